This design comes from an exercise in tuning for small area and a short achievable clock period on the open sky130 flow, not from production work.
RTL that was checked went through simulation tests only; none was proved equivalent to the original.
Order is by start time. A run may have started before the one above it ended, and the first run may already hold edits.
Some runs may be left out. An edit can pass the tests and still lose a function that they never use.
Only the layout flow was run in runs 1 to 3, 8, 9, 12 to 22 and 29 to 31; the RTL was not checked for function there.
Power is estimated from default activity; no workload was simulated.

==> flow/design.v <==
module add_sub (
    input  wire [31:0] A, B,
    input  wire        clk,
    input  wire        reset,
    input  wire        stt,         
    input  wire        op_add,      
    output reg  [31:0] result,
    output reg        result_valid
);
reg comp_fr, comp_se, comp_th, comp_fo, comp_fi;  
wire [23:0] mantissax;  
wire [7:0] expx;  
reg [31:0] A0, B0;
reg        op_add0;
wire       comp;
reg [23:0] A1_mantissa, B1_mantissa;
reg [7:0]  A1_exp, B1_exp;
reg        A1_sign, B1_sign;
reg        op_add1;
reg [23:0] B2_aligned, A2_mantissa;
reg [7:0]  exp2;
reg        op_add2;
reg        A2_sign, B2_sign;
reg [23:0] mantissa2;
reg        carry2;
reg [23:0] mantissa3;
reg [7:0]  exp3;
reg        op_add3;
reg        sign3;
reg        sign5;
reg        carry3;
reg [22:0] mantissa4;
reg [7:0]  exp4;
reg        sign4;
wire [31:0] result5;
reg [4:0] valid_pipe; 
FloatingCompare comp_abs (
  .A(A[31:0]),
  .B(B[31:0]),
  .result(comp)
);
mantissa_normalizer norm (
    .mantissa_in(mantissa2),
    .exponent_in(exp2),
    .mantissa_out(mantissax),
    .exponent_out(expx)
);
always @(posedge clk) begin
    if (reset) begin
        A0 <= 0; B0 <= 0; op_add0 <= 0; comp_fr <= 0;
        valid_pipe[0] <= 0;
    end else if (stt) begin
        A0 <= comp ? A : B;
        B0 <= comp ? B : A;
        op_add0 <= op_add;
        comp_fr <= comp; 
        valid_pipe[0] <= stt; 
    end else valid_pipe[0] <= 0;
end
always @(posedge clk) begin
    valid_pipe[1] <= valid_pipe[0];
    if (valid_pipe[0] && (!reset) ) begin 
        A1_sign <= A0[31];
        B1_sign <= B0[31];
        A1_exp  <= A0[30:23];
        B1_exp  <= B0[30:23];
        A1_mantissa <= (A0[30:23] == 8'h00) ? {1'b0, A0[22:0]} : {1'b1, A0[22:0]};
        B1_mantissa <= (B0[30:23] == 8'h00) ? {1'b0, B0[22:0]} : {1'b1, B0[22:0]};
        op_add1 <= op_add0;
        comp_se <= comp_fr; 
    end else begin
        A1_sign <= 0;
        B1_sign <= 0;
        A1_exp <= 0;
        B1_exp <= 0;
        A1_mantissa <= 0;
        B1_mantissa <= 0;
        op_add1 <= 0;
        comp_se <= 0; 
    end
end
always @(posedge clk) begin
    valid_pipe[2] <= valid_pipe[1];
    if (valid_pipe[1] && (!reset)) begin
        exp2 <= A1_exp;
        op_add2 <= op_add1;
        comp_th <= comp_se;
        A2_sign <= A1_sign;
        B2_sign <= B1_sign;
        if (op_add1) begin
            {carry2, mantissa2} <= (A1_sign ~^ B1_sign) ?
                (A1_mantissa + (B1_mantissa >> (A1_exp - B1_exp))) :
                (A1_mantissa - (B1_mantissa >> (A1_exp - B1_exp)));
        end else begin
            {carry2, mantissa2} <= (A1_sign ~^ B1_sign) ?
                (A1_mantissa - (B1_mantissa >> (A1_exp - B1_exp))) :
                (A1_mantissa + (B1_mantissa >> (A1_exp - B1_exp)));
        end
    end else begin
        exp2 <= 0;
        op_add2 <= 0;
        A2_sign <= 0;
        B2_sign <= 0;
        mantissa2 <= 0;
        carry2 <= 0;
        comp_th <= 0; 
    end
end
always @(posedge clk) begin
    valid_pipe[3] <= valid_pipe[2];
    if (valid_pipe[2] && (!reset)) begin
        sign3 <= A2_sign;
        op_add3 <= op_add2;
        sign5 <= B2_sign;  
        comp_fo <= comp_th; 
        carry3 <= carry2;
        if (carry2) begin
            mantissa3 <= mantissa2 >> 1;
            exp3 <= (exp2 < 8'hFF) ? exp2 + 1 : 8'hFF;
        end else begin
            mantissa3 <= mantissax;
            exp3 <= expx;
        end
    end else begin
        sign3 <= 0;
        op_add3 <= 0;
        mantissa3 <= 0;
        exp3 <= 0;
        comp_fo <= 0; 
        carry3 <= 0;
    end
end
always @(posedge clk) begin
    valid_pipe[4] <= valid_pipe[3];
    if (valid_pipe[3] && (!reset)) begin
        comp_fi <= comp_fo;
        if (mantissa3 == 0 && carry3 == 0)begin
            exp4 <= 8'h00;  
            mantissa4 <= 23'b0;  
            sign4 <= 1'b0;  
        end else if (exp3 == 8'hff) begin 
            exp4 <= 8'h00;  
            mantissa4 <= 23'b0; 
            sign4 <= 1'b0; 
        end else begin
            exp4 <= exp3;
            mantissa4 <= mantissa3[22:0];
            if (!op_add3) begin
                if ((!sign3) && (sign5)) begin
                   if (comp_fo) sign4 <= 1'b0;
                   else sign4 <= 1'b1;
                end else if ((sign3) && (!sign5)) begin
                    if (comp_fo) sign4 <= 1'b1;
                   else sign4 <= 1'b0;
                end else if ((!sign3) &&(!sign5)) begin
                    if(!comp_fo) sign4 <= 1'b1;
                    else sign4 <= 1'b0;
                end else if ((sign3) && (sign5)) begin
                    if(!comp_fo)sign4 <= 1'b0;
                    else sign4 <= 1'b1;
                end 
            end else begin
                sign4 <= sign3;
            end
        end
    end else begin
        exp4 <= 0;
        mantissa4 <= 0;
        sign4 <= 0;
        comp_fi <= 0;  
    end
end 
always @(posedge clk) begin
    if (valid_pipe[4] && (!reset)) begin
        result <= {sign4, exp4, mantissa4};  
        result_valid <= 1'b1;  
    end else begin
        result_valid <= 1'b0;
        result <= 32'b0; 
    end
end
endmodule
module FloatingCompare (
input  [31:0] A,
input  [31:0] B,
output reg    result
);
always @(*) begin
    if (A[30:23] != B[30:23]) begin 
        result = (A[30:23] > B[30:23]) ? 1'b1 : 1'b0;  
    end
    else begin
        if(A[22:0] != B[22:0])begin
            result = (A[22:0] > B[22:0]) ? 1'b1 : 1'b0;  
        end else begin 
            result = 1'b1;
        end
    end 
end
endmodule
module mantissa_normalizer (
    input  wire [23:0] mantissa_in,      
    input  wire [7:0]  exponent_in,      
    output wire [23:0] mantissa_out,     
    output wire [7:0]  exponent_out      
);
    function [4:0] count_leading_zeros;
        input [23:0] in;
        begin
            casex (in)
                24'b1xxxxxxxxxxxxxxxxxxxxxxx: count_leading_zeros = 5'd0;
                24'b01xxxxxxxxxxxxxxxxxxxxxx: count_leading_zeros = 5'd1;
                24'b001xxxxxxxxxxxxxxxxxxxxx: count_leading_zeros = 5'd2;
                24'b0001xxxxxxxxxxxxxxxxxxxx: count_leading_zeros = 5'd3;
                24'b00001xxxxxxxxxxxxxxxxxxx: count_leading_zeros = 5'd4;
                24'b000001xxxxxxxxxxxxxxxxxx: count_leading_zeros = 5'd5;
                24'b0000001xxxxxxxxxxxxxxxxx: count_leading_zeros = 5'd6;
                24'b00000001xxxxxxxxxxxxxxxx: count_leading_zeros = 5'd7;
                24'b000000001xxxxxxxxxxxxxxx: count_leading_zeros = 5'd8;
                24'b0000000001xxxxxxxxxxxxxx: count_leading_zeros = 5'd9;
                24'b00000000001xxxxxxxxxxxxx: count_leading_zeros = 5'd10;
                24'b000000000001xxxxxxxxxxxx: count_leading_zeros = 5'd11;
                24'b0000000000001xxxxxxxxxxx: count_leading_zeros = 5'd12;
                24'b00000000000001xxxxxxxxxx: count_leading_zeros = 5'd13;
                24'b000000000000001xxxxxxxxx: count_leading_zeros = 5'd14;
                24'b0000000000000001xxxxxxxx: count_leading_zeros = 5'd15;
                24'b00000000000000001xxxxxxx: count_leading_zeros = 5'd16;
                24'b000000000000000001xxxxxx: count_leading_zeros = 5'd17;
                24'b0000000000000000001xxxxx: count_leading_zeros = 5'd18;
                24'b00000000000000000001xxxx: count_leading_zeros = 5'd19;
                24'b000000000000000000001xxx: count_leading_zeros = 5'd20;
                24'b0000000000000000000001xx: count_leading_zeros = 5'd21;
                24'b00000000000000000000001x: count_leading_zeros = 5'd22;
                24'b000000000000000000000001: count_leading_zeros = 5'd23;
                default: count_leading_zeros = 5'd24;  
            endcase
        end
    endfunction
    wire [4:0] shift_amount = count_leading_zeros(mantissa_in);
    assign mantissa_out  = mantissa_in << shift_amount;
    assign exponent_out  = exponent_in - shift_amount;
endmodule
module buff_as (
input clk,
input rst,
input enable, 
input [31:0] in_data,
output reg [31:0] out_data
);
reg [31:0] bsa;
reg [31:0] bsn;
reg [31:0]  bus;
reg [31:0] bsz;
reg [31:0]  buz;
always @(posedge clk) begin
    if (enable) bsa <= in_data;
    else bsa <= 0;
end
always @(posedge clk) begin    
    bsn <= bsa;
    bus <= bsn;
    bsz <= bus;
    buz <= bsz;
    out_data <= buz;
end 
  endmodule   
module buff_mul (
input clk,
input rst,
input enable, 
input [31:0] in_data,
output reg [31:0] out_data
);
reg [31:0] bsa;
reg [31:0] bsn;
reg [31:0]  bus;
reg [31:0] bsz;
reg [31:0]  buz;
reg [31:0] bsb;
always @(posedge clk) begin
    if (enable) bsa <= in_data;
    else bsa <= 0;
end 
always @(posedge clk) begin
    bsn <= bsa;
    bus <= bsn;
    bsz <= bus;
    buz <= bsz;
    bsb <= buz;
    out_data <= bsb;
   end 
  endmodule   
module mul (
    input  wire        clk,
    input  wire        rst,
    input  wire        stt,  
    input  wire [31:0] a,
    input  wire [31:0] b,
    output reg  [31:0] z,
    output reg        com
);
reg [6:0] valid_pipe;
reg [23:0] a_m1, b_m1;
reg [9:0]  a_e1, b_e1;
reg        a_s1, b_s1;
always @(posedge clk) begin
    if (rst) begin
        a_m1 <= 0;
        b_m1 <= 0;
        a_e1 <= 0;
        b_e1 <= 0;
        a_s1 <= 0;
        b_s1 <= 0;
        valid_pipe[0] <= 0;
    end else begin
        if (stt) begin  
            a_m1 <= a[22:0];
            b_m1 <= b[22:0];
            a_e1 <= a[30:23] - 127;  
            b_e1 <= b[30:23] - 127;  
            a_s1 <= a[31];           
            b_s1 <= b[31];           
            valid_pipe[0] <= 1; 
        end else begin 
            a_m1 <= 0;
            b_m1 <= 0;
            a_e1 <= 0;
            b_e1 <= 0;
            a_s1 <= 0;
            b_s1 <= 0;
            valid_pipe[0] <= 0;
        end
    end
end
reg [23:0] a_m2, b_m2;
reg [9:0]  a_e2, b_e2;
reg        a_s2, b_s2;
reg [31:0] z2;
reg        early_exit;
always @(posedge clk) begin
    if (valid_pipe[0]) begin
        a_m2 <= a_m1;
        b_m2 <= b_m1;
        a_e2 <= a_e1;
        b_e2 <= b_e1;
        a_s2 <= a_s1;
        b_s2 <= b_s1;
        early_exit <= 0;
        z2 <= 0;
        valid_pipe[1] <= 1;
        if ((a_e1 == 128 && a_m1 != 0) || (b_e1 == 128 && b_m1 != 0)) begin
            z2 <= {1'b1, 8'hFF, 1'b1, 22'b0};   
            early_exit <= 1;
        end else if (a_e1 == 128) begin
            z2 <= {a_s1 ^ b_s1, 8'hFF, 23'b0};
            if (b_e1 == -127 && b_m1 == 0) begin
                z2 <= {1'b1, 8'hFF, 1'b1, 22'b0};   
            end
            early_exit <= 1;
        end else if (b_e1 == 128) begin
            z2 <= {a_s1 ^ b_s1, 8'hFF, 23'b0};
            if (a_e1 == -127 && a_m1 == 0) begin
                z2 <= {1'b1, 8'hFF, 1'b1, 22'b0};   
            end
            early_exit <= 1;
        end else if ((a_e1 == -127 && a_m1 == 0) || (b_e1 == -127 && b_m1 == 0)) begin
            z2 <= {a_s1 ^ b_s1, 31'b0};   
            early_exit <= 1;
        end else begin
            if (a_e1 == -127) a_e2 <= -126; else a_m2[23] <= 1;
            if (b_e1 == -127) b_e2 <= -126; else b_m2[23] <= 1;
        end
    end else begin
        valid_pipe[1] <= 0;
    end 
end
reg [23:0] a_m3, b_m3;
reg [9:0]  a_e3, b_e3;
reg        a_s3, b_s3;
always @(posedge clk) begin
    if (valid_pipe[1]) begin
        a_m3 <= a_m2;
        b_m3 <= b_m2;
        a_s3 <= a_s2;
        b_s3 <= b_s2;
        a_e3 <= (~a_m2[23]) ? a_e2 - 1 : a_e2;
        valid_pipe[2] <= 1;
        b_e3 <= (~b_m2[23]) ? b_e2 - 1 : b_e2;
        if (~a_m2[23]) a_m3 <= a_m2 << 1;
        if (~b_m2[23]) b_m3 <= b_m2 << 1; 
    end else valid_pipe[2] <= 0; 
end
    reg [49:0] product4;
    reg [9:0]  z_e4;
    reg        z_s4;
    always @(posedge clk) begin
        if (valid_pipe[2]) begin
            product4 <= a_m3 * b_m3 * 4;
            z_e4 <= a_e3 + b_e3 + 1;
            z_s4 <= a_s3 ^ b_s3;
            valid_pipe[3] <= 1;
        end else valid_pipe[3] <=0;
    end
    reg [23:0] z_m5;
    reg        guard5, round5, sticky5;
    reg [9:0]  z_e5;
    reg        z_s5;
    always @(posedge clk) begin
        if (valid_pipe[3]) begin
            z_m5 <= product4[49:26];
            guard5  <= product4[25];
            round5  <= product4[24];
            sticky5 <= |product4[23:0];
            z_e5 <= z_e4;
            z_s5 <= z_s4;
            valid_pipe[4] <= 1;
       end else valid_pipe[4] <= 0;
    end
    reg [23:0] z_m6;
    reg [9:0]  z_e6;
    reg        z_s6;
    always @(posedge clk) begin
        if (valid_pipe[4]) begin 
            z_m6 <= z_m5;
            z_e6 <= z_e5;
            z_s6 <= z_s5;
            valid_pipe[5] <= 1;
            if ($signed(z_e5) < -126) begin
                z_e6 <= z_e5 + (-126 - $signed(z_e5));
                z_m6 <= z_m5 >> (-126 - $signed(z_e5));
            end else if (~z_m5[23]) begin
                z_e6 <= z_e5 - 1;
                z_m6 <= (z_m5 << 1) | guard5;
            end else if (guard5 && (round5 | sticky5 | z_m5[0])) begin
                z_m6 <= z_m5 + 1;
                if (z_m5 == 24'hffffff)  z_e6 <= z_e5 + 1;
            end
        end else valid_pipe[5] <= 0;
    end
    always @(posedge clk) begin
        if (valid_pipe[5]) begin 
            valid_pipe[6] <= 1;
            if (early_exit) z <= z2;
            else begin
                z[31] <= z_s6;
                z[30:23] <= ($signed(z_e6) > 127) ? 8'hFF :
                            ($signed(z_e6) == -126 && ~z_m6[23]) ? 8'h00 :
                            z_e6[7:0] + 127;
                z[22:0] <= ($signed(z_e6) > 127) ? 0 : z_m6[22:0];
                com <= 1'b1;
            end
        end else com <= 0;
    end
endmodule
module dct_core (
    input                clk,
    input                rst_n,
    input                start,
    input signed [255:0] a1,
    output reg           done,
    output reg [255:0]   final_output
);
reg signed [31:0] a [0:7];
reg signed [31:0] g0, g1, g2, g3, g4, g5, g6, g7;
reg reset1;
reg stage; 
reg stage1;  
reg stage2;  
reg stage3;  
reg stage4;  
reg stage5;  
reg stage6;  
wire [7:0] re_val_fi;
wire [6:0] re_val_se;
wire [3:0] re_val_th;
wire [5:0] re_val_fiv;
wire [3:0] re_val_si;
wire [4:0] valid ;
parameter  m1 = 32'h3f350481;
parameter  m2 = 32'h3ec3f141;
parameter  m3 = 32'h3f0a8c15;
parameter  m4 = 32'h3fa73b64;
reg signed [31:0] b0, b1, b2, b3, b4, b5, b6, b7;
reg signed [31:0] c0, c1, c2, c3, c4, c5, c6, c7;
reg signed [31:0] d0, d1, d2, d3, d4, d5, d6, d7,d8;
reg signed [31:0] e0, e1, e2, e3, e4, e5, e6, e7,e8;
reg signed [31:0] f0, f1, f2, f3, f4, f5, f6, f7;
wire signed [31:0] resu_a0, resu_a1, resu_a2, resu_a3, resu_a4, resu_a5, resu_a6, resu_a7;
wire signed [31:0] resu_b0, resu_b1, resu_b2, resu_b3, resu_b4, resu_b5, resu_b6, res_b;
wire signed [31:0] resu_c0, resu_c1, resu_c2, resu_c3, resu_c4, resu_c5, resu_c6, res_c2, res_c4, res_c5, res_c6, res_c7;
wire signed [31:0] resu_d2, resu_d3, resu_d4, resu_d6, resu_d7, res_d0, res_d1, res_d5, res_d8;
wire signed [31:0] resu_e2, resu_e3, resu_e4, resu_e5, resu_e6, resu_e7, res_e0, res_e1;
wire signed [31:0] resu_f1, resu_f3, resu_f5, resu_f7, res_f0, res_f1, res_f2, res_f3;
wire signed [31:0] resu_g1, resu_g3, resu_g5, resu_g7;
wire signed [31:0] resu_g0, resu_g2, resu_g4, resu_g6;
always @(posedge clk ) begin
    if (rst_n) begin
        reset1 <= 1;  
        stage <= 0;
    end else begin
        case (start) 
            1:begin
                a[0] <= a1[255:224];
                a[1] <= a1[223:192];
                a[2] <= a1[191:160];
                a[3] <= a1[159:128];
                a[4] <= a1[127:96];
                a[5] <= a1[95:64];
                a[6] <= a1[63:32];
                a[7] <= a1[31:0];
                stage <= 1;
                reset1 <= 0;  
            end 
            0:begin
                stage <= 0;
            end
        endcase
    end
end
add_sub as1_1(a[0], a[7], clk, reset1, stage, 1'b1, resu_a0, re_val_fi[0]);
add_sub as1_2(a[1], a[6], clk, reset1, stage, 1'b1, resu_a1, re_val_fi[1]);
add_sub as1_3(a[2], a[5], clk, reset1, stage, 1'b1, resu_a4, re_val_fi[2]);
add_sub as1_4(a[3], a[4], clk, reset1, stage, 1'b1, resu_a5, re_val_fi[3]);
add_sub as1_5(a[3], a[4], clk, reset1, stage, 1'b0, resu_a2, re_val_fi[4]);
add_sub as1_6(a[1], a[6], clk, reset1, stage, 1'b0, resu_a3, re_val_fi[5]);
add_sub as1_7(a[2], a[5], clk, reset1, stage, 1'b0, resu_a6, re_val_fi[6]);
add_sub as1_8(a[0], a[7], clk, reset1, stage, 1'b0, resu_a7, re_val_fi[7]);
always @(posedge clk) begin
    if (rst_n) begin
        stage1 <= 0;
    end else if (re_val_fi == 8'hff) begin
        b0 <= resu_a0;
        b1 <= resu_a1;
        b2 <= resu_a2;
        b3 <= resu_a3;
        b4 <= resu_a4;
        b5 <= resu_a5;
        b6 <= resu_a6;
        b7 <= resu_a7;
        stage1 <= 1;
    end else begin
        stage1 <= 0;
    end
end
add_sub as2_1(b0, b5, clk, reset1, stage1, 1'b1, resu_b0, re_val_se[0]);
add_sub as2_2(b1, b4, clk, reset1, stage1, 1'b0, resu_b1, re_val_se[1]);
add_sub as2_3(b2, b6, clk, reset1, stage1, 1'b1, resu_b2, re_val_se[2]);
add_sub as2_4(b1, b4, clk, reset1, stage1, 1'b1, resu_b3, re_val_se[3]);
add_sub as2_5(b3, b7, clk, reset1, stage1, 1'b1, resu_b5, re_val_se[4]);
add_sub as2_6(b0, b5, clk, reset1, stage1, 1'b0, resu_b4, re_val_se[5]);
add_sub as2_7(b3, b6, clk, reset1, stage1, 1'b1, resu_b6, re_val_se[6]);
always @(posedge clk) begin
    if (rst_n) begin
        stage2 <= 0;
    end else if (re_val_se == 7'b1111111) begin
        c0 <= resu_b0;
        c1 <= resu_b1;
        c2 <= resu_b2;                          
        c3 <= resu_b3;
        c4 <= resu_b4;
        c5 <= resu_b5;
        c7 <= res_b;    
        c6 <= resu_b6;  
        stage2 <= 1;
    end else begin
        stage2 <= 0;
    end
end
buff_as buff1 (clk, reset1, stage1, b7, res_b);
add_sub as3_1(c0, c3, clk, reset1, stage2, 1'b1, resu_c0, re_val_th[0]);
add_sub as3_2(c0, c3, clk, reset1, stage2, 1'b0, resu_c1, re_val_th[1]);
add_sub as3_4(c1, c4, clk, reset1, stage2, 1'b1, resu_c3, re_val_th[2]);
add_sub as3_5(c2, c5, clk, reset1, stage2, 1'b0, resu_c4, re_val_th[3]);
always @(posedge clk) begin
    if (rst_n) begin
        stage3 <= 0;
    end else if (re_val_th == 4'hf) begin
        d0 <= resu_c0;
        d1 <= resu_c1;
        d2 <= res_c2;
        d3 <= resu_c3;
        d4 <= resu_c4;
        d5 <= res_c4;  
        d6 <= res_c5;  
        d7 <= res_c6;  
        d8 <= res_c7;  
        stage3 <= 1;
    end else stage3 <= 0;
end
buff_as buff12 (clk, reset1, stage2, c2, res_c2);
buff_as buff13 (clk, reset1, stage2, c4, res_c4);
buff_as buff14 (clk, reset1, stage2, c5, res_c5);
buff_as buff15 (clk, reset1, stage2, c6, res_c6);
buff_as buff16 (clk, reset1, stage2, c7, res_c7);
mul m4_1(clk, reset1, stage3, m3, d2, resu_d2, valid[0]);
mul m4_2(clk, reset1, stage3, m1, d7, resu_d3, valid[1]);
mul m4_3(clk, reset1, stage3, m4, d6, resu_d4, valid[2]);
mul m4_4(clk, reset1, stage3, m1, d3, resu_d6, valid[3]);
mul m4_5(clk, reset1, stage3, m2, d4, resu_d7, valid[4]);
always @(posedge clk) begin
    if (rst_n) begin
        stage4 <= 0;
    end else if (valid == 5'b11111) begin
        e0 <= res_d0;
        e1 <= res_d1;
        e2 <= resu_d2;
        e3 <= resu_d3;
        e4 <= resu_d4;
        e5 <= res_d5;  
        e6 <= resu_d6;  
        e7 <= resu_d7;  
        e8 <= res_d8;  
        stage4 <= 1;
    end else begin
        stage4 <= 0;
    end
end
buff_mul buff2 (clk, reset1, stage3, d0, res_d0);
buff_mul buff3 (clk, reset1, stage3, d1, res_d1);
buff_mul buff4 (clk, reset1, stage3, d5, res_d5);
buff_mul buff5 (clk, reset1, stage3, d8, res_d8);
add_sub as5_1(e5, e6, clk, reset1, stage4, 1'b1, resu_e2, re_val_fiv[0]);
add_sub as5_2(e5, e6, clk, reset1, stage4, 1'b0, resu_e3, re_val_fiv[1]);
add_sub as5_3(e3, e8, clk, reset1, stage4, 1'b1, resu_e4, re_val_fiv[2]);
add_sub as5_4(e8, e3, clk, reset1, stage4, 1'b0, resu_e5, re_val_fiv[3]);
add_sub as5_5(e2, e7, clk, reset1, stage4, 1'b1, resu_e6, re_val_fiv[4]);
add_sub as5_6(e4, e7, clk, reset1, stage4, 1'b1, resu_e7, re_val_fiv[5]);
always @(posedge clk) begin
    if (rst_n) begin
        stage5 <= 0;
    end else if (re_val_fiv == 6'b111111) begin
        f0 <= res_e0;
        f1 <= res_e1;
        f2 <= resu_e2;
        f3 <= resu_e3;
        f4 <= resu_e4;
        f5 <= resu_e5;  
        f6 <= resu_e6;  
        f7 <= resu_e7;  
        stage5 <= 1;
    end else begin
        stage5 <= 0;
    end
end
buff_as buff6 (clk, reset1, stage4, e0, res_e0);
buff_as buff7 (clk, reset1, stage4, e1, res_e1);
add_sub as6_1(f4, f7, clk, reset1, stage5, 1'b1, resu_f1, re_val_si[0]);                                    
add_sub as6_3(f6, f5, clk, reset1, stage5, 1'b1, resu_f5, re_val_si[1]);
add_sub as6_5(f5,f6,  clk, reset1, stage5, 1'b0, resu_f3, re_val_si[2]);
add_sub as6_6(f4, f7, clk, reset1, stage5, 1'b0, resu_f7, re_val_si[3]);
 always @(posedge clk) begin
    if (rst_n) begin
            stage6 <= 0;
    end else if (re_val_si[3:0] == 4'hf) begin
            g0 <= res_f0;
            g2 <= res_f2;
            g4 <= res_f1;
            g6 <= res_f3; 
            g1 <= resu_f1;
            g3 <= resu_f3;
            g5 <= resu_f5; 
            g7 <= resu_f7; 
            stage6 <= 1;
    end else stage6 <= 0;
end
buff_as buff8 (clk, reset1, stage5, f0, res_f0);
buff_as buff9 (clk, reset1, stage5, f1, res_f1);
buff_as buff10 (clk, reset1, stage5, f3, res_f3);
buff_as buff11 (clk, reset1, stage5, f2, res_f2);
always @(posedge clk) begin
    if (rst_n) begin
        done <= 0;
        final_output <= 256'h0;
    end else if (stage6 == 1) begin
        final_output <= {g0, g1, g2, g3, g4, g5, g6, g7};
        done <= 1;
    end else begin 
        done <= 0;
        final_output <= 256'h0;  
    end
end
endmodule
==> flow/run.sh <==
#!/bin/bash
# synth_recipe.tcl (not shown) runs the flow's synth.tcl, then flattens the netlist and writes it again
# the make line also repeats each setting of config.mk as NAME=value (left out here)
make -C /OpenROAD-flow-scripts/flow DESIGN_CONFIG=/design/flow/config.mk WORK_HOME=/design/flow/orfs CLKGATE_MAP_FILE= SYNTH_SCRIPT=/design/flow/synth_recipe.tcl finish
==> flow/config.mk <==
export PLATFORM = sky130hd
export DESIGN_NAME = dct_core
export DESIGN_NICKNAME = dct_core
export VERILOG_FILES = /design/flow/design.v
export SDC_FILE = /design/flow/constraint.sdc
export NUM_CORES = 8
export LEC_CHECK = 0
export CAP_MARGIN = 20
export CORE_MARGIN = 2
export CORE_UTILIZATION = 40
export SLEW_MARGIN = 40
==> flow/constraint.sdc <==
create_clock -name core_clock -period 10.0 [get_ports {clk}]
set_input_delay 2.0000 -clock core_clock [delete_from_list [all_inputs] [get_ports {clk}]]
set_output_delay 2.0000 -clock core_clock [all_outputs]
set_load 0.01 [all_outputs]
==> results of run 1 <==
[cells in the final DEF, fill, tap and decap left out, types with 1337 or more instances in the layout]
cell and n:
sky130_fd_sc_hd__inv_1 3949, sky130_fd_sc_hd__dfxtp_1 10097, sky130_fd_sc_hd__edfxtp_1 3080, sky130_fd_sc_hd__mux2i_1 3005, sky130_fd_sc_hd__nand2_1 3553, sky130_fd_sc_hd__a211oi_1 1625
sky130_fd_sc_hd__nor2_1 4513, sky130_fd_sc_hd__clkbuf_16 1501, sky130_fd_sc_hd__ha_1 3140, sky130_fd_sc_hd__o21ai_0 1771, sky130_fd_sc_hd__fa_1 1337, sky130_fd_sc_hd__a21oi_1 2331
sky130_fd_sc_hd__and2_1 4883
[flip-flops by register name (all words and copies together) (netlist names), 46 cells and up]
| register | cells |
|---|---|
| a | 256 |
| final_output | 256 |
| m4_1.product4 | 48 |
| m4_2.product4 | 48 |
| m4_3.product4 | 46 |
| m4_4.product4 | 48 |
| m4_5.product4 | 48 |
[where the power goes]
part | leakage [nW] | switching [W] | internal, W
Clock | 23.2 | 0.0211 | 0.0312
Sequential | 111 | 0.000132 | 0.0545
Combinational | 139 | 0.00106 | 0.000704
[routing by layer]
layer,vias up,track usage (%),wire (µm)
met5,-,0,48
met3,2537,2.12,53300
met4,8,7.20,59700
li1,189759,-,-
met1,177311,25.0,649000
met2,7322,32.2,673000
[layout make-up]
type	count	share of cell area (%)
multi-input combinational	35494	40.2
tap	19357	3.69
clock inverter	554	0.874
timing repair buffer	1098	1.61
sequential	13199	45.0
antenna	139	0.0530
inverter	4009	2.29
clock buffer	2003	6.32
[worst max-delay path: stages, from the launching register on]
cell and delay, ns:
sky130_fd_sc_hd__edfxtp_1 0.56, sky130_fd_sc_hd__buf_6 0.23, sky130_fd_sc_hd__and2_1 0.25, sky130_fd_sc_hd__ha_1 0.25, sky130_fd_sc_hd__inv_1 0.07, sky130_fd_sc_hd__fa_1 0.49
sky130_fd_sc_hd__fa_1 0.55, sky130_fd_sc_hd__inv_1 0.07, sky130_fd_sc_hd__fa_1 0.50, sky130_fd_sc_hd__inv_1 0.06, sky130_fd_sc_hd__fa_1 0.53, sky130_fd_sc_hd__inv_1 0.05
sky130_fd_sc_hd__fa_1 0.49, sky130_fd_sc_hd__fa_1 0.42, sky130_fd_sc_hd__ha_1 0.38, sky130_fd_sc_hd__a211oi_1 0.33, sky130_fd_sc_hd__o221ai_1 0.27, sky130_fd_sc_hd__a32oi_1 0.44
sky130_fd_sc_hd__a21boi_2 0.32, sky130_fd_sc_hd__o21ai_0 0.19, sky130_fd_sc_hd__or4_1 0.41, sky130_fd_sc_hd__o21ai_0 0.21, sky130_fd_sc_hd__o31ai_1 0.21, sky130_fd_sc_hd__or4_1 0.43
sky130_fd_sc_hd__a31o_2 0.26, sky130_fd_sc_hd__a31o_2 0.25, sky130_fd_sc_hd__xnor2_1 0.12
[cells in the mapped netlist (all sizes together), types with 797 or more instances]
master,count,area [µm²]
a211oi,1627,12200
a21oi,2337,11700
and2,4892,30600
clkbuf,2165,8130
dfxtp,10119,203000
edfxtp,3080,92500
fa,1343,26900
ha,3144,39300
inv,3983,15000
mux2i,3007,30100
nand2,3555,13300
nor2,4538,17100
nor3,797,4020
o21ai,1825,9140
xnor2,984,8630
[stage by stage]
| step | worst slack, ns | instances |
|---|---|---|
| 6_report | 1.32 | 75853 |
| 5_1_grt | 0.935 | 75836 |
| 4_1_cts | 1.29 | 75689 |
| 3_5_place_dp | 1.34 | 73132 |
| 3_3_place_gp | 1.16 | 73113 |
| 2_1_floorplan | -4.29 | 55200 |
[kinds of logic (layout without fill, tap and decap cells)]
group,after synthesis,in the layout
flip-flops,13199,13199
AND/OR/NAND/NOR,16648,16648
multiplexers,3615,3615
buffers and inverters,6507,7664
other,0,139
adder cells (fa/ha/maj),4487,4487
AO/OA/AOI/OAI,9218,9218
XOR/XNOR,1526,1526
[worst max path at each step]
stage                  startpoint           endpoint  slack [ns]  depth (start not counted)
global placement    m4_4.a_m3[17]  m4_4.product4[49]        1.16                         25
CTS                 m4_4.a_m3[17]  m4_4.product4[49]        1.29                         26
finish              m4_4.a_m3[17]  m4_4.product4[49]        1.32                         26
floorplan                   rst_n              b0[0]       -4.29                          2
global route        m4_4.a_m3[17]  m4_4.product4[49]        0.93                         26
detailed placement  m4_4.a_m3[17]  m4_4.product4[49]        1.34                         26
==> reports/results.tsv, run 1 <==
stage	metric	value	unit
yosys	number_of_standard_cells_after_synthesis	55200	
finish	sequential_cell_area	0.295	mm²
yosys	avgSynthCellArea	10.5	µm²
critical_path	reg2regPathDepth	26	
yosys	number_of_enable_type_register_cells_in_the_synthesized_netlist	3080	
drt	drcViolationCount	0	
finish	drive_above_1_share	7.04	%
critical_path	crit_type	register to register	
drt	num_vias	376937	
yosys	synth-seq-cells	13199	
grt	first_global_vias	371135	
finish	flow.area_growth_from_synthesis	12.8	%
yosys	synthFlopType	sky130_fd_sc_hd__dfxtp_1	
yosys	synth_top_family_by_area	simple AND/OR/NAND/NOR gates	
yosys	postSynthNetCount	59946	
clock_tree	cts_tree	done	
clock_tree	post_cts_hold_buffer_count	0	
finish	postLayoutCellArea	0.656	mm²
clock_tree	cts.repair_timing.setup_buffer_count	0	
yosys	synthesis.area	0.582	mm²
floorplanning	die_height	1210	µm
critical_path	critical_r2r_launch	m4_4.a_m3[17]	
placement	place.detailed.hpwl	1100000	µm
timing	min_period	8.68	ns
yosys	async_reset_ff_share	0	%
critical_path	critical_path.startpoint_type	register	
critical_path	crit_arrival	9.66	ns
yosys	synth_seq_area_share	50.7	%
timing	fmax	115	MHz
grt	grt_antenna_before_repair	90	
finish	final_net_count	59981	
timing	rsz_0062_raised_after_global_routing	false	
critical_path	reg_to_reg_setup_timing_slack	1.32	ns
grt	grt_use_total	19.0	%
timing	setup_viol	0	
timing	min_period_over_period	86.8	%
clock_tree	cts-root-to-sink-buffers	6	
yosys	post_synth_xor_area_fraction	2.30	%
floorplanning	coreArea	1.45	mm²
clock_tree	cts.sink_count	13199	
clock_tree	cts-htree-levels	7	
timing	max_slew_margin	40.2	%
grt	grt_start_max_net_pins	207	
power	power_density	166	mW/mm²
clock_tree	clk_latency	1.33	ns
timing	drv_slew	0	
timing	worst_pin_slew	0.897	ns
grt	globalRouteOverflowTotal	0	
power	total_power	0.109	W
timing	fin_tns_setup	0	ns
critical_path	r2r-end	m4_4.product4[49]	
floorplanning	initial_utilization	40.0	%
hold_path	worst_hold_path_type	register to register	
critical_path	crit_fanout	15	
clock_tree	master_cell_of_the_clock_root_buffer	sky130_fd_sc_hd__clkbuf_16	
grt	grt_pass1_wl	2220000	µm
yosys	yosys-mux-area-fraction	6.77	%
floorplanning	ios	516	
yosys	synth.distinct_cells	121	
finish	multiInputGateArea	0.264	mm²
drt	number_of_violations_reported_at_the_end_of_detailed_routing_iteration_0	23512	
critical_path	worstSetupEndpointType	register	
drt	antenna_left	0	
hold_path	hold_path_end	buff6.buz[31]	
yosys	synth-adder-area-share	11.4	%
hold_path	worstHoldStart	buff6.bsz[31]	
drt	wl	1430000	µm
drt	avgRoutedWirePerCell	18.9	µm
placement	gp_routability_congestion	0.910	
yosys	synthesized_area_fraction_occupied_by_ao_oa_aoi_and_oai_cells	10.4	%
timing	fin_hold_ws	0.245	ns
run	maxCapViolCount	0	
power	peakVddDrop	0.171	mV
placement	port_buffers	515	
yosys	number_of_warnings_reported_in_the_yosys_synthesis_log	9	
placement	detailed_place.area	0.608	mm²
power	static-leakage-power	273	nW
floorplanning	design.die.area	1.46	mm²
timing	hold_viol_final	0	
floorplanning	rows	443	
critical_path	critPathRequiredTime	10.98	ns
floorplanning	die_w	1210	µm
outcome	run_status	timing/DRC/antenna clean	
yosys	yosys.area_share.simple	14.2	%
timing	worst_clock_skew	0.132	ns
finish	post-route-util	45.2	%
clock_tree	clk_pin_slew	0.07	ns
drt	via_to_cell_ratio	4.97	
hold_path	hold_path_depth	0	
drt	drt_pre_antenna_iters	8	
finish	final.fill_count	136502	
clock_tree	cts_buf_count	1433	
clock_tree	cts.repair.resized	0	
==> run 2, diff against run 1 <==
==> flow/design.v (replaced) <==
module fnorm (
    input         s,
    input  [7:0]  e,
    input  [24:0] m,
    output [31:0] y
);
    wire        z16 = ~|m[23:8];
    wire [23:0] m1  = z16 ? {m[7:0], 16'b0} : m[23:0];
    wire        z8  = ~|m1[23:16];
    wire [23:0] m2  = z8 ? {m1[15:0], 8'b0} : m1;
    wire        z4  = ~|m2[23:20];
    wire [23:0] m3  = z4 ? {m2[19:0], 4'b0} : m2;
    wire        z2  = ~|m3[23:22];
    wire [23:0] m4  = z2 ? {m3[21:0], 2'b0} : m3;
    wire        z1  = ~m4[23];
    wire [22:0] m5  = z1 ? {m4[21:0], 1'b0} : m4[22:0];
    wire [7:0]  en  = e - {3'b0, z16, z8, z4, z2, z1};
    wire        zero = ~|m[23:0];
    wire [7:0]  ec  = e + 8'd1;
    wire        fl  = m[24] ? (e[7:1] == 7'h7f) : (zero | (&en));
    assign y = fl ? 32'b0 : m[24] ? {s, ec, m[23:1]} : {s, en, m5};
endmodule
module ffront (
    input  [30:0] a,
    input  [30:0] b,
    output        comp,
    output [62:0] q
);
    assign comp = a >= b;
    wire [30:0] l = comp ? a : b;
    wire [30:0] s = comp ? b : a;
    wire [7:0]  d = l[30:23] - s[30:23];
    assign q = {l, |s[30:23], s[22:0], d};
endmodule
module falign (
    input  [62:0] q,
    output [55:0] r
);
    wire [30:0] l  = q[62:32];
    wire [23:0] ms = q[31:8];
    wire [7:0]  d  = q[7:0];
    wire [23:0] sh = (|d[7:5]) ? 24'b0 : (ms >> d[4:0]);
    assign r = {l[30:23], |l[30:23], l[22:0], sh};
endmodule
module fadd1 #(parameter K1 = 0, K2 = 1, K3 = 0, K4 = 1) (
    input         clk,
    input  [31:0] a,
    input  [31:0] b,
    output [31:0] y
);
    wire        comp;
    wire [62:0] q0, q1;
    ffront f (.a(a[30:0]), .b(b[30:0]), .comp(comp), .q(q0));
    wire        sg0 = comp ? a[31] : b[31];
    wire        x0  = a[31] ^ b[31];
    wire        sg1, x1;
    dly #(65, K1) c1 (clk, {sg0, x0, q0}, {sg1, x1, q1});
    wire [55:0] r1, r2;
    falign al (.q(q1), .r(r1));
    wire        sg2, x2;
    dly #(58, K2) c2 (clk, {sg1, x1, r1}, {sg2, x2, r2});
    wire [24:0] m = x2 ? ({1'b0, r2[47:24]} - {1'b0, r2[23:0]})
                       : ({1'b0, r2[47:24]} + {1'b0, r2[23:0]});
    wire [24:0] m3;
    wire [7:0]  e3;
    wire        sg3;
    dly #(34, K3) c3 (clk, {sg2, r2[55:48], m}, {sg3, e3, m3});
    wire [31:0] y0;
    fnorm n (.s(sg3), .e(e3), .m(m3), .y(y0));
    dly #(32, K4) c4 (clk, y0, y);
endmodule
module fadd2 #(parameter K1 = 0, K2 = 1, K3 = 0, K4 = 1) (
    input         clk,
    input  [31:0] a,
    input  [31:0] b,
    output [31:0] ya,
    output [31:0] ys
);
    wire        comp;
    wire [62:0] q0, q1;
    ffront f (.a(a[30:0]), .b(b[30:0]), .comp(comp), .q(q0));
    wire        sa0 = comp ? a[31] : b[31];
    wire        ss0 = comp ? a[31] : ~b[31];
    wire        x0  = a[31] ^ b[31];       
    wire        sa1, ss1, x1;
    dly #(66, K1) c1 (clk, {sa0, ss0, x0, q0}, {sa1, ss1, x1, q1});
    wire [55:0] r1, r2;
    falign al (.q(q1), .r(r1));
    wire        sa2, ss2, x2;
    dly #(59, K2) c2 (clk, {sa1, ss1, x1, r1}, {sa2, ss2, x2, r2});
    wire [24:0] mp = {1'b0, r2[47:24]} + {1'b0, r2[23:0]};
    wire [24:0] mm = {1'b0, r2[47:24]} - {1'b0, r2[23:0]};
    wire [24:0] ma = x2 ? mm : mp;
    wire [24:0] ms = x2 ? mp : mm;
    wire [24:0] ma3, ms3;
    wire [7:0]  e3;
    wire        sa3, ss3;
    dly #(60, K3) c3 (clk, {sa2, ss2, r2[55:48], ma, ms}, {sa3, ss3, e3, ma3, ms3});
    wire [31:0] ya0, ys0;
    fnorm na (.s(sa3), .e(e3), .m(ma3), .y(ya0));
    fnorm ns (.s(ss3), .e(e3), .m(ms3), .y(ys0));
    dly #(64, K4) c4 (clk, {ya0, ys0}, {ya, ys});
endmodule
module dly #(parameter W = 32, parameter N = 1) (
    input              clk,
    input  [W-1:0]     d,
    output [W-1:0]     q
);
generate
    if (N == 0) begin : g_wire
        assign q = d;
    end else begin : g_regs
        genvar i;
        for (i = 0; i < N; i = i + 1) begin : s
            reg [W-1:0] r;
            if (i == 0) begin : g0
                always @(posedge clk) r <= d;
            end else begin : gn
                always @(posedge clk) r <= s[i-1].r;
            end
        end
        assign q = s[N-1].r;
    end
endgenerate
endmodule
module fmulc #(parameter [23:0] KM = 24'h800000, parameter [7:0] EA = 8'd127,
               parameter [23:0] THR = 24'h800000, parameter TZ = 0,
               parameter K1 = 1, K2 = 1) (
    input         clk,
    input  [31:0] b,
    output [31:0] y
);
    wire [23:0] mb  = {1'b1, b[22:0]};
    wire [8:0]  es  = {1'b0, EA} + {1'b0, b[30:23]};    
    wire        p47 = mb >= THR;
    wire        den = es < 9'd127;                      
    wire        inj = p47 & ~den;
    wire [48:0] r   = mb * KM + {inj, 23'b0};
    wire        tie = (TZ == 0) ? ~|b[22:0] : (b[21] & ~|b[20:0]);
    wire [25:0] r1;
    wire [8:0]  es1;
    wire        p1, d1, t1, s1;
    dly #(39, K1) c1 (clk, {r[48:23], es, p47, den, tie, b[31]}, {r1, es1, p1, d1, t1, s1});
    wire        ovf  = r1[25];
    wire [7:0]  ex_n = es1[7:0] - 8'd127;
    wire [8:0]  ex_p = es1 - 9'd126 + {8'b0, ovf};
    wire        inf  = ex_p[8] | (&ex_p[7:0]);
    wire [23:0] top  = r1[24:1];                         
    wire [23:0] dsh  = es1[0] ? top >> 2 : top >> 1;    
    wire [22:0] mant = d1 ? dsh[22:0] :
                       ~p1 ? r1[22:0] :
                       inf ? 23'b0 : {r1[23:2], r1[1] & ~t1};
    wire [7:0]  ex   = d1 ? 8'h00 : ~p1 ? ex_n : inf ? 8'hFF : ex_p[7:0];
    dly #(32, K2) c2 (clk, {s1, ex, mant}, y);
endmodule
module dct_core (
    input                clk,
    input                rst_n,
    input                start,
    input signed [255:0] a1,
    output               done,
    output       [255:0] final_output
);
localparam F1 = 0, F2 = 1, F3 = 0, F4 = 1;
localparam A1 = 0, A2 = 1, A3 = 0, A4 = 1;
localparam M1 = 1, M2 = 1;
localparam LF = F1 + F2 + F3 + F4;
localparam LA = A1 + A2 + A3 + A4;
localparam LM = M1 + M2;
localparam T1 = LF;           
localparam T2 = T1 + LA;      
localparam T3 = T2 + LA;      
localparam T4 = T3 + LM;      
localparam T5 = T4 + LA;      
localparam T6 = T5 + LA;      
localparam NEG = 32'h80000000;
wire [31:0] x0 = a1[255:224], x1 = a1[223:192], x2 = a1[191:160], x3 = a1[159:128];
wire [31:0] x4 = a1[127:96],  x5 = a1[95:64],   x6 = a1[63:32],   x7 = a1[31:0];
wire [31:0] b0, b1, b2, b3, b4, b5, b6, b7;
fadd2 #(F1, F2, F3, F4) u_b07 (clk, x0, x7, b0, b7);
fadd2 #(F1, F2, F3, F4) u_b13 (clk, x1, x6, b1, b3);
fadd2 #(F1, F2, F3, F4) u_b46 (clk, x2, x5, b4, b6);
fadd2 #(F1, F2, F3, F4) u_b52 (clk, x3, x4, b5, b2);
wire [31:0] c0, c1, c2, c3, c4, c5, c6;
fadd2 #(A1, A2, A3, A4) u_c04 (clk, b0, b5, c0, c4);
fadd2 #(A1, A2, A3, A4) u_c31 (clk, b1, b4, c3, c1);
fadd1 #(A1, A2, A3, A4) u_c2  (clk, b2, b6, c2);
fadd1 #(A1, A2, A3, A4) u_c5  (clk, b3, b7, c5);
fadd1 #(A1, A2, A3, A4) u_c6  (clk, b3, b6, c6);
wire [31:0] d0, d1, d3, d4;
fadd2 #(A1, A2, A3, A4) u_d01 (clk, c0, c3, d0, d1);
fadd1 #(A1, A2, A3, A4) u_d3  (clk, c1, c4, d3);
fadd1 #(A1, A2, A3, A4) u_d4  (clk, c2, c5 ^ NEG, d4);
wire [31:0] e2, e3, e4, e6, e7, e2i, e3i, e4i;
fmulc #(24'h8a8c15, 8'd126, 24'hec82f0, 0, M1, M2) u_e2 (clk, c2, e2i);
fmulc #(24'hb50481, 8'd126, 24'hb50566, 0, M1, M2) u_e3 (clk, c6, e3i);
fmulc #(24'ha73b64, 8'd127, 24'hc3f181, 2, M1, M2) u_e4 (clk, c5, e4i);
fmulc #(24'hb50481, 8'd126, 24'hb50566, 0, M1, M2) u_e6 (clk, d3, e6);
fmulc #(24'hc3f141, 8'd125, 24'ha73b9b, 0, M1, M2) u_e7 (clk, d4, e7);
dly #(96, T4 - T2 - LM) dl_e (clk, {e2i, e3i, e4i}, {e2, e3, e4});
wire [31:0] b7d, c4d;
dly #(32, T4 - T1) dl_b7 (clk, b7, b7d);
dly #(32, T4 - T2) dl_c4 (clk, c4, c4d);
wire [31:0] f2, f3, f4, f5, f6, f7;
fadd2 #(A1, A2, A3, A4) u_f23 (clk, c4d, e6, f2, f3);
fadd2 #(A1, A2, A3, A4) u_f45 (clk, b7d, e3, f4, f5);
fadd1 #(A1, A2, A3, A4) u_f6  (clk, e2, e7, f6);
fadd1 #(A1, A2, A3, A4) u_f7  (clk, e4, e7, f7);
wire [31:0] y0, y1, y2, y3, y4, y5, y6, y7;
fadd2 #(A1, A2, A3, A4) u_y17 (clk, f4, f7, y1, y7);
fadd2 #(A1, A2, A3, A4) u_y53 (clk, f5, f6, y5, y3);
dly #(64, T6 - T3) dl_d (clk, {d0, d1}, {y0, y4});
dly #(64, T6 - T5) dl_f (clk, {f2, f3}, {y2, y6});
assign final_output = {y0, y1, y2, y3, y4, y5, y6, y7};
reg [T6-1:0] vld;
always @(posedge clk) begin
    if (rst_n) vld <= {T6{1'b0}};
    else       vld <= {vld[T6-2:0], start};
end
assign done = vld[T6-1];
endmodule
==> reports/results.tsv, run 2 <==
stage	metric	value	unit
outcome	run_status	timing/DRC/antenna clean	
hold_path	worst_hold_path_type	register to register	
drt	num_vias	245770	
finish	multiInputGateArea	0.192	mm²
drt	number_of_violations_reported_at_the_end_of_detailed_routing_iteration_0	22682	
hold_path	worstHoldStart	dl_d.g_regs.s[1].r[63]	
grt	globalRouteOverflowTotal	0	
yosys	yosys.area_share.simple	15.6	%
yosys	synth-seq-cells	3374	
finish	final_common_cell	sky130_fd_sc_hd__dfxtp_1	
timing	worst_pin_slew	1.03	ns
floorplanning	die_height	834	µm
timing	rsz_0062_raised_after_global_routing	false	
clock_tree	cts_buf_count	366	
critical_path	crit_fanout	36	
placement	port_buffers	515	
yosys	yosys.cell_count.top_type	sky130_fd_sc_hd__dfxtp_1	
yosys	yosysTopAreaCell	sky130_fd_sc_hd__dfxtp_1	
clock_tree	cts-root-to-sink-buffers	4	
critical_path	worst-path-buf-inv	4	
clock_tree	cts.repair_timing.setup_buffer_count	0	
run	maxCapViolCount	0	
floorplanning	design.die.area	0.695	mm²
finish	largest_register_ffs	384	
drt	avgRoutedWirePerCell	21.3	µm
critical_path	critical_r2r_launch	u_c04.c2.g_regs.s[0].r[7]	
grt	first_global_vias	235121	
yosys	synth_seq_area_share	24.5	%
clock_tree	post_cts_hold_buffer_count	0	
timing	min_period	9.42	ns
critical_path	reg2regPathDepth	28	
drt	drt_pre_antenna_iters	7	
clock_tree	clk_latency	1.05	ns
critical_path	r2r-end	u_c04.c4.g_regs.s[0].r[30]	
yosys	number_of_warnings_reported_in_the_yosys_synthesis_log	11	
yosys	synth-adder-area-share	17.9	%
grt	grt_antenna_before_repair	43	
timing	fmax	106	MHz
hold_path	hold_path_end	dl_d.g_regs.s[2].r[63]	
floorplanning	coreArea	0.686	mm²
clock_tree	clk_pin_slew	0.07	ns
placement	place.detailed.hpwl	727000	µm
timing	drv_slew	0	
drt	wl	898000	µm
drt	antenna_left	0	
critical_path	cpLargestDelayFamily	compound AO/OA/AOI/OAI gates	
yosys	number_of_enable_type_register_cells_in_the_synthesized_netlist	0	
timing	min_period_over_period	94.2	%
clock_tree	master_cell_of_the_clock_root_buffer	sky130_fd_sc_hd__clkbuf_16	
yosys	avgSynthCellArea	8.37	µm²
yosys	post_synth_main_area_contributors	sky130_fd_sc_hd__dfxtp_1 (25%), sky130_fd_sc_hd__ha_1 (12%), sky130_fd_sc_hd__mux2i_1 (6.9%), sky130_fd_sc_hd__fa_1 (5.6%), sky130_fd_sc_hd__a21oi_1 (4.1%)	
timing	hold_viol_final	0	
floorplanning	die_w	834	µm
finish	reg.largest.list	dl_d.g_regs.s.r (384), dl_b7.g_regs.s.r (192), dl_e.g_regs.s.r (192)	
finish	drive_above_1_share	7.31	%
yosys	synth.distinct_cells	153	
floorplanning	initial_utilization	40.2	%
yosys	synth_common_cells	sky130_fd_sc_hd__dfxtp_1 (3374), sky130_fd_sc_hd__ha_1 (2690), sky130_fd_sc_hd__inv_1 (2668), sky130_fd_sc_hd__nor2_1 (2601), sky130_fd_sc_hd__a21oi_1 (2279)	
clock_tree	cts-htree-levels	5	
finish	final_net_count	36407	
grt	grt_start_max_net_pins	89	
timing	max_slew_margin	30.3	%
drt	drcViolationCount	0	
finish	sequential_cell_area	0.0676	mm²
finish	final.fill_count	67582	
finish	most_frequent_cells_in_the_layout	sky130_fd_sc_hd__dfxtp_1 (3362), sky130_fd_sc_hd__ha_1 (2680), sky130_fd_sc_hd__inv_1 (2664), sky130_fd_sc_hd__nor2_1 (2590), sky130_fd_sc_hd__a21oi_1 (2265)	
critical_path	cell_with_the_largest_stage_delay_on_the_worst_path	sky130_fd_sc_hd__a211oi_1	
yosys	yosys-mux-area-fraction	9.54	%
critical_path	critical_path.startpoint_type	register	
critical_path	crit_type	register to register	
yosys	post_synth_xor_area_fraction	4.70	%
yosys	synth_top_family_by_area	compound AO/OA/AOI/OAI gates	
yosys	synth.top_cell.area_share	24.5	%
critical_path	critPathRequiredTime	10.87	ns
yosys	number_of_standard_cells_after_synthesis	32895	
timing	fin_tns_setup	0	ns
clock_tree	cts.sink_count	3374	
floorplanning	ios	516	
timing	worst_clock_skew	0.0725	ns
yosys	postSynthNetCount	36621	
grt	grt_pass1_wl	1380000	µm
placement	gp_routability_congestion	0.992	
critical_path	reg_to_reg_setup_timing_slack	0.58	ns
hold_path	hold_path_depth	0	
critical_path	worstSetupEndpointType	register	
yosys	synthFlopType	sky130_fd_sc_hd__dfxtp_1	
clock_tree	cts_tree	done	
timing	setup_viol	0	
grt	grt_use_total	24.6	%
floorplanning	rows	304	
clock_tree	cts.repair.resized	0	
yosys	synthesis.area	0.275	mm²
finish	flow.area_growth_from_synthesis	10.3	%
finish	largest_register	dl_d.g_regs.s.r	
critical_path	crit_arrival	10.29	ns
critical_path	setup.worst_path.start	u_c04.c2.g_regs.s[0].r[7]	
yosys	synthesized_area_fraction_occupied_by_ao_oa_aoi_and_oai_cells	21.7	%
yosys	async_reset_ff_share	0	%
finish	post-route-util	44.3	%
drt	via_to_cell_ratio	5.83	
critical_path	slowest_delay	0.80	ns
## run 2: final cells by class
class,count,area share (%)
Inverter,2755,3.41
Sequential cell,3374,22.2
Clock inverter,216,1.03
Tap cell,9180,3.78
Timing Repair Buffer,1000,2.91
Multi-Input combinational cell,25184,63.3
Clock buffer,459,3.32
Antenna cell,13,0.0107
## run 2: worst max-delay path by stage
| stage | endpoint | cells past startpoint |
|---|---|---|
| global route | u_d4.c4.g_regs.s[0].r[25] | 36 |
| detailed placement | u_c04.c4.g_regs.s[0].r[30] | 29 |
| CTS | u_c04.c4.g_regs.s[0].r[30] | 29 |
| finish | u_c04.c4.g_regs.s[0].r[30] | 28 |
| floorplan | u_f7.c4.g_regs.s[0].r[10] | 40 |
| global placement | u_e4.c1.g_regs.s[0].r[37] | 27 |
## run 2: cell families after synthesis
family	count (synthesis)
xor gates and xnor gates	1475
muxes	2459
DFF	3374
AOI/OAI and AO/OA	8915
adders and majority gates	3468
buffers and inverters	4337
and+or+nand+nor	8867
## run 2: layer usage
| metal | global-route usage, % | part of all wire, % | up-vias |
|---|---|---|---|
| li1 | - | - | 117954 |
| met1 | 33.5 | 45 | 117263 |
| met2 | 40.1 | 45 | 8779 |
| met3 | 3.12 | 6.4 | 1756 |
| met4 | 8.67 | 4.1 | 18 |
| met5 | 0 | 0.013 | - |
## run 2: stage by stage
stage,setup slack (ns),hold slack [ns],instances,cell area [µm²]
floorplan,1.91,0.310,32895,275000
global placement,1.10,0.310,41488,290000
detailed placement,0.845,0.312,41492,290000
CTS,0.827,0.256,42167,304000
global route,0.0570,0.249,42170,304000
finish,0.581,0.272,42181,304000
Power of run 2 is not shown: default switching activity piles up to over one toggle a cycle in this logic, so the estimate is an artifact.
==> run 3, diff against run 2 <==
==> flow/design.v (replaced) <==
module f_front (
    input  [30:0] a,
    input  [30:0] b,
    output        comp,
    output [63:0] q
);
    assign comp = a >= b;
    wire [7:0]  dab = a[30:23] - b[30:23];
    wire [7:0]  dba = b[30:23] - a[30:23];
    wire [30:0] l   = comp ? a : b;
    wire [22:0] s   = comp ? b[22:0] : a[22:0];
    wire        hs  = comp ? |b[30:23] : |a[30:23];
    assign q = {l[30:23], |l[30:23], l[22:0], hs, s, comp ? dab : dba};
endmodule
module f_align (
    input  [63:0] q,
    output [55:0] r
);
    wire [7:0]  d  = q[7:0];
    wire [23:0] ms = q[31:8];
    wire [23:0] sh = (|d[7:5]) ? 24'b0 : (ms >> d[4:0]);
    assign r = {q[63:32], sh};
endmodule
module f_lzc (
    input  [23:0] m,
    output [4:0]  k
);
    reg [4:0] c;
    integer j;
    always @* begin
        c = 5'd24;
        for (j = 0; j < 24; j = j + 1) if (m[j]) c = 23 - j;
    end
    assign k = c;
endmodule
module f_count (
    input  [23:0] ml,
    input  [23:0] ms,
    output [4:0]  ks,
    output [4:0]  kd,
    output        zs,
    output        zd
);
    wire [23:0] t = ml ^ ms;
    wire [23:0] n = ~ml & ms;
    wire [23:0] f = t & ~{n[22:0], 1'b0};
    f_lzc cs (.m(ml), .k(ks));
    f_lzc cd (.m(f),  .k(kd));
    assign zs = ~|ml;
    assign zd = ~|t;
endmodule
module f_norm (
    input         s,
    input  [7:0]  e,
    input  [24:0] m,
    input  [4:0]  k,
    input         z,
    output [31:0] y
);
    wire [24:0] v   = m << k;
    wire [8:0]  e0  = {1'b0, e} - {4'b0, k};
    wire [22:0] mt  = v[24] ? v[23:1] : v[23] ? v[22:0] : {v[21:0], 1'b0};
    wire [7:0]  ex  = v[24] ? e0[7:0] + 8'd1 : v[23] ? e0[7:0] : e0[7:0] - 8'd1;
    wire        fl  = z | (v[24] ? ((e0[7:1] == 7'h7f) & ~(e0[8] & e0[0])) :
                           v[23] ? (e0[7:0] == 8'hff) : (e0[7:0] == 8'h00));
    assign y = fl ? 32'b0 : {s, ex, mt};
endmodule
module fadd1 #(parameter [3:0] C = 4'b1111) (
    input         clk,
    input  [31:0] a,
    input  [31:0] b,
    output [31:0] y
);
    wire        comp;
    wire [63:0] q0, q1;
    f_front f (.a(a[30:0]), .b(b[30:0]), .comp(comp), .q(q0));
    wire        sg1, x1;
    dly #(66, C[0]) c1 (clk, {comp ? a[31] : b[31], a[31] ^ b[31], q0}, {sg1, x1, q1});
    wire [55:0] r1, r2;
    f_align al (.q(q1), .r(r1));
    wire        sg2, x2;
    dly #(58, C[1]) c2 (clk, {sg1, x1, r1}, {sg2, x2, r2});
    wire [23:0] ml = r2[47:24], ms = r2[23:0];
    wire [4:0]  ks, kd;
    wire        zs, zd;
    f_count ct (.ml(ml), .ms(ms), .ks(ks), .kd(kd), .zs(zs), .zd(zd));
    wire [24:0] m = {1'b0, ml} + {x2, x2 ? ~ms : ms} + {24'b0, x2};
    wire [24:0] m3;
    wire [7:0]  e3;
    wire [4:0]  k3;
    wire        sg3, z3;
    dly #(40, C[2]) c3 (clk, {sg2, r2[55:48], m, x2 ? kd : ks, x2 ? zd : zs}, {sg3, e3, m3, k3, z3});
    wire [31:0] y0;
    f_norm n (.s(sg3), .e(e3), .m(m3), .k(k3), .z(z3), .y(y0));
    dly #(32, C[3]) c4 (clk, y0, y);
endmodule
module fadd2 #(parameter [3:0] C = 4'b1111) (
    input         clk,
    input  [31:0] a,
    input  [31:0] b,
    output [31:0] ya,
    output [31:0] ys
);
    wire        comp;
    wire [63:0] q0, q1;
    f_front f (.a(a[30:0]), .b(b[30:0]), .comp(comp), .q(q0));
    wire        sa1, ss1, x1;
    dly #(67, C[0]) c1 (clk, {comp ? a[31] : b[31], comp ? a[31] : ~b[31], a[31] ^ b[31], q0},
                             {sa1, ss1, x1, q1});
    wire [55:0] r1, r2;
    f_align al (.q(q1), .r(r1));
    wire        sa2, ss2, x2;
    dly #(59, C[1]) c2 (clk, {sa1, ss1, x1, r1}, {sa2, ss2, x2, r2});
    wire [23:0] ml = r2[47:24], ms = r2[23:0];
    wire [4:0]  ks, kd;
    wire        zs, zd;
    f_count ct (.ml(ml), .ms(ms), .ks(ks), .kd(kd), .zs(zs), .zd(zd));
    wire [24:0] mp = {1'b0, ml} + {1'b0, ms};
    wire [24:0] mm = {1'b0, ml} - {1'b0, ms};
    wire [24:0] ma3, ms3;
    wire [7:0]  e3;
    wire [4:0]  ka3, ks3;
    wire        sa3, ss3, za3, zs3;
    dly #(72, C[2]) c3 (clk, {sa2, ss2, r2[55:48], x2 ? mm : mp, x2 ? mp : mm,
                              x2 ? kd : ks, x2 ? ks : kd, x2 ? zd : zs, x2 ? zs : zd},
                             {sa3, ss3, e3, ma3, ms3, ka3, ks3, za3, zs3});
    wire [31:0] ya0, ys0;
    f_norm na (.s(sa3), .e(e3), .m(ma3), .k(ka3), .z(za3), .y(ya0));
    f_norm ns (.s(ss3), .e(e3), .m(ms3), .k(ks3), .z(zs3), .y(ys0));
    dly #(64, C[3]) c4 (clk, {ya0, ys0}, {ya, ys});
endmodule
module dly #(parameter W = 32, parameter N = 1) (
    input              clk,
    input  [W-1:0]     d,
    output [W-1:0]     q
);
generate
    if (N == 0) begin : g_wire
        assign q = d;
    end else begin : g_regs
        genvar i;
        for (i = 0; i < N; i = i + 1) begin : s
            reg [W-1:0] r;
            if (i == 0) begin : g0
                always @(posedge clk) r <= d;
            end else begin : gn
                always @(posedge clk) r <= s[i-1].r;
            end
        end
        assign q = s[N-1].r;
    end
endgenerate
endmodule
module fmulc #(parameter [23:0] KM = 24'h800000, parameter [7:0] EA = 8'd127,
               parameter [23:0] THR = 24'h800000, parameter TZ = 0,
               parameter [1:0] C = 2'b11) (
    input         clk,
    input  [31:0] b,
    output [31:0] y
);
    wire [23:0] mb  = {1'b1, b[22:0]};
    wire [8:0]  es  = {1'b0, EA} + {1'b0, b[30:23]};    
    wire        p47 = mb >= THR;
    wire        den = es < 9'd127;                      
    wire        inj = p47 & ~den;
    wire        tie = (TZ == 0) ? ~|b[22:0] : (b[21] & ~|b[20:0]);
    wire [48:0] s, c;
    generate
        if (KM == 24'hb50481)      begin : g1 csa_m1 u (b[22:0], inj, s, c); end
        else if (KM == 24'hc3f141) begin : g2 csa_m2 u (b[22:0], inj, s, c); end
        else if (KM == 24'h8a8c15) begin : g3 csa_m3 u (b[22:0], inj, s, c); end
        else                       begin : g4 csa_m4 u (b[22:0], inj, s, c); end
    endgenerate
    wire [23:0] lo  = {1'b0, s[22:0]} + {1'b0, c[22:0]};
    wire [24:0] s1, c1;
    wire        ci1;
    wire [8:0]  es1;
    wire        p1, d1, t1, sg1;
    dly #(64, C[0]) k1 (clk, {s[47:23], c[47:23], lo[23], es, p47, den, tie, b[31]},
                             {s1, c1, ci1, es1, p1, d1, t1, sg1});
    wire [24:0] r    = s1 + c1 + {24'b0, ci1};           
    wire [7:0]  ex_n = es1[7:0] - 8'd127;
    wire [8:0]  ex_p = es1 - 9'd126;
    wire        inf  = &ex_p[7:0];
    wire [23:0] top  = r[24:1];                          
    wire [23:0] dsh  = es1[0] ? top >> 2 : top >> 1;     
    wire [22:0] mant = d1 ? dsh[22:0] :
                       ~p1 ? r[22:0] :
                       inf ? 23'b0 : {r[23:2], r[1] & ~t1};
    wire [7:0]  ex   = d1 ? 8'h00 : ~p1 ? ex_n : inf ? 8'hFF : ex_p[7:0];
    dly #(32, C[1]) k2 (clk, {sg1, ex, mant}, y);
endmodule
module csa_m1 (
    input  [22:0] b,
    input         inj,
    output [48:0] s,
    output [48:0] c
);
    wire [23:0] mb = {1'b1, b};
    wire w1 = mb[10] ^ mb[3] ^ mb[0];
    wire w2 = (mb[10] & mb[3]) | (mb[10] & mb[0]) | (mb[3] & mb[0]);
    wire w3 = mb[11] ^ mb[4] ^ mb[1];
    wire w4 = (mb[11] & mb[4]) | (mb[11] & mb[1]) | (mb[4] & mb[1]);
    wire w5 = mb[12] ^ mb[5] ^ mb[2];
    wire w6 = (mb[12] & mb[5]) | (mb[12] & mb[2]) | (mb[5] & mb[2]);
    wire w7 = mb[13] ^ mb[6] ^ mb[3];
    wire w8 = (mb[13] & mb[6]) | (mb[13] & mb[3]) | (mb[6] & mb[3]);
    wire w9 = mb[14] ^ mb[7] ^ mb[4];
    wire w10 = (mb[14] & mb[7]) | (mb[14] & mb[4]) | (mb[7] & mb[4]);
    wire w11 = mb[15] ^ mb[8] ^ mb[5];
    wire w12 = (mb[15] & mb[8]) | (mb[15] & mb[5]) | (mb[8] & mb[5]);
    wire w13 = mb[16] ^ mb[9] ^ mb[6];
    wire w14 = (mb[16] & mb[9]) | (mb[16] & mb[6]) | (mb[9] & mb[6]);
    wire w15 = mb[17] ^ mb[10] ^ mb[7];
    wire w16 = (mb[17] & mb[10]) | (mb[17] & mb[7]) | (mb[10] & mb[7]);
    wire w17 = mb[18] ^ mb[11] ^ mb[8];
    wire w18 = (mb[18] & mb[11]) | (mb[18] & mb[8]) | (mb[11] & mb[8]);
    wire w19 = mb[19] ^ mb[12] ^ mb[9];
    wire w20 = (mb[19] & mb[12]) | (mb[19] & mb[9]) | (mb[12] & mb[9]);
    wire w21 = mb[20] ^ mb[13] ^ mb[10];
    wire w22 = (mb[20] & mb[13]) | (mb[20] & mb[10]) | (mb[13] & mb[10]);
    wire w23 = mb[4] ^ mb[2] ^ ~mb[0];
    wire w24 = (mb[4] & mb[2]) | (mb[4] & ~mb[0]) | (mb[2] & ~mb[0]);
    wire w25 = mb[21] ^ mb[14] ^ mb[11];
    wire w26 = (mb[21] & mb[14]) | (mb[21] & mb[11]) | (mb[14] & mb[11]);
    wire w27 = mb[5] ^ mb[3] ^ ~mb[1];
    wire w28 = (mb[5] & mb[3]) | (mb[5] & ~mb[1]) | (mb[3] & ~mb[1]);
    wire w29 = mb[22] ^ mb[15] ^ mb[12];
    wire w30 = (mb[22] & mb[15]) | (mb[22] & mb[12]) | (mb[15] & mb[12]);
    wire w31 = mb[6] ^ mb[4] ^ ~mb[2];
    wire w32 = (mb[6] & mb[4]) | (mb[6] & ~mb[2]) | (mb[4] & ~mb[2]);
    wire w33 = mb[16] ^ mb[13] ^ mb[7];
    wire w34 = (mb[16] & mb[13]) | (mb[16] & mb[7]) | (mb[13] & mb[7]);
    wire w35 = mb[5] ^ ~mb[3] ^ ~mb[1];
    wire w36 = (mb[5] & ~mb[3]) | (mb[5] & ~mb[1]) | (~mb[3] & ~mb[1]);
    wire w37 = mb[17] ^ mb[14] ^ mb[8];
    wire w38 = (mb[17] & mb[14]) | (mb[17] & mb[8]) | (mb[14] & mb[8]);
    wire w39 = mb[6] ^ ~mb[4] ^ ~mb[2];
    wire w40 = (mb[6] & ~mb[4]) | (mb[6] & ~mb[2]) | (~mb[4] & ~mb[2]);
    wire w41 = mb[18] ^ mb[15] ^ mb[9];
    wire w42 = (mb[18] & mb[15]) | (mb[18] & mb[9]) | (mb[15] & mb[9]);
    wire w43 = mb[7] ^ ~mb[5] ^ ~mb[3];
    wire w44 = (mb[7] & ~mb[5]) | (mb[7] & ~mb[3]) | (~mb[5] & ~mb[3]);
    wire w45 = mb[19] ^ mb[16] ^ mb[10];
    wire w46 = (mb[19] & mb[16]) | (mb[19] & mb[10]) | (mb[16] & mb[10]);
    wire w47 = mb[8] ^ ~mb[6] ^ ~mb[4];
    wire w48 = (mb[8] & ~mb[6]) | (mb[8] & ~mb[4]) | (~mb[6] & ~mb[4]);
    wire w49 = mb[20] ^ mb[17] ^ mb[11];
    wire w50 = (mb[20] & mb[17]) | (mb[20] & mb[11]) | (mb[17] & mb[11]);
    wire w51 = mb[9] ^ ~mb[7] ^ ~mb[5];
    wire w52 = (mb[9] & ~mb[7]) | (mb[9] & ~mb[5]) | (~mb[7] & ~mb[5]);
    wire w53 = mb[21] ^ mb[18] ^ mb[12];
    wire w54 = (mb[21] & mb[18]) | (mb[21] & mb[12]) | (mb[18] & mb[12]);
    wire w55 = mb[10] ^ ~mb[8] ^ ~mb[6];
    wire w56 = (mb[10] & ~mb[8]) | (mb[10] & ~mb[6]) | (~mb[8] & ~mb[6]);
    wire w57 = mb[22] ^ mb[19] ^ mb[13];
    wire w58 = (mb[22] & mb[19]) | (mb[22] & mb[13]) | (mb[19] & mb[13]);
    wire w59 = mb[11] ^ ~mb[9] ^ ~mb[7];
    wire w60 = (mb[11] & ~mb[9]) | (mb[11] & ~mb[7]) | (~mb[9] & ~mb[7]);
    wire w61 = mb[20] ^ mb[14] ^ mb[12];
    wire w62 = (mb[20] & mb[14]) | (mb[20] & mb[12]) | (mb[14] & mb[12]);
    wire w63 = ~mb[10] ^ ~mb[8] ^ mb[6];
    wire w64 = (~mb[10] & ~mb[8]) | (~mb[10] & mb[6]) | (~mb[8] & mb[6]);
    wire w65 = mb[21] ^ mb[15] ^ mb[13];
    wire w66 = (mb[21] & mb[15]) | (mb[21] & mb[13]) | (mb[15] & mb[13]);
    wire w67 = ~mb[11] ^ ~mb[9] ^ mb[7];
    wire w68 = (~mb[11] & ~mb[9]) | (~mb[11] & mb[7]) | (~mb[9] & mb[7]);
    wire w69 = mb[22] ^ mb[16] ^ mb[14];
    wire w70 = (mb[22] & mb[16]) | (mb[22] & mb[14]) | (mb[16] & mb[14]);
    wire w71 = ~mb[12] ^ ~mb[10] ^ mb[8];
    wire w72 = (~mb[12] & ~mb[10]) | (~mb[12] & mb[8]) | (~mb[10] & mb[8]);
    wire w73 = mb[17] ^ mb[15] ^ ~mb[13];
    wire w74 = (mb[17] & mb[15]) | (mb[17] & ~mb[13]) | (mb[15] & ~mb[13]);
    wire w75 = ~mb[11] ^ mb[9] ^ 1'b1;
    wire w76 = (~mb[11] & mb[9]) | (~mb[11] & 1'b1) | (mb[9] & 1'b1);
    wire w77 = mb[18] ^ mb[16] ^ ~mb[14];
    wire w78 = (mb[18] & mb[16]) | (mb[18] & ~mb[14]) | (mb[16] & ~mb[14]);
    wire w79 = mb[19] ^ mb[17] ^ ~mb[15];
    wire w80 = (mb[19] & mb[17]) | (mb[19] & ~mb[15]) | (mb[17] & ~mb[15]);
    wire w81 = mb[20] ^ mb[18] ^ ~mb[16];
    wire w82 = (mb[20] & mb[18]) | (mb[20] & ~mb[16]) | (mb[18] & ~mb[16]);
    wire w83 = mb[21] ^ mb[19] ^ ~mb[17];
    wire w84 = (mb[21] & mb[19]) | (mb[21] & ~mb[17]) | (mb[19] & ~mb[17]);
    wire w85 = mb[22] ^ mb[20] ^ ~mb[18];
    wire w86 = (mb[22] & mb[20]) | (mb[22] & ~mb[18]) | (mb[20] & ~mb[18]);
    wire w87 = mb[21] ^ ~mb[19] ^ ~mb[17];
    wire w88 = (mb[21] & ~mb[19]) | (mb[21] & ~mb[17]) | (~mb[19] & ~mb[17]);
    wire w89 = mb[22] ^ ~mb[20] ^ ~mb[18];
    wire w90 = (mb[22] & ~mb[20]) | (mb[22] & ~mb[18]) | (~mb[20] & ~mb[18]);
    wire w91 = ~mb[21] ^ ~mb[19] ^ mb[17];
    wire w92 = (~mb[21] & ~mb[19]) | (~mb[21] & mb[17]) | (~mb[19] & mb[17]);
    wire w93 = ~mb[22] ^ ~mb[20] ^ mb[18];
    wire w94 = (~mb[22] & ~mb[20]) | (~mb[22] & mb[18]) | (~mb[20] & mb[18]);
    wire w95 = ~mb[22] ^ mb[20] ^ 1'b1;
    wire w96 = (~mb[22] & mb[20]) | (~mb[22] & 1'b1) | (mb[20] & 1'b1);
    wire w97 = w12 ^ w13 ^ mb[0];
    wire w98 = (w12 & w13) | (w12 & mb[0]) | (w13 & mb[0]);
    wire w99 = w14 ^ w15 ^ mb[1];
    wire w100 = (w14 & w15) | (w14 & mb[1]) | (w15 & mb[1]);
    wire w101 = w16 ^ w17 ^ mb[2];
    wire w102 = (w16 & w17) | (w16 & mb[2]) | (w17 & mb[2]);
    wire w103 = w18 ^ w19 ^ mb[3];
    wire w104 = (w18 & w19) | (w18 & mb[3]) | (w19 & mb[3]);
    wire w105 = w20 ^ w21 ^ w23;
    wire w106 = (w20 & w21) | (w20 & w23) | (w21 & w23);
    wire w107 = w22 ^ w24 ^ w25;
    wire w108 = (w22 & w24) | (w22 & w25) | (w24 & w25);
    wire w109 = w26 ^ w28 ^ w29;
    wire w110 = (w26 & w28) | (w26 & w29) | (w28 & w29);
    wire w111 = w31 ^ ~mb[0] ^ 1'b1;
    wire w112 = (w31 & ~mb[0]) | (w31 & 1'b1) | (~mb[0] & 1'b1);
    wire w113 = w30 ^ w32 ^ w33;
    wire w114 = (w30 & w32) | (w30 & w33) | (w32 & w33);
    wire w115 = w35 ^ 1'b1 ^ inj;
    wire w116 = (w35 & 1'b1) | (w35 & inj) | (1'b1 & inj);
    wire w117 = w34 ^ w36 ^ w37;
    wire w118 = (w34 & w36) | (w34 & w37) | (w36 & w37);
    wire w119 = w38 ^ w40 ^ w41;
    wire w120 = (w38 & w40) | (w38 & w41) | (w40 & w41);
    wire w121 = w42 ^ w44 ^ w45;
    wire w122 = (w42 & w44) | (w42 & w45) | (w44 & w45);
    wire w123 = w46 ^ w48 ^ w49;
    wire w124 = (w46 & w48) | (w46 & w49) | (w48 & w49);
    wire w125 = w50 ^ w52 ^ w53;
    wire w126 = (w50 & w52) | (w50 & w53) | (w52 & w53);
    wire w127 = w54 ^ w56 ^ w57;
    wire w128 = (w54 & w56) | (w54 & w57) | (w56 & w57);
    wire w129 = w58 ^ w60 ^ w61;
    wire w130 = (w58 & w60) | (w58 & w61) | (w60 & w61);
    wire w131 = w62 ^ w64 ^ w65;
    wire w132 = (w62 & w64) | (w62 & w65) | (w64 & w65);
    wire w133 = w66 ^ w68 ^ w69;
    wire w134 = (w66 & w68) | (w66 & w69) | (w68 & w69);
    wire w135 = w70 ^ w72 ^ w73;
    wire w136 = (w70 & w72) | (w70 & w73) | (w72 & w73);
    wire w137 = w74 ^ w76 ^ w77;
    wire w138 = (w74 & w76) | (w74 & w77) | (w76 & w77);
    wire w139 = w78 ^ w79 ^ ~mb[13];
    wire w140 = (w78 & w79) | (w78 & ~mb[13]) | (w79 & ~mb[13]);
    wire w141 = w80 ^ w81 ^ ~mb[14];
    wire w142 = (w80 & w81) | (w80 & ~mb[14]) | (w81 & ~mb[14]);
    wire w143 = w82 ^ w83 ^ ~mb[15];
    wire w144 = (w82 & w83) | (w82 & ~mb[15]) | (w83 & ~mb[15]);
    wire w145 = w84 ^ w85 ^ ~mb[16];
    wire w146 = (w84 & w85) | (w84 & ~mb[16]) | (w85 & ~mb[16]);
    wire w147 = w86 ^ w87 ^ mb[15];
    wire w148 = (w86 & w87) | (w86 & mb[15]) | (w87 & mb[15]);
    wire w149 = w88 ^ w89 ^ mb[16];
    wire w150 = (w88 & w89) | (w88 & mb[16]) | (w89 & mb[16]);
    wire w151 = w90 ^ w91 ^ 1'b1;
    wire w152 = (w90 & w91) | (w90 & 1'b1) | (w91 & 1'b1);
    wire w153 = w94 ^ ~mb[21] ^ mb[19];
    wire w154 = (w94 & ~mb[21]) | (w94 & mb[19]) | (~mb[21] & mb[19]);
    wire w155 = w96 ^ mb[21] ^ 1'b1;
    wire w156 = (w96 & mb[21]) | (w96 & 1'b1) | (mb[21] & 1'b1);
    wire w157 = w100 ^ w101 ^ mb[0];
    wire w158 = (w100 & w101) | (w100 & mb[0]) | (w101 & mb[0]);
    wire w159 = w102 ^ w103 ^ mb[1];
    wire w160 = (w102 & w103) | (w102 & mb[1]) | (w103 & mb[1]);
    wire w161 = w104 ^ w105 ^ 1'b1;
    wire w162 = (w104 & w105) | (w104 & 1'b1) | (w105 & 1'b1);
    wire w163 = w106 ^ w107 ^ w27;
    wire w164 = (w106 & w107) | (w106 & w27) | (w107 & w27);
    wire w165 = w108 ^ w109 ^ w111;
    wire w166 = (w108 & w109) | (w108 & w111) | (w109 & w111);
    wire w167 = w110 ^ w112 ^ w113;
    wire w168 = (w110 & w112) | (w110 & w113) | (w112 & w113);
    wire w169 = w114 ^ w116 ^ w117;
    wire w170 = (w114 & w116) | (w114 & w117) | (w116 & w117);
    wire w171 = w118 ^ w119 ^ w43;
    wire w172 = (w118 & w119) | (w118 & w43) | (w119 & w43);
    wire w173 = w120 ^ w121 ^ w47;
    wire w174 = (w120 & w121) | (w120 & w47) | (w121 & w47);
    wire w175 = w122 ^ w123 ^ w51;
    wire w176 = (w122 & w123) | (w122 & w51) | (w123 & w51);
    wire w177 = w124 ^ w125 ^ w55;
    wire w178 = (w124 & w125) | (w124 & w55) | (w125 & w55);
    wire w179 = w126 ^ w127 ^ w59;
    wire w180 = (w126 & w127) | (w126 & w59) | (w127 & w59);
    wire w181 = w128 ^ w129 ^ w63;
    wire w182 = (w128 & w129) | (w128 & w63) | (w129 & w63);
    wire w183 = w130 ^ w131 ^ w67;
    wire w184 = (w130 & w131) | (w130 & w67) | (w131 & w67);
    wire w185 = w132 ^ w133 ^ w71;
    wire w186 = (w132 & w133) | (w132 & w71) | (w133 & w71);
    wire w187 = w134 ^ w135 ^ w75;
    wire w188 = (w134 & w135) | (w134 & w75) | (w135 & w75);
    wire w189 = w136 ^ w137 ^ ~mb[12];
    wire w190 = (w136 & w137) | (w136 & ~mb[12]) | (w137 & ~mb[12]);
    wire w191 = w138 ^ w139 ^ mb[11];
    wire w192 = (w138 & w139) | (w138 & mb[11]) | (w139 & mb[11]);
    wire w193 = w140 ^ w141 ^ mb[12];
    wire w194 = (w140 & w141) | (w140 & mb[12]) | (w141 & mb[12]);
    wire w195 = w142 ^ w143 ^ mb[13];
    wire w196 = (w142 & w143) | (w142 & mb[13]) | (w143 & mb[13]);
    wire w197 = w144 ^ w145 ^ mb[14];
    wire w198 = (w144 & w145) | (w144 & mb[14]) | (w145 & mb[14]);
    wire w199 = w146 ^ w147 ^ 1'b1;
    wire w200 = (w146 & w147) | (w146 & 1'b1) | (w147 & 1'b1);
    wire w201 = w152 ^ w92 ^ w93;
    wire w202 = (w152 & w92) | (w152 & w93) | (w92 & w93);
    wire w203 = w166 ^ w167 ^ w115;
    wire w204 = (w166 & w167) | (w166 & w115) | (w167 & w115);
    wire w205 = w168 ^ w169 ^ w39;
    wire w206 = (w168 & w169) | (w168 & w39) | (w169 & w39);
    wire w207 = w170 ^ w171 ^ mb[1];
    wire w208 = (w170 & w171) | (w170 & mb[1]) | (w171 & mb[1]);
    wire w209 = w172 ^ w173 ^ mb[2];
    wire w210 = (w172 & w173) | (w172 & mb[2]) | (w173 & mb[2]);
    wire w211 = w174 ^ w175 ^ mb[3];
    wire w212 = (w174 & w175) | (w174 & mb[3]) | (w175 & mb[3]);
    wire w213 = w176 ^ w177 ^ mb[4];
    wire w214 = (w176 & w177) | (w176 & mb[4]) | (w177 & mb[4]);
    wire w215 = w178 ^ w179 ^ mb[5];
    wire w216 = (w178 & w179) | (w178 & mb[5]) | (w179 & mb[5]);
    wire w217 = w180 ^ w181 ^ 1'b1;
    wire w218 = (w180 & w181) | (w180 & 1'b1) | (w181 & 1'b1);
    wire w219 = w188 ^ w189 ^ mb[10];
    wire w220 = (w188 & w189) | (w188 & mb[10]) | (w189 & mb[10]);
    wire w221 = w200 ^ w148 ^ w149;
    wire w222 = (w200 & w148) | (w200 & w149) | (w148 & w149);
    wire w223 = w204 ^ w205 ^ mb[0];
    wire w224 = (w204 & w205) | (w204 & mb[0]) | (w205 & mb[0]);
    wire w225 = w218 ^ w182 ^ w183;
    wire w226 = (w218 & w182) | (w218 & w183) | (w182 & w183);
    wire w227 = w220 ^ w190 ^ w191;
    wire w228 = (w220 & w190) | (w220 & w191) | (w190 & w191);
    wire w229 = w222 ^ w150 ^ w151;
    wire w230 = (w222 & w150) | (w222 & w151) | (w150 & w151);
    wire w231 = w224 ^ w206 ^ w207;
    wire w232 = (w224 & w206) | (w224 & w207) | (w206 & w207);
    wire w233 = w226 ^ w184 ^ w185;
    wire w234 = (w226 & w184) | (w226 & w185) | (w184 & w185);
    wire w235 = w228 ^ w192 ^ w193;
    wire w236 = (w228 & w192) | (w228 & w193) | (w192 & w193);
    wire w237 = w232 ^ w208 ^ w209;
    wire w238 = (w232 & w208) | (w232 & w209) | (w208 & w209);
    wire w239 = w234 ^ w186 ^ w187;
    wire w240 = (w234 & w186) | (w234 & w187) | (w186 & w187);
    wire w241 = w236 ^ w194 ^ w195;
    wire w242 = (w236 & w194) | (w236 & w195) | (w194 & w195);
    wire w243 = w238 ^ w210 ^ w211;
    wire w244 = (w238 & w210) | (w238 & w211) | (w210 & w211);
    wire w245 = w242 ^ w196 ^ w197;
    wire w246 = (w242 & w196) | (w242 & w197) | (w196 & w197);
    wire w247 = w244 ^ w212 ^ w213;
    wire w248 = (w244 & w212) | (w244 & w213) | (w212 & w213);
    wire w249 = w246 ^ w198 ^ w199;
    wire w250 = (w246 & w198) | (w246 & w199) | (w198 & w199);
    wire w251 = w248 ^ w214 ^ w215;
    wire w252 = (w248 & w214) | (w248 & w215) | (w214 & w215);
    wire w253 = w252 ^ w216 ^ w217;
    wire w254 = (w252 & w216) | (w252 & w217) | (w216 & w217);
    assign s = {1'b0, 1'b0, w156, w155, w154, w202, w230, w229, w250, w249, w245, w241, w235, w227, w240, w239, w233, w254, w253, w251, w247, w243, w237, w231, w223, w203, w164, w162, w160, w158, w157, w98, w97, w10, w8, w6, w4, w2, w1, mb[9], mb[8], mb[7], mb[6], mb[5], mb[4], mb[3], mb[2], mb[1], mb[0]};
    assign c = {1'b0, 1'b0, mb[22], 1'b0, w95, w153, w201, 1'b0, w221, 1'b0, 1'b0, 1'b0, 1'b0, 1'b0, w219, 1'b0, 1'b0, w225, 1'b0, 1'b0, 1'b0, 1'b0, 1'b0, 1'b0, 1'b0, 1'b0, w165, w163, w161, w159, 1'b0, w99, 1'b0, w11, w9, w7, w5, w3, 1'b0, mb[2], mb[1], mb[0], 1'b0, 1'b0, 1'b0, 1'b0, 1'b0, 1'b0, 1'b0};
endmodule
module csa_m2 (
    input  [22:0] b,
    input         inj,
    output [48:0] s,
    output [48:0] c
);
    wire [23:0] mb = {1'b1, b};
    wire w1 = mb[8] ^ mb[2] ^ mb[0];
    wire w2 = (mb[8] & mb[2]) | (mb[8] & mb[0]) | (mb[2] & mb[0]);
    wire w3 = mb[9] ^ mb[3] ^ mb[1];
    wire w4 = (mb[9] & mb[3]) | (mb[9] & mb[1]) | (mb[3] & mb[1]);
    wire w5 = mb[10] ^ mb[4] ^ mb[2];
    wire w6 = (mb[10] & mb[4]) | (mb[10] & mb[2]) | (mb[4] & mb[2]);
    wire w7 = mb[11] ^ mb[5] ^ mb[3];
    wire w8 = (mb[11] & mb[5]) | (mb[11] & mb[3]) | (mb[5] & mb[3]);
    wire w9 = mb[12] ^ mb[6] ^ mb[4];
    wire w10 = (mb[12] & mb[6]) | (mb[12] & mb[4]) | (mb[6] & mb[4]);
    wire w11 = mb[13] ^ mb[7] ^ mb[5];
    wire w12 = (mb[13] & mb[7]) | (mb[13] & mb[5]) | (mb[7] & mb[5]);
    wire w13 = mb[14] ^ mb[8] ^ mb[6];
    wire w14 = (mb[14] & mb[8]) | (mb[14] & mb[6]) | (mb[8] & mb[6]);
    wire w15 = mb[15] ^ mb[9] ^ mb[7];
    wire w16 = (mb[15] & mb[9]) | (mb[15] & mb[7]) | (mb[9] & mb[7]);
    wire w17 = mb[16] ^ mb[10] ^ mb[8];
    wire w18 = (mb[16] & mb[10]) | (mb[16] & mb[8]) | (mb[10] & mb[8]);
    wire w19 = mb[17] ^ mb[11] ^ mb[9];
    wire w20 = (mb[17] & mb[11]) | (mb[17] & mb[9]) | (mb[11] & mb[9]);
    wire w21 = mb[18] ^ mb[12] ^ mb[10];
    wire w22 = (mb[18] & mb[12]) | (mb[18] & mb[10]) | (mb[12] & mb[10]);
    wire w23 = mb[19] ^ mb[13] ^ mb[11];
    wire w24 = (mb[19] & mb[13]) | (mb[19] & mb[11]) | (mb[13] & mb[11]);
    wire w25 = mb[20] ^ mb[14] ^ mb[12];
    wire w26 = (mb[20] & mb[14]) | (mb[20] & mb[12]) | (mb[14] & mb[12]);
    wire w27 = mb[21] ^ mb[15] ^ mb[13];
    wire w28 = (mb[21] & mb[15]) | (mb[21] & mb[13]) | (mb[15] & mb[13]);
    wire w29 = mb[22] ^ mb[16] ^ mb[14];
    wire w30 = (mb[22] & mb[16]) | (mb[22] & mb[14]) | (mb[16] & mb[14]);
    wire w31 = ~mb[10] ^ mb[4] ^ ~mb[0];
    wire w32 = (~mb[10] & mb[4]) | (~mb[10] & ~mb[0]) | (mb[4] & ~mb[0]);
    wire w33 = mb[17] ^ mb[15] ^ ~mb[11];
    wire w34 = (mb[17] & mb[15]) | (mb[17] & ~mb[11]) | (mb[15] & ~mb[11]);
    wire w35 = mb[5] ^ ~mb[1] ^ 1'b1;
    wire w36 = (mb[5] & ~mb[1]) | (mb[5] & 1'b1) | (~mb[1] & 1'b1);
    wire w37 = mb[18] ^ mb[16] ^ ~mb[12];
    wire w38 = (mb[18] & mb[16]) | (mb[18] & ~mb[12]) | (mb[16] & ~mb[12]);
    wire w39 = mb[6] ^ ~mb[2] ^ mb[0];
    wire w40 = (mb[6] & ~mb[2]) | (mb[6] & mb[0]) | (~mb[2] & mb[0]);
    wire w41 = mb[19] ^ mb[17] ^ ~mb[13];
    wire w42 = (mb[19] & mb[17]) | (mb[19] & ~mb[13]) | (mb[17] & ~mb[13]);
    wire w43 = mb[7] ^ ~mb[3] ^ mb[1];
    wire w44 = (mb[7] & ~mb[3]) | (mb[7] & mb[1]) | (~mb[3] & mb[1]);
    wire w45 = mb[20] ^ mb[18] ^ ~mb[14];
    wire w46 = (mb[20] & mb[18]) | (mb[20] & ~mb[14]) | (mb[18] & ~mb[14]);
    wire w47 = mb[8] ^ ~mb[4] ^ mb[2];
    wire w48 = (mb[8] & ~mb[4]) | (mb[8] & mb[2]) | (~mb[4] & mb[2]);
    wire w49 = mb[21] ^ mb[19] ^ ~mb[15];
    wire w50 = (mb[21] & mb[19]) | (mb[21] & ~mb[15]) | (mb[19] & ~mb[15]);
    wire w51 = mb[9] ^ ~mb[5] ^ mb[3];
    wire w52 = (mb[9] & ~mb[5]) | (mb[9] & mb[3]) | (~mb[5] & mb[3]);
    wire w53 = mb[22] ^ mb[20] ^ ~mb[16];
    wire w54 = (mb[22] & mb[20]) | (mb[22] & ~mb[16]) | (mb[20] & ~mb[16]);
    wire w55 = mb[10] ^ ~mb[6] ^ mb[4];
    wire w56 = (mb[10] & ~mb[6]) | (mb[10] & mb[4]) | (~mb[6] & mb[4]);
    wire w57 = mb[21] ^ ~mb[17] ^ mb[11];
    wire w58 = (mb[21] & ~mb[17]) | (mb[21] & mb[11]) | (~mb[17] & mb[11]);
    wire w59 = ~mb[7] ^ mb[5] ^ 1'b1;
    wire w60 = (~mb[7] & mb[5]) | (~mb[7] & 1'b1) | (mb[5] & 1'b1);
    wire w61 = mb[22] ^ ~mb[18] ^ mb[12];
    wire w62 = (mb[22] & ~mb[18]) | (mb[22] & mb[12]) | (~mb[18] & mb[12]);
    wire w63 = ~mb[19] ^ mb[13] ^ ~mb[9];
    wire w64 = (~mb[19] & mb[13]) | (~mb[19] & ~mb[9]) | (mb[13] & ~mb[9]);
    wire w65 = ~mb[20] ^ mb[14] ^ ~mb[10];
    wire w66 = (~mb[20] & mb[14]) | (~mb[20] & ~mb[10]) | (mb[14] & ~mb[10]);
    wire w67 = ~mb[21] ^ mb[15] ^ ~mb[11];
    wire w68 = (~mb[21] & mb[15]) | (~mb[21] & ~mb[11]) | (mb[15] & ~mb[11]);
    wire w69 = ~mb[22] ^ mb[16] ^ ~mb[12];
    wire w70 = (~mb[22] & mb[16]) | (~mb[22] & ~mb[12]) | (mb[16] & ~mb[12]);
    wire w71 = mb[17] ^ ~mb[13] ^ mb[11];
    wire w72 = (mb[17] & ~mb[13]) | (mb[17] & mb[11]) | (~mb[13] & mb[11]);
    wire w73 = mb[18] ^ ~mb[14] ^ mb[12];
    wire w74 = (mb[18] & ~mb[14]) | (mb[18] & mb[12]) | (~mb[14] & mb[12]);
    wire w75 = mb[19] ^ ~mb[15] ^ mb[13];
    wire w76 = (mb[19] & ~mb[15]) | (mb[19] & mb[13]) | (~mb[15] & mb[13]);
    wire w77 = mb[20] ^ ~mb[16] ^ mb[14];
    wire w78 = (mb[20] & ~mb[16]) | (mb[20] & mb[14]) | (~mb[16] & mb[14]);
    wire w79 = mb[21] ^ ~mb[17] ^ mb[15];
    wire w80 = (mb[21] & ~mb[17]) | (mb[21] & mb[15]) | (~mb[17] & mb[15]);
    wire w81 = mb[22] ^ ~mb[18] ^ mb[16];
    wire w82 = (mb[22] & ~mb[18]) | (mb[22] & mb[16]) | (~mb[18] & mb[16]);
    wire w83 = w8 ^ w9 ^ ~mb[0];
    wire w84 = (w8 & w9) | (w8 & ~mb[0]) | (w9 & ~mb[0]);
    wire w85 = w10 ^ w11 ^ ~mb[1];
    wire w86 = (w10 & w11) | (w10 & ~mb[1]) | (w11 & ~mb[1]);
    wire w87 = w12 ^ w13 ^ ~mb[2];
    wire w88 = (w12 & w13) | (w12 & ~mb[2]) | (w13 & ~mb[2]);
    wire w89 = w14 ^ w15 ^ ~mb[3];
    wire w90 = (w14 & w15) | (w14 & ~mb[3]) | (w15 & ~mb[3]);
    wire w91 = w16 ^ w17 ^ ~mb[4];
    wire w92 = (w16 & w17) | (w16 & ~mb[4]) | (w17 & ~mb[4]);
    wire w93 = w18 ^ w19 ^ ~mb[5];
    wire w94 = (w18 & w19) | (w18 & ~mb[5]) | (w19 & ~mb[5]);
    wire w95 = w20 ^ w21 ^ ~mb[6];
    wire w96 = (w20 & w21) | (w20 & ~mb[6]) | (w21 & ~mb[6]);
    wire w97 = w22 ^ w23 ^ ~mb[7];
    wire w98 = (w22 & w23) | (w22 & ~mb[7]) | (w23 & ~mb[7]);
    wire w99 = w24 ^ w25 ^ ~mb[8];
    wire w100 = (w24 & w25) | (w24 & ~mb[8]) | (w25 & ~mb[8]);
    wire w101 = w26 ^ w27 ^ ~mb[9];
    wire w102 = (w26 & w27) | (w26 & ~mb[9]) | (w27 & ~mb[9]);
    wire w103 = w28 ^ w29 ^ w31;
    wire w104 = (w28 & w29) | (w28 & w31) | (w29 & w31);
    wire w105 = w30 ^ w32 ^ w33;
    wire w106 = (w30 & w32) | (w30 & w33) | (w32 & w33);
    wire w107 = w34 ^ w36 ^ w37;
    wire w108 = (w34 & w36) | (w34 & w37) | (w36 & w37);
    wire w109 = w38 ^ w40 ^ w41;
    wire w110 = (w38 & w40) | (w38 & w41) | (w40 & w41);
    wire w111 = w42 ^ w44 ^ w45;
    wire w112 = (w42 & w44) | (w42 & w45) | (w44 & w45);
    wire w113 = w46 ^ w48 ^ w49;
    wire w114 = (w46 & w48) | (w46 & w49) | (w48 & w49);
    wire w115 = w50 ^ w52 ^ w53;
    wire w116 = (w50 & w52) | (w50 & w53) | (w52 & w53);
    wire w117 = w54 ^ w56 ^ w57;
    wire w118 = (w54 & w56) | (w54 & w57) | (w56 & w57);
    wire w119 = w58 ^ w60 ^ w61;
    wire w120 = (w58 & w60) | (w58 & w61) | (w60 & w61);
    wire w121 = w62 ^ w63 ^ mb[7];
    wire w122 = (w62 & w63) | (w62 & mb[7]) | (w63 & mb[7]);
    wire w123 = w64 ^ w65 ^ mb[8];
    wire w124 = (w64 & w65) | (w64 & mb[8]) | (w65 & mb[8]);
    wire w125 = w66 ^ w67 ^ mb[9];
    wire w126 = (w66 & w67) | (w66 & mb[9]) | (w67 & mb[9]);
    wire w127 = w68 ^ w69 ^ mb[10];
    wire w128 = (w68 & w69) | (w68 & mb[10]) | (w69 & mb[10]);
    wire w129 = w72 ^ w73 ^ 1'b1;
    wire w130 = (w72 & w73) | (w72 & 1'b1) | (w73 & 1'b1);
    wire w131 = w74 ^ w75 ^ 1'b1;
    wire w132 = (w74 & w75) | (w74 & 1'b1) | (w75 & 1'b1);
    wire w133 = w76 ^ w77 ^ 1'b1;
    wire w134 = (w76 & w77) | (w76 & 1'b1) | (w77 & 1'b1);
    wire w135 = w78 ^ w79 ^ 1'b1;
    wire w136 = (w78 & w79) | (w78 & 1'b1) | (w79 & 1'b1);
    wire w137 = w80 ^ w81 ^ 1'b1;
    wire w138 = (w80 & w81) | (w80 & 1'b1) | (w81 & 1'b1);
    wire w139 = w82 ^ ~mb[19] ^ mb[17];
    wire w140 = (w82 & ~mb[19]) | (w82 & mb[17]) | (~mb[19] & mb[17]);
    wire w141 = w94 ^ w95 ^ mb[0];
    wire w142 = (w94 & w95) | (w94 & mb[0]) | (w95 & mb[0]);
    wire w143 = w96 ^ w97 ^ mb[1];
    wire w144 = (w96 & w97) | (w96 & mb[1]) | (w97 & mb[1]);
    wire w145 = w98 ^ w99 ^ mb[2];
    wire w146 = (w98 & w99) | (w98 & mb[2]) | (w99 & mb[2]);
    wire w147 = w100 ^ w101 ^ mb[3];
    wire w148 = (w100 & w101) | (w100 & mb[3]) | (w101 & mb[3]);
    wire w149 = w102 ^ w103 ^ 1'b1;
    wire w150 = (w102 & w103) | (w102 & 1'b1) | (w103 & 1'b1);
    wire w151 = w104 ^ w105 ^ w35;
    wire w152 = (w104 & w105) | (w104 & w35) | (w105 & w35);
    wire w153 = w106 ^ w107 ^ w39;
    wire w154 = (w106 & w107) | (w106 & w39) | (w107 & w39);
    wire w155 = w108 ^ w109 ^ w43;
    wire w156 = (w108 & w109) | (w108 & w43) | (w109 & w43);
    wire w157 = w110 ^ w111 ^ w47;
    wire w158 = (w110 & w111) | (w110 & w47) | (w111 & w47);
    wire w159 = w112 ^ w113 ^ w51;
    wire w160 = (w112 & w113) | (w112 & w51) | (w113 & w51);
    wire w161 = w114 ^ w115 ^ w55;
    wire w162 = (w114 & w115) | (w114 & w55) | (w115 & w55);
    wire w163 = w116 ^ w117 ^ w59;
    wire w164 = (w116 & w117) | (w116 & w59) | (w117 & w59);
    wire w165 = w118 ^ w119 ^ ~mb[8];
    wire w166 = (w118 & w119) | (w118 & ~mb[8]) | (w119 & ~mb[8]);
    wire w167 = w120 ^ w121 ^ 1'b1;
    wire w168 = (w120 & w121) | (w120 & 1'b1) | (w121 & 1'b1);
    wire w169 = w128 ^ w70 ^ w71;
    wire w170 = (w128 & w70) | (w128 & w71) | (w70 & w71);
    wire w171 = w140 ^ ~mb[20] ^ mb[18];
    wire w172 = (w140 & ~mb[20]) | (w140 & mb[18]) | (~mb[20] & mb[18]);
    wire w173 = w150 ^ w151 ^ inj;
    wire w174 = (w150 & w151) | (w150 & inj) | (w151 & inj);
    wire w175 = w164 ^ w165 ^ mb[6];
    wire w176 = (w164 & w165) | (w164 & mb[6]) | (w165 & mb[6]);
    wire w177 = w168 ^ w122 ^ w123;
    wire w178 = (w168 & w122) | (w168 & w123) | (w122 & w123);
    wire w179 = w172 ^ ~mb[21] ^ mb[19];
    wire w180 = (w172 & ~mb[21]) | (w172 & mb[19]) | (~mb[21] & mb[19]);
    wire w181 = w174 ^ w152 ^ w153;
    wire w182 = (w174 & w152) | (w174 & w153) | (w152 & w153);
    wire w183 = w176 ^ w166 ^ w167;
    wire w184 = (w176 & w166) | (w176 & w167) | (w166 & w167);
    wire w185 = w178 ^ w124 ^ w125;
    wire w186 = (w178 & w124) | (w178 & w125) | (w124 & w125);
    wire w187 = w180 ^ ~mb[22] ^ mb[20];
    wire w188 = (w180 & ~mb[22]) | (w180 & mb[20]) | (~mb[22] & mb[20]);
    wire w189 = w182 ^ w154 ^ w155;
    wire w190 = (w182 & w154) | (w182 & w155) | (w154 & w155);
    wire w191 = w186 ^ w126 ^ w127;
    wire w192 = (w186 & w126) | (w186 & w127) | (w126 & w127);
    wire w193 = w190 ^ w156 ^ w157;
    wire w194 = (w190 & w156) | (w190 & w157) | (w156 & w157);
    wire w195 = w194 ^ w158 ^ w159;
    wire w196 = (w194 & w158) | (w194 & w159) | (w158 & w159);
    wire w197 = w196 ^ w160 ^ w161;
    wire w198 = (w196 & w160) | (w196 & w161) | (w160 & w161);
    wire w199 = w198 ^ w162 ^ w163;
    wire w200 = (w198 & w162) | (w198 & w163) | (w162 & w163);
    assign s = {1'b0, 1'b0, mb[22], w188, w187, w179, w171, w138, w136, w134, w132, w130, w170, w192, w191, w185, w184, w183, w200, w199, w197, w195, w193, w189, w181, w173, w148, w146, w144, w142, w141, w92, w90, w88, w86, w84, w83, w6, w4, w2, w1, mb[7], mb[6], mb[5], mb[4], mb[3], mb[2], mb[1], mb[0]};
    assign c = {1'b0, 1'b0, 1'b1, mb[21], 1'b0, 1'b0, 1'b0, w139, w137, w135, w133, w131, w129, w169, 1'b0, 1'b0, w177, 1'b0, w175, 1'b0, 1'b0, 1'b0, 1'b0, 1'b0, 1'b0, 1'b0, w149, w147, w145, w143, 1'b0, w93, w91, w89, w87, w85, 1'b1, w7, w5, w3, 1'b0, mb[1], mb[0], 1'b0, 1'b0, 1'b0, 1'b0, 1'b0, 1'b0};
endmodule
module csa_m3 (
    input  [22:0] b,
    input         inj,
    output [48:0] s,
    output [48:0] c
);
    wire [23:0] mb = {1'b1, b};
    wire w1 = mb[4] ^ mb[2] ^ mb[0];
    wire w2 = (mb[4] & mb[2]) | (mb[4] & mb[0]) | (mb[2] & mb[0]);
    wire w3 = mb[5] ^ mb[3] ^ mb[1];
    wire w4 = (mb[5] & mb[3]) | (mb[5] & mb[1]) | (mb[3] & mb[1]);
    wire w5 = mb[6] ^ mb[4] ^ mb[2];
    wire w6 = (mb[6] & mb[4]) | (mb[6] & mb[2]) | (mb[4] & mb[2]);
    wire w7 = mb[7] ^ mb[5] ^ mb[3];
    wire w8 = (mb[7] & mb[5]) | (mb[7] & mb[3]) | (mb[5] & mb[3]);
    wire w9 = mb[8] ^ mb[6] ^ mb[4];
    wire w10 = (mb[8] & mb[6]) | (mb[8] & mb[4]) | (mb[6] & mb[4]);
    wire w11 = mb[9] ^ mb[7] ^ mb[5];
    wire w12 = (mb[9] & mb[7]) | (mb[9] & mb[5]) | (mb[7] & mb[5]);
    wire w13 = mb[10] ^ mb[8] ^ mb[6];
    wire w14 = (mb[10] & mb[8]) | (mb[10] & mb[6]) | (mb[8] & mb[6]);
    wire w15 = mb[11] ^ mb[9] ^ mb[7];
    wire w16 = (mb[11] & mb[9]) | (mb[11] & mb[7]) | (mb[9] & mb[7]);
    wire w17 = mb[12] ^ mb[10] ^ mb[8];
    wire w18 = (mb[12] & mb[10]) | (mb[12] & mb[8]) | (mb[10] & mb[8]);
    wire w19 = mb[13] ^ mb[11] ^ mb[9];
    wire w20 = (mb[13] & mb[11]) | (mb[13] & mb[9]) | (mb[11] & mb[9]);
    wire w21 = mb[14] ^ mb[12] ^ mb[10];
    wire w22 = (mb[14] & mb[12]) | (mb[14] & mb[10]) | (mb[12] & mb[10]);
    wire w23 = mb[15] ^ mb[13] ^ mb[11];
    wire w24 = (mb[15] & mb[13]) | (mb[15] & mb[11]) | (mb[13] & mb[11]);
    wire w25 = ~mb[5] ^ mb[3] ^ mb[0];
    wire w26 = (~mb[5] & mb[3]) | (~mb[5] & mb[0]) | (mb[3] & mb[0]);
    wire w27 = mb[16] ^ mb[14] ^ mb[12];
    wire w28 = (mb[16] & mb[14]) | (mb[16] & mb[12]) | (mb[14] & mb[12]);
    wire w29 = ~mb[6] ^ mb[4] ^ mb[1];
    wire w30 = (~mb[6] & mb[4]) | (~mb[6] & mb[1]) | (mb[4] & mb[1]);
    wire w31 = mb[17] ^ mb[15] ^ mb[13];
    wire w32 = (mb[17] & mb[15]) | (mb[17] & mb[13]) | (mb[15] & mb[13]);
    wire w33 = ~mb[7] ^ mb[5] ^ mb[2];
    wire w34 = (~mb[7] & mb[5]) | (~mb[7] & mb[2]) | (mb[5] & mb[2]);
    wire w35 = mb[18] ^ mb[16] ^ mb[14];
    wire w36 = (mb[18] & mb[16]) | (mb[18] & mb[14]) | (mb[16] & mb[14]);
    wire w37 = ~mb[8] ^ mb[6] ^ mb[3];
    wire w38 = (~mb[8] & mb[6]) | (~mb[8] & mb[3]) | (mb[6] & mb[3]);
    wire w39 = mb[19] ^ mb[17] ^ mb[15];
    wire w40 = (mb[19] & mb[17]) | (mb[19] & mb[15]) | (mb[17] & mb[15]);
    wire w41 = ~mb[9] ^ mb[7] ^ mb[4];
    wire w42 = (~mb[9] & mb[7]) | (~mb[9] & mb[4]) | (mb[7] & mb[4]);
    wire w43 = mb[20] ^ mb[18] ^ mb[16];
    wire w44 = (mb[20] & mb[18]) | (mb[20] & mb[16]) | (mb[18] & mb[16]);
    wire w45 = ~mb[10] ^ mb[8] ^ mb[5];
    wire w46 = (~mb[10] & mb[8]) | (~mb[10] & mb[5]) | (mb[8] & mb[5]);
    wire w47 = mb[21] ^ mb[19] ^ mb[17];
    wire w48 = (mb[21] & mb[19]) | (mb[21] & mb[17]) | (mb[19] & mb[17]);
    wire w49 = ~mb[11] ^ mb[9] ^ mb[6];
    wire w50 = (~mb[11] & mb[9]) | (~mb[11] & mb[6]) | (mb[9] & mb[6]);
    wire w51 = mb[22] ^ mb[20] ^ mb[18];
    wire w52 = (mb[22] & mb[20]) | (mb[22] & mb[18]) | (mb[20] & mb[18]);
    wire w53 = ~mb[12] ^ mb[10] ^ mb[7];
    wire w54 = (~mb[12] & mb[10]) | (~mb[12] & mb[7]) | (mb[10] & mb[7]);
    wire w55 = mb[21] ^ mb[19] ^ ~mb[13];
    wire w56 = (mb[21] & mb[19]) | (mb[21] & ~mb[13]) | (mb[19] & ~mb[13]);
    wire w57 = mb[11] ^ mb[8] ^ mb[6];
    wire w58 = (mb[11] & mb[8]) | (mb[11] & mb[6]) | (mb[8] & mb[6]);
    wire w59 = mb[4] ^ mb[0] ^ 1'b1;
    wire w60 = (mb[4] & mb[0]) | (mb[4] & 1'b1) | (mb[0] & 1'b1);
    wire w61 = mb[22] ^ mb[20] ^ ~mb[14];
    wire w62 = (mb[22] & mb[20]) | (mb[22] & ~mb[14]) | (mb[20] & ~mb[14]);
    wire w63 = mb[12] ^ mb[9] ^ mb[7];
    wire w64 = (mb[12] & mb[9]) | (mb[12] & mb[7]) | (mb[9] & mb[7]);
    wire w65 = mb[21] ^ ~mb[15] ^ mb[13];
    wire w66 = (mb[21] & ~mb[15]) | (mb[21] & mb[13]) | (~mb[15] & mb[13]);
    wire w67 = mb[10] ^ mb[8] ^ mb[6];
    wire w68 = (mb[10] & mb[8]) | (mb[10] & mb[6]) | (mb[8] & mb[6]);
    wire w69 = mb[22] ^ ~mb[16] ^ mb[14];
    wire w70 = (mb[22] & ~mb[16]) | (mb[22] & mb[14]) | (~mb[16] & mb[14]);
    wire w71 = mb[11] ^ mb[9] ^ mb[7];
    wire w72 = (mb[11] & mb[9]) | (mb[11] & mb[7]) | (mb[9] & mb[7]);
    wire w73 = ~mb[17] ^ mb[15] ^ mb[12];
    wire w74 = (~mb[17] & mb[15]) | (~mb[17] & mb[12]) | (mb[15] & mb[12]);
    wire w75 = mb[10] ^ mb[8] ^ mb[4];
    wire w76 = (mb[10] & mb[8]) | (mb[10] & mb[4]) | (mb[8] & mb[4]);
    wire w77 = ~mb[18] ^ mb[16] ^ mb[13];
    wire w78 = (~mb[18] & mb[16]) | (~mb[18] & mb[13]) | (mb[16] & mb[13]);
    wire w79 = mb[11] ^ mb[9] ^ mb[5];
    wire w80 = (mb[11] & mb[9]) | (mb[11] & mb[5]) | (mb[9] & mb[5]);
    wire w81 = ~mb[19] ^ mb[17] ^ mb[14];
    wire w82 = (~mb[19] & mb[17]) | (~mb[19] & mb[14]) | (mb[17] & mb[14]);
    wire w83 = mb[12] ^ mb[10] ^ mb[6];
    wire w84 = (mb[12] & mb[10]) | (mb[12] & mb[6]) | (mb[10] & mb[6]);
    wire w85 = ~mb[20] ^ mb[18] ^ mb[15];
    wire w86 = (~mb[20] & mb[18]) | (~mb[20] & mb[15]) | (mb[18] & mb[15]);
    wire w87 = mb[13] ^ mb[11] ^ mb[7];
    wire w88 = (mb[13] & mb[11]) | (mb[13] & mb[7]) | (mb[11] & mb[7]);
    wire w89 = ~mb[21] ^ mb[19] ^ mb[16];
    wire w90 = (~mb[21] & mb[19]) | (~mb[21] & mb[16]) | (mb[19] & mb[16]);
    wire w91 = mb[14] ^ mb[12] ^ mb[8];
    wire w92 = (mb[14] & mb[12]) | (mb[14] & mb[8]) | (mb[12] & mb[8]);
    wire w93 = ~mb[22] ^ mb[20] ^ mb[17];
    wire w94 = (~mb[22] & mb[20]) | (~mb[22] & mb[17]) | (mb[20] & mb[17]);
    wire w95 = mb[15] ^ mb[13] ^ mb[9];
    wire w96 = (mb[15] & mb[13]) | (mb[15] & mb[9]) | (mb[13] & mb[9]);
    wire w97 = mb[21] ^ mb[18] ^ mb[16];
    wire w98 = (mb[21] & mb[18]) | (mb[21] & mb[16]) | (mb[18] & mb[16]);
    wire w99 = mb[22] ^ mb[19] ^ mb[17];
    wire w100 = (mb[22] & mb[19]) | (mb[22] & mb[17]) | (mb[19] & mb[17]);
    wire w101 = mb[15] ^ mb[11] ^ 1'b1;
    wire w102 = (mb[15] & mb[11]) | (mb[15] & 1'b1) | (mb[11] & 1'b1);
    wire w103 = mb[20] ^ mb[18] ^ mb[16];
    wire w104 = (mb[20] & mb[18]) | (mb[20] & mb[16]) | (mb[18] & mb[16]);
    wire w105 = mb[21] ^ mb[19] ^ mb[17];
    wire w106 = (mb[21] & mb[19]) | (mb[21] & mb[17]) | (mb[19] & mb[17]);
    wire w107 = mb[22] ^ mb[20] ^ mb[18];
    wire w108 = (mb[22] & mb[20]) | (mb[22] & mb[18]) | (mb[20] & mb[18]);
    wire w109 = mb[21] ^ mb[19] ^ mb[15];
    wire w110 = (mb[21] & mb[19]) | (mb[21] & mb[15]) | (mb[19] & mb[15]);
    wire w111 = mb[22] ^ mb[20] ^ mb[16];
    wire w112 = (mb[22] & mb[20]) | (mb[22] & mb[16]) | (mb[20] & mb[16]);
    wire w113 = mb[21] ^ mb[17] ^ 1'b1;
    wire w114 = (mb[21] & mb[17]) | (mb[21] & 1'b1) | (mb[17] & 1'b1);
    wire w115 = w12 ^ w13 ^ ~mb[0];
    wire w116 = (w12 & w13) | (w12 & ~mb[0]) | (w13 & ~mb[0]);
    wire w117 = w14 ^ w15 ^ ~mb[1];
    wire w118 = (w14 & w15) | (w14 & ~mb[1]) | (w15 & ~mb[1]);
    wire w119 = w16 ^ w17 ^ ~mb[2];
    wire w120 = (w16 & w17) | (w16 & ~mb[2]) | (w17 & ~mb[2]);
    wire w121 = w18 ^ w19 ^ ~mb[3];
    wire w122 = (w18 & w19) | (w18 & ~mb[3]) | (w19 & ~mb[3]);
    wire w123 = w20 ^ w21 ^ ~mb[4];
    wire w124 = (w20 & w21) | (w20 & ~mb[4]) | (w21 & ~mb[4]);
    wire w125 = w22 ^ w23 ^ w25;
    wire w126 = (w22 & w23) | (w22 & w25) | (w23 & w25);
    wire w127 = w24 ^ w26 ^ w27;
    wire w128 = (w24 & w26) | (w24 & w27) | (w26 & w27);
    wire w129 = w28 ^ w30 ^ w31;
    wire w130 = (w28 & w30) | (w28 & w31) | (w30 & w31);
    wire w131 = w32 ^ w34 ^ w35;
    wire w132 = (w32 & w34) | (w32 & w35) | (w34 & w35);
    wire w133 = w36 ^ w38 ^ w39;
    wire w134 = (w36 & w38) | (w36 & w39) | (w38 & w39);
    wire w135 = w41 ^ mb[2] ^ mb[0];
    wire w136 = (w41 & mb[2]) | (w41 & mb[0]) | (mb[2] & mb[0]);
    wire w137 = w40 ^ w42 ^ w43;
    wire w138 = (w40 & w42) | (w40 & w43) | (w42 & w43);
    wire w139 = w45 ^ mb[3] ^ mb[1];
    wire w140 = (w45 & mb[3]) | (w45 & mb[1]) | (mb[3] & mb[1]);
    wire w141 = w44 ^ w46 ^ w47;
    wire w142 = (w44 & w46) | (w44 & w47) | (w46 & w47);
    wire w143 = w49 ^ mb[4] ^ mb[2];
    wire w144 = (w49 & mb[4]) | (w49 & mb[2]) | (mb[4] & mb[2]);
    wire w145 = w48 ^ w50 ^ w51;
    wire w146 = (w48 & w50) | (w48 & w51) | (w50 & w51);
    wire w147 = w53 ^ mb[5] ^ mb[3];
    wire w148 = (w53 & mb[5]) | (w53 & mb[3]) | (mb[5] & mb[3]);
    wire w149 = w52 ^ w54 ^ w55;
    wire w150 = (w52 & w54) | (w52 & w55) | (w54 & w55);
    wire w151 = w57 ^ w59 ^ inj;
    wire w152 = (w57 & w59) | (w57 & inj) | (w59 & inj);
    wire w153 = w56 ^ w58 ^ w60;
    wire w154 = (w56 & w58) | (w56 & w60) | (w58 & w60);
    wire w155 = w61 ^ w63 ^ mb[5];
    wire w156 = (w61 & w63) | (w61 & mb[5]) | (w63 & mb[5]);
    wire w157 = w62 ^ w64 ^ w65;
    wire w158 = (w62 & w64) | (w62 & w65) | (w64 & w65);
    wire w159 = w67 ^ mb[2] ^ 1'b1;
    wire w160 = (w67 & mb[2]) | (w67 & 1'b1) | (mb[2] & 1'b1);
    wire w161 = w66 ^ w68 ^ w69;
    wire w162 = (w66 & w68) | (w66 & w69) | (w68 & w69);
    wire w163 = w70 ^ w72 ^ w73;
    wire w164 = (w70 & w72) | (w70 & w73) | (w72 & w73);
    wire w165 = w74 ^ w76 ^ w77;
    wire w166 = (w74 & w76) | (w74 & w77) | (w76 & w77);
    wire w167 = w78 ^ w80 ^ w81;
    wire w168 = (w78 & w80) | (w78 & w81) | (w80 & w81);
    wire w169 = w82 ^ w84 ^ w85;
    wire w170 = (w82 & w84) | (w82 & w85) | (w84 & w85);
    wire w171 = w86 ^ w88 ^ w89;
    wire w172 = (w86 & w88) | (w86 & w89) | (w88 & w89);
    wire w173 = w90 ^ w92 ^ w93;
    wire w174 = (w90 & w92) | (w90 & w93) | (w92 & w93);
    wire w175 = w94 ^ w96 ^ w97;
    wire w176 = (w94 & w96) | (w94 & w97) | (w96 & w97);
    wire w177 = w98 ^ w99 ^ w101;
    wire w178 = (w98 & w99) | (w98 & w101) | (w99 & w101);
    wire w179 = w100 ^ w102 ^ w103;
    wire w180 = (w100 & w102) | (w100 & w103) | (w102 & w103);
    wire w181 = w104 ^ w105 ^ mb[13];
    wire w182 = (w104 & w105) | (w104 & mb[13]) | (w105 & mb[13]);
    wire w183 = w106 ^ w107 ^ mb[14];
    wire w184 = (w106 & w107) | (w106 & mb[14]) | (w107 & mb[14]);
    wire w185 = w108 ^ w109 ^ 1'b1;
    wire w186 = (w108 & w109) | (w108 & 1'b1) | (w109 & 1'b1);
    wire w187 = w114 ^ mb[22] ^ mb[18];
    wire w188 = (w114 & mb[22]) | (w114 & mb[18]) | (mb[22] & mb[18]);
    wire w189 = w118 ^ w119 ^ mb[0];
    wire w190 = (w118 & w119) | (w118 & mb[0]) | (w119 & mb[0]);
    wire w191 = w120 ^ w121 ^ mb[1];
    wire w192 = (w120 & w121) | (w120 & mb[1]) | (w121 & mb[1]);
    wire w193 = w122 ^ w123 ^ mb[2];
    wire w194 = (w122 & w123) | (w122 & mb[2]) | (w123 & mb[2]);
    wire w195 = w126 ^ w127 ^ w29;
    wire w196 = (w126 & w127) | (w126 & w29) | (w127 & w29);
    wire w197 = w128 ^ w129 ^ w33;
    wire w198 = (w128 & w129) | (w128 & w33) | (w129 & w33);
    wire w199 = w130 ^ w131 ^ w37;
    wire w200 = (w130 & w131) | (w130 & w37) | (w131 & w37);
    wire w201 = w132 ^ w133 ^ w135;
    wire w202 = (w132 & w133) | (w132 & w135) | (w133 & w135);
    wire w203 = w134 ^ w136 ^ w137;
    wire w204 = (w134 & w136) | (w134 & w137) | (w136 & w137);
    wire w205 = w138 ^ w140 ^ w141;
    wire w206 = (w138 & w140) | (w138 & w141) | (w140 & w141);
    wire w207 = w142 ^ w144 ^ w145;
    wire w208 = (w142 & w144) | (w142 & w145) | (w144 & w145);
    wire w209 = w146 ^ w148 ^ w149;
    wire w210 = (w146 & w148) | (w146 & w149) | (w148 & w149);
    wire w211 = w150 ^ w152 ^ w153;
    wire w212 = (w150 & w152) | (w150 & w153) | (w152 & w153);
    wire w213 = w154 ^ w156 ^ w157;
    wire w214 = (w154 & w156) | (w154 & w157) | (w156 & w157);
    wire w215 = w158 ^ w160 ^ w161;
    wire w216 = (w158 & w160) | (w158 & w161) | (w160 & w161);
    wire w217 = w162 ^ w163 ^ w75;
    wire w218 = (w162 & w163) | (w162 & w75) | (w163 & w75);
    wire w219 = w164 ^ w165 ^ w79;
    wire w220 = (w164 & w165) | (w164 & w79) | (w165 & w79);
    wire w221 = w166 ^ w167 ^ w83;
    wire w222 = (w166 & w167) | (w166 & w83) | (w167 & w83);
    wire w223 = w168 ^ w169 ^ w87;
    wire w224 = (w168 & w169) | (w168 & w87) | (w169 & w87);
    wire w225 = w170 ^ w171 ^ w91;
    wire w226 = (w170 & w171) | (w170 & w91) | (w171 & w91);
    wire w227 = w172 ^ w173 ^ w95;
    wire w228 = (w172 & w173) | (w172 & w95) | (w173 & w95);
    wire w229 = w174 ^ w175 ^ mb[14];
    wire w230 = (w174 & w175) | (w174 & mb[14]) | (w175 & mb[14]);
    wire w231 = w178 ^ w179 ^ mb[12];
    wire w232 = (w178 & w179) | (w178 & mb[12]) | (w179 & mb[12]);
    wire w233 = w186 ^ w110 ^ w111;
    wire w234 = (w186 & w110) | (w186 & w111) | (w110 & w111);
    wire w235 = w188 ^ mb[19] ^ 1'b1;
    wire w236 = (w188 & mb[19]) | (w188 & 1'b1) | (mb[19] & 1'b1);
    wire w237 = w194 ^ w124 ^ w125;
    wire w238 = (w194 & w124) | (w194 & w125) | (w124 & w125);
    wire w239 = w196 ^ w197 ^ mb[0];
    wire w240 = (w196 & w197) | (w196 & mb[0]) | (w197 & mb[0]);
    wire w241 = w198 ^ w199 ^ mb[1];
    wire w242 = (w198 & w199) | (w198 & mb[1]) | (w199 & mb[1]);
    wire w243 = w202 ^ w203 ^ w139;
    wire w244 = (w202 & w203) | (w202 & w139) | (w203 & w139);
    wire w245 = w204 ^ w205 ^ w143;
    wire w246 = (w204 & w205) | (w204 & w143) | (w205 & w143);
    wire w247 = w206 ^ w207 ^ w147;
    wire w248 = (w206 & w207) | (w206 & w147) | (w207 & w147);
    wire w249 = w208 ^ w209 ^ w151;
    wire w250 = (w208 & w209) | (w208 & w151) | (w209 & w151);
    wire w251 = w210 ^ w211 ^ w155;
    wire w252 = (w210 & w211) | (w210 & w155) | (w211 & w155);
    wire w253 = w212 ^ w213 ^ w159;
    wire w254 = (w212 & w213) | (w212 & w159) | (w213 & w159);
    wire w255 = w214 ^ w215 ^ w71;
    wire w256 = (w214 & w215) | (w214 & w71) | (w215 & w71);
    wire w257 = w216 ^ w217 ^ 1'b1;
    wire w258 = (w216 & w217) | (w216 & 1'b1) | (w217 & 1'b1);
    wire w259 = w228 ^ w229 ^ mb[10];
    wire w260 = (w228 & w229) | (w228 & mb[10]) | (w229 & mb[10]);
    wire w261 = w230 ^ w176 ^ w177;
    wire w262 = (w230 & w176) | (w230 & w177) | (w176 & w177);
    wire w263 = w232 ^ w180 ^ w181;
    wire w264 = (w232 & w180) | (w232 & w181) | (w180 & w181);
    wire w265 = w234 ^ w112 ^ w113;
    wire w266 = (w234 & w112) | (w234 & w113) | (w112 & w113);
    wire w267 = w242 ^ w200 ^ w201;
    wire w268 = (w242 & w200) | (w242 & w201) | (w200 & w201);
    wire w269 = w250 ^ w251 ^ mb[1];
    wire w270 = (w250 & w251) | (w250 & mb[1]) | (w251 & mb[1]);
    wire w271 = w254 ^ w255 ^ mb[3];
    wire w272 = (w254 & w255) | (w254 & mb[3]) | (w255 & mb[3]);
    wire w273 = w258 ^ w218 ^ w219;
    wire w274 = (w258 & w218) | (w258 & w219) | (w218 & w219);
    wire w275 = w264 ^ w182 ^ w183;
    wire w276 = (w264 & w182) | (w264 & w183) | (w182 & w183);
    wire w277 = w270 ^ w252 ^ w253;
    wire w278 = (w270 & w252) | (w270 & w253) | (w252 & w253);
    wire w279 = w272 ^ w256 ^ w257;
    wire w280 = (w272 & w256) | (w272 & w257) | (w256 & w257);
    wire w281 = w274 ^ w220 ^ w221;
    wire w282 = (w274 & w220) | (w274 & w221) | (w220 & w221);
    wire w283 = w276 ^ w184 ^ w185;
    wire w284 = (w276 & w184) | (w276 & w185) | (w184 & w185);
    wire w285 = w282 ^ w222 ^ w223;
    wire w286 = (w282 & w222) | (w282 & w223) | (w222 & w223);
    wire w287 = w286 ^ w224 ^ w225;
    wire w288 = (w286 & w224) | (w286 & w225) | (w224 & w225);
    wire w289 = w288 ^ w226 ^ w227;
    wire w290 = (w288 & w226) | (w288 & w227) | (w226 & w227);
    assign s = {1'b0, 1'b0, 1'b1, mb[22], mb[21], w236, w235, w266, w265, w284, w283, w275, w263, w262, w260, w290, w289, w287, w285, w281, w280, w279, w278, w277, w269, w248, w246, w244, w268, w267, w240, w239, w238, w237, w192, w190, w189, w116, w115, w10, w8, w6, w4, w2, w1, mb[3], mb[2], mb[1], mb[0]};
    assign c = {1'b0, 1'b0, 1'b0, 1'b0, 1'b0, mb[20], 1'b0, w187, 1'b0, w233, 1'b0, 1'b0, 1'b0, w231, w261, w259, 1'b0, 1'b0, 1'b0, 1'b0, w273, 1'b0, w271, 1'b0, 1'b0, w249, w247, w245, w243, 1'b0, w241, 1'b0, w195, 1'b0, w193, w191, 1'b0, w117, 1'b1, w11, w9, w7, w5, w3, 1'b0, mb[1], mb[0], 1'b0, 1'b0};
endmodule
module csa_m4 (
    input  [22:0] b,
    input         inj,
    output [48:0] s,
    output [48:0] c
);
    wire [23:0] mb = {1'b1, b};
    wire w1 = mb[3] ^ ~mb[0] ^ 1'b1;
    wire w2 = (mb[3] & ~mb[0]) | (mb[3] & 1'b1) | (~mb[0] & 1'b1);
    wire w3 = mb[5] ^ ~mb[2] ^ ~mb[0];
    wire w4 = (mb[5] & ~mb[2]) | (mb[5] & ~mb[0]) | (~mb[2] & ~mb[0]);
    wire w5 = mb[6] ^ ~mb[3] ^ ~mb[1];
    wire w6 = (mb[6] & ~mb[3]) | (mb[6] & ~mb[1]) | (~mb[3] & ~mb[1]);
    wire w7 = mb[7] ^ ~mb[4] ^ ~mb[2];
    wire w8 = (mb[7] & ~mb[4]) | (mb[7] & ~mb[2]) | (~mb[4] & ~mb[2]);
    wire w9 = mb[8] ^ ~mb[5] ^ ~mb[3];
    wire w10 = (mb[8] & ~mb[5]) | (mb[8] & ~mb[3]) | (~mb[5] & ~mb[3]);
    wire w11 = mb[9] ^ ~mb[6] ^ ~mb[4];
    wire w12 = (mb[9] & ~mb[6]) | (mb[9] & ~mb[4]) | (~mb[6] & ~mb[4]);
    wire w13 = mb[10] ^ ~mb[7] ^ ~mb[5];
    wire w14 = (mb[10] & ~mb[7]) | (mb[10] & ~mb[5]) | (~mb[7] & ~mb[5]);
    wire w15 = mb[11] ^ ~mb[8] ^ ~mb[6];
    wire w16 = (mb[11] & ~mb[8]) | (mb[11] & ~mb[6]) | (~mb[8] & ~mb[6]);
    wire w17 = mb[12] ^ ~mb[9] ^ ~mb[7];
    wire w18 = (mb[12] & ~mb[9]) | (mb[12] & ~mb[7]) | (~mb[9] & ~mb[7]);
    wire w19 = mb[13] ^ ~mb[10] ^ ~mb[8];
    wire w20 = (mb[13] & ~mb[10]) | (mb[13] & ~mb[8]) | (~mb[10] & ~mb[8]);
    wire w21 = mb[14] ^ ~mb[11] ^ ~mb[9];
    wire w22 = (mb[14] & ~mb[11]) | (mb[14] & ~mb[9]) | (~mb[11] & ~mb[9]);
    wire w23 = ~mb[6] ^ mb[2] ^ ~mb[0];
    wire w24 = (~mb[6] & mb[2]) | (~mb[6] & ~mb[0]) | (mb[2] & ~mb[0]);
    wire w25 = mb[15] ^ ~mb[12] ^ ~mb[10];
    wire w26 = (mb[15] & ~mb[12]) | (mb[15] & ~mb[10]) | (~mb[12] & ~mb[10]);
    wire w27 = ~mb[7] ^ mb[3] ^ ~mb[1];
    wire w28 = (~mb[7] & mb[3]) | (~mb[7] & ~mb[1]) | (mb[3] & ~mb[1]);
    wire w29 = mb[16] ^ ~mb[13] ^ ~mb[11];
    wire w30 = (mb[16] & ~mb[13]) | (mb[16] & ~mb[11]) | (~mb[13] & ~mb[11]);
    wire w31 = ~mb[8] ^ mb[4] ^ ~mb[2];
    wire w32 = (~mb[8] & mb[4]) | (~mb[8] & ~mb[2]) | (mb[4] & ~mb[2]);
    wire w33 = mb[17] ^ ~mb[14] ^ ~mb[12];
    wire w34 = (mb[17] & ~mb[14]) | (mb[17] & ~mb[12]) | (~mb[14] & ~mb[12]);
    wire w35 = ~mb[9] ^ mb[5] ^ ~mb[3];
    wire w36 = (~mb[9] & mb[5]) | (~mb[9] & ~mb[3]) | (mb[5] & ~mb[3]);
    wire w37 = mb[18] ^ ~mb[15] ^ ~mb[13];
    wire w38 = (mb[18] & ~mb[15]) | (mb[18] & ~mb[13]) | (~mb[15] & ~mb[13]);
    wire w39 = ~mb[10] ^ mb[6] ^ ~mb[4];
    wire w40 = (~mb[10] & mb[6]) | (~mb[10] & ~mb[4]) | (mb[6] & ~mb[4]);
    wire w41 = mb[19] ^ ~mb[16] ^ ~mb[14];
    wire w42 = (mb[19] & ~mb[16]) | (mb[19] & ~mb[14]) | (~mb[16] & ~mb[14]);
    wire w43 = ~mb[11] ^ mb[7] ^ ~mb[5];
    wire w44 = (~mb[11] & mb[7]) | (~mb[11] & ~mb[5]) | (mb[7] & ~mb[5]);
    wire w45 = mb[20] ^ ~mb[17] ^ ~mb[15];
    wire w46 = (mb[20] & ~mb[17]) | (mb[20] & ~mb[15]) | (~mb[17] & ~mb[15]);
    wire w47 = ~mb[12] ^ mb[8] ^ ~mb[6];
    wire w48 = (~mb[12] & mb[8]) | (~mb[12] & ~mb[6]) | (mb[8] & ~mb[6]);
    wire w49 = mb[21] ^ ~mb[18] ^ ~mb[16];
    wire w50 = (mb[21] & ~mb[18]) | (mb[21] & ~mb[16]) | (~mb[18] & ~mb[16]);
    wire w51 = ~mb[13] ^ mb[9] ^ ~mb[7];
    wire w52 = (~mb[13] & mb[9]) | (~mb[13] & ~mb[7]) | (mb[9] & ~mb[7]);
    wire w53 = mb[4] ^ mb[2] ^ mb[0];
    wire w54 = (mb[4] & mb[2]) | (mb[4] & mb[0]) | (mb[2] & mb[0]);
    wire w55 = mb[22] ^ ~mb[19] ^ ~mb[17];
    wire w56 = (mb[22] & ~mb[19]) | (mb[22] & ~mb[17]) | (~mb[19] & ~mb[17]);
    wire w57 = ~mb[14] ^ mb[10] ^ ~mb[8];
    wire w58 = (~mb[14] & mb[10]) | (~mb[14] & ~mb[8]) | (mb[10] & ~mb[8]);
    wire w59 = mb[5] ^ mb[3] ^ mb[1];
    wire w60 = (mb[5] & mb[3]) | (mb[5] & mb[1]) | (mb[3] & mb[1]);
    wire w61 = ~mb[20] ^ ~mb[18] ^ ~mb[15];
    wire w62 = (~mb[20] & ~mb[18]) | (~mb[20] & ~mb[15]) | (~mb[18] & ~mb[15]);
    wire w63 = mb[11] ^ ~mb[9] ^ mb[6];
    wire w64 = (mb[11] & ~mb[9]) | (mb[11] & mb[6]) | (~mb[9] & mb[6]);
    wire w65 = mb[4] ^ mb[2] ^ 1'b1;
    wire w66 = (mb[4] & mb[2]) | (mb[4] & 1'b1) | (mb[2] & 1'b1);
    wire w67 = ~mb[21] ^ ~mb[19] ^ ~mb[16];
    wire w68 = (~mb[21] & ~mb[19]) | (~mb[21] & ~mb[16]) | (~mb[19] & ~mb[16]);
    wire w69 = mb[12] ^ ~mb[10] ^ mb[7];
    wire w70 = (mb[12] & ~mb[10]) | (mb[12] & mb[7]) | (~mb[10] & mb[7]);
    wire w71 = ~mb[22] ^ ~mb[20] ^ ~mb[17];
    wire w72 = (~mb[22] & ~mb[20]) | (~mb[22] & ~mb[17]) | (~mb[20] & ~mb[17]);
    wire w73 = mb[13] ^ ~mb[11] ^ mb[8];
    wire w74 = (mb[13] & ~mb[11]) | (mb[13] & mb[8]) | (~mb[11] & mb[8]);
    wire w75 = ~mb[21] ^ ~mb[18] ^ mb[14];
    wire w76 = (~mb[21] & ~mb[18]) | (~mb[21] & mb[14]) | (~mb[18] & mb[14]);
    wire w77 = ~mb[12] ^ mb[9] ^ mb[7];
    wire w78 = (~mb[12] & mb[9]) | (~mb[12] & mb[7]) | (mb[9] & mb[7]);
    wire w79 = ~mb[22] ^ ~mb[19] ^ mb[15];
    wire w80 = (~mb[22] & ~mb[19]) | (~mb[22] & mb[15]) | (~mb[19] & mb[15]);
    wire w81 = ~mb[13] ^ mb[10] ^ mb[8];
    wire w82 = (~mb[13] & mb[10]) | (~mb[13] & mb[8]) | (mb[10] & mb[8]);
    wire w83 = ~mb[20] ^ mb[16] ^ ~mb[14];
    wire w84 = (~mb[20] & mb[16]) | (~mb[20] & ~mb[14]) | (mb[16] & ~mb[14]);
    wire w85 = mb[11] ^ mb[9] ^ mb[7];
    wire w86 = (mb[11] & mb[9]) | (mb[11] & mb[7]) | (mb[9] & mb[7]);
    wire w87 = ~mb[21] ^ mb[17] ^ ~mb[15];
    wire w88 = (~mb[21] & mb[17]) | (~mb[21] & ~mb[15]) | (mb[17] & ~mb[15]);
    wire w89 = mb[12] ^ mb[10] ^ mb[8];
    wire w90 = (mb[12] & mb[10]) | (mb[12] & mb[8]) | (mb[10] & mb[8]);
    wire w91 = ~mb[22] ^ mb[18] ^ ~mb[16];
    wire w92 = (~mb[22] & mb[18]) | (~mb[22] & ~mb[16]) | (mb[18] & ~mb[16]);
    wire w93 = mb[13] ^ mb[11] ^ mb[9];
    wire w94 = (mb[13] & mb[11]) | (mb[13] & mb[9]) | (mb[11] & mb[9]);
    wire w95 = mb[19] ^ ~mb[17] ^ mb[14];
    wire w96 = (mb[19] & ~mb[17]) | (mb[19] & mb[14]) | (~mb[17] & mb[14]);
    wire w97 = mb[12] ^ mb[10] ^ 1'b1;
    wire w98 = (mb[12] & mb[10]) | (mb[12] & 1'b1) | (mb[10] & 1'b1);
    wire w99 = mb[20] ^ ~mb[18] ^ mb[15];
    wire w100 = (mb[20] & ~mb[18]) | (mb[20] & mb[15]) | (~mb[18] & mb[15]);
    wire w101 = mb[21] ^ ~mb[19] ^ mb[16];
    wire w102 = (mb[21] & ~mb[19]) | (mb[21] & mb[16]) | (~mb[19] & mb[16]);
    wire w103 = mb[14] ^ mb[12] ^ 1'b1;
    wire w104 = (mb[14] & mb[12]) | (mb[14] & 1'b1) | (mb[12] & 1'b1);
    wire w105 = mb[22] ^ ~mb[20] ^ mb[17];
    wire w106 = (mb[22] & ~mb[20]) | (mb[22] & mb[17]) | (~mb[20] & mb[17]);
    wire w107 = mb[15] ^ mb[13] ^ 1'b1;
    wire w108 = (mb[15] & mb[13]) | (mb[15] & 1'b1) | (mb[13] & 1'b1);
    wire w109 = ~mb[21] ^ mb[18] ^ mb[16];
    wire w110 = (~mb[21] & mb[18]) | (~mb[21] & mb[16]) | (mb[18] & mb[16]);
    wire w111 = ~mb[22] ^ mb[19] ^ mb[17];
    wire w112 = (~mb[22] & mb[19]) | (~mb[22] & mb[17]) | (mb[19] & mb[17]);
    wire w113 = mb[20] ^ mb[18] ^ mb[16];
    wire w114 = (mb[20] & mb[18]) | (mb[20] & mb[16]) | (mb[18] & mb[16]);
    wire w115 = mb[21] ^ mb[19] ^ mb[17];
    wire w116 = (mb[21] & mb[19]) | (mb[21] & mb[17]) | (mb[19] & mb[17]);
    wire w117 = mb[22] ^ mb[20] ^ mb[18];
    wire w118 = (mb[22] & mb[20]) | (mb[22] & mb[18]) | (mb[20] & mb[18]);
    wire w119 = w2 ^ mb[4] ^ ~mb[1];
    wire w120 = (w2 & mb[4]) | (w2 & ~mb[1]) | (mb[4] & ~mb[1]);
    wire w121 = w8 ^ w9 ^ ~mb[0];
    wire w122 = (w8 & w9) | (w8 & ~mb[0]) | (w9 & ~mb[0]);
    wire w123 = w10 ^ w11 ^ ~mb[1];
    wire w124 = (w10 & w11) | (w10 & ~mb[1]) | (w11 & ~mb[1]);
    wire w125 = w12 ^ w13 ^ ~mb[2];
    wire w126 = (w12 & w13) | (w12 & ~mb[2]) | (w13 & ~mb[2]);
    wire w127 = w14 ^ w15 ^ ~mb[3];
    wire w128 = (w14 & w15) | (w14 & ~mb[3]) | (w15 & ~mb[3]);
    wire w129 = w16 ^ w17 ^ ~mb[4];
    wire w130 = (w16 & w17) | (w16 & ~mb[4]) | (w17 & ~mb[4]);
    wire w131 = w18 ^ w19 ^ ~mb[5];
    wire w132 = (w18 & w19) | (w18 & ~mb[5]) | (w19 & ~mb[5]);
    wire w133 = w20 ^ w21 ^ w23;
    wire w134 = (w20 & w21) | (w20 & w23) | (w21 & w23);
    wire w135 = w22 ^ w24 ^ w25;
    wire w136 = (w22 & w24) | (w22 & w25) | (w24 & w25);
    wire w137 = w26 ^ w28 ^ w29;
    wire w138 = (w26 & w28) | (w26 & w29) | (w28 & w29);
    wire w139 = w30 ^ w32 ^ w33;
    wire w140 = (w30 & w32) | (w30 & w33) | (w32 & w33);
    wire w141 = w34 ^ w36 ^ w37;
    wire w142 = (w34 & w36) | (w34 & w37) | (w36 & w37);
    wire w143 = w38 ^ w40 ^ w41;
    wire w144 = (w38 & w40) | (w38 & w41) | (w40 & w41);
    wire w145 = w43 ^ mb[2] ^ mb[0];
    wire w146 = (w43 & mb[2]) | (w43 & mb[0]) | (mb[2] & mb[0]);
    wire w147 = w42 ^ w44 ^ w45;
    wire w148 = (w42 & w44) | (w42 & w45) | (w44 & w45);
    wire w149 = w47 ^ mb[3] ^ mb[1];
    wire w150 = (w47 & mb[3]) | (w47 & mb[1]) | (mb[3] & mb[1]);
    wire w151 = w46 ^ w48 ^ w49;
    wire w152 = (w46 & w48) | (w46 & w49) | (w48 & w49);
    wire w153 = w51 ^ w53 ^ inj;
    wire w154 = (w51 & w53) | (w51 & inj) | (w53 & inj);
    wire w155 = w50 ^ w52 ^ w54;
    wire w156 = (w50 & w52) | (w50 & w54) | (w52 & w54);
    wire w157 = w55 ^ w57 ^ w59;
    wire w158 = (w55 & w57) | (w55 & w59) | (w57 & w59);
    wire w159 = w56 ^ w58 ^ w60;
    wire w160 = (w56 & w58) | (w56 & w60) | (w58 & w60);
    wire w161 = w61 ^ w63 ^ w65;
    wire w162 = (w61 & w63) | (w61 & w65) | (w63 & w65);
    wire w163 = w62 ^ w64 ^ w66;
    wire w164 = (w62 & w64) | (w62 & w66) | (w64 & w66);
    wire w165 = w67 ^ w69 ^ mb[5];
    wire w166 = (w67 & w69) | (w67 & mb[5]) | (w69 & mb[5]);
    wire w167 = w68 ^ w70 ^ w71;
    wire w168 = (w68 & w70) | (w68 & w71) | (w70 & w71);
    wire w169 = w73 ^ mb[6] ^ mb[4];
    wire w170 = (w73 & mb[6]) | (w73 & mb[4]) | (mb[6] & mb[4]);
    wire w171 = w72 ^ w74 ^ w75;
    wire w172 = (w72 & w74) | (w72 & w75) | (w74 & w75);
    wire w173 = w76 ^ w78 ^ w79;
    wire w174 = (w76 & w78) | (w76 & w79) | (w78 & w79);
    wire w175 = w81 ^ mb[6] ^ 1'b1;
    wire w176 = (w81 & mb[6]) | (w81 & 1'b1) | (mb[6] & 1'b1);
    wire w177 = w80 ^ w82 ^ w83;
    wire w178 = (w80 & w82) | (w80 & w83) | (w82 & w83);
    wire w179 = w84 ^ w86 ^ w87;
    wire w180 = (w84 & w86) | (w84 & w87) | (w86 & w87);
    wire w181 = w88 ^ w90 ^ w91;
    wire w182 = (w88 & w90) | (w88 & w91) | (w90 & w91);
    wire w183 = w92 ^ w94 ^ w95;
    wire w184 = (w92 & w94) | (w92 & w95) | (w94 & w95);
    wire w185 = w96 ^ w98 ^ w99;
    wire w186 = (w96 & w98) | (w96 & w99) | (w98 & w99);
    wire w187 = w100 ^ w101 ^ w103;
    wire w188 = (w100 & w101) | (w100 & w103) | (w101 & w103);
    wire w189 = w102 ^ w104 ^ w105;
    wire w190 = (w102 & w104) | (w102 & w105) | (w104 & w105);
    wire w191 = w106 ^ w108 ^ w109;
    wire w192 = (w106 & w108) | (w106 & w109) | (w108 & w109);
    wire w193 = w110 ^ w111 ^ mb[15];
    wire w194 = (w110 & w111) | (w110 & mb[15]) | (w111 & mb[15]);
    wire w195 = w114 ^ w115 ^ 1'b1;
    wire w196 = (w114 & w115) | (w114 & 1'b1) | (w115 & 1'b1);
    wire w197 = w116 ^ w117 ^ 1'b1;
    wire w198 = (w116 & w117) | (w116 & 1'b1) | (w117 & 1'b1);
    wire w199 = w118 ^ mb[21] ^ mb[19];
    wire w200 = (w118 & mb[21]) | (w118 & mb[19]) | (mb[21] & mb[19]);
    wire w201 = w120 ^ w3 ^ 1'b1;
    wire w202 = (w120 & w3) | (w120 & 1'b1) | (w3 & 1'b1);
    wire w203 = w128 ^ w129 ^ mb[0];
    wire w204 = (w128 & w129) | (w128 & mb[0]) | (w129 & mb[0]);
    wire w205 = w130 ^ w131 ^ mb[1];
    wire w206 = (w130 & w131) | (w130 & mb[1]) | (w131 & mb[1]);
    wire w207 = w132 ^ w133 ^ 1'b1;
    wire w208 = (w132 & w133) | (w132 & 1'b1) | (w133 & 1'b1);
    wire w209 = w134 ^ w135 ^ w27;
    wire w210 = (w134 & w135) | (w134 & w27) | (w135 & w27);
    wire w211 = w136 ^ w137 ^ w31;
    wire w212 = (w136 & w137) | (w136 & w31) | (w137 & w31);
    wire w213 = w138 ^ w139 ^ w35;
    wire w214 = (w138 & w139) | (w138 & w35) | (w139 & w35);
    wire w215 = w140 ^ w141 ^ w39;
    wire w216 = (w140 & w141) | (w140 & w39) | (w141 & w39);
    wire w217 = w142 ^ w143 ^ w145;
    wire w218 = (w142 & w143) | (w142 & w145) | (w143 & w145);
    wire w219 = w144 ^ w146 ^ w147;
    wire w220 = (w144 & w146) | (w144 & w147) | (w146 & w147);
    wire w221 = w148 ^ w150 ^ w151;
    wire w222 = (w148 & w150) | (w148 & w151) | (w150 & w151);
    wire w223 = w152 ^ w154 ^ w155;
    wire w224 = (w152 & w154) | (w152 & w155) | (w154 & w155);
    wire w225 = w156 ^ w158 ^ w159;
    wire w226 = (w156 & w158) | (w156 & w159) | (w158 & w159);
    wire w227 = w160 ^ w162 ^ w163;
    wire w228 = (w160 & w162) | (w160 & w163) | (w162 & w163);
    wire w229 = w164 ^ w166 ^ w167;
    wire w230 = (w164 & w166) | (w164 & w167) | (w166 & w167);
    wire w231 = w168 ^ w170 ^ w171;
    wire w232 = (w168 & w170) | (w168 & w171) | (w170 & w171);
    wire w233 = w172 ^ w173 ^ w175;
    wire w234 = (w172 & w173) | (w172 & w175) | (w173 & w175);
    wire w235 = w174 ^ w176 ^ w177;
    wire w236 = (w174 & w176) | (w174 & w177) | (w176 & w177);
    wire w237 = w178 ^ w179 ^ w89;
    wire w238 = (w178 & w179) | (w178 & w89) | (w179 & w89);
    wire w239 = w180 ^ w181 ^ w93;
    wire w240 = (w180 & w181) | (w180 & w93) | (w181 & w93);
    wire w241 = w182 ^ w183 ^ w97;
    wire w242 = (w182 & w183) | (w182 & w97) | (w183 & w97);
    wire w243 = w184 ^ w185 ^ mb[13];
    wire w244 = (w184 & w185) | (w184 & mb[13]) | (w185 & mb[13]);
    wire w245 = w188 ^ w189 ^ w107;
    wire w246 = (w188 & w189) | (w188 & w107) | (w189 & w107);
    wire w247 = w190 ^ w191 ^ mb[14];
    wire w248 = (w190 & w191) | (w190 & mb[14]) | (w191 & mb[14]);
    wire w249 = w194 ^ w112 ^ w113;
    wire w250 = (w194 & w112) | (w194 & w113) | (w112 & w113);
    wire w251 = w200 ^ mb[22] ^ mb[20];
    wire w252 = (w200 & mb[22]) | (w200 & mb[20]) | (mb[22] & mb[20]);
    wire w253 = w202 ^ w4 ^ w5;
    wire w254 = (w202 & w4) | (w202 & w5) | (w4 & w5);
    wire w255 = w212 ^ w213 ^ mb[0];
    wire w256 = (w212 & w213) | (w212 & mb[0]) | (w213 & mb[0]);
    wire w257 = w214 ^ w215 ^ mb[1];
    wire w258 = (w214 & w215) | (w214 & mb[1]) | (w215 & mb[1]);
    wire w259 = w218 ^ w219 ^ w149;
    wire w260 = (w218 & w219) | (w218 & w149) | (w219 & w149);
    wire w261 = w220 ^ w221 ^ w153;
    wire w262 = (w220 & w221) | (w220 & w153) | (w221 & w153);
    wire w263 = w222 ^ w223 ^ w157;
    wire w264 = (w222 & w223) | (w222 & w157) | (w223 & w157);
    wire w265 = w224 ^ w225 ^ w161;
    wire w266 = (w224 & w225) | (w224 & w161) | (w225 & w161);
    wire w267 = w226 ^ w227 ^ w165;
    wire w268 = (w226 & w227) | (w226 & w165) | (w227 & w165);
    wire w269 = w228 ^ w229 ^ w169;
    wire w270 = (w228 & w229) | (w228 & w169) | (w229 & w169);
    wire w271 = w230 ^ w231 ^ w77;
    wire w272 = (w230 & w231) | (w230 & w77) | (w231 & w77);
    wire w273 = w234 ^ w235 ^ w85;
    wire w274 = (w234 & w235) | (w234 & w85) | (w235 & w85);
    wire w275 = w238 ^ w239 ^ 1'b1;
    wire w276 = (w238 & w239) | (w238 & 1'b1) | (w239 & 1'b1);
    wire w277 = w242 ^ w243 ^ mb[11];
    wire w278 = (w242 & w243) | (w242 & mb[11]) | (w243 & mb[11]);
    wire w279 = w244 ^ w186 ^ w187;
    wire w280 = (w244 & w186) | (w244 & w187) | (w186 & w187);
    wire w281 = w248 ^ w192 ^ w193;
    wire w282 = (w248 & w192) | (w248 & w193) | (w192 & w193);
    wire w283 = w252 ^ mb[21] ^ 1'b1;
    wire w284 = (w252 & mb[21]) | (w252 & 1'b1) | (mb[21] & 1'b1);
    wire w285 = w254 ^ w6 ^ w7;
    wire w286 = (w254 & w6) | (w254 & w7) | (w6 & w7);
    wire w287 = w258 ^ w216 ^ w217;
    wire w288 = (w258 & w216) | (w258 & w217) | (w216 & w217);
    wire w289 = w266 ^ w267 ^ mb[3];
    wire w290 = (w266 & w267) | (w266 & mb[3]) | (w267 & mb[3]);
    wire w291 = w270 ^ w271 ^ mb[5];
    wire w292 = (w270 & w271) | (w270 & mb[5]) | (w271 & mb[5]);
    wire w293 = w272 ^ w232 ^ w233;
    wire w294 = (w272 & w232) | (w272 & w233) | (w232 & w233);
    wire w295 = w274 ^ w236 ^ w237;
    wire w296 = (w274 & w236) | (w274 & w237) | (w236 & w237);
    wire w297 = w276 ^ w240 ^ w241;
    wire w298 = (w276 & w240) | (w276 & w241) | (w240 & w241);
    wire w299 = w286 ^ w121 ^ 1'b1;
    wire w300 = (w286 & w121) | (w286 & 1'b1) | (w121 & 1'b1);
    wire w301 = w290 ^ w268 ^ w269;
    wire w302 = (w290 & w268) | (w290 & w269) | (w268 & w269);
    wire w303 = w294 ^ w273 ^ 1'b1;
    wire w304 = (w294 & w273) | (w294 & 1'b1) | (w273 & 1'b1);
    wire w305 = w300 ^ w122 ^ w123;
    wire w306 = (w300 & w122) | (w300 & w123) | (w122 & w123);
    wire w307 = w306 ^ w124 ^ w125;
    wire w308 = (w306 & w124) | (w306 & w125) | (w124 & w125);
    wire w309 = w308 ^ w126 ^ w127;
    wire w310 = (w308 & w126) | (w308 & w127) | (w126 & w127);
    assign s = {1'b0, 1'b0, 1'b1, w284, w283, w251, w198, w196, w250, w282, w281, w246, w280, w278, w298, w297, w296, w304, w303, w292, w302, w301, w289, w264, w262, w260, w288, w287, w256, w255, w210, w208, w206, w204, w310, w309, w307, w305, w299, w285, w253, w201, w119, w1, mb[2], mb[1], mb[0], 1'b0, 1'b0};
    assign c = {1'b0, 1'b0, 1'b0, mb[22], 1'b0, 1'b0, w199, w197, w195, w249, 1'b0, w247, w245, w279, w277, 1'b0, w275, w295, 1'b0, w293, w291, 1'b0, 1'b0, w265, w263, w261, w259, 1'b0, w257, 1'b0, w211, w209, w207, w205, w203, 1'b0, 1'b0, 1'b0, 1'b0, 1'b0, 1'b0, 1'b0, 1'b0, 1'b0, 1'b0, 1'b0, 1'b0, 1'b0, 1'b0};
endmodule
module dct_core (
    input                clk,
    input                rst_n,
    input                start,
    input signed [255:0] a1,
    output               done,
    output       [255:0] final_output
);
localparam [3:0] CF = 4'b1111;
localparam [3:0] CA = 4'b1111;
localparam [1:0] CM = 2'b11;
function integer ones(input [3:0] c);
    ones = c[0] + c[1] + c[2] + c[3];
endfunction
localparam LF = ones(CF);
localparam LA = ones(CA);
localparam LM = ones({2'b0, CM});
localparam T1 = LF;           
localparam T2 = T1 + LA;      
localparam T3 = T2 + LA;      
localparam T4 = T3 + LM;      
localparam T5 = T4 + LA;      
localparam T6 = T5 + LA;      
localparam NEG = 32'h80000000;
wire [31:0] x0 = a1[255:224], x1 = a1[223:192], x2 = a1[191:160], x3 = a1[159:128];
wire [31:0] x4 = a1[127:96],  x5 = a1[95:64],   x6 = a1[63:32],   x7 = a1[31:0];
wire [31:0] b0, b1, b2, b3, b4, b5, b6, b7;
fadd2 #(CF) u_b07 (clk, x0, x7, b0, b7);
fadd2 #(CF) u_b13 (clk, x1, x6, b1, b3);
fadd2 #(CF) u_b46 (clk, x2, x5, b4, b6);
fadd2 #(CF) u_b52 (clk, x3, x4, b5, b2);
wire [31:0] c0, c1, c2, c3, c4, c5, c6;
fadd2 #(CA) u_c04 (clk, b0, b5, c0, c4);
fadd2 #(CA) u_c31 (clk, b1, b4, c3, c1);
fadd1 #(CA) u_c2  (clk, b2, b6, c2);
fadd1 #(CA) u_c5  (clk, b3, b7, c5);
fadd1 #(CA) u_c6  (clk, b3, b6, c6);
wire [31:0] d0, d1, d3, d4;
fadd2 #(CA) u_d01 (clk, c0, c3, d0, d1);
fadd1 #(CA) u_d3  (clk, c1, c4, d3);
fadd1 #(CA) u_d4  (clk, c2, c5 ^ NEG, d4);
wire [31:0] e2, e3, e4, e6, e7, e2i, e3i, e4i;
fmulc #(24'h8a8c15, 8'd126, 24'hec82f0, 0, CM) u_e2 (clk, c2, e2i);
fmulc #(24'hb50481, 8'd126, 24'hb50566, 0, CM) u_e3 (clk, c6, e3i);
fmulc #(24'ha73b64, 8'd127, 24'hc3f181, 2, CM) u_e4 (clk, c5, e4i);
fmulc #(24'hb50481, 8'd126, 24'hb50566, 0, CM) u_e6 (clk, d3, e6);
fmulc #(24'hc3f141, 8'd125, 24'ha73b9b, 0, CM) u_e7 (clk, d4, e7);
dly #(96, T4 - T2 - LM) dl_e (clk, {e2i, e3i, e4i}, {e2, e3, e4});
wire [31:0] b7d, c4d;
dly #(32, T4 - T1) dl_b7 (clk, b7, b7d);
dly #(32, T4 - T2) dl_c4 (clk, c4, c4d);
wire [31:0] f2, f3, f4, f5, f6, f7;
fadd2 #(CA) u_f23 (clk, c4d, e6, f2, f3);
fadd2 #(CA) u_f45 (clk, b7d, e3, f4, f5);
fadd1 #(CA) u_f6  (clk, e2, e7, f6);
fadd1 #(CA) u_f7  (clk, e4, e7, f7);
wire [31:0] y0, y1, y2, y3, y4, y5, y6, y7;
fadd2 #(CA) u_y17 (clk, f4, f7, y1, y7);
fadd2 #(CA) u_y53 (clk, f5, f6, y5, y3);
dly #(64, T6 - T3) dl_d (clk, {d0, d1}, {y0, y4});
dly #(64, T6 - T5) dl_f (clk, {f2, f3}, {y2, y6});
assign final_output = {y0, y1, y2, y3, y4, y5, y6, y7};
reg [T6-1:0] vld;
always @(posedge clk) begin
    if (rst_n) vld <= {T6{1'b0}};
    else       vld <= {vld[T6-2:0], start};
end
assign done = vld[T6-1];
endmodule
==> reports/results.tsv, run 3 <==
stage	metric	value	unit
yosys	avgSynthCellArea	9.30	µm²
finish	flow.area_growth_from_synthesis	11.7	%
grt	met3_track_usage_gr	2.26	%
timing	fin_tns_setup	0	ns
critical_path	critPathRequiredTime	10.98	ns
grt	first_global_vias	242549	
finish	most_frequent_cells_in_the_layout	sky130_fd_sc_hd__dfxtp_1 (6382), sky130_fd_sc_hd__nor2_1 (3374), sky130_fd_sc_hd__inv_1 (2771), sky130_fd_sc_hd__nand2_1 (2672), sky130_fd_sc_hd__a21oi_1 (2220)	
drt	drt_pre_antenna_iters	8	
finish	largest_register	dl_d.g_regs.s.r	
grt	globalRouteOverflowTotal	0	
grt	grt_antenna_before_repair	38	
critical_path	worstSetupEndpointType	register	
clock_tree	cts-htree-levels	6	
placement	gp_routability_congestion	0.949	
clock_tree	master_cell_of_the_clock_root_buffer	sky130_fd_sc_hd__clkbuf_16	
timing	min_period	6.78	ns
critical_path	critical_path.startpoint_type	register	
yosys	number_of_enable_type_register_cells_in_the_synthesized_netlist	0	
finish	largest_register_ffs	640	
floorplanning	die_w	914	µm
clock_tree	clk_latency	1.15	ns
clock_tree	cts.repair.resized	0	
yosys	synthFlopType	sky130_fd_sc_hd__dfxtp_1	
yosys	synth_seq_area_share	39.0	%
drt	avgRoutedWirePerCell	19.5	µm
finish	reg.largest.list	dl_d.g_regs.s.r (640), dl_e.g_regs.s.r (384), dl_b7.g_regs.s.r (320)	
timing	worst_clock_skew	0.0676	ns
timing	max_slew_margin	38.5	%
finish	drive_above_1_share	9.27	%
clock_tree	cts_buf_count	673	
critical_path	crit_arrival	7.76	ns
yosys	async_reset_ff_share	0	%
floorplanning	coreArea	0.826	mm²
clock_tree	cts.sink_count	6449	
timing	fmax	148	MHz
drt	wl	915000	µm
floorplanning	ios	516	
clock_tree	cts-root-to-sink-buffers	4	
drt	num_vias	249167	
yosys	synth_top_family_by_area	compound AO/OA/AOI/OAI gates	
timing	worst_pin_slew	0.914	ns
placement	detailed_place.area	0.345	mm²
grt	grt_use_total	21.0	%
yosys	synth.top_cell.area_share	39.0	%
timing	rsz_0062_raised_after_global_routing	false	
drt	antenna_left	0	
yosys	synth-adder-area-share	12.5	%
yosys	yosys.area_share.simple	12.9	%
outcome	run_status	timing/DRC/antenna clean	
yosys	synth.distinct_cells	106	
yosys	synth-seq-cells	6449	
finish	final_net_count	38457	
yosys	yosys-mux-area-fraction	11.6	%
critical_path	crit_type	register to register	
clock_tree	clk_pin_slew	0.06	ns
placement	port_buffers	515	
yosys	postSynthNetCount	38765	
grt	grt_start_max_net_pins	103	
timing	min_period_over_period	67.8	%
clock_tree	cts_tree	done	
floorplanning	die_height	914	µm
yosys	yosysTopAreaCell	sky130_fd_sc_hd__dfxtp_1	
floorplanning	rows	334	
yosys	post_synth_xor_area_fraction	3.79	%
run	maxCapViolCount	0	
grt	grtUsageMet1	28.0	%
yosys	number_of_standard_cells_after_synthesis	35620	
finish	postLayoutCellArea	0.370	mm²
clock_tree	cts.repair_timing.setup_buffer_count	0	
drt	number_of_violations_reported_at_the_end_of_detailed_routing_iteration_0	17464	
grt	grt_pass1_wl	1420000	µm
yosys	yosys.cell_count.top_type	sky130_fd_sc_hd__dfxtp_1	
timing	hold_viol_final	0	
yosys	synth_common_cells	sky130_fd_sc_hd__dfxtp_1 (6449), sky130_fd_sc_hd__nor2_1 (3374), sky130_fd_sc_hd__inv_1 (2771), sky130_fd_sc_hd__nand2_1 (2677), sky130_fd_sc_hd__a21oi_1 (2236)	
drt	drcViolationCount	0	
placement	place.detailed.hpwl	729000	µm
grt	groute.layer.met2.usage	35.6	%
critical_path	crit_fanout	9	
hold_path	worst_hold_path_type	register to register	
timing	setup_viol	0	
yosys	post_synth_main_area_contributors	sky130_fd_sc_hd__dfxtp_1 (39%), sky130_fd_sc_hd__ha_1 (8.3%), sky130_fd_sc_hd__mux2i_1 (4.3%), sky130_fd_sc_hd__mux4_2 (4.2%), sky130_fd_sc_hd__fa_1 (4.1%)	
yosys	synthesized_area_fraction_occupied_by_ao_oa_aoi_and_oai_cells	14.9	%
grt	global_route.peak_usage_layer	met2	
clock_tree	post_cts_hold_buffer_count	0	
timing	drv_slew	0	
yosys	synthesis.area	0.331	mm²
finish	final_common_cell	sky130_fd_sc_hd__dfxtp_1	
timing	fin_hold_ws	0.282	ns
finish	final.fill_count	78488	
drt	via_to_cell_ratio	5.32	
floorplanning	initial_utilization	40.1	%
yosys	number_of_warnings_reported_in_the_yosys_synthesis_log	15	
floorplanning	design.die.area	0.835	mm²
-- run 3: changes by cell type after synthesis, moves of 414 or more --
cell                      before   now
sky130_fd_sc_hd__dfxtp_1    3374  6449
sky130_fd_sc_hd__ha_1       2690  2202
sky130_fd_sc_hd__mux2_2      471   885
sky130_fd_sc_hd__mux2i_1    1897  1433
sky130_fd_sc_hd__mux4_2       84   624
sky130_fd_sc_hd__nand2_1    2213  2677
sky130_fd_sc_hd__nor2_1     2601  3374
-- run 3: critical path, cell delays in order, from the launching register on --
cell and delay (ns):
sky130_fd_sc_hd__dfxtp_1 0.71, sky130_fd_sc_hd__a211oi_1 0.17, sky130_fd_sc_hd__o31ai_1 0.29, sky130_fd_sc_hd__a21oi_1 0.12, sky130_fd_sc_hd__o21ai_0 0.24, sky130_fd_sc_hd__a21oi_1 0.10, sky130_fd_sc_hd__nor2_1 0.15, sky130_fd_sc_hd__nor2_1 0.05
sky130_fd_sc_hd__o31ai_1 0.34, sky130_fd_sc_hd__o21ai_0 0.36, sky130_fd_sc_hd__ha_1 0.29, sky130_fd_sc_hd__inv_1 0.07, sky130_fd_sc_hd__fa_1 0.16, sky130_fd_sc_hd__inv_1 0.06, sky130_fd_sc_hd__fa_1 0.52, sky130_fd_sc_hd__fa_1 0.17
sky130_fd_sc_hd__inv_1 0.06, sky130_fd_sc_hd__fa_1 0.45, sky130_fd_sc_hd__fa_1 0.48, sky130_fd_sc_hd__fa_1 0.47, sky130_fd_sc_hd__fa_1 0.46, sky130_fd_sc_hd__fa_1 0.46, sky130_fd_sc_hd__fa_1 0.48
-- run 3: path summary, 6_finish.rpt --
path | start | endpoint | slack, ns | cells past startpoint
max reg2reg | u_d3.c4.g_regs.s[0].r[1] | u_e6.k1.g_regs.s[0].r[46] | 3.22 | 22
min | dl_b7.g_regs.s[1].r[16] | dl_b7.g_regs.s[2].r[16] | 0.28 | 0
min reg2reg | dl_b7.g_regs.s[1].r[16] | dl_b7.g_regs.s[2].r[16] | 0.28 | 0
max | u_d3.c4.g_regs.s[0].r[1] | u_e6.k1.g_regs.s[0].r[46] | 3.22 | 22
-- run 3: final cells by class --
| cell class | count | area (µm²) | area share, % |
|---|---|---|---|
| diodes | 18 | 45.0 | 0.0122 |
| clock buffers | 877 | 18800 | 5.08 |
| repair buffers | 776 | 7160 | 1.94 |
| well taps | 10920 | 13700 | 3.69 |
| clock inverters | 363 | 5510 | 1.49 |
| multi-input cells | 24557 | 185000 | 50.0 |
| inverters | 2855 | 10700 | 2.90 |
| flip-flops and latches | 6449 | 129000 | 34.9 |
-- run 3: logic make-up after synthesis --
| family | after synthesis |
|---|---|
| AO/OA/AOI/OAI | 7888 |
| XOR/XNOR | 1434 |
| adder cells (fa/ha/maj) | 2889 |
| buffers and inverters | 4614 |
| flip-flops | 6449 |
| multiplexers | 2951 |
| AND/OR/NAND/NOR | 9395 |
-- run 3: metal layers --
layer,routed length [µm],vias up
met5,198,-
met4,32800,28
met3,39600,1358
met2,428000,6063
met1,414000,118203
li1,-,123515
-- run 3: metrics by stage --
| step | utilization, % | cells | worst slack, ns |
|---|---|---|---|
| floorplan | - | 35620 | 4.23 |
| global placement | 41.8 | 45549 | 3.14 |
| detailed placement | 41.8 | 45555 | 3.16 |
| CTS | 44.8 | 46795 | 3.09 |
| global route | 44.8 | 46798 | 2.78 |
| finish | 44.8 | 46815 | 3.22 |
Power of run 3 is not shown: the default activity estimate is doubtful for this run.
--- run 4: outline of the changes from run 3 ---
flow/design.v: 1355 -> 1400 lines; modules unchanged: 6
  f_norm: edited, 16 -> 20 lines
  fadd1: edited, 29 -> 29 lines
  fmulc: edited, 39 -> 42 lines
  csa_m1: edited, 264 -> 270 lines, not shown
  csa_m2: edited, 210 -> 224 lines
  csa_m3: edited, 300 -> 306 lines, not shown
  csa_m4: edited, 320 -> 332 lines, shown in part
  dct_core: edited, 69 -> 69 lines
==> module f_norm as of run 4 <==
module f_norm (
    input         s,
    input  [7:0]  e,
    input  [24:0] m,
    input  [4:0]  k,
    input         z,
    output [31:0] y
);
    wire [24:0] v   = m << k;
    wire [7:0]  ep  = e + 8'd1;
    wire [7:0]  em  = e - 8'd1;
    wire [7:0]  e2  = e + 8'd2;
    wire        fp  = (e2 == {3'b0, k}) | ((e == 8'hff) & (k == 5'd0));
    wire        f0  = (ep == {3'b0, k});
    wire        fm  = (e  == {3'b0, k});
    wire [22:0] mt  = v[24] ? v[23:1] : v[23] ? v[22:0] : {v[21:0], 1'b0};
    wire [7:0]  ex  = v[24] ? ep - {3'b0, k} : v[23] ? e - {3'b0, k} : em - {3'b0, k};
    wire        fl  = z | (v[24] ? fp : v[23] ? f0 : fm);
    assign y = fl ? 32'b0 : {s, ex, mt};
endmodule
==> module fadd1, changes in run 4 <==
@@ -12,12 +12,12 @@
     wire [55:0] r1, r2;
     f_align al (.q(q1), .r(r1));
     wire        sg2, x2;
-    dly #(58, C[1]) c2 (clk, {sg1, x1, r1}, {sg2, x2, r2});
-    wire [23:0] ml = r2[47:24], ms = r2[23:0];
+    dly #(58, C[1]) c2 (clk, {sg1, x1, r1[55:24], r1[23:0] ^ {24{x1}}}, {sg2, x2, r2});
+    wire [23:0] ml = r2[47:24], mx = r2[23:0];
     wire [4:0]  ks, kd;
     wire        zs, zd;
-    f_count ct (.ml(ml), .ms(ms), .ks(ks), .kd(kd), .zs(zs), .zd(zd));
-    wire [24:0] m = {1'b0, ml} + {x2, x2 ? ~ms : ms} + {24'b0, x2};
+    f_count ct (.ml(ml), .ms(~mx), .ks(ks), .kd(kd), .zs(zs), .zd(zd));
+    wire [24:0] m = {1'b0, ml} + {x2, mx} + {24'b0, x2};
     wire [24:0] m3;
     wire [7:0]  e3;
     wire [4:0]  k3;
==> module fmulc as of run 4 <==
module fmulc #(parameter [23:0] KM = 24'h800000, parameter [7:0] EA = 8'd127,
               parameter [23:0] THR = 24'h800000, parameter TZ = 0,
               parameter [2:0] C = 3'b101) (
    input         clk,
    input  [31:0] b,
    output [31:0] y
);
    wire [23:0] mb  = {1'b1, b[22:0]};
    wire [8:0]  es  = {1'b0, EA} + {1'b0, b[30:23]};    
    wire        p47 = mb >= THR;
    wire        den = es < 9'd127;                      
    wire        inj = p47 & ~den;
    wire        tie = (TZ == 0) ? ~|b[22:0] : (b[21] & ~|b[20:0]);
    wire [48:0] s, c;
    generate
        if (KM == 24'hb50481)      begin : g1 csa_m1 u (b[22:0], inj, s, c); end
        else if (KM == 24'hc3f141) begin : g2 csa_m2 u (b[22:0], inj, s, c); end
        else if (KM == 24'h8a8c15) begin : g3 csa_m3 u (b[22:0], inj, s, c); end
        else                       begin : g4 csa_m4 u (b[22:0], inj, s, c); end
    endgenerate
    wire [47:0] s1, c1;
    wire [8:0]  es1;
    wire        p1, d1, t1, sg1;
    dly #(109, C[0]) k1 (clk, {s[47:0], c[47:0], es, p47, den, tie, b[31]},
                              {s1, c1, es1, p1, d1, t1, sg1});
    wire [47:0] rf = s1 + c1;
    wire [24:0] r1 = rf[47:23];
    wire [24:0] r;
    wire [8:0]  es2;
    wire        p2, d2, t2, sg2;
    dly #(38, C[1]) k2 (clk, {r1, es1, p1, d1, t1, sg1}, {r, es2, p2, d2, t2, sg2});
    wire [7:0]  ex_n = es2[7:0] - 8'd127;
    wire [8:0]  ex_p = es2 - 9'd126;
    wire        inf  = &ex_p[7:0];
    wire [23:0] top  = r[24:1];                          
    wire [23:0] dsh  = es2[0] ? top >> 2 : top >> 1;     
    wire [22:0] mant = d2 ? dsh[22:0] :
                       ~p2 ? r[22:0] :
                       inf ? 23'b0 : {r[23:2], r[1] & ~t2};
    wire [7:0]  ex   = d2 ? 8'h00 : ~p2 ? ex_n : inf ? 8'hFF : ex_p[7:0];
    dly #(32, C[2]) k3 (clk, {sg2, ex, mant}, y);
endmodule
==> module csa_m2 as of run 4 <==
module csa_m2 (
    input  [22:0] b,
    input         inj,
    output [48:0] s,
    output [48:0] c
);
    wire [23:0] mb = {1'b1, b};
    wire w1 = 1'b1 ^ mb[22];
    wire w2 = 1'b1 & mb[22];
    wire w3 = 1'b1 ^ mb[17] ^ mb[15];
    wire w4 = (1'b1 & mb[17]) | (1'b1 & mb[15]) | (mb[17] & mb[15]);
    wire w5 = mb[18] ^ mb[16];
    wire w6 = mb[18] & mb[16];
    wire w7 = mb[19] ^ mb[17];
    wire w8 = mb[19] & mb[17];
    wire w9 = mb[20] ^ mb[18];
    wire w10 = mb[20] & mb[18];
    wire w11 = mb[21] ^ mb[19];
    wire w12 = mb[21] & mb[19];
    wire w13 = mb[22] ^ mb[20];
    wire w14 = mb[22] & mb[20];
    wire w15 = 1'b1 ^ mb[21];
    wire w16 = 1'b1 & mb[21];
    wire w17 = 1'b1 ^ mb[12];
    wire w18 = 1'b1 & mb[12];
    wire w19 = mb[13] ^ mb[7];
    wire w20 = mb[13] & mb[7];
    wire w21 = mb[14] ^ mb[8];
    wire w22 = mb[14] & mb[8];
    wire w23 = mb[15] ^ mb[9];
    wire w24 = mb[15] & mb[9];
    wire w25 = mb[16] ^ mb[10];
    wire w26 = mb[16] & mb[10];
    wire w27 = mb[17] ^ mb[11];
    wire w28 = mb[17] & mb[11];
    wire w29 = mb[18] ^ mb[12] ^ mb[10];
    wire w30 = (mb[18] & mb[12]) | (mb[18] & mb[10]) | (mb[12] & mb[10]);
    wire w31 = mb[19] ^ mb[13] ^ mb[11];
    wire w32 = (mb[19] & mb[13]) | (mb[19] & mb[11]) | (mb[13] & mb[11]);
    wire w33 = mb[20] ^ mb[14] ^ mb[12];
    wire w34 = (mb[20] & mb[14]) | (mb[20] & mb[12]) | (mb[14] & mb[12]);
    wire w35 = mb[21] ^ mb[15] ^ mb[13];
    wire w36 = (mb[21] & mb[15]) | (mb[21] & mb[13]) | (mb[15] & mb[13]);
    wire w37 = mb[16] ^ mb[14] ^ ~mb[10];
    wire w38 = (mb[16] & mb[14]) | (mb[16] & ~mb[10]) | (mb[14] & ~mb[10]);
    wire w39 = mb[4] ^ ~mb[0];
    wire w40 = mb[4] & ~mb[0];
    wire w41 = ~mb[11] ^ mb[5] ^ ~mb[1];
    wire w42 = (~mb[11] & mb[5]) | (~mb[11] & ~mb[1]) | (mb[5] & ~mb[1]);
    wire w43 = w2 ^ w3 ^ inj;
    wire w44 = (w2 & w3) | (w2 & inj) | (w3 & inj);
    wire w45 = ~mb[12] ^ mb[6] ^ ~mb[2];
    wire w46 = (~mb[12] & mb[6]) | (~mb[12] & ~mb[2]) | (mb[6] & ~mb[2]);
    wire w47 = mb[0] ^ w5 ^ w4;
    wire w48 = (mb[0] & w5) | (mb[0] & w4) | (w5 & w4);
    wire w49 = ~mb[13] ^ mb[7] ^ ~mb[3];
    wire w50 = (~mb[13] & mb[7]) | (~mb[13] & ~mb[3]) | (mb[7] & ~mb[3]);
    wire w51 = mb[1] ^ w6 ^ w7;
    wire w52 = (mb[1] & w6) | (mb[1] & w7) | (w6 & w7);
    wire w53 = ~mb[14] ^ mb[8] ^ ~mb[4];
    wire w54 = (~mb[14] & mb[8]) | (~mb[14] & ~mb[4]) | (mb[8] & ~mb[4]);
    wire w55 = mb[2] ^ w8 ^ w9;
    wire w56 = (mb[2] & w8) | (mb[2] & w9) | (w8 & w9);
    wire w57 = ~mb[15] ^ mb[9] ^ ~mb[5];
    wire w58 = (~mb[15] & mb[9]) | (~mb[15] & ~mb[5]) | (mb[9] & ~mb[5]);
    wire w59 = mb[3] ^ w10 ^ w11;
    wire w60 = (mb[3] & w10) | (mb[3] & w11) | (w10 & w11);
    wire w61 = ~mb[16] ^ mb[10] ^ ~mb[6];
    wire w62 = (~mb[16] & mb[10]) | (~mb[16] & ~mb[6]) | (mb[10] & ~mb[6]);
    wire w63 = mb[4] ^ w12 ^ w13;
    wire w64 = (mb[4] & w12) | (mb[4] & w13) | (w12 & w13);
    wire w65 = ~mb[17] ^ mb[11] ^ ~mb[7];
    wire w66 = (~mb[17] & mb[11]) | (~mb[17] & ~mb[7]) | (mb[11] & ~mb[7]);
    wire w67 = mb[5] ^ w14 ^ w15;
    wire w68 = (mb[5] & w14) | (mb[5] & w15) | (w14 & w15);
    wire w69 = mb[22] ^ ~mb[18] ^ mb[12];
    wire w70 = (mb[22] & ~mb[18]) | (mb[22] & mb[12]) | (~mb[18] & mb[12]);
    wire w71 = ~mb[8] ^ mb[6] ^ w16;
    wire w72 = (~mb[8] & mb[6]) | (~mb[8] & w16) | (mb[6] & w16);
    wire w73 = 1'b1 ^ ~mb[19] ^ mb[13];
    wire w74 = (1'b1 & ~mb[19]) | (1'b1 & mb[13]) | (~mb[19] & mb[13]);
    wire w75 = ~mb[9] ^ mb[7];
    wire w76 = ~mb[9] & mb[7];
    wire w77 = ~mb[20] ^ mb[14] ^ ~mb[10];
    wire w78 = (~mb[20] & mb[14]) | (~mb[20] & ~mb[10]) | (mb[14] & ~mb[10]);
    wire w79 = ~mb[21] ^ mb[15];
    wire w80 = ~mb[21] & mb[15];
    wire w81 = ~mb[22] ^ mb[16];
    wire w82 = ~mb[22] & mb[16];
    wire w83 = mb[6] ^ mb[4];
    wire w84 = mb[6] & mb[4];
    wire w85 = mb[5] ^ ~mb[1] ^ w18;
    wire w86 = (mb[5] & ~mb[1]) | (mb[5] & w18) | (~mb[1] & w18);
    wire w87 = mb[6] ^ ~mb[2] ^ w20;
    wire w88 = (mb[6] & ~mb[2]) | (mb[6] & w20) | (~mb[2] & w20);
    wire w89 = mb[7] ^ ~mb[3] ^ w22;
    wire w90 = (mb[7] & ~mb[3]) | (mb[7] & w22) | (~mb[3] & w22);
    wire w91 = mb[8] ^ ~mb[4] ^ w24;
    wire w92 = (mb[8] & ~mb[4]) | (mb[8] & w24) | (~mb[4] & w24);
    wire w93 = mb[9] ^ ~mb[5] ^ w26;
    wire w94 = (mb[9] & ~mb[5]) | (mb[9] & w26) | (~mb[5] & w26);
    wire w95 = ~mb[6] ^ mb[0] ^ w28;
    wire w96 = (~mb[6] & mb[0]) | (~mb[6] & w28) | (mb[0] & w28);
    wire w97 = ~mb[7] ^ mb[1] ^ w30;
    wire w98 = (~mb[7] & mb[1]) | (~mb[7] & w30) | (mb[1] & w30);
    wire w99 = ~mb[8] ^ mb[2] ^ w32;
    wire w100 = (~mb[8] & mb[2]) | (~mb[8] & w32) | (mb[2] & w32);
    wire w101 = ~mb[9] ^ mb[3] ^ w34;
    wire w102 = (~mb[9] & mb[3]) | (~mb[9] & w34) | (mb[3] & w34);
    wire w103 = w1 ^ w39 ^ w36;
    wire w104 = (w1 & w39) | (w1 & w36) | (w39 & w36);
    wire w105 = w40 ^ w38 ^ w41;
    wire w106 = (w40 & w38) | (w40 & w41) | (w38 & w41);
    wire w107 = w42 ^ w45 ^ w47;
    wire w108 = (w42 & w45) | (w42 & w47) | (w45 & w47);
    wire w109 = w46 ^ w49 ^ w51;
    wire w110 = (w46 & w49) | (w46 & w51) | (w49 & w51);
    wire w111 = w50 ^ w53 ^ w52;
    wire w112 = (w50 & w53) | (w50 & w52) | (w53 & w52);
    wire w113 = w54 ^ w57 ^ w56;
    wire w114 = (w54 & w57) | (w54 & w56) | (w57 & w56);
    wire w115 = w58 ^ w61 ^ w60;
    wire w116 = (w58 & w61) | (w58 & w60) | (w61 & w60);
    wire w117 = w62 ^ w65 ^ w64;
    wire w118 = (w62 & w65) | (w62 & w64) | (w65 & w64);
    wire w119 = w66 ^ w69 ^ w71;
    wire w120 = (w66 & w69) | (w66 & w71) | (w69 & w71);
    wire w121 = w75 ^ w70 ^ w73;
    wire w122 = (w75 & w70) | (w75 & w73) | (w70 & w73);
    wire w123 = mb[8] ^ w76 ^ w74;
    wire w124 = (mb[8] & w76) | (mb[8] & w74) | (w76 & w74);
    wire w125 = ~mb[11] ^ mb[9] ^ w79;
    wire w126 = (~mb[11] & mb[9]) | (~mb[11] & w79) | (mb[9] & w79);
    wire w127 = ~mb[12] ^ mb[10] ^ w80;
    wire w128 = (~mb[12] & mb[10]) | (~mb[12] & w80) | (mb[10] & w80);
    wire w129 = mb[17] ^ ~mb[13] ^ mb[11];
    wire w130 = (mb[17] & ~mb[13]) | (mb[17] & mb[11]) | (~mb[13] & mb[11]);
    wire w131 = 1'b1 ^ mb[18] ^ ~mb[14];
    wire w132 = (1'b1 & mb[18]) | (1'b1 & ~mb[14]) | (mb[18] & ~mb[14]);
    wire w133 = 1'b1 ^ mb[19] ^ ~mb[15];
    wire w134 = (1'b1 & mb[19]) | (1'b1 & ~mb[15]) | (mb[19] & ~mb[15]);
    wire w135 = 1'b1 ^ mb[20] ^ ~mb[16];
    wire w136 = (1'b1 & mb[20]) | (1'b1 & ~mb[16]) | (mb[20] & ~mb[16]);
    wire w137 = 1'b1 ^ mb[21] ^ ~mb[17];
    wire w138 = (1'b1 & mb[21]) | (1'b1 & ~mb[17]) | (mb[21] & ~mb[17]);
    wire w139 = 1'b1 ^ mb[22] ^ ~mb[18];
    wire w140 = (1'b1 & mb[22]) | (1'b1 & ~mb[18]) | (mb[22] & ~mb[18]);
    wire w141 = mb[8] ^ mb[2];
    wire w142 = mb[8] & mb[2];
    wire w143 = mb[9] ^ mb[3] ^ mb[1];
    wire w144 = (mb[9] & mb[3]) | (mb[9] & mb[1]) | (mb[3] & mb[1]);
    wire w145 = mb[10] ^ mb[4] ^ mb[2];
    wire w146 = (mb[10] & mb[4]) | (mb[10] & mb[2]) | (mb[4] & mb[2]);
    wire w147 = mb[11] ^ mb[5] ^ mb[3];
    wire w148 = (mb[11] & mb[5]) | (mb[11] & mb[3]) | (mb[5] & mb[3]);
    wire w149 = ~mb[0] ^ w17 ^ w83;
    wire w150 = (~mb[0] & w17) | (~mb[0] & w83) | (w17 & w83);
    wire w151 = w84 ^ w19 ^ w85;
    wire w152 = (w84 & w19) | (w84 & w85) | (w19 & w85);
    wire w153 = w21 ^ w86 ^ w87;
    wire w154 = (w21 & w86) | (w21 & w87) | (w86 & w87);
    wire w155 = w23 ^ w88 ^ w89;
    wire w156 = (w23 & w88) | (w23 & w89) | (w88 & w89);
    wire w157 = w25 ^ w90 ^ w91;
    wire w158 = (w25 & w90) | (w25 & w91) | (w90 & w91);
    wire w159 = w27 ^ w92 ^ w93;
    wire w160 = (w27 & w92) | (w27 & w93) | (w92 & w93);
    wire w161 = w29 ^ w94 ^ w95;
    wire w162 = (w29 & w94) | (w29 & w95) | (w94 & w95);
    wire w163 = w31 ^ w96 ^ w97;
    wire w164 = (w31 & w96) | (w31 & w97) | (w96 & w97);
    wire w165 = w33 ^ w98 ^ w99;
    wire w166 = (w33 & w98) | (w33 & w99) | (w98 & w99);
    wire w167 = w35 ^ w100 ^ w101;
    wire w168 = (w35 & w100) | (w35 & w101) | (w100 & w101);
    wire w169 = w37 ^ w102 ^ w103;
    wire w170 = (w37 & w102) | (w37 & w103) | (w102 & w103);
    wire w171 = w104 ^ w105 ^ w43;
    wire w172 = (w104 & w105) | (w104 & w43) | (w105 & w43);
    wire w173 = w106 ^ w44 ^ w107;
    wire w174 = (w106 & w44) | (w106 & w107) | (w44 & w107);
    wire w175 = w48 ^ w109 ^ w108;
    wire w176 = (w48 & w109) | (w48 & w108) | (w109 & w108);
    wire w177 = w55 ^ w110 ^ w111;
    wire w178 = (w55 & w110) | (w55 & w111) | (w110 & w111);
    wire w179 = w59 ^ w112 ^ w113;
    wire w180 = (w59 & w112) | (w59 & w113) | (w112 & w113);
    wire w181 = w63 ^ w114 ^ w115;
    wire w182 = (w63 & w114) | (w63 & w115) | (w114 & w115);
    wire w183 = w67 ^ w116 ^ w117;
    wire w184 = (w67 & w116) | (w67 & w117) | (w116 & w117);
    wire w185 = w68 ^ w118 ^ w119;
    wire w186 = (w68 & w118) | (w68 & w119) | (w118 & w119);
    wire w187 = w72 ^ w121 ^ w120;
    wire w188 = (w72 & w121) | (w72 & w120) | (w121 & w120);
    wire w189 = w77 ^ w122 ^ w123;
    wire w190 = (w77 & w122) | (w77 & w123) | (w122 & w123);
    wire w191 = w78 ^ w125 ^ w124;
    wire w192 = (w78 & w125) | (w78 & w124) | (w125 & w124);
    wire w193 = w81 ^ w127 ^ w126;
    wire w194 = (w81 & w127) | (w81 & w126) | (w127 & w126);
    wire w195 = w82 ^ w129 ^ w128;
    wire w196 = (w82 & w129) | (w82 & w128) | (w129 & w128);
    wire w197 = mb[12] ^ w130 ^ w131;
    wire w198 = (mb[12] & w130) | (mb[12] & w131) | (w130 & w131);
    wire w199 = mb[13] ^ w132 ^ w133;
    wire w200 = (mb[13] & w132) | (mb[13] & w133) | (w132 & w133);
    wire w201 = mb[14] ^ w134 ^ w135;
    wire w202 = (mb[14] & w134) | (mb[14] & w135) | (w134 & w135);
    wire w203 = mb[15] ^ w136 ^ w137;
    wire w204 = (mb[15] & w136) | (mb[15] & w137) | (w136 & w137);
    wire w205 = mb[16] ^ w138 ^ w139;
    wire w206 = (mb[16] & w138) | (mb[16] & w139) | (w138 & w139);
    wire w207 = ~mb[19] ^ mb[17] ^ w140;
    wire w208 = (~mb[19] & mb[17]) | (~mb[19] & w140) | (mb[17] & w140);
    wire w209 = ~mb[20] ^ mb[18];
    wire w210 = ~mb[20] & mb[18];
    wire w211 = ~mb[21] ^ mb[19];
    wire w212 = ~mb[21] & mb[19];
    wire w213 = ~mb[22] ^ mb[20];
    wire w214 = ~mb[22] & mb[20];
    assign s = {1'b0, 1'b0, 1'b1, mb[21], w212, w210, w209, w206, w204, w202, w200, w198, w197, w195, w193, w190, w189, w186, w184, w182, w180, w178, w177, w175, w172, w170, w168, w166, w164, w162, w160, w158, w156, w154, w152, w150, w148, w146, w144, w142, mb[0], mb[7], mb[6], mb[5], mb[4], mb[3], mb[2], mb[1], mb[0]};
    assign c = {1'b0, 1'b0, mb[22], w214, w213, w211, w208, w207, w205, w203, w201, w199, w196, w194, w192, w191, w188, w187, w185, w183, w181, w179, w176, w174, w173, w171, w169, w167, w165, w163, w161, w159, w157, w155, w153, w151, w149, w147, w145, w143, w141, mb[1], mb[0], 1'b0, 1'b0, 1'b0, 1'b0, 1'b0, 1'b0};
endmodule
==> module csa_m4 as of run 4, first 43 of 332 lines <==
module csa_m4 (
    input  [22:0] b,
    input         inj,
    output [48:0] s,
    output [48:0] c
);
    wire [23:0] mb = {1'b1, b};
    wire w1 = mb[21] ^ ~mb[18];
    wire w2 = mb[21] & ~mb[18];
    wire w3 = mb[22] ^ ~mb[19];
    wire w4 = mb[22] & ~mb[19];
    wire w5 = 1'b1 ^ ~mb[20];
    wire w6 = 1'b1 & ~mb[20];
    wire w7 = 1'b1 ^ mb[14];
    wire w8 = 1'b1 & mb[14];
    wire w9 = mb[15] ^ ~mb[12];
    wire w10 = mb[15] & ~mb[12];
    wire w11 = mb[16] ^ ~mb[13];
    wire w12 = mb[16] & ~mb[13];
    wire w13 = mb[17] ^ ~mb[14] ^ ~mb[12];
    wire w14 = (mb[17] & ~mb[14]) | (mb[17] & ~mb[12]) | (~mb[14] & ~mb[12]);
    wire w15 = mb[18] ^ ~mb[15] ^ ~mb[13];
    wire w16 = (mb[18] & ~mb[15]) | (mb[18] & ~mb[13]) | (~mb[15] & ~mb[13]);
    wire w17 = mb[19] ^ ~mb[16] ^ ~mb[14];
    wire w18 = (mb[19] & ~mb[16]) | (mb[19] & ~mb[14]) | (~mb[16] & ~mb[14]);
    wire w19 = ~mb[11] ^ mb[7];
    wire w20 = ~mb[11] & mb[7];
    wire w21 = mb[20] ^ ~mb[17] ^ ~mb[15];
    wire w22 = (mb[20] & ~mb[17]) | (mb[20] & ~mb[15]) | (~mb[17] & ~mb[15]);
    wire w23 = ~mb[12] ^ mb[8] ^ ~mb[6];
    wire w24 = (~mb[12] & mb[8]) | (~mb[12] & ~mb[6]) | (mb[8] & ~mb[6]);
    wire w25 = ~mb[16] ^ ~mb[13] ^ mb[9];
    wire w26 = (~mb[16] & ~mb[13]) | (~mb[16] & mb[9]) | (~mb[13] & mb[9]);
    wire w27 = ~mb[7] ^ mb[4] ^ mb[2];
    wire w28 = (~mb[7] & mb[4]) | (~mb[7] & mb[2]) | (mb[4] & mb[2]);
    wire w29 = mb[0] ^ w1;
    wire w30 = mb[0] & w1;
    wire w31 = ~mb[17] ^ ~mb[14] ^ mb[10];
    wire w32 = (~mb[17] & ~mb[14]) | (~mb[17] & mb[10]) | (~mb[14] & mb[10]);
    wire w33 = ~mb[8] ^ mb[5] ^ mb[3];
    wire w34 = (~mb[8] & mb[5]) | (~mb[8] & mb[3]) | (mb[5] & mb[3]);
    wire w35 = mb[1] ^ w2 ^ w3;
    wire w36 = (mb[1] & w2) | (mb[1] & w3) | (w2 & w3);
==> module dct_core, changes in run 4 <==
@@ -8,13 +8,13 @@
 );
 localparam [3:0] CF = 4'b1111;
 localparam [3:0] CA = 4'b1111;
-localparam [1:0] CM = 2'b11;
+localparam [2:0] CM = 3'b101;
 function integer ones(input [3:0] c);
     ones = c[0] + c[1] + c[2] + c[3];
 endfunction
 localparam LF = ones(CF);
 localparam LA = ones(CA);
-localparam LM = ones({2'b0, CM});
+localparam LM = ones({1'b0, CM});
 localparam T1 = LF;           
 localparam T2 = T1 + LA;      
 localparam T3 = T2 + LA;      
removed: flow/run.sh
==> flow/flow/run.sh (new file) <==
#!/bin/bash
# Standard ORFS flow (standard.sh, standard synthesis) with two
# changes to how the layout is made: the ports are buffered with buf_4
# instead of the default pick, and timing repair aims at a 3.7 ns period
# (setup margin 6.3 ns against the 10 ns clock). Constraints are unchanged.
set -e
bash standard.sh BUFFER_PORTS_ARGS="-buffer_cell sky130_fd_sc_hd__buf_4" \
    SETUP_SLACK_MARGIN=6.3 finish > flow.log 2>&1
==> flow/standard.sh (new file) <==
#!/bin/bash
# synth_recipe.tcl (not shown) runs the flow's synth.tcl, then flattens the netlist and writes it again
# the make line also repeats each setting of config.mk as NAME=value (left out here)
make -C /OpenROAD-flow-scripts/flow DESIGN_CONFIG=/design/flow/config.mk WORK_HOME=/design/flow/orfs CLKGATE_MAP_FILE= SYNTH_SCRIPT=/design/flow/synth_recipe.tcl "${@:-finish}"
==> reports/results.tsv, run 4 <==
stage	metric	value	unit
yosys	yosys.cell_count.top_type	sky130_fd_sc_hd__dfxtp_1	
yosys	yosys-mux-area-fraction	9.97	%
drt	drcViolationCount	0	
drt	drt_pre_antenna_iters	7	
floorplanning	initial_utilization	40.1	%
yosys	post_synth_main_area_contributors	sky130_fd_sc_hd__dfxtp_1 (38%), sky130_fd_sc_hd__ha_1 (9.4%), sky130_fd_sc_hd__mux2i_1 (4.4%), sky130_fd_sc_hd__fa_1 (3.9%), sky130_fd_sc_hd__nor2_1 (3.8%)	
critical_path	crit_fanout	11	
grt	grt_start_max_net_pins	95	
critical_path	r2r-end	u_b46.c4.g_regs.s[0].r[2]	
drt	avgRoutedWirePerCell	20.0	µm
finish	final_common_cell	sky130_fd_sc_hd__dfxtp_1	
yosys	async_reset_ff_share	0	%
yosys	post_synth_xor_area_fraction	4.49	%
timing	worst_clock_skew	0.0883	ns
critical_path	crit_arrival	4.71	ns
clock_tree	cts.sink_count	6682	
clock_tree	clk_pin_slew	0.06	ns
critical_path	reg2regPathDepth	12	
placement	port_buffers	515	
timing	min_period	3.71	ns
yosys	number_of_standard_cells_after_synthesis	38235	
yosys	yosys.area_share.simple	12.9	%
clock_tree	cts_tree	done	
timing	worst_pin_slew	0.995	ns
floorplanning	design.die.area	0.880	mm²
yosys	yosysTopAreaCell	sky130_fd_sc_hd__dfxtp_1	
drt	num_vias	267127	
timing	fmax	270	MHz
grt	grt_use_total	21.7	%
hold_path	hold_path_depth	0	
clock_tree	master_cell_of_the_clock_root_buffer	sky130_fd_sc_hd__clkbuf_16	
floorplanning	rows	343	
timing	min_period_over_period	37.1	%
yosys	synth.top_cell.area_share	38.3	%
timing	setup_viol	0	
hold_path	hold_path_end	dl_e.g_regs.s[1].r[42]	
floorplanning	die_height	938	µm
timing	fin_tns_setup	0	ns
timing	max_slew_margin	33.3	%
run	maxCapViolCount	0	
yosys	synth-adder-area-share	13.3	%
floorplanning	die_w	938	µm
yosys	synth_seq_area_share	38.3	%
placement	place.detailed.hpwl	787000	µm
floorplanning	ios	516	
drt	antenna_left	0	
critical_path	worstSetupEndpointType	register	
finish	most_frequent_cells_in_the_layout	sky130_fd_sc_hd__dfxtp_1 (6248), sky130_fd_sc_hd__nor2_1 (3549), sky130_fd_sc_hd__nand2_1 (2845), sky130_fd_sc_hd__inv_1 (2838), sky130_fd_sc_hd__ha_1 (2587)	
yosys	synthFlopType	sky130_fd_sc_hd__dfxtp_1	
finish	largest_register	dl_d.g_regs.s.r	
timing	rsz_0062_raised_after_global_routing	true	
critical_path	critPathRequiredTime	11.00	ns
critical_path	critical_r2r_launch	u_b46.c3.g_regs.s[0].r[2]	
grt	grt_antenna_before_repair	31	
floorplanning	coreArea	0.871	mm²
finish	drive_above_1_share	12.4	%
yosys	postSynthNetCount	41800	
clock_tree	cts-htree-levels	6	
timing	hold_viol_final	0	
grt	globalRouteOverflowTotal	0	
yosys	synth.distinct_cells	94	
critical_path	critical_path.startpoint_type	input port	
grt	grt_pass1_wl	1540000	µm
yosys	synth_common_cells	sky130_fd_sc_hd__dfxtp_1 (6682), sky130_fd_sc_hd__nor2_1 (3577), sky130_fd_sc_hd__inv_1 (2897), sky130_fd_sc_hd__nand2_1 (2861), sky130_fd_sc_hd__ha_1 (2619)	
clock_tree	clk_latency	1.17	ns
timing	drv_slew	0	
finish	flow.area_growth_from_synthesis	13.5	%
yosys	number_of_warnings_reported_in_the_yosys_synthesis_log	16	
yosys	synthesized_area_fraction_occupied_by_ao_oa_aoi_and_oai_cells	15.6	%
placement	gp_routability_congestion	0.929	
finish	reg.largest.list	dl_d.g_regs.s.r (640), dl_e.g_regs.s.r (384), dl_b7.g_regs.s.r (320)	
clock_tree	post_cts_hold_buffer_count	0	
yosys	number_of_enable_type_register_cells_in_the_synthesized_netlist	0	
yosys	synthesis.area	0.349	mm²
finish	final_net_count	41635	
yosys	synth_top_family_by_area	compound AO/OA/AOI/OAI gates	
outcome	run_status	timing/DRC/antenna clean	
drt	number_of_violations_reported_at_the_end_of_detailed_routing_iteration_0	18246	
hold_path	worst_hold_path_type	register to register	
clock_tree	cts_buf_count	705	
critical_path	reg_to_reg_setup_timing_slack	6.35	ns
drt	via_to_cell_ratio	5.32	
grt	first_global_vias	259332	
yosys	synth-seq-cells	6682	
drt	wl	1000000	µm
clock_tree	cts-root-to-sink-buffers	4	
finish	largest_register_ffs	640	
hold_path	worstHoldStart	dl_e.g_regs.s[0].r[42]	
critical_path	crit_type	input port to register	
yosys	avgSynthCellArea	9.13	µm²
-- run 4: cell type report --
cell class,count,area [µm²]
sequential,6682,134000
timing repair buffer,1049,9880
antenna,5,12.5
fill,82857,475000
clock buffer,904,19600
clock inverter,395,5790
multi-input combinational,26646,200000
tap,11557,14500
inverter,2969,11400
timing repair inverter,17,85.1
-- run 4: how the worst max path moves through the flow --
stage                     cells after the start                 startpoint                          to
after floorplan                              16                    a1[119]   u_b52.c1.g_regs.s[0].r[5]
after global placement                       13                     a1[51]  u_b13.c1.g_regs.s[0].r[55]
after detailed placement                     14                     a1[87]   u_b46.c1.g_regs.s[0].r[8]
after CTS                                     1  u_y17.c4.g_regs.s[0].r[7]             final_output[7]
after global routing                         16                     a1[65]   u_b46.c1.g_regs.s[0].r[5]
final                                        16                      a1[1]   u_b07.c1.g_regs.s[0].r[5]
-- run 4: metrics by stage --
step	util, %	cells	worst slack (ns)	hold slack [ns]	instance area [µm²]
final	45.5	50224	6.29	0.250	396000
after detailed placement	41.7	48647	4.06	0.312	363000
after global placement	41.7	48642	4.09	0.310	363000
after CTS	45.1	50062	6.16	0.229	392000
after global routing	45.5	50220	6.19	0.236	396000
after floorplan	-	38235	5.58	0.310	350000
-- run 4: worst max-delay path, stage by stage --
cell and delay (ns):
sky130_fd_sc_hd__buf_4 0.13, sky130_fd_sc_hd__inv_12 0.03, sky130_fd_sc_hd__ha_4 0.26, sky130_fd_sc_hd__nor2b_1 0.13, sky130_fd_sc_hd__o21a_1 0.12, sky130_fd_sc_hd__o21a_1 0.11
sky130_fd_sc_hd__o21ai_1 0.07, sky130_fd_sc_hd__a211o_1 0.32, sky130_fd_sc_hd__a31oi_4 0.24, sky130_fd_sc_hd__nor3_4 0.08, sky130_fd_sc_hd__o31ai_4 0.31, sky130_fd_sc_hd__buf_6 0.21
sky130_fd_sc_hd__mux2_4 0.33, sky130_fd_sc_hd__o21ai_1 0.14, sky130_fd_sc_hd__a21oi_1 0.09, sky130_fd_sc_hd__xnor2_1 0.13
-- run 4: per-layer routing --
layer,up-vias,wire length (µm),GRT usage [%]
li1,132243,-,-
met1,126711,452000,28.9
met2,6530,451000,35.3
met3,1637,41900,2.19
met4,6,58200,10.8
met5,-,41,0
-- run 4: cells by family (layout without fill, tap and decap cells) --
logic type,after synthesis,after routing
and+or+nand+nor,9937,9947
AOI/OAI and AO/OA,8822,8836
DFF,6682,6682
buffers and inverters,4933,5334
adders and majority gates,3306,3306
muxes,2768,2770
xor gates and xnor gates,1787,1787
other,0,5
-- run 4: repair_timing --
item | CTS | global route
gates resized for setup | 916 | 577
pin swaps | 38 | 115
setup endpoints to repair | 1785 | 961
cloned | 33 | 20
buffers inserted | 83 | 137
hold endpoints to repair | 0 | 0
Power of run 4 is not shown: the default activity estimate is doubtful for this run.
==> run 5, diff against run 4 <==
==> flow/flow/run.sh (replaced) <==
#!/bin/bash
# Standard ORFS flow (standard.sh, standard synthesis) with two
# changes to how the layout is made: the ports are buffered with buf_4
# instead of the default pick, the core is 60% utilised, and timing repair aims at a 3.7 ns period
# (setup margin 6.3 ns against the 10 ns clock). Constraints are unchanged.
set -e
bash standard.sh BUFFER_PORTS_ARGS="-buffer_cell sky130_fd_sc_hd__buf_4" \
    SETUP_SLACK_MARGIN=6.3 CORE_UTILIZATION=60 PLACE_DENSITY=0.72 finish > flow.log 2>&1
==> reports/results.tsv, run 5 <==
stage	metric	value	unit
clock_tree	clk_latency	1.24	ns
finish	drive_above_1_share	11.9	%
drt	drcViolationCount	0	
yosys	avgSynthCellArea	9.13	µm²
yosys	number_of_standard_cells_after_synthesis	38235	
timing	min_period	3.72	ns
timing	drv_slew	0	
clock_tree	cts.sink_count	6682	
critical_path	critPathRequiredTime	11.06	ns
critical_path	crit_fanout	8	
yosys	synthesis.area	0.349	mm²
yosys	synth_seq_area_share	38.3	%
drt	num_vias	272206	
yosys	synthFlopType	sky130_fd_sc_hd__dfxtp_1	
yosys	synth_common_cells	sky130_fd_sc_hd__dfxtp_1 (6682), sky130_fd_sc_hd__nor2_1 (3577), sky130_fd_sc_hd__inv_1 (2897), sky130_fd_sc_hd__nand2_1 (2861), sky130_fd_sc_hd__ha_1 (2619)	
clock_tree	cts-htree-levels	6	
placement	gp_routability_congestion	0.995	
clock_tree	cts_tree	done	
floorplanning	design.die.area	0.588	mm²
yosys	synth-seq-cells	6682	
drt	avgRoutedWirePerCell	21.5	µm
outcome	run_status	timing/DRC/antenna clean	
timing	worst_pin_slew	0.996	ns
timing	hold_viol_final	0	
placement	numPlacedInstances	44870	
finish	instances_no_fill	46420	
finish	largest_register_ffs	640	
yosys	synth.distinct_cells	94	
timing	min_period_over_period	37.2	%
clock_tree	post_cts_hold_buffer_count	0	
drt	number_of_violations_reported_at_the_end_of_detailed_routing_iteration_0	20947	
hold_path	worst_hold_path_type	register to register	
drt	antenna_left	0	
timing	worst_clock_skew	0.0970	ns
yosys	yosys.cell_count.top_type	sky130_fd_sc_hd__dfxtp_1	
timing	setup_viol	0	
yosys	async_reset_ff_share	0	%
floorplanning	die_w	767	µm
finish	final_net_count	41636	
drt	via_to_cell_ratio	5.86	
placement	place.detailed.hpwl	776000	µm
yosys	postSynthNetCount	41800	
clock_tree	master_cell_of_the_clock_root_buffer	sky130_fd_sc_hd__clkbuf_16	
yosys	number_of_enable_type_register_cells_in_the_synthesized_netlist	0	
yosys	synth.top_cell.area_share	38.3	%
finish	most_frequent_cells_in_the_layout	sky130_fd_sc_hd__dfxtp_1 (6439), sky130_fd_sc_hd__nor2_1 (3549), sky130_fd_sc_hd__nand2_1 (2847), sky130_fd_sc_hd__inv_1 (2843), sky130_fd_sc_hd__ha_1 (2587)	
timing	fin_tns_setup	0	ns
grt	globalRouteOverflowTotal	0	
floorplanning	rows	280	
drt	drt_pre_antenna_iters	7	
finish	post-route-util	67.1	%
floorplanning	coreArea	0.581	mm²
clock_tree	cts_buf_count	667	
finish	final_common_cell	sky130_fd_sc_hd__dfxtp_1	
finish	flow.area_growth_from_synthesis	11.6	%
timing	max_slew_margin	33.2	%
grt	grt_start_max_net_pins	100	
critical_path	critical_path.startpoint_type	input port	
yosys	post_synth_main_area_contributors	sky130_fd_sc_hd__dfxtp_1 (38%), sky130_fd_sc_hd__ha_1 (9.4%), sky130_fd_sc_hd__mux2i_1 (4.4%), sky130_fd_sc_hd__fa_1 (3.9%), sky130_fd_sc_hd__nor2_1 (3.8%)	
yosys	number_of_warnings_reported_in_the_yosys_synthesis_log	16	
critical_path	crit_type	input port to register	
timing	fmax	269	MHz
grt	first_global_vias	260842	
finish	largest_register	dl_d.g_regs.s.r	
timing	rsz_0062_raised_after_global_routing	true	
timing	fin_hold_ws	0.246	ns
placement	port_buffers	515	
finish	reg.largest.list	dl_d.g_regs.s.r (640), dl_e.g_regs.s.r (384), dl_b7.g_regs.s.r (320)	
drt	wl	999000	µm
grt	grt_pass1_wl	1520000	µm
critical_path	reg_to_reg_setup_timing_slack	6.28	ns
clock_tree	clk_pin_slew	0.07	ns
grt	grt_use_total	32.4	%
floorplanning	initial_utilization	60.1	%
run	maxCapViolCount	0	
critical_path	worstSetupEndpointType	register	
floorplanning	die_height	767	µm
critical_path	crit_arrival	4.78	ns
grt	grt_antenna_before_repair	50	
yosys	yosysTopAreaCell	sky130_fd_sc_hd__dfxtp_1	
floorplanning	ios	516	
clock_tree	cts-root-to-sink-buffers	4	
run 5: cell counts after synthesis:
No cell type changed its count.
run 5: worst paths after layout:
path,startpoint,end,depth (start not counted)
worst max-delay path,a1[87],u_b46.c1.g_regs.s[0].r[5],16
worst min-delay path,u_y17.c1.g_regs.s[0].r[32],u_y17.c2.g_regs.s[0].r[24],0
worst max register to register,u_c04.c4.g_regs.s[0].r[19],u_d3.c1.g_regs.s[0].r[55],14
worst min register to register,u_y17.c1.g_regs.s[0].r[32],u_y17.c2.g_regs.s[0].r[24],0
run 5: per-layer routing:
layer,share of wire [%],global-route usage (%)
met5,0.011,0
met4,6.9,18.9
met3,5.1,3.43
met2,47,54.3
met1,41,40.6
run 5: repair_timing:
item                        CTS  global route
pin swaps                    38           136
setup endpoints to repair  1441           811
resized for setup           570           574
gates cloned                 30            33
setup buffers                58           166
run 5: worst max-delay path, stage by stage:
cell and delay (ns):
sky130_fd_sc_hd__buf_12 0.09, sky130_fd_sc_hd__inv_12 0.03, sky130_fd_sc_hd__ha_4 0.15, sky130_fd_sc_hd__fa_2 0.36, sky130_fd_sc_hd__a21oi_2 0.17, sky130_fd_sc_hd__o21bai_1 0.09, sky130_fd_sc_hd__a21oi_1 0.18, sky130_fd_sc_hd__o21bai_1 0.14
sky130_fd_sc_hd__a211oi_2 0.26, sky130_fd_sc_hd__o21ai_2 0.10, sky130_fd_sc_hd__o31ai_4 0.34, sky130_fd_sc_hd__buf_6 0.19, sky130_fd_sc_hd__mux2_4 0.32, sky130_fd_sc_hd__o21ai_2 0.16, sky130_fd_sc_hd__a21oi_2 0.08, sky130_fd_sc_hd__xnor2_1 0.13
run 5: kinds of logic (layout without fill, tap and decap cells):
kind of cell / Yosys count / count (layout) / synth area share (%)
XOR/XNOR: 1787 / 1787 / 4.49
buffers and inverters: 4933 / 5309 / 5.35
AO/OA/AOI/OAI: 8822 / 8843 / 15.6
multiplexers: 2768 / 2768 / 9.97
other: 0 / 27 / 0
flip-flops: 6682 / 6682 / 38.3
AND/OR/NAND/NOR: 9937 / 9943 / 12.9
adder cells (fa/ha/maj): 3306 / 3306 / 13.3
run 5: final cells by class:
type | instances | area (µm²)
Antenna cell | 27 | 67.6
Clock buffer | 856 | 18400
Clock inverter | 380 | 5640
Fill cell | 46786 | 191000
Inverter | 2969 | 11400
Multi-Input combinational cell | 26647 | 201000
Sequential cell | 6682 | 134000
Tap cell | 7755 | 9700
Timing Repair Buffer | 1092 | 9560
Timing Repair inverter | 12 | 60.1
run 5: metrics by stage:
step | area (µm²) | setup slack (ns)
floorplan | 350000 | 5.58
global placement | 358000 | 4.11
detailed placement | 359000 | 4.52
CTS | 385000 | 6.24
global route | 389000 | 6.22
finish | 389000 | 6.28
Power of run 5 is not shown: the default activity estimate is doubtful for this run.
==> run 6, diff against run 5 <==
==> flow/flow/run.sh (replaced) <==
#!/bin/bash
# Standard ORFS flow (standard.sh, standard synthesis) with two
# changes to how the layout is made: the ports are buffered with buf_4
# instead of the default pick, the core is 60% utilised, and timing repair aims at a 3.3 ns period
# (setup margin 6.7 ns against the 10 ns clock). Constraints are unchanged.
set -e
bash standard.sh BUFFER_PORTS_ARGS="-buffer_cell sky130_fd_sc_hd__buf_4" \
    SETUP_SLACK_MARGIN=6.7 CORE_UTILIZATION=60 PLACE_DENSITY=0.72 finish > flow.log 2>&1
==> reports/results.tsv, run 6 <==
stage	metric	value	unit
grt	first_global_vias	267921	
grt	grt_pass1_wl	1550000	µm
finish	largest_register_ffs	640	
timing	hold_viol_final	0	
grt	grt_antenna_before_repair	43	
hold_path	worst_hold_path_type	register to register	
timing	fin_tns_setup	0	ns
yosys	yosysTopAreaCell	sky130_fd_sc_hd__dfxtp_1	
yosys	synth_seq_area_share	38.3	%
critical_path	critical_path.startpoint_type	input port	
run	maxCapViolCount	0	
timing	max_slew_margin	35.5	%
timing	rsz_0062_raised_after_global_routing	true	
yosys	avgSynthCellArea	9.13	µm²
yosys	synth.distinct_cells	94	
placement	gp_routability_congestion	0.992	
yosys	yosys.cell_count.top_type	sky130_fd_sc_hd__dfxtp_1	
finish	largest_register	dl_d.g_regs.s.r	
yosys	number_of_warnings_reported_in_the_yosys_synthesis_log	16	
finish	most_frequent_cells_in_the_layout	sky130_fd_sc_hd__dfxtp_1 (5983), sky130_fd_sc_hd__nor2_1 (3516), sky130_fd_sc_hd__nand2_1 (2758), sky130_fd_sc_hd__inv_1 (2744), sky130_fd_sc_hd__ha_1 (2472)	
drt	num_vias	278939	
critical_path	reg_to_reg_setup_timing_slack	6.34	ns
finish	reg.largest.list	dl_d.g_regs.s.r (640), dl_e.g_regs.s.r (384), dl_b7.g_regs.s.r (320)	
yosys	synthesis.area	0.349	mm²
yosys	synth_common_cells	sky130_fd_sc_hd__dfxtp_1 (6682), sky130_fd_sc_hd__nor2_1 (3577), sky130_fd_sc_hd__inv_1 (2897), sky130_fd_sc_hd__nand2_1 (2861), sky130_fd_sc_hd__ha_1 (2619)	
critical_path	cell_with_the_largest_stage_delay_on_the_worst_path	sky130_fd_sc_hd__o31a_1	
timing	fmax	261	MHz
finish	drive_above_1_share	17.2	%
placement	place.detailed.hpwl	760000	µm
finish	final_net_count	42399	
yosys	synth.top_cell.area_share	38.3	%
drt	number_of_violations_reported_at_the_end_of_detailed_routing_iteration_0	22666	
clock_tree	post_cts_hold_buffer_count	0	
timing	worst_clock_skew	0.0850	ns
critical_path	critPathRequiredTime	11.01	ns
floorplanning	die_w	767	µm
floorplanning	ios	516	
timing	drv_slew	0	
clock_tree	cts-htree-levels	6	
drt	via_to_cell_ratio	5.91	
grt	globalRouteOverflowTotal	0	
floorplanning	coreArea	0.581	mm²
finish	final_common_cell	sky130_fd_sc_hd__dfxtp_1	
timing	worst_pin_slew	0.954	ns
yosys	postSynthNetCount	41800	
floorplanning	die_height	767	µm
timing	setup_viol	0	
clock_tree	master_cell_of_the_clock_root_buffer	sky130_fd_sc_hd__clkbuf_16	
critical_path	crit_type	input port to register	
critical_path	crit_fanout	4	
drt	drt_pre_antenna_iters	8	
drt	antenna_left	0	
critical_path	timing.critical_path.cells	buf_4 -> inv_1 -> ha_1 -> a21oi_1 -> nor2b_1 -> o21ai_0 -> o41ai_1 -> o31a_1 -> o31ai_4 -> buf_12 -> mux2_4 -> o21ai_2 -> a21oi_2 -> xnor2_1	
clock_tree	cts_tree	done	
hold_path	hold_path_depth	0	
drt	avgRoutedWirePerCell	21.9	µm
yosys	synth-seq-cells	6682	
timing	min_period	3.83	ns
clock_tree	clk_latency	1.18	ns
critical_path	crit_arrival	4.84	ns
clock_tree	cts-root-to-sink-buffers	4	
critical_path	worstSetupEndpointType	register	
timing	min_period_over_period	38.3	%
yosys	post_synth_main_area_contributors	sky130_fd_sc_hd__dfxtp_1 (38%), sky130_fd_sc_hd__ha_1 (9.4%), sky130_fd_sc_hd__mux2i_1 (4.4%), sky130_fd_sc_hd__fa_1 (3.9%), sky130_fd_sc_hd__nor2_1 (3.8%)	
clock_tree	cts_buf_count	672	
clock_tree	clk_pin_slew	0.06	ns
clock_tree	cts.sink_count	6682	
floorplanning	design.die.area	0.588	mm²
drt	drcViolationCount	0	
critical_path	slowest_delay	0.40	ns
yosys	number_of_enable_type_register_cells_in_the_synthesized_netlist	0	
outcome	run_status	timing/DRC/antenna clean	
yosys	async_reset_ff_share	0	%
critical_path	reg2regPathDepth	15	
drt	wl	1030000	µm
yosys	number_of_standard_cells_after_synthesis	38235	
floorplanning	initial_utilization	60.1	%
grt	grt_start_max_net_pins	81	
grt	grt_use_total	33.1	%
floorplanning	rows	280	
yosys	synthFlopType	sky130_fd_sc_hd__dfxtp_1	
placement	port_buffers	515	
finish	flow.area_growth_from_synthesis	16.5	%
[run 6: kinds of logic after synthesis]
logic type,Yosys count,synth area share [%]
AOI/OAI and AO/OA,8822,15.6
DFF,6682,38.3
and+or+nand+nor,9937,12.9
xor gates and xnor gates,1787,4.49
muxes,2768,9.97
buffers and inverters,4933,5.35
adders and majority gates,3306,13.3
[run 6: area by class of cell]
type / instances / area [µm²]
Sequential cell: 6682 / 135000
Multi-Input combinational cell: 26668 / 206000
Timing Repair Buffer: 1826 / 19800
Clock inverter: 368 / 5120
Timing Repair inverter: 15 / 77.6
Tap cell: 7755 / 9700
Clock buffer: 870 / 18700
Fill cell: 44324 / 174000
Inverter: 2969 / 11600
Antenna cell: 41 / 103
[run 6: metal layers]
layer | vias up | global-route usage [%] | wire length (µm)
met2 | 9584 | 55.6 | 486000
met4 | 12 | 19.5 | 72000
met5 | - | 0 | 80
met3 | 2511 | 3.94 | 56800
met1 | 132955 | 41.0 | 418000
li1 | 133877 | - | -
[run 6: per-stage QoR]
stage | setup slack [ns] | instances | hold slack (ns) | area [µm²] | util (%)
after floorplan | 5.58 | 38235 | 0.310 | 350000 | -
after global placement | 3.98 | 44822 | 0.310 | 358000 | 61.7
after detailed placement | 4.31 | 44829 | 0.312 | 358000 | 61.8
after CTS | 6.24 | 46638 | 0.258 | 396000 | 68.3
after global routing | 6.15 | 47168 | 0.264 | 406000 | 70.0
final | 6.17 | 47194 | 0.266 | 407000 | 70.0
[run 6: worst paths after layout]
check / to / from
worst max register to register: u_e7.k3.g_regs.s[0].r[20] / u_e7.k1.g_regs.s[0].r[69]
worst min-delay path: dl_b7.g_regs.s[8].r[20] / dl_b7.g_regs.s[7].r[20]
worst min register to register: dl_b7.g_regs.s[8].r[20] / dl_b7.g_regs.s[7].r[20]
worst max-delay path: u_b46.c1.g_regs.s[0].r[5] / a1[76]
[run 6: critical path: cells and delay by family]
family	cells	cell delay, ns
buf+inv	3	0.31
compound gates	7	1.65
mux	1	0.31
xor+xnor	1	0.13
simple gates	1	0.09
fa+ha+maj	1	0.33
[run 6: timing repair]
item                        CTS  global route
gates resized for setup    2098          1470
pin swaps                   299           537
cloned                      151            51
setup endpoints to repair  2459          1723
buffers inserted            420           464
Power of run 6 is not shown: the default activity estimate is doubtful for this run.
==> run 7, diff against run 6 <==
==> flow/flow/run.sh (replaced) <==
#!/bin/bash
set -e
bash standard.sh BUFFER_PORTS_ARGS="-buffer_cell sky130_fd_sc_hd__buf_4" \
    SETUP_SLACK_MARGIN=6.4 finish > flow.log 2>&1
--- a/flow/config.mk
+++ b/flow/config.mk
@@ -5,7 +5,11 @@
 export SDC_FILE = /design/flow/constraint.sdc
 export NUM_CORES = 8
 export LEC_CHECK = 0
+export ABC_AREA = 1
 export CAP_MARGIN = 20
 export CORE_MARGIN = 2
-export CORE_UTILIZATION = 40
+export CORE_UTILIZATION = 60
+export CTS_CLUSTER_DIAMETER = 70
+export CTS_CLUSTER_SIZE = 30
+export PLACE_DENSITY = 0.72
 export SLEW_MARGIN = 40
==> reports/results.tsv, run 7 <==
stage	metric	value	unit
yosys	postSynthNetCount	51019	
timing	min_period	3.60	ns
outcome	run_status	timing/DRC/antenna clean	
clock_tree	clk_latency	1.11	ns
yosys	async_reset_ff_share	0	%
timing	fmax	278	MHz
finish	largest_register_ffs	640	
timing	hold_viol_final	0	
yosys	yosys.cell_count.top_type	sky130_fd_sc_hd__nand2_1	
timing	rsz_0062_raised_after_global_routing	true	
timing	drv_slew	0	
clock_tree	cts_buf_count	404	
floorplanning	die_w	776	µm
clock_tree	clk_pin_slew	0.10	ns
critical_path	setup.worst_path.start	u_y53.c4.g_regs.s[0].r[49]	
clock_tree	cts-htree-levels	5	
timing	setup_viol	0	
finish	final_net_count	50412	
critical_path	crit_arrival	1.60	ns
timing	min_period_over_period	36.0	%
yosys	number_of_standard_cells_after_synthesis	47454	
floorplanning	rows	283	
critical_path	timing.critical_path.cells	buf_6	
drt	drcViolationCount	0	
yosys	synth_seq_area_share	37.4	%
critical_path	cpLargestDelayFamily	flip-flops	
yosys	synth_top_family_by_area	simple AND/OR/NAND/NOR gates	
drt	avgRoutedWirePerCell	19.6	µm
yosys	yosys-mux-area-fraction	0.882	%
floorplanning	design.die.area	0.602	mm²
drt	number_of_violations_reported_at_the_end_of_detailed_routing_iteration_0	27013	
critical_path	crit_fanout	1	
timing	fin_tns_setup	0	ns
finish	multiInputGateArea	0.196	mm²
timing	max_slew_margin	27.5	%
finish	final.fill_count	51630	
finish	flow.area_growth_from_synthesis	7.87	%
yosys	synthFlopType	sky130_fd_sc_hd__dfxtp_1	
critical_path	critical_r2r_launch	u_b13.c4.g_regs.s[0].r[28]	
floorplanning	coreArea	0.594	mm²
yosys	synthesis.area	0.358	mm²
hold_path	worst_hold_path_type	register to register	
yosys	number_of_enable_type_register_cells_in_the_synthesized_netlist	0	
critical_path	worstSetupEndpointType	primary output	
clock_tree	post_cts_hold_buffer_count	0	
timing	worst_clock_skew	0.0661	ns
clock_tree	cts.sink_count	6682	
floorplanning	die_height	776	µm
run	maxCapViolCount	0	
finish	drive_above_1_share	6.26	%
placement	port_buffers	515	
placement	place.detailed.hpwl	856000	µm
clock_tree	cts-root-to-sink-buffers	4	
yosys	post_synth_main_area_contributors	sky130_fd_sc_hd__dfxtp_1 (37%), sky130_fd_sc_hd__nand2_1 (11%), sky130_fd_sc_hd__ha_1 (9.2%), sky130_fd_sc_hd__o21ai_0 (6.1%), sky130_fd_sc_hd__inv_1 (5.7%)	
yosys	synth_common_cells	sky130_fd_sc_hd__nand2_1 (10252), sky130_fd_sc_hd__dfxtp_1 (6682), sky130_fd_sc_hd__inv_1 (5448), sky130_fd_sc_hd__o21ai_0 (4380), sky130_fd_sc_hd__nor2_1 (4148)	
yosys	post_synth_xor_area_fraction	3.69	%
drt	drt_pre_antenna_iters	13	
drt	via_to_cell_ratio	5.67	
grt	globalRouteOverflowTotal	0	
critical_path	crit_type	register to primary output	
yosys	synth-adder-area-share	13.0	%
yosys	avgSynthCellArea	7.54	µm²
drt	wl	1080000	µm
critical_path	cell_with_the_largest_stage_delay_on_the_worst_path	sky130_fd_sc_hd__dfxtp_4	
yosys	synth.distinct_cells	100	
finish	reg.largest.list	dl_d.g_regs.s.r (640), dl_e.g_regs.s.r (384), dl_b7.g_regs.s.r (320)	
placement	gp_routability_congestion	1.04	
hold_path	worstHoldStart	dl_e.g_regs.s[0].r[83]	
grt	grt_pass1_wl	1640000	µm
yosys	synth-seq-cells	6682	
yosys	number_of_warnings_reported_in_the_yosys_synthesis_log	16	
finish	largest_register	dl_d.g_regs.s.r	
yosys	yosysTopAreaCell	sky130_fd_sc_hd__dfxtp_1	
grt	grt_use_total	34.0	%
grt	first_global_vias	293876	
critical_path	slowest_delay	0.38	ns
critical_path	critPathRequiredTime	8.00	ns
finish	final_common_cell	sky130_fd_sc_hd__nand2_1	
clock_tree	master_cell_of_the_clock_root_buffer	sky130_fd_sc_hd__clkbuf_16	
finish	most_frequent_cells_in_the_layout	sky130_fd_sc_hd__nand2_1 (10206), sky130_fd_sc_hd__dfxtp_1 (6324), sky130_fd_sc_hd__inv_1 (5354), sky130_fd_sc_hd__o21ai_0 (4246), sky130_fd_sc_hd__nor2_1 (4128)	
finish	sequential_cell_area	0.134	mm²
yosys	synth.top_cell.area_share	37.4	%
clock_tree	cts_tree	done	
yosys	yosys.area_share.simple	20.4	%
critical_path	critical_path.startpoint_type	register	
critical_path	worst-path-buf-inv	1	
drt	antenna_left	0	
timing	worst_pin_slew	1.08	ns
grt	grt_antenna_before_repair	72	
yosys	synthesized_area_fraction_occupied_by_ao_oa_aoi_and_oai_cells	16.3	%
grt	grt_start_max_net_pins	121	
floorplanning	initial_utilization	60.2	%
floorplanning	ios	516	
drt	num_vias	312640	
-- run 7: path summary, 6_finish.rpt --
| check | slack (ns) | cells after the start | to |
|---|---|---|---|
| worst max register to register | 6.41 | 8 | u_c5.c1.g_regs.s[0].r[36] |
| worst max-delay path | 6.40 | 1 | final_output[81] |
| worst min-delay path | 0.30 | 0 | dl_e.g_regs.s[1].r[83] |
| worst min register to register | 0.30 | 0 | dl_e.g_regs.s[1].r[83] |
-- run 7: repair_timing --
item,4_1_cts,5_1_grt
pin swaps,11,27
gates resized for setup,617,281
buffers inserted,18,118
gates cloned,29,34
endpoints found under the setup margin,1307,1269
-- run 7: metrics by stage --
step	hold slack, ns	util [%]	std cells	setup WS (ns)	area [µm²]
5_1_grt	0.301	65.0	55089	6.30	386000
3_5_place_dp	0.312	61.6	54079	4.92	366000
2_1_floorplan	0.310	-	47454	6.08	359000
3_3_place_gp	0.310	61.5	54071	4.30	365000
6_report	0.305	65.0	55116	6.40	386000
4_1_cts	0.284	64.6	54833	6.32	383000
-- run 7: logic make-up after synthesis --
kind of cell               count (synthesis)
buffers and inverters                   7552
xor gates and xnor gates                1506
and+or+nand+nor                        17825
muxes                                    312
AOI/OAI and AO/OA                      10271
DFF                                     6682
adders and majority gates               3306
-- run 7: final cells by class --
type	instances	share of cell area (%)
inverters	5631	5.58
diodes	131	0.0849
well taps	7837	2.54
multi-input cells	33241	50.9
clock inverters	284	1.40
flip-flops and latches	6682	34.8
clock buffers	423	2.68
repair inverters	38	0.0512
repair buffers	849	1.99
-- run 7: worst reg2reg max path: stages, from the launching register on --
cell and delay, ns:
sky130_fd_sc_hd__dfxtp_1 0.64, sky130_fd_sc_hd__inv_1 0.28, sky130_fd_sc_hd__ha_1 0.48, sky130_fd_sc_hd__a21oi_1 0.24, sky130_fd_sc_hd__o221ai_1 0.16, sky130_fd_sc_hd__a21oi_2 0.40, sky130_fd_sc_hd__nand3_4 0.27, sky130_fd_sc_hd__buf_16 0.29
sky130_fd_sc_hd__o21ai_0 0.66
-- run 7: metal layers --
layer / vias up / global-route usage [%] / part of all wire, %
met2: 11722 / 57.1 / 46
met3: 2828 / 4.64 / 6.6
met4: 50 / 19.9 / 7.0
li1: 153829 / - / -
met1: 144211 / 41.8 / 40
met5: - / 0 / 0.029
Power of run 7 is not shown: the default activity estimate is doubtful for this run.
==> run 8, diff against run 7 <==
--- a/flow/design.v
+++ b/flow/design.v
@@ -12,93 +12,103 @@
     wire        hs  = comp ? |b[30:23] : |a[30:23];
     assign q = {l[30:23], |l[30:23], l[22:0], hs, s, comp ? dab : dba};
 endmodule
-module f_align (
+module f_align1 (
     input  [63:0] q,
-    output [55:0] r
+    input         x,
+    output [56:0] r
 );
     wire [7:0]  d  = q[7:0];
     wire [23:0] ms = q[31:8];
-    wire [23:0] sh = (|d[7:5]) ? 24'b0 : (ms >> d[4:0]);
-    assign r = {q[63:32], sh};
+    wire [23:0] s1 = (|d[7:5] | (&d[4:3])) ? 24'b0 : (ms >> {d[4:1], 1'b0});
+    assign r = {q[63:32], s1 ^ {24{x}}, d[0]};
+endmodule
+module f_align2 (
+    input  [56:0] q,
+    input         x,
+    output [55:0] r
+);
+    wire [23:0] s1 = q[24:1];
+    assign r = {q[56:25], q[0] ? {x, s1[23:1]} : s1};
 endmodule
 module f_lzc (
     input  [23:0] m,
     output [4:0]  k
 );
-    reg [4:0] c;
-    integer j;
-    always @* begin
-        c = 5'd24;
-        for (j = 0; j < 24; j = j + 1) if (m[j]) c = 23 - j;
+    wire [31:0] x = {m, 8'b0};
+    genvar i;
+    wire [15:0] z1, p1;
+    for (i = 0; i < 16; i = i + 1) begin : l1
+        assign z1[i] = ~(x[2*i+1] | x[2*i]);
+        assign p1[i] = ~x[2*i+1];
+    end
+    wire [7:0] z2; wire [15:0] p2;
+    for (i = 0; i < 8; i = i + 1) begin : l2
+        assign z2[i] = z1[2*i+1] & z1[2*i];
+        assign p2[2*i+1:2*i] = z1[2*i+1] ? {1'b1, p1[2*i]} : {1'b0, p1[2*i+1]};
+    end
+    wire [3:0] z3; wire [11:0] p3;
+    for (i = 0; i < 4; i = i + 1) begin : l3
+        assign z3[i] = z2[2*i+1] & z2[2*i];
+        assign p3[3*i+2:3*i] = z2[2*i+1] ? {1'b1, p2[4*i+1:4*i]} : {1'b0, p2[4*i+3:4*i+2]};
+    end
+    wire [1:0] z4; wire [7:0] p4;
+    for (i = 0; i < 2; i = i + 1) begin : l4
+        assign z4[i] = z3[2*i+1] & z3[2*i];
+        assign p4[4*i+3:4*i] = z3[2*i+1] ? {1'b1, p3[6*i+2:6*i]} : {1'b0, p3[6*i+5:6*i+3]};
     end
-    assign k = c;
+    assign k = z4[1] ? {1'b1, p4[3:0]} : {1'b0, p4[7:4]};
 endmodule
-module f_count (
-    input  [23:0] ml,
-    input  [23:0] ms,
-    output [4:0]  ks,
-    output [4:0]  kd,
-    output        zs,
-    output        zd
+module f_esub (
+    input  [7:0] e,
+    input  [4:0] k,
+    output [7:0] d
 );
-    wire [23:0] t = ml ^ ms;
-    wire [23:0] n = ~ml & ms;
-    wire [23:0] f = t & ~{n[22:0], 1'b0};
-    f_lzc cs (.m(ml), .k(ks));
-    f_lzc cd (.m(f),  .k(kd));
-    assign zs = ~|ml;
-    assign zd = ~|t;
+    wire [5:0] lo  = {1'b1, e[4:0]} - {1'b0, k};
+    wire [2:0] hi1 = e[7:5] - 3'd1;
+    assign d = {lo[5] ? e[7:5] : hi1, lo[4:0]};
 endmodule
 module f_norm (
     input         s,
     input  [7:0]  e,
     input  [24:0] m,
-    input  [4:0]  k,
-    input         z,
     output [31:0] y
 );
-    wire [24:0] v   = m << k;
-    wire [7:0]  ep  = e + 8'd1;
-    wire [7:0]  em  = e - 8'd1;
-    wire [7:0]  e2  = e + 8'd2;
-    wire        fp  = (e2 == {3'b0, k}) | ((e == 8'hff) & (k == 5'd0));
-    wire        f0  = (ep == {3'b0, k});
-    wire        fm  = (e  == {3'b0, k});
-    wire [22:0] mt  = v[24] ? v[23:1] : v[23] ? v[22:0] : {v[21:0], 1'b0};
-    wire [7:0]  ex  = v[24] ? ep - {3'b0, k} : v[23] ? e - {3'b0, k} : em - {3'b0, k};
-    wire        fl  = z | (v[24] ? fp : v[23] ? f0 : fm);
-    assign y = fl ? 32'b0 : {s, ex, mt};
+    wire [4:0]  k;
+    f_lzc z (.m(m[23:0]), .k(k));
+    wire [23:0] ms   = m[23:0] << k;
+    wire [7:0]  en;
+    f_esub xn (.e(e), .k(k), .d(en));
+    wire [7:0]  e1   = e + 8'd1;
+    wire        zero = ~|m[23:0];
+    wire        fl   = m[24] ? (e[7:1] == 7'h7f) : (zero | (e1 == {3'b0, k}));
+    assign y = fl ? 32'b0 : m[24] ? {s, e1, m[23:1]} : {s, en, ms[22:0]};
 endmodule
-module fadd1 #(parameter [3:0] C = 4'b1111) (
+module fadd1 #(parameter [2:0] C = 3'b111) (
     input         clk,
     input  [31:0] a,
     input  [31:0] b,
     output [31:0] y
 );
     wire        comp;
-    wire [63:0] q0, q1;
+    wire [63:0] q0;
+    wire [56:0] r0, r1;
     f_front f (.a(a[30:0]), .b(b[30:0]), .comp(comp), .q(q0));
+    wire        x0 = a[31] ^ b[31];
+    f_align1 a1 (.q(q0), .x(x0), .r(r0));
     wire        sg1, x1;
-    dly #(66, C[0]) c1 (clk, {comp ? a[31] : b[31], a[31] ^ b[31], q0}, {sg1, x1, q1});
-    wire [55:0] r1, r2;
-    f_align al (.q(q1), .r(r1));
-    wire        sg2, x2;
-    dly #(58, C[1]) c2 (clk, {sg1, x1, r1[55:24], r1[23:0] ^ {24{x1}}}, {sg2, x2, r2});
-    wire [23:0] ml = r2[47:24], mx = r2[23:0];
-    wire [4:0]  ks, kd;
-    wire        zs, zd;
-    f_count ct (.ml(ml), .ms(~mx), .ks(ks), .kd(kd), .zs(zs), .zd(zd));
-    wire [24:0] m = {1'b0, ml} + {x2, mx} + {24'b0, x2};
-    wire [24:0] m3;
-    wire [7:0]  e3;
-    wire [4:0]  k3;
-    wire        sg3, z3;
-    dly #(40, C[2]) c3 (clk, {sg2, r2[55:48], m, x2 ? kd : ks, x2 ? zd : zs}, {sg3, e3, m3, k3, z3});
+    dly #(59, C[0]) c1 (clk, {comp ? a[31] : b[31], x0, r0}, {sg1, x1, r1});
+    wire [55:0] t1;
+    f_align2 a2 (.q(r1), .x(x1), .r(t1));
+    wire [24:0] m = {1'b0, t1[47:24]} + {x1, t1[23:0]} + {24'b0, x1};
+    wire [24:0] m2;
+    wire [7:0]  e2;
+    wire        sg2;
+    dly #(34, C[1]) c2 (clk, {sg1, t1[55:48], m}, {sg2, e2, m2});
     wire [31:0] y0;
-    f_norm n (.s(sg3), .e(e3), .m(m3), .k(k3), .z(z3), .y(y0));
-    dly #(32, C[3]) c4 (clk, y0, y);
+    f_norm n (.s(sg2), .e(e2), .m(m2), .y(y0));
+    dly #(32, C[2]) c3 (clk, y0, y);
 endmodule
-module fadd2 #(parameter [3:0] C = 4'b1111) (
+module fadd2 #(parameter [2:0] C = 3'b111) (
     input         clk,
     input  [31:0] a,
     input  [31:0] b,
@@ -106,32 +116,27 @@
     output [31:0] ys
 );
     wire        comp;
-    wire [63:0] q0, q1;
+    wire [63:0] q0;
+    wire [56:0] r0, r1;
     f_front f (.a(a[30:0]), .b(b[30:0]), .comp(comp), .q(q0));
+    f_align1 a1 (.q(q0), .x(1'b0), .r(r0));
     wire        sa1, ss1, x1;
-    dly #(67, C[0]) c1 (clk, {comp ? a[31] : b[31], comp ? a[31] : ~b[31], a[31] ^ b[31], q0},
-                             {sa1, ss1, x1, q1});
-    wire [55:0] r1, r2;
-    f_align al (.q(q1), .r(r1));
-    wire        sa2, ss2, x2;
-    dly #(59, C[1]) c2 (clk, {sa1, ss1, x1, r1}, {sa2, ss2, x2, r2});
-    wire [23:0] ml = r2[47:24], ms = r2[23:0];
-    wire [4:0]  ks, kd;
-    wire        zs, zd;
-    f_count ct (.ml(ml), .ms(ms), .ks(ks), .kd(kd), .zs(zs), .zd(zd));
+    dly #(60, C[0]) c1 (clk, {comp ? a[31] : b[31], comp ? a[31] : ~b[31], a[31] ^ b[31], r0},
+                             {sa1, ss1, x1, r1});
+    wire [55:0] t1;
+    f_align2 a2 (.q(r1), .x(1'b0), .r(t1));
+    wire [23:0] ml = t1[47:24], ms = t1[23:0];
     wire [24:0] mp = {1'b0, ml} + {1'b0, ms};
     wire [24:0] mm = {1'b0, ml} - {1'b0, ms};
-    wire [24:0] ma3, ms3;
-    wire [7:0]  e3;
-    wire [4:0]  ka3, ks3;
-    wire        sa3, ss3, za3, zs3;
-    dly #(72, C[2]) c3 (clk, {sa2, ss2, r2[55:48], x2 ? mm : mp, x2 ? mp : mm,
-                              x2 ? kd : ks, x2 ? ks : kd, x2 ? zd : zs, x2 ? zs : zd},
-                             {sa3, ss3, e3, ma3, ms3, ka3, ks3, za3, zs3});
+    wire [24:0] ma2, ms2;
+    wire [7:0]  e2;
+    wire        sa2, ss2;
+    dly #(60, C[1]) c2 (clk, {sa1, ss1, t1[55:48], x1 ? mm : mp, x1 ? mp : mm},
+                             {sa2, ss2, e2, ma2, ms2});
     wire [31:0] ya0, ys0;
-    f_norm na (.s(sa3), .e(e3), .m(ma3), .k(ka3), .z(za3), .y(ya0));
-    f_norm ns (.s(ss3), .e(e3), .m(ms3), .k(ks3), .z(zs3), .y(ys0));
-    dly #(64, C[3]) c4 (clk, {ya0, ys0}, {ya, ys});
+    f_norm na (.s(sa2), .e(e2), .m(ma2), .y(ya0));
+    f_norm ns (.s(ss2), .e(e2), .m(ms2), .y(ys0));
+    dly #(64, C[2]) c3 (clk, {ya0, ys0}, {ya, ys});
 endmodule
 module dly #(parameter W = 32, parameter N = 1) (
     input              clk,
@@ -1337,15 +1342,15 @@
     output               done,
     output       [255:0] final_output
 );
-localparam [3:0] CF = 4'b1111;
-localparam [3:0] CA = 4'b1111;
+localparam [2:0] CF = 3'b111;
+localparam [2:0] CA = 3'b111;
 localparam [2:0] CM = 3'b101;
-function integer ones(input [3:0] c);
-    ones = c[0] + c[1] + c[2] + c[3];
+function integer ones(input [2:0] c);
+    ones = c[0] + c[1] + c[2];
 endfunction
 localparam LF = ones(CF);
 localparam LA = ones(CA);
-localparam LM = ones({1'b0, CM});
+localparam LM = ones(CM);
 localparam T1 = LF;           
 localparam T2 = T1 + LA;      
 localparam T3 = T2 + LA;      
==> reports/results.tsv, run 8 <==
stage	metric	value	unit
drt	number_of_violations_reported_at_the_end_of_detailed_routing_iteration_0	31823	
yosys	synthFlopType	sky130_fd_sc_hd__dfxtp_1	
placement	place.detailed.hpwl	751000	µm
timing	min_period_over_period	37.0	%
clock_tree	cts-root-to-sink-buffers	4	
grt	groute.layer.met2.usage	59.3	%
yosys	synthesized_area_fraction_occupied_by_ao_oa_aoi_and_oai_cells	13.8	%
finish	reg.largest.list	dl_d.g_regs.s.r (512), dl_e.g_regs.s.r (288), dl_b7.g_regs.s.r (256)	
timing	min_period	3.70	ns
clock_tree	clk_pin_slew	0.10	ns
yosys	synth_top_family_by_area	simple AND/OR/NAND/NOR gates	
finish	final_net_count	44408	
yosys	post_synth_xor_area_fraction	3.18	%
yosys	number_of_enable_type_register_cells_in_the_synthesized_netlist	0	
clock_tree	cts-htree-levels	5	
floorplanning	design.die.area	0.493	mm²
finish	most_frequent_cells_in_the_layout	sky130_fd_sc_hd__nand2_1 (10979), sky130_fd_sc_hd__dfxtp_1 (4793), sky130_fd_sc_hd__inv_1 (4525), sky130_fd_sc_hd__o21ai_0 (3541), sky130_fd_sc_hd__nand3_1 (3196)	
drt	wl	975000	µm
yosys	synth-seq-cells	4938	
critical_path	reg2regPathDepth	21	
timing	rsz_0062_raised_after_global_routing	true	
grt	first_global_vias	258630	
yosys	async_reset_ff_share	0	%
hold_path	worst_hold_path_type	register to register	
critical_path	crit_arrival	4.61	ns
run	maxCapViolCount	0	
yosys	number_of_warnings_reported_in_the_yosys_synthesis_log	12	
timing	fin_hold_ws	0.292	ns
critical_path	critical_r2r_launch	u_b46.c3.g_regs.s[0].r[20]	
floorplanning	ios	516	
critical_path	worstSetupEndpointType	register	
yosys	yosysTopAreaCell	sky130_fd_sc_hd__dfxtp_1	
timing	fmax	270	MHz
clock_tree	clk_latency	1.06	ns
critical_path	critical_path.startpoint_type	input port	
grt	met3_track_usage_gr	5.40	%
grt	grt_start_max_net_pins	81	
yosys	synth_common_cells	sky130_fd_sc_hd__nand2_1 (11228), sky130_fd_sc_hd__dfxtp_1 (4938), sky130_fd_sc_hd__inv_1 (4642), sky130_fd_sc_hd__o21ai_0 (3805), sky130_fd_sc_hd__nand3_1 (3287)	
clock_tree	cts.sink_count	4938	
placement	gp_routability_congestion	1.05	
floorplanning	die_w	702	µm
timing	hold_viol_final	0	
yosys	synth-adder-area-share	12.7	%
yosys	avgSynthCellArea	7.04	µm²
yosys	yosys.area_share.simple	27.5	%
yosys	yosys-mux-area-fraction	0.252	%
timing	worst_pin_slew	1.13	ns
clock_tree	cts_tree	done	
clock_tree	cts_buf_count	317	
timing	max_slew_margin	23.9	%
yosys	yosys.cell_count.top_type	sky130_fd_sc_hd__nand2_1	
finish	post-route-util	66.7	%
yosys	synth_seq_area_share	33.8	%
yosys	synthesis.area	0.293	mm²
timing	setup_viol	0	
finish	flow.area_growth_from_synthesis	10.8	%
grt	grt_antenna_before_repair	58	
drt	num_vias	281928	
drt	via_to_cell_ratio	5.84	
grt	global_route.peak_usage_layer	met2	
drt	antenna_left	0	
grt	grtUsageMet1	47.9	%
finish	final_common_cell	sky130_fd_sc_hd__nand2_1	
floorplanning	initial_utilization	60.2	%
floorplanning	rows	256	
hold_path	hold_path_end	dl_e.g_regs.s[0].r[14]	
clock_tree	post_cts_hold_buffer_count	0	
timing	fin_tns_setup	0	ns
drt	avgRoutedWirePerCell	20.2	µm
floorplanning	die_height	702	µm
hold_path	worstHoldStart	u_e4.k3.g_regs.s[0].r[14]	
critical_path	crit_fanout	7	
clock_tree	master_cell_of_the_clock_root_buffer	sky130_fd_sc_hd__clkbuf_16	
critical_path	reg_to_reg_setup_timing_slack	6.44	ns
yosys	post_synth_main_area_contributors	sky130_fd_sc_hd__dfxtp_1 (34%), sky130_fd_sc_hd__nand2_1 (14%), sky130_fd_sc_hd__ha_1 (8.4%), sky130_fd_sc_hd__o21ai_0 (6.5%), sky130_fd_sc_hd__inv_1 (6.0%)	
grt	grt_use_total	37.3	%
floorplanning	coreArea	0.486	mm²
outcome	run_status	timing/DRC/antenna clean	
critical_path	crit_type	input port to register	
finish	drive_above_1_share	9.15	%
timing	worst_clock_skew	0.0728	ns
timing	drv_slew	0	
yosys	postSynthNetCount	44417	
yosys	synth.distinct_cells	80	
drt	drt_pre_antenna_iters	10	
finish	largest_register	dl_d.g_regs.s.r	
placement	port_buffers	515	
hold_path	hold_path_depth	0	
grt	globalRouteOverflowTotal	0	
grt	grt_pass1_wl	1470000	µm
critical_path	critPathRequiredTime	10.91	ns
yosys	synth.top_cell.area_share	33.8	%
critical_path	r2r-end	u_c6.c1.g_regs.s[0].r[7]	
finish	largest_register_ffs	512	
yosys	number_of_standard_cells_after_synthesis	41560	
drt	drcViolationCount	0	
==> run 8: cell types whose count changed in the layout (fill, tap and decap cells not counted), moves of 228 or more <==
cell and change:
sky130_fd_sc_hd__o21ai_0 -705, sky130_fd_sc_hd__inv_1 -829, sky130_fd_sc_hd__xor2_1 -397, sky130_fd_sc_hd__ha_1 -761, sky130_fd_sc_hd__buf_4 +487, sky130_fd_sc_hd__nand2_1 +773
sky130_fd_sc_hd__nand3_1 +1355, sky130_fd_sc_hd__dfxtp_1 -1531, sky130_fd_sc_hd__nor2_1 -1723, sky130_fd_sc_hd__a21oi_1 -758, sky130_fd_sc_hd__buf_6 -228
==> run 8: cells by family after synthesis <==
group           count (synthesis)
simple gates                18947
compound gates               7508
buf+inv                      6435
flops                        4938
fa+ha+maj                    2598
xor+xnor                     1061
mux                            73
==> run 8: worst max path at each step <==
stage | depth (start not counted) | slack, ns | start | endpoint
floorplan | 20 | 5.83 | a1[57] | u_b13.c1.g_regs.s[0].r[3]
global placement | 15 | 3.48 | a1[91] | u_b46.c1.g_regs.s[0].r[4]
detailed placement | 18 | 3.47 | a1[185] | u_b46.c1.g_regs.s[0].r[1]
CTS | 17 | 6.32 | u_f45.c2.g_regs.s[0].r[18] | u_f45.c3.g_regs.s[0].r[30]
global route | 22 | 6.27 | a1[66] | u_b46.c1.g_regs.s[0].r[7]
finish | 20 | 6.30 | a1[92] | u_b46.c1.g_regs.s[0].r[7]
==> run 8: layer usage <==
| layer | share of wire (%) | vias to the layer above |
|---|---|---|
| met2 | 44 | 14447 |
| met4 | 7.4 | 30 |
| li1 | - | 135201 |
| met1 | 40 | 129143 |
| met3 | 8.7 | 3107 |
| met5 | 0.021 | - |
==> run 8: metrics by stage <==
step           std cells  worst slack, ns  instance area, µm²
2_1_floorplan      41560             5.83              294000
3_3_place_gp       47054             3.48              299000
3_5_place_dp       47057             3.47              300000
4_1_cts            47893             6.32              317000
5_1_grt            48284             6.27              324000
6_report           48310             6.30              324000
==> run 8: worst max-delay path, stage by stage <==
cell                      delay (ns)
sky130_fd_sc_hd__buf_6          0.10
sky130_fd_sc_hd__inv_12         0.03
sky130_fd_sc_hd__ha_4           0.26
sky130_fd_sc_hd__a21oi_4        0.16
sky130_fd_sc_hd__nor2_1         0.06
sky130_fd_sc_hd__nor2_1         0.18
sky130_fd_sc_hd__nand3_2        0.12
sky130_fd_sc_hd__a21oi_4        0.22
sky130_fd_sc_hd__nand3_4        0.18
sky130_fd_sc_hd__buf_16         0.20
sky130_fd_sc_hd__buf_8          0.13
sky130_fd_sc_hd__buf_4          0.13
sky130_fd_sc_hd__o21ai_2        0.21
sky130_fd_sc_hd__nand2_1        0.13
sky130_fd_sc_hd__nand2_1        0.09
sky130_fd_sc_hd__nand2_1        0.06
sky130_fd_sc_hd__nand3_1        0.08
sky130_fd_sc_hd__nand3_1        0.10
sky130_fd_sc_hd__nand2_1        0.10
sky130_fd_sc_hd__inv_1          0.05
==> run 8: final cells by class <==
cell class                 count  area (µm²)
timing repair inverter        40         298
sequential                  4938       99100
clock buffer                 341        8390
antenna                       69         173
timing repair buffer        1193       10600
inverter                    4786       18600
fill                       42523      162000
tap                         6450        8070
multi-input combinational  30275      175000
clock inverter               218        3730
==> run 8: repair_timing <==
action,CTS,global route
resized for setup,829,945
cloned,100,63
endpoints found under the setup margin,1696,1349
setup buffers,177,285
pin swaps,98,239
Power of run 8 is not shown: default switching activity piles up to over one toggle a cycle in this logic, so the estimate is an artifact.
==> run 9, diff against run 8 <==
--- a/flow/design.v
+++ b/flow/design.v
@@ -22,6 +22,26 @@
     wire [23:0] s1 = (|d[7:5] | (&d[4:3])) ? 24'b0 : (ms >> {d[4:1], 1'b0});
     assign r = {q[63:32], s1 ^ {24{x}}, d[0]};
 endmodule
+module f_front_al (
+    input  [30:0] a,
+    input  [30:0] b,
+    input         x,
+    output        comp,
+    output [56:0] r
+);
+    assign comp = a >= b;
+    wire        ge  = a[30:23] >= b[30:23];
+    wire        eq  = a[30:23] == b[30:23];
+    wire [7:0]  dab = a[30:23] - b[30:23];
+    wire [7:0]  dba = b[30:23] - a[30:23];
+    wire [7:0]  d   = ge ? dab : dba;
+    wire [23:0] ma  = {|a[30:23], a[22:0]};
+    wire [23:0] mb  = {|b[30:23], b[22:0]};
+    wire [23:0] se  = ge ? mb : ma;
+    wire [23:0] s1  = (|d[7:5] | (&d[4:3])) ? 24'b0 : (se >> {d[4:1], 1'b0});
+    wire [23:0] s2  = eq ? (comp ? mb : ma) : s1;
+    assign r = {ge ? a[30:23] : b[30:23], comp ? ma : mb, s2 ^ {24{x}}, d[0]};
+endmodule
 module f_align2 (
     input  [56:0] q,
     input         x,
@@ -83,32 +103,41 @@
     wire        fl   = m[24] ? (e[7:1] == 7'h7f) : (zero | (e1 == {3'b0, k}));
     assign y = fl ? 32'b0 : m[24] ? {s, e1, m[23:1]} : {s, en, ms[22:0]};
 endmodule
-module fadd1 #(parameter [2:0] C = 3'b111) (
+module fadd1 #(parameter [3:0] C = 4'b1110) (
     input         clk,
     input  [31:0] a,
     input  [31:0] b,
     output [31:0] y
 );
     wire        comp;
-    wire [63:0] q0;
-    wire [56:0] r0, r1;
-    f_front f (.a(a[30:0]), .b(b[30:0]), .comp(comp), .q(q0));
-    wire        x0 = a[31] ^ b[31];
-    f_align1 a1 (.q(q0), .x(x0), .r(r0));
+    wire [56:0] r1, r2;
     wire        sg1, x1;
-    dly #(59, C[0]) c1 (clk, {comp ? a[31] : b[31], x0, r0}, {sg1, x1, r1});
-    wire [55:0] t1;
-    f_align2 a2 (.q(r1), .x(x1), .r(t1));
-    wire [24:0] m = {1'b0, t1[47:24]} + {x1, t1[23:0]} + {24'b0, x1};
-    wire [24:0] m2;
-    wire [7:0]  e2;
-    wire        sg2;
-    dly #(34, C[1]) c2 (clk, {sg1, t1[55:48], m}, {sg2, e2, m2});
+    generate
+        if (C[0]) begin : g_cut
+            wire [63:0] q0, q1;
+            f_front f (.a(a[30:0]), .b(b[30:0]), .comp(comp), .q(q0));
+            dly #(66, 1) c0 (clk, {comp ? a[31] : b[31], a[31] ^ b[31], q0}, {sg1, x1, q1});
+            f_align1 a1 (.q(q1), .x(x1), .r(r1));
+        end else begin : g_comb
+            assign x1 = a[31] ^ b[31];
+            f_front_al f (.a(a[30:0]), .b(b[30:0]), .x(x1), .comp(comp), .r(r1));
+            assign sg1 = comp ? a[31] : b[31];
+        end
+    endgenerate
+    wire        sg2, x2;
+    dly #(59, C[1]) c1 (clk, {sg1, x1, r1}, {sg2, x2, r2});
+    wire [55:0] t2;
+    f_align2 a2 (.q(r2), .x(x2), .r(t2));
+    wire [24:0] m = {1'b0, t2[47:24]} + {x2, t2[23:0]} + {24'b0, x2};
+    wire [24:0] m3;
+    wire [7:0]  e3;
+    wire        sg3;
+    dly #(34, C[2]) c2 (clk, {sg2, t2[55:48], m}, {sg3, e3, m3});
     wire [31:0] y0;
-    f_norm n (.s(sg2), .e(e2), .m(m2), .y(y0));
-    dly #(32, C[2]) c3 (clk, y0, y);
+    f_norm n (.s(sg3), .e(e3), .m(m3), .y(y0));
+    dly #(32, C[3]) c3 (clk, y0, y);
 endmodule
-module fadd2 #(parameter [2:0] C = 3'b111) (
+module fadd2 #(parameter [3:0] C = 4'b1110) (
     input         clk,
     input  [31:0] a,
     input  [31:0] b,
@@ -116,27 +145,38 @@
     output [31:0] ys
 );
     wire        comp;
-    wire [63:0] q0;
-    wire [56:0] r0, r1;
-    f_front f (.a(a[30:0]), .b(b[30:0]), .comp(comp), .q(q0));
-    f_align1 a1 (.q(q0), .x(1'b0), .r(r0));
+    wire [56:0] r1, r2;
     wire        sa1, ss1, x1;
-    dly #(60, C[0]) c1 (clk, {comp ? a[31] : b[31], comp ? a[31] : ~b[31], a[31] ^ b[31], r0},
-                             {sa1, ss1, x1, r1});
-    wire [55:0] t1;
-    f_align2 a2 (.q(r1), .x(1'b0), .r(t1));
-    wire [23:0] ml = t1[47:24], ms = t1[23:0];
+    generate
+        if (C[0]) begin : g_cut
+            wire [63:0] q0, q1;
+            f_front f (.a(a[30:0]), .b(b[30:0]), .comp(comp), .q(q0));
+            dly #(67, 1) c0 (clk, {comp ? a[31] : b[31], comp ? a[31] : ~b[31], a[31] ^ b[31], q0},
+                                  {sa1, ss1, x1, q1});
+            f_align1 a1 (.q(q1), .x(1'b0), .r(r1));
+        end else begin : g_comb
+            f_front_al f (.a(a[30:0]), .b(b[30:0]), .x(1'b0), .comp(comp), .r(r1));
+            assign sa1 = comp ? a[31] : b[31];
+            assign ss1 = comp ? a[31] : ~b[31];
+            assign x1  = a[31] ^ b[31];
+        end
+    endgenerate
+    wire        sa2, ss2, x2;
+    dly #(60, C[1]) c1 (clk, {sa1, ss1, x1, r1}, {sa2, ss2, x2, r2});
+    wire [55:0] t2;
+    f_align2 a2 (.q(r2), .x(1'b0), .r(t2));
+    wire [23:0] ml = t2[47:24], ms = t2[23:0];
     wire [24:0] mp = {1'b0, ml} + {1'b0, ms};
     wire [24:0] mm = {1'b0, ml} - {1'b0, ms};
-    wire [24:0] ma2, ms2;
-    wire [7:0]  e2;
-    wire        sa2, ss2;
-    dly #(60, C[1]) c2 (clk, {sa1, ss1, t1[55:48], x1 ? mm : mp, x1 ? mp : mm},
-                             {sa2, ss2, e2, ma2, ms2});
+    wire [24:0] ma3, ms3;
+    wire [7:0]  e3;
+    wire        sa3, ss3;
+    dly #(60, C[2]) c2 (clk, {sa2, ss2, t2[55:48], x2 ? mm : mp, x2 ? mp : mm},
+                             {sa3, ss3, e3, ma3, ms3});
     wire [31:0] ya0, ys0;
-    f_norm na (.s(sa2), .e(e2), .m(ma2), .y(ya0));
-    f_norm ns (.s(ss2), .e(e2), .m(ms2), .y(ys0));
-    dly #(64, C[2]) c3 (clk, {ya0, ys0}, {ya, ys});
+    f_norm na (.s(sa3), .e(e3), .m(ma3), .y(ya0));
+    f_norm ns (.s(ss3), .e(e3), .m(ms3), .y(ys0));
+    dly #(64, C[3]) c3 (clk, {ya0, ys0}, {ya, ys});
 endmodule
 module dly #(parameter W = 32, parameter N = 1) (
     input              clk,
@@ -1342,15 +1382,15 @@
     output               done,
     output       [255:0] final_output
 );
-localparam [2:0] CF = 3'b111;
-localparam [2:0] CA = 3'b111;
+localparam [3:0] CF = 4'b1111;
+localparam [3:0] CA = 4'b1110;
 localparam [2:0] CM = 3'b101;
-function integer ones(input [2:0] c);
-    ones = c[0] + c[1] + c[2];
+function integer ones(input [3:0] c);
+    ones = c[0] + c[1] + c[2] + c[3];
 endfunction
 localparam LF = ones(CF);
 localparam LA = ones(CA);
-localparam LM = ones(CM);
+localparam LM = ones({1'b0, CM});
 localparam T1 = LF;           
 localparam T2 = T1 + LA;      
 localparam T3 = T2 + LA;      
==> reports/results.tsv, run 9 <==
stage	metric	value	unit
timing	min_period_over_period	36.0	%
grt	globalRouteOverflowTotal	0	
timing	drv_slew	0	
floorplanning	coreArea	0.512	mm²
yosys	synth_common_cells	sky130_fd_sc_hd__nand2_1 (11460), sky130_fd_sc_hd__dfxtp_1 (5207), sky130_fd_sc_hd__nand3_1 (4835), sky130_fd_sc_hd__inv_1 (4791), sky130_fd_sc_hd__o21ai_0 (3572)	
timing	fmax	278	MHz
drt	avgRoutedWirePerCell	20.8	µm
grt	first_global_vias	278046	
placement	gp_routability_congestion	1.06	
finish	drive_above_1_share	7.16	%
timing	rsz_0062_raised_after_global_routing	true	
yosys	number_of_enable_type_register_cells_in_the_synthesized_netlist	0	
floorplanning	ios	516	
drt	drt_pre_antenna_iters	22	
finish	final_net_count	46581	
drt	num_vias	301719	
critical_path	setup.worst_path.start	u_b13.c1.g_regs.s[0].r[0]	
critical_path	setup.worst_path.end	u_b13.c2.g_regs.s[0].r[17]	
yosys	number_of_standard_cells_after_synthesis	43986	
finish	most_frequent_cells_in_the_layout	sky130_fd_sc_hd__nand2_1 (11384), sky130_fd_sc_hd__dfxtp_1 (5101), sky130_fd_sc_hd__nand3_1 (4822), sky130_fd_sc_hd__inv_1 (4720), sky130_fd_sc_hd__o21ai_0 (3427)	
clock_tree	cts.sink_count	5207	
clock_tree	cts_tree	done	
yosys	synth-seq-cells	5207	
yosys	synthesis.area	0.308	mm²
yosys	yosys.cell_count.top_type	sky130_fd_sc_hd__nand2_1	
timing	worst_clock_skew	0.0873	ns
critical_path	timing.critical_path.cells	buf_12 -> clkinvlp_4 -> or2_2 -> o21ai_0 -> ha_2 -> inv_1 -> a21oi_1 -> a21boi_2 -> o21ai_2 -> a21oi_1 -> o21ai_2 -> a21oi_1 -> inv_1 -> nand2_1 -> nand3_1 -> nand2_1	
hold_path	worst_hold_path_type	register to register	
yosys	synth.top_cell.area_share	33.8	%
finish	flow.area_growth_from_synthesis	9.07	%
finish	final_common_cell	sky130_fd_sc_hd__nand2_1	
floorplanning	initial_utilization	60.2	%
grt	grt_start_max_net_pins	116	
timing	hold_viol_final	0	
critical_path	crit_fanout	27	
critical_path	reg2regPathDepth	16	
floorplanning	rows	263	
drt	wl	1060000	µm
outcome	run_status	timing/DRC/antenna clean	
yosys	avgSynthCellArea	7.01	µm²
yosys	postSynthNetCount	46843	
finish	largest_register	dl_d.g_regs.s.r	
critical_path	reg_to_reg_setup_timing_slack	6.40	ns
yosys	number_of_warnings_reported_in_the_yosys_synthesis_log	13	
clock_tree	cts-root-to-sink-buffers	4	
clock_tree	cts_buf_count	350	
critical_path	slowest_delay	0.42	ns
drt	antenna_left	0	
critical_path	crit_type	register to register	
grt	grt_pass1_wl	1600000	µm
yosys	synth.distinct_cells	81	
placement	place.detailed.hpwl	807000	µm
clock_tree	clk_pin_slew	0.10	ns
clock_tree	master_cell_of_the_clock_root_buffer	sky130_fd_sc_hd__clkbuf_16	
critical_path	crit_arrival	4.53	ns
critical_path	r2r-end	u_b13.c2.g_regs.s[0].r[17]	
placement	port_buffers	515	
drt	drcViolationCount	0	
yosys	async_reset_ff_share	0	%
drt	number_of_violations_reported_at_the_end_of_detailed_routing_iteration_0	37831	
grt	grt_antenna_before_repair	79	
timing	fin_tns_setup	0	ns
floorplanning	design.die.area	0.520	mm²
clock_tree	cts-htree-levels	5	
yosys	yosysTopAreaCell	sky130_fd_sc_hd__dfxtp_1	
critical_path	critPathRequiredTime	10.93	ns
timing	setup_viol	0	
critical_path	critical_r2r_launch	u_b13.c1.g_regs.s[0].r[0]	
floorplanning	die_height	721	µm
yosys	synthFlopType	sky130_fd_sc_hd__dfxtp_1	
critical_path	worst_path_most_repeated_cell	sky130_fd_sc_hd__a21oi_1	
finish	reg.largest.list	dl_d.g_regs.s.r (512), dl_e.g_regs.s.r (288), dl_b7.g_regs.s.r (256)	
clock_tree	post_cts_hold_buffer_count	0	
yosys	synth_seq_area_share	33.8	%
timing	max_slew_margin	28.5	%
drt	via_to_cell_ratio	5.93	
critical_path	worstSetupEndpointType	register	
critical_path	cell_with_the_largest_stage_delay_on_the_worst_path	sky130_fd_sc_hd__ha_2	
clock_tree	clk_latency	1.06	ns
run	maxCapViolCount	0	
critical_path	critical_path.startpoint_type	register	
timing	min_period	3.60	ns
grt	grt_use_total	38.5	%
floorplanning	die_w	721	µm
finish	largest_register_ffs	512	
timing	worst_pin_slew	1.06	ns
yosys	post_synth_main_area_contributors	sky130_fd_sc_hd__dfxtp_1 (34%), sky130_fd_sc_hd__nand2_1 (14%), sky130_fd_sc_hd__ha_1 (8.0%), sky130_fd_sc_hd__nand3_1 (7.8%), sky130_fd_sc_hd__inv_1 (5.8%)	
[run 9: cell type report]
type	instances	area [µm²]
clock inverter	258	4850
fill	45079	176000
clock buffer	368	9000
multi-input combinational	32106	181000
inverter	4988	19200
antenna	100	250
tap	6757	8450
timing repair buffer	1046	8870
sequential	5207	104000
timing repair inverter	25	160
[run 9: logic make-up (layout without fill, tap and decap cells)]
group | count (synthesis) | after routing | share of synthesized area (%)
AO/OA/AOI/OAI | 7594 | 7603 | 13.3
buffers and inverters | 6745 | 6685 | 8.74
adder cells (fa/ha/maj) | 2598 | 2598 | 12.1
flip-flops | 5207 | 5207 | 33.8
multiplexers | 70 | 70 | 0.235
AND/OR/NAND/NOR | 20796 | 20859 | 29.1
XOR/XNOR | 976 | 976 | 2.77
other | 0 | 100 | 0
[run 9: worst min path at each step]
stage | slack (ns) | cells after the start | end | from
3_3_place_gp | 0.31 | 0 | dl_f.g_regs.s[1].r[0] | dl_f.g_regs.s[0].r[0]
4_1_cts | 0.29 | 0 | dl_e.g_regs.s[0].r[19] | u_e4.k3.g_regs.s[0].r[19]
3_5_place_dp | 0.31 | 0 | dl_b7.g_regs.s[1].r[15] | dl_b7.g_regs.s[0].r[15]
5_1_grt | 0.29 | 0 | dl_e.g_regs.s[0].r[19] | u_e4.k3.g_regs.s[0].r[19]
6_report | 0.29 | 0 | dl_e.g_regs.s[0].r[19] | u_e4.k3.g_regs.s[0].r[19]
2_1_floorplan | 0.31 | 0 | dl_b7.g_regs.s[1].r[0] | dl_b7.g_regs.s[0].r[0]
[run 9: per-stage QoR]
stage / worst slack, ns / hold slack, ns / util (%) / cells / instance area (µm²)
after detailed placement: 4.88 / 0.312 / 61.5 / 49726 / 315000
after global placement: 4.89 / 0.310 / 61.5 / 49726 / 315000
final: 6.40 / 0.291 / 65.6 / 50855 / 336000
after CTS: 6.36 / 0.292 / 64.8 / 50508 / 332000
after floorplan: 6.27 / 0.310 / - / 43986 / 309000
after global routing: 6.22 / 0.290 / 65.6 / 50821 / 336000
[run 9: layer usage]
layer | vias to the layer above | global-route usage (%) | wire length, µm
li1 | 143285 | - | -
met1 | 138612 | 50.0 | 419000
met2 | 16340 | 60.0 | 459000
met3 | 3440 | 6.85 | 103000
met4 | 42 | 22.9 | 76500
met5 | - | 0 | 275
[run 9: critical path: cells and delay by family, from the launching register on]
kind                     cells  cell delay [ns]
AO/OA/AOI/OAI                7             1.47
adder cells (fa/ha/maj)      1             0.42
buffers and inverters        4             0.52
flip-flops                   1             0.36
AND/OR/NAND/NOR              4             0.72
[run 9: repair_timing]
| action | in CTS | in global routing |
|---|---|---|
| resized for setup | 503 | 546 |
| pin swaps | 63 | 107 |
| gates cloned | 61 | 43 |
| buffers inserted | 95 | 204 |
| setup endpoints to repair | 1549 | 1388 |
Power of run 9 is left out for the same reason.
==> run 10, diff against run 9 <==
--- a/flow/design.v
+++ b/flow/design.v
@@ -22,26 +22,6 @@
     wire [23:0] s1 = (|d[7:5] | (&d[4:3])) ? 24'b0 : (ms >> {d[4:1], 1'b0});
     assign r = {q[63:32], s1 ^ {24{x}}, d[0]};
 endmodule
-module f_front_al (
-    input  [30:0] a,
-    input  [30:0] b,
-    input         x,
-    output        comp,
-    output [56:0] r
-);
-    assign comp = a >= b;
-    wire        ge  = a[30:23] >= b[30:23];
-    wire        eq  = a[30:23] == b[30:23];
-    wire [7:0]  dab = a[30:23] - b[30:23];
-    wire [7:0]  dba = b[30:23] - a[30:23];
-    wire [7:0]  d   = ge ? dab : dba;
-    wire [23:0] ma  = {|a[30:23], a[22:0]};
-    wire [23:0] mb  = {|b[30:23], b[22:0]};
-    wire [23:0] se  = ge ? mb : ma;
-    wire [23:0] s1  = (|d[7:5] | (&d[4:3])) ? 24'b0 : (se >> {d[4:1], 1'b0});
-    wire [23:0] s2  = eq ? (comp ? mb : ma) : s1;
-    assign r = {ge ? a[30:23] : b[30:23], comp ? ma : mb, s2 ^ {24{x}}, d[0]};
-endmodule
 module f_align2 (
     input  [56:0] q,
     input         x,
@@ -110,20 +90,12 @@
     output [31:0] y
 );
     wire        comp;
+    wire [63:0] q0, q1;
     wire [56:0] r1, r2;
+    f_front f (.a(a[30:0]), .b(b[30:0]), .comp(comp), .q(q0));
     wire        sg1, x1;
-    generate
-        if (C[0]) begin : g_cut
-            wire [63:0] q0, q1;
-            f_front f (.a(a[30:0]), .b(b[30:0]), .comp(comp), .q(q0));
-            dly #(66, 1) c0 (clk, {comp ? a[31] : b[31], a[31] ^ b[31], q0}, {sg1, x1, q1});
-            f_align1 a1 (.q(q1), .x(x1), .r(r1));
-        end else begin : g_comb
-            assign x1 = a[31] ^ b[31];
-            f_front_al f (.a(a[30:0]), .b(b[30:0]), .x(x1), .comp(comp), .r(r1));
-            assign sg1 = comp ? a[31] : b[31];
-        end
-    endgenerate
+    dly #(66, C[0]) c0 (clk, {comp ? a[31] : b[31], a[31] ^ b[31], q0}, {sg1, x1, q1});
+    f_align1 a1 (.q(q1), .x(x1), .r(r1));
     wire        sg2, x2;
     dly #(59, C[1]) c1 (clk, {sg1, x1, r1}, {sg2, x2, r2});
     wire [55:0] t2;
@@ -145,22 +117,13 @@
     output [31:0] ys
 );
     wire        comp;
+    wire [63:0] q0, q1;
     wire [56:0] r1, r2;
+    f_front f (.a(a[30:0]), .b(b[30:0]), .comp(comp), .q(q0));
     wire        sa1, ss1, x1;
-    generate
-        if (C[0]) begin : g_cut
-            wire [63:0] q0, q1;
-            f_front f (.a(a[30:0]), .b(b[30:0]), .comp(comp), .q(q0));
-            dly #(67, 1) c0 (clk, {comp ? a[31] : b[31], comp ? a[31] : ~b[31], a[31] ^ b[31], q0},
-                                  {sa1, ss1, x1, q1});
-            f_align1 a1 (.q(q1), .x(1'b0), .r(r1));
-        end else begin : g_comb
-            f_front_al f (.a(a[30:0]), .b(b[30:0]), .x(1'b0), .comp(comp), .r(r1));
-            assign sa1 = comp ? a[31] : b[31];
-            assign ss1 = comp ? a[31] : ~b[31];
-            assign x1  = a[31] ^ b[31];
-        end
-    endgenerate
+    dly #(67, C[0]) c0 (clk, {comp ? a[31] : b[31], comp ? a[31] : ~b[31], a[31] ^ b[31], q0},
+                             {sa1, ss1, x1, q1});
+    f_align1 a1 (.q(q1), .x(1'b0), .r(r1));
     wire        sa2, ss2, x2;
     dly #(60, C[1]) c1 (clk, {sa1, ss1, x1, r1}, {sa2, ss2, x2, r2});
     wire [55:0] t2;
==> reports/results.tsv, run 10 <==
stage	metric	value	unit
grt	groute.layer.met2.usage	59.9	%
timing	drv_slew	0	
placement	gp_routability_congestion	1.06	
critical_path	reg_to_reg_setup_timing_slack	6.41	ns
critical_path	critical_r2r_launch	u_c31.c2.g_regs.s[0].r[47]	
finish	flow.area_growth_from_synthesis	9.27	%
critical_path	reg2regPathDepth	17	
yosys	number_of_enable_type_register_cells_in_the_synthesized_netlist	0	
yosys	number_of_warnings_reported_in_the_yosys_synthesis_log	13	
finish	final_net_count	44153	
timing	hold_viol_final	0	
finish	largest_register_ffs	512	
yosys	synthesis.area	0.297	mm²
grt	grt_pass1_wl	1460000	µm
finish	reg.largest.list	dl_d.g_regs.s.r (512), dl_e.g_regs.s.r (288), dl_b7.g_regs.s.r (256)	
yosys	number_of_standard_cells_after_synthesis	41476	
yosys	synth.top_cell.area_share	35.2	%
finish	final_common_cell	sky130_fd_sc_hd__nand2_1	
critical_path	setup.worst_path.end	u_c31.c3.g_regs.s[0].r[62]	
critical_path	critical_path.startpoint_type	register	
floorplanning	rows	258	
critical_path	crit_type	register to register	
finish	largest_register	dl_d.g_regs.s.r	
critical_path	worstSetupEndpointType	register	
outcome	run_status	timing/DRC/antenna clean	
finish	sequential_cell_area	0.104	mm²
timing	min_period	3.59	ns
drt	antenna_left	0	
timing	min_period_over_period	35.9	%
finish	drive_above_1_share	7.39	%
grt	global_route.peak_usage_layer	met2	
grt	grt_start_max_net_pins	122	
clock_tree	cts-root-to-sink-buffers	4	
drt	number_of_violations_reported_at_the_end_of_detailed_routing_iteration_0	30950	
grt	grt_use_total	36.6	%
yosys	synth-seq-cells	5207	
yosys	synthFlopType	sky130_fd_sc_hd__dfxtp_1	
clock_tree	clk_pin_slew	0.10	ns
yosys	yosysTopAreaCell	sky130_fd_sc_hd__dfxtp_1	
critical_path	r2r-end	u_c31.c3.g_regs.s[0].r[62]	
timing	max_slew_margin	35.9	%
floorplanning	ios	516	
yosys	postSynthNetCount	44333	
drt	num_vias	279003	
yosys	yosys.cell_count.top_type	sky130_fd_sc_hd__nand2_1	
floorplanning	coreArea	0.493	mm²
clock_tree	clk_latency	1.07	ns
placement	place.detailed.hpwl	752000	µm
timing	worst_pin_slew	0.951	ns
yosys	post_synth_main_area_contributors	sky130_fd_sc_hd__dfxtp_1 (35%), sky130_fd_sc_hd__nand2_1 (14%), sky130_fd_sc_hd__ha_1 (8.3%), sky130_fd_sc_hd__o21ai_0 (6.5%), sky130_fd_sc_hd__inv_1 (6.0%)	
grt	grtUsageMet1	45.0	%
grt	met3_track_usage_gr	5.36	%
grt	grt_antenna_before_repair	87	
timing	fmax	279	MHz
clock_tree	master_cell_of_the_clock_root_buffer	sky130_fd_sc_hd__clkbuf_16	
clock_tree	cts_tree	done	
critical_path	critPathRequiredTime	10.88	ns
clock_tree	cts-htree-levels	5	
drt	wl	971000	µm
placement	port_buffers	515	
critical_path	crit_fanout	29	
timing	rsz_0062_raised_after_global_routing	true	
yosys	async_reset_ff_share	0	%
floorplanning	die_height	707	µm
yosys	synth.distinct_cells	88	
finish	most_frequent_cells_in_the_layout	sky130_fd_sc_hd__nand2_1 (10665), sky130_fd_sc_hd__dfxtp_1 (5087), sky130_fd_sc_hd__inv_1 (4626), sky130_fd_sc_hd__o21ai_0 (3688), sky130_fd_sc_hd__nand3_1 (2975)	
drt	drt_pre_antenna_iters	10	
drt	via_to_cell_ratio	5.79	
timing	worst_clock_skew	0.0690	ns
clock_tree	cts_buf_count	326	
drt	drcViolationCount	0	
critical_path	crit_arrival	4.47	ns
yosys	synth_seq_area_share	35.2	%
clock_tree	cts.sink_count	5207	
grt	first_global_vias	257781	
floorplanning	die_w	707	µm
floorplanning	design.die.area	0.500	mm²
finish	final.fill_count	43607	
drt	avgRoutedWirePerCell	20.1	µm
finish	multiInputGateArea	0.171	mm²
yosys	synth_common_cells	sky130_fd_sc_hd__nand2_1 (10775), sky130_fd_sc_hd__dfxtp_1 (5207), sky130_fd_sc_hd__inv_1 (4702), sky130_fd_sc_hd__o21ai_0 (3876), sky130_fd_sc_hd__nand3_1 (2990)	
timing	fin_tns_setup	0	ns
grt	globalRouteOverflowTotal	0	
run	maxCapViolCount	0	
hold_path	worst_hold_path_type	register to register	
clock_tree	post_cts_hold_buffer_count	0	
yosys	avgSynthCellArea	7.15	µm²
floorplanning	initial_utilization	60.2	%
critical_path	setup.worst_path.start	u_c31.c2.g_regs.s[0].r[47]	
timing	setup_viol	0	
-- run 10: cell types whose count changed after synthesis, moves of 49 or more --
cell and delta:
sky130_fd_sc_hd__nand4_1 -107, sky130_fd_sc_hd__nand3_1 -1845, sky130_fd_sc_hd__o22ai_1 +49, sky130_fd_sc_hd__o21ai_1 +95, sky130_fd_sc_hd__a21oi_1 -148, sky130_fd_sc_hd__inv_1 -89
sky130_fd_sc_hd__mux2i_1 +60, sky130_fd_sc_hd__o211ai_1 -83, sky130_fd_sc_hd__o21ai_0 +304, sky130_fd_sc_hd__clkbuf_1 -61, sky130_fd_sc_hd__a21boi_0 -58, sky130_fd_sc_hd__nand2_1 -685
sky130_fd_sc_hd__xor2_1 +79, sky130_fd_sc_hd__nor3_1 +147
-- run 10: worst min-delay path by stage --
stage / start / endpoint / slack [ns] / cells past startpoint
after detailed placement: dl_b7.g_regs.s[0].r[15] / dl_b7.g_regs.s[1].r[15] / 0.31 / 0
after global routing: u_f23.c3.g_regs.s[0].r[16] / dl_f.g_regs.s[0].r[16] / 0.31 / 0
final: u_f23.c3.g_regs.s[0].r[10] / dl_f.g_regs.s[0].r[10] / 0.30 / 0
after floorplan: dl_b7.g_regs.s[0].r[0] / dl_b7.g_regs.s[1].r[0] / 0.31 / 0
after global placement: dl_d.g_regs.s[3].r[43] / dl_d.g_regs.s[4].r[43] / 0.31 / 0
after CTS: dl_e.g_regs.s[1].r[49] / dl_e.g_regs.s[2].r[49] / 0.29 / 0
-- run 10: cell type report --
type / instances / area share (%)
well taps: 6500 / 2.51
repair buffers: 1025 / 2.68
repair inverters: 28 / 0.0599
inverters: 4873 / 5.80
diodes: 190 / 0.147
multi-input cells: 29835 / 52.7
flip-flops and latches: 5207 / 32.2
clock inverters: 231 / 1.25
clock buffers: 338 / 2.58
-- run 10: kinds of logic (layout without fill, tap and decap cells) --
logic type	after synthesis	count (layout)	synth area share [%]
flops	5207	5207	35.2
mux	123	123	0.421
buf+inv	6512	6495	8.71
simple gates	18137	18212	25.8
other cells	0	190	0
compound gates	7821	7824	14.1
xor+xnor	1078	1078	3.18
fa+ha+maj	2598	2598	12.6
-- run 10: worst max-delay path: stages, from the launching register on --
cell and delay (ns):
sky130_fd_sc_hd__dfxtp_1 0.39, sky130_fd_sc_hd__nor2_1 0.16, sky130_fd_sc_hd__nand3_2 0.14, sky130_fd_sc_hd__nor2_4 0.19, sky130_fd_sc_hd__inv_1 0.14, sky130_fd_sc_hd__nor2_4 0.13
sky130_fd_sc_hd__nand2_1 0.15, sky130_fd_sc_hd__nand2_8 0.21, sky130_fd_sc_hd__ha_1 0.31, sky130_fd_sc_hd__a21oi_1 0.17, sky130_fd_sc_hd__nand2_1 0.12, sky130_fd_sc_hd__a21oi_1 0.17
sky130_fd_sc_hd__nor2_1 0.06, sky130_fd_sc_hd__nor2_1 0.12, sky130_fd_sc_hd__inv_1 0.10, sky130_fd_sc_hd__o21ai_0 0.14, sky130_fd_sc_hd__o21ai_0 0.17, sky130_fd_sc_hd__nor2_4 0.56
-- run 10: per-layer routing --
layer	wire [µm]	part of all wire, %
met1	377000	39
met2	437000	45
met3	77800	8.0
met4	78400	8.1
met5	245	0.025
-- run 10: timing repair --
action                                  in CTS  in global routing
pin swaps                                   58                118
cloned                                      62                 62
endpoints found under the setup margin    1644               1251
gates resized for setup                    569                599
setup buffers                              105                166
-- run 10: through the flow --
stage	worst slack (ns)	utilization [%]	hold WS, ns	cell area, µm²	std cells
final	6.41	65.7	0.302	324000	48227
after detailed placement	4.62	61.6	0.312	304000	47073
after floorplan	6.13	-	0.310	297000	41476
after CTS	6.37	64.8	0.288	319000	47809
after global routing	6.25	65.7	0.309	324000	48197
after global placement	4.49	61.5	0.309	303000	47071
Power of run 10 is left out for the same reason.
==> run 11, diff against run 10 <==
==> flow/flow/run.sh (replaced) <==
#!/bin/bash
set -e
bash standard.sh BUFFER_PORTS_ARGS="-buffer_cell sky130_fd_sc_hd__buf_4" \
    SETUP_SLACK_MARGIN=6.5 finish > flow.log 2>&1
==> reports/results.tsv, run 11 <==
stage	metric	value	unit
critical_path	critPathRequiredTime	8.00	ns
grt	grt_use_total	36.8	%
placement	port_buffers	515	
timing	hold_viol_final	0	
floorplanning	design.die.area	0.500	mm²
finish	final_net_count	44236	
timing	rsz_0062_raised_after_global_routing	true	
yosys	yosys.cell_count.top_type	sky130_fd_sc_hd__nand2_1	
finish	most_frequent_cells_in_the_layout	sky130_fd_sc_hd__nand2_1 (10626), sky130_fd_sc_hd__dfxtp_1 (4811), sky130_fd_sc_hd__inv_1 (4606), sky130_fd_sc_hd__o21ai_0 (3571), sky130_fd_sc_hd__nand3_1 (2972)	
critical_path	crit_arrival	1.53	ns
critical_path	crit_fanout	1	
clock_tree	cts.sink_count	5207	
floorplanning	ios	516	
grt	grt_pass1_wl	1470000	µm
clock_tree	cts-root-to-sink-buffers	4	
floorplanning	rows	258	
grt	grt_start_max_net_pins	113	
finish	reg.largest.list	dl_d.g_regs.s.r (512), dl_e.g_regs.s.r (288), dl_b7.g_regs.s.r (256)	
yosys	post_synth_main_area_contributors	sky130_fd_sc_hd__dfxtp_1 (35%), sky130_fd_sc_hd__nand2_1 (14%), sky130_fd_sc_hd__ha_1 (8.3%), sky130_fd_sc_hd__o21ai_0 (6.5%), sky130_fd_sc_hd__inv_1 (6.0%)	
clock_tree	cts_tree	done	
finish	final.fill_count	42729	
yosys	synth-seq-cells	5207	
drt	num_vias	280340	
timing	fmax	283	MHz
floorplanning	coreArea	0.493	mm²
yosys	number_of_warnings_reported_in_the_yosys_synthesis_log	13	
drt	drt_pre_antenna_iters	11	
timing	worst_pin_slew	0.964	ns
hold_path	worst_hold_path_type	register to register	
finish	flow.area_growth_from_synthesis	10.5	%
yosys	yosysTopAreaCell	sky130_fd_sc_hd__dfxtp_1	
timing	fin_tns_setup	0	ns
yosys	number_of_enable_type_register_cells_in_the_synthesized_netlist	0	
critical_path	cpLargestDelayFamily	flip-flops	
yosys	avgSynthCellArea	7.15	µm²
clock_tree	cts-htree-levels	5	
finish	largest_register	dl_d.g_regs.s.r	
outcome	run_status	timing/DRC/antenna clean	
critical_path	crit_type	register to primary output	
yosys	synthesis.area	0.297	mm²
yosys	postSynthNetCount	44333	
grt	globalRouteOverflowTotal	0	
finish	largest_register_ffs	512	
critical_path	worst-path-buf-inv	1	
run	maxCapViolCount	0	
yosys	synthFlopType	sky130_fd_sc_hd__dfxtp_1	
timing	min_period	3.53	ns
placement	gp_routability_congestion	1.07	
critical_path	cell_with_the_largest_stage_delay_on_the_worst_path	sky130_fd_sc_hd__dfxtp_1	
timing	setup_viol	0	
placement	place.detailed.hpwl	751000	µm
floorplanning	die_height	707	µm
yosys	synth_common_cells	sky130_fd_sc_hd__nand2_1 (10775), sky130_fd_sc_hd__dfxtp_1 (5207), sky130_fd_sc_hd__inv_1 (4702), sky130_fd_sc_hd__o21ai_0 (3876), sky130_fd_sc_hd__nand3_1 (2990)	
grt	grt_antenna_before_repair	88	
timing	min_period_over_period	35.3	%
finish	drive_above_1_share	8.71	%
floorplanning	die_w	707	µm
yosys	number_of_standard_cells_after_synthesis	41476	
drt	via_to_cell_ratio	5.81	
clock_tree	master_cell_of_the_clock_root_buffer	sky130_fd_sc_hd__clkbuf_16	
drt	wl	979000	µm
drt	drcViolationCount	0	
yosys	synth.top_cell.area_share	35.2	%
grt	first_global_vias	258177	
drt	antenna_left	0	
floorplanning	initial_utilization	60.2	%
clock_tree	clk_pin_slew	0.10	ns
yosys	async_reset_ff_share	0	%
timing	worst_clock_skew	0.0722	ns
clock_tree	clk_latency	1.06	ns
critical_path	critical_path.startpoint_type	register	
drt	avgRoutedWirePerCell	20.3	µm
timing	max_slew_margin	35.1	%
finish	final_common_cell	sky130_fd_sc_hd__nand2_1	
critical_path	worstSetupEndpointType	primary output	
clock_tree	cts_buf_count	329	
yosys	synth.distinct_cells	88	
timing	drv_slew	0	
critical_path	slowest_delay	0.36	ns
drt	number_of_violations_reported_at_the_end_of_detailed_routing_iteration_0	32244	
yosys	synth_seq_area_share	35.2	%
critical_path	timing.critical_path.cells	buf_6	
-- run 11: changes by cell type in the layout (fill, tap and decap cells not counted), sizes merged, moves of 13 or more --
cell | previous run | this run
buf | 1005 | 1051
clkbuf | 351 | 364
clkinvlp | 83 | 99
diode | 190 | 105
inv | 4899 | 4878
nand2 | 10966 | 10982
-- run 11: per-stage QoR --
stage / cells / utilization (%) / worst slack (ns) / hold WS [ns] / instance area (µm²)
6_report: 48235 / 66.5 / 6.47 / 0.287 / 328000
5_1_grt: 48209 / 66.5 / 6.25 / 0.264 / 328000
4_1_cts: 47836 / 65.3 / 6.40 / 0.285 / 322000
3_5_place_dp: 47049 / 61.5 / 4.92 / 0.312 / 303000
3_3_place_gp: 47048 / 61.5 / 4.42 / 0.310 / 303000
2_1_floorplan: 41476 / - / 6.13 / 0.310 / 298000
-- run 11: cell families (layout without fill, tap and decap cells) --
logic type	after synthesis	count (layout)	synth area share [%]
other	0	105	0
AO/OA/AOI/OAI	7821	7826	14.1
multiplexers	123	123	0.421
adder cells (fa/ha/maj)	2598	2598	12.6
buffers and inverters	6512	6566	8.71
AND/OR/NAND/NOR	18137	18232	25.8
XOR/XNOR	1078	1078	3.18
flip-flops	5207	5207	35.2
-- run 11: timing repair --
action,CTS,global route
cloned,79,83
hold buffers,0,0
endpoints found under the setup margin,2050,1593
setup buffers,126,211
pin swaps,82,170
resized for setup,1170,890
-- run 11: final timing paths --
path	start	to	slack (ns)	cells past startpoint
setup / recovery	u_y53.c3.g_regs.s[0].r[29]	final_output[157]	6.47	1
hold / removal	dl_d.g_regs.s[3].r[50]	dl_d.g_regs.s[4].r[50]	0.29	0
setup reg to reg	u_y53.c2.g_regs.s[0].r[22]	u_y53.c3.g_regs.s[0].r[29]	6.50	16
hold reg to reg	dl_d.g_regs.s[3].r[50]	dl_d.g_regs.s[4].r[50]	0.29	0
-- run 11: area by class of cell --
class	instances	area [µm²]	area share (%)
multi-input cells	29857	172000	52.6
flip-flops and latches	5207	105000	32.0
inverters	4873	18900	5.75
repair buffers	1080	10400	3.16
clock buffers	345	8450	2.58
well taps	6500	8130	2.48
clock inverters	237	4330	1.32
diodes	105	263	0.0802
repair inverters	31	216	0.0661
-- run 11: per-layer routing --
| metal | up-vias | track usage [%] | share of wire, % | routed length, µm |
|---|---|---|---|---|
| li1 | 134752 | - | - | - |
| met1 | 128361 | 46.8 | 40 | 388000 |
| met2 | 14142 | 58.7 | 44 | 433000 |
| met3 | 3057 | 5.81 | 8.7 | 85100 |
| met4 | 28 | 23.2 | 7.5 | 73700 |
| met5 | - | 0 | 0.019 | 183 |
Power of run 11 is left out for the same reason.
==> run 12, diff against run 11 <==
--- a/flow/design.v
+++ b/flow/design.v
@@ -100,7 +100,8 @@
     dly #(59, C[1]) c1 (clk, {sg1, x1, r1}, {sg2, x2, r2});
     wire [55:0] t2;
     f_align2 a2 (.q(r2), .x(x2), .r(t2));
-    wire [24:0] m = {1'b0, t2[47:24]} + {x2, t2[23:0]} + {24'b0, x2};
+    wire [25:0] ms = {1'b0, t2[47:24], 1'b1} + {x2, t2[23:0], x2};
+    wire [24:0] m  = ms[25:1];
     wire [24:0] m3;
     wire [7:0]  e3;
     wire        sg3;
@@ -123,19 +124,20 @@
     wire        sa1, ss1, x1;
     dly #(67, C[0]) c0 (clk, {comp ? a[31] : b[31], comp ? a[31] : ~b[31], a[31] ^ b[31], q0},
                              {sa1, ss1, x1, q1});
-    f_align1 a1 (.q(q1), .x(1'b0), .r(r1));
+    f_align1 a1 (.q(q1), .x(x1), .r(r1));
     wire        sa2, ss2, x2;
     dly #(60, C[1]) c1 (clk, {sa1, ss1, x1, r1}, {sa2, ss2, x2, r2});
     wire [55:0] t2;
-    f_align2 a2 (.q(r2), .x(1'b0), .r(t2));
-    wire [23:0] ml = t2[47:24], ms = t2[23:0];
-    wire [24:0] mp = {1'b0, ml} + {1'b0, ms};
-    wire [24:0] mm = {1'b0, ml} - {1'b0, ms};
+    f_align2 a2 (.q(r2), .x(x2), .r(t2));
+    wire [23:0] ml = t2[47:24], mt = t2[23:0];
+    wire [25:0] sa = {1'b0, ml, 1'b1} + {x2, mt, x2};
+    wire [25:0] sz = {1'b0, ml, 1'b1} + {~x2, ~mt, ~x2};
+    wire [24:0] ma = sa[25:1];
+    wire [24:0] mz = sz[25:1];
     wire [24:0] ma3, ms3;
     wire [7:0]  e3;
     wire        sa3, ss3;
-    dly #(60, C[2]) c2 (clk, {sa2, ss2, t2[55:48], x2 ? mm : mp, x2 ? mp : mm},
-                             {sa3, ss3, e3, ma3, ms3});
+    dly #(60, C[2]) c2 (clk, {sa2, ss2, t2[55:48], ma, mz}, {sa3, ss3, e3, ma3, ms3});
     wire [31:0] ya0, ys0;
     f_norm na (.s(sa3), .e(e3), .m(ma3), .y(ya0));
     f_norm ns (.s(ss3), .e(e3), .m(ms3), .y(ys0));
==> flow/flow/run.sh (replaced) <==
#!/bin/bash
set -e
bash standard.sh BUFFER_PORTS_ARGS="-buffer_cell sky130_fd_sc_hd__buf_4" \
    SETUP_SLACK_MARGIN=6.4 finish > flow.log 2>&1
==> reports/results.tsv, run 12 <==
stage	metric	value	unit
clock_tree	cts-htree-levels	5	
drt	avgRoutedWirePerCell	20.4	µm
floorplanning	rows	257	
finish	final_net_count	43584	
grt	grt_pass1_wl	1460000	µm
placement	port_buffers	515	
grt	globalRouteOverflowTotal	0	
outcome	run_status	timing/DRC/antenna clean	
drt	via_to_cell_ratio	5.76	
yosys	number_of_standard_cells_after_synthesis	40790	
critical_path	timing.critical_path.cells	buf_6	
placement	place.detailed.hpwl	754000	µm
clock_tree	cts_buf_count	330	
clock_tree	cts.sink_count	5218	
drt	drcViolationCount	0	
finish	largest_register	dl_d.g_regs.s.r	
finish	flow.area_growth_from_synthesis	9.60	%
finish	final_common_cell	sky130_fd_sc_hd__nand2_1	
finish	drive_above_1_share	7.13	%
timing	max_slew_margin	31.7	%
finish	final.fill_count	42746	
yosys	yosysTopAreaCell	sky130_fd_sc_hd__dfxtp_1	
critical_path	slowest_delay	0.43	ns
timing	drv_slew	0	
yosys	synth_common_cells	sky130_fd_sc_hd__nand2_1 (10554), sky130_fd_sc_hd__dfxtp_1 (5218), sky130_fd_sc_hd__inv_1 (4778), sky130_fd_sc_hd__o21ai_0 (3527), sky130_fd_sc_hd__nand3_1 (2807)	
drt	antenna_left	0	
timing	fmax	278	MHz
drt	drt_pre_antenna_iters	11	
yosys	synthFlopType	sky130_fd_sc_hd__dfxtp_1	
floorplanning	coreArea	0.490	mm²
clock_tree	master_cell_of_the_clock_root_buffer	sky130_fd_sc_hd__clkbuf_16	
critical_path	setup.worst_path.start	dl_d.g_regs.s[7].r[29]	
timing	hold_viol_final	0	
critical_path	cpLargestDelayFamily	flip-flops	
timing	fin_tns_setup	0	ns
timing	min_period	3.60	ns
yosys	synthesis.area	0.295	mm²
critical_path	cell_with_the_largest_stage_delay_on_the_worst_path	sky130_fd_sc_hd__dfxtp_4	
drt	number_of_violations_reported_at_the_end_of_detailed_routing_iteration_0	31407	
grt	grt_start_max_net_pins	72	
yosys	postSynthNetCount	43677	
floorplanning	die_height	705	µm
drt	wl	973000	µm
run	maxCapViolCount	0	
drt	num_vias	274926	
timing	setup_viol	0	
floorplanning	design.die.area	0.497	mm²
clock_tree	cts_tree	done	
finish	multiInputGateArea	0.169	mm²
critical_path	crit_arrival	1.60	ns
clock_tree	clk_latency	1.03	ns
finish	sequential_cell_area	0.105	mm²
finish	most_frequent_cells_in_the_layout	sky130_fd_sc_hd__nand2_1 (10450), sky130_fd_sc_hd__dfxtp_1 (5137), sky130_fd_sc_hd__inv_1 (4695), sky130_fd_sc_hd__o21ai_0 (3371), sky130_fd_sc_hd__nand3_1 (2796)	
critical_path	crit_fanout	1	
timing	worst_clock_skew	0.0721	ns
finish	largest_register_ffs	512	
hold_path	worst_hold_path_type	register to register	
floorplanning	ios	516	
timing	worst_pin_slew	1.01	ns
yosys	number_of_enable_type_register_cells_in_the_synthesized_netlist	0	
critical_path	critical_r2r_launch	u_y53.c2.g_regs.s[0].r[16]	
critical_path	critPathRequiredTime	8.00	ns
critical_path	worst-path-buf-inv	1	
critical_path	critical_path.startpoint_type	register	
critical_path	crit_type	register to primary output	
yosys	number_of_warnings_reported_in_the_yosys_synthesis_log	13	
floorplanning	die_w	705	µm
yosys	synth.distinct_cells	89	
clock_tree	clk_pin_slew	0.10	ns
yosys	synth_seq_area_share	35.4	%
critical_path	worstSetupEndpointType	primary output	
yosys	synth.top_cell.area_share	35.4	%
floorplanning	initial_utilization	60.2	%
yosys	avgSynthCellArea	7.23	µm²
clock_tree	cts-root-to-sink-buffers	4	
yosys	synth-seq-cells	5218	
grt	grt_antenna_before_repair	93	
timing	rsz_0062_raised_after_global_routing	true	
grt	first_global_vias	253893	
yosys	post_synth_main_area_contributors	sky130_fd_sc_hd__dfxtp_1 (35%), sky130_fd_sc_hd__nand2_1 (13%), sky130_fd_sc_hd__ha_1 (8.5%), sky130_fd_sc_hd__inv_1 (6.1%), sky130_fd_sc_hd__o21ai_0 (6.0%)	
finish	reg.largest.list	dl_d.g_regs.s.r (512), dl_e.g_regs.s.r (288), dl_b7.g_regs.s.r (256)	
hold_path	worstHoldStart	dl_e.g_regs.s[1].r[72]	
timing	min_period_over_period	36.0	%
placement	gp_routability_congestion	1.04	
yosys	async_reset_ff_share	0	%
yosys	yosys.cell_count.top_type	sky130_fd_sc_hd__nand2_1	
grt	grt_use_total	36.9	%
clock_tree	post_cts_hold_buffer_count	0	
==> run 12: metrics by stage <==
| step | hold slack [ns] | std cells | instance area (µm²) | worst slack, ns | util, % |
|---|---|---|---|---|---|
| 2_1_floorplan | 0.310 | 40790 | 296000 | 6.17 | - |
| 3_3_place_gp | 0.310 | 46439 | 302000 | 4.59 | 61.6 |
| 3_5_place_dp | 0.312 | 46446 | 302000 | 4.77 | 61.7 |
| 4_1_cts | 0.293 | 47208 | 318000 | 6.35 | 65.0 |
| 5_1_grt | 0.299 | 47755 | 323000 | 6.31 | 66.0 |
| 6_report | 0.295 | 47767 | 323000 | 6.40 | 66.0 |
==> run 12: worst paths after layout <==
check / cells after the start / to / slack, ns
max: 1 / final_output[125] / 6.40
min: 0 / dl_e.g_regs.s[2].r[72] / 0.29
max reg2reg: 15 / u_y53.c3.g_regs.s[0].r[23] / 6.44
min reg2reg: 0 / dl_e.g_regs.s[2].r[72] / 0.29
==> run 12: cells by family after synthesis <==
| group | Yosys count | synth area share, % |
|---|---|---|
| mux | 104 | 0.355 |
| compound gates | 7505 | 13.7 |
| flops | 5218 | 35.4 |
| fa+ha+maj | 2628 | 12.7 |
| buf+inv | 6506 | 8.79 |
| xor+xnor | 1413 | 4.20 |
| simple gates | 17416 | 24.8 |
==> run 12: layer usage <==
| layer | up-vias | global-route usage [%] | wire length, µm |
|---|---|---|---|
| met5 | - | 0 | 193 |
| met4 | 26 | 21.9 | 69800 |
| met3 | 2739 | 5.20 | 81500 |
| met2 | 13391 | 58.4 | 427000 |
| met1 | 126777 | 48.1 | 395000 |
| li1 | 131993 | - | - |
==> run 12: cell type report <==
class | instances | share of cell area [%]
inverter | 4960 | 5.91
clock inverter | 240 | 1.32
timing repair inverter | 25 | 0.0526
multi-input combinational | 29142 | 52.3
clock buffer | 350 | 2.64
timing repair buffer | 1020 | 2.69
sequential | 5218 | 32.4
tap | 6475 | 2.51
antenna | 337 | 0.261
==> run 12: repair_timing <==
item | CTS | global route
endpoints found under the setup margin | 1343 | 1266
buffers inserted | 106 | 171
pin swaps | 60 | 88
gates resized for setup | 482 | 589
cloned | 66 | 51
Power of run 12 is left out for the same reason.
==> run 13, diff against run 12 <==
==> flow/flow/run.sh (replaced) <==
#!/bin/bash
set -e
bash standard.sh BUFFER_PORTS_ARGS="-buffer_cell sky130_fd_sc_hd__buf_4" \
    SETUP_SLACK_MARGIN=6.5 finish > flow.log 2>&1
==> reports/results.tsv, run 13 <==
stage	metric	value	unit
drt	via_to_cell_ratio	5.78	
critical_path	critPathRequiredTime	8.00	ns
timing	fin_tns_setup	0	ns
yosys	yosysTopAreaCell	sky130_fd_sc_hd__dfxtp_1	
floorplanning	rows	257	
timing	rsz_0062_raised_after_global_routing	true	
critical_path	worst-path-buf-inv	1	
placement	port_buffers	515	
yosys	yosys.cell_count.top_type	sky130_fd_sc_hd__nand2_1	
yosys	synthesis.area	0.295	mm²
yosys	number_of_standard_cells_after_synthesis	40790	
grt	grt_use_total	37.1	%
finish	largest_register_ffs	512	
grt	first_global_vias	254702	
critical_path	critical_r2r_launch	u_c04.c2.g_regs.s[0].r[16]	
yosys	number_of_enable_type_register_cells_in_the_synthesized_netlist	0	
timing	worst_pin_slew	1.07	ns
outcome	run_status	timing/DRC/antenna clean	
yosys	synth_common_cells	sky130_fd_sc_hd__nand2_1 (10554), sky130_fd_sc_hd__dfxtp_1 (5218), sky130_fd_sc_hd__inv_1 (4778), sky130_fd_sc_hd__o21ai_0 (3527), sky130_fd_sc_hd__nand3_1 (2807)	
yosys	synth-seq-cells	5218	
drt	drt_pre_antenna_iters	10	
critical_path	slowest_delay	0.43	ns
hold_path	hold_path_depth	0	
floorplanning	ios	516	
hold_path	worst_hold_path_type	register to register	
critical_path	reg_to_reg_setup_timing_slack	6.50	ns
drt	number_of_violations_reported_at_the_end_of_detailed_routing_iteration_0	32869	
yosys	synth.top_cell.area_share	35.4	%
drt	wl	985000	µm
clock_tree	cts-htree-levels	5	
grt	grt_antenna_before_repair	107	
timing	fin_hold_ws	0.303	ns
drt	num_vias	276749	
run	maxCapViolCount	0	
timing	fmax	277	MHz
critical_path	critical_path.startpoint_type	register	
grt	globalRouteOverflowTotal	0	
hold_path	worstHoldStart	dl_d.g_regs.s[4].r[60]	
finish	drive_above_1_share	8.48	%
yosys	async_reset_ff_share	0	%
finish	final_net_count	43712	
drt	avgRoutedWirePerCell	20.6	µm
finish	post-route-util	66.8	%
yosys	avgSynthCellArea	7.23	µm²
critical_path	cell_with_the_largest_stage_delay_on_the_worst_path	sky130_fd_sc_hd__dfxtp_4	
yosys	post_synth_main_area_contributors	sky130_fd_sc_hd__dfxtp_1 (35%), sky130_fd_sc_hd__nand2_1 (13%), sky130_fd_sc_hd__ha_1 (8.5%), sky130_fd_sc_hd__inv_1 (6.1%), sky130_fd_sc_hd__o21ai_0 (6.0%)	
finish	flow.area_growth_from_synthesis	10.9	%
timing	worst_clock_skew	0.0531	ns
placement	place.detailed.hpwl	753000	µm
hold_path	hold_path_end	dl_d.g_regs.s[5].r[60]	
clock_tree	post_cts_hold_buffer_count	0	
floorplanning	design.die.area	0.497	mm²
grt	grt_start_max_net_pins	72	
clock_tree	cts_buf_count	340	
timing	min_period_over_period	36.1	%
finish	largest_register	dl_d.g_regs.s.r	
finish	most_frequent_cells_in_the_layout	sky130_fd_sc_hd__nand2_1 (10408), sky130_fd_sc_hd__dfxtp_1 (4863), sky130_fd_sc_hd__inv_1 (4675), sky130_fd_sc_hd__o21ai_0 (3296), sky130_fd_sc_hd__nand3_1 (2792)	
yosys	synthFlopType	sky130_fd_sc_hd__dfxtp_1	
critical_path	timing.critical_path.cells	buf_6	
finish	reg.largest.list	dl_d.g_regs.s.r (512), dl_e.g_regs.s.r (288), dl_b7.g_regs.s.r (256)	
floorplanning	initial_utilization	60.2	%
clock_tree	cts.sink_count	5218	
clock_tree	clk_latency	1.05	ns
critical_path	worstSetupEndpointType	primary output	
yosys	number_of_warnings_reported_in_the_yosys_synthesis_log	13	
yosys	synth.distinct_cells	89	
timing	drv_slew	0	
critical_path	crit_type	register to primary output	
critical_path	crit_fanout	1	
drt	drcViolationCount	0	
floorplanning	die_w	705	µm
yosys	postSynthNetCount	43677	
grt	grt_pass1_wl	1470000	µm
critical_path	r2r-end	u_c04.c3.g_regs.s[0].r[7]	
clock_tree	master_cell_of_the_clock_root_buffer	sky130_fd_sc_hd__clkbuf_16	
critical_path	cpLargestDelayFamily	flip-flops	
placement	gp_routability_congestion	1.06	
clock_tree	clk_pin_slew	0.10	ns
clock_tree	cts-root-to-sink-buffers	4	
timing	max_slew_margin	27.6	%
floorplanning	die_height	705	µm
timing	setup_viol	0	
finish	final_common_cell	sky130_fd_sc_hd__nand2_1	
timing	final.setup.worst_slack	6.39	ns
timing	hold_viol_final	0	
critical_path	reg2regPathDepth	16	
timing	min_period	3.61	ns
clock_tree	cts_tree	done	
yosys	synth_seq_area_share	35.4	%
placement	place_worst_setup_slack	4.84	ns
drt	antenna_left	0	
critical_path	crit_arrival	1.61	ns
floorplanning	coreArea	0.490	mm²
==> run 13: worst max path at each step <==
stage                                          start  depth (start not counted)                          to  slack, ns
after CTS                     dl_d.g_regs.s[7].r[28]                          1           final_output[124]       6.34
after global routing          dl_d.g_regs.s[7].r[28]                          1           final_output[124]       6.36
after global placement                        a1[61]                         15  u_b13.c0.g_regs.s[0].r[55]       4.68
after floorplan                              a1[156]                         12  u_b52.c0.g_regs.s[0].r[55]       6.23
final                         dl_d.g_regs.s[7].r[28]                          1           final_output[124]       6.39
after detailed placement  u_b07.c3.g_regs.s[0].r[30]                         18    u_c5.c1.g_regs.s[0].r[3]       4.84
==> run 13: routing by layer <==
metal	up-vias	global-route usage, %	part of all wire, %
met5	-	0	0.021
met4	30	21.5	7.0
met3	2932	5.55	8.7
met2	14003	58.9	44
met1	127507	48.3	40
li1	132277	-	-
==> run 13: per-stage QoR <==
stage / area (µm²) / instances
floorplan: 296000 / 40790
global placement: 302000 / 46420
detailed placement: 302000 / 46425
CTS: 321000 / 47252
global route: 327000 / 47819
finish: 327000 / 47854
==> run 13: cells by family after synthesis <==
logic type	count (synthesis)	share of synthesized area [%]
adder cells (fa/ha/maj)	2628	12.7
XOR/XNOR	1413	4.20
buffers and inverters	6506	8.79
flip-flops	5218	35.4
AND/OR/NAND/NOR	17416	24.8
multiplexers	104	0.355
AO/OA/AOI/OAI	7505	13.7
==> run 13: area by class of cell <==
type                    instances  area (µm²)
fillers                     42132      163000
repair buffers               1115       10700
diodes                        289         723
multi-input cells           29164      170000
well taps                    6475        8100
repair inverters               26         184
flip-flops and latches       5218      105000
inverters                    4960       19200
clock buffers                 360        8800
clock inverters               247        4310
==> run 13: repair_timing <==
action | in CTS | in global routing
endpoints found under the hold margin | 0 | 0
endpoints found under the setup margin | 1730 | 1558
resized for setup | 1034 | 816
setup buffers | 140 | 240
gates cloned | 80 | 73
pin swaps | 85 | 140
Power of run 13 is left out for the same reason.
==> run 14, diff against run 13 <==
==> flow/flow/run.sh (replaced) <==
#!/bin/bash
set -e
bash standard.sh BUFFER_PORTS_ARGS="-buffer_cell sky130_fd_sc_hd__buf_4" \
    SETUP_SLACK_MARGIN=6.6 finish > flow.log 2>&1
==> reports/results.tsv, run 14 <==
stage	metric	value	unit
finish	drive_above_1_share	9.34	%
yosys	synthesis.area	0.295	mm²
yosys	synth.distinct_cells	89	
yosys	synth_seq_area_share	35.4	%
finish	flow.area_growth_from_synthesis	11.8	%
critical_path	crit_type	register to primary output	
critical_path	reg2regPathDepth	17	
finish	post-route-util	67.3	%
grt	grt_use_total	36.7	%
yosys	post_synth_main_area_contributors	sky130_fd_sc_hd__dfxtp_1 (35%), sky130_fd_sc_hd__nand2_1 (13%), sky130_fd_sc_hd__ha_1 (8.5%), sky130_fd_sc_hd__inv_1 (6.1%), sky130_fd_sc_hd__o21ai_0 (6.0%)	
critical_path	cell_with_the_largest_stage_delay_on_the_worst_path	sky130_fd_sc_hd__dfxtp_4	
timing	hold_viol_final	0	
timing	fin_tns_setup	0	ns
grt	globalRouteOverflowTotal	0	
yosys	postSynthNetCount	43677	
drt	wl	976000	µm
drt	number_of_violations_reported_at_the_end_of_detailed_routing_iteration_0	31283	
outcome	run_status	timing/DRC/antenna clean	
yosys	yosys.cell_count.top_type	sky130_fd_sc_hd__nand2_1	
placement	place.detailed.hpwl	741000	µm
clock_tree	post_cts_hold_buffer_count	0	
yosys	number_of_warnings_reported_in_the_yosys_synthesis_log	13	
hold_path	hold_path_depth	0	
run	maxCapViolCount	0	
timing	worst_pin_slew	1.01	ns
drt	antenna_left	0	
drt	via_to_cell_ratio	5.79	
clock_tree	cts-root-to-sink-buffers	4	
grt	grt_antenna_before_repair	88	
drt	num_vias	277351	
finish	most_frequent_cells_in_the_layout	sky130_fd_sc_hd__nand2_1 (10373), sky130_fd_sc_hd__dfxtp_1 (4804), sky130_fd_sc_hd__inv_1 (4662), sky130_fd_sc_hd__o21ai_0 (3291), sky130_fd_sc_hd__nand3_1 (2775)	
yosys	number_of_enable_type_register_cells_in_the_synthesized_netlist	0	
placement	place_worst_setup_slack	4.82	ns
drt	drcViolationCount	0	
critical_path	crit_fanout	1	
yosys	yosys.area_share.simple	24.8	%
floorplanning	coreArea	0.490	mm²
drt	drt_pre_antenna_iters	10	
timing	min_period_over_period	36.2	%
timing	min_period	3.62	ns
clock_tree	cts_buf_count	338	
yosys	yosysTopAreaCell	sky130_fd_sc_hd__dfxtp_1	
placement	port_buffers	515	
yosys	synth-seq-cells	5218	
critical_path	critical_path.startpoint_type	register	
yosys	async_reset_ff_share	0	%
yosys	yosys-mux-area-fraction	0.355	%
critical_path	slowest_delay	0.42	ns
yosys	synthesized_area_fraction_occupied_by_ao_oa_aoi_and_oai_cells	13.7	%
placement	gp_routability_congestion	1.04	
critical_path	critPathRequiredTime	8.00	ns
critical_path	crit_arrival	1.62	ns
finish	reg.largest.list	dl_d.g_regs.s.r (512), dl_e.g_regs.s.r (288), dl_b7.g_regs.s.r (256)	
critical_path	cpLargestDelayFamily	flip-flops	
finish	final_common_cell	sky130_fd_sc_hd__nand2_1	
yosys	synth.top_cell.area_share	35.4	%
clock_tree	master_cell_of_the_clock_root_buffer	sky130_fd_sc_hd__clkbuf_16	
timing	setup_viol	0	
critical_path	worst-path-buf-inv	1	
yosys	synthFlopType	sky130_fd_sc_hd__dfxtp_1	
grt	first_global_vias	253600	
timing	drv_slew	0	
yosys	post_synth_xor_area_fraction	4.20	%
floorplanning	initial_utilization	60.2	%
finish	largest_register_ffs	512	
clock_tree	clk_pin_slew	0.10	ns
grt	grt_pass1_wl	1450000	µm
critical_path	timing.critical_path.cells	buf_6	
timing	max_slew_margin	31.7	%
floorplanning	rows	257	
floorplanning	ios	516	
timing	worst_clock_skew	0.0650	ns
yosys	number_of_standard_cells_after_synthesis	40790	
timing	final.setup.worst_slack	6.38	ns
finish	largest_register	dl_d.g_regs.s.r	
drt	avgRoutedWirePerCell	20.4	µm
timing	rsz_0062_raised_after_global_routing	true	
yosys	synth_top_family_by_area	simple AND/OR/NAND/NOR gates	
hold_path	worst_hold_path_type	register to register	
clock_tree	clk_latency	1.08	ns
yosys	avgSynthCellArea	7.23	µm²
critical_path	path_depth	1	
critical_path	worstSetupEndpointType	primary output	
grt	grt_start_max_net_pins	85	
floorplanning	die_w	705	µm
finish	final_net_count	43835	
yosys	synth-adder-area-share	12.7	%
clock_tree	cts.sink_count	5218	
floorplanning	design.die.area	0.497	mm²
clock_tree	cts_tree	done	
timing	fmax	277	MHz
yosys	synth_common_cells	sky130_fd_sc_hd__nand2_1 (10554), sky130_fd_sc_hd__dfxtp_1 (5218), sky130_fd_sc_hd__inv_1 (4778), sky130_fd_sc_hd__o21ai_0 (3527), sky130_fd_sc_hd__nand3_1 (2807)	
floorplanning	die_height	705	µm
clock_tree	cts-htree-levels	5	
-- run 14: what timing repair did --
item                        CTS  global route
resized for setup          1203          1055
gates cloned                 96            96
buffers inserted            194           273
pin swaps                   107           192
setup endpoints to repair  1944          1701
-- run 14: metal layers --
metal	routed length (µm)	global-route usage, %
met2	431000	58.5
met1	393000	47.9
met3	85700	5.31
met5	248	0
met4	66400	20.2
-- run 14: worst paths after layout --
kind / startpoint / end / slack [ns]
worst min-delay path: dl_e.g_regs.s[1].r[26] / dl_e.g_regs.s[2].r[26] / 0.29
worst min register to register: dl_e.g_regs.s[1].r[26] / dl_e.g_regs.s[2].r[26] / 0.29
worst max register to register: u_c04.c2.g_regs.s[0].r[16] / u_c04.c3.g_regs.s[0].r[30] / 6.56
worst max-delay path: dl_d.g_regs.s[7].r[60] / final_output[252] / 6.38
-- run 14: layout make-up --
type,instances,area [µm²]
multi-input combinational,29204,172000
fill,42018,160000
sequential,5218,105000
inverter,4960,19300
timing repair buffer,1197,11500
clock buffer,352,8610
tap,6475,8100
clock inverter,254,4580
antenna,250,626
timing repair inverter,29,198
-- run 14: metrics by stage --
stage	cells	cell area, µm²	hold slack [ns]
finish	47939	330000	0.285
detailed placement	46424	302000	0.312
global route	47912	330000	0.275
floorplan	40790	296000	0.310
CTS	47320	322000	0.285
global placement	46421	302000	0.309
-- run 14: logic make-up (layout without fill, tap and decap cells) --
kind of cell    count (synthesis)  after routing
xor+xnor                     1413           1413
compound gates               7505           7509
mux                           104            104
simple gates                17416          17550
flops                        5218           5218
fa+ha+maj                    2628           2628
other cells                     0            250
buf+inv                      6506           6792
Power of run 14 is left out for the same reason.
==> run 15, diff against run 14 <==
--- a/flow/design.v
+++ b/flow/design.v
@@ -31,10 +31,10 @@
     assign r = {q[56:25], q[0] ? {x, s1[23:1]} : s1};
 endmodule
 module f_lzc (
-    input  [23:0] m,
+    input  [24:0] m,
     output [4:0]  k
 );
-    wire [31:0] x = {m, 8'b0};
+    wire [31:0] x = {m, 7'b0};
     genvar i;
     wire [15:0] z1, p1;
     for (i = 0; i < 16; i = i + 1) begin : l1
@@ -74,14 +74,15 @@
     output [31:0] y
 );
     wire [4:0]  k;
-    f_lzc z (.m(m[23:0]), .k(k));
-    wire [23:0] ms   = m[23:0] << k;
-    wire [7:0]  en;
-    f_esub xn (.e(e), .k(k), .d(en));
+    f_lzc z (.m(m), .k(k));
+    wire [24:0] v    = m << k;
     wire [7:0]  e1   = e + 8'd1;
-    wire        zero = ~|m[23:0];
-    wire        fl   = m[24] ? (e[7:1] == 7'h7f) : (zero | (e1 == {3'b0, k}));
-    assign y = fl ? 32'b0 : m[24] ? {s, e1, m[23:1]} : {s, en, ms[22:0]};
+    wire [7:0]  e2   = e + 8'd2;
+    wire [7:0]  en;
+    f_esub xn (.e(e1), .k(k), .d(en));
+    wire        zero = ~|m;
+    wire        fl   = zero | (e2 == {3'b0, k}) | ((e == 8'hff) & (k == 5'd0));
+    assign y = fl ? 32'b0 : {s, en, v[23:1]};
 endmodule
 module fadd1 #(parameter [3:0] C = 4'b1110) (
     input         clk,
==> reports/results.tsv, run 15 <==
stage	metric	value	unit
grt	globalRouteOverflowTotal	0	
timing	setup_viol	0	
critical_path	path_depth	1	
drt	antenna_left	0	
clock_tree	clk_latency	1.06	ns
critical_path	slowest_delay	0.38	ns
critical_path	crit_fanout	1	
yosys	number_of_enable_type_register_cells_in_the_synthesized_netlist	0	
yosys	yosysTopAreaCell	sky130_fd_sc_hd__dfxtp_1	
grt	groute.layer.met2.usage	60.8	%
yosys	synth.top_cell.area_share	35.8	%
finish	post-route-util	67.4	%
clock_tree	cts.sink_count	5218	
timing	max_slew_margin	19.3	%
finish	largest_register_ffs	512	
yosys	synthFlopType	sky130_fd_sc_hd__dfxtp_1	
yosys	number_of_warnings_reported_in_the_yosys_synthesis_log	13	
drt	via_to_cell_ratio	5.74	
critical_path	critical_path.startpoint_type	register	
timing	fin_tns_setup	0	ns
finish	flow.area_growth_from_synthesis	12.0	%
yosys	avgSynthCellArea	7.28	µm²
clock_tree	cts_buf_count	337	
grt	grt_antenna_before_repair	86	
grt	grt_pass1_wl	1430000	µm
yosys	synth_seq_area_share	35.8	%
critical_path	reg2regPathDepth	18	
critical_path	crit_type	register to primary output	
yosys	async_reset_ff_share	0	%
floorplanning	design.die.area	0.491	mm²
floorplanning	die_height	701	µm
timing	worst_clock_skew	0.0838	ns
placement	port_buffers	515	
finish	final.fill_count	41243	
outcome	run_status	timing/DRC/antenna clean	
yosys	number_of_standard_cells_after_synthesis	40055	
timing	fmax	282	MHz
hold_path	hold_path_depth	0	
yosys	post_synth_main_area_contributors	sky130_fd_sc_hd__dfxtp_1 (36%), sky130_fd_sc_hd__nand2_1 (13%), sky130_fd_sc_hd__ha_1 (8.5%), sky130_fd_sc_hd__nand3_1 (6.8%), sky130_fd_sc_hd__inv_1 (6.1%)	
hold_path	worst_hold_path_type	register to register	
yosys	yosys.cell_count.top_type	sky130_fd_sc_hd__nand2_1	
timing	min_period_over_period	35.4	%
yosys	postSynthNetCount	42914	
finish	largest_register	dl_d.g_regs.s.r	
critical_path	cell_with_the_largest_stage_delay_on_the_worst_path	sky130_fd_sc_hd__dfxtp_4	
critical_path	worstSetupEndpointType	primary output	
clock_tree	cts_tree	done	
yosys	synth_common_cells	sky130_fd_sc_hd__nand2_1 (10042), sky130_fd_sc_hd__dfxtp_1 (5218), sky130_fd_sc_hd__inv_1 (4705), sky130_fd_sc_hd__nand3_1 (3976), sky130_fd_sc_hd__nor2_1 (2812)	
timing	hold_viol_final	0	
clock_tree	clk_pin_slew	0.10	ns
finish	drive_above_1_share	9.92	%
drt	number_of_violations_reported_at_the_end_of_detailed_routing_iteration_0	27855	
finish	final_net_count	43212	
drt	wl	957000	µm
grt	first_global_vias	252236	
placement	place_worst_setup_slack	4.73	ns
grt	grtUsageMet1	45.3	%
finish	sequential_cell_area	0.105	mm²
yosys	synthesis.area	0.292	mm²
critical_path	worst-path-buf-inv	1	
drt	drt_pre_antenna_iters	7	
placement	place.detailed.hpwl	735000	µm
floorplanning	initial_utilization	60.1	%
grt	met3_track_usage_gr	5.28	%
drt	num_vias	270297	
drt	avgRoutedWirePerCell	20.3	µm
finish	reg.largest.list	dl_d.g_regs.s.r (512), dl_e.g_regs.s.r (288), dl_b7.g_regs.s.r (256)	
placement	gp_routability_congestion	1.06	
timing	min_period	3.54	ns
drt	drcViolationCount	0	
timing	fin_hold_ws	0.300	ns
yosys	synth.distinct_cells	87	
grt	global_route.peak_usage_layer	met2	
timing	rsz_0062_raised_after_global_routing	true	
clock_tree	post_cts_hold_buffer_count	0	
critical_path	critPathRequiredTime	8.00	ns
critical_path	timing.critical_path.cells	buf_6	
timing	final.setup.worst_slack	6.46	ns
floorplanning	coreArea	0.485	mm²
critical_path	crit_arrival	1.54	ns
yosys	synth-seq-cells	5218	
clock_tree	cts-root-to-sink-buffers	4	
timing	worst_pin_slew	1.20	ns
floorplanning	die_w	701	µm
run	maxCapViolCount	0	
critical_path	cpLargestDelayFamily	flip-flops	
clock_tree	master_cell_of_the_clock_root_buffer	sky130_fd_sc_hd__clkbuf_16	
floorplanning	ios	516	
finish	multiInputGateArea	0.169	mm²
grt	grt_start_max_net_pins	97	
floorplanning	rows	256	
finish	final_common_cell	sky130_fd_sc_hd__nand2_1	
clock_tree	cts-htree-levels	5	
timing	drv_slew	0	
grt	grt_use_total	36.8	%
finish	most_frequent_cells_in_the_layout	sky130_fd_sc_hd__nand2_1 (9871), sky130_fd_sc_hd__dfxtp_1 (4844), sky130_fd_sc_hd__inv_1 (4570), sky130_fd_sc_hd__nand3_1 (3919), sky130_fd_sc_hd__nor2_1 (2656)	
## run 15: final cells by class
type                    instances  share of cell area, %
well taps                    6450                   2.47
clock inverters               235                   1.28
clock buffers                 354                   2.66
repair inverters               51                 0.0954
multi-input cells           28646                   51.9
inverters                    4882                   5.85
repair buffers               1217                   3.58
flip-flops and latches       5218                   32.2
diodes                         42                 0.0322
## run 15: final timing paths
kind / start / to / slack (ns)
worst max-delay path: dl_d.g_regs.s[7].r[5] / final_output[101] / 6.46
worst min-delay path: u_e4.k3.g_regs.s[0].r[21] / dl_e.g_regs.s[0].r[21] / 0.30
worst min register to register: u_e4.k3.g_regs.s[0].r[21] / dl_e.g_regs.s[0].r[21] / 0.30
worst max register to register: u_d01.c2.g_regs.s[0].r[41] / u_d01.c3.g_regs.s[0].r[54] / 6.59
## run 15: metal layers
metal,routed length (µm),share of wire [%],vias up
li1,-,-,130142
met1,377000,39,124834
met2,437000,46,12314
met3,70600,7.4,2957
met4,72200,7.5,50
met5,325,0.034,-
## run 15: cell families (layout without fill, tap and decap cells)
| family | Yosys count | count (layout) | share of synthesized area, % |
|---|---|---|---|
| AND/OR/NAND/NOR | 18283 | 18404 | 26.6 |
| XOR/XNOR | 1474 | 1474 | 4.43 |
| flip-flops | 5218 | 5218 | 35.8 |
| adder cells (fa/ha/maj) | 2600 | 2600 | 12.8 |
| buffers and inverters | 6316 | 6739 | 8.58 |
| multiplexers | 65 | 65 | 0.232 |
| other | 0 | 42 | 0 |
| AO/OA/AOI/OAI | 6099 | 6103 | 11.5 |
## run 15: through the flow
step / instances / instance area [µm²]
finish: 47095 / 327000
global route: 47063 / 327000
CTS: 46697 / 320000
detailed placement: 45750 / 299000
global placement: 45748 / 299000
floorplan: 40055 / 293000
## run 15: what timing repair did
item,CTS,global route
setup endpoints to repair,1970,1593
resized for setup,1322,1039
buffers inserted,226,282
pin swaps,131,211
cloned,132,74
Power of run 15 is left out for the same reason.
==> run 16, diff against run 15 <==
==> flow/flow/run.sh (replaced) <==
#!/bin/bash
set -e
bash standard.sh BUFFER_PORTS_ARGS="-buffer_cell sky130_fd_sc_hd__buf_4" \
    SETUP_SLACK_MARGIN=6.5 finish > flow.log 2>&1
==> reports/results.tsv, run 16 <==
stage	metric	value	unit
outcome	run_status	timing/DRC/antenna clean	
drt	via_to_cell_ratio	5.72	
drt	number_of_violations_reported_at_the_end_of_detailed_routing_iteration_0	27531	
critical_path	cpLargestDelayFamily	flip-flops	
grt	grt_pass1_wl	1420000	µm
critical_path	crit_fanout	1	
critical_path	cell_with_the_largest_stage_delay_on_the_worst_path	sky130_fd_sc_hd__dfxtp_2	
timing	drv_slew	0	
placement	gp_routability_congestion	1.04	
floorplanning	rows	256	
yosys	synthesis.area	0.292	mm²
yosys	postSynthNetCount	42914	
critical_path	worst-path-buf-inv	1	
critical_path	worstSetupEndpointType	primary output	
critical_path	crit_arrival	1.55	ns
floorplanning	coreArea	0.485	mm²
drt	wl_met1	376000	µm
critical_path	timing.critical_path.cells	buf_6	
timing	rsz_0062_raised_after_global_routing	true	
timing	min_period_over_period	35.5	%
critical_path	crit_type	register to primary output	
hold_path	worst_hold_path_type	register to register	
drt	drt_pre_antenna_iters	9	
floorplanning	initial_utilization	60.1	%
critical_path	critical_r2r_launch	u_d01.c2.g_regs.s[0].r[40]	
grt	first_global_vias	249181	
critical_path	slowest_delay	0.36	ns
yosys	synthFlopType	sky130_fd_sc_hd__dfxtp_1	
finish	final_common_cell	sky130_fd_sc_hd__nand2_1	
drt	wl	950000	µm
clock_tree	cts_buf_count	330	
yosys	number_of_warnings_reported_in_the_yosys_synthesis_log	13	
timing	worst_clock_skew	0.0893	ns
yosys	synth_common_cells	sky130_fd_sc_hd__nand2_1 (10042), sky130_fd_sc_hd__dfxtp_1 (5218), sky130_fd_sc_hd__inv_1 (4705), sky130_fd_sc_hd__nand3_1 (3976), sky130_fd_sc_hd__nor2_1 (2812)	
hold_path	hold_path_depth	0	
yosys	synth_seq_area_share	35.8	%
yosys	avgSynthCellArea	7.28	µm²
critical_path	critical_path.startpoint_type	register	
yosys	yosysTopAreaCell	sky130_fd_sc_hd__dfxtp_1	
timing	min_period	3.55	ns
yosys	synth-seq-cells	5218	
drt	routed-wl-met3	68800	µm
drt	dr_wl_met2	434000	µm
grt	globalRouteOverflowTotal	0	
finish	flow.area_growth_from_synthesis	11.1	%
grt	grt_start_max_net_pins	93	
clock_tree	master_cell_of_the_clock_root_buffer	sky130_fd_sc_hd__clkbuf_16	
yosys	async_reset_ff_share	0	%
clock_tree	cts-htree-levels	5	
yosys	synth.top_cell.area_share	35.8	%
drt	avgRoutedWirePerCell	20.2	µm
finish	largest_register_ffs	512	
drt	antenna_left	0	
yosys	number_of_enable_type_register_cells_in_the_synthesized_netlist	0	
critical_path	critPathRequiredTime	8.00	ns
yosys	post_synth_main_area_contributors	sky130_fd_sc_hd__dfxtp_1 (36%), sky130_fd_sc_hd__nand2_1 (13%), sky130_fd_sc_hd__ha_1 (8.5%), sky130_fd_sc_hd__nand3_1 (6.8%), sky130_fd_sc_hd__inv_1 (6.1%)	
placement	place.detailed.hpwl	733000	µm
timing	fin_tns_setup	0	ns
drt	drcViolationCount	0	
finish	most_frequent_cells_in_the_layout	sky130_fd_sc_hd__nand2_1 (9883), sky130_fd_sc_hd__dfxtp_1 (4851), sky130_fd_sc_hd__inv_1 (4588), sky130_fd_sc_hd__nand3_1 (3937), sky130_fd_sc_hd__nor2_1 (2713)	
floorplanning	die_height	701	µm
yosys	number_of_standard_cells_after_synthesis	40055	
finish	reg.largest.list	dl_d.g_regs.s.r (512), dl_e.g_regs.s.r (288), dl_b7.g_regs.s.r (256)	
hold_path	worstHoldStart	u_d01.c1.g_regs.s[0].r[52]	
hold_path	hold_path_end	u_d01.c2.g_regs.s[0].r[53]	
floorplanning	design.die.area	0.491	mm²
grt	grt_antenna_before_repair	62	
placement	port_buffers	515	
grt	grt_use_total	36.5	%
floorplanning	die_w	701	µm
yosys	yosys.cell_count.top_type	sky130_fd_sc_hd__nand2_1	
timing	setup_viol	0	
critical_path	reg2regPathDepth	15	
yosys	synth.distinct_cells	87	
finish	drive_above_1_share	9.14	%
clock_tree	cts-root-to-sink-buffers	4	
finish	largest_register	dl_d.g_regs.s.r	
timing	worst_pin_slew	1.01	ns
run	maxCapViolCount	0	
drt	num_vias	268644	
timing	fmax	282	MHz
finish	final_net_count	43104	
clock_tree	clk_pin_slew	0.11	ns
timing	hold_viol_final	0	
clock_tree	clk_latency	1.08	ns
floorplanning	ios	516	
timing	max_slew_margin	32.0	%
drt	top_layer_used	met5	
critical_path	reg_to_reg_setup_timing_slack	6.50	ns
clock_tree	cts_tree	done	
critical_path	r2r-end	u_d01.c3.g_regs.s[0].r[44]	
clock_tree	cts.sink_count	5218	
-- run 16: logic make-up after synthesis --
| family | Yosys count | share of synthesized area, % |
|---|---|---|
| simple gates | 18283 | 26.6 |
| buf+inv | 6316 | 8.58 |
| compound gates | 6099 | 11.5 |
| flops | 5218 | 35.8 |
| fa+ha+maj | 2600 | 12.8 |
| xor+xnor | 1474 | 4.43 |
| mux | 65 | 0.232 |
-- run 16: metrics by stage --
step                      util [%]  instance area [µm²]  setup WS [ns]  hold slack [ns]  instances
after floorplan                  -               293000           6.22            0.310      40055
after global placement        61.6               299000           4.45            0.310      45725
after detailed placement      61.7               299000           4.96            0.312      45727
after CTS                     65.5               318000           6.39            0.281      46563
after global routing          66.8               324000           6.27            0.285      46961
final                         66.8               324000           6.45            0.284      46985
-- run 16: worst max path at each step --
| stage | startpoint | depth (start not counted) | end | slack, ns |
|---|---|---|---|---|
| after detailed placement | u_b13.c3.g_regs.s[0].r[29] | 16 | u_c5.c1.g_regs.s[0].r[13] | 4.96 |
| after global routing | u_b13.c2.g_regs.s[0].r[16] | 16 | u_b13.c3.g_regs.s[0].r[14] | 6.27 |
| after global placement | u_c04.c2.g_regs.s[0].r[16] | 18 | u_c04.c3.g_regs.s[0].r[30] | 4.45 |
| final | dl_f.g_regs.s[2].r[19] | 1 | final_output[51] | 6.45 |
| after CTS | dl_d.g_regs.s[7].r[49] | 1 | final_output[241] | 6.39 |
| after floorplan | a1[88] | 12 | u_b46.c0.g_regs.s[0].r[55] | 6.22 |
-- run 16: area by class of cell --
| cell class | instances | area [µm²] |
|---|---|---|
| Inverter | 4882 | 18900 |
| Fill cell | 41313 | 161000 |
| Antenna cell | 43 | 108 |
| Clock buffer | 341 | 8380 |
| Multi-Input combinational cell | 28630 | 168000 |
| Tap cell | 6450 | 8070 |
| Sequential cell | 5218 | 105000 |
| Clock inverter | 238 | 4260 |
| Timing Repair inverter | 55 | 330 |
| Timing Repair Buffer | 1128 | 10700 |
-- run 16: what timing repair did --
item | 4_1_cts | 5_1_grt
cloned | 105 | 86
pin swaps | 94 | 159
resized for setup | 1111 | 848
hold buffers | 0 | 0
setup buffers | 152 | 293
endpoints found under the setup margin | 1657 | 1567
-- run 16: routing by layer --
metal | up-vias | GRT usage [%]
li1 | 129828 | -
met1 | 123753 | 45.2
met2 | 12278 | 60.5
met3 | 2755 | 4.45
met4 | 30 | 22.7
met5 | - | 0
Power of run 16 is left out for the same reason.
==> run 17, diff against run 16 <==
==> flow/flow/run.sh (replaced) <==
#!/bin/bash
set -e
bash standard.sh BUFFER_PORTS_ARGS="-buffer_cell sky130_fd_sc_hd__buf_4" \
    SETUP_SLACK_MARGIN=6.6 finish > flow.log 2>&1
--- a/flow/config.mk
+++ b/flow/config.mk
@@ -8,8 +8,8 @@
 export ABC_AREA = 1
 export CAP_MARGIN = 20
 export CORE_MARGIN = 2
-export CORE_UTILIZATION = 60
+export CORE_UTILIZATION = 65
 export CTS_CLUSTER_DIAMETER = 70
 export CTS_CLUSTER_SIZE = 30
-export PLACE_DENSITY = 0.72
+export PLACE_DENSITY = 0.75
 export SLEW_MARGIN = 40
==> reports/results.tsv, run 17 <==
stage	metric	value	unit
placement	port_buffers	515	
yosys	synthFlopType	sky130_fd_sc_hd__dfxtp_1	
timing	worst_clock_skew	0.0534	ns
critical_path	worst-path-buf-inv	1	
clock_tree	clk_latency	1.07	ns
floorplanning	die_height	674	µm
finish	final_common_cell	sky130_fd_sc_hd__nand2_1	
timing	worst_pin_slew	1.07	ns
yosys	yosysTopAreaCell	sky130_fd_sc_hd__dfxtp_1	
finish	drive_above_1_share	9.75	%
timing	max_slew_margin	27.9	%
drt	drt_pre_antenna_iters	12	
critical_path	crit_type	register to register	
timing	setup_viol	0	
timing	fin_tns_setup	0	ns
yosys	number_of_enable_type_register_cells_in_the_synthesized_netlist	0	
floorplanning	design.die.area	0.454	mm²
finish	final_net_count	43205	
yosys	synthesis.area	0.292	mm²
yosys	synth_common_cells	sky130_fd_sc_hd__nand2_1 (10042), sky130_fd_sc_hd__dfxtp_1 (5218), sky130_fd_sc_hd__inv_1 (4705), sky130_fd_sc_hd__nand3_1 (3976), sky130_fd_sc_hd__nor2_1 (2812)	
grt	grt_use_total	40.0	%
run	maxCapViolCount	0	
finish	flow.area_growth_from_synthesis	11.4	%
critical_path	crit_fanout	6	
yosys	number_of_standard_cells_after_synthesis	40055	
yosys	post_synth_main_area_contributors	sky130_fd_sc_hd__dfxtp_1 (36%), sky130_fd_sc_hd__nand2_1 (13%), sky130_fd_sc_hd__ha_1 (8.5%), sky130_fd_sc_hd__nand3_1 (6.8%), sky130_fd_sc_hd__inv_1 (6.1%)	
clock_tree	cts_tree	done	
drt	via_to_cell_ratio	5.93	
clock_tree	clk_pin_slew	0.10	ns
critical_path	cpLargestDelayFamily	simple AND/OR/NAND/NOR gates	
placement	gp_routability_congestion	1.07	
placement	place.detailed.hpwl	719000	µm
grt	globalRouteOverflowTotal	0	
grt	grt_pass1_wl	1440000	µm
drt	drcViolationCount	0	
critical_path	crit_arrival	4.72	ns
drt	number_of_violations_reported_at_the_end_of_detailed_routing_iteration_0	33112	
yosys	avgSynthCellArea	7.28	µm²
timing	fmax	264	MHz
floorplanning	die_w	674	µm
hold_path	worst_hold_path_type	register to register	
yosys	postSynthNetCount	42914	
floorplanning	rows	245	
critical_path	cell_with_the_largest_stage_delay_on_the_worst_path	sky130_fd_sc_hd__nor4_1	
drt	avgRoutedWirePerCell	20.7	µm
grt	grt_start_max_net_pins	88	
yosys	number_of_warnings_reported_in_the_yosys_synthesis_log	13	
drt	antenna_left	0	
timing	drv_slew	0	
drt	routed-wl-met3	85100	µm
outcome	run_status	timing/DRC/antenna clean	
yosys	synth_seq_area_share	35.8	%
finish	reg.largest.list	dl_d.g_regs.s.r (512), dl_e.g_regs.s.r (288), dl_b7.g_regs.s.r (256)	
finish	largest_register	dl_d.g_regs.s.r	
finish	largest_register_ffs	512	
floorplanning	ios	516	
drt	wl_met1	369000	µm
yosys	synth.distinct_cells	87	
drt	num_vias	275765	
yosys	synth-seq-cells	5218	
timing	min_period	3.79	ns
clock_tree	master_cell_of_the_clock_root_buffer	sky130_fd_sc_hd__clkbuf_16	
drt	dr_wl_met2	429000	µm
drt	wl	964000	µm
yosys	yosys.cell_count.top_type	sky130_fd_sc_hd__nand2_1	
floorplanning	initial_utilization	65.4	%
grt	first_global_vias	255935	
critical_path	timing.critical_path.cells	nor4_1 -> nand4_1 -> a31o_2 -> nand4_1 -> a41oi_1 -> o21ai_0 -> fa_1 -> inv_1 -> fa_1	
clock_tree	cts-root-to-sink-buffers	4	
critical_path	critical_path.startpoint_type	register	
finish	most_frequent_cells_in_the_layout	sky130_fd_sc_hd__nand2_1 (9882), sky130_fd_sc_hd__dfxtp_1 (4832), sky130_fd_sc_hd__inv_1 (4573), sky130_fd_sc_hd__nand3_1 (3924), sky130_fd_sc_hd__nor2_1 (2674)	
placement	numPlacedInstances	45193	
clock_tree	cts-htree-levels	5	
clock_tree	cts_buf_count	320	
yosys	synth.top_cell.area_share	35.8	%
finish	instances_no_fill	46532	
timing	hold_viol_final	0	
timing	rsz_0062_raised_after_global_routing	true	
grt	grt_antenna_before_repair	61	
drt	top_layer_used	met5	
timing	fin_hold_ws	0.299	ns
timing	min_period_over_period	37.9	%
floorplanning	coreArea	0.446	mm²
yosys	async_reset_ff_share	0	%
critical_path	slowest_delay	0.91	ns
clock_tree	cts.sink_count	5218	
critical_path	worstSetupEndpointType	register	
critical_path	critPathRequiredTime	10.93	ns
run 17: path summary, 6_finish.rpt:
path,startpoint,to,slack [ns],depth (start not counted)
min reg2reg,dl_f.g_regs.s[1].r[7],dl_f.g_regs.s[2].r[7],0.30,0
max,u_c5.c3.g_regs.s[0].r[0],u_e4.k1.g_regs.s[0].r[36],6.21,9
max reg2reg,u_c5.c3.g_regs.s[0].r[0],u_e4.k1.g_regs.s[0].r[36],6.21,9
min,dl_f.g_regs.s[1].r[7],dl_f.g_regs.s[2].r[7],0.30,0
run 17: timing repair:
action / in CTS / in global routing
hold buffers: 0 / 0
pin swaps: 130 / 205
cloned: 126 / 78
buffers inserted: 225 / 330
hold endpoints to repair: 0 / 0
endpoints found under the setup margin: 1885 / 1537
gates resized for setup: 1264 / 1015
run 17: routing by layer:
metal  up-vias  track usage [%]
met2     15217             64.4
met4        38             27.6
met5         -                0
li1     130014                -
met1    126654             49.6
met3      3842             5.89
run 17: cell families after synthesis:
logic type                 Yosys count  share of synthesized area, %
xor gates and xnor gates          1474                          4.43
adders and majority gates         2600                          12.8
buffers and inverters             6316                          8.58
DFF                               5218                          35.8
and+or+nand+nor                  18283                          26.6
AOI/OAI and AO/OA                 6099                          11.5
muxes                               65                         0.232
run 17: area by class of cell:
| class | instances | area [µm²] |
|---|---|---|
| sequential | 5218 | 105000 |
| timing repair inverter | 51 | 318 |
| antenna | 22 | 55.1 |
| clock inverter | 224 | 4030 |
| fill | 34885 | 121000 |
| tap | 5928 | 7420 |
| clock buffer | 334 | 8240 |
| inverter | 4882 | 19000 |
| multi-input combinational | 28648 | 169000 |
| timing repair buffer | 1225 | 11500 |
run 17: through the flow:
stage | utilization (%) | worst slack (ns) | area (µm²)
after global placement | 66.8 | 4.58 | 298000
after CTS | 71.2 | 6.38 | 318000
after floorplan | - | 6.22 | 293000
final | 72.8 | 6.21 | 325000
after detailed placement | 66.9 | 4.59 | 298000
after global routing | 72.8 | 6.19 | 325000
Power of run 17 is left out for the same reason.
==> run 18, diff against run 17 <==
==> flow/flow/run.sh (replaced) <==
#!/bin/bash
set -e
bash standard.sh BUFFER_PORTS_ARGS="-buffer_cell sky130_fd_sc_hd__buf_4" \
    SETUP_SLACK_MARGIN=6.7 finish > flow.log 2>&1
--- a/flow/config.mk
+++ b/flow/config.mk
@@ -8,8 +8,8 @@
 export ABC_AREA = 1
 export CAP_MARGIN = 20
 export CORE_MARGIN = 2
-export CORE_UTILIZATION = 65
+export CORE_UTILIZATION = 60
 export CTS_CLUSTER_DIAMETER = 70
 export CTS_CLUSTER_SIZE = 30
-export PLACE_DENSITY = 0.75
+export PLACE_DENSITY = 0.72
 export SLEW_MARGIN = 40
==> reports/results.tsv, run 18 <==
stage	metric	value	unit
outcome	run_status	timing/DRC/antenna clean	
critical_path	critical_path.startpoint_type	register	
floorplanning	coreArea	0.485	mm²
drt	routed-wl-met3	73100	µm
critical_path	crit_fanout	1	
critical_path	timing.critical_path.cells	buf_6	
critical_path	crit_arrival	1.53	ns
drt	top_layer_used	met5	
drt	drcViolationCount	0	
yosys	yosys.cell_count.top_type	sky130_fd_sc_hd__nand2_1	
timing	min_period_over_period	35.3	%
floorplanning	initial_utilization	60.1	%
clock_tree	cts-htree-levels	5	
yosys	synth.distinct_cells	87	
placement	port_buffers	515	
finish	drive_above_1_share	11.4	%
finish	flow.area_growth_from_synthesis	13.7	%
yosys	number_of_enable_type_register_cells_in_the_synthesized_netlist	0	
timing	min_period	3.53	ns
critical_path	worstSetupEndpointType	primary output	
clock_tree	cts.sink_count	5218	
yosys	synth-adder-area-share	12.8	%
hold_path	worst_hold_path_type	register to register	
yosys	postSynthNetCount	42914	
drt	number_of_violations_reported_at_the_end_of_detailed_routing_iteration_0	27879	
yosys	synth_top_family_by_area	simple AND/OR/NAND/NOR gates	
drt	wl_met1	379000	µm
placement	place_worst_setup_slack	4.61	ns
floorplanning	die_height	701	µm
yosys	avgSynthCellArea	7.28	µm²
drt	antenna_left	0	
critical_path	worst-path-buf-inv	1	
clock_tree	post_cts_hold_buffer_count	0	
yosys	number_of_standard_cells_after_synthesis	40055	
timing	fin_hold_ws	0.278	ns
yosys	yosysTopAreaCell	sky130_fd_sc_hd__dfxtp_1	
yosys	synth.top_cell.area_share	35.8	%
yosys	yosys-mux-area-fraction	0.232	%
run	maxCapViolCount	0	
finish	largest_register_ffs	512	
timing	fin_tns_setup	0	ns
finish	multiInputGateArea	0.171	mm²
critical_path	critical_r2r_launch	u_f23.c2.g_regs.s[0].r[21]	
clock_tree	clk_latency	1.04	ns
finish	sequential_cell_area	0.105	mm²
drt	wl	959000	µm
yosys	async_reset_ff_share	0	%
drt	dr_wl_met2	434000	µm
clock_tree	cts_buf_count	332	
finish	final_net_count	43507	
placement	gp_routability_congestion	1.05	
finish	final_common_cell	sky130_fd_sc_hd__nand2_1	
timing	hold_viol_final	0	
floorplanning	design.die.area	0.491	mm²
yosys	synth-seq-cells	5218	
grt	grt_antenna_before_repair	79	
finish	most_frequent_cells_in_the_layout	sky130_fd_sc_hd__nand2_1 (9814), sky130_fd_sc_hd__dfxtp_1 (4792), sky130_fd_sc_hd__inv_1 (4538), sky130_fd_sc_hd__nand3_1 (3884), sky130_fd_sc_hd__nor2_1 (2597)	
yosys	post_synth_main_area_contributors	sky130_fd_sc_hd__dfxtp_1 (36%), sky130_fd_sc_hd__nand2_1 (13%), sky130_fd_sc_hd__ha_1 (8.5%), sky130_fd_sc_hd__nand3_1 (6.8%), sky130_fd_sc_hd__inv_1 (6.1%)	
drt	avgRoutedWirePerCell	20.2	µm
critical_path	setup.worst_path.start	dl_d.g_regs.s[7].r[49]	
grt	globalRouteOverflowTotal	0	
finish	final.fill_count	40725	
yosys	synthesized_area_fraction_occupied_by_ao_oa_aoi_and_oai_cells	11.5	%
yosys	post_synth_xor_area_fraction	4.43	%
floorplanning	ios	516	
yosys	synthesis.area	0.292	mm²
yosys	yosys.area_share.simple	26.6	%
critical_path	crit_type	register to primary output	
yosys	synth_seq_area_share	35.8	%
clock_tree	cts-root-to-sink-buffers	4	
timing	fmax	283	MHz
timing	rsz_0062_raised_after_global_routing	true	
timing	drv_slew	0	
critical_path	slowest_delay	0.38	ns
yosys	number_of_warnings_reported_in_the_yosys_synthesis_log	13	
grt	grt_use_total	36.7	%
grt	grt_pass1_wl	1430000	µm
finish	reg.largest.list	dl_d.g_regs.s.r (512), dl_e.g_regs.s.r (288), dl_b7.g_regs.s.r (256)	
drt	via_to_cell_ratio	5.72	
grt	first_global_vias	250494	
finish	post-route-util	68.3	%
hold_path	worstHoldStart	u_d3.c1.g_regs.s[0].r[51]	
finish	largest_register	dl_d.g_regs.s.r	
grt	grt_start_max_net_pins	96	
floorplanning	rows	256	
timing	max_slew_margin	30.8	%
critical_path	cell_with_the_largest_stage_delay_on_the_worst_path	sky130_fd_sc_hd__dfxtp_2	
drt	drt_pre_antenna_iters	17	
yosys	synth_common_cells	sky130_fd_sc_hd__nand2_1 (10042), sky130_fd_sc_hd__dfxtp_1 (5218), sky130_fd_sc_hd__inv_1 (4705), sky130_fd_sc_hd__nand3_1 (3976), sky130_fd_sc_hd__nor2_1 (2812)	
critical_path	critPathRequiredTime	8.00	ns
timing	final.setup.worst_slack	6.47	ns
clock_tree	master_cell_of_the_clock_root_buffer	sky130_fd_sc_hd__clkbuf_16	
placement	place.detailed.hpwl	729000	µm
timing	setup_viol	0	
drt	num_vias	271376	
floorplanning	die_w	701	µm
timing	worst_clock_skew	0.0779	ns
clock_tree	cts_tree	done	
critical_path	cpLargestDelayFamily	flip-flops	
timing	worst_pin_slew	1.03	ns
clock_tree	clk_pin_slew	0.10	ns
yosys	synthFlopType	sky130_fd_sc_hd__dfxtp_1	
[run 18: path summary, 6_finish.rpt]
kind | end | slack (ns) | cells after the start
setup / recovery | final_output[241] | 6.47 | 1
hold / removal | u_d3.c2.g_regs.s[0].r[27] | 0.28 | 0
hold reg to reg | u_d3.c2.g_regs.s[0].r[27] | 0.28 | 0
setup reg to reg | u_f23.c3.g_regs.s[0].r[30] | 6.66 | 21
[run 18: layout make-up]
type | instances | area share, %
sequential | 5218 | 31.7
tap | 6450 | 2.44
clock buffer | 354 | 2.57
timing repair buffer | 1488 | 4.28
antenna | 57 | 0.0430
inverter | 4882 | 5.80
clock inverter | 233 | 1.33
multi-input combinational | 28669 | 51.7
timing repair inverter | 57 | 0.106
[run 18: routing by layer]
metal	global-route usage (%)	vias to the layer above
li1	-	130675
met1	45.6	125141
met2	60.3	12592
met3	5.32	2926
met4	22.7	42
met5	0	-
[run 18: what timing repair did]
| action | CTS | global route |
|---|---|---|
| cloned | 157 | 90 |
| gates resized for setup | 1539 | 1385 |
| endpoints found under the setup margin | 2009 | 1650 |
| pin swaps | 176 | 310 |
| buffers inserted | 298 | 474 |
[run 18: cells by family (layout without fill, tap and decap cells)]
logic type,Yosys count,after routing
and+or+nand+nor,18283,18426
buffers and inverters,6316,7014
AOI/OAI and AO/OA,6099,6104
DFF,5218,5218
adders and majority gates,2600,2600
xor gates and xnor gates,1474,1474
muxes,65,65
other,0,57
[run 18: metrics by stage]
| step | std cells | cell area, µm² |
|---|---|---|
| 6_report | 47408 | 331000 |
| 5_1_grt | 47356 | 331000 |
| 4_1_cts | 46787 | 321000 |
| 3_5_place_dp | 45745 | 299000 |
| 3_3_place_gp | 45742 | 299000 |
| 2_1_floorplan | 40055 | 293000 |
Power of run 18 is left out for the same reason.
==> run 19, diff against run 18 <==
--- a/flow/design.v
+++ b/flow/design.v
@@ -4,13 +4,14 @@
     output        comp,
     output [63:0] q
 );
-    assign comp = a >= b;
-    wire [7:0]  dab = a[30:23] - b[30:23];
+    wire [8:0]  dab = {1'b0, a[30:23]} - {1'b0, b[30:23]};
     wire [7:0]  dba = b[30:23] - a[30:23];
+    wire        eq  = a[30:23] == b[30:23];
+    assign comp = ~dab[8] & (~eq | (a[22:0] >= b[22:0]));
     wire [30:0] l   = comp ? a : b;
     wire [22:0] s   = comp ? b[22:0] : a[22:0];
     wire        hs  = comp ? |b[30:23] : |a[30:23];
-    assign q = {l[30:23], |l[30:23], l[22:0], hs, s, comp ? dab : dba};
+    assign q = {l[30:23], |l[30:23], l[22:0], hs, s, dab[8] ? dba : dab[7:0]};
 endmodule
 module f_align1 (
     input  [63:0] q,
@@ -19,7 +20,7 @@
 );
     wire [7:0]  d  = q[7:0];
     wire [23:0] ms = q[31:8];
-    wire [23:0] s1 = (|d[7:5] | (&d[4:3])) ? 24'b0 : (ms >> {d[4:1], 1'b0});
+    wire [23:0] s1 = (|d[7:5]) ? 24'b0 : (ms >> {d[4:1], 1'b0});
     assign r = {q[63:32], s1 ^ {24{x}}, d[0]};
 endmodule
 module f_align2 (
==> flow/flow/run.sh (replaced) <==
#!/bin/bash
set -e
bash standard.sh BUFFER_PORTS_ARGS="-buffer_cell sky130_fd_sc_hd__buf_4" \
    SETUP_SLACK_MARGIN=6.6 finish > flow.log 2>&1
==> reports/results.tsv, run 19 <==
stage	metric	value	unit
yosys	synthFlopType	sky130_fd_sc_hd__dfxtp_1	
clock_tree	cts-root-to-sink-buffers	4	
finish	most_frequent_cells_in_the_layout	sky130_fd_sc_hd__nand2_1 (8754), sky130_fd_sc_hd__dfxtp_1 (4811), sky130_fd_sc_hd__inv_1 (4657), sky130_fd_sc_hd__nand3_1 (3467), sky130_fd_sc_hd__o21ai_0 (2806)	
grt	grt_start_max_net_pins	82	
critical_path	critPathRequiredTime	8.00	ns
yosys	yosysTopAreaCell	sky130_fd_sc_hd__dfxtp_1	
hold_path	worst_hold_path_type	register to register	
critical_path	reg2regPathDepth	17	
clock_tree	clk_latency	1.05	ns
yosys	synth_common_cells	sky130_fd_sc_hd__nand2_1 (8883), sky130_fd_sc_hd__dfxtp_1 (5218), sky130_fd_sc_hd__inv_1 (4852), sky130_fd_sc_hd__nand3_1 (3502), sky130_fd_sc_hd__o21ai_0 (3068)	
finish	largest_register_ffs	512	
critical_path	critical_r2r_launch	u_y17.c2.g_regs.s[0].r[32]	
timing	setup_viol	0	
yosys	async_reset_ff_share	0	%
critical_path	cpLargestDelayFamily	flip-flops	
floorplanning	ios	516	
finish	sequential_cell_area	0.105	mm²
finish	instances_no_fill	46166	
timing	min_period	3.56	ns
yosys	synthesis.area	0.287	mm²
yosys	yosys.cell_count.top_type	sky130_fd_sc_hd__nand2_1	
finish	largest_register	dl_d.g_regs.s.r	
placement	port_buffers	515	
timing	fmax	281	MHz
critical_path	worstSetupEndpointType	primary output	
drt	avgRoutedWirePerCell	19.6	µm
clock_tree	clk_pin_slew	0.10	ns
critical_path	crit_fanout	1	
finish	drive_above_1_share	9.70	%
critical_path	slowest_delay	0.38	ns
finish	flow.area_growth_from_synthesis	12.3	%
yosys	post_synth_main_area_contributors	sky130_fd_sc_hd__dfxtp_1 (36%), sky130_fd_sc_hd__nand2_1 (12%), sky130_fd_sc_hd__ha_1 (8.5%), sky130_fd_sc_hd__inv_1 (6.3%), sky130_fd_sc_hd__nand3_1 (6.1%)	
placement	gp_routability_congestion	1.04	
drt	via_to_cell_ratio	5.65	
critical_path	path_depth	1	
drt	num_vias	261048	
critical_path	r2r-end	u_y17.c3.g_regs.s[0].r[61]	
placement	place.detailed.hpwl	693000	µm
yosys	number_of_standard_cells_after_synthesis	39048	
yosys	number_of_warnings_reported_in_the_yosys_synthesis_log	13	
drt	antenna_left	0	
critical_path	crit_arrival	1.56	ns
run	maxCapViolCount	0	
yosys	synth.distinct_cells	83	
floorplanning	die_height	696	µm
timing	fin_tns_setup	0	ns
finish	reg.largest.list	dl_d.g_regs.s.r (512), dl_e.g_regs.s.r (288), dl_b7.g_regs.s.r (256)	
finish	final.fill_count	40607	
outcome	run_status	timing/DRC/antenna clean	
clock_tree	cts_tree	done	
critical_path	setup.worst_path.end	final_output[234]	
floorplanning	coreArea	0.478	mm²
finish	post-route-util	67.5	%
timing	worst_pin_slew	0.967	ns
yosys	synth-seq-cells	5218	
drt	drt_pre_antenna_iters	9	
grt	grt_pass1_wl	1350000	µm
critical_path	setup.worst_path.start	dl_d.g_regs.s[7].r[42]	
floorplanning	initial_utilization	60.1	%
drt	number_of_violations_reported_at_the_end_of_detailed_routing_iteration_0	27109	
timing	hold_viol_final	0	
floorplanning	rows	254	
clock_tree	cts.sink_count	5218	
yosys	number_of_enable_type_register_cells_in_the_synthesized_netlist	0	
yosys	avgSynthCellArea	7.35	µm²
placement	numPlacedInstances	44732	
timing	fin_hold_ws	0.307	ns
drt	drcViolationCount	0	
clock_tree	post_cts_hold_buffer_count	0	
timing	drv_slew	0	
clock_tree	master_cell_of_the_clock_root_buffer	sky130_fd_sc_hd__clkbuf_16	
critical_path	worst-path-buf-inv	1	
finish	final_net_count	42254	
timing	min_period_over_period	35.6	%
critical_path	cell_with_the_largest_stage_delay_on_the_worst_path	sky130_fd_sc_hd__dfxtp_4	
grt	first_global_vias	240186	
drt	wl	903000	µm
grt	grt_antenna_before_repair	60	
grt	grt_use_total	35.1	%
timing	rsz_0062_raised_after_global_routing	true	
grt	globalRouteOverflowTotal	0	
finish	final_common_cell	sky130_fd_sc_hd__nand2_1	
critical_path	timing.critical_path.cells	buf_6	
clock_tree	cts_buf_count	333	
yosys	synth_seq_area_share	36.4	%
critical_path	critical_path.startpoint_type	register	
timing	worst_clock_skew	0.0550	ns
finish	multiInputGateArea	0.164	mm²
critical_path	crit_type	register to primary output	
critical_path	reg_to_reg_setup_timing_slack	6.57	ns
yosys	synth.top_cell.area_share	36.4	%
floorplanning	design.die.area	0.484	mm²
clock_tree	cts-htree-levels	5	
timing	max_slew_margin	35.1	%
floorplanning	die_w	696	µm
yosys	postSynthNetCount	41891	
run 19: worst min-delay path by stage:
stage | start | to | slack (ns) | depth (start not counted)
after floorplan | dl_b7.g_regs.s[0].r[0] | dl_b7.g_regs.s[1].r[0] | 0.31 | 0
after CTS | dl_d.g_regs.s[1].r[31] | dl_d.g_regs.s[2].r[31] | 0.31 | 0
after detailed placement | dl_b7.g_regs.s[1].r[15] | dl_b7.g_regs.s[2].r[15] | 0.31 | 0
after global placement | u_f23.c1.g_regs.s[0].r[58] | u_f23.c2.g_regs.s[0].r[58] | 0.31 | 0
final | u_d01.c3.g_regs.s[0].r[15] | dl_d.g_regs.s[0].r[15] | 0.31 | 0
after global routing | dl_b7.g_regs.s[0].r[20] | dl_b7.g_regs.s[1].r[20] | 0.31 | 0
run 19: repair_timing:
item,in CTS,in global routing
buffers inserted,214,354
pin swaps,66,172
cloned,95,81
endpoints found under the setup margin,2020,1627
gates resized for setup,1311,981
run 19: per-layer routing:
metal | global-route usage [%] | vias to the layer above | share of wire (%)
met5 | 0 | - | 0.017
met4 | 21.2 | 26 | 7.2
met3 | 4.95 | 2428 | 7.3
met2 | 56.7 | 11288 | 45
met1 | 44.7 | 119876 | 41
li1 | - | 127430 | -
run 19: cells by family after synthesis:
family / count (synthesis) / synth area share (%)
multiplexers: 128 / 0.454
AND/OR/NAND/NOR: 16453 / 24.1
XOR/XNOR: 1510 / 4.67
AO/OA/AOI/OAI: 6744 / 12.9
flip-flops: 5218 / 36.4
adder cells (fa/ha/maj): 2584 / 12.9
buffers and inverters: 6411 / 8.62
run 19: layout make-up:
type                            count  share of cell area [%]
Antenna cell                       98                  0.0761
Inverter                         4994                    6.07
Timing Repair Buffer             1308                    3.89
Clock buffer                      348                    2.64
Clock inverter                    244                    1.34
Sequential cell                  5218                    32.6
Tap cell                         6400                    2.48
Timing Repair inverter             67                   0.123
Multi-Input combinational cell  27489                    50.8
run 19: metrics by stage:
stage	area (µm²)	setup slack, ns
5_1_grt	322000	6.40
4_1_cts	315000	6.36
3_3_place_gp	295000	4.53
6_report	322000	6.44
3_5_place_dp	296000	4.90
2_1_floorplan	288000	6.24
Power of run 19 is left out for the same reason.
==> run 20, diff against run 19 <==
--- a/flow/config.mk
+++ b/flow/config.mk
@@ -8,8 +8,8 @@
 export ABC_AREA = 1
 export CAP_MARGIN = 20
 export CORE_MARGIN = 2
-export CORE_UTILIZATION = 60
+export CORE_UTILIZATION = 50
 export CTS_CLUSTER_DIAMETER = 70
 export CTS_CLUSTER_SIZE = 30
-export PLACE_DENSITY = 0.72
+export PLACE_DENSITY = 0.62
 export SLEW_MARGIN = 40
==> reports/results.tsv, run 20 <==
stage	metric	value	unit
drt	avgRoutedWirePerCell	19.7	µm
yosys	synth.top_cell.area_share	36.4	%
grt	grt_start_max_net_pins	90	
critical_path	crit_arrival	4.45	ns
yosys	postSynthNetCount	41891	
drt	antenna_left	0	
timing	rsz_0062_raised_after_global_routing	true	
critical_path	worstSetupEndpointType	register	
placement	place_worst_setup_slack	4.86	ns
timing	worst_pin_slew	1.07	ns
timing	worst_clock_skew	0.0919	ns
yosys	synth.distinct_cells	83	
grt	grt_antenna_before_repair	70	
floorplanning	die_height	762	µm
yosys	synthFlopType	sky130_fd_sc_hd__dfxtp_1	
finish	final_net_count	42309	
yosys	yosysTopAreaCell	sky130_fd_sc_hd__dfxtp_1	
finish	flow.area_growth_from_synthesis	13.4	%
critical_path	reg2regPathDepth	13	
yosys	async_reset_ff_share	0	%
finish	largest_register	dl_d.g_regs.s.r	
yosys	yosys-mux-area-fraction	0.454	%
placement	gp_routability_congestion	0.993	
finish	largest_register_ffs	512	
run	maxCapViolCount	0	
floorplanning	rows	278	
yosys	number_of_standard_cells_after_synthesis	39048	
hold_path	worstHoldStart	dl_b7.g_regs.s[0].r[23]	
finish	sequential_cell_area	0.105	mm²
placement	place.detailed.hpwl	731000	µm
timing	hold_viol_final	0	
critical_path	crit_type	register to register	
timing	drv_slew	0	
drt	number_of_violations_reported_at_the_end_of_detailed_routing_iteration_0	22781	
clock_tree	cts.sink_count	5218	
timing	setup_viol	0	
drt	drcViolationCount	0	
finish	reg.largest.list	dl_d.g_regs.s.r (512), dl_e.g_regs.s.r (288), dl_b7.g_regs.s.r (256)	
yosys	yosys.cell_count.top_type	sky130_fd_sc_hd__nand2_1	
finish	most_frequent_cells_in_the_layout	sky130_fd_sc_hd__nand2_1 (8753), sky130_fd_sc_hd__dfxtp_1 (4812), sky130_fd_sc_hd__inv_1 (4645), sky130_fd_sc_hd__nand3_1 (3454), sky130_fd_sc_hd__o21ai_0 (2794)	
timing	final.setup.worst_slack	6.45	ns
finish	final.fill_count	54489	
critical_path	crit_fanout	14	
timing	max_slew_margin	28.1	%
critical_path	critical_r2r_launch	u_e7.k3.g_regs.s[0].r[23]	
yosys	synth_common_cells	sky130_fd_sc_hd__nand2_1 (8883), sky130_fd_sc_hd__dfxtp_1 (5218), sky130_fd_sc_hd__inv_1 (4852), sky130_fd_sc_hd__nand3_1 (3502), sky130_fd_sc_hd__o21ai_0 (3068)	
timing	min_period_over_period	35.5	%
yosys	synth_seq_area_share	36.4	%
outcome	run_status	timing/DRC/antenna clean	
drt	num_vias	256680	
hold_path	worst_hold_path_type	register to register	
floorplanning	design.die.area	0.580	mm²
clock_tree	post_cts_hold_buffer_count	0	
clock_tree	clk_latency	1.07	ns
yosys	post_synth_xor_area_fraction	4.67	%
clock_tree	cts-root-to-sink-buffers	4	
hold_path	hold_path_end	dl_b7.g_regs.s[1].r[23]	
critical_path	reg_to_reg_setup_timing_slack	6.45	ns
placement	port_buffers	515	
hold_path	hold_path_depth	0	
critical_path	critPathRequiredTime	10.89	ns
clock_tree	cts_tree	done	
floorplanning	coreArea	0.573	mm²
clock_tree	master_cell_of_the_clock_root_buffer	sky130_fd_sc_hd__clkbuf_16	
clock_tree	cts_buf_count	352	
grt	grt_pass1_wl	1400000	µm
drt	wl	935000	µm
yosys	number_of_enable_type_register_cells_in_the_synthesized_netlist	0	
timing	min_period	3.55	ns
drt	via_to_cell_ratio	5.40	
yosys	number_of_warnings_reported_in_the_yosys_synthesis_log	13	
finish	multiInputGateArea	0.164	mm²
floorplanning	ios	516	
grt	globalRouteOverflowTotal	0	
yosys	synthesis.area	0.287	mm²
drt	drt_pre_antenna_iters	12	
yosys	avgSynthCellArea	7.35	µm²
yosys	synth-adder-area-share	12.9	%
yosys	synthesized_area_fraction_occupied_by_ao_oa_aoi_and_oai_cells	12.9	%
grt	first_global_vias	240297	
floorplanning	initial_utilization	50.2	%
floorplanning	die_w	762	µm
timing	fmax	282	MHz
yosys	post_synth_main_area_contributors	sky130_fd_sc_hd__dfxtp_1 (36%), sky130_fd_sc_hd__nand2_1 (12%), sky130_fd_sc_hd__ha_1 (8.5%), sky130_fd_sc_hd__inv_1 (6.3%), sky130_fd_sc_hd__nand3_1 (6.1%)	
timing	fin_tns_setup	0	ns
finish	drive_above_1_share	10.0	%
grt	grt_use_total	30.4	%
yosys	yosys.area_share.simple	24.1	%
clock_tree	cts-htree-levels	5	
critical_path	critical_path.startpoint_type	register	
yosys	synth_top_family_by_area	simple AND/OR/NAND/NOR gates	
yosys	synth-seq-cells	5218	
critical_path	r2r-end	u_f7.c1.g_regs.s[0].r[3]	
clock_tree	clk_pin_slew	0.11	ns
finish	final_common_cell	sky130_fd_sc_hd__nand2_1	
run 20: metrics by stage:
step / std cells / area (µm²) / utilization (%) / hold slack, ns
global placement: 45909 / 297000 / 51.9 / 0.310
detailed placement: 45910 / 297000 / 51.9 / 0.312
floorplan: 39048 / 288000 / - / 0.310
CTS: 46901 / 318000 / 55.5 / 0.277
global route: 47508 / 326000 / 56.9 / 0.278
finish: 47531 / 326000 / 56.9 / 0.293
run 20: layout make-up:
cell class	instances	share of cell area (%)
sequential	5218	32.3
tap	7560	2.91
timing repair inverter	66	0.121
timing repair buffer	1355	4.03
inverter	4994	6.04
clock buffer	368	2.77
antenna	233	0.179
multi-input combinational	27479	50.3
clock inverter	258	1.34
run 20: worst max-delay path, stage by stage (launching register included):
cell	delay (ns)
sky130_fd_sc_hd__dfxtp_2	0.41
sky130_fd_sc_hd__inv_1	0.11
sky130_fd_sc_hd__ha_1	0.27
sky130_fd_sc_hd__fa_1	0.46
sky130_fd_sc_hd__inv_1	0.08
sky130_fd_sc_hd__nor2_1	0.04
sky130_fd_sc_hd__o21ai_0	0.83
sky130_fd_sc_hd__nand2_2	0.45
sky130_fd_sc_hd__nand3_1	0.23
sky130_fd_sc_hd__nand3_1	0.12
sky130_fd_sc_hd__a21oi_1	0.18
sky130_fd_sc_hd__nand2_1	0.07
sky130_fd_sc_hd__nand2_1	0.07
sky130_fd_sc_hd__nand2_1	0.05
run 20: kinds of logic (layout without fill, tap and decap cells):
| family | count (synthesis) | in the layout |
|---|---|---|
| AO/OA/AOI/OAI | 6744 | 6751 |
| XOR/XNOR | 1510 | 1513 |
| adder cells (fa/ha/maj) | 2584 | 2584 |
| buffers and inverters | 6411 | 7041 |
| flip-flops | 5218 | 5218 |
| multiplexers | 128 | 128 |
| other | 0 | 233 |
| AND/OR/NAND/NOR | 16453 | 16503 |
run 20: what timing repair did:
item                       4_1_cts  5_1_grt
pin swaps                       94      161
setup endpoints to repair     2035     1646
resized for setup             1375     1008
setup buffers                  266      317
cloned                          99       80
run 20: worst max-delay path by stage:
stage                                          start                    endpoint  slack [ns]
after global routing          dl_d.g_regs.s[7].r[40]           final_output[232]        6.40
after floorplan                              a1[247]   u_b07.c0.g_regs.s[0].r[5]        6.24
final                      u_e7.k3.g_regs.s[0].r[23]    u_f7.c1.g_regs.s[0].r[3]        6.45
after global placement    u_c31.c2.g_regs.s[0].r[46]  u_c31.c3.g_regs.s[0].r[62]        4.46
after CTS                     dl_d.g_regs.s[7].r[40]           final_output[232]        6.37
after detailed placement  u_c31.c2.g_regs.s[0].r[46]  u_c31.c3.g_regs.s[0].r[62]        4.86
run 20: layer usage:
layer | routed length (µm) | part of all wire (%) | GRT usage (%) | vias to the layer above
met3 | 53500 | 5.7 | 3.29 | 1865
li1 | - | - | - | 127662
met4 | 57300 | 6.1 | 15.5 | 14
met5 | 103 | 0.011 | 0 | -
met1 | 399000 | 43 | 39.4 | 118540
met2 | 424000 | 45 | 50.1 | 8599
Power of run 20 is left out for the same reason.
==> run 21, diff against run 20 <==
--- a/flow/design.v
+++ b/flow/design.v
@@ -1,3 +1,39 @@
+module f_padd #(parameter W = 26) (
+    input  [W-1:0] a,
+    input  [W-1:0] b,
+    output [W-1:0] s
+);
+    localparam L = $clog2(W);
+    wire [W-1:0] g [0:L];
+    wire [W-1:0] p [0:L];
+    assign g[0] = a & b;
+    assign p[0] = a ^ b;
+    genvar l, i;
+    generate
+        for (l = 0; l < L; l = l + 1) begin : lv
+            for (i = 0; i < W; i = i + 1) begin : bt
+                if ((i >> l) & 1) begin : cmb
+                    localparam J = ((i >> l) << l) - 1;
+                    assign g[l+1][i] = g[l][i] | (p[l][i] & g[l][J]);
+                    assign p[l+1][i] = p[l][i] & p[l][J];
+                end else begin : pas
+                    assign g[l+1][i] = g[l][i];
+                    assign p[l+1][i] = p[l][i];
+                end
+            end
+        end
+    endgenerate
+    assign s = p[0] ^ {g[L][W-2:0], 1'b0};
+endmodule
+module f_pge #(parameter W = 23) (
+    input  [W-1:0] a,
+    input  [W-1:0] b,
+    output         ge
+);
+    wire [W+1:0] s;
+    f_padd #(W + 2) u (.a({1'b0, a, 1'b1}), .b({1'b0, ~b, 1'b1}), .s(s));
+    assign ge = s[W+1];
+endmodule
 module f_front (
     input  [30:0] a,
     input  [30:0] b,
@@ -7,29 +43,23 @@
     wire [8:0]  dab = {1'b0, a[30:23]} - {1'b0, b[30:23]};
     wire [7:0]  dba = b[30:23] - a[30:23];
     wire        eq  = a[30:23] == b[30:23];
-    assign comp = ~dab[8] & (~eq | (a[22:0] >= b[22:0]));
+    wire        mge;
+    f_pge #(23) cm (.a(a[22:0]), .b(b[22:0]), .ge(mge));
+    assign comp = ~dab[8] & (~eq | mge);
     wire [30:0] l   = comp ? a : b;
     wire [22:0] s   = comp ? b[22:0] : a[22:0];
     wire        hs  = comp ? |b[30:23] : |a[30:23];
     assign q = {l[30:23], |l[30:23], l[22:0], hs, s, dab[8] ? dba : dab[7:0]};
 endmodule
-module f_align1 (
+module f_align (
     input  [63:0] q,
     input         x,
-    output [56:0] r
+    output [55:0] r
 );
     wire [7:0]  d  = q[7:0];
     wire [23:0] ms = q[31:8];
-    wire [23:0] s1 = (|d[7:5]) ? 24'b0 : (ms >> {d[4:1], 1'b0});
-    assign r = {q[63:32], s1 ^ {24{x}}, d[0]};
-endmodule
-module f_align2 (
-    input  [56:0] q,
-    input         x,
-    output [55:0] r
-);
-    wire [23:0] s1 = q[24:1];
-    assign r = {q[56:25], q[0] ? {x, s1[23:1]} : s1};
+    wire [23:0] sh = (|d[7:5]) ? 24'b0 : (ms >> d[4:0]);
+    assign r = {q[63:32], sh ^ {24{x}}};
 endmodule
 module f_lzc (
     input  [24:0] m,
@@ -93,21 +123,19 @@
 );
     wire        comp;
     wire [63:0] q0, q1;
-    wire [56:0] r1, r2;
+    wire [55:0] r1, r2;
     f_front f (.a(a[30:0]), .b(b[30:0]), .comp(comp), .q(q0));
     wire        sg1, x1;
     dly #(66, C[0]) c0 (clk, {comp ? a[31] : b[31], a[31] ^ b[31], q0}, {sg1, x1, q1});
-    f_align1 a1 (.q(q1), .x(x1), .r(r1));
+    f_align al (.q(q1), .x(x1), .r(r1));
     wire        sg2, x2;
-    dly #(59, C[1]) c1 (clk, {sg1, x1, r1}, {sg2, x2, r2});
-    wire [55:0] t2;
-    f_align2 a2 (.q(r2), .x(x2), .r(t2));
-    wire [25:0] ms = {1'b0, t2[47:24], 1'b1} + {x2, t2[23:0], x2};
-    wire [24:0] m  = ms[25:1];
+    dly #(58, C[1]) c1 (clk, {sg1, x1, r1}, {sg2, x2, r2});
+    wire [25:0] sm;
+    f_padd #(26) ad (.a({1'b0, r2[47:24], 1'b1}), .b({x2, r2[23:0], x2}), .s(sm));
     wire [24:0] m3;
     wire [7:0]  e3;
     wire        sg3;
-    dly #(34, C[2]) c2 (clk, {sg2, t2[55:48], m}, {sg3, e3, m3});
+    dly #(34, C[2]) c2 (clk, {sg2, r2[55:48], sm[25:1]}, {sg3, e3, m3});
     wire [31:0] y0;
     f_norm n (.s(sg3), .e(e3), .m(m3), .y(y0));
     dly #(32, C[3]) c3 (clk, y0, y);
@@ -121,25 +149,22 @@
 );
     wire        comp;
     wire [63:0] q0, q1;
-    wire [56:0] r1, r2;
+    wire [55:0] r1, r2;
     f_front f (.a(a[30:0]), .b(b[30:0]), .comp(comp), .q(q0));
     wire        sa1, ss1, x1;
     dly #(67, C[0]) c0 (clk, {comp ? a[31] : b[31], comp ? a[31] : ~b[31], a[31] ^ b[31], q0},
                              {sa1, ss1, x1, q1});
-    f_align1 a1 (.q(q1), .x(x1), .r(r1));
+    f_align al (.q(q1), .x(x1), .r(r1));
     wire        sa2, ss2, x2;
-    dly #(60, C[1]) c1 (clk, {sa1, ss1, x1, r1}, {sa2, ss2, x2, r2});
-    wire [55:0] t2;
-    f_align2 a2 (.q(r2), .x(x2), .r(t2));
-    wire [23:0] ml = t2[47:24], mt = t2[23:0];
-    wire [25:0] sa = {1'b0, ml, 1'b1} + {x2, mt, x2};
-    wire [25:0] sz = {1'b0, ml, 1'b1} + {~x2, ~mt, ~x2};
-    wire [24:0] ma = sa[25:1];
-    wire [24:0] mz = sz[25:1];
+    dly #(59, C[1]) c1 (clk, {sa1, ss1, x1, r1}, {sa2, ss2, x2, r2});
+    wire [23:0] ml = r2[47:24], mt = r2[23:0];
+    wire [25:0] sa, sz;
+    f_padd #(26) aa (.a({1'b0, ml, 1'b1}), .b({x2, mt, x2}), .s(sa));
+    f_padd #(26) az (.a({1'b0, ml, 1'b1}), .b({~x2, ~mt, ~x2}), .s(sz));
     wire [24:0] ma3, ms3;
     wire [7:0]  e3;
     wire        sa3, ss3;
-    dly #(60, C[2]) c2 (clk, {sa2, ss2, t2[55:48], ma, mz}, {sa3, ss3, e3, ma3, ms3});
+    dly #(60, C[2]) c2 (clk, {sa2, ss2, r2[55:48], sa[25:1], sz[25:1]}, {sa3, ss3, e3, ma3, ms3});
     wire [31:0] ya0, ys0;
     f_norm na (.s(sa3), .e(e3), .m(ma3), .y(ya0));
     f_norm ns (.s(ss3), .e(e3), .m(ms3), .y(ys0));
@@ -192,7 +217,8 @@
     wire        p1, d1, t1, sg1;
     dly #(109, C[0]) k1 (clk, {s[47:0], c[47:0], es, p47, den, tie, b[31]},
                               {s1, c1, es1, p1, d1, t1, sg1});
-    wire [47:0] rf = s1 + c1;
+    wire [47:0] rf;
+    f_padd #(48) cp (.a(s1), .b(c1), .s(rf));
     wire [24:0] r1 = rf[47:23];
     wire [24:0] r;
     wire [8:0]  es2;
--- a/flow/config.mk
+++ b/flow/config.mk
@@ -8,8 +8,8 @@
 export ABC_AREA = 1
 export CAP_MARGIN = 20
 export CORE_MARGIN = 2
-export CORE_UTILIZATION = 50
+export CORE_UTILIZATION = 60
 export CTS_CLUSTER_DIAMETER = 70
 export CTS_CLUSTER_SIZE = 30
-export PLACE_DENSITY = 0.62
+export PLACE_DENSITY = 0.72
 export SLEW_MARGIN = 40
==> reports/results.tsv, run 21 <==
stage	metric	value	unit
outcome	run_status	timing/DRC/antenna clean	
drt	wl_met1	342000	µm
yosys	post_synth_xor_area_fraction	4.34	%
yosys	synth_top_family_by_area	simple AND/OR/NAND/NOR gates	
finish	drive_above_1_share	10.7	%
placement	gp_routability_congestion	1.08	
yosys	synth-seq-cells	5200	
floorplanning	coreArea	0.459	mm²
critical_path	cell_with_the_largest_stage_delay_on_the_worst_path	sky130_fd_sc_hd__dfxtp_4	
finish	largest_register_ffs	512	
timing	worst_clock_skew	0.0588	ns
grt	first_global_vias	225232	
clock_tree	clk_pin_slew	0.10	ns
finish	final.fill_count	38838	
yosys	postSynthNetCount	39158	
drt	num_vias	243685	
clock_tree	post_cts_hold_buffer_count	0	
timing	worst_pin_slew	1.01	ns
critical_path	crit_fanout	1	
finish	flow.area_growth_from_synthesis	12.1	%
finish	final_net_count	39663	
placement	detailed_place.area	0.284	mm²
finish	most_frequent_cells_in_the_layout	sky130_fd_sc_hd__nand2_1 (8584), sky130_fd_sc_hd__dfxtp_1 (4790), sky130_fd_sc_hd__inv_1 (4049), sky130_fd_sc_hd__nand3_1 (3611), sky130_fd_sc_hd__o21ai_0 (2169)	
grt	grt_antenna_before_repair	62	
critical_path	critical_r2r_launch	u_b46.c2.g_regs.s[0].r[40]	
finish	largest_register	dl_d.g_regs.s.r	
drt	via_to_cell_ratio	5.65	
yosys	number_of_standard_cells_after_synthesis	36243	
yosys	avgSynthCellArea	7.62	µm²
yosys	yosys.area_share.simple	24.4	%
run	maxCapViolCount	0	
critical_path	path_depth	1	
finish	final_common_cell	sky130_fd_sc_hd__nand2_1	
critical_path	critPathRequiredTime	8.00	ns
clock_tree	cts-root-to-sink-buffers	4	
drt	top_layer_used	met5	
yosys	yosys-mux-area-fraction	0.532	%
grt	grt_use_total	35.2	%
clock_tree	master_cell_of_the_clock_root_buffer	sky130_fd_sc_hd__clkbuf_16	
placement	port_buffers	515	
critical_path	reg2regPathDepth	15	
timing	fmax	281	MHz
floorplanning	rows	249	
critical_path	critical_path.startpoint_type	register	
timing	max_slew_margin	32.0	%
critical_path	timing.critical_path.cells	buf_6	
clock_tree	clk_latency	1.04	ns
yosys	yosys.cell_count.top_type	sky130_fd_sc_hd__nand2_1	
critical_path	reg_to_reg_setup_timing_slack	6.55	ns
clock_tree	cts-htree-levels	5	
timing	hold_viol_final	0	
finish	postLayoutCellArea	0.310	mm²
yosys	yosysTopAreaCell	sky130_fd_sc_hd__dfxtp_1	
critical_path	cpLargestDelayFamily	flip-flops	
timing	fin_tns_setup	0	ns
hold_path	worst_hold_path_type	register to register	
drt	drt_pre_antenna_iters	9	
critical_path	worst-path-buf-inv	1	
drt	wl	867000	µm
finish	reg.largest.list	dl_d.g_regs.s.r (512), dl_e.g_regs.s.r (288), dl_b7.g_regs.s.r (256)	
yosys	post_synth_main_area_contributors	sky130_fd_sc_hd__dfxtp_1 (38%), sky130_fd_sc_hd__nand2_1 (12%), sky130_fd_sc_hd__ha_1 (8.7%), sky130_fd_sc_hd__nand3_1 (6.6%), sky130_fd_sc_hd__inv_1 (5.7%)	
hold_path	hold_path_end	dl_b7.g_regs.s[3].r[4]	
yosys	synth.distinct_cells	89	
floorplanning	die_height	682	µm
critical_path	worstSetupEndpointType	primary output	
drt	dr_wl_met2	391000	µm
placement	place.detailed.hpwl	663000	µm
yosys	number_of_warnings_reported_in_the_yosys_synthesis_log	17	
clock_tree	cts_tree	done	
grt	grt_pass1_wl	1290000	µm
critical_path	r2r-end	u_b46.c3.g_regs.s[0].r[53]	
floorplanning	initial_utilization	60.1	%
critical_path	slowest_delay	0.41	ns
yosys	synth-adder-area-share	14.1	%
drt	number_of_violations_reported_at_the_end_of_detailed_routing_iteration_0	23234	
drt	drcViolationCount	0	
drt	routed-wl-met3	66500	µm
yosys	synthesis.area	0.276	mm²
yosys	synth_seq_area_share	37.7	%
yosys	synth_common_cells	sky130_fd_sc_hd__nand2_1 (8718), sky130_fd_sc_hd__dfxtp_1 (5200), sky130_fd_sc_hd__inv_1 (4212), sky130_fd_sc_hd__nand3_1 (3657), sky130_fd_sc_hd__o21ai_0 (2426)	
yosys	synthFlopType	sky130_fd_sc_hd__dfxtp_1	
timing	setup_viol	0	
timing	min_period	3.56	ns
hold_path	hold_path_depth	0	
critical_path	crit_type	register to primary output	
drt	antenna_left	0	
yosys	synth.top_cell.area_share	37.7	%
yosys	synthesized_area_fraction_occupied_by_ao_oa_aoi_and_oai_cells	10.8	%
clock_tree	cts.sink_count	5200	
drt	avgRoutedWirePerCell	20.1	µm
grt	grt_start_max_net_pins	67	
floorplanning	die_w	682	µm
hold_path	worstHoldStart	dl_b7.g_regs.s[2].r[4]	
yosys	async_reset_ff_share	0	%
timing	drv_slew	0	
floorplanning	design.die.area	0.466	mm²
yosys	number_of_enable_type_register_cells_in_the_synthesized_netlist	0	
floorplanning	ios	516	
timing	rsz_0062_raised_after_global_routing	true	
timing	min_period_over_period	35.6	%
critical_path	crit_arrival	1.56	ns
grt	globalRouteOverflowTotal	0	
clock_tree	cts_buf_count	307	
run 21: area by class of cell:
type | instances | area [µm²] | area share (%)
multi-input cells | 25478 | 156000 | 50.4
flip-flops and latches | 5200 | 105000 | 33.8
inverters | 4452 | 17700 | 5.71
repair buffers | 1263 | 11600 | 3.74
clock buffers | 321 | 7820 | 2.52
well taps | 6149 | 7690 | 2.48
clock inverters | 209 | 3670 | 1.18
repair inverters | 46 | 293 | 0.0946
diodes | 36 | 90.1 | 0.0291
run 21: how the worst max path moves through the flow:
stage                                  to  slack [ns]                       start
3_3_place_gp   u_c04.c3.g_regs.s[0].r[28]        4.44  u_c04.c2.g_regs.s[0].r[15]
3_5_place_dp   u_b46.c0.g_regs.s[0].r[53]        4.77                      a1[88]
4_1_cts                 final_output[241]        6.39      dl_d.g_regs.s[7].r[49]
5_1_grt                 final_output[241]        6.42      dl_d.g_regs.s[7].r[49]
2_1_floorplan   u_b52.c0.g_regs.s[0].r[5]        6.28                     a1[151]
6_report                final_output[241]        6.44      dl_d.g_regs.s[7].r[49]
run 21: what timing repair did:
action	in CTS	in global routing
pin swaps	100	209
resized for setup	1173	968
buffers inserted	148	396
hold endpoints to repair	0	0
setup endpoints to repair	1931	1701
cloned	105	75
run 21: logic make-up (layout without fill, tap and decap cells):
kind of cell | after synthesis | count (layout)
AND/OR/NAND/NOR | 15810 | 15912
flip-flops | 5200 | 5200
AO/OA/AOI/OAI | 5395 | 5404
XOR/XNOR | 1361 | 1361
multiplexers | 145 | 145
other | 0 | 36
buffers and inverters | 5676 | 6291
adder cells (fa/ha/maj) | 2656 | 2656
run 21: metal layers:
| layer | global-route usage [%] | vias to the layer above |
|---|---|---|
| li1 | - | 118174 |
| met4 | 22.3 | 34 |
| met2 | 57.4 | 10602 |
| met5 | 0 | - |
| met3 | 5.57 | 2690 |
| met1 | 43.6 | 112185 |
run 21: stage by stage:
step / cells / hold WS, ns / util, % / setup slack, ns
2_1_floorplan: 36243 / 0.310 / - / 6.28
4_1_cts: 42647 / 0.301 / 65.7 / 6.39
6_report: 43154 / 0.307 / 67.4 / 6.44
3_5_place_dp: 41864 / 0.312 / 61.9 / 4.77
3_3_place_gp: 41860 / 0.309 / 61.9 / 4.44
5_1_grt: 43128 / 0.311 / 67.4 / 6.42
run 21: worst register-to-register path: stages (launching register included):
cell and delay [ns]:
sky130_fd_sc_hd__dfxtp_1 0.36, sky130_fd_sc_hd__nor2_2 0.18, sky130_fd_sc_hd__nand3_1 0.22, sky130_fd_sc_hd__nor2_4 0.22, sky130_fd_sc_hd__nand2_8 0.15, sky130_fd_sc_hd__inv_8 0.17, sky130_fd_sc_hd__o31ai_4 0.11, sky130_fd_sc_hd__nand2_4 0.16
sky130_fd_sc_hd__clkinvlp_4 0.16, sky130_fd_sc_hd__buf_4 0.17, sky130_fd_sc_hd__o21ai_0 0.54, sky130_fd_sc_hd__o21ai_1 0.30, sky130_fd_sc_hd__a21oi_1 0.22, sky130_fd_sc_hd__nand2_1 0.12, sky130_fd_sc_hd__nor2_1 0.16, sky130_fd_sc_hd__nor2_2 0.11
Power of run 21 is left out for the same reason.
==> run 22, diff against run 21 <==
--- a/flow/design.v
+++ b/flow/design.v
@@ -106,7 +106,11 @@
 );
     wire [4:0]  k;
     f_lzc z (.m(m), .k(k));
-    wire [24:0] v    = m << k;
+    wire [24:0] v4   = k[4] ? {m[8:0], 16'b0} : m;
+    wire [24:0] v3   = k[3] ? {v4[16:0], 8'b0} : v4;
+    wire [24:0] v2   = k[2] ? {v3[20:0], 4'b0} : v3;
+    wire [24:0] v1   = k[1] ? {v2[22:0], 2'b0} : v2;
+    wire [24:0] v    = k[0] ? {v1[23:0], 1'b0} : v1;
     wire [7:0]  e1   = e + 8'd1;
     wire [7:0]  e2   = e + 8'd2;
     wire [7:0]  en;
==> reports/results.tsv, run 22 <==
stage	metric	value	unit
outcome	run_status	timing/DRC/antenna clean	
critical_path	worstSetupEndpointType	primary output	
yosys	synth-seq-cells	5200	
critical_path	crit_arrival	1.52	ns
yosys	post_synth_main_area_contributors	sky130_fd_sc_hd__dfxtp_1 (38%), sky130_fd_sc_hd__nand2_1 (11%), sky130_fd_sc_hd__ha_1 (8.7%), sky130_fd_sc_hd__nand3_1 (6.5%), sky130_fd_sc_hd__inv_1 (6.0%)	
drt	number_of_violations_reported_at_the_end_of_detailed_routing_iteration_0	22880	
timing	worst_clock_skew	0.0812	ns
critical_path	cpLargestDelayFamily	flip-flops	
timing	max_slew_margin	36.4	%
clock_tree	cts_tree	done	
critical_path	worst-path-buf-inv	1	
timing	drv_slew	0	
critical_path	critical_path.startpoint_type	register	
timing	worst_pin_slew	0.945	ns
yosys	synth.top_cell.area_share	37.9	%
finish	postLayoutCellArea	0.307	mm²
finish	largest_register_ffs	512	
drt	wl	848000	µm
placement	detailed_place.area	0.282	mm²
floorplanning	initial_utilization	60.2	%
timing	setup_viol	0	
critical_path	cell_with_the_largest_stage_delay_on_the_worst_path	sky130_fd_sc_hd__dfxtp_2	
yosys	number_of_enable_type_register_cells_in_the_synthesized_netlist	0	
yosys	postSynthNetCount	38365	
grt	first_global_vias	223790	
timing	min_period	3.52	ns
timing	rsz_0062_raised_after_global_routing	true	
grt	grt_pass1_wl	1270000	µm
grt	grt_antenna_before_repair	32	
clock_tree	clk_pin_slew	0.11	ns
drt	avgRoutedWirePerCell	20.1	µm
yosys	synth.distinct_cells	105	
clock_tree	cts.sink_count	5200	
drt	num_vias	238661	
placement	port_buffers	515	
finish	flow.area_growth_from_synthesis	11.7	%
drt	drt_pre_antenna_iters	10	
drt	via_to_cell_ratio	5.67	
clock_tree	cts_buf_count	309	
grt	grt_use_total	34.6	%
yosys	async_reset_ff_share	0	%
drt	antenna_left	0	
floorplanning	die_w	680	µm
finish	final_net_count	38781	
finish	drive_above_1_share	10.3	%
placement	place.detailed.hpwl	644000	µm
critical_path	timing.critical_path.cells	buf_6	
clock_tree	cts-root-to-sink-buffers	4	
floorplanning	ios	516	
clock_tree	clk_latency	1.05	ns
yosys	yosysTopAreaCell	sky130_fd_sc_hd__dfxtp_1	
yosys	yosys.cell_count.top_type	sky130_fd_sc_hd__nand2_1	
yosys	number_of_standard_cells_after_synthesis	35451	
yosys	synthFlopType	sky130_fd_sc_hd__dfxtp_1	
hold_path	worst_hold_path_type	register to register	
drt	drcViolationCount	0	
critical_path	slowest_delay	0.37	ns
finish	reg.largest.list	dl_d.g_regs.s.r (512), dl_e.g_regs.s.r (288), dl_b7.g_regs.s.r (256)	
timing	min_period_over_period	35.2	%
floorplanning	design.die.area	0.463	mm²
floorplanning	coreArea	0.456	mm²
yosys	synth_common_cells	sky130_fd_sc_hd__nand2_1 (7834), sky130_fd_sc_hd__dfxtp_1 (5200), sky130_fd_sc_hd__inv_1 (4377), sky130_fd_sc_hd__nand3_1 (3550), sky130_fd_sc_hd__nor2_1 (2273)	
grt	globalRouteOverflowTotal	0	
clock_tree	cts-htree-levels	5	
critical_path	crit_fanout	1	
timing	fin_tns_setup	0	ns
clock_tree	master_cell_of_the_clock_root_buffer	sky130_fd_sc_hd__clkbuf_16	
timing	hold_viol_final	0	
timing	final.setup.worst_slack	6.48	ns
timing	fmax	284	MHz
finish	most_frequent_cells_in_the_layout	sky130_fd_sc_hd__nand2_1 (7723), sky130_fd_sc_hd__dfxtp_1 (4756), sky130_fd_sc_hd__inv_1 (4248), sky130_fd_sc_hd__nand3_1 (3500), sky130_fd_sc_hd__nor2_1 (2198)	
yosys	synthesis.area	0.274	mm²
floorplanning	die_height	680	µm
finish	final_common_cell	sky130_fd_sc_hd__nand2_1	
critical_path	critPathRequiredTime	8.00	ns
timing	fin_hold_ws	0.296	ns
yosys	number_of_warnings_reported_in_the_yosys_synthesis_log	17	
placement	gp_routability_congestion	1.01	
placement	place_worst_setup_slack	5.16	ns
critical_path	crit_type	register to primary output	
finish	largest_register	dl_d.g_regs.s.r	
grt	grt_start_max_net_pins	76	
run	maxCapViolCount	0	
yosys	synth_seq_area_share	37.9	%
floorplanning	rows	248	
yosys	avgSynthCellArea	7.74	µm²
-- run 22: layout make-up --
cell class,count,area (µm²)
Multi-Input combinational cell,24586,153000
Inverter,4582,18000
Tap cell,6000,7510
Timing Repair inverter,61,355
Clock inverter,209,3600
Fill cell,38258,149000
Clock buffer,327,7990
Antenna cell,20,50.0
Timing Repair Buffer,1127,11100
Sequential cell,5200,105000
-- run 22: layer usage --
layer | GRT usage, % | vias to the layer above | routed length, µm
li1 | - | 115708 | -
met1 | 42.4 | 110490 | 333000
met2 | 57.4 | 10115 | 388000
met3 | 5.03 | 2336 | 62500
met4 | 21.2 | 12 | 64400
met5 | 0 | - | 68
-- run 22: cell families (layout without fill, tap and decap cells) --
logic type	after synthesis	after routing	share of synthesized area [%]
AO/OA/AOI/OAI	5417	5427	11.1
XOR/XNOR	1331	1331	4.30
adder cells (fa/ha/maj)	2655	2655	14.1
buffers and inverters	5767	6306	8.37
flip-flops	5200	5200	37.9
multiplexers	341	341	1.25
other	0	20	0
AND/OR/NAND/NOR	14740	14832	22.9
-- run 22: path summary, 6_finish.rpt --
path / startpoint / slack, ns / end / cells past startpoint
setup / recovery: u_y17.c3.g_regs.s[0].r[21] / 6.48 / final_output[21] / 1
hold / removal: dl_c4.g_regs.s[0].r[6] / 0.30 / dl_c4.g_regs.s[1].r[6] / 0
setup reg to reg: u_c2.c3.g_regs.s[0].r[24] / 6.60 / u_e2.k1.g_regs.s[0].r[36] / 11
hold reg to reg: dl_c4.g_regs.s[0].r[6] / 0.30 / dl_c4.g_regs.s[1].r[6] / 0
-- run 22: through the flow --
stage	utilization, %	instances
after floorplan	-	35451
after global placement	61.8	40915
after detailed placement	61.9	40919
after CTS	65.7	41741
after global routing	67.3	42093
final	67.3	42112
-- run 22: what timing repair did --
item | CTS | global route
hold buffers | 0 | 0
resized for setup | 1089 | 978
endpoints found under the setup margin | 2020 | 1772
setup buffers | 176 | 256
pin swaps | 92 | 144
cloned | 110 | 95
Power of run 22 is left out for the same reason.
==> run 23, diff against run 22 <==
--- a/flow/design.v
+++ b/flow/design.v
@@ -3,7 +3,14 @@
     input  [W-1:0] b,
     output [W-1:0] s
 );
-    localparam L = $clog2(W);
+    function integer lg2(input integer n);
+        integer t;
+        begin
+            lg2 = 0;
+            for (t = 1; t < n; t = t * 2) lg2 = lg2 + 1;
+        end
+    endfunction
+    localparam L = lg2(W);
     wire [W-1:0] g [0:L];
     wire [W-1:0] p [0:L];
     assign g[0] = a & b;
@@ -106,11 +113,7 @@
 );
     wire [4:0]  k;
     f_lzc z (.m(m), .k(k));
-    wire [24:0] v4   = k[4] ? {m[8:0], 16'b0} : m;
-    wire [24:0] v3   = k[3] ? {v4[16:0], 8'b0} : v4;
-    wire [24:0] v2   = k[2] ? {v3[20:0], 4'b0} : v3;
-    wire [24:0] v1   = k[1] ? {v2[22:0], 2'b0} : v2;
-    wire [24:0] v    = k[0] ? {v1[23:0], 1'b0} : v1;
+    wire [24:0] v    = m << k;
     wire [7:0]  e1   = e + 8'd1;
     wire [7:0]  e2   = e + 8'd2;
     wire [7:0]  en;
==> reports/results.tsv, run 23 <==
stage	metric	value	unit
yosys	synth_common_cells	sky130_fd_sc_hd__nand2_1 (8834), sky130_fd_sc_hd__dfxtp_1 (5200), sky130_fd_sc_hd__inv_1 (4346), sky130_fd_sc_hd__nand3_1 (3744), sky130_fd_sc_hd__o21ai_0 (2573)	
drt	drt_pre_antenna_iters	12	
floorplanning	coreArea	0.456	mm²
drt	num_vias	244122	
finish	multiInputGateArea	0.155	mm²
yosys	post_synth_main_area_contributors	sky130_fd_sc_hd__dfxtp_1 (38%), sky130_fd_sc_hd__nand2_1 (12%), sky130_fd_sc_hd__ha_1 (8.7%), sky130_fd_sc_hd__nand3_1 (6.8%), sky130_fd_sc_hd__inv_1 (5.9%)	
clock_tree	clk_latency	1.07	ns
finish	final.fill_count	38243	
drt	via_to_cell_ratio	5.63	
drt	avgRoutedWirePerCell	19.7	µm
floorplanning	initial_utilization	60.3	%
floorplanning	design.die.area	0.464	mm²
grt	first_global_vias	223955	
timing	fin_tns_setup	0	ns
clock_tree	master_cell_of_the_clock_root_buffer	sky130_fd_sc_hd__clkbuf_16	
finish	largest_register_ffs	512	
finish	final_net_count	39804	
yosys	async_reset_ff_share	0	%
timing	worst_pin_slew	0.993	ns
timing	drv_slew	0	
timing	max_slew_margin	33.1	%
placement	place_worst_setup_slack	4.72	ns
outcome	run_status	timing/DRC/antenna clean	
floorplanning	die_height	681	µm
drt	drcViolationCount	0	
yosys	synth.distinct_cells	81	
timing	hold_viol_final	0	
critical_path	crit_type	register to primary output	
critical_path	worst-path-buf-inv	1	
finish	drive_above_1_share	10.3	%
finish	final_common_cell	sky130_fd_sc_hd__nand2_1	
finish	reg.largest.list	dl_d.g_regs.s.r (512), dl_e.g_regs.s.r (288), dl_b7.g_regs.s.r (256)	
hold_path	worst_hold_path_type	register to register	
critical_path	slowest_delay	0.37	ns
clock_tree	cts_buf_count	321	
finish	sequential_cell_area	0.105	mm²
yosys	number_of_enable_type_register_cells_in_the_synthesized_netlist	0	
critical_path	cpLargestDelayFamily	flip-flops	
floorplanning	die_w	681	µm
timing	setup_viol	0	
placement	gp_routability_congestion	1.02	
clock_tree	cts-htree-levels	5	
drt	number_of_violations_reported_at_the_end_of_detailed_routing_iteration_0	24856	
placement	port_buffers	515	
yosys	synth_seq_area_share	37.9	%
grt	grt_antenna_before_repair	77	
timing	fmax	282	MHz
finish	most_frequent_cells_in_the_layout	sky130_fd_sc_hd__nand2_1 (8697), sky130_fd_sc_hd__dfxtp_1 (4756), sky130_fd_sc_hd__inv_1 (4158), sky130_fd_sc_hd__nand3_1 (3701), sky130_fd_sc_hd__o21ai_0 (2292)	
finish	flow.area_growth_from_synthesis	12.9	%
timing	min_period	3.54	ns
yosys	postSynthNetCount	39287	
critical_path	critPathRequiredTime	8.00	ns
critical_path	critical_path.startpoint_type	register	
timing	rsz_0062_raised_after_global_routing	true	
floorplanning	ios	516	
grt	globalRouteOverflowTotal	0	
floorplanning	rows	248	
grt	grt_start_max_net_pins	67	
drt	antenna_left	0	
critical_path	cell_with_the_largest_stage_delay_on_the_worst_path	sky130_fd_sc_hd__dfxtp_2	
yosys	synth-seq-cells	5200	
critical_path	crit_fanout	1	
yosys	synthFlopType	sky130_fd_sc_hd__dfxtp_1	
clock_tree	cts-root-to-sink-buffers	4	
critical_path	timing.critical_path.cells	buf_6	
critical_path	crit_arrival	1.54	ns
run	maxCapViolCount	0	
yosys	synthesis.area	0.275	mm²
clock_tree	cts_tree	done	
yosys	number_of_warnings_reported_in_the_yosys_synthesis_log	17	
grt	grt_pass1_wl	1280000	µm
yosys	yosysTopAreaCell	sky130_fd_sc_hd__dfxtp_1	
clock_tree	cts.sink_count	5200	
timing	final.setup.worst_slack	6.46	ns
yosys	synth.top_cell.area_share	37.9	%
placement	place.detailed.hpwl	650000	µm
clock_tree	clk_pin_slew	0.11	ns
yosys	number_of_standard_cells_after_synthesis	36372	
timing	worst_clock_skew	0.0691	ns
grt	grt_use_total	34.9	%
critical_path	worstSetupEndpointType	primary output	
drt	wl	856000	µm
finish	largest_register	dl_d.g_regs.s.r	
yosys	avgSynthCellArea	7.56	µm²
yosys	yosys.cell_count.top_type	sky130_fd_sc_hd__nand2_1	
timing	min_period_over_period	35.4	%
-- run 23: cell count changes in the layout (fill, tap and decap cells not counted), sizes merged, moves of 224 or more --
cell / before / now
nand2: 8022 / 8964
o21ai: 2383 / 2820
diode: 20 / 259
a21oi: 1901 / 1668
mux2i: 329 / 104
o22ai: 251 / 27
-- run 23: final timing paths --
check | from | endpoint | cells past startpoint | slack, ns
worst max-delay path | dl_d.g_regs.s[7].r[6] | final_output[102] | 1 | 6.46
worst min-delay path | dl_b7.g_regs.s[3].r[11] | dl_b7.g_regs.s[4].r[11] | 0 | 0.31
worst max register to register | u_b46.c3.g_regs.s[0].r[14] | u_c6.c1.g_regs.s[0].r[3] | 23 | 6.59
worst min register to register | dl_b7.g_regs.s[3].r[11] | dl_b7.g_regs.s[4].r[11] | 0 | 0.31
-- run 23: cells by family after synthesis --
group                    after synthesis  share of synthesized area (%)
flip-flops                          5200                           37.9
AO/OA/AOI/OAI                       5374                           10.7
XOR/XNOR                            1342                           4.29
buffers and inverters               5778                           8.19
multiplexers                         116                          0.428
AND/OR/NAND/NOR                    15906                           24.4
adder cells (fa/ha/maj)             2656                           14.1
-- run 23: cell type report --
type / instances / area share, %
Timing Repair Buffer: 1289 / 3.93
Antenna cell: 259 / 0.209
Inverter: 4531 / 5.81
Clock buffer: 338 / 2.65
Clock inverter: 224 / 1.30
Tap cell: 6000 / 2.42
Sequential cell: 5200 / 33.7
Timing Repair inverter: 66 / 0.139
Multi-Input combinational cell: 25480 / 49.8
-- run 23: repair_timing --
item	4_1_cts	5_1_grt
cloned	111	79
buffers inserted	168	371
resized for setup	1300	990
pin swaps	97	171
endpoints found under the setup margin	1983	1696
hold buffers	0	0
-- run 23: worst register-to-register path, cell delays in order, from the launching register on --
cell and delay [ns]:
sky130_fd_sc_hd__dfxtp_4 0.45, sky130_fd_sc_hd__clkinvlp_4 0.26, sky130_fd_sc_hd__buf_4 0.22, sky130_fd_sc_hd__ha_4 0.26, sky130_fd_sc_hd__nand2_1 0.05, sky130_fd_sc_hd__nor2_1 0.16
sky130_fd_sc_hd__nand2_1 0.07, sky130_fd_sc_hd__nor2_1 0.09, sky130_fd_sc_hd__nand2_1 0.06, sky130_fd_sc_hd__nand2_1 0.16, sky130_fd_sc_hd__nand2_4 0.11, sky130_fd_sc_hd__nand2_4 0.13
sky130_fd_sc_hd__nand2_8 0.10, sky130_fd_sc_hd__clkbuf_16 0.19, sky130_fd_sc_hd__nand2_1 0.08, sky130_fd_sc_hd__nand2_1 0.07, sky130_fd_sc_hd__nand2_1 0.10, sky130_fd_sc_hd__nand3_1 0.10
sky130_fd_sc_hd__nand3_1 0.12, sky130_fd_sc_hd__nand3_1 0.13, sky130_fd_sc_hd__a21oi_1 0.20, sky130_fd_sc_hd__nand2_1 0.08, sky130_fd_sc_hd__nand2_1 0.06, sky130_fd_sc_hd__nand2_1 0.06
-- run 23: metrics by stage --
| step | instance area [µm²] | utilization, % | hold slack (ns) | instances |
|---|---|---|---|---|
| floorplan | 276000 | - | 0.310 | 36372 |
| global placement | 283000 | 62.1 | 0.310 | 41834 |
| detailed placement | 283000 | 62.1 | 0.312 | 41835 |
| CTS | 302000 | 66.3 | 0.298 | 42676 |
| global route | 310000 | 68.0 | 0.303 | 43332 |
| finish | 310000 | 68.1 | 0.309 | 43387 |
-- run 23: metal layers --
| layer | wire length (µm) | track usage [%] | share of wire [%] | vias to the layer above |
|---|---|---|---|---|
| met5 | 161 | 0 | 0.019 | - |
| li1 | - | - | - | 118716 |
| met3 | 64700 | 5.17 | 7.6 | 2240 |
| met1 | 344000 | 44.3 | 40 | 112574 |
| met4 | 64500 | 22.1 | 7.5 | 22 |
| met2 | 383000 | 55.8 | 45 | 10570 |
Power of run 23 is left out for the same reason.
==> run 24, diff against run 23 <==
--- a/flow/design.v
+++ b/flow/design.v
@@ -113,7 +113,11 @@
 );
     wire [4:0]  k;
     f_lzc z (.m(m), .k(k));
-    wire [24:0] v    = m << k;
+    wire [24:0] v4   = k[4] ? {m[8:0], 16'b0} : m;
+    wire [24:0] v3   = k[3] ? {v4[16:0], 8'b0} : v4;
+    wire [24:0] v2   = k[2] ? {v3[20:0], 4'b0} : v3;
+    wire [24:0] v1   = k[1] ? {v2[22:0], 2'b0} : v2;
+    wire [24:0] v    = k[0] ? {v1[23:0], 1'b0} : v1;
     wire [7:0]  e1   = e + 8'd1;
     wire [7:0]  e2   = e + 8'd2;
     wire [7:0]  en;
--- a/flow/config.mk
+++ b/flow/config.mk
@@ -11,5 +11,6 @@
 export CORE_UTILIZATION = 60
 export CTS_CLUSTER_DIAMETER = 70
 export CTS_CLUSTER_SIZE = 30
+export GPL_ROUTABILITY_DRIVEN = 0
 export PLACE_DENSITY = 0.72
 export SLEW_MARGIN = 40
==> reports/results.tsv, run 24 <==
stage	metric	value	unit
critical_path	timing.critical_path.cells	buf_6	
drt	antenna_left	0	
timing	worst_pin_slew	1.52	ns
yosys	post_synth_main_area_contributors	sky130_fd_sc_hd__dfxtp_1 (38%), sky130_fd_sc_hd__nand2_1 (11%), sky130_fd_sc_hd__ha_1 (8.7%), sky130_fd_sc_hd__nand3_1 (6.4%), sky130_fd_sc_hd__inv_1 (6.1%)	
grt	globalRouteOverflowTotal	0	
run	maxCapViolCount	1	
timing	hold_viol_final	0	
finish	largest_register_ffs	512	
yosys	number_of_standard_cells_after_synthesis	35547	
yosys	yosysTopAreaCell	sky130_fd_sc_hd__dfxtp_1	
critical_path	critical_r2r_launch	u_b13.c3.g_regs.s[0].r[26]	
outcome	run_status	complete, but fails checks	
timing	max_slew_margin	-2.44	%
clock_tree	cts-htree-levels	5	
clock_tree	cts_tree	done	
timing	fin_tns_setup	0	ns
yosys	synth_common_cells	sky130_fd_sc_hd__nand2_1 (8023), sky130_fd_sc_hd__dfxtp_1 (5200), sky130_fd_sc_hd__inv_1 (4483), sky130_fd_sc_hd__nand3_1 (3504), sky130_fd_sc_hd__o21ai_0 (2254)	
placement	place.detailed.hpwl	580000	µm
critical_path	crit_type	register to primary output	
finish	flow.area_growth_from_synthesis	12.0	%
timing	drv_slew	5	
critical_path	critical_path.startpoint_type	register	
drt	num_vias	240114	
critical_path	worst-path-buf-inv	1	
yosys	synthFlopType	sky130_fd_sc_hd__dfxtp_1	
drt	avgRoutedWirePerCell	18.5	µm
hold_path	hold_path_end	u_d3.c2.g_regs.s[0].r[32]	
grt	grt_antenna_before_repair	34	
clock_tree	master_cell_of_the_clock_root_buffer	sky130_fd_sc_hd__clkbuf_16	
critical_path	slowest_delay	0.37	ns
hold_path	worstHoldStart	u_d3.c1.g_regs.s[0].r[55]	
clock_tree	cts-root-to-sink-buffers	4	
yosys	number_of_enable_type_register_cells_in_the_synthesized_netlist	0	
yosys	number_of_warnings_reported_in_the_yosys_synthesis_log	17	
timing	worst_clock_skew	0.0451	ns
timing	fmax	285	MHz
finish	final_net_count	38994	
floorplanning	die_w	680	µm
grt	first_global_vias	220763	
critical_path	crit_arrival	1.51	ns
drt	drcViolationCount	0	
floorplanning	coreArea	0.456	mm²
yosys	avgSynthCellArea	7.71	µm²
critical_path	crit_fanout	1	
timing	min_period_over_period	35.1	%
clock_tree	clk_pin_slew	0.10	ns
yosys	synth.top_cell.area_share	38.0	%
grt	grt_pass1_wl	1190000	µm
finish	drive_above_1_share	10.3	%
floorplanning	initial_utilization	60.2	%
yosys	synth-seq-cells	5200	
drt	drt_pre_antenna_iters	14	
placement	port_buffers	515	
finish	reg.largest.list	dl_d.g_regs.s.r (512), dl_e.g_regs.s.r (288), dl_b7.g_regs.s.r (256)	
yosys	synth_seq_area_share	38.0	%
drt	wl	785000	µm
yosys	synthesis.area	0.274	mm²
critical_path	r2r-end	u_c5.c1.g_regs.s[0].r[7]	
floorplanning	design.die.area	0.462	mm²
clock_tree	cts_buf_count	315	
critical_path	reg_to_reg_setup_timing_slack	6.61	ns
finish	most_frequent_cells_in_the_layout	sky130_fd_sc_hd__nand2_1 (7896), sky130_fd_sc_hd__dfxtp_1 (4786), sky130_fd_sc_hd__inv_1 (4310), sky130_fd_sc_hd__nand3_1 (3444), sky130_fd_sc_hd__nor2_1 (2133)	
yosys	synth.distinct_cells	93	
critical_path	reg2regPathDepth	19	
yosys	async_reset_ff_share	0	%
critical_path	worstSetupEndpointType	primary output	
clock_tree	cts.sink_count	5200	
grt	grt_use_total	31.7	%
finish	largest_register	dl_d.g_regs.s.r	
hold_path	hold_path_depth	0	
floorplanning	ios	516	
timing	setup_viol	0	
yosys	yosys.cell_count.top_type	sky130_fd_sc_hd__nand2_1	
drt	number_of_violations_reported_at_the_end_of_detailed_routing_iteration_0	26329	
grt	grt_start_max_net_pins	72	
timing	rsz_0062_raised_after_global_routing	true	
floorplanning	die_height	680	µm
yosys	postSynthNetCount	38461	
clock_tree	clk_latency	1.03	ns
drt	via_to_cell_ratio	5.67	
floorplanning	rows	248	
hold_path	worst_hold_path_type	register to register	
critical_path	cell_with_the_largest_stage_delay_on_the_worst_path	sky130_fd_sc_hd__dfxtp_4	
finish	final_common_cell	sky130_fd_sc_hd__nand2_1	
critical_path	critPathRequiredTime	8.00	ns
critical_path	cpLargestDelayFamily	flip-flops	
outcome	check.faults	capacitance limit, slew limit	
timing	min_period	3.51	ns
-- run 24: logic make-up (layout without fill, tap and decap cells) --
logic type,count (synthesis),count (layout),synth area share (%)
AND/OR/NAND/NOR,14795,14916,22.9
XOR/XNOR,1294,1294,4.17
other,0,25,0
buffers and inverters,5848,6482,8.44
flip-flops,5200,5200,38.0
multiplexers,328,328,1.20
AO/OA/AOI/OAI,5427,5435,11.1
adder cells (fa/ha/maj),2655,2655,14.2
-- run 24: final cells by class --
cell class | count | area [µm²]
Multi-Input combinational cell | 24628 | 153000
Clock buffer | 338 | 8300
Inverter | 4670 | 18400
Fill cell | 37612 | 149000
Clock inverter | 209 | 3640
Antenna cell | 25 | 62.6
Timing Repair Buffer | 1189 | 11000
Tap cell | 6000 | 7510
Timing Repair inverter | 76 | 460
Sequential cell | 5200 | 105000
-- run 24: worst max path at each step --
stage	start	cells past startpoint	to
2_1_floorplan	a1[247]	10	u_b07.c0.g_regs.s[0].r[5]
3_3_place_gp	a1[60]	9	u_b13.c0.g_regs.s[0].r[65]
3_5_place_dp	u_c04.c3.g_regs.s[0].r[55]	18	u_d01.c1.g_regs.s[0].r[8]
4_1_cts	dl_f.g_regs.s[2].r[31]	1	final_output[63]
5_1_grt	dl_f.g_regs.s[2].r[31]	1	final_output[63]
6_report	dl_f.g_regs.s[2].r[31]	1	final_output[63]
-- run 24: what timing repair did --
| item | 4_1_cts | 5_1_grt |
|---|---|---|
| gates cloned | 134 | 97 |
| hold buffers | 0 | 0 |
| pin swaps | 116 | 192 |
| resized for setup | 1082 | 944 |
| setup endpoints to repair | 2008 | 1754 |
| buffers inserted | 182 | 351 |
-- run 24: stage by stage --
stage               std cells  setup slack (ns)  hold WS (ns)  cell area (µm²)  util (%)
global placement        40994              4.29         0.309           281000      61.8
global route            42324              6.42         0.304           307000      67.4
floorplan               35547              6.30         0.310           275000         -
CTS                     41861              6.41         0.313           300000      65.8
detailed placement      40998              4.89         0.312           281000      61.8
finish                  42335              6.49         0.310           307000      67.4
-- run 24: routing by layer --
metal	track usage [%]	up-vias	routed length (µm)
li1	-	116210	-
met1	39.4	109080	308000
met2	50.9	11860	346000
met3	5.29	2948	67200
met4	20.6	16	63600
met5	0	-	99
Power of run 24 is left out for the same reason.
==> run 25, diff against run 24 <==
--- a/flow/config.mk
+++ b/flow/config.mk
@@ -11,6 +11,5 @@
 export CORE_UTILIZATION = 60
 export CTS_CLUSTER_DIAMETER = 70
 export CTS_CLUSTER_SIZE = 30
-export GPL_ROUTABILITY_DRIVEN = 0
 export PLACE_DENSITY = 0.72
 export SLEW_MARGIN = 40
==> reports/results.tsv, run 25 <==
stage	metric	value	unit
outcome	run_status	timing/DRC/antenna clean	
yosys	synth_seq_area_share	38.0	%
timing	max_slew_margin	18.6	%
yosys	yosys.cell_count.top_type	sky130_fd_sc_hd__nand2_1	
clock_tree	cts-htree-levels	5	
critical_path	timing.critical_path.cells	buf_6	
finish	final_common_cell	sky130_fd_sc_hd__nand2_1	
timing	worst_clock_skew	0.0445	ns
grt	grt_antenna_before_repair	36	
floorplanning	ios	516	
yosys	synthesis.area	0.274	mm²
clock_tree	post_cts_hold_buffer_count	0	
drt	antenna_left	0	
yosys	synth_common_cells	sky130_fd_sc_hd__nand2_1 (8023), sky130_fd_sc_hd__dfxtp_1 (5200), sky130_fd_sc_hd__inv_1 (4483), sky130_fd_sc_hd__nand3_1 (3504), sky130_fd_sc_hd__o21ai_0 (2254)	
critical_path	worstSetupEndpointType	primary output	
yosys	number_of_warnings_reported_in_the_yosys_synthesis_log	17	
critical_path	critical_path.startpoint_type	register	
timing	min_period_over_period	35.3	%
drt	via_to_cell_ratio	5.66	
critical_path	critical_r2r_launch	u_c31.c3.g_regs.s[0].r[47]	
yosys	number_of_enable_type_register_cells_in_the_synthesized_netlist	0	
timing	fin_hold_ws	0.310	ns
floorplanning	initial_utilization	60.2	%
grt	globalRouteOverflowTotal	0	
clock_tree	master_cell_of_the_clock_root_buffer	sky130_fd_sc_hd__clkbuf_16	
finish	drive_above_1_share	10.5	%
critical_path	cpLargestDelayFamily	flip-flops	
yosys	yosysTopAreaCell	sky130_fd_sc_hd__dfxtp_1	
critical_path	critPathRequiredTime	8.00	ns
yosys	synth.distinct_cells	93	
timing	fin_tns_setup	0	ns
critical_path	crit_type	register to primary output	
floorplanning	die_w	680	µm
finish	most_frequent_cells_in_the_layout	sky130_fd_sc_hd__nand2_1 (7898), sky130_fd_sc_hd__dfxtp_1 (4754), sky130_fd_sc_hd__inv_1 (4308), sky130_fd_sc_hd__nand3_1 (3431), sky130_fd_sc_hd__nor2_1 (2139)	
drt	avgRoutedWirePerCell	19.7	µm
timing	min_period	3.53	ns
clock_tree	cts_buf_count	316	
timing	drv_slew	0	
drt	drt_pre_antenna_iters	10	
finish	largest_register_ffs	512	
yosys	post_synth_main_area_contributors	sky130_fd_sc_hd__dfxtp_1 (38%), sky130_fd_sc_hd__nand2_1 (11%), sky130_fd_sc_hd__ha_1 (8.7%), sky130_fd_sc_hd__nand3_1 (6.4%), sky130_fd_sc_hd__inv_1 (6.1%)	
critical_path	cell_with_the_largest_stage_delay_on_the_worst_path	sky130_fd_sc_hd__dfxtp_4	
finish	final_net_count	38987	
placement	place.detailed.hpwl	630000	µm
timing	setup_viol	0	
clock_tree	cts_tree	done	
finish	flow.area_growth_from_synthesis	12.2	%
grt	grt_use_total	34.1	%
finish	largest_register	dl_d.g_regs.s.r	
clock_tree	clk_pin_slew	0.11	ns
floorplanning	rows	248	
run	maxCapViolCount	0	
timing	fmax	283	MHz
grt	grt_pass1_wl	1260000	µm
finish	reg.largest.list	dl_d.g_regs.s.r (512), dl_e.g_regs.s.r (288), dl_b7.g_regs.s.r (256)	
critical_path	setup.worst_path.end	final_output[234]	
critical_path	setup.worst_path.start	dl_d.g_regs.s[7].r[42]	
critical_path	slowest_delay	0.38	ns
timing	rsz_0062_raised_after_global_routing	true	
finish	post-route-util	67.5	%
finish	multiInputGateArea	0.153	mm²
yosys	number_of_standard_cells_after_synthesis	35547	
grt	grt_start_max_net_pins	67	
clock_tree	cts-root-to-sink-buffers	4	
critical_path	crit_fanout	1	
timing	hold_viol_final	0	
critical_path	crit_arrival	1.53	ns
yosys	synth.top_cell.area_share	38.0	%
drt	wl	834000	µm
yosys	avgSynthCellArea	7.71	µm²
placement	port_buffers	515	
clock_tree	cts.sink_count	5200	
finish	sequential_cell_area	0.105	mm²
yosys	synth-seq-cells	5200	
yosys	postSynthNetCount	38461	
finish	final.fill_count	38080	
floorplanning	die_height	680	µm
drt	number_of_violations_reported_at_the_end_of_detailed_routing_iteration_0	22284	
critical_path	reg2regPathDepth	17	
clock_tree	clk_latency	1.02	ns
drt	num_vias	239606	
critical_path	worst-path-buf-inv	1	
critical_path	r2r-end	u_d01.c1.g_regs.s[0].r[3]	
yosys	async_reset_ff_share	0	%
grt	first_global_vias	225167	
yosys	synthFlopType	sky130_fd_sc_hd__dfxtp_1	
drt	drcViolationCount	0	
placement	gp_routability_congestion	1.04	
floorplanning	design.die.area	0.462	mm²
hold_path	worst_hold_path_type	register to register	
timing	worst_pin_slew	1.20	ns
critical_path	reg_to_reg_setup_timing_slack	6.55	ns
critical_path	path_depth	1	
floorplanning	coreArea	0.456	mm²
-- run 25: cell counts after synthesis --
No cell type changed its count.
-- run 25: metrics by stage --
stage                     setup WS (ns)  cell area (µm²)  std cells
after detailed placement           4.82           282000      41025
after global placement             4.50           282000      41021
final                              6.47           307000      42345
after global routing               6.43           307000      42333
after CTS                          6.35           301000      41938
after floorplan                    6.30           275000      35547
-- run 25: timing repair --
action                                 in CTS  in global routing
endpoints found under the hold margin       0                  0
cloned                                    130                 93
setup buffers                             222                284
resized for setup                        1201                880
pin swaps                                 116                171
setup endpoints to repair                1964               1802
-- run 25: layout make-up --
cell class,instances,share of cell area [%]
diodes,29,0.0236
clock buffers,331,2.66
clock inverters,230,1.29
inverters,4670,6.00
multi-input cells,24624,49.8
flip-flops and latches,5200,34.1
well taps,6000,2.44
repair buffers,1189,3.61
repair inverters,72,0.138
-- run 25: worst min path at each step --
stage,startpoint,end,depth (start not counted)
after global placement,dl_d.g_regs.s[4].r[55],dl_d.g_regs.s[5].r[55],0
after detailed placement,dl_b7.g_regs.s[1].r[0],dl_b7.g_regs.s[2].r[0],0
after global routing,u_e3.k3.g_regs.s[0].r[11],dl_e.g_regs.s[0].r[43],0
after floorplan,dl_b7.g_regs.s[0].r[0],dl_b7.g_regs.s[1].r[0],0
final,u_b07.c1.g_regs.s[0].r[54],u_b07.c2.g_regs.s[0].r[56],0
after CTS,u_e3.k3.g_regs.s[0].r[11],dl_e.g_regs.s[0].r[43],0
-- run 25: worst reg2reg max path, stage by stage (launching register included) --
cell and delay, ns:
sky130_fd_sc_hd__dfxtp_1 0.79, sky130_fd_sc_hd__inv_1 0.17, sky130_fd_sc_hd__ha_1 0.32, sky130_fd_sc_hd__nand2_1 0.06, sky130_fd_sc_hd__nor4_1 0.37, sky130_fd_sc_hd__nand2_2 0.24
sky130_fd_sc_hd__nand2_8 0.23, sky130_fd_sc_hd__nand2_8 0.14, sky130_fd_sc_hd__nand2_1 0.10, sky130_fd_sc_hd__nand3_1 0.16, sky130_fd_sc_hd__nand3_1 0.16, sky130_fd_sc_hd__nand2_1 0.07
sky130_fd_sc_hd__nand2_1 0.07, sky130_fd_sc_hd__nand3_1 0.09, sky130_fd_sc_hd__a21oi_1 0.19, sky130_fd_sc_hd__nand2_1 0.08, sky130_fd_sc_hd__nand2_1 0.06, sky130_fd_sc_hd__nand2_1 0.05
-- run 25: per-layer routing --
layer  vias up  wire length [µm]  global-route usage, %
met2     10312            379000                   55.9
met4        14             62000                   21.0
met3      2409             60300                   4.46
met1    110715            333000                   42.6
li1     116156                 -                      -
met5         -                97                      0
-- run 25: cells by family (layout without fill, tap and decap cells) --
group,after synthesis,in the layout,synth area share (%)
simple gates,14795,14915,22.9
compound gates,5427,5432,11.1
fa+ha+maj,2655,2655,14.2
mux,328,328,1.20
other cells,0,29,0
xor+xnor,1294,1294,4.17
flops,5200,5200,38.0
buf+inv,5848,6492,8.44
Power of run 25 is left out for the same reason.
==> run 26, diff against run 25 <==
--- a/flow/config.mk
+++ b/flow/config.mk
@@ -13,3 +13,4 @@
 export CTS_CLUSTER_SIZE = 30
 export PLACE_DENSITY = 0.72
 export SLEW_MARGIN = 40
+export TNS_END_PERCENT = 30
==> reports/results.tsv, run 26 <==
stage	metric	value	unit
grt	globalRouteOverflowTotal	0	
yosys	synth.distinct_cells	93	
critical_path	critical_path.startpoint_type	register	
grt	grt_use_total	33.8	%
critical_path	critical_r2r_launch	u_c5.c3.g_regs.s[0].r[22]	
drt	via_to_cell_ratio	5.63	
timing	drv_slew	0	
clock_tree	cts_buf_count	316	
drt	num_vias	237755	
critical_path	setup.worst_path.start	dl_d.g_regs.s[7].r[36]	
placement	gp_routability_congestion	1.02	
finish	final_net_count	38884	
drt	number_of_violations_reported_at_the_end_of_detailed_routing_iteration_0	22388	
floorplanning	die_height	680	µm
floorplanning	die_w	680	µm
yosys	async_reset_ff_share	0	%
critical_path	cpLargestDelayFamily	flip-flops	
floorplanning	ios	516	
grt	first_global_vias	222973	
critical_path	critPathRequiredTime	8.00	ns
critical_path	reg_to_reg_setup_timing_slack	6.48	ns
drt	drt_pre_antenna_iters	10	
placement	detailed_place.area	0.282	mm²
yosys	synthesis.area	0.274	mm²
critical_path	cell_with_the_largest_stage_delay_on_the_worst_path	sky130_fd_sc_hd__dfxtp_1	
yosys	number_of_warnings_reported_in_the_yosys_synthesis_log	17	
yosys	yosysTopAreaCell	sky130_fd_sc_hd__dfxtp_1	
critical_path	timing.critical_path.cells	buf_4	
critical_path	reg2regPathDepth	10	
timing	min_period_over_period	35.8	%
yosys	synth_seq_area_share	38.0	%
timing	hold_viol_final	0	
yosys	yosys.cell_count.top_type	sky130_fd_sc_hd__nand2_1	
placement	numPlacedInstances	41028	
yosys	post_synth_main_area_contributors	sky130_fd_sc_hd__dfxtp_1 (38%), sky130_fd_sc_hd__nand2_1 (11%), sky130_fd_sc_hd__ha_1 (8.7%), sky130_fd_sc_hd__nand3_1 (6.4%), sky130_fd_sc_hd__inv_1 (6.1%)	
outcome	run_status	timing/DRC/antenna clean	
drt	antenna_left	0	
clock_tree	cts-root-to-sink-buffers	4	
yosys	synth_common_cells	sky130_fd_sc_hd__nand2_1 (8023), sky130_fd_sc_hd__dfxtp_1 (5200), sky130_fd_sc_hd__inv_1 (4483), sky130_fd_sc_hd__nand3_1 (3504), sky130_fd_sc_hd__o21ai_0 (2254)	
finish	post-route-util	66.8	%
critical_path	worstSetupEndpointType	primary output	
finish	drive_above_1_share	9.09	%
critical_path	crit_arrival	1.58	ns
drt	wl	825000	µm
clock_tree	clk_latency	1.03	ns
finish	largest_register	dl_d.g_regs.s.r	
floorplanning	coreArea	0.456	mm²
clock_tree	clk_pin_slew	0.11	ns
critical_path	setup.worst_path.end	final_output[228]	
yosys	number_of_enable_type_register_cells_in_the_synthesized_netlist	0	
yosys	number_of_standard_cells_after_synthesis	35547	
floorplanning	initial_utilization	60.2	%
timing	rsz_0062_raised_after_global_routing	true	
finish	final_common_cell	sky130_fd_sc_hd__nand2_1	
timing	setup_viol	0	
grt	grt_start_max_net_pins	67	
floorplanning	rows	248	
clock_tree	cts_tree	done	
yosys	synthFlopType	sky130_fd_sc_hd__dfxtp_1	
finish	flow.area_growth_from_synthesis	11.0	%
clock_tree	cts-htree-levels	5	
placement	port_buffers	515	
finish	instances_no_fill	42225	
finish	reg.largest.list	dl_d.g_regs.s.r (512), dl_e.g_regs.s.r (288), dl_b7.g_regs.s.r (256)	
grt	grt_pass1_wl	1250000	µm
placement	place.detailed.hpwl	629000	µm
timing	fmax	279	MHz
run	maxCapViolCount	0	
critical_path	worst-path-buf-inv	1	
yosys	avgSynthCellArea	7.71	µm²
timing	max_slew_margin	30.9	%
critical_path	crit_fanout	1	
finish	postLayoutCellArea	0.304	mm²
yosys	postSynthNetCount	38461	
grt	grt_antenna_before_repair	38	
timing	fin_tns_setup	0	ns
finish	largest_register_ffs	512	
hold_path	worst_hold_path_type	register to register	
drt	drcViolationCount	0	
critical_path	path_depth	1	
timing	worst_pin_slew	1.02	ns
clock_tree	cts.sink_count	5200	
timing	worst_clock_skew	0.0656	ns
floorplanning	design.die.area	0.462	mm²
timing	min_period	3.58	ns
critical_path	slowest_delay	0.40	ns
yosys	synth.top_cell.area_share	38.0	%
clock_tree	master_cell_of_the_clock_root_buffer	sky130_fd_sc_hd__clkbuf_16	
critical_path	crit_type	register to primary output	
yosys	synth-seq-cells	5200	
critical_path	r2r-end	u_e4.k1.g_regs.s[0].r[37]	
drt	avgRoutedWirePerCell	19.5	µm
finish	most_frequent_cells_in_the_layout	sky130_fd_sc_hd__nand2_1 (7911), sky130_fd_sc_hd__dfxtp_1 (5009), sky130_fd_sc_hd__inv_1 (4327), sky130_fd_sc_hd__nand3_1 (3430), sky130_fd_sc_hd__nor2_1 (2144)	
-- run 26: logic make-up after synthesis --
group	synth area share, %
fa+ha+maj	14.2
mux	1.20
buf+inv	8.44
simple gates	22.9
flops	38.0
xor+xnor	4.17
compound gates	11.1
-- run 26: final cells by class --
class                           instances  area, µm²
Fill cell                           38774     151000
Tap cell                             6000       7510
Sequential cell                      5200     104000
Clock inverter                        223       4130
Clock buffer                          334       8150
Antenna cell                           16       40.0
Inverter                             4670      18400
Timing Repair inverter                 66        399
Multi-Input combinational cell      24598     152000
Timing Repair Buffer                 1118       9400
-- run 26: per-layer routing --
metal	GRT usage, %	vias up	part of all wire (%)
met1	42.3	109708	40
met3	4.61	2361	7.2
met5	0	-	0.0058
met4	20.6	8	7.4
met2	55.5	9779	45
li1	-	115899	-
-- run 26: through the flow --
stage	setup WS [ns]	hold slack (ns)
detailed placement	4.79	0.312
finish	6.42	0.301
floorplan	6.30	0.310
global placement	4.64	0.310
global route	6.33	0.299
CTS	6.35	0.299
-- run 26: worst min-delay path by stage --
stage,depth (start not counted),start,slack [ns],to
finish,0,u_e2.k3.g_regs.s[0].r[3],0.30,dl_e.g_regs.s[0].r[67]
detailed placement,0,dl_b7.g_regs.s[0].r[9],0.31,dl_b7.g_regs.s[1].r[9]
CTS,0,u_e2.k3.g_regs.s[0].r[3],0.30,dl_e.g_regs.s[0].r[67]
global placement,0,dl_f.g_regs.s[1].r[35],0.31,dl_f.g_regs.s[2].r[35]
global route,0,u_f23.c3.g_regs.s[0].r[25],0.30,dl_f.g_regs.s[0].r[25]
floorplan,0,dl_b7.g_regs.s[0].r[0],0.31,dl_b7.g_regs.s[1].r[0]
-- run 26: what timing repair did --
action                      CTS  global route
gates resized for setup     644           708
cloned                      116            75
hold buffers                  0             0
setup endpoints to repair  1980          1894
hold endpoints to repair      0             0
pin swaps                    91           131
buffers inserted            166           266
Power of run 26 is left out for the same reason.
==> run 27, diff against run 26 <==
--- a/flow/design.v
+++ b/flow/design.v
@@ -151,7 +151,7 @@
     f_norm n (.s(sg3), .e(e3), .m(m3), .y(y0));
     dly #(32, C[3]) c3 (clk, y0, y);
 endmodule
-module fadd2 #(parameter [3:0] C = 4'b1110) (
+module fadd2 #(parameter [3:0] C = 4'b1110, parameter D = 0) (
     input         clk,
     input  [31:0] a,
     input  [31:0] b,
@@ -167,7 +167,7 @@
                              {sa1, ss1, x1, q1});
     f_align al (.q(q1), .x(x1), .r(r1));
     wire        sa2, ss2, x2;
-    dly #(59, C[1]) c1 (clk, {sa1, ss1, x1, r1}, {sa2, ss2, x2, r2});
+    dly #(59, C[1] + D) c1 (clk, {sa1, ss1, x1, r1}, {sa2, ss2, x2, r2});
     wire [23:0] ml = r2[47:24], mt = r2[23:0];
     wire [25:0] sa, sz;
     f_padd #(26) aa (.a({1'b0, ml, 1'b1}), .b({x2, mt, x2}), .s(sa));
@@ -1416,7 +1416,7 @@
 fadd1 #(CA) u_c5  (clk, b3, b7, c5);
 fadd1 #(CA) u_c6  (clk, b3, b6, c6);
 wire [31:0] d0, d1, d3, d4;
-fadd2 #(CA) u_d01 (clk, c0, c3, d0, d1);
+fadd2 #(CA, T6 - T3) u_d01 (clk, c0, c3, d0, d1);     
 fadd1 #(CA) u_d3  (clk, c1, c4, d3);
 fadd1 #(CA) u_d4  (clk, c2, c5 ^ NEG, d4);
 wire [31:0] e2, e3, e4, e6, e7, e2i, e3i, e4i;
@@ -1430,15 +1430,15 @@
 dly #(32, T4 - T1) dl_b7 (clk, b7, b7d);
 dly #(32, T4 - T2) dl_c4 (clk, c4, c4d);
 wire [31:0] f2, f3, f4, f5, f6, f7;
-fadd2 #(CA) u_f23 (clk, c4d, e6, f2, f3);
+fadd2 #(CA, T6 - T5) u_f23 (clk, c4d, e6, f2, f3);     
 fadd2 #(CA) u_f45 (clk, b7d, e3, f4, f5);
 fadd1 #(CA) u_f6  (clk, e2, e7, f6);
 fadd1 #(CA) u_f7  (clk, e4, e7, f7);
 wire [31:0] y0, y1, y2, y3, y4, y5, y6, y7;
 fadd2 #(CA) u_y17 (clk, f4, f7, y1, y7);
 fadd2 #(CA) u_y53 (clk, f5, f6, y5, y3);
-dly #(64, T6 - T3) dl_d (clk, {d0, d1}, {y0, y4});
-dly #(64, T6 - T5) dl_f (clk, {f2, f3}, {y2, y6});
+assign y0 = d0, y4 = d1;
+assign y2 = f2, y6 = f3;
 assign final_output = {y0, y1, y2, y3, y4, y5, y6, y7};
 reg [T6-1:0] vld;
 always @(posedge clk) begin
--- a/flow/config.mk
+++ b/flow/config.mk
@@ -13,4 +13,3 @@
 export CTS_CLUSTER_SIZE = 30
 export PLACE_DENSITY = 0.72
 export SLEW_MARGIN = 40
-export TNS_END_PERCENT = 30
==> reports/results.tsv, run 27 <==
stage	metric	value	unit
critical_path	crit_type	register to primary output	
critical_path	slowest_delay	0.36	ns
timing	setup_viol	0	
drt	number_of_violations_reported_at_the_end_of_detailed_routing_iteration_0	22966	
finish	flow.area_growth_from_synthesis	11.7	%
floorplanning	ios	516	
run	maxCapViolCount	0	
timing	hold_viol_final	0	
yosys	avgSynthCellArea	7.68	µm²
clock_tree	cts-htree-levels	5	
drt	wl	800000	µm
timing	rsz_0062_raised_after_global_routing	true	
yosys	number_of_enable_type_register_cells_in_the_synthesized_netlist	0	
finish	drive_above_1_share	10.0	%
critical_path	worstSetupEndpointType	primary output	
yosys	number_of_warnings_reported_in_the_yosys_synthesis_log	17	
floorplanning	initial_utilization	60.3	%
floorplanning	die_height	678	µm
critical_path	critPathRequiredTime	8.00	ns
timing	worst_pin_slew	1.02	ns
yosys	synth_common_cells	sky130_fd_sc_hd__nand2_1 (8035), sky130_fd_sc_hd__dfxtp_1 (5145), sky130_fd_sc_hd__inv_1 (4455), sky130_fd_sc_hd__nand3_1 (3529), sky130_fd_sc_hd__nor2_1 (2266)	
drt	drcViolationCount	0	
critical_path	path_depth	1	
finish	reg.largest.list	u_d01.c1.g_regs.s.r (531), dl_e.g_regs.s.r (288), dl_b7.g_regs.s.r (256)	
drt	drt_pre_antenna_iters	9	
yosys	synth_seq_area_share	37.8	%
finish	final_common_cell	sky130_fd_sc_hd__nand2_1	
clock_tree	post_cts_hold_buffer_count	0	
critical_path	timing.critical_path.cells	buf_6	
drt	avgRoutedWirePerCell	19.0	µm
finish	largest_register_ffs	531	
critical_path	cell_with_the_largest_stage_delay_on_the_worst_path	sky130_fd_sc_hd__dfxtp_2	
yosys	number_of_standard_cells_after_synthesis	35514	
critical_path	crit_fanout	1	
timing	max_slew_margin	32.0	%
yosys	async_reset_ff_share	0	%
floorplanning	rows	247	
finish	final_net_count	38824	
placement	port_buffers	515	
yosys	yosysTopAreaCell	sky130_fd_sc_hd__dfxtp_1	
critical_path	setup.worst_path.start	u_d01.c3.g_regs.s[0].r[41]	
critical_path	cpLargestDelayFamily	flip-flops	
drt	via_to_cell_ratio	5.63	
critical_path	critical_r2r_launch	u_c5.c3.g_regs.s[0].r[18]	
finish	most_frequent_cells_in_the_layout	sky130_fd_sc_hd__nand2_1 (7908), sky130_fd_sc_hd__dfxtp_1 (4732), sky130_fd_sc_hd__inv_1 (4288), sky130_fd_sc_hd__nand3_1 (3476), sky130_fd_sc_hd__nor2_1 (2191)	
yosys	postSynthNetCount	38429	
timing	worst_clock_skew	0.0605	ns
critical_path	reg2regPathDepth	10	
grt	grt_antenna_before_repair	57	
timing	fmax	286	MHz
outcome	run_status	timing/DRC/antenna clean	
grt	grt_use_total	32.8	%
yosys	synthesis.area	0.273	mm²
clock_tree	cts-root-to-sink-buffers	4	
hold_path	worst_hold_path_type	register to register	
placement	gp_routability_congestion	1.04	
yosys	synth.distinct_cells	93	
timing	drv_slew	0	
yosys	synth.top_cell.area_share	37.8	%
clock_tree	cts.sink_count	5145	
critical_path	worst-path-buf-inv	1	
hold_path	worstHoldStart	u_c5.c1.g_regs.s[0].r[55]	
yosys	synthFlopType	sky130_fd_sc_hd__dfxtp_1	
yosys	synth-seq-cells	5145	
floorplanning	die_w	678	µm
grt	first_global_vias	221702	
timing	fin_tns_setup	0	ns
clock_tree	cts_tree	done	
clock_tree	clk_latency	1.02	ns
timing	min_period_over_period	35.0	%
finish	largest_register	u_d01.c1.g_regs.s.r	
placement	place.detailed.hpwl	603000	µm
yosys	post_synth_main_area_contributors	sky130_fd_sc_hd__dfxtp_1 (38%), sky130_fd_sc_hd__nand2_1 (11%), sky130_fd_sc_hd__ha_1 (8.8%), sky130_fd_sc_hd__nand3_1 (6.5%), sky130_fd_sc_hd__inv_1 (6.1%)	
drt	num_vias	237499	
critical_path	crit_arrival	1.50	ns
critical_path	critical_path.startpoint_type	register	
clock_tree	clk_pin_slew	0.11	ns
timing	min_period	3.50	ns
grt	grt_pass1_wl	1210000	µm
yosys	yosys.cell_count.top_type	sky130_fd_sc_hd__nand2_1	
clock_tree	cts_buf_count	312	
grt	grt_start_max_net_pins	67	
grt	globalRouteOverflowTotal	0	
hold_path	hold_path_depth	0	
floorplanning	coreArea	0.453	mm²
drt	antenna_left	0	
floorplanning	design.die.area	0.460	mm²
clock_tree	master_cell_of_the_clock_root_buffer	sky130_fd_sc_hd__clkbuf_16	
## run 27: changes by cell type after synthesis, moves of 25 or more
| cell | before | now |
|---|---|---|
| sky130_fd_sc_hd__nand3_1 | 3504 | 3529 |
| sky130_fd_sc_hd__o21ai_1 | 132 | 157 |
| sky130_fd_sc_hd__nor2_1 | 2207 | 2266 |
| sky130_fd_sc_hd__inv_1 | 4483 | 4455 |
| sky130_fd_sc_hd__clkbuf_1 | 503 | 530 |
| sky130_fd_sc_hd__dfxtp_1 | 5200 | 5145 |
| sky130_fd_sc_hd__o21ai_0 | 2254 | 2193 |
## run 27: repair_timing
action | CTS | global route
endpoints found under the setup margin | 2026 | 1821
gates cloned | 112 | 84
gates resized for setup | 1109 | 885
setup buffers | 184 | 245
pin swaps | 107 | 120
hold endpoints to repair | 0 | 0
## run 27: kinds of logic (layout without fill, tap and decap cells)
logic type | Yosys count | count (layout) | synth area share, %
AO/OA/AOI/OAI | 5359 | 5367 | 10.9
XOR/XNOR | 1312 | 1312 | 4.24
adder cells (fa/ha/maj) | 2656 | 2656 | 14.2
buffers and inverters | 5827 | 6351 | 8.46
flip-flops | 5145 | 5145 | 37.8
multiplexers | 352 | 352 | 1.30
other | 0 | 30 | 0
AND/OR/NAND/NOR | 14863 | 14960 | 23.1
## run 27: metal layers
metal  part of all wire (%)  track usage, %  wire length (µm)
met3                    7.9            5.25             63200
met4                    5.9            16.5             47300
met1                     41            42.3            330000
met2                     45            53.3            360000
met5                  0.035               0               282
## run 27: area by class of cell
| cell class | count | area (µm²) |
|---|---|---|
| Multi-Input combinational cell | 24647 | 153000 |
| Fill cell | 38509 | 148000 |
| Sequential cell | 5145 | 104000 |
| Inverter | 4648 | 18200 |
| Timing Repair Buffer | 1091 | 10400 |
| Clock buffer | 328 | 8090 |
| Tap cell | 5976 | 7480 |
| Clock inverter | 220 | 3730 |
| Timing Repair inverter | 64 | 373 |
| Antenna cell | 30 | 75.1 |
## run 27: path summary, 6_finish.rpt
check                                                 end  slack, ns
worst max-delay path                    final_output[233]       6.50
worst min-delay path            u_c5.c2.g_regs.s[0].r[32]       0.31
worst max register to register  u_e4.k1.g_regs.s[0].r[91]       6.62
worst min register to register  u_c5.c2.g_regs.s[0].r[32]       0.31
## run 27: per-stage QoR
stage	std cells	utilization [%]	setup WS, ns	hold slack (ns)	area [µm²]
6_report	42149	67.3	6.50	0.313	305000
5_1_grt	42121	67.3	6.45	0.302	305000
3_5_place_dp	40946	62.0	4.92	0.312	281000
4_1_cts	41790	66.0	6.41	0.290	299000
2_1_floorplan	35514	-	6.29	0.310	274000
3_3_place_gp	40938	61.9	4.49	0.309	280000
## run 27: worst register-to-register path, cell delays in order (launching register included)
cell and delay [ns]:
sky130_fd_sc_hd__dfxtp_1 0.32, sky130_fd_sc_hd__buf_4 0.26, sky130_fd_sc_hd__clkinvlp_4 0.24, sky130_fd_sc_hd__buf_4 0.19
sky130_fd_sc_hd__buf_4 0.13, sky130_fd_sc_hd__fa_1 0.53, sky130_fd_sc_hd__inv_1 0.06, sky130_fd_sc_hd__fa_1 0.47
sky130_fd_sc_hd__inv_1 0.05, sky130_fd_sc_hd__fa_1 0.42, sky130_fd_sc_hd__fa_1 0.56
Power of run 27 is left out for the same reason.
==> run 28, diff against run 27 <==
--- a/flow/config.mk
+++ b/flow/config.mk
@@ -11,5 +11,5 @@
 export CORE_UTILIZATION = 60
 export CTS_CLUSTER_DIAMETER = 70
 export CTS_CLUSTER_SIZE = 30
-export PLACE_DENSITY = 0.72
+export PLACE_DENSITY = 0.65
 export SLEW_MARGIN = 40
==> reports/results.tsv, run 28 <==
stage	metric	value	unit
outcome	run_status	timing/DRC/antenna clean	
clock_tree	cts-root-to-sink-buffers	4	
placement	numPlacedInstances	40964	
drt	number_of_violations_reported_at_the_end_of_detailed_routing_iteration_0	19840	
critical_path	crit_arrival	4.37	ns
floorplanning	rows	247	
yosys	synth.distinct_cells	93	
yosys	synth-seq-cells	5145	
drt	top_layer_used	met5	
yosys	number_of_standard_cells_after_synthesis	35514	
yosys	synth-adder-area-share	14.2	%
yosys	synthFlopType	sky130_fd_sc_hd__dfxtp_1	
clock_tree	cts.sink_count	5145	
drt	via_to_cell_ratio	5.61	
timing	hold_viol_final	0	
timing	fmax	283	MHz
floorplanning	ios	516	
timing	max_slew_margin	10.2	%
drt	antenna_left	0	
placement	place.detailed.hpwl	617000	µm
yosys	synth_top_family_by_area	simple AND/OR/NAND/NOR gates	
clock_tree	cts-htree-levels	5	
drt	avgRoutedWirePerCell	19.2	µm
clock_tree	clk_pin_slew	0.10	ns
clock_tree	cts_tree	done	
timing	setup_viol	0	
hold_path	worst_hold_path_type	register to register	
placement	gp_routability_congestion	1.05	
finish	most_frequent_cells_in_the_layout	sky130_fd_sc_hd__nand2_1 (7915), sky130_fd_sc_hd__dfxtp_1 (4756), sky130_fd_sc_hd__inv_1 (4273), sky130_fd_sc_hd__nand3_1 (3481), sky130_fd_sc_hd__nor2_1 (2185)	
yosys	post_synth_main_area_contributors	sky130_fd_sc_hd__dfxtp_1 (38%), sky130_fd_sc_hd__nand2_1 (11%), sky130_fd_sc_hd__ha_1 (8.8%), sky130_fd_sc_hd__nand3_1 (6.5%), sky130_fd_sc_hd__inv_1 (6.1%)	
floorplanning	initial_utilization	60.3	%
timing	worst_pin_slew	1.34	ns
yosys	yosysTopAreaCell	sky130_fd_sc_hd__dfxtp_1	
placement	port_buffers	515	
yosys	yosys-mux-area-fraction	1.30	%
yosys	avgSynthCellArea	7.68	µm²
yosys	post_synth_xor_area_fraction	4.24	%
grt	first_global_vias	223468	
finish	multiInputGateArea	0.153	mm²
grt	grt_use_total	33.5	%
critical_path	worstSetupEndpointType	register	
finish	final.fill_count	38117	
yosys	number_of_enable_type_register_cells_in_the_synthesized_netlist	0	
floorplanning	coreArea	0.453	mm²
grt	grt_start_max_net_pins	67	
finish	instances_no_fill	42366	
yosys	yosys.area_share.simple	23.1	%
timing	fin_tns_setup	0	ns
critical_path	critical_path.startpoint_type	register	
yosys	postSynthNetCount	38429	
finish	drive_above_1_share	10.1	%
drt	routed-wl-met3	56200	µm
finish	largest_register	u_d01.c1.g_regs.s.r	
critical_path	crit_type	register to register	
yosys	async_reset_ff_share	0	%
yosys	number_of_warnings_reported_in_the_yosys_synthesis_log	17	
timing	worst_clock_skew	0.0640	ns
timing	drv_slew	0	
yosys	synthesized_area_fraction_occupied_by_ao_oa_aoi_and_oai_cells	10.9	%
drt	wl	815000	µm
finish	final_common_cell	sky130_fd_sc_hd__nand2_1	
drt	drcViolationCount	0	
timing	min_period	3.54	ns
floorplanning	die_height	678	µm
finish	largest_register_ffs	531	
grt	grt_pass1_wl	1240000	µm
grt	globalRouteOverflowTotal	0	
finish	reg.largest.list	u_d01.c1.g_regs.s.r (531), dl_e.g_regs.s.r (288), dl_b7.g_regs.s.r (256)	
critical_path	critPathRequiredTime	10.84	ns
finish	flow.area_growth_from_synthesis	12.2	%
grt	grt_antenna_before_repair	60	
drt	wl_met1	317000	µm
drt	num_vias	237571	
finish	sequential_cell_area	0.104	mm²
clock_tree	master_cell_of_the_clock_root_buffer	sky130_fd_sc_hd__clkbuf_16	
critical_path	crit_fanout	18	
yosys	yosys.cell_count.top_type	sky130_fd_sc_hd__nand2_1	
timing	min_period_over_period	35.4	%
clock_tree	clk_latency	1.04	ns
drt	drt_pre_antenna_iters	9	
yosys	synth_common_cells	sky130_fd_sc_hd__nand2_1 (8035), sky130_fd_sc_hd__dfxtp_1 (5145), sky130_fd_sc_hd__inv_1 (4455), sky130_fd_sc_hd__nand3_1 (3529), sky130_fd_sc_hd__nor2_1 (2266)	
run	maxCapViolCount	0	
floorplanning	die_w	678	µm
drt	dr_wl_met2	379000	µm
yosys	synth.top_cell.area_share	37.8	%
yosys	synthesis.area	0.273	mm²
floorplanning	design.die.area	0.460	mm²
finish	final_net_count	38881	
clock_tree	cts_buf_count	322	
yosys	synth_seq_area_share	37.8	%
timing	rsz_0062_raised_after_global_routing	true	
-- run 28: cell counts after synthesis --
No cell type changed its count.
-- run 28: timing repair --
| item | 4_1_cts | 5_1_grt |
|---|---|---|
| resized for setup | 1039 | 937 |
| setup endpoints to repair | 1987 | 1788 |
| setup buffers | 168 | 292 |
| hold buffers | 0 | 0 |
| pin swaps | 99 | 154 |
| cloned | 111 | 82 |
-- run 28: cells by family after synthesis --
group,Yosys count
and+or+nand+nor,14863
buffers and inverters,5827
AOI/OAI and AO/OA,5359
DFF,5145
adders and majority gates,2656
xor gates and xnor gates,1312
muxes,352
-- run 28: layer usage --
metal | vias up | global-route usage (%)
met5 | - | 0
met4 | 28 | 21.8
met3 | 2527 | 5.29
met2 | 9645 | 56.3
met1 | 109364 | 39.9
li1 | 116007 | -
-- run 28: critical path: stages (launching register included) --
cell	delay (ns)
sky130_fd_sc_hd__dfxtp_2	0.35
sky130_fd_sc_hd__inv_1	0.10
sky130_fd_sc_hd__nand2_2	0.11
sky130_fd_sc_hd__nor3_4	0.27
sky130_fd_sc_hd__nand2_4	0.14
sky130_fd_sc_hd__clkinvlp_4	0.15
sky130_fd_sc_hd__buf_4	0.13
sky130_fd_sc_hd__a21oi_4	0.07
sky130_fd_sc_hd__nand2_8	0.11
sky130_fd_sc_hd__clkinv_8	0.10
sky130_fd_sc_hd__ha_4	0.18
sky130_fd_sc_hd__fa_2	0.39
sky130_fd_sc_hd__nor2_2	0.15
sky130_fd_sc_hd__nor2_1	0.06
sky130_fd_sc_hd__nor2_1	0.10
sky130_fd_sc_hd__nor2_1	0.06
sky130_fd_sc_hd__or2_4	0.23
sky130_fd_sc_hd__a21oi_4	0.65
-- run 28: path summary, 6_finish.rpt --
check                                  start                         end  slack (ns)  cells past startpoint
setup reg to reg  u_b07.c2.g_regs.s[0].r[24]  u_b07.c3.g_regs.s[0].r[27]        6.46                     17
hold / removal       dl_b7.g_regs.s[1].r[29]     dl_b7.g_regs.s[2].r[29]        0.30                      0
setup / recovery  u_b07.c2.g_regs.s[0].r[24]  u_b07.c3.g_regs.s[0].r[27]        6.46                     17
hold reg to reg      dl_b7.g_regs.s[1].r[29]     dl_b7.g_regs.s[2].r[29]        0.30                      0
-- run 28: final cells by class --
class / instances / share of cell area, %
diodes: 174 / 0.142
clock buffers: 341 / 2.71
clock inverters: 233 / 1.36
inverters: 4648 / 5.99
multi-input cells: 24648 / 49.9
flip-flops and latches: 5145 / 33.8
well taps: 5976 / 2.44
repair buffers: 1139 / 3.52
repair inverters: 62 / 0.118
-- run 28: through the flow --
stage	hold WS [ns]	util, %	setup slack, ns	instance area, µm²
after global placement	0.310	62.0	4.78	281000
after CTS	0.276	66.0	6.42	299000
after floorplan	0.310	-	6.29	274000
after global routing	0.284	67.6	6.36	306000
after detailed placement	0.312	62.0	4.95	281000
final	0.301	67.6	6.46	306000
Power of run 28 is left out for the same reason.
==> run 29, diff against run 28 <==
--- a/flow/design.v
+++ b/flow/design.v
@@ -223,14 +223,17 @@
         else if (KM == 24'h8a8c15) begin : g3 csa_m3 u (b[22:0], inj, s, c); end
         else                       begin : g4 csa_m4 u (b[22:0], inj, s, c); end
     endgenerate
-    wire [47:0] s1, c1;
+    wire [16:0] lo;
+    f_padd #(17) cl (.a({1'b0, s[15:0]}), .b({1'b0, c[15:0]}), .s(lo));
+    wire [31:0] s1, c1;
+    wire        ci1;
     wire [8:0]  es1;
     wire        p1, d1, t1, sg1;
-    dly #(109, C[0]) k1 (clk, {s[47:0], c[47:0], es, p47, den, tie, b[31]},
-                              {s1, c1, es1, p1, d1, t1, sg1});
-    wire [47:0] rf;
-    f_padd #(48) cp (.a(s1), .b(c1), .s(rf));
-    wire [24:0] r1 = rf[47:23];
+    dly #(78, C[0]) k1 (clk, {s[47:16], c[47:16], lo[16], es, p47, den, tie, b[31]},
+                             {s1, c1, ci1, es1, p1, d1, t1, sg1});
+    wire [32:0] rf;
+    f_padd #(33) cp (.a({s1, 1'b1}), .b({c1, ci1}), .s(rf));
+    wire [24:0] r1 = rf[32:8];
     wire [24:0] r;
     wire [8:0]  es2;
     wire        p2, d2, t2, sg2;
--- a/flow/config.mk
+++ b/flow/config.mk
@@ -11,5 +11,5 @@
 export CORE_UTILIZATION = 60
 export CTS_CLUSTER_DIAMETER = 70
 export CTS_CLUSTER_SIZE = 30
-export PLACE_DENSITY = 0.65
+export PLACE_DENSITY = 0.72
 export SLEW_MARGIN = 40
==> reports/results.tsv, run 29 <==
stage	metric	value	unit
finish	final.fill_count	37805	
finish	instances_no_fill	41852	
grt	global_route.peak_usage_layer	met2	
drt	number_of_violations_reported_at_the_end_of_detailed_routing_iteration_0	23052	
grt	grtUsageMet1	42.9	%
critical_path	worstSetupEndpointType	primary output	
grt	grt_start_max_net_pins	67	
critical_path	worst-path-buf-inv	1	
yosys	yosysTopAreaCell	sky130_fd_sc_hd__dfxtp_1	
floorplanning	die_w	676	µm
yosys	synth_common_cells	sky130_fd_sc_hd__nand2_1 (7913), sky130_fd_sc_hd__dfxtp_1 (5048), sky130_fd_sc_hd__inv_1 (4370), sky130_fd_sc_hd__nand3_1 (3487), sky130_fd_sc_hd__nor2_1 (2216)	
drt	num_vias	237057	
yosys	synthesis.area	0.271	mm²
timing	drv_slew	0	
drt	avgRoutedWirePerCell	19.5	µm
hold_path	worst_hold_path_type	register to register	
drt	drcViolationCount	0	
critical_path	crit_arrival	1.55	ns
grt	globalRouteOverflowTotal	0	
grt	grt_use_total	34.0	%
clock_tree	cts.sink_count	5048	
critical_path	critPathRequiredTime	8.00	ns
placement	numPlacedInstances	40599	
finish	final_net_count	38575	
timing	worst_clock_skew	0.0795	ns
yosys	postSynthNetCount	38129	
critical_path	crit_fanout	1	
grt	met3_track_usage_gr	5.32	%
clock_tree	master_cell_of_the_clock_root_buffer	sky130_fd_sc_hd__clkbuf_16	
finish	final_common_cell	sky130_fd_sc_hd__nand2_1	
clock_tree	clk_latency	1.06	ns
floorplanning	initial_utilization	60.3	%
yosys	number_of_standard_cells_after_synthesis	35206	
finish	flow.area_growth_from_synthesis	11.9	%
critical_path	reg_to_reg_setup_timing_slack	6.60	ns
grt	grt_pass1_wl	1240000	µm
critical_path	critical_path.startpoint_type	register	
drt	antenna_left	0	
critical_path	cpLargestDelayFamily	flip-flops	
clock_tree	cts_tree	done	
timing	setup_viol	0	
drt	drt_pre_antenna_iters	10	
outcome	run_status	timing/DRC/antenna clean	
finish	largest_register	u_d01.c1.g_regs.s.r	
yosys	post_synth_main_area_contributors	sky130_fd_sc_hd__dfxtp_1 (37%), sky130_fd_sc_hd__nand2_1 (11%), sky130_fd_sc_hd__ha_1 (8.9%), sky130_fd_sc_hd__nand3_1 (6.4%), sky130_fd_sc_hd__inv_1 (6.1%)	
placement	gp_routability_congestion	1.04	
floorplanning	design.die.area	0.456	mm²
grt	grt_antenna_before_repair	36	
yosys	number_of_enable_type_register_cells_in_the_synthesized_netlist	0	
timing	rsz_0062_raised_after_global_routing	true	
yosys	synth_seq_area_share	37.3	%
run	maxCapViolCount	0	
clock_tree	cts_buf_count	306	
clock_tree	clk_pin_slew	0.10	ns
critical_path	cell_with_the_largest_stage_delay_on_the_worst_path	sky130_fd_sc_hd__dfxtp_4	
grt	groute.layer.met2.usage	56.4	%
yosys	yosys.cell_count.top_type	sky130_fd_sc_hd__nand2_1	
critical_path	crit_type	register to primary output	
critical_path	timing.critical_path.cells	buf_6	
timing	fmax	281	MHz
finish	drive_above_1_share	10.4	%
timing	fin_tns_setup	0	ns
placement	port_buffers	515	
yosys	synthFlopType	sky130_fd_sc_hd__dfxtp_1	
drt	via_to_cell_ratio	5.66	
drt	wl	818000	µm
timing	max_slew_margin	35.4	%
critical_path	slowest_delay	0.38	ns
timing	min_period	3.55	ns
yosys	synth.distinct_cells	92	
clock_tree	cts-root-to-sink-buffers	4	
clock_tree	cts-htree-levels	5	
floorplanning	ios	516	
finish	most_frequent_cells_in_the_layout	sky130_fd_sc_hd__nand2_1 (7780), sky130_fd_sc_hd__dfxtp_1 (4614), sky130_fd_sc_hd__inv_1 (4215), sky130_fd_sc_hd__nand3_1 (3436), sky130_fd_sc_hd__nor2_1 (2133)	
yosys	synth.top_cell.area_share	37.3	%
finish	reg.largest.list	u_d01.c1.g_regs.s.r (531), dl_e.g_regs.s.r (288), dl_b7.g_regs.s.r (256)	
timing	min_period_over_period	35.5	%
placement	place.detailed.hpwl	616000	µm
floorplanning	rows	246	
timing	worst_pin_slew	0.961	ns
finish	largest_register_ffs	531	
yosys	number_of_warnings_reported_in_the_yosys_synthesis_log	18	
yosys	synth-seq-cells	5048	
yosys	avgSynthCellArea	7.69	µm²
yosys	async_reset_ff_share	0	%
floorplanning	die_height	676	µm
grt	first_global_vias	222696	
floorplanning	coreArea	0.449	mm²
timing	hold_viol_final	0	
run 29: worst reg2reg max path, cell delays in order (launching register included):
cell                      delay [ns]
sky130_fd_sc_hd__dfxtp_2        0.39
sky130_fd_sc_hd__inv_1          0.13
sky130_fd_sc_hd__ha_2           0.43
sky130_fd_sc_hd__nand2_1        0.13
sky130_fd_sc_hd__o21ai_2        0.18
sky130_fd_sc_hd__nand2_1        0.13
sky130_fd_sc_hd__nand2_4        0.20
sky130_fd_sc_hd__buf_12         0.22
sky130_fd_sc_hd__inv_1          0.11
sky130_fd_sc_hd__nand2_1        0.09
sky130_fd_sc_hd__nand3_1        0.12
sky130_fd_sc_hd__nor2_4         0.29
sky130_fd_sc_hd__inv_2          0.18
sky130_fd_sc_hd__nor2_4         0.24
sky130_fd_sc_hd__inv_2          0.13
sky130_fd_sc_hd__nor2_1         0.16
sky130_fd_sc_hd__xor2_1         0.21
run 29: metrics by stage:
step	util [%]	area (µm²)	hold slack, ns	setup WS [ns]
after floorplan	-	272000	0.310	6.24
after global placement	61.9	278000	0.310	3.91
after detailed placement	61.9	278000	0.312	4.72
after CTS	65.9	296000	0.265	6.38
after global routing	67.4	303000	0.264	6.39
final	67.5	303000	0.283	6.45
run 29: final timing paths:
kind / from / cells past startpoint / to
setup / recovery: u_d01.c3.g_regs.s[0].r[10] / 1 / final_output[106]
hold / removal: dl_b7.g_regs.s[4].r[13] / 0 / dl_b7.g_regs.s[5].r[13]
hold reg to reg: dl_b7.g_regs.s[4].r[13] / 0 / dl_b7.g_regs.s[5].r[13]
setup reg to reg: u_b52.c3.g_regs.s[0].r[25] / 16 / u_c2.c1.g_regs.s[0].r[21]
run 29: area by class of cell:
| cell class | count | area, µm² | share of cell area (%) |
|---|---|---|---|
| diodes | 17 | 42.5 | 0.0140 |
| clock buffers | 327 | 7910 | 2.61 |
| clock inverters | 212 | 3610 | 1.19 |
| inverters | 4568 | 18000 | 5.94 |
| multi-input cells | 24511 | 153000 | 50.5 |
| flip-flops and latches | 5048 | 102000 | 33.6 |
| well taps | 5952 | 7450 | 2.46 |
| repair buffers | 1159 | 10900 | 3.59 |
| repair inverters | 58 | 338 | 0.112 |
run 29: timing repair:
action,CTS,global route
hold buffers,0,0
pin swaps,120,185
setup buffers,192,306
endpoints found under the setup margin,2040,1876
resized for setup,1119,973
gates cloned,123,76
run 29: routing by layer:
metal / part of all wire [%] / wire (µm) / vias to the layer above
li1: - / - / 114939
met5: 0.027 / 217 / -
met3: 7.7 / 62900 / 2281
met1: 40 / 330000 / 109873
met4: 6.0 / 49000 / 26
met2: 46 / 376000 / 9938
run 29: logic make-up (layout without fill, tap and decap cells):
kind of cell,Yosys count,count (layout),share of synthesized area (%)
AOI/OAI and AO/OA,5404,5413,11.1
xor gates and xnor gates,1330,1330,4.34
adders and majority gates,2664,2664,14.4
buffers and inverters,5762,6324,8.47
DFF,5048,5048,37.3
muxes,332,332,1.23
other,0,17,0
and+or+nand+nor,14666,14772,23.1
Power of run 29 is left out for the same reason.
==> run 30, diff against run 29 <==
--- a/flow/config.mk
+++ b/flow/config.mk
@@ -12,4 +12,4 @@
 export CTS_CLUSTER_DIAMETER = 70
 export CTS_CLUSTER_SIZE = 30
 export PLACE_DENSITY = 0.72
-export SLEW_MARGIN = 40
+export SLEW_MARGIN = 30
==> reports/results.tsv, run 30 <==
stage	metric	value	unit
drt	drt_pre_antenna_iters	9	
grt	grt_antenna_before_repair	50	
hold_path	worst_hold_path_type	register to register	
clock_tree	post_cts_hold_buffer_count	0	
floorplanning	die_height	676	µm
clock_tree	cts-root-to-sink-buffers	4	
critical_path	critPathRequiredTime	8.00	ns
yosys	synth-seq-cells	5048	
timing	min_period	3.54	ns
yosys	synth.top_cell.area_share	37.3	%
finish	final_net_count	38586	
clock_tree	master_cell_of_the_clock_root_buffer	sky130_fd_sc_hd__clkbuf_16	
drt	routed-wl-met3	62300	µm
drt	drcViolationCount	0	
critical_path	critical_path.startpoint_type	register	
finish	drive_above_1_share	10.4	%
grt	first_global_vias	222651	
floorplanning	rows	246	
timing	worst_pin_slew	1.15	ns
timing	drv_slew	0	
grt	grt_start_max_net_pins	67	
yosys	avgSynthCellArea	7.69	µm²
timing	worst_clock_skew	0.0835	ns
clock_tree	cts.sink_count	5048	
yosys	number_of_enable_type_register_cells_in_the_synthesized_netlist	0	
clock_tree	clk_pin_slew	0.10	ns
yosys	synth_seq_area_share	37.3	%
drt	wl	818000	µm
critical_path	cpLargestDelayFamily	flip-flops	
placement	port_buffers	515	
clock_tree	clk_latency	1.06	ns
drt	avgRoutedWirePerCell	19.5	µm
yosys	number_of_standard_cells_after_synthesis	35206	
drt	antenna_left	0	
finish	final_common_cell	sky130_fd_sc_hd__nand2_1	
floorplanning	die_w	676	µm
yosys	synthesis.area	0.271	mm²
finish	largest_register	u_d01.c1.g_regs.s.r	
grt	grt_pass1_wl	1240000	µm
floorplanning	initial_utilization	60.3	%
critical_path	crit_type	register to primary output	
run	maxCapViolCount	0	
yosys	number_of_warnings_reported_in_the_yosys_synthesis_log	18	
timing	fmax	282	MHz
timing	rsz_0062_raised_after_global_routing	true	
clock_tree	cts_buf_count	304	
finish	reg.largest.list	u_d01.c1.g_regs.s.r (531), dl_e.g_regs.s.r (288), dl_b7.g_regs.s.r (256)	
timing	min_period_over_period	35.4	%
critical_path	timing.critical_path.cells	buf_6	
drt	num_vias	237240	
critical_path	slowest_delay	0.38	ns
timing	max_slew_margin	22.4	%
timing	fin_tns_setup	0	ns
finish	largest_register_ffs	531	
timing	hold_viol_final	0	
yosys	yosysTopAreaCell	sky130_fd_sc_hd__dfxtp_1	
finish	flow.area_growth_from_synthesis	12.1	%
yosys	postSynthNetCount	38129	
finish	most_frequent_cells_in_the_layout	sky130_fd_sc_hd__nand2_1 (7772), sky130_fd_sc_hd__dfxtp_1 (4630), sky130_fd_sc_hd__inv_1 (4221), sky130_fd_sc_hd__nand3_1 (3417), sky130_fd_sc_hd__nor2_1 (2130)	
yosys	synthFlopType	sky130_fd_sc_hd__dfxtp_1	
outcome	run_status	timing/DRC/antenna clean	
drt	top_layer_used	met5	
drt	number_of_violations_reported_at_the_end_of_detailed_routing_iteration_0	23086	
drt	wl_met1	331000	µm
clock_tree	cts_tree	done	
critical_path	cell_with_the_largest_stage_delay_on_the_worst_path	sky130_fd_sc_hd__dfxtp_4	
yosys	async_reset_ff_share	0	%
yosys	synth.distinct_cells	92	
timing	setup_viol	0	
critical_path	worst-path-buf-inv	1	
yosys	yosys.cell_count.top_type	sky130_fd_sc_hd__nand2_1	
critical_path	crit_arrival	1.54	ns
clock_tree	cts-htree-levels	5	
grt	grt_use_total	33.9	%
critical_path	crit_fanout	1	
grt	globalRouteOverflowTotal	0	
placement	gp_routability_congestion	1.04	
drt	via_to_cell_ratio	5.67	
yosys	synth_common_cells	sky130_fd_sc_hd__nand2_1 (7913), sky130_fd_sc_hd__dfxtp_1 (5048), sky130_fd_sc_hd__inv_1 (4370), sky130_fd_sc_hd__nand3_1 (3487), sky130_fd_sc_hd__nor2_1 (2216)	
yosys	post_synth_main_area_contributors	sky130_fd_sc_hd__dfxtp_1 (37%), sky130_fd_sc_hd__nand2_1 (11%), sky130_fd_sc_hd__ha_1 (8.9%), sky130_fd_sc_hd__nand3_1 (6.4%), sky130_fd_sc_hd__inv_1 (6.1%)	
floorplanning	ios	516	
placement	place.detailed.hpwl	616000	µm
critical_path	worstSetupEndpointType	primary output	
floorplanning	design.die.area	0.456	mm²
drt	dr_wl_met2	374000	µm
floorplanning	coreArea	0.449	mm²
[run 30: repair_timing]
action / in CTS / in global routing
buffers inserted: 186 / 320
gates resized for setup: 1147 / 1012
pin swaps: 122 / 203
cloned: 122 / 84
endpoints found under the setup margin: 2073 / 1880
[run 30: worst paths after layout]
kind	from	endpoint	slack, ns	cells after the start
worst max register to register	u_b46.c3.g_regs.s[0].r[18]	u_c6.c1.g_regs.s[0].r[21]	6.51	18
worst min-delay path	u_d01.c1.g_regs.s[1].r[3]	u_d01.c1.g_regs.s[2].r[3]	0.28	0
worst min register to register	u_d01.c1.g_regs.s[1].r[3]	u_d01.c1.g_regs.s[2].r[3]	0.28	0
worst max-delay path	u_d01.c3.g_regs.s[0].r[10]	final_output[106]	6.46	1
[run 30: final cells by class]
class / count / area, µm²
repair inverters: 56 / 325
multi-input cells: 24518 / 153000
inverters: 4568 / 18000
fillers: 37705 / 146000
clock buffers: 326 / 7940
flip-flops and latches: 5048 / 102000
diodes: 24 / 60.1
well taps: 5952 / 7450
repair buffers: 1167 / 11100
clock inverters: 206 / 3600
[run 30: cell families after synthesis]
family,synth area share (%)
AND/OR/NAND/NOR,23.1
buffers and inverters,8.47
AO/OA/AOI/OAI,11.1
flip-flops,37.3
adder cells (fa/ha/maj),14.4
XOR/XNOR,4.34
multiplexers,1.23
[run 30: layer usage]
| metal | GRT usage, % | vias up |
|---|---|---|
| met3 | 5.10 | 2432 |
| met1 | 42.9 | 109717 |
| met4 | 17.4 | 26 |
| li1 | - | 115021 |
| met2 | 56.2 | 10044 |
| met5 | 0 | - |
[run 30: per-stage QoR]
step	hold slack, ns	utilization, %	area (µm²)	worst slack, ns	instances
after global placement	0.310	61.9	278000	3.91	40595
after CTS	0.263	65.9	296000	6.39	41437
after floorplan	0.310	-	272000	6.24	35206
final	0.283	67.6	303000	6.46	41865
after detailed placement	0.312	61.9	278000	4.72	40597
after global routing	0.266	67.6	303000	6.41	41853
Power of run 30 is left out for the same reason.
==> run 31, diff against run 30 <==
==> flow/flow/run.sh (replaced) <==
#!/bin/bash
set -e
bash standard.sh BUFFER_PORTS_ARGS="-buffer_cell sky130_fd_sc_hd__buf_4" \
    SETUP_SLACK_MARGIN=0 synth floorplan > flow_floorplan.log 2>&1
bash standard.sh BUFFER_PORTS_ARGS="-buffer_cell sky130_fd_sc_hd__buf_4" \
    SETUP_SLACK_MARGIN=6.6 finish > flow.log 2>&1
--- a/flow/config.mk
+++ b/flow/config.mk
@@ -12,4 +12,4 @@
 export CTS_CLUSTER_DIAMETER = 70
 export CTS_CLUSTER_SIZE = 30
 export PLACE_DENSITY = 0.72
-export SLEW_MARGIN = 30
+export SLEW_MARGIN = 40
==> reports/results.tsv, run 31 <==
stage	metric	value	unit
yosys	number_of_enable_type_register_cells_in_the_synthesized_netlist	0	
finish	reg.largest.list	u_d01.c1.g_regs.s.r (531), dl_e.g_regs.s.r (288), dl_b7.g_regs.s.r (256)	
grt	met3_track_usage_gr	5.30	%
critical_path	critPathRequiredTime	8.00	ns
yosys	synth-seq-cells	5048	
yosys	async_reset_ff_share	0	%
drt	drt_pre_antenna_iters	12	
drt	number_of_violations_reported_at_the_end_of_detailed_routing_iteration_0	24009	
grt	globalRouteOverflowTotal	0	
grt	grt_pass1_wl	1230000	µm
timing	drv_slew	0	
grt	grt_use_total	33.8	%
clock_tree	cts_tree	done	
placement	gp_routability_congestion	1.02	
grt	grt_start_max_net_pins	67	
yosys	number_of_warnings_reported_in_the_yosys_synthesis_log	18	
finish	final.fill_count	37893	
critical_path	crit_type	register to primary output	
clock_tree	cts-root-to-sink-buffers	4	
placement	place.detailed.hpwl	614000	µm
drt	avgRoutedWirePerCell	19.6	µm
grt	global_route.peak_usage_layer	met2	
critical_path	timing.critical_path.cells	buf_6	
clock_tree	cts_buf_count	306	
critical_path	worst-path-buf-inv	1	
clock_tree	clk_latency	1.06	ns
critical_path	crit_arrival	1.54	ns
yosys	postSynthNetCount	38129	
yosys	synth.top_cell.area_share	37.3	%
floorplanning	die_w	676	µm
timing	worst_clock_skew	0.0713	ns
critical_path	slowest_delay	0.38	ns
grt	groute.layer.met2.usage	55.9	%
timing	min_period	3.54	ns
outcome	run_status	timing/DRC/antenna clean	
finish	post-route-util	67.5	%
critical_path	critical_path.startpoint_type	register	
finish	drive_above_1_share	10.3	%
yosys	yosysTopAreaCell	sky130_fd_sc_hd__dfxtp_1	
finish	multiInputGateArea	0.153	mm²
drt	drcViolationCount	0	
clock_tree	master_cell_of_the_clock_root_buffer	sky130_fd_sc_hd__clkbuf_16	
run	maxCapViolCount	0	
clock_tree	post_cts_hold_buffer_count	0	
drt	via_to_cell_ratio	5.68	
finish	largest_register	u_d01.c1.g_regs.s.r	
timing	rsz_0062_raised_after_global_routing	true	
yosys	synthesis.area	0.271	mm²
clock_tree	clk_pin_slew	0.11	ns
yosys	synth_seq_area_share	37.3	%
clock_tree	cts-htree-levels	5	
yosys	avgSynthCellArea	7.69	µm²
floorplanning	rows	246	
drt	wl	822000	µm
drt	num_vias	238184	
timing	worst_pin_slew	0.945	ns
timing	fin_tns_setup	0	ns
critical_path	crit_fanout	1	
finish	sequential_cell_area	0.102	mm²
placement	port_buffers	515	
grt	grt_antenna_before_repair	39	
floorplanning	design.die.area	0.456	mm²
yosys	number_of_standard_cells_after_synthesis	35206	
hold_path	worst_hold_path_type	register to register	
critical_path	cpLargestDelayFamily	flip-flops	
floorplanning	initial_utilization	60.3	%
finish	final_common_cell	sky130_fd_sc_hd__nand2_1	
yosys	synth_common_cells	sky130_fd_sc_hd__nand2_1 (7913), sky130_fd_sc_hd__dfxtp_1 (5048), sky130_fd_sc_hd__inv_1 (4370), sky130_fd_sc_hd__nand3_1 (3487), sky130_fd_sc_hd__nor2_1 (2216)	
finish	flow.area_growth_from_synthesis	12.1	%
yosys	synthFlopType	sky130_fd_sc_hd__dfxtp_1	
yosys	yosys.cell_count.top_type	sky130_fd_sc_hd__nand2_1	
timing	hold_viol_final	0	
floorplanning	die_height	676	µm
yosys	synth.distinct_cells	92	
critical_path	cell_with_the_largest_stage_delay_on_the_worst_path	sky130_fd_sc_hd__dfxtp_2	
finish	most_frequent_cells_in_the_layout	sky130_fd_sc_hd__nand2_1 (7790), sky130_fd_sc_hd__dfxtp_1 (4595), sky130_fd_sc_hd__inv_1 (4252), sky130_fd_sc_hd__nand3_1 (3421), sky130_fd_sc_hd__nor2_1 (2142)	
timing	setup_viol	0	
drt	antenna_left	0	
floorplanning	coreArea	0.449	mm²
finish	largest_register_ffs	531	
grt	first_global_vias	222304	
timing	min_period_over_period	35.4	%
timing	max_slew_margin	36.5	%
critical_path	reg_to_reg_setup_timing_slack	6.63	ns
grt	grtUsageMet1	43.0	%
yosys	post_synth_main_area_contributors	sky130_fd_sc_hd__dfxtp_1 (37%), sky130_fd_sc_hd__nand2_1 (11%), sky130_fd_sc_hd__ha_1 (8.9%), sky130_fd_sc_hd__nand3_1 (6.4%), sky130_fd_sc_hd__inv_1 (6.1%)	
clock_tree	cts.sink_count	5048	
finish	final_net_count	38642	
timing	fmax	282	MHz
critical_path	worstSetupEndpointType	primary output	
floorplanning	ios	516	
[run 31: repair_timing]
item / in CTS / in global routing
cloned: 119 / 95
pin swaps: 125 / 191
buffers inserted: 188 / 369
gates resized for setup: 1166 / 985
endpoints found under the setup margin: 2068 / 1803
[run 31: final timing paths]
path,startpoint,end,depth (start not counted)
worst max register to register,u_e7.k3.g_regs.s[0].r[25],u_f7.c1.g_regs.s[0].r[15],14
worst max-delay path,u_d01.c3.g_regs.s[0].r[9],final_output[105],1
worst min-delay path,dl_e.g_regs.s[1].r[37],dl_e.g_regs.s[2].r[37],0
worst min register to register,dl_e.g_regs.s[1].r[37],dl_e.g_regs.s[2].r[37],0
[run 31: final cells by class]
class	instances	area share [%]
Inverter	4568	5.89
Timing Repair inverter	60	0.118
Multi-Input combinational cell	24519	50.3
Sequential cell	5048	33.6
Antenna cell	21	0.0173
Clock inverter	216	1.29
Timing Repair Buffer	1216	3.75
Clock buffer	323	2.60
Tap cell	5952	2.46
[run 31: cells by family after synthesis]
logic type,after synthesis,share of synthesized area (%)
XOR/XNOR,1330,4.34
buffers and inverters,5762,8.47
AO/OA/AOI/OAI,5404,11.1
multiplexers,332,1.23
adder cells (fa/ha/maj),2664,14.4
flip-flops,5048,37.3
AND/OR/NAND/NOR,14666,23.1
[run 31: layer usage]
layer / wire length, µm / up-vias / share of wire [%]
met5: 148 / - / 0.018
met4: 50700 / 20 / 6.2
met3: 64300 / 2558 / 7.8
met2: 374000 / 10359 / 46
met1: 332000 / 110132 / 40
li1: - / 115115 / -
[run 31: stage by stage]
step           hold slack, ns  std cells  worst slack (ns)  cell area (µm²)
6_report                0.281      41923              6.46           303000
3_3_place_gp            0.310      40591              4.83           277000
2_1_floorplan           0.310      35206              5.93           271000
4_1_cts                 0.286      41438              6.40           295000
5_1_grt                 0.285      41912              6.40           303000
3_5_place_dp            0.312      40592              4.91           277000
Power of run 31 is left out for the same reason.
==> run 32, diff against run 31 <==
--- a/flow/design.v
+++ b/flow/design.v
@@ -61,12 +61,12 @@
 module f_align (
     input  [63:0] q,
     input         x,
-    output [55:0] r
+    output [54:0] r
 );
     wire [7:0]  d  = q[7:0];
     wire [23:0] ms = q[31:8];
     wire [23:0] sh = (|d[7:5]) ? 24'b0 : (ms >> d[4:0]);
-    assign r = {q[63:32], sh ^ {24{x}}};
+    assign r = {q[63:56], q[54:32], sh ^ {24{x}}};
 endmodule
 module f_lzc (
     input  [24:0] m,
@@ -134,19 +134,21 @@
 );
     wire        comp;
     wire [63:0] q0, q1;
-    wire [55:0] r1, r2;
+    wire [54:0] r1, r2;
     f_front f (.a(a[30:0]), .b(b[30:0]), .comp(comp), .q(q0));
     wire        sg1, x1;
     dly #(66, C[0]) c0 (clk, {comp ? a[31] : b[31], a[31] ^ b[31], q0}, {sg1, x1, q1});
     f_align al (.q(q1), .x(x1), .r(r1));
     wire        sg2, x2;
-    dly #(58, C[1]) c1 (clk, {sg1, x1, r1}, {sg2, x2, r2});
+    dly #(57, C[1]) c1 (clk, {sg1, x1, r1}, {sg2, x2, r2});
+    wire [7:0]  el = r2[54:47];
+    wire [23:0] ml = {|el, r2[46:24]};
     wire [25:0] sm;
-    f_padd #(26) ad (.a({1'b0, r2[47:24], 1'b1}), .b({x2, r2[23:0], x2}), .s(sm));
+    f_padd #(26) ad (.a({1'b0, ml, 1'b1}), .b({x2, r2[23:0], x2}), .s(sm));
     wire [24:0] m3;
     wire [7:0]  e3;
     wire        sg3;
-    dly #(34, C[2]) c2 (clk, {sg2, r2[55:48], sm[25:1]}, {sg3, e3, m3});
+    dly #(34, C[2]) c2 (clk, {sg2, el, sm[25:1]}, {sg3, e3, m3});
     wire [31:0] y0;
     f_norm n (.s(sg3), .e(e3), .m(m3), .y(y0));
     dly #(32, C[3]) c3 (clk, y0, y);
@@ -160,22 +162,23 @@
 );
     wire        comp;
     wire [63:0] q0, q1;
-    wire [55:0] r1, r2;
+    wire [54:0] r1, r2;
     f_front f (.a(a[30:0]), .b(b[30:0]), .comp(comp), .q(q0));
     wire        sa1, ss1, x1;
     dly #(67, C[0]) c0 (clk, {comp ? a[31] : b[31], comp ? a[31] : ~b[31], a[31] ^ b[31], q0},
                              {sa1, ss1, x1, q1});
     f_align al (.q(q1), .x(x1), .r(r1));
     wire        sa2, ss2, x2;
-    dly #(59, C[1] + D) c1 (clk, {sa1, ss1, x1, r1}, {sa2, ss2, x2, r2});
-    wire [23:0] ml = r2[47:24], mt = r2[23:0];
+    dly #(58, C[1] + D) c1 (clk, {sa1, ss1, x1, r1}, {sa2, ss2, x2, r2});
+    wire [7:0]  el = r2[54:47];
+    wire [23:0] ml = {|el, r2[46:24]}, mt = r2[23:0];
     wire [25:0] sa, sz;
     f_padd #(26) aa (.a({1'b0, ml, 1'b1}), .b({x2, mt, x2}), .s(sa));
     f_padd #(26) az (.a({1'b0, ml, 1'b1}), .b({~x2, ~mt, ~x2}), .s(sz));
     wire [24:0] ma3, ms3;
     wire [7:0]  e3;
     wire        sa3, ss3;
-    dly #(60, C[2]) c2 (clk, {sa2, ss2, r2[55:48], sa[25:1], sz[25:1]}, {sa3, ss3, e3, ma3, ms3});
+    dly #(60, C[2]) c2 (clk, {sa2, ss2, el, sa[25:1], sz[25:1]}, {sa3, ss3, e3, ma3, ms3});
     wire [31:0] ya0, ys0;
     f_norm na (.s(sa3), .e(e3), .m(ma3), .y(ya0));
     f_norm ns (.s(ss3), .e(e3), .m(ms3), .y(ys0));
@@ -1422,19 +1425,19 @@
 fadd2 #(CA, T6 - T3) u_d01 (clk, c0, c3, d0, d1);     
 fadd1 #(CA) u_d3  (clk, c1, c4, d3);
 fadd1 #(CA) u_d4  (clk, c2, c5 ^ NEG, d4);
-wire [31:0] e2, e3, e4, e6, e7, e2i, e3i, e4i;
+wire [31:0] e2, e4, e6, e7, e2i, e3i, e4i;
 fmulc #(24'h8a8c15, 8'd126, 24'hec82f0, 0, CM) u_e2 (clk, c2, e2i);
 fmulc #(24'hb50481, 8'd126, 24'hb50566, 0, CM) u_e3 (clk, c6, e3i);
 fmulc #(24'ha73b64, 8'd127, 24'hc3f181, 2, CM) u_e4 (clk, c5, e4i);
 fmulc #(24'hb50481, 8'd126, 24'hb50566, 0, CM) u_e6 (clk, d3, e6);
 fmulc #(24'hc3f141, 8'd125, 24'ha73b9b, 0, CM) u_e7 (clk, d4, e7);
-dly #(96, T4 - T2 - LM) dl_e (clk, {e2i, e3i, e4i}, {e2, e3, e4});
-wire [31:0] b7d, c4d;
-dly #(32, T4 - T1) dl_b7 (clk, b7, b7d);
+dly #(64, T4 - T2 - LM) dl_e (clk, {e2i, e4i}, {e2, e4});
+wire [31:0] b7e, c4d;
+dly #(32, T2 + LM - T1) dl_b7 (clk, b7, b7e);
 dly #(32, T4 - T2) dl_c4 (clk, c4, c4d);
 wire [31:0] f2, f3, f4, f5, f6, f7;
 fadd2 #(CA, T6 - T5) u_f23 (clk, c4d, e6, f2, f3);     
-fadd2 #(CA) u_f45 (clk, b7d, e3, f4, f5);
+fadd2 #(CA, T4 - T2 - LM) u_f45 (clk, b7e, e3i, f4, f5);     
 fadd1 #(CA) u_f6  (clk, e2, e7, f6);
 fadd1 #(CA) u_f7  (clk, e4, e7, f7);
 wire [31:0] y0, y1, y2, y3, y4, y5, y6, y7;
==> reports/results.tsv, run 32 <==
stage	metric	value	unit
outcome	run_status	timing/DRC/antenna clean	
run	maxCapViolCount	0	
drt	avgRoutedWirePerCell	19.3	µm
yosys	avgSynthCellArea	7.65	µm²
critical_path	crit_type	register to primary output	
timing	fmax	283	MHz
finish	flow.area_growth_from_synthesis	12.0	%
clock_tree	master_cell_of_the_clock_root_buffer	sky130_fd_sc_hd__clkbuf_16	
critical_path	critical_r2r_launch	u_y53.c2.g_regs.s[0].r[15]	
timing	hold_viol_final	0	
drt	antenna_left	0	
timing	worst_pin_slew	0.918	ns
drt	drcViolationCount	0	
finish	largest_register	u_d01.c1.g_regs.s.r	
clock_tree	clk_pin_slew	0.10	ns
critical_path	crit_fanout	1	
timing	fin_tns_setup	0	ns
yosys	synth.top_cell.area_share	37.1	%
timing	rsz_0062_raised_after_global_routing	true	
drt	num_vias	236013	
floorplanning	rows	246	
yosys	synth_seq_area_share	37.1	%
clock_tree	cts-htree-levels	5	
clock_tree	cts_tree	done	
critical_path	slowest_delay	0.40	ns
drt	wl	806000	µm
critical_path	crit_arrival	1.53	ns
yosys	synth-seq-cells	4997	
critical_path	timing.critical_path.cells	buf_6	
timing	drv_slew	0	
clock_tree	cts.sink_count	4997	
grt	grt_antenna_before_repair	30	
yosys	yosys.cell_count.top_type	sky130_fd_sc_hd__nand2_1	
critical_path	worstSetupEndpointType	primary output	
critical_path	cpLargestDelayFamily	flip-flops	
clock_tree	clk_latency	1.03	ns
finish	final.fill_count	38012	
drt	drt_pre_antenna_iters	10	
floorplanning	design.die.area	0.454	mm²
timing	min_period	3.53	ns
grt	globalRouteOverflowTotal	0	
drt	number_of_violations_reported_at_the_end_of_detailed_routing_iteration_0	22026	
finish	most_frequent_cells_in_the_layout	sky130_fd_sc_hd__nand2_1 (7745), sky130_fd_sc_hd__dfxtp_1 (4603), sky130_fd_sc_hd__inv_1 (4272), sky130_fd_sc_hd__nand3_1 (3433), sky130_fd_sc_hd__nor2_1 (2238)	
finish	largest_register_ffs	522	
grt	grt_use_total	33.6	%
timing	max_slew_margin	38.1	%
yosys	synth.distinct_cells	95	
clock_tree	cts-root-to-sink-buffers	4	
yosys	yosysTopAreaCell	sky130_fd_sc_hd__dfxtp_1	
floorplanning	coreArea	0.448	mm²
floorplanning	ios	516	
yosys	synthesis.area	0.269	mm²
finish	final_common_cell	sky130_fd_sc_hd__nand2_1	
critical_path	critPathRequiredTime	8.00	ns
critical_path	critical_path.startpoint_type	register	
yosys	async_reset_ff_share	0	%
critical_path	cell_with_the_largest_stage_delay_on_the_worst_path	sky130_fd_sc_hd__dfxtp_4	
yosys	synthFlopType	sky130_fd_sc_hd__dfxtp_1	
hold_path	worstHoldStart	u_d01.c1.g_regs.s[1].r[30]	
grt	grt_start_max_net_pins	113	
placement	port_buffers	515	
yosys	number_of_enable_type_register_cells_in_the_synthesized_netlist	0	
finish	final_net_count	38587	
floorplanning	initial_utilization	60.1	%
yosys	number_of_warnings_reported_in_the_yosys_synthesis_log	17	
grt	first_global_vias	221541	
placement	place.detailed.hpwl	609000	µm
floorplanning	die_height	674	µm
timing	worst_clock_skew	0.0722	ns
finish	reg.largest.list	u_d01.c1.g_regs.s.r (522), u_f23.c1.g_regs.s.r (232), u_f45.c1.g_regs.s.r (232)	
finish	instances_no_fill	41859	
critical_path	setup.worst_path.start	u_f23.c3.g_regs.s[0].r[48]	
timing	setup_viol	0	
yosys	postSynthNetCount	38137	
hold_path	worst_hold_path_type	register to register	
yosys	synth_common_cells	sky130_fd_sc_hd__nand2_1 (7858), sky130_fd_sc_hd__dfxtp_1 (4997), sky130_fd_sc_hd__inv_1 (4382), sky130_fd_sc_hd__nand3_1 (3493), sky130_fd_sc_hd__nor2_1 (2347)	
grt	grt_pass1_wl	1220000	µm
clock_tree	cts_buf_count	300	
timing	fin_hold_ws	0.291	ns
placement	numPlacedInstances	40642	
finish	drive_above_1_share	9.90	%
critical_path	worst-path-buf-inv	1	
yosys	number_of_standard_cells_after_synthesis	35213	
yosys	post_synth_main_area_contributors	sky130_fd_sc_hd__dfxtp_1 (37%), sky130_fd_sc_hd__nand2_1 (11%), sky130_fd_sc_hd__ha_1 (8.9%), sky130_fd_sc_hd__nand3_1 (6.5%), sky130_fd_sc_hd__inv_1 (6.1%)	
drt	via_to_cell_ratio	5.64	
placement	gp_routability_congestion	1.03	
timing	min_period_over_period	35.3	%
floorplanning	die_w	674	µm
[run 32: changes by cell type in the layout (fill, tap and decap cells not counted), moves of 41 or more]
cell,delta
sky130_fd_sc_hd__nor2_1,+96
sky130_fd_sc_hd__dfxtp_2,-41
sky130_fd_sc_hd__o21ai_1,-70
sky130_fd_sc_hd__nand2_1,-45
sky130_fd_sc_hd__buf_4,-47
sky130_fd_sc_hd__nor4_1,-44
[run 32: cells by family after synthesis]
logic type | synth area share, %
XOR/XNOR | 4.36
flip-flops | 37.1
AO/OA/AOI/OAI | 11.3
buffers and inverters | 8.43
multiplexers | 1.24
AND/OR/NAND/NOR | 23.1
adder cells (fa/ha/maj) | 14.5
[run 32: path summary, 6_finish.rpt]
path | depth (start not counted) | to | slack (ns)
hold / removal | 0 | u_d01.c1.g_regs.s[2].r[30] | 0.29
hold reg to reg | 0 | u_d01.c1.g_regs.s[2].r[30] | 0.29
setup reg to reg | 19 | u_y53.c3.g_regs.s[0].r[3] | 6.63
setup / recovery | 1 | final_output[176] | 6.47
[run 32: area by class of cell]
cell class                 count  area [µm²]  share of cell area (%)
inverter                    4582       17900                    5.95
multi-input combinational  24527      152000                    50.4
sequential                  4997      101000                    33.4
clock buffer                 314        7740                    2.57
tap                         5952        7450                    2.47
timing repair buffer        1199       11700                    3.88
antenna                       19        47.5                  0.0158
timing repair inverter        56         325                   0.108
clock inverter               213        3850                    1.28
[run 32: timing repair]
action | CTS | global route
gates resized for setup | 1123 | 996
pin swaps | 118 | 174
hold buffers | 0 | 0
endpoints found under the setup margin | 2047 | 1842
gates cloned | 115 | 68
hold endpoints to repair | 0 | 0
buffers inserted | 185 | 302
[run 32: per-layer routing]
metal | share of wire [%] | vias up | track usage, % | routed length (µm)
met5 | 0.060 | - | 0 | 481
met3 | 7.5 | 2263 | 5.37 | 60800
li1 | - | 114888 | - | -
met1 | 40 | 109214 | 42.4 | 326000
met2 | 46 | 9622 | 55.9 | 370000
met4 | 6.1 | 26 | 16.7 | 48800
[run 32: metrics by stage]
step                      utilization (%)  cell area [µm²]  setup slack, ns
after floorplan                         -           269000             5.93
after global placement               61.7           276000             4.45
after detailed placement             61.8           277000             4.91
after CTS                            65.8           295000             6.38
after global routing                 67.3           302000             6.42
final                                67.3           302000             6.47
Power of run 32 is left out for the same reason.
==> run 33, diff against run 32 <==
--- a/flow/config.mk
+++ b/flow/config.mk
@@ -8,8 +8,8 @@
 export ABC_AREA = 1
 export CAP_MARGIN = 20
 export CORE_MARGIN = 2
-export CORE_UTILIZATION = 60
+export CORE_UTILIZATION = 55
 export CTS_CLUSTER_DIAMETER = 70
 export CTS_CLUSTER_SIZE = 30
-export PLACE_DENSITY = 0.72
+export PLACE_DENSITY = 0.68
 export SLEW_MARGIN = 40
==> reports/results.tsv, run 33 <==
stage	metric	value	unit
finish	most_frequent_cells_in_the_layout	sky130_fd_sc_hd__nand2_1 (7754), sky130_fd_sc_hd__dfxtp_1 (4591), sky130_fd_sc_hd__inv_1 (4268), sky130_fd_sc_hd__nand3_1 (3433), sky130_fd_sc_hd__nor2_1 (2224)	
timing	min_period_over_period	34.9	%
yosys	synthFlopType	sky130_fd_sc_hd__dfxtp_1	
grt	grt_antenna_before_repair	28	
yosys	avgSynthCellArea	7.65	µm²
yosys	synth_common_cells	sky130_fd_sc_hd__nand2_1 (7858), sky130_fd_sc_hd__dfxtp_1 (4997), sky130_fd_sc_hd__inv_1 (4382), sky130_fd_sc_hd__nand3_1 (3493), sky130_fd_sc_hd__nor2_1 (2347)	
finish	final_net_count	38587	
grt	first_global_vias	219365	
grt	grt_pass1_wl	1240000	µm
floorplanning	initial_utilization	55.3	%
yosys	synth.top_cell.area_share	37.1	%
critical_path	cpLargestDelayFamily	flip-flops	
timing	fin_tns_setup	0	ns
floorplanning	coreArea	0.487	mm²
clock_tree	master_cell_of_the_clock_root_buffer	sky130_fd_sc_hd__clkbuf_16	
clock_tree	cts-root-to-sink-buffers	4	
placement	port_buffers	515	
drt	wl	816000	µm
yosys	postSynthNetCount	38137	
finish	largest_register_ffs	522	
floorplanning	rows	256	
yosys	synth_seq_area_share	37.1	%
timing	max_slew_margin	33.3	%
finish	largest_register	u_d01.c1.g_regs.s.r	
grt	globalRouteOverflowTotal	0	
hold_path	worst_hold_path_type	register to register	
critical_path	critPathRequiredTime	8.00	ns
yosys	number_of_standard_cells_after_synthesis	35213	
timing	worst_pin_slew	0.996	ns
critical_path	slowest_delay	0.37	ns
drt	drcViolationCount	0	
floorplanning	design.die.area	0.495	mm²
critical_path	timing.critical_path.cells	buf_6	
yosys	synth.distinct_cells	95	
placement	gp_routability_congestion	1.01	
timing	setup_viol	0	
timing	drv_slew	0	
critical_path	crit_arrival	1.49	ns
yosys	yosysTopAreaCell	sky130_fd_sc_hd__dfxtp_1	
finish	reg.largest.list	u_d01.c1.g_regs.s.r (522), u_f23.c1.g_regs.s.r (232), u_f45.c1.g_regs.s.r (232)	
floorplanning	die_height	704	µm
yosys	post_synth_main_area_contributors	sky130_fd_sc_hd__dfxtp_1 (37%), sky130_fd_sc_hd__nand2_1 (11%), sky130_fd_sc_hd__ha_1 (8.9%), sky130_fd_sc_hd__nand3_1 (6.5%), sky130_fd_sc_hd__inv_1 (6.1%)	
clock_tree	clk_pin_slew	0.10	ns
yosys	number_of_enable_type_register_cells_in_the_synthesized_netlist	0	
finish	final_common_cell	sky130_fd_sc_hd__nand2_1	
drt	num_vias	232998	
grt	grt_use_total	31.5	%
clock_tree	cts.sink_count	4997	
yosys	number_of_warnings_reported_in_the_yosys_synthesis_log	17	
timing	rsz_0062_raised_after_global_routing	true	
clock_tree	clk_latency	1.03	ns
yosys	yosys.cell_count.top_type	sky130_fd_sc_hd__nand2_1	
drt	number_of_violations_reported_at_the_end_of_detailed_routing_iteration_0	19978	
finish	final.fill_count	43855	
timing	fmax	287	MHz
run	maxCapViolCount	0	
critical_path	critical_path.startpoint_type	register	
critical_path	crit_fanout	1	
grt	grt_start_max_net_pins	113	
floorplanning	ios	516	
drt	via_to_cell_ratio	5.50	
drt	drt_pre_antenna_iters	9	
drt	avgRoutedWirePerCell	19.3	µm
clock_tree	cts_buf_count	330	
finish	flow.area_growth_from_synthesis	12.4	%
finish	drive_above_1_share	10.0	%
clock_tree	cts-htree-levels	5	
critical_path	crit_type	register to primary output	
yosys	synth-seq-cells	4997	
critical_path	worst-path-buf-inv	1	
critical_path	worstSetupEndpointType	primary output	
drt	antenna_left	0	
timing	worst_clock_skew	0.0612	ns
timing	hold_viol_final	0	
outcome	run_status	timing/DRC/antenna clean	
critical_path	cell_with_the_largest_stage_delay_on_the_worst_path	sky130_fd_sc_hd__dfxtp_2	
yosys	async_reset_ff_share	0	%
timing	min_period	3.49	ns
floorplanning	die_w	704	µm
clock_tree	cts_tree	done	
placement	place.detailed.hpwl	625000	µm
yosys	synthesis.area	0.269	mm²
==> run 33: final cells by class <==
type / instances / area, µm² / area share (%)
Inverter: 4582 / 17900 / 5.91
Antenna cell: 9 / 22.5 / 0.00744
Multi-Input combinational cell: 24528 / 152000 / 50.2
Clock buffer: 345 / 8450 / 2.79
Clock inverter: 245 / 4050 / 1.34
Timing Repair inverter: 56 / 334 / 0.110
Tap cell: 6450 / 8070 / 2.66
Sequential cell: 4997 / 101000 / 33.2
Timing Repair Buffer: 1168 / 11500 / 3.78
==> run 33: layer usage <==
layer / vias up / wire length, µm / share of wire [%] / track usage, %
li1: 114937 / - / - / -
met5: - / 112 / 0.014 / 0
met2: 8283 / 368000 / 45 / 51.6
met3: 1976 / 55900 / 6.9 / 4.62
met1: 107786 / 342000 / 42 / 40.6
met4: 16 / 49600 / 6.1 / 15.5
==> run 33: worst paths after layout <==
path | depth (start not counted) | endpoint | from | slack (ns)
setup / recovery | 1 | final_output[251] | u_d01.c3.g_regs.s[0].r[59] | 6.51
setup reg to reg | 15 | u_b13.c3.g_regs.s[0].r[38] | u_b13.c2.g_regs.s[0].r[49] | 6.59
hold / removal | 0 | u_d01.c1.g_regs.s[1].r[15] | u_d01.c1.g_regs.s[0].r[15] | 0.29
hold reg to reg | 0 | u_d01.c1.g_regs.s[1].r[15] | u_d01.c1.g_regs.s[0].r[15] | 0.29
==> run 33: timing repair <==
item,4_1_cts,5_1_grt
setup endpoints to repair,2022,1861
buffers inserted,185,259
pin swaps,130,179
cloned,117,63
gates resized for setup,1166,975
hold buffers,0,0
==> run 33: cell families after synthesis <==
kind of cell,count (synthesis),share of synthesized area (%)
AND/OR/NAND/NOR,14674,23.1
buffers and inverters,5770,8.43
AO/OA/AOI/OAI,5443,11.3
flip-flops,4997,37.1
adder cells (fa/ha/maj),2665,14.5
XOR/XNOR,1331,4.36
multiplexers,333,1.24
==> run 33: stage by stage <==
stage | area (µm²) | hold WS, ns | std cells | setup WS (ns) | util, %
2_1_floorplan | 269000 | 0.310 | 35213 | 5.93 | -
3_3_place_gp | 277000 | 0.310 | 41154 | 4.67 | 56.9
3_5_place_dp | 277000 | 0.312 | 41157 | 4.88 | 57.0
4_1_cts | 297000 | 0.285 | 42049 | 6.42 | 60.9
5_1_grt | 303000 | 0.288 | 42372 | 6.45 | 62.2
6_report | 303000 | 0.294 | 42380 | 6.51 | 62.2
Power of run 33 is left out for the same reason.
==> run 34, diff against run 33 <==
==> flow/flow/run.sh (replaced) <==
#!/bin/bash
set -e
bash standard.sh BUFFER_PORTS_ARGS="-buffer_cell sky130_fd_sc_hd__buf_4" \
    SETUP_SLACK_MARGIN=0 synth floorplan > flow_floorplan.log 2>&1
bash standard.sh BUFFER_PORTS_ARGS="-buffer_cell sky130_fd_sc_hd__buf_4" \
    SETUP_SLACK_MARGIN=6.7 finish > flow.log 2>&1
--- a/flow/config.mk
+++ b/flow/config.mk
@@ -8,8 +8,8 @@
 export ABC_AREA = 1
 export CAP_MARGIN = 20
 export CORE_MARGIN = 2
-export CORE_UTILIZATION = 55
+export CORE_UTILIZATION = 60
 export CTS_CLUSTER_DIAMETER = 70
 export CTS_CLUSTER_SIZE = 30
-export PLACE_DENSITY = 0.68
+export PLACE_DENSITY = 0.72
 export SLEW_MARGIN = 40
==> reports/results.tsv, run 34 <==
stage	metric	value	unit
yosys	postSynthNetCount	38137	
critical_path	slowest_delay	0.40	ns
grt	globalRouteOverflowTotal	0	
hold_path	hold_path_depth	0	
drt	avgRoutedWirePerCell	19.5	µm
timing	fin_tns_setup	0	ns
yosys	synth_seq_area_share	37.1	%
placement	place.detailed.hpwl	609000	µm
hold_path	worst_hold_path_type	register to register	
floorplanning	coreArea	0.448	mm²
yosys	post_synth_main_area_contributors	sky130_fd_sc_hd__dfxtp_1 (37%), sky130_fd_sc_hd__nand2_1 (11%), sky130_fd_sc_hd__ha_1 (8.9%), sky130_fd_sc_hd__nand3_1 (6.5%), sky130_fd_sc_hd__inv_1 (6.1%)	
finish	largest_register_ffs	522	
critical_path	cell_with_the_largest_stage_delay_on_the_worst_path	sky130_fd_sc_hd__dfxtp_4	
critical_path	crit_type	register to primary output	
yosys	number_of_warnings_reported_in_the_yosys_synthesis_log	17	
run	maxCapViolCount	0	
yosys	synth-seq-cells	4997	
outcome	run_status	timing/DRC/antenna clean	
timing	worst_clock_skew	0.0726	ns
timing	worst_pin_slew	0.907	ns
drt	num_vias	238081	
floorplanning	design.die.area	0.454	mm²
critical_path	critical_r2r_launch	u_y53.c2.g_regs.s[0].r[49]	
yosys	synth.distinct_cells	95	
critical_path	r2r-end	u_y53.c3.g_regs.s[0].r[61]	
finish	most_frequent_cells_in_the_layout	sky130_fd_sc_hd__nand2_1 (7665), sky130_fd_sc_hd__dfxtp_1 (4556), sky130_fd_sc_hd__inv_1 (4246), sky130_fd_sc_hd__nand3_1 (3314), sky130_fd_sc_hd__nor2_1 (2198)	
clock_tree	clk_pin_slew	0.10	ns
yosys	synthesis.area	0.269	mm²
yosys	avgSynthCellArea	7.65	µm²
clock_tree	cts_buf_count	300	
grt	grt_start_max_net_pins	113	
critical_path	critical_path.startpoint_type	register	
drt	top_layer_used	met5	
yosys	number_of_standard_cells_after_synthesis	35213	
drt	routed-wl-met3	62400	µm
yosys	yosysTopAreaCell	sky130_fd_sc_hd__dfxtp_1	
timing	setup_viol	0	
timing	fmax	282	MHz
yosys	synth.top_cell.area_share	37.1	%
floorplanning	ios	516	
timing	min_period	3.54	ns
drt	number_of_violations_reported_at_the_end_of_detailed_routing_iteration_0	22719	
drt	antenna_left	0	
critical_path	critPathRequiredTime	8.00	ns
clock_tree	cts_tree	done	
grt	grt_antenna_before_repair	30	
clock_tree	master_cell_of_the_clock_root_buffer	sky130_fd_sc_hd__clkbuf_16	
floorplanning	die_height	674	µm
drt	via_to_cell_ratio	5.66	
timing	drv_slew	0	
finish	reg.largest.list	u_d01.c1.g_regs.s.r (522), u_f23.c1.g_regs.s.r (232), u_f45.c1.g_regs.s.r (232)	
grt	grt_use_total	33.8	%
critical_path	crit_fanout	1	
finish	drive_above_1_share	11.6	%
critical_path	crit_arrival	1.54	ns
timing	hold_viol_final	0	
critical_path	worstSetupEndpointType	primary output	
drt	dr_wl_met2	375000	µm
drt	drt_pre_antenna_iters	9	
grt	first_global_vias	222912	
floorplanning	initial_utilization	60.1	%
drt	drcViolationCount	0	
yosys	number_of_enable_type_register_cells_in_the_synthesized_netlist	0	
grt	grt_pass1_wl	1230000	µm
timing	rsz_0062_raised_after_global_routing	true	
finish	final_net_count	38789	
floorplanning	rows	246	
critical_path	reg2regPathDepth	20	
critical_path	timing.critical_path.cells	buf_6	
critical_path	worst-path-buf-inv	1	
clock_tree	cts-htree-levels	5	
drt	wl	818000	µm
hold_path	hold_path_end	u_d01.c1.g_regs.s[2].r[30]	
floorplanning	die_w	674	µm
yosys	yosys.cell_count.top_type	sky130_fd_sc_hd__nand2_1	
drt	wl_met1	329000	µm
critical_path	reg_to_reg_setup_timing_slack	6.69	ns
critical_path	cpLargestDelayFamily	flip-flops	
placement	port_buffers	515	
clock_tree	clk_latency	1.03	ns
timing	min_period_over_period	35.4	%
timing	max_slew_margin	38.9	%
yosys	synthFlopType	sky130_fd_sc_hd__dfxtp_1	
clock_tree	cts-root-to-sink-buffers	4	
finish	largest_register	u_d01.c1.g_regs.s.r	
placement	gp_routability_congestion	1.03	
hold_path	worstHoldStart	u_d01.c1.g_regs.s[1].r[30]	
finish	final_common_cell	sky130_fd_sc_hd__nand2_1	
finish	flow.area_growth_from_synthesis	13.6	%
clock_tree	cts.sink_count	4997	
clock_tree	post_cts_hold_buffer_count	0	
yosys	synth_common_cells	sky130_fd_sc_hd__nand2_1 (7858), sky130_fd_sc_hd__dfxtp_1 (4997), sky130_fd_sc_hd__inv_1 (4382), sky130_fd_sc_hd__nand3_1 (3493), sky130_fd_sc_hd__nor2_1 (2347)	
yosys	async_reset_ff_share	0	%
==> run 34: cell counts after synthesis <==
No cell type changed its count.
==> run 34: kinds of logic (layout without fill, tap and decap cells) <==
group,after synthesis,in the layout,share of synthesized area (%)
flip-flops,4997,4997,37.1
multiplexers,333,333,1.24
buffers and inverters,5770,6549,8.43
AO/OA/AOI/OAI,5443,5451,11.3
AND/OR/NAND/NOR,14674,14764,23.1
XOR/XNOR,1331,1331,4.36
adder cells (fa/ha/maj),2665,2665,14.5
other,0,13,0
==> run 34: repair_timing <==
action | 4_1_cts | 5_1_grt
setup buffers | 258 | 392
pin swaps | 157 | 331
gates resized for setup | 1350 | 1368
cloned | 134 | 88
hold endpoints to repair | 0 | 0
setup endpoints to repair | 2224 | 1942
==> run 34: area by class of cell <==
| type | count | area, µm² |
|---|---|---|
| Timing Repair Buffer | 1379 | 13500 |
| Multi-Input combinational cell | 24544 | 154000 |
| Tap cell | 5952 | 7450 |
| Timing Repair inverter | 61 | 355 |
| Clock inverter | 213 | 3850 |
| Sequential cell | 4997 | 101000 |
| Antenna cell | 13 | 32.5 |
| Inverter | 4582 | 18000 |
| Fill cell | 37439 | 142000 |
| Clock buffer | 314 | 7740 |
==> run 34: metal layers <==
metal	vias to the layer above	global-route usage, %
li1	115346	-
met1	110131	42.4
met2	10161	56.2
met3	2421	5.55
met4	22	17.4
met5	-	0
==> run 34: per-stage QoR <==
stage          instances  worst slack, ns  hold slack (ns)  utilization [%]  cell area, µm²
2_1_floorplan      35213             5.93            0.310                -          269000
3_3_place_gp       40640             4.45            0.310             61.7          276000
3_5_place_dp       40642             4.91            0.312             61.8          277000
4_1_cts            41561             6.38            0.273             66.1          296000
5_1_grt            42048             6.42            0.269             68.3          306000
6_report           42055             6.46            0.296             68.3          306000
==> run 34: worst max path at each step <==
stage | startpoint | endpoint | slack [ns] | cells past startpoint
2_1_floorplan | a1[183] | u_b46.c0.g_regs.s[0].r[65] | 5.93 | 11
3_3_place_gp | u_f6.c2.g_regs.s[0].r[24] | u_f6.c3.g_regs.s[0].r[5] | 4.45 | 15
3_5_place_dp | a1[97] | u_b52.c0.g_regs.s[0].r[56] | 4.91 | 13
4_1_cts | u_f23.c3.g_regs.s[0].r[47] | final_output[175] | 6.38 | 1
5_1_grt | u_f23.c3.g_regs.s[0].r[47] | final_output[175] | 6.42 | 1
6_report | u_f23.c3.g_regs.s[0].r[48] | final_output[176] | 6.46 | 1
Power of run 34 is left out for the same reason.
==> run 35, diff against run 34 <==
==> flow/flow/run.sh (replaced) <==
#!/bin/bash
set -e
bash standard.sh BUFFER_PORTS_ARGS="-buffer_cell sky130_fd_sc_hd__buf_4" \
    SETUP_SLACK_MARGIN=0 synth floorplan > flow_floorplan.log 2>&1
bash standard.sh BUFFER_PORTS_ARGS="-buffer_cell sky130_fd_sc_hd__buf_4" \
    SETUP_SLACK_MARGIN=6.6 finish > flow.log 2>&1
--- a/flow/config.mk
+++ b/flow/config.mk
@@ -5,7 +5,7 @@
 export SDC_FILE = /design/flow/constraint.sdc
 export NUM_CORES = 8
 export LEC_CHECK = 0
-export ABC_AREA = 1
+export ABC_AREA = 0
 export CAP_MARGIN = 20
 export CORE_MARGIN = 2
 export CORE_UTILIZATION = 60
==> reports/results.tsv, run 35 <==
stage	metric	value	unit
timing	worst_pin_slew	1.09	ns
clock_tree	cts.sink_count	4997	
timing	rsz_0062_raised_after_global_routing	true	
yosys	post_synth_main_area_contributors	sky130_fd_sc_hd__dfxtp_1 (37%), sky130_fd_sc_hd__ha_1 (8.8%), sky130_fd_sc_hd__fa_1 (5.5%), sky130_fd_sc_hd__mux2i_1 (4.5%), sky130_fd_sc_hd__nor2_1 (3.7%)	
grt	grt_use_total	36.1	%
timing	fin_tns_setup	0	ns
critical_path	crit_fanout	8	
clock_tree	clk_latency	1.04	ns
floorplanning	rows	247	
critical_path	slowest_delay	0.63	ns
grt	grt_start_max_net_pins	116	
grt	grt_antenna_before_repair	62	
critical_path	critical_path.startpoint_type	register	
drt	avgRoutedWirePerCell	23.8	µm
yosys	avgSynthCellArea	9.06	µm²
grt	globalRouteOverflowTotal	0	
outcome	run_status	timing/DRC/antenna clean	
clock_tree	cts-htree-levels	5	
drt	antenna_left	0	
finish	largest_register	u_d01.c1.g_regs.s.r	
placement	detailed_place.area	0.282	mm²
critical_path	worstSetupEndpointType	register	
critical_path	reg_to_reg_setup_timing_slack	6.01	ns
hold_path	hold_path_depth	0	
clock_tree	cts_buf_count	306	
critical_path	critical_r2r_launch	u_f7.c3.g_regs.s[0].r[18]	
yosys	synthFlopType	sky130_fd_sc_hd__dfxtp_1	
floorplanning	design.die.area	0.460	mm²
yosys	synth-seq-cells	4997	
critical_path	timing.critical_path.cells	inv_1 -> ha_1 -> o21ai_0 -> o21a_1 -> o21ai_4 -> buf_4 -> a311oi_1 -> a311o_1 -> a22o_1 -> a222oi_1 -> buf_4 -> nor3_1 -> a211oi_2 -> xnor2_1	
timing	max_slew_margin	26.4	%
finish	instances_no_fill	38421	
yosys	yosysTopAreaCell	sky130_fd_sc_hd__dfxtp_1	
timing	min_period_over_period	39.9	%
placement	gp_routability_congestion	1.00	
floorplanning	die_height	678	µm
placement	port_buffers	515	
finish	final_net_count	35095	
timing	setup_viol	0	
yosys	synth.distinct_cells	138	
grt	grt_pass1_wl	1330000	µm
finish	largest_register_ffs	522	
finish	flow.area_growth_from_synthesis	26.4	%
finish	drive_above_1_share	26.4	%
floorplanning	coreArea	0.452	mm²
placement	numPlacedInstances	35407	
yosys	synth_seq_area_share	36.7	%
yosys	async_reset_ff_share	0	%
drt	num_vias	241217	
floorplanning	initial_utilization	60.2	%
timing	min_period	3.99	ns
yosys	number_of_warnings_reported_in_the_yosys_synthesis_log	17	
drt	drcViolationCount	0	
drt	drt_pre_antenna_iters	13	
finish	most_frequent_cells_in_the_layout	sky130_fd_sc_hd__dfxtp_1 (4187), sky130_fd_sc_hd__nor2_1 (2467), sky130_fd_sc_hd__inv_1 (2197), sky130_fd_sc_hd__buf_4 (2087), sky130_fd_sc_hd__nand2_1 (2047)	
yosys	synthesis.area	0.272	mm²
finish	final_common_cell	sky130_fd_sc_hd__dfxtp_1	
floorplanning	ios	516	
clock_tree	master_cell_of_the_clock_root_buffer	sky130_fd_sc_hd__clkbuf_16	
clock_tree	cts-root-to-sink-buffers	4	
yosys	synth_common_cells	sky130_fd_sc_hd__dfxtp_1 (4997), sky130_fd_sc_hd__nor2_1 (2695), sky130_fd_sc_hd__inv_1 (2422), sky130_fd_sc_hd__nand2_1 (2187), sky130_fd_sc_hd__ha_1 (1917)	
timing	fmax	251	MHz
clock_tree	clk_pin_slew	0.10	ns
timing	drv_slew	0	
critical_path	cpLargestDelayFamily	compound AO/OA/AOI/OAI gates	
floorplanning	die_w	678	µm
finish	reg.largest.list	u_d01.c1.g_regs.s.r (522), u_f23.c1.g_regs.s.r (232), u_f45.c1.g_regs.s.r (232)	
timing	hold_viol_final	0	
yosys	number_of_enable_type_register_cells_in_the_synthesized_netlist	0	
critical_path	crit_arrival	4.91	ns
critical_path	cell_with_the_largest_stage_delay_on_the_worst_path	sky130_fd_sc_hd__dfxtp_1	
drt	wl	915000	µm
clock_tree	post_cts_hold_buffer_count	0	
run	maxCapViolCount	0	
drt	number_of_violations_reported_at_the_end_of_detailed_routing_iteration_0	24804	
finish	postLayoutCellArea	0.344	mm²
critical_path	worst_path_most_repeated_cell	sky130_fd_sc_hd__buf_4	
critical_path	r2r-end	u_y17.c1.g_regs.s[0].r[4]	
yosys	synth.top_cell.area_share	36.7	%
hold_path	worstHoldStart	dl_b7.g_regs.s[0].r[29]	
critical_path	worst-path-buf-inv	3	
timing	fin_hold_ws	0.291	ns
critical_path	reg2regPathDepth	14	
yosys	postSynthNetCount	32991	
clock_tree	cts_tree	done	
yosys	yosys.cell_count.top_type	sky130_fd_sc_hd__dfxtp_1	
critical_path	crit_type	register to register	
timing	worst_clock_skew	0.0660	ns
drt	via_to_cell_ratio	6.28	
hold_path	worst_hold_path_type	register to register	
yosys	number_of_standard_cells_after_synthesis	30067	
placement	place.detailed.hpwl	611000	µm
grt	first_global_vias	226416	
hold_path	hold_path_end	dl_b7.g_regs.s[1].r[29]	
critical_path	path_depth	14	
critical_path	critPathRequiredTime	10.93	ns
## run 35: cell types whose count changed after synthesis, moves of 433 or more
| cell | previous run | this run |
|---|---|---|
| sky130_fd_sc_hd__mux2i_1 | 322 | 1221 |
| sky130_fd_sc_hd__nand2_1 | 7858 | 2187 |
| sky130_fd_sc_hd__xor2_1 | 1086 | 484 |
| sky130_fd_sc_hd__inv_1 | 4382 | 2422 |
| sky130_fd_sc_hd__xnor2_1 | 233 | 1131 |
| sky130_fd_sc_hd__o21ai_0 | 2190 | 1436 |
| sky130_fd_sc_hd__nand3_1 | 3493 | 696 |
| sky130_fd_sc_hd__a211oi_1 | 105 | 538 |
| sky130_fd_sc_hd__clkbuf_1 | 547 | 1087 |
## run 35: cell families (layout without fill, tap and decap cells)
| family | Yosys count | after routing | share of synthesized area [%] |
|---|---|---|---|
| other | 0 | 46 | 0 |
| buffers and inverters | 3916 | 6157 | 5.55 |
| AO/OA/AOI/OAI | 7148 | 7181 | 17.6 |
| flip-flops | 4997 | 4997 | 36.7 |
| XOR/XNOR | 1616 | 1619 | 5.20 |
| adder cells (fa/ha/maj) | 2665 | 2665 | 14.3 |
| multiplexers | 1754 | 1772 | 7.22 |
| AND/OR/NAND/NOR | 7971 | 8008 | 13.4 |
## run 35: cell type report
class | count | area [µm²]
fill | 30536 | 108000
clock inverter | 206 | 3430
tap | 5976 | 7480
clock buffer | 330 | 7970
antenna | 46 | 115
multi-input combinational | 21245 | 182000
timing repair inverter | 15 | 78.8
inverter | 2456 | 9820
timing repair buffer | 3150 | 32100
sequential | 4997 | 102000
## run 35: per-stage QoR
stage	utilization (%)	setup WS (ns)
final	76.1	6.01
after global routing	76.1	5.91
after CTS	71.9	6.19
after detailed placement	62.2	4.35
after global placement	62.1	4.32
after floorplan	-	5.07
## run 35: metal layers
metal	up-vias	wire (µm)	GRT usage [%]	share of wire [%]
met3	3978	77200	6.09	8.4
met4	22	69700	21.3	7.6
li1	109706	-	-	-
met1	114311	353000	45.4	39
met5	-	118	0	0.013
met2	13200	415000	58.4	45
## run 35: worst max-delay path by stage
stage / from / end / slack, ns
finish: u_f7.c3.g_regs.s[0].r[18] / u_y17.c1.g_regs.s[0].r[4] / 6.01
detailed placement: a1[1] / u_b07.c0.g_regs.s[0].r[11] / 4.35
global placement: a1[1] / u_b07.c0.g_regs.s[0].r[9] / 4.32
CTS: u_b13.c3.g_regs.s[0].r[55] / u_c31.c1.g_regs.s[0].r[4] / 6.19
floorplan: a1[183] / u_b46.c0.g_regs.s[0].r[29] / 5.07
global route: dl_c4.g_regs.s[4].r[23] / u_f23.c1.g_regs.s[0].r[5] / 5.91
## run 35: repair_timing
item / in CTS / in global routing
endpoints found under the setup margin: 2202 / 1878
cloned: 219 / 72
pin swaps: 1192 / 1449
gates resized for setup: 4423 / 2433
buffers inserted: 1279 / 862
Power of run 35 is left out for the same reason.

==> port drivers added, routing unchanged <==
The flow's constraints put no driver on any port. The routed layouts listed below were extracted and timed again, unchanged, in two steps. Step 1 (the two cells are an assumption about what drives the block):
set clk [get_ports {clk}]
set_driving_cell -lib_cell sky130_fd_sc_hd__clkbuf_16 $clk
set_driving_cell -lib_cell sky130_fd_sc_hd__buf_2 [delete_from_list [all_inputs] $clk]
Step 2, shift: input delay + t, output delay - t, t = (earliest + latest rising clock arrival at the registers) / 2. This alone moves slack from input paths to output paths. a / b / c = ideal / step 1 / step 2; a / b = the first two.
run	t, ns	setup WS [ns]	hold slack, ns	worst setup path at the end
run 1	1.429	1.324 / 1.324 / 1.324	0.245 / 0.245 / 0.245	register to register
run 2	1.155	0.581 / 0.581 / 0.581	0.272 / 0.272 / 0.272	register to register
run 3	1.262	3.223 / 3.223 / 3.223	0.282 / 0.282 / 0.282	register to register
run 4	1.292	6.292 / 6.146 / 5.121	0.250 / 0.250 / 0.250	input to register
run 5	1.287	6.277 / 6.180 / 5.030	0.246 / 0.246 / 0.246	input to register
run 6	1.263	6.165 / 6.198 / 5.017	0.266 / 0.266 / 0.266	input to register
run 7	1.224	6.402 / 6.241 / 5.468	0.305 / 0.305 / 0.305	input to register
run 8	1.158	6.301 / 6.301 / 5.249	0.292 / 0.292 / 0.292	input to register
run 9	1.173	6.402 / 6.294 / 5.427	0.291 / 0.291 / 0.291	input to register
run 10	1.166	6.415 / 6.328 / 5.512	0.302 / 0.302 / 0.302	input to register
run 11	1.172	6.465 / 6.322 / 5.639	0.287 / 0.287 / 0.287	input to register
run 12	1.161	6.404 / 6.254 / 5.421	0.295 / 0.295 / 0.295	input to register
run 13	1.179	6.388 / 6.241 / 5.624	0.303 / 0.303 / 0.303	input to register
run 14	1.183	6.383 / 6.241 / 5.606	0.285 / 0.285 / 0.285	input to register
run 15	1.159	6.457 / 6.319 / 5.608	0.300 / 0.300 / 0.300	input to register
run 16	1.177	6.450 / 6.313 / 5.553	0.284 / 0.284 / 0.284	input to register
run 17	1.188	6.209 / 6.209 / 5.573	0.299 / 0.299 / 0.299	input to register
run 18	1.145	6.468 / 6.327 / 5.707	0.278 / 0.278 / 0.278	input to register
run 19	1.172	6.437 / 6.291 / 5.585	0.307 / 0.307 / 0.307	input to register
run 20	1.172	6.448 / 6.324 / 5.634	0.293 / 0.293 / 0.293	input to register
run 21	1.149	6.445 / 6.308 / 5.599	0.307 / 0.307 / 0.307	input to register
run 22	1.139	6.483 / 6.355 / 5.644	0.296 / 0.296 / 0.296	input to register
run 23	1.164	6.458 / 6.323 / 5.631	0.309 / 0.309 / 0.309	input to register
run 24	1.141	6.485 / 6.356 / 5.597	0.310 / 0.310 / 0.310	input to register
run 25	1.146	6.471 / 6.332 / 5.651	0.310 / 0.310 / 0.310	input to register
run 26	1.144	6.421 / 6.288 / 5.596	0.301 / 0.301 / 0.301	input to register
run 27	1.127	6.502 / 6.369 / 5.685	0.313 / 0.313 / 0.313	input to register
run 28	1.147	6.463 / 6.357 / 5.708	0.301 / 0.301 / 0.301	input to register
run 29	1.155	6.447 / 6.315 / 5.662	0.283 / 0.283 / 0.283	input to register
run 30	1.155	6.459 / 6.327 / 5.727	0.283 / 0.283 / 0.283	input to register
run 31	1.161	6.456 / 6.325 / 5.655	0.281 / 0.281 / 0.281	input to register
run 32	1.120	6.467 / 6.339 / 5.626	0.291 / 0.291 / 0.291	input to register
run 33	1.127	6.510 / 6.377 / 5.606	0.294 / 0.294 / 0.294	input to register
run 34	1.133	6.457 / 6.324 / 5.692	0.296 / 0.296 / 0.296	input to register
run 35	1.143	6.015 / 6.015 / 5.226	0.291 / 0.291 / 0.291	input to register
For run 5, which loses most, drivers alone change the setup slack by -0.097 ns; drivers and shift together by -1.247 ns.
